Source: an optimization exercise on an open RTL-to-GDS flow (aim: small area, a short achievable clock period and few clock cycles per item). Production flows keep margins and buffers that such runs may drop. Where RTL was checked, it was by simulation tests only, not by an equivalence proof against the original. Order is by start time. A run may have started before the one above it ended, and the first run may already hold edits. Not every run is shown, and edits may drop behaviour that the tests do not exercise. Only the layout flow was run in runs 2 to 34, 36 to 41, 54 to 58, 60 to 69, 72 to 74, 77, 79, 80, 82, 83, 88 and 89; the RTL was not checked for function there. No driver is modelled on the clock port, so clock power and skew are understated where the tree is cut down; a real chip needs a root buffer or a tree.

<file path="flow/design.v">
`timescale 1ns / 1ps
module function_calculator(
    input clk_i,
    input rst_i,
    input [15:0] sw_i,
    input start_i,
    output busy_o,
    output reg [15:0] y_calc
 );
    reg [7:0] a_q;
    reg [2:0] r_q;
    reg [2:0] r_d;
    wire [7:0] b_i = sw_i[7:0];
    always @(*) begin
        if (b_i >= 8'd216)      r_d = 3'd6;
        else if (b_i >= 8'd125) r_d = 3'd5;
        else if (b_i >= 8'd64)  r_d = 3'd4;
        else if (b_i >= 8'd27)  r_d = 3'd3;
        else if (b_i >= 8'd8)   r_d = 3'd2;
        else if (b_i >= 8'd1)   r_d = 3'd1;
        else                    r_d = 3'd0;
    end
    always @(posedge clk_i) begin
        if (rst_i) begin
            a_q <= 8'd0;
            r_q <= 3'd0;
        end else if (start_i) begin
            a_q <= sw_i[15:8];
            r_q <= r_d;
        end
    end
    assign busy_o = 1'b0;
    always @(*) y_calc = a_q * a_q + r_q;
endmodule
</file>
<file path="flow/constraint.sdc">
create_clock -name core_clock -period 5.0 [get_ports {clk_i}]
set_input_delay 1.0000 -clock core_clock [delete_from_list [all_inputs] [get_ports {clk_i}]]
set_output_delay 1.0000 -clock core_clock [all_outputs]
set_load 0.01 [all_outputs]
</file>
<file path="flow/run.sh">
#!/bin/bash
# synth_recipe.tcl (not shown) runs the flow's synth.tcl, then flattens the netlist and writes it again
# the make line also repeats each setting of config.mk as NAME=value (left out here)
make -C /OpenROAD-flow-scripts/flow DESIGN_CONFIG=/design/flow/config.mk WORK_HOME=/design/flow/orfs CLKGATE_MAP_FILE= SYNTH_SCRIPT=/design/flow/synth_recipe.tcl finish
</file>
<file path="flow/config.mk">
export PLATFORM = sky130hd
export DESIGN_NAME = function_calculator
export DESIGN_NICKNAME = function_calculator
export VERILOG_FILES = /design/flow/design.v
export SDC_FILE = /design/flow/constraint.sdc
export NUM_CORES = 4
export LEC_CHECK = 0
export CAP_MARGIN = 20
export CORE_MARGIN = 2
export CORE_UTILIZATION = 40
export SLEW_MARGIN = 20
</file>
==> qor.csv, run 1 <==
stage,metric,value,unit
synth,Post-synth top flop,dfxtp_1,
cells_and_area,footprint of the multi-input gates,2270,um2
drt,first-pass iteration count of the detailed router,5,
drt,Vias per Instance,4.98,
synth,Post-Synthesis Cells,298,
sta,final hold viol count,0,
sta,min cycle time layout,5.14,ns
setup_path,cell mode on critical path,fa_1,
setup_path,Critical Path AT,4.14,ns
drt,Routed WL,5.58,mm
placed_design,Post-Place Cells,440,
clocking,root buffer cell,clkbuf_8,
clocking,Clock Path Buffers,2,
setup_path,Critical Path RT,4.00,ns
synth,"Avg Cell Area, Syn",8.14,um2
cells_and_area,Final Non-Filler Cells,450,
cells_and_area,fillers,535,
flow_run,maxcap violations,0,
floorplan,Core ar.,5890,um2
cells_and_area,P&R area growth vs syn,44.0,%
floorplan,row cnt,28,
setup_path,worst-path fanout max,5,
synth,Ys Warns,1,
sta,slack of the critical path,-0.138,ns
sta,Final Cycle Share,103,%
cells_and_area,share of cells above drive strength 1,33.9,%
synth,syn nets,372,
floorplan,Chip Width,81.9,um
sta,final setup fails,3,
placed_design,RD Place Congestion,0.869,
cells_and_area,Final Core Density,59.3,%
setup_path,Crit path largest cell delay,0.54,ns
drt,Iter 0 DRT Violations,42,
cells_and_area,post-layout instance area,3490,um2
setup_path,"slowest stage cell, crit path",fa_1,
cells_and_area,Nets,450,
sta,Slew HR,56.5,%
status,Layout Check Fails,negative setup slack,
sta,worst-margin pin slew,0.651,ns
clocking,Worst-Skew Late Latency,0.23,ns
sta,RSZ-0062 raised after global routing,yes,
floorplan,Initial Utilization,41.2,%
cells_and_area,most frequent cells in the layout,"buf_4 (49), inv_1 (32), clkdlybuf4s50_1 (24)",
drt,DRC viols,0,
sta,final hold slack,0.540,ns
global_routing,first-pass GRT wire length,9.81,mm
clocking,CTS buffer count,3,
synth,"EDFF count, synth",0,
floorplan,Die H,81.9,um
setup_path,WP buf/inv,5,
placed_design,Placement Cell Area,3190,um2
global_routing,vias in the first global route,2335,
sta,Setup Skew,0,ns
placed_design,number of port buffers,34,
global_routing,initial antenna violation count,0,
synth,Yosys reg bits,11,
setup_path,critical path type,flip-flop to output port,
drt,vias after detailed routing,2243,
synth,"FFs w/ async S/R, synth",0,%
setup_path,Worst setup EP type,output port,
global_routing,Overall Global Routing Usage,18.2,%
clocking,clock sink total,11,
cells_and_area,n_diodes,0,
setup_path,Crit path max-delay family,adder cells,
placed_design,hpwl dp,4.52,mm
drt,ANT nets after route,0,
floorplan,full die area,6700,um2
clocking,H-tree levels,1,
cells_and_area,"commonest non-fill, non-tap cell in the layout",buf_4,
synth,post-synth cell types,46,
clocking,TritonCTS clock tree,built,
global_routing,largest net degree at the start of global routing,15,
clocking,"Reg clk slew, reported paths",0.05,ns
synth,"Seq/Total Area, Yosys",9.08,%
setup_path,critical path launch point type,flip-flop,
setup_path,CP cell instances,"inv_2, buf_4, ha_2, or2_4, fa_1, fa_1, inv_1, fa_1, inv_2, ha_4, and3_4, nand4_4, a2111o_1, a221oi_2, buf_2",
floorplan,IO Pins,36,
sta,fmax,195,MHz
global_routing,gr ovfl total,0,
min_path,HP Class,flip-flop to flip-flop,
synth,Mapped Area,2420,um2
drt,Routed WL per cell,12.4,um
status,status,failed layout checks,
cells_and_area,register area,230,um2
sta,fin. max-slew vios,0,
==> flip-flops by register name (all words and copies together) (netlist names) <==
register	count
a_q	8
r_q	3
==> per-stage QoR <==
stage | worst slack (ns) | TNS, ns
final | -0.138 | -0.210
after global routing | -0.292 | -1.16
after CTS | -0.231 | -0.266
after detailed placement | -0.514 | -2.92
after global placement | -0.421 | -2.33
after floorplan | 0.000327 | 0
==> kinds of logic (layout without fill, tap and decap cells) <==
| family | count (synthesis) | after routing | share of synthesized area, % |
|---|---|---|---|
| and+or+nand+nor | 94 | 94 | 20.2 |
| adders and majority gates | 56 | 56 | 36.2 |
| AOI/OAI and AO/OA | 53 | 53 | 13.8 |
| buffers and inverters | 51 | 128 | 8.41 |
| xor gates and xnor gates | 21 | 21 | 7.58 |
| muxes | 11 | 11 | 4.59 |
| DFF | 11 | 11 | 9.08 |
| other | 1 | 1 | 0.155 |
==> final timing paths <==
check                      start                  end  slack, ns  cells past startpoint
max          a_q[3]$_SDFFE_PP0P_           y_calc[15]      -0.14                     15
min          r_q[1]$_SDFFE_PP0P_  r_q[1]$_SDFFE_PP0P_       0.54                      2
max reg2reg  a_q[0]$_SDFFE_PP0P_  a_q[0]$_SDFFE_PP0P_       4.03                      4
min reg2reg  r_q[1]$_SDFFE_PP0P_  r_q[1]$_SDFFE_PP0P_       0.54                      2
==> synth_stat cells, types with 3 or more instances <==
cell type	instances	area share [%]
nand2_1	19	2.9
inv_1	37	5.7
mux2i_1	10	4.1
ha_1	31	16
fa_1	24	20
a21oi_1	24	5.0
nand4_1	3	0.77
nand2b_1	4	1.0
nor2b_1	3	0.77
xnor2_1	11	4.0
nand3_1	9	1.9
and2_1	26	6.7
dfxtp_1	11	9.1
xor2_1	10	3.6
o21ai_0	9	1.9
clkbuf_1	10	1.5
nor2_1	21	3.3
and3_1	3	0.77
==> worst reg2reg max path, stage by stage (launching register included) <==
cell	delay, ns
dfxtp_1	0.33
buf_4	0.14
buf_4	0.17
mux2i_1	0.15
nor2_1	0.06
==> routing by layer <==
| metal | share of wire, % | GRT usage (%) |
|---|---|---|
| met5 | 0 | 0 |
| met4 | 0.52 | 2.50 |
| met3 | 1.8 | 2.20 |
| met2 | 52 | 34.3 |
| met1 | 45 | 22.3 |
==> repair_timing <==
item / in CTS / in global routing
setup endpoints to repair: 10 / 11
hold buffers: 0 / 0
pin swaps: 28 / 26
buffers inserted: 5 / 2
gates resized for setup: 65 / 35
==> final cells by class <==
type | instances | share of cell area [%]
tap | 75 | 2.69
inverter | 37 | 3.98
sequential | 11 | 6.59
multi-input combinational | 236 | 65.0
clock buffer | 4 | 1.29
timing repair buffer | 87 | 20.4
Testbench counts, summed over its fixed seeds: cycles 1,280, items 1,280.
Power of run 1 is not shown: the default activity estimate is doubtful for this run.
==> run 2: changes to the inputs <==
==> flow/design.v (replaced) <==
`timescale 1ns / 1ps
module function_calculator(
    input clk_i,
    input rst_i,
    input [15:0] sw_i,
    input start_i,
    output busy_o,
    output reg [15:0] y_calc
 );
    wire [7:0] b_i = sw_i[7:0];
    reg [2:0] r_d;
    always @(*) begin
        if (b_i >= 8'd216)      r_d = 3'd6;
        else if (b_i >= 8'd125) r_d = 3'd5;
        else if (b_i >= 8'd64)  r_d = 3'd4;
        else if (b_i >= 8'd27)  r_d = 3'd3;
        else if (b_i >= 8'd8)   r_d = 3'd2;
        else if (b_i >= 8'd1)   r_d = 3'd1;
        else                    r_d = 3'd0;
    end
    wire [7:0] aa = sw_i[15:8];
    wire [2:0] rr = r_d;
    wire n0 = aa[1] & ~aa[0];
    wire n1 = aa[1] & aa[0];
    wire n2 = aa[2] & ~aa[1];
    wire n3 = aa[2] & aa[1];
    wire n4 = aa[3] & ~aa[2];
    wire n5 = aa[3] & aa[2];
    wire n6 = aa[4] & ~aa[3];
    wire n7 = aa[4] & aa[3];
    wire n8 = aa[5] & ~aa[4];
    wire n9 = aa[5] & aa[4];
    wire n10 = aa[6] & ~aa[5];
    wire n11 = aa[6] & aa[5];
    wire n12 = aa[7] & ~aa[6];
    wire n13 = aa[7] & aa[6];
    wire n14 = aa[0] & aa[2];
    wire n15 = aa[0] & aa[3];
    wire n16 = aa[0] & aa[4];
    wire n17 = aa[0] & aa[5];
    wire n18 = aa[0] & aa[6];
    wire n19 = aa[0] & aa[7];
    wire n20 = aa[1] & aa[3];
    wire n21 = aa[1] & aa[4];
    wire n22 = aa[1] & aa[5];
    wire n23 = aa[1] & aa[6];
    wire n24 = aa[1] & aa[7];
    wire n25 = aa[2] & aa[4];
    wire n26 = aa[2] & aa[5];
    wire n27 = aa[2] & aa[6];
    wire n28 = aa[2] & aa[7];
    wire n29 = aa[3] & aa[5];
    wire n30 = aa[3] & aa[6];
    wire n31 = aa[3] & aa[7];
    wire n32 = aa[4] & aa[6];
    wire n33 = aa[4] & aa[7];
    wire n34 = aa[5] & aa[7];
    wire n35 = n5 ^ n18;
    wire n36 = n5 & n18;
    wire n37 = n6 ^ n19 ^ n23;
    wire n38 = (n6 & n19) | (n6 & n23) | (n19 & n23);
    wire n39 = n7 ^ n24 ^ n27;
    wire n40 = (n7 & n24) | (n7 & n27) | (n24 & n27);
    wire n41 = n8 ^ n28;
    wire n42 = n8 & n28;
    wire n43 = n9 ^ n31;
    wire n44 = n9 & n31;
    wire n45 = n3 ^ n16;
    wire n46 = n3 & n16;
    wire n47 = n4 ^ n17 ^ n21;
    wire n48 = (n4 & n17) | (n4 & n21) | (n17 & n21);
    wire n49 = n22 ^ n25 ^ n35;
    wire n50 = (n22 & n25) | (n22 & n35) | (n25 & n35);
    wire n51 = n26 ^ n36 ^ n37;
    wire n52 = (n26 & n36) | (n26 & n37) | (n36 & n37);
    wire n53 = n29 ^ n38 ^ n39;
    wire n54 = (n29 & n38) | (n29 & n39) | (n38 & n39);
    wire n55 = n30 ^ n40 ^ n41;
    wire n56 = (n30 & n40) | (n30 & n41) | (n40 & n41);
    wire n57 = n32 ^ n42 ^ n43;
    wire n58 = (n32 & n42) | (n32 & n43) | (n42 & n43);
    wire n59 = n10 ^ n33 ^ n44;
    wire n60 = (n10 & n33) | (n10 & n44) | (n33 & n44);
    wire n61 = n11 ^ n34;
    wire n62 = n11 & n34;
    wire n63 = aa[0] ^ rr[0];
    wire n64 = aa[0] & rr[0];
    wire n65 = rr[1] ^ n64;
    wire n66 = rr[1] & n64;
    wire n67 = n0 ^ rr[2] ^ n66;
    wire n68 = (n0 & rr[2]) | (n0 & n66) | (rr[2] & n66);
    wire n69 = n1 ^ n14 ^ n68;
    wire n70 = (n1 & n14) | (n1 & n68) | (n14 & n68);
    wire n71 = n2 ^ n15 ^ n70;
    wire n72 = (n2 & n15) | (n2 & n70) | (n15 & n70);
    wire n73 = n20 ^ n45 ^ n72;
    wire n74 = (n20 & n45) | (n20 & n72) | (n45 & n72);
    wire n75 = n46 ^ n47 ^ n74;
    wire n76 = (n46 & n47) | (n46 & n74) | (n47 & n74);
    wire n77 = n48 ^ n49 ^ n76;
    wire n78 = (n48 & n49) | (n48 & n76) | (n49 & n76);
    wire n79 = n50 ^ n51 ^ n78;
    wire n80 = (n50 & n51) | (n50 & n78) | (n51 & n78);
    wire n81 = n52 ^ n53 ^ n80;
    wire n82 = (n52 & n53) | (n52 & n80) | (n53 & n80);
    wire n83 = n54 ^ n55 ^ n82;
    wire n84 = (n54 & n55) | (n54 & n82) | (n55 & n82);
    wire n85 = n56 ^ n57 ^ n84;
    wire n86 = (n56 & n57) | (n56 & n84) | (n57 & n84);
    wire n87 = n58 ^ n59 ^ n86;
    wire n88 = (n58 & n59) | (n58 & n86) | (n59 & n86);
    wire n89 = n60 ^ n61 ^ n88;
    wire n90 = (n60 & n61) | (n60 & n88) | (n61 & n88);
    wire n91 = n12 ^ n62 ^ n90;
    wire n92 = (n12 & n62) | (n12 & n90) | (n62 & n90);
    wire n93 = n13 ^ n92;
    wire n94 = n13 & n92;
    wire [15:0] sq = {n93, n91, n89, n87, n85, n83, n81, n79, n77, n75, n73, n71, n69, n67, n65, n63};
    always @(posedge clk_i) begin
        if (rst_i)
            y_calc <= 16'd0;
        else if (start_i)
            y_calc <= sq;
    end
    assign busy_o = 1'b0;
endmodule
==> run 2 against run 1 <==
Compared with the run above: still fails the layout checks on negative setup slack; sequential share of layout area up 9.0 points; via count down 48%; worst setup slack got worse by 1.3 ns; register-to-register slack better by 0.26 ns; cell count fell by 46%; synthesized area is 40% lower; synthesized cell count shrank 49%; critical path type is now primary input to flip-flop.
==> qor.csv, run 2 <==
stage,metric,value,unit
cells_and_area,post-layout instance area,2050,um2
synth,complex-gate fraction of the synthesized area,5.97,%
synth,Commonest cells post-synth,"and2_1 (23), fa_1 (22), inv_1 (19)",
drt,Routed WL,3.02,mm
cells_and_area,P&R area growth vs syn,39.9,%
placed_design,RD Place Congestion,0.741,
synth,Synth top area share,30.0,%
sta,min cycle time layout,6.46,ns
sta,final setup fails,6,
min_path,HP Class,flip-flop to flip-flop,
floorplan,row cnt,21,
cells_and_area,Final Non-Filler Cells,244,
status,status,failed layout checks,
clocking,root buffer cell,clkbuf_4,
floorplan,full die area,4170,um2
min_path,hold depth,2,
sta,Sum Neg Setup Slack,-5.09,ns
setup_path,RR Endpoint,y_calc[15]$_SDFFE_PP0P_,
cells_and_area,fillers,308,
global_routing,vias in the first global route,1183,
synth,Post-Synthesis Cells,151,
cells_and_area,Seq Cell Count,16,
synth,"Seq/Total Area, Yosys",21.8,%
clocking,Clock Path Buffers,2,
cells_and_area,final-layout non-clock buffer area share,21.9,%
synth,Synth Area in XOR/XNOR,0.597,%
sta,RSZ-0062 raised after global routing,yes,
flow_run,maxcap violations,0,
clocking,CTS buffer count,3,
setup_path,WP buf/inv,5,
synth,Yosys reg bits,16,
drt,DRC viols,0,
floorplan,IO Pins,36,
setup_path,"slowest stage cell, crit path",fa_2,
sta,slack of the critical path,-1.46,ns
sta,Slew HR,34.3,%
cells_and_area,multi-input combinational area share,54.5,%
setup_path,Critical Path RT,5.19,ns
cells_and_area,n_diodes,0,
cells_and_area,Nets,247,
setup_path,critical path type,primary input to flip-flop,
synth,syn nets,199,
drt,ANT nets after route,0,
floorplan,Initial Utilization,42.9,%
setup_path,Crit path max-delay family,adder cells,
synth,post-synth cell types,26,
synth,"area leader, netlist",fa_1,
status,Layout Check Fails,negative setup slack,
setup_path,critical path launch point type,primary input,
run 2: cell types whose count changed after synthesis, moves of 11 or more:
cell / previous run / this run
xnor2_1: 11 / 0
inv_1: 37 / 19
ha_1: 31 / 7
a21oi_1: 24 / 1
nand2_1: 19 / 6
run 2: worst max path at each step:
stage | to | cells past startpoint | slack [ns] | startpoint
3_3_place_gp | y_calc[15]$_SDFFE_PP0P_ | 25 | -2.04 | sw_i[0]
4_1_cts | y_calc[15]$_SDFFE_PP0P_ | 25 | -1.68 | sw_i[0]
6_report | y_calc[15]$_SDFFE_PP0P_ | 25 | -1.46 | sw_i[4]
2_1_floorplan | y_calc[15]$_SDFFE_PP0P_ | 24 | -1.42 | sw_i[0]
5_1_grt | y_calc[15]$_SDFFE_PP0P_ | 25 | -1.64 | sw_i[1]
3_5_place_dp | y_calc[15]$_SDFFE_PP0P_ | 25 | -2.18 | sw_i[0]
run 2: per-layer routing:
layer  track usage, %  wire [um]
met1             17.8       1210
met2             29.2       1650
met3             3.65        120
met4             4.52         36
met5                0          0
run 2: what timing repair did:
item	4_1_cts	5_1_grt
gates resized for setup	37	3
setup endpoints to repair	7	6
hold endpoints to repair	0	0
setup buffers	0	1
gates cloned	0	0
pin swaps	22	21
Power of run 2 is not shown: the default activity estimate is doubtful for this run.
==> run 3: changes to the inputs <==
--- a/flow/design.v
+++ b/flow/design.v
@@ -7,3 +7,3 @@
     output busy_o,
-    output reg [15:0] y_calc
+    output [15:0] y_calc
  );
@@ -20,4 +20,13 @@
     end
-    wire [7:0] aa = sw_i[15:8];
-    wire [2:0] rr = r_d;
+    reg [7:0] aa;
+    reg [2:0] rr;
+    always @(posedge clk_i) begin
+        if (rst_i) begin
+            aa <= 8'd0;
+            rr <= 3'd0;
+        end else if (start_i) begin
+            aa <= sw_i[15:8];
+            rr <= r_d;
+        end
+    end
     wire n0 = aa[1] & ~aa[0];
@@ -118,8 +127,3 @@
     wire [15:0] sq = {n93, n91, n89, n87, n85, n83, n81, n79, n77, n75, n73, n71, n69, n67, n65, n63};
-    always @(posedge clk_i) begin
-        if (rst_i)
-            y_calc <= 16'd0;
-        else if (start_i)
-            y_calc <= sq;
-    end
+    assign y_calc = sq;
     assign busy_o = 1'b0;
==> run 3 against run 2 <==
Compared with the run above: critical path type is now flip-flop to output port; the layout still fails its checks (negative setup slack); non-clock buffer count down 3; sequential share of layout area fell by 3.6 points; global-route usage down 2.5 points; largest cell class unchanged.
==> qor.csv, run 3 <==
stage,metric,value,unit
clocking,Resize count post-CTS,33,
setup_path,Critical Path AT,5.46,ns
setup_path,worst-path fanout max,2,
drt,Routed WL per cell,10.8,um
sta,final setup fails,6,
synth,Ys Warns,1,
min_path,HP Class,flip-flop to flip-flop,
drt,Iter 0 DRT Violations,16,
global_routing,vias in the first global route,1047,
status,status,failed layout checks,
sta,slack of the critical path,-1.46,ns
setup_path,Crit path largest cell delay,0.38,ns
synth,Synth top area share,30.4,%
placed_design,pre-CTS WS,-1.58,ns
floorplan,full die area,4110,um2
min_path,worst hold path startpoint,rr[1]$_SDFFE_PP0P_,
drt,metal2 WL,1.23,mm
drt,ANT nets after route,0,
flow_run,maxcap violations,0,
synth,Mapped Area,1450,um2
setup_path,cell mode on critical path,fa_2,
global_routing,first-pass GRT wire length,4.38,mm
setup_path,"slowest stage cell, crit path",fa_2,
sta,Setup Skew,0,ns
sta,Slew HR,57.0,%
floorplan,IO Pins,36,
sta,worst-margin pin slew,0.643,ns
drt,highest metal used,met3,
status,Layout Check Fails,negative setup slack,
sta,final hold viol count,0,
synth,"Seq/Total Area, Yosys",15.2,%
sta,Sum Neg Setup Slack,-5.13,ns
synth,largest family of logic cells by synthesized area,adder cells,
setup_path,worst reg2reg path startpoint,rr[0]$_SDFFE_PP0P_,
synth,Synth Area in Adders,38.0,%
sta,Final Cycle Share,129,%
synth,"top cells by area, synth","fa_1 (30%), dfxtp_1 (15%), buf_4 (9.3%), and2_1 (8.7%), inv_1 (6.2%)",
sta,RSZ-0062 raised after global routing,yes,
floorplan,Chip Width,64.1,um
cells_and_area,footprint of the multi-input gates,1050,um2
floorplan,Core ar.,3420,um2
sta,min cycle time layout,6.46,ns
synth,syn nets,205,
synth,Post-synth top flop,dfxtp_1,
drt,Vias per Instance,4.56,
synth,most frequent cell after synthesis,inv_1,
placed_design,Post-Place Cells,227,
synth,Commonest cells post-synth,"inv_1 (24), fa_1 (22), and2_1 (20)",
clocking,post-CTS setup buffer count,0,
[run 3: cell count changes after synthesis, sizes merged, moves of 4 or more]
cell	change
a211oi	-4
buf	+14
dfxtp	-5
inv	+6
mux2i	-4
nor2	-7
[run 3: cell type report]
| class | count | area share (%) |
|---|---|---|
| inverters | 25 | 5.00 |
| clock buffers | 4 | 1.40 |
| repair buffers | 45 | 22.5 |
| flip-flops and latches | 11 | 12.0 |
| well taps | 46 | 3.07 |
| multi-input cells | 100 | 56.0 |
[run 3: path summary, 6_finish.rpt]
kind | endpoint | depth (start not counted) | slack [ns]
max reg2reg | rr[0]$_SDFFE_PP0P_ | 3 | 4.01
min | rr[1]$_SDFFE_PP0P_ | 2 | 0.53
min reg2reg | rr[1]$_SDFFE_PP0P_ | 2 | 0.53
max | y_calc[15] | 21 | -1.46
[run 3: logic make-up (layout without fill, tap and decap cells)]
family | count (synthesis) | in the layout
muxes | 8 | 8
AOI/OAI and AO/OA | 9 | 9
other | 1 | 1
DFF | 11 | 11
xor gates and xnor gates | 3 | 3
buffers and inverters | 46 | 74
and+or+nand+nor | 48 | 48
adders and majority gates | 31 | 31
Power of run 3 is not shown: the default activity estimate is doubtful for this run.
==> run 4: changes to the inputs <==
--- a/flow/design.v
+++ b/flow/design.v
@@ -7,3 +7,3 @@
     output busy_o,
-    output [15:0] y_calc
+    output reg [15:0] y_calc
  );
@@ -20,13 +20,4 @@
     end
-    reg [7:0] aa;
-    reg [2:0] rr;
-    always @(posedge clk_i) begin
-        if (rst_i) begin
-            aa <= 8'd0;
-            rr <= 3'd0;
-        end else if (start_i) begin
-            aa <= sw_i[15:8];
-            rr <= r_d;
-        end
-    end
+    wire [7:0] aa = sw_i[15:8];
+    wire [2:0] rr = r_d;
     wire n0 = aa[1] & ~aa[0];
@@ -94,36 +85,11 @@
     wire n62 = n11 & n34;
-    wire n63 = aa[0] ^ rr[0];
-    wire n64 = aa[0] & rr[0];
-    wire n65 = rr[1] ^ n64;
-    wire n66 = rr[1] & n64;
-    wire n67 = n0 ^ rr[2] ^ n66;
-    wire n68 = (n0 & rr[2]) | (n0 & n66) | (rr[2] & n66);
-    wire n69 = n1 ^ n14 ^ n68;
-    wire n70 = (n1 & n14) | (n1 & n68) | (n14 & n68);
-    wire n71 = n2 ^ n15 ^ n70;
-    wire n72 = (n2 & n15) | (n2 & n70) | (n15 & n70);
-    wire n73 = n20 ^ n45 ^ n72;
-    wire n74 = (n20 & n45) | (n20 & n72) | (n45 & n72);
-    wire n75 = n46 ^ n47 ^ n74;
-    wire n76 = (n46 & n47) | (n46 & n74) | (n47 & n74);
-    wire n77 = n48 ^ n49 ^ n76;
-    wire n78 = (n48 & n49) | (n48 & n76) | (n49 & n76);
-    wire n79 = n50 ^ n51 ^ n78;
-    wire n80 = (n50 & n51) | (n50 & n78) | (n51 & n78);
-    wire n81 = n52 ^ n53 ^ n80;
-    wire n82 = (n52 & n53) | (n52 & n80) | (n53 & n80);
-    wire n83 = n54 ^ n55 ^ n82;
-    wire n84 = (n54 & n55) | (n54 & n82) | (n55 & n82);
-    wire n85 = n56 ^ n57 ^ n84;
-    wire n86 = (n56 & n57) | (n56 & n84) | (n57 & n84);
-    wire n87 = n58 ^ n59 ^ n86;
-    wire n88 = (n58 & n59) | (n58 & n86) | (n59 & n86);
-    wire n89 = n60 ^ n61 ^ n88;
-    wire n90 = (n60 & n61) | (n60 & n88) | (n61 & n88);
-    wire n91 = n12 ^ n62 ^ n90;
-    wire n92 = (n12 & n62) | (n12 & n90) | (n62 & n90);
-    wire n93 = n13 ^ n92;
-    wire n94 = n13 & n92;
-    wire [15:0] sq = {n93, n91, n89, n87, n85, n83, n81, n79, n77, n75, n73, n71, n69, n67, n65, n63};
-    assign y_calc = sq;
+    wire [15:0] ra = {n13, n12, n60, n58, n56, n54, n52, n50, n48, n46, n20, n2, n1, n0, rr[1], aa[0]};
+    wire [15:0] rb = {1'b0, n62, n61, n59, n57, n55, n53, n51, n49, n47, n45, n15, n14, rr[2], 1'b0, rr[0]};
+    wire [15:0] sq = ra + rb;
+    always @(posedge clk_i) begin
+        if (rst_i)
+            y_calc <= 16'd0;
+        else if (start_i)
+            y_calc <= sq;
+    end
     assign busy_o = 1'b0;
==> run 4 against run 3 <==
Compared with the run above: the run now finishes clean; synthesized cell count grew 57%; maximum frequency grew 53%; via count grew 62%; count of clock-buffer cells in the layout is the same; routed wire length grew 68%; clock skew is the same; critical path depth shrank 9; sequential share of layout area grew 1.1 points; core utilization shrank 4.0 points; non-clock buffer count shrank 11; global-route usage grew 3.2 points; sequential cell count grew 5; critical path type is now primary input to flip-flop.
==> qor.csv, run 4 <==
stage,metric,value,unit
status,status,finished clean,
floorplan,row cnt,25,
sta,RSZ-0062 raised after global routing,no,
setup_path,Critical Path RT,5.13,ns
synth,Post-synth top flop,dfxtp_1,
drt,Vias per Instance,5.04,
cells_and_area,multi-input combinational area share,64.4,%
synth,largest family of logic cells by synthesized area,simple AND/OR/NAND/NOR gates,
clocking,TritonCTS clock tree,built,
drt,ANT nets after route,0,
clocking,root buffer cell,clkbuf_8,
synth,"top cells by area, synth","dfxtp_1 (16%), ha_1 (13%), fa_1 (9.0%), and2_1 (5.9%), mux2i_1 (4.5%)",
synth,Ys Warns,1,
cells_and_area,ClkCell Share,2.26,%
synth,"FFs w/ async S/R, synth",0,%
synth,most frequent cell after synthesis,nand2_1,
clocking,post-CTS setup buffer count,0,
global_routing,first-pass GRT wire length,7.35,mm
cells_and_area,Final Core Density,50.9,%
sta,final setup fails,0,
synth,Mapped Area,2010,um2
setup_path,Critical Path AT,4.34,ns
placed_design,RD Place Congestion,0.800,
cells_and_area,final-layout non-clock buffer area share,14.0,%
global_routing,largest net degree at the start of global routing,22,
cells_and_area,P&R area growth vs syn,21.2,%
sta,fin. max-slew vios,0,
drt,Iter 0 DRT Violations,59,
synth,Synth Area in Adders,22.0,%
floorplan,Well Taps,67,
clocking,Resize count post-CTS,0,
synth,Synth top area share,15.9,%
cells_and_area,post-layout instance area,2440,um2
cells_and_area,share of cells above drive strength 1,5.88,%
## run 4: cell count changes after synthesis, sizes merged, moves of 6 or more
| cell | previous run | this run |
|---|---|---|
| inv | 25 | 18 |
| ha | 7 | 21 |
| fa | 22 | 9 |
| buf | 18 | 4 |
| nand2 | 9 | 24 |
| clkbuf | 3 | 9 |
| nor2 | 11 | 18 |
| o21ai | 1 | 12 |
| a21oi | 2 | 16 |
| xor2 | 0 | 6 |
## run 4: worst paths after layout
path                            from                       to  slack [ns]  cells after the start
max                         sw_i[12]  y_calc[12]$_SDFFE_PP0P_        0.78                     12
min reg2reg  y_calc[15]$_SDFFE_PP0P_  y_calc[15]$_SDFFE_PP0P_        0.45                      2
min          y_calc[15]$_SDFFE_PP0P_  y_calc[15]$_SDFFE_PP0P_        0.45                      2
max reg2reg  y_calc[12]$_SDFFE_PP0P_  y_calc[12]$_SDFFE_PP0P_        4.12                      2
## run 4: worst min-delay path, cell delays in order (launching register included)
cell and delay (ns):
dfxtp_1 0.32, nand2_1 0.05, o21ai_0 0.05
## run 4: metal layers
layer | wire length [um] | global-route usage, %
met2 | 1810 | 24.4
met3 | 98 | 0.803
met5 | 0 | 0
met4 | 31 | 4.17
met1 | 2270 | 25.9
Power of run 4 is not shown: the default activity estimate is doubtful for this run.
==> run 5: changes to the inputs <==
--- a/flow/design.v
+++ b/flow/design.v
@@ -7,3 +7,3 @@
     output busy_o,
-    output reg [15:0] y_calc
+    output [15:0] y_calc
  );
@@ -20,4 +20,13 @@
     end
-    wire [7:0] aa = sw_i[15:8];
-    wire [2:0] rr = r_d;
+    reg [7:0] aa;
+    reg [2:0] rr;
+    always @(posedge clk_i) begin
+        if (rst_i) begin
+            aa <= 8'd0;
+            rr <= 3'd0;
+        end else if (start_i) begin
+            aa <= sw_i[15:8];
+            rr <= r_d;
+        end
+    end
     wire n0 = aa[1] & ~aa[0];
@@ -88,8 +97,3 @@
     wire [15:0] sq = ra + rb;
-    always @(posedge clk_i) begin
-        if (rst_i)
-            y_calc <= 16'd0;
-        else if (start_i)
-            y_calc <= sq;
-    end
+    assign y_calc = sq;
     assign busy_o = 1'b0;
==> run 5 against run 4 <==
Compared with the run above: still clean; via count decreased by 7.7%; global-route usage decreased by 0.76 points; synthesized cell count decreased by 12%; sequential share of layout area decreased by 2.7 points; critical path type is now flip-flop to output port.
==> qor.csv, run 5 <==
stage,metric,value,unit
drt,ANT nets after route,0,
sta,final hold viol count,0,
clocking,TritonCTS clock tree,built,
clocking,Worst-Skew Late Latency,0.23,ns
synth,Simple-Gate Fraction of Synth Area,24.4,%
setup_path,critical path type,flip-flop to output port,
floorplan,row cnt,23,
status,status,finished clean,
cells_and_area,Top reg by flops,aa,
cells_and_area,ClkCell Share,2.09,%
min_path,hold depth,2,
sta,final hold slack,0.489,ns
synth,"Seq/Total Area, Yosys",12.8,%
cells_and_area,Final Non-Filler Cells,298,
clocking,H-tree levels,1,
cells_and_area,#MultiIn Comb,182,
cells_and_area,P&R area growth vs syn,25.3,%
min_path,Worst Hold Path EP,rr[1]$_SDFFE_PP0P_,
sta,RSZ-0062 raised after global routing,no,
clocking,root buffer cell,clkbuf_8,
cells_and_area,Seq area share,10.4,%
cells_and_area,clock buffer count in the final layout,4,
cells_and_area,Largest register FFs,8,
global_routing,gr ovfl total,0,
floorplan,Well Taps,50,
cells_and_area,Nets,297,
global_routing,Top Usage Layer GRT,met2,
synth,"top cells by area, synth","ha_1 (15%), dfxtp_1 (13%), fa_1 (10%), and2_1 (6.5%), xnor2_1 (5.1%)",
sta,fmax,209,MHz
synth,most frequent cell after synthesis,ha_1,
setup_path,FF-to-FF path depth,3,
drt,vias after detailed routing,1579,
flow_run,maxcap violations,0,
sta,Slew HR,55.8,%
setup_path,worst-path fanout max,10,
cells_and_area,"commonest non-fill, non-tap cell in the layout",clkdlybuf4s50_1,
sta,worst-margin pin slew,0.660,ns
setup_path,RR Endpoint,aa[6]$_SDFFE_PP0P_,
global_routing,vias in the first global route,1560,
clocking,CTS buffer count,3,
drt,first-pass iteration count of the detailed router,5,
global_routing,GR Util met1,22.8,%
global_routing,largest net degree at the start of global routing,15,
sta,Final Cycle Share,95.7,%
cells_and_area,fillers,406,
sta,Sum Neg Setup Slack,0,ns
floorplan,Chip Width,69.6,um
global_routing,met3 usage,0.872,%
floorplan,Initial Utilization,42.2,%
## run 5: changes by cell type after synthesis, sizes merged, moves of 3 or more
cell    change
nand4       -5
or3         -3
o21ai       -3
nand2       -8
inv         -3
xnor2       +3
nor2        -3
o211ai      +3
nor3        +3
dfxtp       -5
xor2        -3
## run 5: through the flow
stage | utilization [%] | cell area (um2)
floorplan | - | 1720
global placement | 51.5 | 2100
detailed placement | 51.5 | 2100
CTS | 52.6 | 2150
global route | 52.8 | 2160
finish | 52.8 | 2160
## run 5: metal layers
layer,vias to the layer above,wire length (um)
met4,0,10
met1,720,1900
met3,2,123
met2,34,1650
met5,-,0
li1,823,-
## run 5: what timing repair did
item,CTS,global route
resized for setup,0,5
buffers inserted,0,0
endpoints found under the setup margin,0,3
## run 5: worst max-delay path: stages, from the launching register on
cell and delay, ns:
dfxtp_2 0.36, nand2b_1 0.18, fa_1 0.54, inv_1 0.05, fa_1 0.43, ha_1 0.36, a21oi_1 0.22, nor2_1 0.10
or4_4 0.42, a21oi_2 0.20, xnor2_1 0.13, clkdlybuf4s50_1 0.55
Power of run 5 is not shown: the default activity estimate is doubtful for this run.
==> run 6: changes to the inputs <==
--- a/flow/design.v
+++ b/flow/design.v
@@ -7,3 +7,3 @@
     output busy_o,
-    output [15:0] y_calc
+    output reg [15:0] y_calc
  );
@@ -20,13 +20,4 @@
     end
-    reg [7:0] aa;
-    reg [2:0] rr;
-    always @(posedge clk_i) begin
-        if (rst_i) begin
-            aa <= 8'd0;
-            rr <= 3'd0;
-        end else if (start_i) begin
-            aa <= sw_i[15:8];
-            rr <= r_d;
-        end
-    end
+    wire [7:0] aa = sw_i[15:8];
+    wire [2:0] rr = r_d;
     wire n0 = aa[1] & ~aa[0];
@@ -97,3 +88,8 @@
     wire [15:0] sq = ra + rb;
-    assign y_calc = sq;
+    always @(posedge clk_i) begin
+        if (rst_i)
+            y_calc <= 16'd0;
+        else if (start_i)
+            y_calc <= sq;
+    end
     assign busy_o = 1'b0;
--- a/flow/config.mk
+++ b/flow/config.mk
@@ -7,2 +7,3 @@
 export LEC_CHECK = 0
+export ABC_AREA = 1
 export CAP_MARGIN = 20
==> run 6 against run 5 <==
Compared with the run above: die area rose by 16%; register-to-register slack better by 0.08 ns; maximum frequency up 20%; non-clock buffer count shrank 1; largest cell class unchanged; final area up 14%; critical endpoint is now y_calc[13]$_SDFFE_PP0P_; via count increased by 24%; cell count up 39%; clock skew did not move.
==> qor.csv, run 6 <==
stage,metric,value,unit
clocking,cts hold-fix bufs,0,
placed_design,Placement Cell Area,2400,um2
drt,Iter 0 DRT Violations,59,
setup_path,Crit path max-delay family,adder cells,
setup_path,worst-path fanout max,8,
sta,fin. max-slew vios,0,
placed_design,RD Place Congestion,0.922,
clocking,CTS buffer count,3,
global_routing,met2 GRT Util,31.9,%
status,status,finished clean,
min_path,hold depth,2,
sta,Final Cycle Share,80.0,%
setup_path,"slowest stage cell, crit path",clkdlybuf4s50_1,
setup_path,critical path type,primary input to flip-flop,
placed_design,pre-CTS WS,0.731,ns
cells_and_area,n_diodes,0,
global_routing,first-pass GRT wire length,8.07,mm
global_routing,initial antenna violation count,0,
synth,syn nets,371,
drt,WL met1,2.20,mm
cells_and_area,P&R area growth vs syn,21.4,%
floorplan,row cnt,25,
synth,"FFs w/ async S/R, synth",0,%
setup_path,cell mode on critical path,nand2_1,
global_routing,Overall Global Routing Usage,17.9,%
synth,Synth top area share,15.8,%
drt,ANT nets after route,0,
cells_and_area,fillers,540,
setup_path,Critical Path AT,4.14,ns
sta,final hold slack,0.509,ns
min_path,HP Class,flip-flop to flip-flop,
setup_path,Critical Path RT,5.15,ns
global_routing,GR Util met1,24.0,%
cells_and_area,most frequent cells in the layout,"inv_1 (63), nand2_1 (60), nor2_1 (48)",
synth,Mapped Area,2020,um2
drt,Routed WL,4.56,mm
cells_and_area,Nets,398,
sta,worst-margin pin slew,0.824,ns
floorplan,full die area,5650,um2
drt,Vias per Instance,4.72,
clocking,clock sink total,16,
drt,Routed WL per cell,11.0,um
sta,Slew HR,44.9,%
placed_design,hpwl dp,3.77,mm
global_routing,gr ovfl total,0,
sta,fmax,250,MHz
cells_and_area,post-layout instance area,2460,um2
global_routing,largest net degree at the start of global routing,26,
setup_path,FF-to-FF path depth,4,
run 6: path summary, 6_finish.rpt:
path                                         startpoint                 endpoint  slack, ns
worst max-delay path                           sw_i[11]  y_calc[13]$_SDFFE_PP0P_       1.00
worst min-delay path             y_calc[1]$_SDFFE_PP0P_   y_calc[1]$_SDFFE_PP0P_       0.51
worst max register to register  y_calc[10]$_SDFFE_PP0P_  y_calc[10]$_SDFFE_PP0P_       4.30
worst min register to register   y_calc[1]$_SDFFE_PP0P_   y_calc[1]$_SDFFE_PP0P_       0.51
run 6: cells by family (layout without fill, tap and decap cells):
group,Yosys count,after routing,share of synthesized area [%]
and+or+nand+nor,137,137,28.6
xor gates and xnor gates,7,7,3.03
adders and majority gates,30,30,21.9
AOI/OAI and AO/OA,53,53,15.9
buffers and inverters,78,104,14.6
DFF,16,16,15.8
other,1,1,0.185
run 6: layout make-up:
type,count,area share (%)
Inverter,65,9.92
Timing Repair Buffer,35,14.1
Tap cell,67,3.41
Multi-Input combinational cell,228,57.3
Sequential cell,16,13.0
Clock buffer,4,2.24
Power of run 6 is not shown: the default activity estimate is doubtful for this run.
==> run 7: changes to the inputs <==
--- a/flow/design.v
+++ b/flow/design.v
@@ -7,3 +7,3 @@
     output busy_o,
-    output reg [15:0] y_calc
+    output [15:0] y_calc
  );
@@ -20,4 +20,13 @@
     end
-    wire [7:0] aa = sw_i[15:8];
-    wire [2:0] rr = r_d;
+    reg [7:0] aa;
+    reg [2:0] rr;
+    always @(posedge clk_i) begin
+        if (rst_i) begin
+            aa <= 8'd0;
+            rr <= 3'd0;
+        end else if (start_i) begin
+            aa <= sw_i[15:8];
+            rr <= r_d;
+        end
+    end
     wire n0 = aa[1] & ~aa[0];
@@ -88,8 +97,3 @@
     wire [15:0] sq = ra + rb;
-    always @(posedge clk_i) begin
-        if (rst_i)
-            y_calc <= 16'd0;
-        else if (start_i)
-            y_calc <= sq;
-    end
+    assign y_calc = sq;
     assign busy_o = 1'b0;
==> run 7 against run 6 <==
Compared with the run above: hold slack worse by 0.012 ns; final area down 12%; non-clock buffer count unchanged; routed wire length down 19%; register-to-register slack worse by 0.20 ns; critical path depth down 4; first-iteration DRC count up 51%; global-route usage down 1.9 points; via count down 13%; maximum frequency down 12%; synthesized area down 14%; critical endpoint is now y_calc[15].
==> qor.csv, run 7 <==
stage,metric,value,unit
synth,"area leader, netlist",nand2_1,
floorplan,row cnt,24,
synth,"Avg Cell Area, Syn",6.06,um2
sta,RSZ-0062 raised after global routing,no,
drt,ANT nets after route,0,
min_path,hold depth,2,
setup_path,Critical path origin,aa[4]$_SDFFE_PP0P_,
cells_and_area,Final Non-Filler Cells,368,
setup_path,"setup slack, reg-to-reg",4.10,ns
setup_path,FF-to-FF path depth,2,
sta,final hold viol count,0,
status,status,finished clean,
cells_and_area,most frequent cells in the layout,"nand2_1 (84), inv_1 (54), clkdlybuf4s50_1 (34)",
cells_and_area,n_diodes,0,
setup_path,critical path type,flip-flop to output port,
setup_path,RR Endpoint,aa[2]$_SDFFE_PP0P_,
synth,most frequent cell after synthesis,nand2_1,
clocking,TritonCTS clock tree,built,
synth,Commonest cells post-synth,"nand2_1 (84), inv_1 (54), nor2_1 (30)",
drt,Vias per Instance,4.65,
clocking,clock sink total,11,
synth,Ys Warns,1,
floorplan,Die H,70.1,um
synth,"Seq/Total Area, Yosys",12.6,%
cells_and_area,P&R area growth vs syn,23.5,%
sta,Final Cycle Share,90.7,%
sta,final setup fails,0,
sta,fin. max-slew vios,0,
clocking,"Reg clk slew, reported paths",0.05,ns
setup_path,Critical Path AT,3.53,ns
flow_run,maxcap violations,0,
placed_design,hpwl dp,3.23,mm
cells_and_area,"commonest non-fill, non-tap cell in the layout",nand2_1,
setup_path,worst-path fanout max,10,
placed_design,Post-Place Cells,364,
global_routing,vias in the first global route,1607,
floorplan,full die area,4910,um2
sta,Sum Neg Setup Slack,0,ns
drt,vias after detailed routing,1711,
clocking,Worst-Skew Late Latency,0.23,ns
sta,slack of the critical path,0.467,ns
global_routing,largest net degree at the start of global routing,17,
clocking,root buffer cell,clkbuf_8,
setup_path,Critical Path RT,4.00,ns
clocking,Resize count post-CTS,0,
placed_design,number of port buffers,34,
synth,Mapped Area,1750,um2
global_routing,Overall Global Routing Usage,16.0,%
synth,Synth top area share,18.1,%
## run 7: cells by family (layout without fill, tap and decap cells)
logic type      Yosys count  after routing  share of synthesized area [%]
fa+ha+maj                29             29                           24.6
other cells               1              1                          0.215
xor+xnor                  8              8                           4.01
compound gates           35             35                           11.7
simple gates            138            138                           32.2
buf+inv                  66             94                           14.6
flops                    11             11                           12.6
## run 7: per-layer routing
metal | vias up | GRT usage (%) | routed length [um]
met2 | 44 | 27.4 | 1700
met3 | 0 | 1.73 | 176
met4 | 0 | 1.28 | 0
li1 | 943 | - | -
met5 | - | 0 | 0
met1 | 724 | 22.5 | 1830
## run 7: critical path: stages, from the launching register on
cell	delay, ns
dfxtp_1	0.48
nand2_1	0.13
fa_1	0.54
inv_1	0.05
fa_1	0.43
ha_1	0.36
a21oi_1	0.28
o21ai_0	0.16
a21oi_1	0.18
nand3b_1	0.09
nand2_1	0.07
clkdlybuf4s50_1	0.52
## run 7: area by class of cell
type	count	area, um2
Fill cell	479	2140
Sequential cell	11	220
Inverter	55	208
Clock buffer	4	45.0
Tap cell	52	65.1
Multi-Input combinational cell	211	1270
Timing Repair Buffer	35	348
Power of run 7 is not shown: the default activity estimate is doubtful for this run.
==> run 8: changes to the inputs <==
--- a/flow/design.v
+++ b/flow/design.v
@@ -7,3 +7,3 @@
     output busy_o,
-    output [15:0] y_calc
+    output reg [15:0] y_calc
  );
@@ -20,13 +20,4 @@
     end
-    reg [7:0] aa;
-    reg [2:0] rr;
-    always @(posedge clk_i) begin
-        if (rst_i) begin
-            aa <= 8'd0;
-            rr <= 3'd0;
-        end else if (start_i) begin
-            aa <= sw_i[15:8];
-            rr <= r_d;
-        end
-    end
+    wire [7:0] aa = sw_i[15:8];
+    wire [2:0] rr = r_d;
     wire n0 = aa[1] & ~aa[0];
@@ -97,3 +88,8 @@
     wire [15:0] sq = ra + rb;
-    assign y_calc = sq;
+    always @(posedge clk_i) begin
+        if (rst_i)
+            y_calc <= 16'd0;
+        else if (start_i)
+            y_calc <= sq;
+    end
     assign busy_o = 1'b0;
==> flow/flow/run.sh (new file) <==
#!/bin/bash
# Standard layout, with the port buffers inserted as buf_1 cells instead of
# the resizer's default choice (clkdlybuf4s50_1, larger and slower).
set -euo pipefail
echo 'export BUFFER_PORTS_ARGS = -buffer_cell sky130_fd_sc_hd__buf_1' >> config.mk
bash standard.sh > standard.log 2>&1
==> flow/standard.sh (new file) <==
#!/bin/bash
# synth_recipe.tcl (not shown) runs the flow's synth.tcl, then flattens the netlist and writes it again
# the make line also repeats each setting of config.mk as NAME=value (left out here)
make -C /OpenROAD-flow-scripts/flow DESIGN_CONFIG=/design/flow/config.mk WORK_HOME=/design/flow/orfs CLKGATE_MAP_FILE= SYNTH_SCRIPT=/design/flow/synth_recipe.tcl "${@:-finish}"
--- a/flow/config.mk
+++ b/flow/config.mk
@@ -12 +12,2 @@
 export SLEW_MARGIN = 20
+export BUFFER_PORTS_ARGS = -buffer_cell sky130_fd_sc_hd__buf_1
removed: flow/run.sh
==> run 8 against run 7 <==
Compared with the run above: sequential share of layout area grew 4.2 points; routed wire length up 23%; final area increased by 3.1%; maximum frequency is 20% higher; synthesized cell count up 12%; clock skew is the same; die area rose by 15%; core utilization fell by 4.1 points.
==> qor.csv, run 8 <==
stage,metric,value,unit
status,status,finished clean,
cells_and_area,P&R area growth vs syn,9.89,%
setup_path,critical path type,primary input to flip-flop,
flow_run,maxcap violations,0,
synth,"EDFF count, synth",0,
synth,Synth top area share,15.8,%
min_path,worst hold path startpoint,y_calc[1]$_SDFFE_PP0P_,
placed_design,RD Place Congestion,0.906,
cells_and_area,n_diodes,0,
global_routing,gr ovfl total,0,
cells_and_area,Top reg by flops,y_calc,
cells_and_area,Nets,397,
sta,Final Cycle Share,75.3,%
placed_design,pre-CTS WS,0.987,ns
sta,final setup fails,0,
setup_path,Critical Path AT,3.92,ns
sta,Slew HR,27.9,%
sta,Setup Skew,0,ns
synth,Mapped Area,2020,um2
clocking,Worst-Skew Late Latency,0.25,ns
synth,"area leader, netlist",dfxtp_1,
cells_and_area,Final Core Density,46.2,%
synth,"Avg Cell Area, Syn",6.29,um2
cells_and_area,Largest register FFs,16,
synth,Yosys reg bits,16,
setup_path,worst reg2reg path startpoint,y_calc[10]$_SDFFE_PP0P_,
setup_path,CP Depth,14,
setup_path,RR Endpoint,y_calc[10]$_SDFFE_PP0P_,
drt,Routed WL,4.53,mm
sta,RSZ-0062 raised after global routing,no,
drt,ANT nets after route,0,
synth,"top cells by area, synth","dfxtp_1 (16%), ha_1 (13%), inv_1 (12%), nand2_1 (11%), fa_1 (8.9%)",
sta,worst-margin pin slew,1.08,ns
clocking,"Reg clk slew, reported paths",0.06,ns
synth,most frequent cell after synthesis,inv_1,
floorplan,row cnt,25,
sta,final hold viol count,0,
cells_and_area,most frequent cells in the layout,"inv_1 (63), nand2_1 (60), nor2_1 (48)",
setup_path,FF-to-FF path depth,4,
placed_design,hpwl dp,3.72,mm
floorplan,Core ar.,4820,um2
clocking,Clock Path Buffers,2,
cells_and_area,"commonest non-fill, non-tap cell in the layout",inv_1,
clocking,clock sink total,16,
placed_design,Placement Cell Area,2180,um2
clocking,CTS buffer count,3,
global_routing,initial antenna violation count,0,
clocking,post-CTS setup buffer count,0,
global_routing,largest net degree at the start of global routing,26,
==> run 8: changes by cell type after synthesis, sizes merged, moves of 2 or more <==
cell / change
nand2: -20
nor2: +19
o21ai: +15
inv: +10
a211oi: -5
dfxtp: +5
clkbuf: +4
a21o: +2
buf: -2
o31ai: +2
==> run 8: metrics by stage <==
stage / cells / hold WS [ns]
after floorplan: 322 / 0.533
after detailed placement: 410 / 0.491
after CTS: 413 / 0.504
after global routing: 413 / 0.548
after global placement: 410 / 0.482
final: 413 / 0.504
==> run 8: routing by layer <==
metal	GRT usage [%]	share of wire, %	vias up
met5	0	0	-
met4	2.92	0.88	0
met3	2.81	3.5	6
met2	32.0	48	54
met1	22.8	47	901
li1	-	-	1038
==> run 8: layout make-up <==
| class | instances | area (um2) | share of cell area [%] |
|---|---|---|---|
| multi-input combinational | 228 | 1410 | 63.3 |
| tap | 67 | 83.8 | 3.77 |
| inverter | 65 | 244 | 11.0 |
| sequential | 16 | 320 | 14.4 |
| timing repair buffer | 34 | 128 | 5.74 |
| clock buffer | 3 | 41.3 | 1.86 |
Power of run 8 is not shown: the default activity estimate is doubtful for this run.
==> run 9: changes to the inputs <==
--- a/flow/config.mk
+++ b/flow/config.mk
@@ -7,3 +7,2 @@
 export LEC_CHECK = 0
-export ABC_AREA = 1
 export CAP_MARGIN = 20
==> run 9 against run 8 <==
Compared with the run above: sequential cell count is the same; synthesized area shrank 0.68%; register-to-register slack lost 0.18 ns; count of clock-buffer cells in the layout grew 1; worst setup slack lost 0.12 ns; highest routed layer unchanged; first-iteration DRC count shrank 28%; final area is essentially flat; core utilization grew 0.28 points; hold slack lost 0.046 ns.
==> qor.csv, run 9 <==
stage,metric,value,unit
sta,fmax,257,MHz
sta,Slew HR,28.1,%
synth,post-synth cell types,51,
cells_and_area,post-layout instance area,2220,um2
floorplan,row cnt,25,
setup_path,CP cell instances,"buf_1, nand2_1, fa_1, inv_1, fa_1, ha_1, a21oi_1, o21bai_1, a21oi_1, o21ai_2, and4bb_1, or3_1",
setup_path,Critical Path AT,4.02,ns
drt,Routed WL,4.23,mm
global_routing,first-pass GRT wire length,7.24,mm
sta,final setup fails,0,
clocking,cts hold-fix bufs,0,
synth,"EDFF count, synth",0,
global_routing,gr ovfl total,0,
setup_path,Worst setup EP type,flip-flop,
setup_path,worst-path fanout max,9,
synth,"Seq/Total Area, Yosys",15.9,%
drt,Iter 0 DRT Violations,64,
sta,RSZ-0062 raised after global routing,no,
drt,metal2 WL,1.85,mm
global_routing,met2 GRT Util,26.3,%
floorplan,Initial Utilization,42.0,%
cells_and_area,fillers,501,
clocking,Worst-Skew Late Latency,0.24,ns
status,status,finished clean,
clocking,Resize count post-CTS,0,
setup_path,critical path launch point type,primary input,
cells_and_area,Nets,322,
placed_design,number of port buffers,34,
synth,Post-Synthesis Cells,247,
drt,ANT nets after route,0,
cells_and_area,n_diodes,0,
global_routing,vias in the first global route,1600,
synth,Yosys reg bits,16,
synth,Commonest cells post-synth,"nand2_1 (24), ha_1 (21), and2_1 (19)",
run 9: path summary, 6_finish.rpt:
check | endpoint | slack, ns | cells past startpoint
min | y_calc[11]$_SDFFE_PP0P_ | 0.46 | 2
max reg2reg | y_calc[12]$_SDFFE_PP0P_ | 4.13 | 2
max | y_calc[12]$_SDFFE_PP0P_ | 1.11 | 12
min reg2reg | y_calc[11]$_SDFFE_PP0P_ | 0.46 | 2
run 9: cells by family (layout without fill, tap and decap cells):
family                     Yosys count  after routing  synth area share, %
AOI/OAI and AO/OA                   52             52                 20.0
xor gates and xnor gates            13             13                 6.04
adders and majority gates           30             30                 22.0
buffers and inverters               31             56                 6.04
DFF                                 16             16                 15.9
muxes                                9              9                 4.48
other                                1              1                0.187
and+or+nand+nor                     95             95                 25.3
run 9: area by class of cell:
type | count | area (um2) | area share (%)
Sequential cell | 16 | 320 | 14.4
Tap cell | 67 | 83.8 | 3.77
Inverter | 18 | 67.6 | 3.04
Clock buffer | 4 | 55.1 | 2.48
Timing Repair Buffer | 34 | 128 | 5.74
Multi-Input combinational cell | 200 | 1570 | 70.6
run 9: worst register-to-register path, cell delays in order, from the launching register on:
cell and delay [ns]:
dfxtp_1 0.31, nor3b_1 0.12, or3_1 0.33
Power of run 9 is not shown: the default activity estimate is doubtful for this run.
==> run 10: changes to the inputs <==
--- a/flow/design.v
+++ b/flow/design.v
@@ -7,17 +7,22 @@
     output busy_o,
-    output reg [15:0] y_calc
+    output [15:0] y_calc
  );
     wire [7:0] b_i = sw_i[7:0];
-    reg [2:0] r_d;
-    always @(*) begin
-        if (b_i >= 8'd216)      r_d = 3'd6;
-        else if (b_i >= 8'd125) r_d = 3'd5;
-        else if (b_i >= 8'd64)  r_d = 3'd4;
-        else if (b_i >= 8'd27)  r_d = 3'd3;
-        else if (b_i >= 8'd8)   r_d = 3'd2;
-        else if (b_i >= 8'd1)   r_d = 3'd1;
-        else                    r_d = 3'd0;
+    wire [2:0] r_d = (b_i >= 8'd216) ? 3'd6 :
+                     (b_i >= 8'd125) ? 3'd5 :
+                     (b_i >= 8'd64)  ? 3'd4 :
+                     (b_i >= 8'd27)  ? 3'd3 :
+                     (b_i >= 8'd8)   ? 3'd2 :
+                     (b_i >= 8'd1)   ? 3'd1 : 3'd0;
+    reg [7:0] aa;
+    reg [2:0] rr;
+    always @(posedge clk_i) begin
+        if (rst_i) begin
+            aa <= 8'd0;
+            rr <= 3'd0;
+        end else if (start_i) begin
+            aa <= sw_i[15:8];
+            rr <= r_d;
+        end
     end
-    wire [7:0] aa = sw_i[15:8];
-    wire [2:0] rr = r_d;
     wire n0 = aa[1] & ~aa[0];
@@ -85,11 +90,36 @@
     wire n62 = n11 & n34;
-    wire [15:0] ra = {n13, n12, n60, n58, n56, n54, n52, n50, n48, n46, n20, n2, n1, n0, rr[1], aa[0]};
-    wire [15:0] rb = {1'b0, n62, n61, n59, n57, n55, n53, n51, n49, n47, n45, n15, n14, rr[2], 1'b0, rr[0]};
-    wire [15:0] sq = ra + rb;
-    always @(posedge clk_i) begin
-        if (rst_i)
-            y_calc <= 16'd0;
-        else if (start_i)
-            y_calc <= sq;
-    end
+    wire n63 = aa[0] ^ rr[0];
+    wire n64 = aa[0] & rr[0];
+    wire n65 = rr[1] ^ n64;
+    wire n66 = rr[1] & n64;
+    wire n67 = n0 ^ rr[2] ^ n66;
+    wire n68 = (n0 & rr[2]) | (n0 & n66) | (rr[2] & n66);
+    wire n69 = n1 ^ n14 ^ n68;
+    wire n70 = (n1 & n14) | (n1 & n68) | (n14 & n68);
+    wire n71 = n2 ^ n15 ^ n70;
+    wire n72 = (n2 & n15) | (n2 & n70) | (n15 & n70);
+    wire n73 = n20 ^ n45 ^ n72;
+    wire n74 = (n20 & n45) | (n20 & n72) | (n45 & n72);
+    wire n75 = n46 ^ n47 ^ n74;
+    wire n76 = (n46 & n47) | (n46 & n74) | (n47 & n74);
+    wire n77 = n48 ^ n49 ^ n76;
+    wire n78 = (n48 & n49) | (n48 & n76) | (n49 & n76);
+    wire n79 = n50 ^ n51 ^ n78;
+    wire n80 = (n50 & n51) | (n50 & n78) | (n51 & n78);
+    wire n81 = n52 ^ n53 ^ n80;
+    wire n82 = (n52 & n53) | (n52 & n80) | (n53 & n80);
+    wire n83 = n54 ^ n55 ^ n82;
+    wire n84 = (n54 & n55) | (n54 & n82) | (n55 & n82);
+    wire n85 = n56 ^ n57 ^ n84;
+    wire n86 = (n56 & n57) | (n56 & n84) | (n57 & n84);
+    wire n87 = n58 ^ n59 ^ n86;
+    wire n88 = (n58 & n59) | (n58 & n86) | (n59 & n86);
+    wire n89 = n60 ^ n61 ^ n88;
+    wire n90 = (n60 & n61) | (n60 & n88) | (n61 & n88);
+    wire n91 = n12 ^ n62 ^ n90;
+    wire n92 = (n12 & n62) | (n12 & n90) | (n62 & n90);
+    wire n93 = n13 ^ n92;
+    wire n94 = n13 & n92;
+    wire [15:0] sq = {n93, n91, n89, n87, n85, n83, n81, n79, n77, n75, n73, n71, n69, n67, n65, n63};
+    assign y_calc = sq;
     assign busy_o = 1'b0;
--- a/flow/config.mk
+++ b/flow/config.mk
@@ -7,2 +7,3 @@
 export LEC_CHECK = 0
+export ABC_AREA = 1
 export CAP_MARGIN = 20
==> run 10 against run 9 <==
Compared with the run above: routed wire length fell by 42%; sequential cell count decreased by 5; cell count is 19% lower; final area fell by 21%; hold slack gained 0.048 ns; die area is 25% lower; critical path type is now flip-flop to output port; maximum frequency decreased by 40%; largest cell class unchanged; worst setup slack lost 2.6 ns; now fails the layout checks on negative setup slack; register-to-register slack lost 0.05 ns; count of clock-buffer cells in the layout is the same.
==> qor.csv, run 10 <==
stage,metric,value,unit
clocking,clock sink total,11,
synth,Commonest cells post-synth,"inv_1 (49), nand2_1 (40), fa_1 (22)",
clocking,Worst-Skew Late Latency,0.23,ns
cells_and_area,share of cells above drive strength 1,21.9,%
cells_and_area,Final Core Density,48.5,%
setup_path,worst-path fanout max,2,
global_routing,largest net degree at the start of global routing,18,
floorplan,row cnt,22,
synth,most frequent cell after synthesis,inv_1,
sta,final setup fails,6,
placed_design,hpwl dp,2.17,mm
drt,Vias per Instance,4.20,
placed_design,Post-Place Cells,272,
synth,"EDFF count, synth",0,
setup_path,cell mode on critical path,fa_2,
synth,"area leader, netlist",fa_1,
floorplan,Die H,64.9,um
global_routing,vias in the first global route,1221,
cells_and_area,Largest register FFs,8,
sta,slack of the critical path,-1.45,ns
clocking,CTS buffer count,3,
floorplan,IO Pins,36,
drt,DRC viols,0,
drt,Routed WL per cell,8.83,um
status,Layout Check Fails,negative setup slack,
min_path,HP Class,flip-flop to flip-flop,
synth,Post-synth top flop,dfxtp_1,
floorplan,Chip Width,64.9,um
drt,ANT nets after route,0,
global_routing,met2 GRT Util,26.2,%
status,status,failed layout checks,
global_routing,gr ovfl total,0,
global_routing,initial antenna violation count,0,
setup_path,critical path launch point type,flip-flop,
run 10: final cells by class:
class                      count  share of cell area, %
multi-input combinational    112                   54.5
timing repair buffer          47                   15.1
clock buffer                   4                   2.58
sequential                    11                   12.7
inverter                      54                   11.6
tap                           48                   3.44
run 10: path summary, 6_finish.rpt:
kind / from / to / depth (start not counted)
worst min-delay path: rr[0]$_SDFFE_PP0P_ / rr[0]$_SDFFE_PP0P_ / 2
worst max register to register: aa[0]$_SDFFE_PP0P_ / aa[0]$_SDFFE_PP0P_ / 4
worst min register to register: rr[0]$_SDFFE_PP0P_ / rr[0]$_SDFFE_PP0P_ / 2
worst max-delay path: aa[0]$_SDFFE_PP0P_ / y_calc[14] / 18
run 10: cells by family after synthesis:
kind of cell | share of synthesized area [%]
buf+inv | 24.7
fa+ha+maj | 35.6
simple gates | 14.9
flops | 14.9
compound gates | 9.12
xor+xnor | 0.591
other cells | 0.253
run 10: worst max-delay path: cells and delay by family, from the launching register on:
family                   cells  cell delay, ns
adder cells (fa/ha/maj)     15            4.68
buffers and inverters        3            0.20
flip-flops                   1            0.33
run 10: repair_timing:
item                                    4_1_cts  5_1_grt
pin swaps                                     2        1
resized for setup                            11        0
endpoints found under the setup margin        6        6
Power of run 10 is not shown: the default activity estimate is doubtful for this run.
--- run 11: outline of the changes from run 10 ---
flow/design.v: 126 -> 130 lines; modules unchanged: 0
  function_calculator: edited, 125 -> 129 lines, shown in part
==> module function_calculator as of run 11, first 32 of 129 lines <==
module function_calculator(
    input clk_i,
    input rst_i,
    input [15:0] sw_i,
    input start_i,
    output busy_o,
    output [15:0] y_calc
 );
    wire [7:0] b_i = sw_i[7:0];
    wire [2:0] r_d = (b_i >= 8'd216) ? 3'd6 :
                     (b_i >= 8'd125) ? 3'd5 :
                     (b_i >= 8'd64)  ? 3'd4 :
                     (b_i >= 8'd27)  ? 3'd3 :
                     (b_i >= 8'd8)   ? 3'd2 :
                     (b_i >= 8'd1)   ? 3'd1 : 3'd0;
    reg [7:0] aa;
    reg [2:0] rr;
    always @(posedge clk_i) begin
        if (rst_i) begin
            aa <= 8'd0;
            rr <= 3'd0;
        end else if (start_i) begin
            aa <= sw_i[15:8];
            rr <= r_d;
        end
    end
    wire n0 = ~aa[0];
    wire n1 = ~(aa[1] & ~aa[0]);
    wire n2 = ~(aa[1] & aa[0]);
    wire n3 = ~(aa[2] & ~aa[1]);
    wire n4 = ~(aa[2] & aa[1]);
    wire n5 = ~(aa[3] & ~aa[2]);
==> run 11 against run 10 <==
Compared with the run above: the layout still fails its checks (negative setup slack); global-route usage grew 0.63 points; cell count rose by 4.3%; hold slack worse by 0.017 ns; synthesized cell count decreased by 0.99%; core utilization up 4.5 points; count of clock-buffer cells in the layout did not move; clock skew unchanged; first-iteration DRC count is 20% lower; sequential cell count stayed put; critical path depth rose by 6; synthesized area decreased by 4.8%; sequential share of layout area decreased by 0.25 points.
==> qor.csv, run 11 <==
stage,metric,value,unit
placed_design,RD Place Congestion,0.733,
drt,Routed WL per cell,8.81,um
synth,"Seq/Total Area, Yosys",15.6,%
cells_and_area,Largest register FFs,8,
placed_design,Post-Place Cells,284,
drt,Routed WL,2.54,mm
sta,slack of the critical path,-1.26,ns
synth,Commonest cells post-synth,"inv_1 (63), nand2_1 (44), fa_1 (22), nor2_1 (22), dfxtp_1 (11)",
drt,ANT nets after route,0,
cells_and_area,register area,223,um2
global_routing,met2 GRT Util,25.8,%
placed_design,number of port buffers,34,
cells_and_area,n_diodes,0,
global_routing,met3 usage,2.14,%
setup_path,Critical Path AT,5.26,ns
sta,final setup fails,6,
synth,Post-synth top flop,dfxtp_1,
sta,fin. max-slew vios,0,
status,Layout Check Fails,negative setup slack,
floorplan,Well Taps,46,
drt,Iter 0 DRT Violations,8,
setup_path,worst reg2reg path startpoint,aa[2]$_SDFFE_PP0P_,
synth,Mapped Area,1410,um2
min_path,Worst Hold Path EP,rr[0]$_SDFFE_PP0P_,
cells_and_area,Largest cell class,multi-input gates,
cells_and_area,Nets,291,
setup_path,"setup slack, reg-to-reg",4.04,ns
synth,Yosys reg bits,11,
sta,final hold slack,0.489,ns
synth,post-synth cell types,19,
sta,fmax,160,MHz
global_routing,vias in the first global route,1170,
synth,most frequent cell after synthesis,inv_1,
status,status,failed layout checks,
setup_path,Critical path origin,aa[0]$_SDFFE_PP0P_,
clocking,Worst-Skew Late Latency,0.26,ns
global_routing,initial antenna violation count,0,
min_path,worst hold path startpoint,rr[0]$_SDFFE_PP0P_,
cells_and_area,Inverters,64,
setup_path,CP Capture Point,y_calc[14],
drt,first-pass iteration count of the detailed router,4,
cells_and_area,fillers,372,
global_routing,largest net degree at the start of global routing,19,
sta,Setup Skew,0,ns
cells_and_area,Final Non-Filler Cells,288,
setup_path,critical path launch point type,flip-flop,
cells_and_area,Top reg by flops,aa,
synth,"area leader, netlist",fa_1,
synth,Ys Warns,1,
[run 11: worst max-delay path: stages, from the launching register on]
cell	delay (ns)
dfxtp_2	0.37
ha_4	0.14
ha_4	0.12
fa_2	0.19
inv_2	0.04
fa_2	0.32
inv_2	0.07
fa_2	0.19
inv_2	0.04
fa_2	0.32
inv_2	0.06
fa_2	0.18
inv_2	0.04
fa_2	0.33
fa_2	0.34
fa_2	0.34
fa_2	0.34
fa_2	0.34
inv_2	0.06
fa_2	0.18
inv_2	0.04
fa_2	0.32
inv_2	0.06
fa_2	0.44
buf_6	0.13
[run 11: per-layer routing]
metal / wire (um) / share of wire (%) / vias up
met3: 81 / 3.2 / 2
met2: 1300 / 51 / 23
li1: - / - / 643
met1: 1150 / 45 / 553
met5: 0 / 0 / -
met4: 12 / 0.47 / 0
[run 11: cells by family after synthesis]
| logic type | count (synthesis) | synth area share (%) |
|---|---|---|
| compound gates | 15 | 7.10 |
| xor+xnor | 1 | 0.621 |
| fa+ha+maj | 29 | 37.4 |
| buf+inv | 75 | 20.3 |
| flops | 11 | 15.6 |
| other cells | 1 | 0.266 |
| simple gates | 69 | 18.6 |
Power of run 11 is not shown: the default activity estimate is doubtful for this run.
--- run 12: outline of the changes from run 11 ---
flow/design.v: 130 -> 145 lines; modules unchanged: 0
  function_calculator: edited, 129 -> 144 lines, shown in part
==> module function_calculator as of run 12, first 32 of 144 lines <==
module function_calculator(
    input clk_i,
    input rst_i,
    input [15:0] sw_i,
    input start_i,
    output busy_o,
    output [15:0] y_calc
 );
    wire [7:0] b_i = sw_i[7:0];
    wire [2:0] r_d = (b_i >= 8'd216) ? 3'd6 :
                     (b_i >= 8'd125) ? 3'd5 :
                     (b_i >= 8'd64)  ? 3'd4 :
                     (b_i >= 8'd27)  ? 3'd3 :
                     (b_i >= 8'd8)   ? 3'd2 :
                     (b_i >= 8'd1)   ? 3'd1 : 3'd0;
    reg [7:0] aa;
    reg [2:0] rr;
    always @(posedge clk_i) begin
        if (rst_i) begin
            aa <= 8'd0;
            rr <= 3'd0;
        end else if (start_i) begin
            aa <= sw_i[15:8];
            rr <= r_d;
        end
    end
    wire n0 = aa[1] & ~aa[0];
    wire n1 = aa[1] & aa[0];
    wire n2 = aa[2] & ~aa[1];
    wire n3 = aa[2] & aa[1];
    wire n4 = aa[3] & ~aa[2];
    wire n5 = aa[3] & aa[2];
==> run 12 against run 11 <==
Compared with the run above: the run now finishes clean; count of clock-buffer cells in the layout stayed put; critical endpoint unchanged; hold slack worse by 0.016 ns; synthesized area is 17% higher; critical path depth is 8 lower; cell count is 9.4% higher; largest cell class unchanged; global-route usage is 0.15 points higher; first-iteration DRC count grew to 5.9 times the previous value.
==> qor.csv, run 12 <==
stage,metric,value,unit
status,status,finished clean,
sta,final hold slack,0.473,ns
synth,"FFs w/ async S/R, synth",0,%
setup_path,RR Endpoint,aa[2]$_SDFFE_PP0P_,
sta,final hold viol count,0,
clocking,TritonCTS clock tree,built,
sta,Setup Skew,0,ns
floorplan,row cnt,23,
sta,RSZ-0062 raised after global routing,no,
cells_and_area,P&R area growth vs syn,7.39,%
placed_design,hpwl dp,2.39,mm
cells_and_area,Nets,315,
synth,syn nets,297,
setup_path,Critical Path AT,3.73,ns
synth,Mapped Area,1640,um2
cells_and_area,most frequent cells in the layout,"nand2_1 (68), inv_1 (52), buf_1 (34)",
global_routing,gr ovfl total,0,
cells_and_area,post-layout instance area,1760,um2
global_routing,vias in the first global route,1336,
setup_path,FF-to-FF path depth,2,
synth,Ys Warns,1,
cells_and_area,share of cells above drive strength 1,4.53,%
clocking,Clock Path Buffers,2,
global_routing,first-pass GRT wire length,5.29,mm
floorplan,IO Pins,36,
setup_path,CP Depth,16,
min_path,worst hold path startpoint,rr[0]$_SDFFE_PP0P_,
setup_path,Critical Path RT,4.00,ns
global_routing,initial antenna violation count,0,
cells_and_area,Largest register FFs,8,
setup_path,worst-path fanout max,12,
min_path,HP Class,flip-flop to flip-flop,
synth,post-synth cell types,26,
sta,min cycle time layout,4.73,ns
## run 12: changes by cell type after synthesis, sizes merged, moves of 4 or more
cell,change
xnor2,+4
inv,-10
nor2,-5
nand3,+6
ha,+8
or2,+5
fa,-7
buf,+10
nand2,+26
o21ai,+5
## run 12: layer usage
metal,wire length [um],vias to the layer above,track usage [%]
met3,107,2,2.47
met1,1410,605,18.3
met5,0,-,0
met2,1270,23,26.0
li1,-,761,-
met4,17,0,1.50
## run 12: repair_timing
action	4_1_cts	5_1_grt
hold buffers	0	0
gates resized for setup	0	1
setup endpoints to repair	0	7
## run 12: final cells by class
| cell class | count | area, um2 |
|---|---|---|
| Multi-Input combinational cell | 162 | 1110 |
| Inverter | 54 | 203 |
| Clock buffer | 4 | 45.0 |
| Tap cell | 50 | 62.6 |
| Fill cell | 444 | 2210 |
| Timing Repair Buffer | 34 | 128 |
| Sequential cell | 11 | 220 |
## run 12: logic make-up after synthesis
logic type	after synthesis	share of synthesized area, %
adders and majority gates	30	29.7
buffers and inverters	75	19.4
xor gates and xnor gates	7	3.73
AOI/OAI and AO/OA	23	8.30
other	1	0.228
and+or+nand+nor	101	25.2
DFF	11	13.4
Power of run 12 is not shown: the default activity estimate is doubtful for this run.
--- run 13: outline of the changes from run 12 ---
flow/design.v: 145 -> 149 lines; modules unchanged: 0
  function_calculator: edited, 144 -> 148 lines, shown in part
==> module function_calculator as of run 13, first 32 of 148 lines <==
module function_calculator(
    input clk_i,
    input rst_i,
    input [15:0] sw_i,
    input start_i,
    output busy_o,
    output [15:0] y_calc
 );
    wire [7:0] b_i = sw_i[7:0];
    wire [2:0] r_d = (b_i >= 8'd216) ? 3'd6 :
                     (b_i >= 8'd125) ? 3'd5 :
                     (b_i >= 8'd64)  ? 3'd4 :
                     (b_i >= 8'd27)  ? 3'd3 :
                     (b_i >= 8'd8)   ? 3'd2 :
                     (b_i >= 8'd1)   ? 3'd1 : 3'd0;
    reg [7:0] aa;
    reg [2:0] rr;
    always @(posedge clk_i) begin
        if (rst_i) begin
            aa <= 8'd0;
            rr <= 3'd0;
        end else if (start_i) begin
            aa <= sw_i[15:8];
            rr <= r_d;
        end
    end
    wire n0 = ~aa[0];
    wire n1 = ~(aa[1] & ~aa[0]);
    wire n2 = ~(aa[1] & aa[0]);
    wire n3 = ~(aa[2] & ~aa[1]);
    wire n4 = ~(aa[2] & aa[1]);
    wire n5 = ~(aa[3] & ~aa[2]);
==> run 13 against run 12 <==
Compared with the run above: now fails the layout checks on negative setup slack; largest cell class unchanged; critical path type unchanged; synthesized area is 0.53% lower; count of clock-buffer cells in the layout unchanged; non-clock buffer count increased by 14; maximum frequency shrank 9.2%; hold slack better by 0.021 ns; final area is 12% higher; global-route usage grew 0.20 points.
==> qor.csv, run 13 <==
stage,metric,value,unit
status,status,failed layout checks,
status,Layout Check Fails,negative setup slack,
cells_and_area,register area,221,um2
cells_and_area,"commonest non-fill, non-tap cell in the layout",inv_1,
setup_path,"slowest stage cell, crit path",fa_1,
cells_and_area,Final Non-Filler Cells,303,
synth,Yosys reg bits,11,
cells_and_area,post-layout instance area,1970,um2
placed_design,RD Place Congestion,0.832,
synth,"top cells by area, synth","fa_1 (33%), dfxtp_1 (13%), inv_1 (13%), nand2_1 (9.2%), ha_1 (6.9%)",
cells_and_area,Largest cell class,multi-input gates,
sta,fmax,192,MHz
global_routing,Overall Global Routing Usage,14.5,%
sta,min cycle time layout,5.21,ns
cells_and_area,final-layout non-clock buffer area share,12.5,%
sta,final setup fails,2,
cells_and_area,n_diodes,0,
synth,"EDFF count, synth",0,
floorplan,Well Taps,50,
synth,"Avg Cell Area, Syn",7.67,um2
sta,slack of the critical path,-0.210,ns
floorplan,row cnt,23,
sta,Sum Neg Setup Slack,-0.394,ns
synth,Synth top area share,33.1,%
sta,fin. max-slew vios,0,
synth,Ys Warns,1,
min_path,HP Class,flip-flop to flip-flop,
sta,RSZ-0062 raised after global routing,yes,
setup_path,worst reg2reg path startpoint,aa[6]$_SDFFE_PP0P_,
clocking,root buffer cell,clkbuf_8,
cells_and_area,Seq Cell Count,11,
global_routing,vias in the first global route,1315,
global_routing,gr ovfl total,0,
clocking,CTS buffer count,3,
run 13: changes by cell type after synthesis, sizes merged, moves of 4 or more:
cell,previous run,this run
fa,15,27
nor2,17,23
inv,54,61
mux2,0,4
or2,5,0
buf,12,3
nand3,8,3
a21oi,8,3
ha,15,9
nand2,70,41
run 13: path summary, 6_finish.rpt:
kind                         to  depth (start not counted)  slack [ns]
max                  y_calc[14]                         16       -0.21
min          rr[0]$_SDFFE_PP0P_                          2        0.49
max reg2reg  aa[6]$_SDFFE_PP0P_                          3        4.11
min reg2reg  rr[0]$_SDFFE_PP0P_                          2        0.49
run 13: cell families (layout without fill, tap and decap cells):
group / Yosys count / after routing / share of synthesized area [%]
AOI/OAI and AO/OA: 13 / 13 / 5.28
xor gates and xnor gates: 2 / 2 / 1.07
adders and majority gates: 36 / 36 / 40.0
buffers and inverters: 73 / 113 / 17.9
DFF: 11 / 11 / 13.5
muxes: 7 / 7 / 4.59
other: 1 / 1 / 0.229
and+or+nand+nor: 70 / 70 / 17.5
run 13: layer usage:
layer  GRT usage [%]  wire (um)  part of all wire (%)
met1            18.1       1330                    47
met5               0          0                     0
met3            1.97         70                   2.4
met2            26.5       1440                    50
met4            3.75         21                  0.73
Power of run 13 is not shown: the default activity estimate is doubtful for this run.
==> run 14: changes to the inputs <==
--- a/flow/design.v
+++ b/flow/design.v
@@ -94,54 +94,5 @@
     wire n66 = n12 | n35;
-    wire n67 = ~(n0 ^ n36);
-    wire n68 = n0 | n36;
-    wire n69 = ~(n37 ^ n68);
-    wire n70 = n37 | n68;
-    wire n71 = n1 ^ n38 ^ n70;
-    wire n72 = (n1 & n38) | (n1 & n70) | (n38 & n70);
-    wire n73 = n2 ^ n15 ^ n72;
-    wire n74 = (n2 & n15) | (n2 & n72) | (n15 & n72);
-    wire n75 = n3 ^ n16 ^ n74;
-    wire n76 = (n3 & n16) | (n3 & n74) | (n16 & n74);
-    wire n77 = n21 ^ n49 ^ n76;
-    wire n78 = (n21 & n49) | (n21 & n76) | (n49 & n76);
-    wire n79 = n50 ^ n51 ^ n78;
-    wire n80 = (n50 & n51) | (n50 & n78) | (n51 & n78);
-    wire n81 = n52 ^ n53 ^ n80;
-    wire n82 = (n52 & n53) | (n52 & n80) | (n53 & n80);
-    wire n83 = ~(n54 ^ n55);
-    wire n84 = n54 | n55;
-    wire n85 = n56 ^ n57 ^ n84;
-    wire n86 = (n56 & n57) | (n56 & n84) | (n57 & n84);
-    wire n87 = n58 ^ n59 ^ n86;
-    wire n88 = (n58 & n59) | (n58 & n86) | (n59 & n86);
-    wire n89 = n60 ^ n61 ^ n88;
-    wire n90 = (n60 & n61) | (n60 & n88) | (n61 & n88);
-    wire n91 = n62 ^ n63 ^ n90;
-    wire n92 = (n62 & n63) | (n62 & n90) | (n63 & n90);
-    wire n93 = n64 ^ n65 ^ n92;
-    wire n94 = (n64 & n65) | (n64 & n92) | (n65 & n92);
-    wire n95 = n13 ^ n66 ^ n94;
-    wire n96 = (n13 & n66) | (n13 & n94) | (n66 & n94);
-    wire n97 = ~(n14 ^ n96);
-    wire n98 = n14 | n96;
-    wire n99 = n54 ^ n55 ^ 1'b0;
-    wire n100 = (n54 & n55) | (n54 & 1'b0) | (n55 & 1'b0);
-    wire n101 = n56 ^ n57 ^ n100;
-    wire n102 = (n56 & n57) | (n56 & n100) | (n57 & n100);
-    wire n103 = n58 ^ n59 ^ n102;
-    wire n104 = (n58 & n59) | (n58 & n102) | (n59 & n102);
-    wire n105 = n60 ^ n61 ^ n104;
-    wire n106 = (n60 & n61) | (n60 & n104) | (n61 & n104);
-    wire n107 = n62 ^ n63 ^ n106;
-    wire n108 = (n62 & n63) | (n62 & n106) | (n63 & n106);
-    wire n109 = n64 ^ n65 ^ n108;
-    wire n110 = (n64 & n65) | (n64 & n108) | (n65 & n108);
-    wire n111 = n13 ^ n66 ^ n110;
-    wire n112 = (n13 & n66) | (n13 & n110) | (n66 & n110);
-    wire n113 = ~(n14 ^ n112);
-    wire n114 = n14 | n112;
-    wire [7:0] hi0 = ~{n97, n95, n93, n91, n89, n87, n85, n83};
-    wire [7:0] hi1 = ~{n113, n111, n109, n107, n105, n103, n101, n99};
-    wire [7:0] lo = ~{n81, n79, n77, n75, n73, n71, n69, n67};
-    wire [15:0] sq = {~n82 ? hi1 : hi0, lo};
+    wire [15:0] ra = {n14, n13, n64, n62, n60, n58, n56, n54, n52, n50, n21, n3, n2, n1, n37, n0};
+    wire [15:0] rb = {1'b1, n66, n65, n63, n61, n59, n57, n55, n53, n51, n49, n16, n15, n38, 1'b1, n36};
+    wire [15:0] sq = ~(ra + rb + 16'd1);
     assign y_calc = sq;
==> run 14 against run 13 <==
Compared with the run above: now clean on timing, DRC and antenna; clock skew did not move; critical path type unchanged; maximum frequency increased by 26%; largest cell class unchanged; count of clock-buffer cells in the layout stayed put; routed wire length up 29%; worst setup slack improved by 1.1 ns; sequential cell count stayed put; highest routed layer unchanged; sequential share of layout area down 0.24 points.
==> qor.csv, run 14 <==
stage,metric,value,unit
cells_and_area,clock buffer count in the final layout,4,
sta,fin. max-slew vios,0,
cells_and_area,Largest register FFs,8,
min_path,hold depth,2,
clocking,"Reg clk slew, reported paths",0.05,ns
drt,first-pass iteration count of the detailed router,4,
clocking,cts hold-fix bufs,0,
synth,"area leader, netlist",nand2_1,
cells_and_area,multi-input combinational area share,65.0,%
sta,final hold viol count,0,
setup_path,worst-path fanout max,9,
drt,Routed WL per cell,9.74,um
synth,Post-Synthesis Cells,300,
floorplan,Die H,71.3,um
placed_design,RD Place Congestion,0.840,
cells_and_area,fillers,499,
floorplan,IO Pins,36,
global_routing,largest net degree at the start of global routing,17,
sta,min cycle time layout,4.15,ns
drt,ANT nets after route,0,
cells_and_area,register area,220,um2
sta,fmax,241,MHz
synth,post-synth cell types,29,
cells_and_area,final-layout non-clock buffer area share,6.37,%
drt,Iter 0 DRT Violations,83,
synth,Synth Area in XOR/XNOR,4.83,%
clocking,Clock Path Buffers,2,
setup_path,Critical Path RT,4.00,ns
cells_and_area,Inverters,65,
synth,mux contribution to synthesized area,0,%
synth,"EDFF count, synth",0,
status,status,finished clean,
setup_path,WP buf/inv,3,
floorplan,Chip Width,71.3,um
cells_and_area,ClkCell Share,2.25,%
cells_and_area,Nets,376,
setup_path,CP Depth,12,
global_routing,gr ovfl total,0,
global_routing,initial antenna violation count,0,
floorplan,Initial Utilization,41.6,%
synth,largest family of logic cells by synthesized area,simple AND/OR/NAND/NOR gates,
sta,Setup Skew,0,ns
synth,"FFs w/ async S/R, synth",0,%
cells_and_area,"commonest non-fill, non-tap cell in the layout",nand2_1,
setup_path,critical path type,flip-flop to output port,
synth,"top cells by area, synth","nand2_1 (17%), ha_1 (14%), inv_1 (13%), dfxtp_1 (12%), fa_1 (9.9%)",
cells_and_area,Top reg by flops,aa,
floorplan,row cnt,24,
drt,Vias per Instance,4.68,
==> run 14: per-stage QoR <==
stage	util, %	cells	area [um2]	hold slack (ns)	setup WS [ns]
CTS	46.0	379	2000	0.501	0.832
floorplan	-	300	1810	0.448	1.38
global placement	45.0	375	1960	0.481	1.10
global route	46.0	379	2000	0.518	0.518
finish	46.0	379	2000	0.498	0.849
detailed placement	45.0	375	1960	0.493	1.09
==> run 14: worst register-to-register path: stages, from the launching register on <==
cell	delay [ns]
dfxtp_1	0.48
inv_1	0.15
a211oi_1	0.24
==> run 14: final timing paths <==
check                           from            endpoint  slack [ns]
setup reg to reg  aa[6]$_SDFFE_PP0P_  aa[6]$_SDFFE_PP0P_        4.04
hold / removal    rr[0]$_SDFFE_PP0P_  rr[0]$_SDFFE_PP0P_        0.50
setup / recovery  aa[4]$_SDFFE_PP0P_          y_calc[15]        0.85
hold reg to reg   rr[0]$_SDFFE_PP0P_  rr[0]$_SDFFE_PP0P_        0.50
==> run 14: layer usage <==
metal	part of all wire [%]	vias to the layer above	GRT usage, %
li1	-	971	-
met1	53	772	23.4
met2	43	30	27.0
met3	3.4	2	1.69
met4	0.49	0	3.35
met5	0	-	0
Power of run 14 is not shown: the default activity estimate is doubtful for this run.
==> run 15: changes to the inputs <==
==> flow/design.v (replaced) <==
`timescale 1ns / 1ps
module fa3(input x, input y, input z, output s, output c);
    assign s = x ^ y ^ z;
    assign c = (x & y) | (x & z) | (y & z);
endmodule
module ha2(input x, input y, output s, output c);
    assign s = x ^ y;
    assign c = x & y;
endmodule
`timescale 1ns / 1ps
module function_calculator(
    input clk_i,
    input rst_i,
    input [15:0] sw_i,
    input start_i,
    output busy_o,
    output [15:0] y_calc
 );
    wire [7:0] b_i = sw_i[7:0];
    wire [2:0] r_d = (b_i >= 8'd216) ? 3'd6 :
                     (b_i >= 8'd125) ? 3'd5 :
                     (b_i >= 8'd64)  ? 3'd4 :
                     (b_i >= 8'd27)  ? 3'd3 :
                     (b_i >= 8'd8)   ? 3'd2 :
                     (b_i >= 8'd1)   ? 3'd1 : 3'd0;
    reg [7:0] aa;
    reg [2:0] rr;
    always @(posedge clk_i) begin
        if (rst_i) begin
            aa <= 8'd0;
            rr <= 3'd0;
        end else if (start_i) begin
            aa <= sw_i[15:8];
            rr <= r_d;
        end
    end
    wire n0 = aa[1] & ~aa[0];
    wire n1 = aa[1] & aa[0];
    wire n2 = aa[2] & ~aa[1];
    wire n3 = aa[2] & aa[1];
    wire n4 = aa[3] & ~aa[2];
    wire n5 = aa[3] & aa[2];
    wire n6 = aa[4] & ~aa[3];
    wire n7 = aa[4] & aa[3];
    wire n8 = aa[5] & ~aa[4];
    wire n9 = aa[5] & aa[4];
    wire n10 = aa[6] & ~aa[5];
    wire n11 = aa[6] & aa[5];
    wire n12 = aa[7] & ~aa[6];
    wire n13 = aa[7] & aa[6];
    wire n14 = aa[0] & aa[2];
    wire n15 = aa[0] & aa[3];
    wire n16 = aa[0] & aa[4];
    wire n17 = aa[0] & aa[5];
    wire n18 = aa[0] & aa[6];
    wire n19 = aa[0] & aa[7];
    wire n20 = aa[1] & aa[3];
    wire n21 = aa[1] & aa[4];
    wire n22 = aa[1] & aa[5];
    wire n23 = aa[1] & aa[6];
    wire n24 = aa[1] & aa[7];
    wire n25 = aa[2] & aa[4];
    wire n26 = aa[2] & aa[5];
    wire n27 = aa[2] & aa[6];
    wire n28 = aa[2] & aa[7];
    wire n29 = aa[3] & aa[5];
    wire n30 = aa[3] & aa[6];
    wire n31 = aa[3] & aa[7];
    wire n32 = aa[4] & aa[6];
    wire n33 = aa[4] & aa[7];
    wire n34 = aa[5] & aa[7];
    wire n35, n36;
    ha2 un35 (.x(n5), .y(n18), .s(n35), .c(n36));
    wire n37, n38;
    fa3 un37 (.x(n6), .y(n19), .z(n23), .s(n37), .c(n38));
    wire n39, n40;
    fa3 un39 (.x(n7), .y(n24), .z(n27), .s(n39), .c(n40));
    wire n41, n42;
    ha2 un41 (.x(n8), .y(n28), .s(n41), .c(n42));
    wire n43, n44;
    ha2 un43 (.x(n9), .y(n31), .s(n43), .c(n44));
    wire n45, n46;
    ha2 un45 (.x(n3), .y(n16), .s(n45), .c(n46));
    wire n47, n48;
    fa3 un47 (.x(n4), .y(n17), .z(n21), .s(n47), .c(n48));
    wire n49, n50;
    fa3 un49 (.x(n22), .y(n25), .z(n35), .s(n49), .c(n50));
    wire n51, n52;
    fa3 un51 (.x(n26), .y(n36), .z(n37), .s(n51), .c(n52));
    wire n53, n54;
    fa3 un53 (.x(n29), .y(n38), .z(n39), .s(n53), .c(n54));
    wire n55, n56;
    fa3 un55 (.x(n30), .y(n40), .z(n41), .s(n55), .c(n56));
    wire n57, n58;
    fa3 un57 (.x(n32), .y(n42), .z(n43), .s(n57), .c(n58));
    wire n59, n60;
    fa3 un59 (.x(n10), .y(n33), .z(n44), .s(n59), .c(n60));
    wire n61, n62;
    ha2 un61 (.x(n11), .y(n34), .s(n61), .c(n62));
    wire [15:0] ra = {n13, n12, n60, n58, n56, n54, n52, n50, n48, n46, n20, n2, n1, n0, rr[1], aa[0]};
    wire [15:0] rb = {1'b0, n62, n61, n59, n57, n55, n53, n51, n49, n47, n45, n15, n14, rr[2], 1'b0, rr[0]};
    wire [15:0] sq = ra + rb;
    assign y_calc = sq;
    assign busy_o = 1'b0;
endmodule
--- a/flow/config.mk
+++ b/flow/config.mk
@@ -7,3 +7,3 @@
 export LEC_CHECK = 0
-export ABC_AREA = 1
+export ABC_AREA = 0
 export CAP_MARGIN = 20
@@ -12,2 +12,4 @@
 export SLEW_MARGIN = 20
+export SYNTH_HIERARCHICAL = 1
+export SYNTH_MINIMUM_KEEP_SIZE = 0
 export BUFFER_PORTS_ARGS = -buffer_cell sky130_fd_sc_hd__buf_1
==> run 15 against run 14 <==
Compared with the run above: routed wire length shrank 3.1%; largest cell class unchanged; critical path depth shrank 2; core utilization is 1.1 points higher; synthesized area down 6.1%.
==> qor.csv, run 15 <==
stage,metric,value,unit
status,status,finished clean,
global_routing,gr ovfl total,0,
clocking,"Reg clk slew, reported paths",0.05,ns
synth,Synth Area in Adders,25.9,%
clocking,root buffer cell,clkbuf_8,
floorplan,IO Pins,36,
cells_and_area,most frequent cells in the layout,"buf_1 (34), and2_1 (28), nor2_1 (21)",
sta,final hold viol count,0,
synth,mux contribution to synthesized area,4.70,%
floorplan,Die H,69.2,um
synth,post-synth cell types,47,
synth,largest family of logic cells by synthesized area,adder cells,
synth,Synth top area share,14.7,%
sta,slack of the critical path,0.688,ns
cells_and_area,Final Non-Filler Cells,286,
global_routing,initial antenna violation count,0,
placed_design,Post-Place Cells,282,
setup_path,Crit path max-delay family,adder cells,
sta,final hold slack,0.495,ns
floorplan,Core ar.,4060,um2
setup_path,Critical Path RT,4.00,ns
drt,Iter 0 DRT Violations,46,
setup_path,"slowest stage cell, crit path",dfxtp_1,
global_routing,largest net degree at the start of global routing,15,
global_routing,first-pass GRT wire length,6.19,mm
cells_and_area,post-layout instance area,1910,um2
drt,DRC viols,0,
synth,syn nets,251,
sta,final setup fails,0,
placed_design,RD Place Congestion,0.793,
clocking,H-tree levels,1,
drt,Routed WL per cell,12.5,um
min_path,HP Class,flip-flop to flip-flop,
clocking,CTS buffer count,3,
placed_design,number of port buffers,34,
clocking,Clock Path Buffers,2,
synth,Simple-Gate Fraction of Synth Area,23.1,%
setup_path,worst-path fanout max,10,
setup_path,critical path type,flip-flop to output port,
synth,Post-synth top flop,dfxtp_1,
setup_path,critical path launch point type,flip-flop,
setup_path,Worst setup EP type,output port,
synth,most frequent cell after synthesis,and2_1,
synth,"Avg Cell Area, Syn",8.39,um2
sta,Final Cycle Share,86.2,%
floorplan,Initial Utilization,42.0,%
setup_path,Critical Path AT,3.31,ns
synth,Synth Area in XOR/XNOR,6.69,%
clocking,Resize count post-CTS,0,
## run 15: cell count changes after synthesis, moves of 7 or more
cell      previous run  this run
mux2i_1              0         8
nor2b_1              0         7
a21oi_1             20        13
nand2_1             83         5
inv_1               65         7
nand3_1             10         2
and2_1               0        28
clkbuf_1             9         2
nor2_1              30        21
## run 15: cell type report
cell class / instances / area (um2)
fill: 424 / 2140
multi-input combinational: 180 / 1430
sequential: 11 / 220
timing repair buffer: 34 / 128
tap: 50 / 62.6
clock buffer: 4 / 45.0
inverter: 7 / 26.3
## run 15: metal layers
layer,global-route usage [%],routed length [um],vias to the layer above
met4,5.23,39,0
met3,1.16,115,4
met5,0,0,-
met1,22.6,1930,665
met2,23.6,1490,38
li1,-,-,798
## run 15: final timing paths
kind,start,depth (start not counted),slack (ns),endpoint
worst max-delay path,aa[4]$_SDFFE_PP0P_,10,0.69,y_calc[13]
worst min-delay path,rr[0]$_SDFFE_PP0P_,2,0.50,rr[0]$_SDFFE_PP0P_
worst max register to register,aa[5]$_SDFFE_PP0P_,2,4.24,aa[5]$_SDFFE_PP0P_
worst min register to register,rr[0]$_SDFFE_PP0P_,2,0.50,rr[0]$_SDFFE_PP0P_
Power of run 15 is not shown: the default activity estimate is doubtful for this run.
==> run 16: changes to the inputs <==
--- a/flow/design.v
+++ b/flow/design.v
@@ -99,5 +99,35 @@
     ha2 un61 (.x(n11), .y(n34), .s(n61), .c(n62));
-    wire [15:0] ra = {n13, n12, n60, n58, n56, n54, n52, n50, n48, n46, n20, n2, n1, n0, rr[1], aa[0]};
-    wire [15:0] rb = {1'b0, n62, n61, n59, n57, n55, n53, n51, n49, n47, n45, n15, n14, rr[2], 1'b0, rr[0]};
-    wire [15:0] sq = ra + rb;
+    wire n63, n64;
+    ha2 un63 (.x(aa[0]), .y(rr[0]), .s(n63), .c(n64));
+    wire n65, n66;
+    ha2 un65 (.x(rr[1]), .y(n64), .s(n65), .c(n66));
+    wire n67, n68;
+    fa3 un67 (.x(n0), .y(rr[2]), .z(n66), .s(n67), .c(n68));
+    wire n69, n70;
+    fa3 un69 (.x(n1), .y(n14), .z(n68), .s(n69), .c(n70));
+    wire n71, n72;
+    fa3 un71 (.x(n2), .y(n15), .z(n70), .s(n71), .c(n72));
+    wire n73, n74;
+    fa3 un73 (.x(n20), .y(n45), .z(n72), .s(n73), .c(n74));
+    wire n75, n76;
+    fa3 un75 (.x(n46), .y(n47), .z(n74), .s(n75), .c(n76));
+    wire n77, n78;
+    fa3 un77 (.x(n48), .y(n49), .z(n76), .s(n77), .c(n78));
+    wire n79, n80;
+    fa3 un79 (.x(n50), .y(n51), .z(n78), .s(n79), .c(n80));
+    wire n81, n82;
+    fa3 un81 (.x(n52), .y(n53), .z(n80), .s(n81), .c(n82));
+    wire n83, n84;
+    fa3 un83 (.x(n54), .y(n55), .z(n82), .s(n83), .c(n84));
+    wire n85, n86;
+    fa3 un85 (.x(n56), .y(n57), .z(n84), .s(n85), .c(n86));
+    wire n87, n88;
+    fa3 un87 (.x(n58), .y(n59), .z(n86), .s(n87), .c(n88));
+    wire n89, n90;
+    fa3 un89 (.x(n60), .y(n61), .z(n88), .s(n89), .c(n90));
+    wire n91, n92;
+    fa3 un91 (.x(n12), .y(n62), .z(n90), .s(n91), .c(n92));
+    wire n93, n94;
+    ha2 un93 (.x(n13), .y(n92), .s(n93), .c(n94));
+    wire [15:0] sq = {n93, n91, n89, n87, n85, n83, n81, n79, n77, n75, n73, n71, n69, n67, n65, n63};
     assign y_calc = sq;
==> run 16 against run 15 <==
Compared with the run above: now fails the layout checks on negative setup slack; die area shrank 18%; hold slack improved by 0.017 ns; clock skew is the same; via count decreased by 35%; critical path depth rose by 7; critical path type unchanged; highest routed layer unchanged.
==> qor.csv, run 16 <==
stage,metric,value,unit
setup_path,"slowest stage cell, crit path",fa_2,
global_routing,met3 usage,2.16,%
drt,vias after detailed routing,975,
sta,RSZ-0062 raised after global routing,yes,
drt,ANT nets after route,0,
cells_and_area,Seq area share,13.6,%
clocking,TritonCTS clock tree,built,
global_routing,largest net degree at the start of global routing,14,
min_path,HP Class,flip-flop to flip-flop,
flow_run,maxcap violations,0,
cells_and_area,Seq Cell Count,11,
cells_and_area,clock buffer count in the final layout,4,
synth,Mapped Area,1380,um2
status,Layout Check Fails,negative setup slack,
setup_path,worst-path fanout max,2,
setup_path,worst reg2reg path startpoint,rr[0]$_SDFFE_PP0P_,
cells_and_area,"commonest non-fill, non-tap cell in the layout",and2_1,
cells_and_area,P&R area growth vs syn,19.9,%
cells_and_area,most frequent cells in the layout,"and2_1 (28), buf_1 (27), fa_2 (13)",
setup_path,FF-to-FF path depth,3,
synth,"EDFF count, synth",0,
synth,"Avg Cell Area, Syn",10.3,um2
drt,first-pass iteration count of the detailed router,2,
cells_and_area,Largest register FFs,8,
cells_and_area,ClkCell Share,1.58,%
cells_and_area,#MultiIn Comb,100,
clocking,CTS buffer count,3,
floorplan,Well Taps,46,
drt,Iter 0 DRT Violations,13,
cells_and_area,Inverters,4,
cells_and_area,Top reg by flops,aa,
cells_and_area,footprint of the multi-input gates,1080,um2
sta,final setup fails,7,
sta,slack of the critical path,-1.86,ns
setup_path,Crit path max-delay family,adder cells,
clocking,"Reg clk slew, reported paths",0.07,ns
cells_and_area,n_diodes,0,
placed_design,Post-Place Cells,205,
clocking,H-tree levels,1,
status,status,failed layout checks,
cells_and_area,Nets,213,
setup_path,RR Endpoint,rr[0]$_SDFFE_PP0P_,
setup_path,cell mode on critical path,fa_2,
sta,final hold viol count,0,
synth,Commonest cells post-synth,"and2_1 (28), fa_1 (22), buf_4 (18)",
setup_path,Worst setup EP type,output port,
floorplan,Initial Utilization,41.5,%
drt,Vias per Instance,4.67,
cells_and_area,fillers,328,
## run 16: timing repair
| item | 4_1_cts | 5_1_grt |
|---|---|---|
| resized for setup | 15 | 0 |
| hold buffers | 0 | 0 |
| setup endpoints to repair | 7 | 7 |
| cloned | 0 | 0 |
| setup buffers | 0 | 0 |
| pin swaps | 3 | 0 |
## run 16: cells by family (layout without fill, tap and decap cells)
kind of cell | after synthesis | after routing | share of synthesized area (%)
compound gates | 9 | 9 | 5.24
xor+xnor | 2 | 2 | 1.27
fa+ha+maj | 32 | 32 | 40.6
buf+inv | 23 | 52 | 11.1
flops | 11 | 11 | 15.9
mux | 8 | 8 | 5.79
other cells | 1 | 1 | 0.271
simple gates | 48 | 48 | 19.8
## run 16: metrics by stage
step,hold WS (ns),instance area [um2]
2_1_floorplan,0.477,1480
3_3_place_gp,0.503,1580
3_5_place_dp,0.503,1580
4_1_cts,0.513,1660
5_1_grt,0.556,1660
6_report,0.512,1660
## run 16: routing by layer
layer,vias to the layer above,routed length [um]
li1,473,-
met1,481,1080
met2,19,1240
met3,2,83
met4,0,13
met5,-,0
Power of run 16 is not shown: the default activity estimate is doubtful for this run.
==> run 17: changes to the inputs <==
--- a/flow/design.v
+++ b/flow/design.v
@@ -116,3 +116,3 @@
     wire n79, n80;
-    fa3 un79 (.x(n50), .y(n51), .z(n78), .s(n79), .c(n80));
+    ha2 un79 (.x(n50), .y(n51), .s(n79), .c(n80));
     wire n81, n82;
@@ -131,3 +131,22 @@
     ha2 un93 (.x(n13), .y(n92), .s(n93), .c(n94));
-    wire [15:0] sq = {n93, n91, n89, n87, n85, n83, n81, n79, n77, n75, n73, n71, n69, n67, n65, n63};
+    wire n95, n96;
+    fa3 un95 (.x(n50), .y(n51), .z(1'b1), .s(n95), .c(n96));
+    wire n97, n98;
+    fa3 un97 (.x(n52), .y(n53), .z(n96), .s(n97), .c(n98));
+    wire n99, n100;
+    fa3 un99 (.x(n54), .y(n55), .z(n98), .s(n99), .c(n100));
+    wire n101, n102;
+    fa3 un101 (.x(n56), .y(n57), .z(n100), .s(n101), .c(n102));
+    wire n103, n104;
+    fa3 un103 (.x(n58), .y(n59), .z(n102), .s(n103), .c(n104));
+    wire n105, n106;
+    fa3 un105 (.x(n60), .y(n61), .z(n104), .s(n105), .c(n106));
+    wire n107, n108;
+    fa3 un107 (.x(n12), .y(n62), .z(n106), .s(n107), .c(n108));
+    wire n109, n110;
+    ha2 un109 (.x(n13), .y(n108), .s(n109), .c(n110));
+    wire [7:0] hi0 = {n93, n91, n89, n87, n85, n83, n81, n79};
+    wire [7:0] hi1 = {n109, n107, n105, n103, n101, n99, n97, n95};
+    wire [7:0] lo = {n77, n75, n73, n71, n69, n67, n65, n63};
+    wire [15:0] sq = {n78 ? hi1 : hi0, lo};
     assign y_calc = sq;
==> run 17 against run 16 <==
Compared with the run above: the layout still fails its checks (negative setup slack); clock skew unchanged; first-iteration DRC count up 130%; synthesized area up 12%; critical path type unchanged; largest cell class unchanged; worst setup slack better by 0.95 ns.
==> qor.csv, run 17 <==
stage,metric,value,unit
status,status,failed layout checks,
status,Layout Check Fails,negative setup slack,
clocking,TritonCTS clock tree,built,
setup_path,Crit path largest cell delay,0.55,ns
clocking,Clock Path Buffers,2,
synth,complex-gate fraction of the synthesized area,4.35,%
clocking,CTS buffer count,3,
setup_path,worst-path fanout max,2,
synth,Commonest cells post-synth,"and2_1 (28), fa_1 (28), nor2_1 (13)",
synth,Synth Area in XOR/XNOR,0.565,%
sta,Sum Neg Setup Slack,-2.11,ns
setup_path,Worst setup EP type,output port,
drt,WL met1,1.21,mm
placed_design,number of port buffers,34,
floorplan,Core ar.,3690,um2
global_routing,gr ovfl total,0,
setup_path,"slowest stage cell, crit path",fa_1,
sta,slack of the critical path,-0.901,ns
floorplan,Die H,66.3,um
synth,Ys Warns,7,
synth,mux contribution to synthesized area,11.0,%
synth,Post-synth top flop,dfxtp_1,
sta,min cycle time layout,5.90,ns
setup_path,critical path launch point type,flip-flop,
drt,Vias per Instance,4.88,
drt,vias after detailed routing,1136,
drt,met3 WL,98,um
cells_and_area,share of cells above drive strength 1,33.0,%
drt,Routed WL,2.92,mm
sta,final setup fails,4,
sta,final hold viol count,0,
cells_and_area,Final Non-Filler Cells,233,
synth,Yosys reg bits,11,
drt,first-pass iteration count of the detailed router,4,
synth,Post-Synthesis Cells,145,
sta,fin. max-slew vios,0,
synth,"EDFF count, synth",0,
global_routing,Overall Global Routing Usage,15.0,%
setup_path,critical path type,flip-flop to output port,
sta,Setup Skew,0,ns
floorplan,Initial Utilization,42.1,%
sta,fmax,169,MHz
drt,DRC viols,0,
synth,syn nets,202,
synth,Synth top area share,36.1,%
global_routing,initial antenna violation count,0,
min_path,HP Class,flip-flop to flip-flop,
global_routing,first-pass GRT wire length,5.17,mm
clocking,H-tree levels,1,
-- run 17: changes by cell type in the layout (fill, tap and decap cells not counted), sizes merged, moves of 2 or more --
cell and delta:
nor2 +2, buf +2, mux2 +8, ha +2, fa +6, nor4 +2, clkbuf +2
-- run 17: worst paths after layout --
kind,startpoint,slack [ns],endpoint
max reg2reg,rr[0]$_SDFFE_PP0P_,3.74,rr[0]$_SDFFE_PP0P_
max,aa[0]$_SDFFE_PP0P_,-0.90,y_calc[15]
min reg2reg,rr[1]$_SDFFE_PP0P_,0.48,rr[1]$_SDFFE_PP0P_
min,rr[1]$_SDFFE_PP0P_,0.48,rr[1]$_SDFFE_PP0P_
-- run 17: worst min-delay path: stages, from the launching register on --
cell and delay [ns]:
dfxtp_1 0.31, nand2_1 0.06, a21oi_1 0.05
-- run 17: timing repair --
action	4_1_cts	5_1_grt
pin swaps	11	9
endpoints found under the setup margin	8	8
resized for setup	12	18
buffers inserted	1	0
hold buffers	0	0
-- run 17: layout make-up --
class | count | area [um2]
Fill cell | 340 | 1720
Timing Repair Buffer | 48 | 274
Sequential cell | 11 | 226
Tap cell | 48 | 60.1
Multi-Input combinational cell | 119 | 1350
Clock buffer | 4 | 45.0
Inverter | 3 | 11.3
Power of run 17 is not shown: the default activity estimate is doubtful for this run.
==> run 18: changes to the inputs <==
--- a/flow/design.v
+++ b/flow/design.v
@@ -107,46 +107,75 @@
     fa3 un69 (.x(n1), .y(n14), .z(n68), .s(n69), .c(n70));
-    wire n71, n72;
-    fa3 un71 (.x(n2), .y(n15), .z(n70), .s(n71), .c(n72));
-    wire n73, n74;
-    fa3 un73 (.x(n20), .y(n45), .z(n72), .s(n73), .c(n74));
-    wire n75, n76;
-    fa3 un75 (.x(n46), .y(n47), .z(n74), .s(n75), .c(n76));
-    wire n77, n78;
-    fa3 un77 (.x(n48), .y(n49), .z(n76), .s(n77), .c(n78));
-    wire n79, n80;
-    ha2 un79 (.x(n50), .y(n51), .s(n79), .c(n80));
-    wire n81, n82;
-    fa3 un81 (.x(n52), .y(n53), .z(n80), .s(n81), .c(n82));
-    wire n83, n84;
-    fa3 un83 (.x(n54), .y(n55), .z(n82), .s(n83), .c(n84));
-    wire n85, n86;
-    fa3 un85 (.x(n56), .y(n57), .z(n84), .s(n85), .c(n86));
-    wire n87, n88;
-    fa3 un87 (.x(n58), .y(n59), .z(n86), .s(n87), .c(n88));
-    wire n89, n90;
-    fa3 un89 (.x(n60), .y(n61), .z(n88), .s(n89), .c(n90));
-    wire n91, n92;
-    fa3 un91 (.x(n12), .y(n62), .z(n90), .s(n91), .c(n92));
-    wire n93, n94;
-    ha2 un93 (.x(n13), .y(n92), .s(n93), .c(n94));
-    wire n95, n96;
-    fa3 un95 (.x(n50), .y(n51), .z(1'b1), .s(n95), .c(n96));
-    wire n97, n98;
-    fa3 un97 (.x(n52), .y(n53), .z(n96), .s(n97), .c(n98));
-    wire n99, n100;
-    fa3 un99 (.x(n54), .y(n55), .z(n98), .s(n99), .c(n100));
-    wire n101, n102;
-    fa3 un101 (.x(n56), .y(n57), .z(n100), .s(n101), .c(n102));
-    wire n103, n104;
-    fa3 un103 (.x(n58), .y(n59), .z(n102), .s(n103), .c(n104));
-    wire n105, n106;
-    fa3 un105 (.x(n60), .y(n61), .z(n104), .s(n105), .c(n106));
-    wire n107, n108;
-    fa3 un107 (.x(n12), .y(n62), .z(n106), .s(n107), .c(n108));
-    wire n109, n110;
-    ha2 un109 (.x(n13), .y(n108), .s(n109), .c(n110));
-    wire [7:0] hi0 = {n93, n91, n89, n87, n85, n83, n81, n79};
-    wire [7:0] hi1 = {n109, n107, n105, n103, n101, n99, n97, n95};
-    wire [7:0] lo = {n77, n75, n73, n71, n69, n67, n65, n63};
-    wire [15:0] sq = {n78 ? hi1 : hi0, lo};
+    wire n71 = n2 ^ n15;
+    wire n72 = n2 & n15;
+    wire n73 = n20 ^ n45;
+    wire n74 = n20 & n45;
+    wire n75 = n46 ^ n47;
+    wire n76 = n46 & n47;
+    wire n77 = n48 ^ n49;
+    wire n78 = n48 & n49;
+    wire n79 = n50 ^ n51;
+    wire n80 = n50 & n51;
+    wire n81 = n52 ^ n53;
+    wire n82 = n52 & n53;
+    wire n83 = n54 ^ n55;
+    wire n84 = n54 & n55;
+    wire n85 = n56 ^ n57;
+    wire n86 = n56 & n57;
+    wire n87 = n58 ^ n59;
+    wire n88 = n58 & n59;
+    wire n89 = n60 ^ n61;
+    wire n90 = n60 & n61;
+    wire n91 = n12 ^ n62;
+    wire n92 = n12 & n62;
+    wire n93 = n72 | (n71 & n70);
+    wire n94 = n71 & 1'b0;
+    wire n95 = n76 | (n75 & n74);
+    wire n96 = n75 & n73;
+    wire n97 = n80 | (n79 & n78);
+    wire n98 = n79 & n77;
+    wire n99 = n84 | (n83 & n82);
+    wire n100 = n83 & n81;
+    wire n101 = n88 | (n87 & n86);
+    wire n102 = n87 & n85;
+    wire n103 = n92 | (n91 & n90);
+    wire n104 = n91 & n89;
+    wire n105 = n95 | (n96 & n93);
+    wire n106 = n96 & n94;
+    wire n107 = n99 | (n100 & n97);
+    wire n108 = n100 & n98;
+    wire n109 = n103 | (n104 & n101);
+    wire n110 = n104 & n102;
+    wire n111 = n107 | (n108 & n105);
+    wire n112 = n108 & n106;
+    wire n113 = n109 | (n110 & n111);
+    wire n114 = n110 & n112;
+    wire n115 = n97 | (n98 & n105);
+    wire n116 = n98 & n106;
+    wire n117 = n101 | (n102 & n111);
+    wire n118 = n102 & n112;
+    wire n119 = n74 | (n73 & n93);
+    wire n120 = n73 & n94;
+    wire n121 = n78 | (n77 & n105);
+    wire n122 = n77 & n106;
+    wire n123 = n82 | (n81 & n115);
+    wire n124 = n81 & n116;
+    wire n125 = n86 | (n85 & n111);
+    wire n126 = n85 & n112;
+    wire n127 = n90 | (n89 & n117);
+    wire n128 = n89 & n118;
+    wire n129 = 1'b0 | (n13 & n113);
+    wire n130 = n13 & n114;
+    wire n131 = n71 ^ n70;
+    wire n132 = n73 ^ n93;
+    wire n133 = n75 ^ n119;
+    wire n134 = n77 ^ n105;
+    wire n135 = n79 ^ n121;
+    wire n136 = n81 ^ n115;
+    wire n137 = n83 ^ n123;
+    wire n138 = n85 ^ n111;
+    wire n139 = n87 ^ n125;
+    wire n140 = n89 ^ n117;
+    wire n141 = n91 ^ n127;
+    wire n142 = n13 ^ n113;
+    wire [15:0] sq = {n142, n141, n140, n139, n138, n137, n136, n135, n134, n133, n132, n131, n69, n67, n65, n63};
     assign y_calc = sq;
==> run 18 against run 17 <==
Compared with the run above: the run now finishes clean; clock skew stayed put; global-route usage fell by 1.9 points; maximum frequency up 31%; sequential share of layout area increased by 1.5 points; first-iteration DRC count down 13%; die area is 2.8% higher; cell count up 5.2%; count of clock-buffer cells in the layout did not move; register-to-register slack improved by 0.40 ns; critical endpoint is now y_calc[11]; highest routed layer unchanged.
==> qor.csv, run 18 <==
stage,metric,value,unit
status,status,finished clean,
setup_path,Critical Path AT,3.52,ns
setup_path,WP buf/inv,3,
global_routing,Top Usage Layer GRT,met2,
placed_design,pre-CTS WS,0.710,ns
clocking,"Reg clk slew, reported paths",0.05,ns
cells_and_area,Final Non-Filler Cells,245,
setup_path,"setup slack, reg-to-reg",4.14,ns
clocking,cts hold-fix bufs,0,
sta,RSZ-0062 raised after global routing,no,
global_routing,vias in the first global route,1103,
cells_and_area,n_diodes,0,
sta,final hold viol count,0,
sta,Setup Skew,0,ns
setup_path,worst-path fanout max,10,
synth,Post-synth top flop,dfxtp_1,
cells_and_area,P&R area growth vs syn,6.03,%
floorplan,Initial Utilization,42.7,%
cells_and_area,Nets,251,
sta,final setup fails,0,
setup_path,"slowest stage cell, crit path",fa_1,
drt,Iter 0 DRT Violations,26,
setup_path,critical path launch point type,flip-flop,
drt,met3 WL,71,um
synth,"FFs w/ async S/R, synth",0,%
sta,fin. max-slew vios,0,
synth,Commonest cells post-synth,"and2_1 (26), buf_4 (17), fa_1 (17), ha_1 (17), nor2_1 (15)",
drt,Routed WL,2.62,mm
setup_path,Worst setup EP type,output port,
placed_design,RD Place Congestion,0.788,
cells_and_area,Final Core Density,45.3,%
setup_path,Crit path max-delay family,adder cells,
drt,Routed WL per cell,10.7,um
global_routing,largest net degree at the start of global routing,15,
synth,complex-gate fraction of the synthesized area,8.30,%
setup_path,critical path type,flip-flop to output port,
global_routing,GR Util met1,18.0,%
global_routing,Overall Global Routing Usage,13.1,%
synth,syn nets,231,
synth,Yosys reg bits,11,
sta,final hold slack,0.495,ns
cells_and_area,most frequent cells in the layout,"buf_1 (34), and2_1 (26), fa_1 (17), ha_1 (17), nor2_1 (15)",
synth,most frequent cell after synthesis,and2_1,
sta,worst-margin pin slew,0.774,ns
drt,Vias per Instance,4.77,
flow_run,maxcap violations,0,
setup_path,Critical Path RT,4.00,ns
drt,DRC viols,0,
clocking,CTS buffer count,3,
==> run 18: final cells by class <==
class                   instances  area [um2]
clock buffers                   4        45.0
fillers                       386        2050
inverters                      14        52.6
multi-input cells             134        1190
flip-flops and latches         11         220
well taps                      48        60.1
repair buffers                 34         128
==> run 18: path summary, 6_finish.rpt <==
path | start | endpoint | cells after the start
setup / recovery | aa[0]$_SDFFE_PP0P_ | y_calc[11] | 14
hold / removal | rr[1]$_SDFFE_PP0P_ | rr[1]$_SDFFE_PP0P_ | 2
setup reg to reg | rr[0]$_SDFFE_PP0P_ | rr[0]$_SDFFE_PP0P_ | 2
hold reg to reg | rr[1]$_SDFFE_PP0P_ | rr[1]$_SDFFE_PP0P_ | 2
==> run 18: modules after synthesis, one instance, submodules excluded <==
module | flops+latches | cells | area (um2)
fa3 | 0 | 1 | 20.0
function_calculator | 11 | 160 | 1290
ha2 | 0 | 1 | 12.5
==> run 18: cells by family after synthesis <==
group,after synthesis
DFF,11
xor gates and xnor gates,7
adders and majority gates,36
other,1
and+or+nand+nor,63
AOI/OAI and AO/OA,19
buffers and inverters,33
muxes,8
Power of run 18 is not shown: the default activity estimate is doubtful for this run.
==> run 19: changes to the inputs <==
--- a/flow/design.v
+++ b/flow/design.v
@@ -107,75 +107,44 @@
     fa3 un69 (.x(n1), .y(n14), .z(n68), .s(n69), .c(n70));
-    wire n71 = n2 ^ n15;
-    wire n72 = n2 & n15;
-    wire n73 = n20 ^ n45;
-    wire n74 = n20 & n45;
-    wire n75 = n46 ^ n47;
-    wire n76 = n46 & n47;
-    wire n77 = n48 ^ n49;
-    wire n78 = n48 & n49;
-    wire n79 = n50 ^ n51;
-    wire n80 = n50 & n51;
-    wire n81 = n52 ^ n53;
-    wire n82 = n52 & n53;
-    wire n83 = n54 ^ n55;
-    wire n84 = n54 & n55;
-    wire n85 = n56 ^ n57;
-    wire n86 = n56 & n57;
-    wire n87 = n58 ^ n59;
-    wire n88 = n58 & n59;
-    wire n89 = n60 ^ n61;
-    wire n90 = n60 & n61;
-    wire n91 = n12 ^ n62;
-    wire n92 = n12 & n62;
-    wire n93 = n72 | (n71 & n70);
-    wire n94 = n71 & 1'b0;
-    wire n95 = n76 | (n75 & n74);
-    wire n96 = n75 & n73;
-    wire n97 = n80 | (n79 & n78);
-    wire n98 = n79 & n77;
-    wire n99 = n84 | (n83 & n82);
-    wire n100 = n83 & n81;
-    wire n101 = n88 | (n87 & n86);
-    wire n102 = n87 & n85;
-    wire n103 = n92 | (n91 & n90);
-    wire n104 = n91 & n89;
-    wire n105 = n95 | (n96 & n93);
-    wire n106 = n96 & n94;
-    wire n107 = n99 | (n100 & n97);
-    wire n108 = n100 & n98;
-    wire n109 = n103 | (n104 & n101);
-    wire n110 = n104 & n102;
-    wire n111 = n107 | (n108 & n105);
-    wire n112 = n108 & n106;
-    wire n113 = n109 | (n110 & n111);
-    wire n114 = n110 & n112;
-    wire n115 = n97 | (n98 & n105);
-    wire n116 = n98 & n106;
-    wire n117 = n101 | (n102 & n111);
-    wire n118 = n102 & n112;
-    wire n119 = n74 | (n73 & n93);
-    wire n120 = n73 & n94;
-    wire n121 = n78 | (n77 & n105);
-    wire n122 = n77 & n106;
-    wire n123 = n82 | (n81 & n115);
-    wire n124 = n81 & n116;
-    wire n125 = n86 | (n85 & n111);
-    wire n126 = n85 & n112;
-    wire n127 = n90 | (n89 & n117);
-    wire n128 = n89 & n118;
-    wire n129 = 1'b0 | (n13 & n113);
-    wire n130 = n13 & n114;
-    wire n131 = n71 ^ n70;
-    wire n132 = n73 ^ n93;
-    wire n133 = n75 ^ n119;
-    wire n134 = n77 ^ n105;
-    wire n135 = n79 ^ n121;
-    wire n136 = n81 ^ n115;
-    wire n137 = n83 ^ n123;
-    wire n138 = n85 ^ n111;
-    wire n139 = n87 ^ n125;
-    wire n140 = n89 ^ n117;
-    wire n141 = n91 ^ n127;
-    wire n142 = n13 ^ n113;
-    wire [15:0] sq = {n142, n141, n140, n139, n138, n137, n136, n135, n134, n133, n132, n131, n69, n67, n65, n63};
+    wire n71, n72;
+    fa3 un71 (.x(n2), .y(n15), .z(n70), .s(n71), .c(n72));
+    wire n73, n74;
+    fa3 un73 (.x(n20), .y(n45), .z(n72), .s(n73), .c(n74));
+    wire n75, n76;
+    fa3 un75 (.x(n46), .y(n47), .z(n74), .s(n75), .c(n76));
+    wire n77, n78;
+    fa3 un77 (.x(n48), .y(n49), .z(n76), .s(n77), .c(n78));
+    wire n79, n80;
+    fa3 un79 (.x(n50), .y(n51), .z(n78), .s(n79), .c(n80));
+    wire n81, n82;
+    ha2 un81 (.x(n52), .y(n53), .s(n81), .c(n82));
+    wire n83, n84;
+    fa3 un83 (.x(n54), .y(n55), .z(n82), .s(n83), .c(n84));
+    wire n85, n86;
+    fa3 un85 (.x(n56), .y(n57), .z(n84), .s(n85), .c(n86));
+    wire n87, n88;
+    fa3 un87 (.x(n58), .y(n59), .z(n86), .s(n87), .c(n88));
+    wire n89, n90;
+    fa3 un89 (.x(n60), .y(n61), .z(n88), .s(n89), .c(n90));
+    wire n91, n92;
+    fa3 un91 (.x(n12), .y(n62), .z(n90), .s(n91), .c(n92));
+    wire n93, n94;
+    ha2 un93 (.x(n13), .y(n92), .s(n93), .c(n94));
+    wire n95, n96;
+    fa3 un95 (.x(n52), .y(n53), .z(1'b1), .s(n95), .c(n96));
+    wire n97, n98;
+    fa3 un97 (.x(n54), .y(n55), .z(n96), .s(n97), .c(n98));
+    wire n99, n100;
+    fa3 un99 (.x(n56), .y(n57), .z(n98), .s(n99), .c(n100));
+    wire n101, n102;
+    fa3 un101 (.x(n58), .y(n59), .z(n100), .s(n101), .c(n102));
+    wire n103, n104;
+    fa3 un103 (.x(n60), .y(n61), .z(n102), .s(n103), .c(n104));
+    wire n105, n106;
+    fa3 un105 (.x(n12), .y(n62), .z(n104), .s(n105), .c(n106));
+    wire n107, n108;
+    ha2 un107 (.x(n13), .y(n106), .s(n107), .c(n108));
+    wire [6:0] hi0 = {n93, n91, n89, n87, n85, n83, n81};
+    wire [6:0] hi1 = {n107, n105, n103, n101, n99, n97, n95};
+    wire [8:0] lo = {n79, n77, n75, n73, n71, n69, n67, n65, n63};
+    wire [15:0] sq = {n80 ? hi1 : hi0, lo};
     assign y_calc = sq;
==> run 19 against run 18 <==
Compared with the run above: now fails the layout checks on negative setup slack; clock skew stayed put; final area is 12% higher; count of clock-buffer cells in the layout stayed put; cell count is 4.9% lower.
==> qor.csv, run 19 <==
stage,metric,value,unit
sta,Final Cycle Share,111,%
setup_path,cell mode on critical path,fa_2,
drt,metal2 WL,1.54,mm
setup_path,FF-to-FF path depth,3,
sta,final hold slack,0.527,ns
cells_and_area,#MultiIn Comb,118,
flow_run,maxcap violations,0,
setup_path,Crit path largest cell delay,0.55,ns
synth,"Avg Cell Area, Syn",10.6,um2
sta,slack of the critical path,-0.537,ns
min_path,HP Class,flip-flop to flip-flop,
clocking,TritonCTS clock tree,built,
setup_path,CP Capture Point,y_calc[15],
sta,fin. max-slew vios,0,
setup_path,Critical Path RT,4.00,ns
synth,"EDFF count, synth",0,
status,Layout Check Fails,negative setup slack,
floorplan,row cnt,22,
sta,final hold viol count,0,
clocking,CTS buffer count,3,
floorplan,Well Taps,48,
cells_and_area,fillers,329,
synth,complex-gate fraction of the synthesized area,3.84,%
synth,Post-synth top flop,dfxtp_1,
synth,Mapped Area,1530,um2
synth,Synth Area in Adders,44.9,%
synth,most frequent cell after synthesis,and2_1,
floorplan,Initial Utilization,41.8,%
sta,final setup fails,2,
synth,Yosys reg bits,11,
cells_and_area,share of cells above drive strength 1,33.0,%
clocking,Resize count post-CTS,16,
global_routing,largest net degree at the start of global routing,14,
cells_and_area,Inverters,3,
sta,Sum Neg Setup Slack,-0.847,ns
synth,mux contribution to synthesized area,10.4,%
floorplan,Chip Width,65.9,um
placed_design,hpwl dp,2.42,mm
drt,highest metal used,met4,
synth,post-synth cell types,26,
status,status,failed layout checks,
synth,"FFs w/ async S/R, synth",0,%
cells_and_area,register area,230,um2
global_routing,met2 GRT Util,27.9,%
drt,Routed WL per cell,12.0,um
setup_path,"setup slack, reg-to-reg",3.98,ns
global_routing,gr ovfl total,0,
setup_path,Crit path max-delay family,adder cells,
synth,Commonest cells post-synth,"and2_1 (28), fa_1 (27), nor2_1 (15)",
[run 19: cell types whose count changed in the layout (fill, tap and decap cells not counted), sizes merged, moves of 4 or more]
| cell | delta |
|---|---|
| mux2 | +7 |
| buf | +15 |
| nand2b | -5 |
| inv | -11 |
| fa | +10 |
| nand2 | -5 |
| o21ai | -4 |
| a21oi | -6 |
| ha | -7 |
[run 19: how the worst min path moves through the flow]
stage                        from                  to  cells past startpoint
2_1_floorplan  rr[1]$_SDFFE_PP0P_  rr[1]$_SDFFE_PP0P_                      2
3_3_place_gp   rr[2]$_SDFFE_PP0P_  rr[2]$_SDFFE_PP0P_                      2
3_5_place_dp   rr[2]$_SDFFE_PP0P_  rr[2]$_SDFFE_PP0P_                      2
4_1_cts        rr[2]$_SDFFE_PP0P_  rr[2]$_SDFFE_PP0P_                      2
5_1_grt        rr[2]$_SDFFE_PP0P_  rr[2]$_SDFFE_PP0P_                      2
6_report       rr[2]$_SDFFE_PP0P_  rr[2]$_SDFFE_PP0P_                      2
[run 19: per-stage QoR]
step,area [um2],instances
after global routing,1900,233
after floorplan,1590,145
after global placement,1790,228
after detailed placement,1790,228
final,1900,233
after CTS,1890,233
Power of run 19 is not shown: the default activity estimate is doubtful for this run.
==> run 20: changes to the inputs <==
--- a/flow/design.v
+++ b/flow/design.v
@@ -107,44 +107,81 @@
     fa3 un69 (.x(n1), .y(n14), .z(n68), .s(n69), .c(n70));
-    wire n71, n72;
-    fa3 un71 (.x(n2), .y(n15), .z(n70), .s(n71), .c(n72));
-    wire n73, n74;
-    fa3 un73 (.x(n20), .y(n45), .z(n72), .s(n73), .c(n74));
-    wire n75, n76;
-    fa3 un75 (.x(n46), .y(n47), .z(n74), .s(n75), .c(n76));
-    wire n77, n78;
-    fa3 un77 (.x(n48), .y(n49), .z(n76), .s(n77), .c(n78));
-    wire n79, n80;
-    fa3 un79 (.x(n50), .y(n51), .z(n78), .s(n79), .c(n80));
-    wire n81, n82;
-    ha2 un81 (.x(n52), .y(n53), .s(n81), .c(n82));
-    wire n83, n84;
-    fa3 un83 (.x(n54), .y(n55), .z(n82), .s(n83), .c(n84));
-    wire n85, n86;
-    fa3 un85 (.x(n56), .y(n57), .z(n84), .s(n85), .c(n86));
-    wire n87, n88;
-    fa3 un87 (.x(n58), .y(n59), .z(n86), .s(n87), .c(n88));
-    wire n89, n90;
-    fa3 un89 (.x(n60), .y(n61), .z(n88), .s(n89), .c(n90));
-    wire n91, n92;
-    fa3 un91 (.x(n12), .y(n62), .z(n90), .s(n91), .c(n92));
-    wire n93, n94;
-    ha2 un93 (.x(n13), .y(n92), .s(n93), .c(n94));
-    wire n95, n96;
-    fa3 un95 (.x(n52), .y(n53), .z(1'b1), .s(n95), .c(n96));
-    wire n97, n98;
-    fa3 un97 (.x(n54), .y(n55), .z(n96), .s(n97), .c(n98));
-    wire n99, n100;
-    fa3 un99 (.x(n56), .y(n57), .z(n98), .s(n99), .c(n100));
-    wire n101, n102;
-    fa3 un101 (.x(n58), .y(n59), .z(n100), .s(n101), .c(n102));
-    wire n103, n104;
-    fa3 un103 (.x(n60), .y(n61), .z(n102), .s(n103), .c(n104));
-    wire n105, n106;
-    fa3 un105 (.x(n12), .y(n62), .z(n104), .s(n105), .c(n106));
-    wire n107, n108;
-    ha2 un107 (.x(n13), .y(n106), .s(n107), .c(n108));
-    wire [6:0] hi0 = {n93, n91, n89, n87, n85, n83, n81};
-    wire [6:0] hi1 = {n107, n105, n103, n101, n99, n97, n95};
-    wire [8:0] lo = {n79, n77, n75, n73, n71, n69, n67, n65, n63};
-    wire [15:0] sq = {n80 ? hi1 : hi0, lo};
+    wire n71 = n2 ^ n15;
+    wire n72 = n2 & n15;
+    wire n73 = n20 ^ n45;
+    wire n74 = n20 & n45;
+    wire n75 = n46 ^ n47;
+    wire n76 = n46 & n47;
+    wire n77 = n48 ^ n49;
+    wire n78 = n48 & n49;
+    wire n79 = n50 ^ n51;
+    wire n80 = n50 & n51;
+    wire n81 = n52 ^ n53;
+    wire n82 = n52 & n53;
+    wire n83 = n54 ^ n55;
+    wire n84 = n54 & n55;
+    wire n85 = n56 ^ n57;
+    wire n86 = n56 & n57;
+    wire n87 = n58 ^ n59;
+    wire n88 = n58 & n59;
+    wire n89 = n60 ^ n61;
+    wire n90 = n60 & n61;
+    wire n91 = n12 ^ n62;
+    wire n92 = n12 & n62;
+    wire n93 = n72 | (n71 & n70);
+    wire n94 = n71 & 1'b0;
+    wire n95 = n76 | (n75 & n74);
+    wire n96 = n75 & n73;
+    wire n97 = n80 | (n79 & n78);
+    wire n98 = n79 & n77;
+    wire n99 = n84 | (n83 & n82);
+    wire n100 = n83 & n81;
+    wire n101 = n88 | (n87 & n86);
+    wire n102 = n87 & n85;
+    wire n103 = n92 | (n91 & n90);
+    wire n104 = n91 & n89;
+    wire n105 = n74 | (n73 & n93);
+    wire n106 = n73 & n94;
+    wire n107 = n95 | (n96 & n93);
+    wire n108 = n96 & n94;
+    wire n109 = n82 | (n81 & n97);
+    wire n110 = n81 & n98;
+    wire n111 = n99 | (n100 & n97);
+    wire n112 = n100 & n98;
+    wire n113 = n90 | (n89 & n101);
+    wire n114 = n89 & n102;
+    wire n115 = n103 | (n104 & n101);
+    wire n116 = n104 & n102;
+    wire n117 = n78 | (n77 & n107);
+    wire n118 = n77 & n108;
+    wire n119 = n97 | (n98 & n107);
+    wire n120 = n98 & n108;
+    wire n121 = n109 | (n110 & n107);
+    wire n122 = n110 & n108;
+    wire n123 = n111 | (n112 & n107);
+    wire n124 = n112 & n108;
+    wire n125 = 1'b0 | (n13 & n115);
+    wire n126 = n13 & n116;
+    wire n127 = n86 | (n85 & n123);
+    wire n128 = n85 & n124;
+    wire n129 = n101 | (n102 & n123);
+    wire n130 = n102 & n124;
+    wire n131 = n113 | (n114 & n123);
+    wire n132 = n114 & n124;
+    wire n133 = n115 | (n116 & n123);
+    wire n134 = n116 & n124;
+    wire n135 = n125 | (n126 & n123);
+    wire n136 = n126 & n124;
+    wire n137 = n71 ^ n70;
+    wire n138 = n73 ^ n93;
+    wire n139 = n75 ^ n105;
+    wire n140 = n77 ^ n107;
+    wire n141 = n79 ^ n117;
+    wire n142 = n81 ^ n119;
+    wire n143 = n83 ^ n121;
+    wire n144 = n85 ^ n123;
+    wire n145 = n87 ^ n127;
+    wire n146 = n89 ^ n129;
+    wire n147 = n91 ^ n131;
+    wire n148 = n13 ^ n133;
+    wire [15:0] sq = {n148, n147, n146, n145, n144, n143, n142, n141, n140, n139, n138, n137, n69, n67, n65, n63};
     assign y_calc = sq;
==> run 20 against run 19 <==
Compared with the run above: synthesized cell count is 22% higher; sequential share of layout area is 0.96 points higher; cell count is 4.7% higher; the run now finishes clean; critical path depth is 2 higher; hold slack worse by 0.039 ns; non-clock buffer count is 15 lower; die area is 3.3% higher; synthesized area is 3.5% higher; clock skew stayed put.
==> qor.csv, run 20 <==
stage,metric,value,unit
clocking,Clock Path Buffers,2,
cells_and_area,Seq Cell Count,11,
setup_path,FF-to-FF path depth,2,
global_routing,vias in the first global route,1176,
sta,final hold slack,0.488,ns
synth,Post-synth top flop,dfxtp_1,
synth,"Avg Cell Area, Syn",8.96,um2
clocking,CTS buffer count,3,
setup_path,cell mode on critical path,fa_1,
drt,DRC viols,0,
cells_and_area,Signal buffers,34,
synth,"top cells by area, synth","fa_1 (19%), dfxtp_1 (14%), ha_1 (13%), and2_1 (10%), buf_4 (8.1%)",
synth,"EDFF count, synth",0,
cells_and_area,Final Non-Filler Cells,244,
floorplan,row cnt,22,
setup_path,WP buf/inv,2,
setup_path,CP Depth,14,
drt,vias after detailed routing,1166,
sta,final hold viol count,0,
cells_and_area,Largest cell class,multi-input gates,
drt,first-pass iteration count of the detailed router,4,
clocking,TritonCTS clock tree,built,
setup_path,critical path type,flip-flop to output port,
setup_path,"slowest stage cell, crit path",fa_1,
clocking,Worst-Skew Late Latency,0.23,ns
sta,Slew HR,48.4,%
global_routing,gr ovfl total,0,
clocking,cts hold-fix bufs,0,
synth,Yosys reg bits,11,
synth,Mapped Area,1590,um2
placed_design,RD Place Congestion,0.701,
status,status,finished clean,
floorplan,Die H,67.0,um
drt,Vias per Instance,4.78,
setup_path,Critical Path AT,3.54,ns
setup_path,Worst setup EP type,output port,
floorplan,Initial Utilization,42.3,%
sta,Setup Skew,0,ns
clocking,root buffer cell,clkbuf_8,
placed_design,hpwl dp,2.18,mm
cells_and_area,multi-input combinational area share,70.4,%
global_routing,initial antenna violation count,0,
sta,fmax,220,MHz
clocking,Resize count post-CTS,0,
floorplan,Well Taps,48,
cells_and_area,clock buffer count in the final layout,4,
clocking,clock sink total,11,
setup_path,Crit path max-delay family,adder cells,
synth,Post-Synthesis Cells,177,
-- run 20: metal layers --
| layer | up-vias | global-route usage, % | part of all wire (%) |
|---|---|---|---|
| met1 | 536 | 18.3 | 48 |
| li1 | 605 | - | - |
| met5 | - | 0 | 0 |
| met4 | 0 | 3.06 | 0.68 |
| met3 | 2 | 1.52 | 3.8 |
| met2 | 23 | 24.3 | 47 |
-- run 20: final timing paths --
path | start | to | slack (ns)
setup / recovery | aa[0]$_SDFFE_PP0P_ | y_calc[12] | 0.46
hold reg to reg | rr[0]$_SDFFE_PP0P_ | rr[0]$_SDFFE_PP0P_ | 0.49
setup reg to reg | aa[2]$_SDFFE_PP0P_ | aa[2]$_SDFFE_PP0P_ | 4.21
hold / removal | rr[0]$_SDFFE_PP0P_ | rr[0]$_SDFFE_PP0P_ | 0.49
-- run 20: cells by family (layout without fill, tap and decap cells) --
kind of cell / Yosys count / count (layout) / share of synthesized area (%)
simple gates: 60 / 60 / 20.0
fa+ha+maj: 34 / 34 / 33.7
buf+inv: 31 / 50 / 11.4
compound gates: 24 / 24 / 11.2
flops: 11 / 11 / 13.9
xor+xnor: 8 / 8 / 4.42
mux: 8 / 8 / 5.05
other cells: 1 / 1 / 0.237
Power of run 20 is not shown: the default activity estimate is doubtful for this run.
==> run 21: changes to the inputs <==
--- a/flow/design.v
+++ b/flow/design.v
@@ -16,3 +16,3 @@
     output busy_o,
-    output [15:0] y_calc
+    output reg [15:0] y_calc
  );
@@ -25,13 +25,4 @@
                      (b_i >= 8'd1)   ? 3'd1 : 3'd0;
-    reg [7:0] aa;
-    reg [2:0] rr;
-    always @(posedge clk_i) begin
-        if (rst_i) begin
-            aa <= 8'd0;
-            rr <= 3'd0;
-        end else if (start_i) begin
-            aa <= sw_i[15:8];
-            rr <= r_d;
-        end
-    end
+    wire [7:0] aa = sw_i[15:8];
+    wire [2:0] rr = r_d;
     wire n0 = aa[1] & ~aa[0];
@@ -186,3 +177,8 @@
     wire [15:0] sq = {n148, n147, n146, n145, n144, n143, n142, n141, n140, n139, n138, n137, n69, n67, n65, n63};
-    assign y_calc = sq;
+    always @(posedge clk_i) begin
+        if (rst_i)
+            y_calc <= 16'd0;
+        else if (start_i)
+            y_calc <= sq;
+    end
     assign busy_o = 1'b0;
==> run 21 against run 20 <==
Compared with the run above: still clean; count of clock-buffer cells in the layout decreased by 1; synthesized area increased by 5.3%; die area increased by 5.0%; synthesized cell count increased by 5.1%; maximum frequency decreased by 2.1%; routed wire length increased by 22%.
==> qor.csv, run 21 <==
stage,metric,value,unit
status,status,finished clean,
setup_path,"slowest stage cell, crit path",fa_1,
floorplan,full die area,4710,um2
global_routing,vias in the first global route,1186,
placed_design,hpwl dp,2.63,mm
synth,mux contribution to synthesized area,4.20,%
placed_design,RD Place Congestion,0.804,
cells_and_area,Nets,271,
synth,Synth Area in XOR/XNOR,2.10,%
synth,largest family of logic cells by synthesized area,adder cells,
setup_path,critical path launch point type,primary input,
min_path,HP Class,flip-flop to flip-flop,
cells_and_area,most frequent cells in the layout,"buf_1 (34), and2_1 (25), nor2_1 (18)",
sta,final hold slack,0.477,ns
setup_path,Critical Path AT,4.73,ns
sta,final setup fails,0,
cells_and_area,share of cells above drive strength 1,3.67,%
setup_path,worst-path fanout max,4,
clocking,root buffer cell,clkbuf_8,
setup_path,"setup slack, reg-to-reg",4.09,ns
clocking,CTS buffer count,3,
min_path,hold depth,2,
clocking,H-tree levels,1,
cells_and_area,Largest register FFs,16,
synth,"EDFF count, synth",0,
cells_and_area,fillers,428,
floorplan,Initial Utilization,41.7,%
synth,"area leader, netlist",dfxtp_1,
global_routing,largest net degree at the start of global routing,28,
synth,Mapped Area,1670,um2
setup_path,Critical Path RT,5.09,ns
synth,complex-gate fraction of the synthesized area,12.1,%
setup_path,Critical path origin,sw_i[3],
cells_and_area,register area,320,um2
synth,Ys Warns,7,
min_path,worst hold path startpoint,y_calc[7]$_SDFFE_PP0P_,
global_routing,gr ovfl total,0,
synth,syn nets,237,
floorplan,Chip Width,68.6,um
drt,Routed WL,3.22,mm
sta,fmax,216,MHz
clocking,TritonCTS clock tree,built,
cells_and_area,n_diodes,0,
sta,Final Cycle Share,92.7,%
drt,Iter 0 DRT Violations,37,
drt,ANT nets after route,0,
cells_and_area,Top reg by flops,y_calc,
cells_and_area,footprint of the multi-input gates,1300,um2
floorplan,Die H,68.6,um
==> run 21: area by class of cell <==
type	count	share of cell area [%]
Sequential cell	16	17.0
Tap cell	50	3.32
Timing Repair Buffer	35	7.17
Clock buffer	3	2.19
Inverter	7	1.39
Multi-Input combinational cell	157	68.9
==> run 21: worst max-delay path: cells and delay by family <==
family	cells	cell delay (ns)
adder cells (fa/ha/maj)	7	2.14
AO/OA/AOI/OAI	7	0.97
buffers and inverters	3	0.30
XOR/XNOR	1	0.20
AND/OR/NAND/NOR	1	0.13
==> run 21: Yosys stat by module, one instance, submodules excluded <==
module,cells,cell area [um2],copies in the design
ha2,1,12.5,7
function_calculator,168,1360,1
fa3,1,20.0,11
==> run 21: stage by stage <==
step	setup WS (ns)	cells
4_1_cts	0.346	268
6_report	0.366	268
3_5_place_dp	0.0999	265
5_1_grt	0.000871	268
3_3_place_gp	0.189	265
2_1_floorplan	0.513	186
==> run 21: layer usage <==
| layer | GRT usage, % | wire length, um |
|---|---|---|
| met5 | 0 | 0 |
| met4 | 4.50 | 28 |
| met3 | 0.974 | 93 |
| met2 | 24.2 | 1420 |
| met1 | 21.3 | 1690 |
Power of run 21 is not shown: the default activity estimate is doubtful for this run.
--- run 22: outline of the changes from run 21 ---
flow/design.v: 185 -> 203 lines; modules unchanged: 2
  function_calculator: edited, 175 -> 193 lines, shown in part
==> module function_calculator, changes in run 22, first 33 of 170 lines <==
@@ -6,3 +6,3 @@
     output busy_o,
-    output reg [15:0] y_calc
+    output [15:0] y_calc
  );
@@ -15,4 +15,13 @@
                      (b_i >= 8'd1)   ? 3'd1 : 3'd0;
-    wire [7:0] aa = sw_i[15:8];
-    wire [2:0] rr = r_d;
+    reg [7:0] aa;
+    reg [2:0] rr;
+    always @(posedge clk_i) begin
+        if (rst_i) begin
+            aa <= 8'd0;
+            rr <= 3'd0;
+        end else if (start_i) begin
+            aa <= sw_i[15:8];
+            rr <= r_d;
+        end
+    end
     wire n0 = aa[1] & ~aa[0];
@@ -84,6 +93,6 @@
     ha2 un65 (.x(rr[1]), .y(n64), .s(n65), .c(n66));
-    wire n67, n68;
-    fa3 un67 (.x(n0), .y(rr[2]), .z(n66), .s(n67), .c(n68));
-    wire n69, n70;
-    fa3 un69 (.x(n1), .y(n14), .z(n68), .s(n69), .c(n70));
+    wire n67 = n0 ^ rr[2];
+    wire n68 = n0 & rr[2];
+    wire n69 = n1 ^ n14;
+    wire n70 = n1 & n14;
     wire n71 = n2 ^ n15;
@@ -110,65 +119,74 @@
==> run 22 against run 21 <==
Compared with the run above: non-clock buffer count shrank 1; count of clock-buffer cells in the layout grew 1; clock skew stayed put; via count is 0.98% higher; synthesized cell count rose by 9.1%; cell count grew 1.1%; still clean; synthesized area rose by 3.9%; routed wire length is 9.1% lower; highest routed layer unchanged.
==> qor.csv, run 22 <==
stage,metric,value,unit
clocking,root buffer cell,clkbuf_8,
setup_path,WP buf/inv,1,
sta,final setup fails,0,
cells_and_area,most frequent cells in the layout,"buf_1 (34), and2_1 (29), ha_1 (19)",
global_routing,GR Util met1,16.3,%
global_routing,Overall Global Routing Usage,12.7,%
drt,highest metal used,met4,
drt,vias after detailed routing,1346,
drt,Iter 0 DRT Violations,33,
min_path,Worst Hold Path EP,rr[1]$_SDFFE_PP0P_,
status,status,finished clean,
global_routing,Top Usage Layer GRT,met2,
global_routing,met3 usage,1.60,%
cells_and_area,fillers,418,
floorplan,Chip Width,69.8,um
floorplan,row cnt,23,
setup_path,Worst setup EP type,output port,
drt,first-pass iteration count of the detailed router,4,
global_routing,initial antenna violation count,0,
global_routing,first-pass GRT wire length,5.36,mm
setup_path,critical path launch point type,flip-flop,
cells_and_area,register area,220,um2
floorplan,Initial Utilization,42.4,%
cells_and_area,Top reg by flops,aa,
synth,"Avg Cell Area, Syn",8.54,um2
setup_path,worst reg2reg path startpoint,aa[5]$_SDFFE_PP0P_,
cells_and_area,#MultiIn Comb,156,
cells_and_area,Inverters,16,
setup_path,FF-to-FF path depth,2,
global_routing,largest net degree at the start of global routing,15,
floorplan,full die area,4880,um2
placed_design,RD Place Congestion,0.789,
drt,ANT nets after route,0,
setup_path,Critical Path AT,3.17,ns
synth,Yosys reg bits,11,
clocking,H-tree levels,1,
setup_path,"slowest stage cell, crit path",dfxtp_1,
setup_path,CP Capture Point,y_calc[10],
setup_path,Critical Path RT,4.00,ns
clocking,clock sink total,11,
placed_design,hpwl dp,2.42,mm
global_routing,vias in the first global route,1314,
sta,worst-margin pin slew,0.767,ns
floorplan,IO Pins,36,
cells_and_area,clock buffer count in the final layout,4,
floorplan,Well Taps,50,
cells_and_area,P&R area growth vs syn,5.41,%
cells_and_area,share of cells above drive strength 1,4.98,%
placed_design,Placement Cell Area,1780,um2
==> run 22: cell count changes after synthesis, sizes merged, moves of 3 or more <==
cell,previous run,this run
o21ai,3,6
xor2,0,4
inv,7,16
nand2,10,7
dfxtp,16,11
a21oi,7,11
a211oi,4,1
a21o,7,2
buf,3,19
nor3b,3,0
and2,25,29
==> run 22: metrics by stage <==
step | hold slack [ns] | setup WS, ns | std cells | util, %
final | 0.480 | 0.835 | 271 | 44.7
after global routing | 0.524 | 0.593 | 271 | 44.7
after CTS | 0.485 | 0.779 | 271 | 44.7
after detailed placement | 0.476 | 1.04 | 267 | 43.6
after global placement | 0.465 | 1.02 | 267 | 43.6
after floorplan | 0.449 | 1.39 | 203 | -
==> run 22: cell families (layout without fill, tap and decap cells) <==
kind of cell / Yosys count / after routing / synth area share, %
simple gates: 74 / 74 / 23.2
buf+inv: 36 / 54 / 11.6
fa+ha+maj: 34 / 34 / 29.9
compound gates: 30 / 30 / 13.2
flops: 11 / 11 / 12.7
xor+xnor: 9 / 9 / 4.55
mux: 8 / 8 / 4.62
other cells: 1 / 1 / 0.216
Power of run 22 is not shown: the default activity estimate is doubtful for this run.
==> run 23: changes to the inputs <==
--- a/flow/design.v
+++ b/flow/design.v
@@ -103,10 +103,10 @@
     ha2 un65 (.x(rr[1]), .y(n64), .s(n65), .c(n66));
-    wire n67 = n0 ^ rr[2];
-    wire n68 = n0 & rr[2];
-    wire n69 = n1 ^ n14;
-    wire n70 = n1 & n14;
-    wire n71 = n2 ^ n15;
-    wire n72 = n2 & n15;
-    wire n73 = n20 ^ n45;
-    wire n74 = n20 & n45;
+    wire n67, n68;
+    fa3 un67 (.x(n0), .y(rr[2]), .z(n66), .s(n67), .c(n68));
+    wire n69, n70;
+    fa3 un69 (.x(n1), .y(n14), .z(n68), .s(n69), .c(n70));
+    wire n71, n72;
+    fa3 un71 (.x(n2), .y(n15), .z(n70), .s(n71), .c(n72));
+    wire n73, n74;
+    fa3 un73 (.x(n20), .y(n45), .z(n72), .s(n73), .c(n74));
     wire n75 = n46 ^ n47;
@@ -129,73 +129,47 @@
     wire n92 = n12 & n62;
-    wire n93 = n68 | (n67 & n66);
-    wire n94 = n67 & 1'b0;
-    wire n95 = n72 | (n71 & n70);
-    wire n96 = n71 & n69;
-    wire n97 = n76 | (n75 & n74);
-    wire n98 = n75 & n73;
-    wire n99 = n80 | (n79 & n78);
-    wire n100 = n79 & n77;
-    wire n101 = n84 | (n83 & n82);
-    wire n102 = n83 & n81;
-    wire n103 = n88 | (n87 & n86);
-    wire n104 = n87 & n85;
-    wire n105 = n92 | (n91 & n90);
-    wire n106 = n91 & n89;
-    wire n107 = n70 | (n69 & n93);
-    wire n108 = n69 & n94;
-    wire n109 = n95 | (n96 & n93);
-    wire n110 = n96 & n94;
-    wire n111 = n78 | (n77 & n97);
-    wire n112 = n77 & n98;
-    wire n113 = n99 | (n100 & n97);
-    wire n114 = n100 & n98;
-    wire n115 = n86 | (n85 & n101);
-    wire n116 = n85 & n102;
-    wire n117 = n103 | (n104 & n101);
-    wire n118 = n104 & n102;
-    wire n119 = 1'b0 | (n13 & n105);
-    wire n120 = n13 & n106;
-    wire n121 = n74 | (n73 & n109);
-    wire n122 = n73 & n110;
-    wire n123 = n97 | (n98 & n109);
-    wire n124 = n98 & n110;
-    wire n125 = n111 | (n112 & n109);
-    wire n126 = n112 & n110;
-    wire n127 = n113 | (n114 & n109);
-    wire n128 = n114 & n110;
-    wire n129 = n90 | (n89 & n117);
-    wire n130 = n89 & n118;
-    wire n131 = n105 | (n106 & n117);
-    wire n132 = n106 & n118;
-    wire n133 = n119 | (n120 & n117);
-    wire n134 = n120 & n118;
-    wire n135 = n82 | (n81 & n127);
-    wire n136 = n81 & n128;
-    wire n137 = n101 | (n102 & n127);
-    wire n138 = n102 & n128;
-    wire n139 = n115 | (n116 & n127);
-    wire n140 = n116 & n128;
-    wire n141 = n117 | (n118 & n127);
-    wire n142 = n118 & n128;
-    wire n143 = n129 | (n130 & n127);
-    wire n144 = n130 & n128;
-    wire n145 = n131 | (n132 & n127);
-    wire n146 = n132 & n128;
-    wire n147 = n133 | (n134 & n127);
-    wire n148 = n134 & n128;
-    wire n149 = n67 ^ n66;
-    wire n150 = n69 ^ n93;
-    wire n151 = n71 ^ n107;
-    wire n152 = n73 ^ n109;
-    wire n153 = n75 ^ n121;
-    wire n154 = n77 ^ n123;
-    wire n155 = n79 ^ n125;
-    wire n156 = n81 ^ n127;
-    wire n157 = n83 ^ n135;
-    wire n158 = n85 ^ n137;
-    wire n159 = n87 ^ n139;
-    wire n160 = n89 ^ n141;
-    wire n161 = n91 ^ n143;
-    wire n162 = n13 ^ n145;
-    wire [15:0] sq = {n162, n161, n160, n159, n158, n157, n156, n155, n154, n153, n152, n151, n150, n149, n65, n63};
+    wire n93 = n76 | (n75 & n74);
+    wire n94 = n75 & 1'b0;
+    wire n95 = n80 | (n79 & n78);
+    wire n96 = n79 & n77;
+    wire n97 = n84 | (n83 & n82);
+    wire n98 = n83 & n81;
+    wire n99 = n88 | (n87 & n86);
+    wire n100 = n87 & n85;
+    wire n101 = n92 | (n91 & n90);
+    wire n102 = n91 & n89;
+    wire n103 = n78 | (n77 & n93);
+    wire n104 = n77 & n94;
+    wire n105 = n95 | (n96 & n93);
+    wire n106 = n96 & n94;
+    wire n107 = n86 | (n85 & n97);
+    wire n108 = n85 & n98;
+    wire n109 = n99 | (n100 & n97);
+    wire n110 = n100 & n98;
+    wire n111 = 1'b0 | (n13 & n101);
+    wire n112 = n13 & n102;
+    wire n113 = n82 | (n81 & n105);
+    wire n114 = n81 & n106;
+    wire n115 = n97 | (n98 & n105);
+    wire n116 = n98 & n106;
+    wire n117 = n107 | (n108 & n105);
+    wire n118 = n108 & n106;
+    wire n119 = n109 | (n110 & n105);
+    wire n120 = n110 & n106;
+    wire n121 = n90 | (n89 & n119);
+    wire n122 = n89 & n120;
+    wire n123 = n101 | (n102 & n119);
+    wire n124 = n102 & n120;
+    wire n125 = n111 | (n112 & n119);
+    wire n126 = n112 & n120;
+    wire n127 = n75 ^ n74;
+    wire n128 = n77 ^ n93;
+    wire n129 = n79 ^ n103;
+    wire n130 = n81 ^ n105;
+    wire n131 = n83 ^ n113;
+    wire n132 = n85 ^ n115;
+    wire n133 = n87 ^ n117;
+    wire n134 = n89 ^ n119;
+    wire n135 = n91 ^ n121;
+    wire n136 = n13 ^ n123;
+    wire [15:0] sq = {n136, n135, n134, n133, n132, n131, n130, n129, n128, n127, n73, n71, n69, n67, n65, n63};
     assign y_calc = sq;
==> run 23 against run 22 <==
Compared with the run above: via count fell by 13%; maximum frequency fell by 14%; die area fell by 9.7%; final area fell by 5.3%; sequential share of layout area rose by 0.74 points.
==> qor.csv, run 23 <==
stage,metric,value,unit
floorplan,Core ar.,3690,um2
drt,vias after detailed routing,1166,
setup_path,"setup slack, reg-to-reg",4.09,ns
drt,Routed WL per cell,11.6,um
drt,DRC viols,0,
min_path,HP Class,flip-flop to flip-flop,
cells_and_area,post-layout instance area,1730,um2
cells_and_area,P&R area growth vs syn,11.3,%
sta,final hold slack,0.478,ns
synth,"FFs w/ async S/R, synth",0,%
cells_and_area,most frequent cells in the layout,"buf_1 (32), and2_1 (28), nor2_1 (14)",
clocking,H-tree levels,1,
clocking,TritonCTS clock tree,built,
placed_design,Post-Place Cells,236,
placed_design,Placement Cell Area,1640,um2
setup_path,critical path type,flip-flop to output port,
placed_design,hpwl dp,2.35,mm
global_routing,vias in the first global route,1143,
clocking,CTS buffer count,3,
synth,"Seq/Total Area, Yosys",14.2,%
synth,largest family of logic cells by synthesized area,adder cells,
global_routing,gr ovfl total,0,
cells_and_area,n_diodes,0,
setup_path,"slowest stage cell, crit path",fa_2,
sta,final hold viol count,0,
setup_path,Crit path largest cell delay,0.53,ns
setup_path,Critical path origin,rr[0]$_SDFFE_PP0P_,
min_path,Worst Hold Path EP,rr[1]$_SDFFE_PP0P_,
drt,Routed WL,2.81,mm
synth,Simple-Gate Fraction of Synth Area,20.0,%
status,status,finished clean,
setup_path,CP Capture Point,y_calc[13],
setup_path,Worst setup EP type,output port,
placed_design,RD Place Congestion,0.764,
cells_and_area,Final Core Density,46.9,%
sta,Slew HR,44.6,%
drt,ANT nets after route,0,
drt,first-pass iteration count of the detailed router,4,
floorplan,Initial Utilization,42.2,%
global_routing,initial antenna violation count,0,
setup_path,critical path launch point type,flip-flop,
min_path,worst hold path startpoint,rr[1]$_SDFFE_PP0P_,
clocking,Worst-Skew Late Latency,0.23,ns
flow_run,maxcap violations,0,
cells_and_area,share of cells above drive strength 1,12.4,%
global_routing,first-pass GRT wire length,4.62,mm
synth,Post-Synthesis Cells,169,
clocking,cts hold-fix bufs,0,
synth,Synth Area in Adders,35.2,%
-- run 23: changes by cell type in the layout (fill, tap and decap cells not counted), moves of 3 or more --
cell	delta
o21a_1	+3
fa_2	+6
ha_1	-6
a21oi_1	-3
nand2_1	-4
buf_4	+6
nand2b_1	-7
inv_1	-6
-- run 23: layer usage --
layer | wire length [um] | share of wire (%) | global-route usage [%]
met4 | 18 | 0.64 | 3.06
met3 | 86 | 3.1 | 1.87
met1 | 1270 | 45 | 16.4
met2 | 1440 | 51 | 24.0
met5 | 0 | 0 | 0
-- run 23: cell type report --
class                   instances  area (um2)  area share [%]
inverters                      10        37.5            2.17
clock buffers                   4        45.0            2.60
flip-flops and latches         11         221            12.8
well taps                      48        60.1            3.47
repair buffers                 40         181            10.5
multi-input cells             129        1190            68.5
-- run 23: what timing repair did --
action / CTS / global route
resized for setup: 8 / 6
setup buffers: 2 / 0
pin swaps: 5 / 5
setup endpoints to repair: 5 / 3
-- run 23: tightest hold or removal path: stages (launching register included) --
cell     delay, ns
dfxtp_1       0.31
nand2_1       0.07
a21oi_1       0.05
Power of run 23 is not shown: the default activity estimate is doubtful for this run.
==> run 24: changes to the inputs <==
--- a/flow/design.v
+++ b/flow/design.v
@@ -16,3 +16,3 @@
     output busy_o,
-    output [15:0] y_calc
+    output reg [15:0] y_calc
  );
@@ -25,13 +25,4 @@
                      (b_i >= 8'd1)   ? 3'd1 : 3'd0;
-    reg [7:0] aa;
-    reg [2:0] rr;
-    always @(posedge clk_i) begin
-        if (rst_i) begin
-            aa <= 8'd0;
-            rr <= 3'd0;
-        end else if (start_i) begin
-            aa <= sw_i[15:8];
-            rr <= r_d;
-        end
-    end
+    wire [7:0] aa = sw_i[15:8];
+    wire [2:0] rr = r_d;
     wire n0 = aa[1] & ~aa[0];
@@ -107,6 +98,6 @@
     fa3 un69 (.x(n1), .y(n14), .z(n68), .s(n69), .c(n70));
-    wire n71, n72;
-    fa3 un71 (.x(n2), .y(n15), .z(n70), .s(n71), .c(n72));
-    wire n73, n74;
-    fa3 un73 (.x(n20), .y(n45), .z(n72), .s(n73), .c(n74));
+    wire n71 = n2 ^ n15;
+    wire n72 = n2 & n15;
+    wire n73 = n20 ^ n45;
+    wire n74 = n20 & n45;
     wire n75 = n46 ^ n47;
@@ -129,48 +120,59 @@
     wire n92 = n12 & n62;
-    wire n93 = n76 | (n75 & n74);
-    wire n94 = n75 & 1'b0;
-    wire n95 = n80 | (n79 & n78);
-    wire n96 = n79 & n77;
-    wire n97 = n84 | (n83 & n82);
-    wire n98 = n83 & n81;
-    wire n99 = n88 | (n87 & n86);
-    wire n100 = n87 & n85;
-    wire n101 = n92 | (n91 & n90);
-    wire n102 = n91 & n89;
-    wire n103 = n78 | (n77 & n93);
-    wire n104 = n77 & n94;
+    wire n93 = n72 | (n71 & n70);
+    wire n94 = n71 & 1'b0;
+    wire n95 = n76 | (n75 & n74);
+    wire n96 = n75 & n73;
+    wire n97 = n80 | (n79 & n78);
+    wire n98 = n79 & n77;
+    wire n99 = n84 | (n83 & n82);
+    wire n100 = n83 & n81;
+    wire n101 = n88 | (n87 & n86);
+    wire n102 = n87 & n85;
+    wire n103 = n92 | (n91 & n90);
+    wire n104 = n91 & n89;
     wire n105 = n95 | (n96 & n93);
     wire n106 = n96 & n94;
-    wire n107 = n86 | (n85 & n97);
-    wire n108 = n85 & n98;
-    wire n109 = n99 | (n100 & n97);
-    wire n110 = n100 & n98;
-    wire n111 = 1'b0 | (n13 & n101);
-    wire n112 = n13 & n102;
-    wire n113 = n82 | (n81 & n105);
-    wire n114 = n81 & n106;
+    wire n107 = n99 | (n100 & n97);
+    wire n108 = n100 & n98;
+    wire n109 = n103 | (n104 & n101);
+    wire n110 = n104 & n102;
+    wire n111 = n107 | (n108 & n105);
+    wire n112 = n108 & n106;
+    wire n113 = n109 | (n110 & n111);
+    wire n114 = n110 & n112;
     wire n115 = n97 | (n98 & n105);
     wire n116 = n98 & n106;
-    wire n117 = n107 | (n108 & n105);
-    wire n118 = n108 & n106;
-    wire n119 = n109 | (n110 & n105);
-    wire n120 = n110 & n106;
-    wire n121 = n90 | (n89 & n119);
-    wire n122 = n89 & n120;
-    wire n123 = n101 | (n102 & n119);
-    wire n124 = n102 & n120;
-    wire n125 = n111 | (n112 & n119);
-    wire n126 = n112 & n120;
-    wire n127 = n75 ^ n74;
-    wire n128 = n77 ^ n93;
-    wire n129 = n79 ^ n103;
-    wire n130 = n81 ^ n105;
-    wire n131 = n83 ^ n113;
-    wire n132 = n85 ^ n115;
-    wire n133 = n87 ^ n117;
-    wire n134 = n89 ^ n119;
-    wire n135 = n91 ^ n121;
-    wire n136 = n13 ^ n123;
-    wire [15:0] sq = {n136, n135, n134, n133, n132, n131, n130, n129, n128, n127, n73, n71, n69, n67, n65, n63};
-    assign y_calc = sq;
+    wire n117 = n101 | (n102 & n111);
+    wire n118 = n102 & n112;
+    wire n119 = n74 | (n73 & n93);
+    wire n120 = n73 & n94;
+    wire n121 = n78 | (n77 & n105);
+    wire n122 = n77 & n106;
+    wire n123 = n82 | (n81 & n115);
+    wire n124 = n81 & n116;
+    wire n125 = n86 | (n85 & n111);
+    wire n126 = n85 & n112;
+    wire n127 = n90 | (n89 & n117);
+    wire n128 = n89 & n118;
+    wire n129 = 1'b0 | (n13 & n113);
+    wire n130 = n13 & n114;
+    wire n131 = n71 ^ n70;
+    wire n132 = n73 ^ n93;
+    wire n133 = n75 ^ n119;
+    wire n134 = n77 ^ n105;
+    wire n135 = n79 ^ n121;
+    wire n136 = n81 ^ n115;
+    wire n137 = n83 ^ n123;
+    wire n138 = n85 ^ n111;
+    wire n139 = n87 ^ n125;
+    wire n140 = n89 ^ n117;
+    wire n141 = n91 ^ n127;
+    wire n142 = n13 ^ n113;
+    wire [15:0] sq = {n142, n141, n140, n139, n138, n137, n136, n135, n134, n133, n132, n131, n69, n67, n65, n63};
+    always @(posedge clk_i) begin
+        if (rst_i)
+            y_calc <= 16'd0;
+        else if (start_i)
+            y_calc <= sq;
+    end
     assign busy_o = 1'b0;
==> run 24 against run 23 <==
Compared with the run above: hold slack got worse by 0.0039 ns; routed wire length rose by 11%; global-route usage rose by 2.1 points; die area rose by 6.6%; count of clock-buffer cells in the layout did not move; register-to-register slack improved by 0.08 ns; final area rose by 8.1%; non-clock buffer count fell by 5; worst setup slack improved by 0.63 ns; sequential cell count rose by 5.
==> qor.csv, run 24 <==
stage,metric,value,unit
setup_path,critical path launch point type,primary input,
cells_and_area,P&R area growth vs syn,12.5,%
clocking,root buffer cell,clkbuf_8,
synth,Synth top area share,20.5,%
setup_path,worst-path fanout max,5,
clocking,cts hold-fix bufs,0,
floorplan,Initial Utilization,41.6,%
placed_design,RD Place Congestion,0.817,
drt,ANT nets after route,0,
clocking,Clock Path Buffers,2,
synth,"Avg Cell Area, Syn",9.14,um2
setup_path,Crit path largest cell delay,0.41,ns
global_routing,gr ovfl total,0,
floorplan,Die H,68.5,um
synth,largest family of logic cells by synthesized area,adder cells,
setup_path,CP Capture Point,y_calc[14]$_SDFFE_PP0P_,
sta,RSZ-0062 raised after global routing,no,
global_routing,first-pass GRT wire length,5.55,mm
sta,slack of the critical path,0.779,ns
flow_run,maxcap violations,0,
synth,most frequent cell after synthesis,and2_1,
setup_path,CP Depth,19,
synth,Ys Warns,7,
clocking,H-tree levels,1,
setup_path,cell mode on critical path,fa_1,
synth,Simple-Gate Fraction of Synth Area,21.7,%
synth,Mapped Area,1660,um2
status,status,finished clean,
clocking,clock sink total,16,
setup_path,CP cell instances,"buf_1, xor2_1, nor2_1, o21ai_0, nand2_1, ha_1, ha_1, fa_1, fa_1, inv_1, fa_1, nand2b_1, a21o_2, nand2_1, o21ai_1, nand2_1, fa_1, xnor2_1, a211oi_1",
synth,Synth Area in XOR/XNOR,3.16,%
cells_and_area,Nets,269,
sta,final hold viol count,0,
synth,"FFs w/ async S/R, synth",0,%
-- run 24: cell count changes after synthesis, sizes merged, moves of 5 or more --
cell / delta
buf: -15
dfxtp: +5
nor2: +7
nand2: +10
-- run 24: metal layers --
metal	GRT usage (%)	up-vias	wire length, um
met5	0	-	0
met4	3.75	0	21
met3	1.14	2	122
met1	23.1	577	1660
li1	-	672	-
met2	23.7	23	1320
-- run 24: cell type report --
cell class / count / share of cell area (%)
repair buffers: 35 / 7.22
clock buffers: 4 / 2.94
well taps: 50 / 3.34
inverters: 10 / 2.01
multi-input cells: 150 / 67.4
flip-flops and latches: 16 / 17.1
-- run 24: through the flow --
| step | hold WS [ns] | utilization (%) | cell area, um2 |
|---|---|---|---|
| 2_1_floorplan | 0.497 | - | 1660 |
| 3_3_place_gp | 0.472 | 45.4 | 1820 |
| 3_5_place_dp | 0.469 | 45.4 | 1820 |
| 4_1_cts | 0.478 | 46.8 | 1870 |
| 5_1_grt | 0.509 | 46.8 | 1870 |
| 6_report | 0.474 | 46.8 | 1870 |
-- run 24: tightest hold or removal path: cells and delay by family (launching register included) --
kind | cells | cell delay [ns]
AOI/OAI and AO/OA | 1 | 0.04
DFF | 1 | 0.31
and+or+nand+nor | 1 | 0.08
Power of run 24 is not shown: the default activity estimate is doubtful for this run.
--- run 25: outline of the changes from run 24 ---
flow/design.v: 179 -> 219 lines; modules unchanged: 2
  function_calculator: edited, 169 -> 209 lines, shown in part
==> module function_calculator, changes in run 25, first 33 of 165 lines <==
@@ -6,3 +6,3 @@
     output busy_o,
-    output reg [15:0] y_calc
+    output [15:0] y_calc
  );
@@ -15,4 +15,13 @@
                      (b_i >= 8'd1)   ? 3'd1 : 3'd0;
-    wire [7:0] aa = sw_i[15:8];
-    wire [2:0] rr = r_d;
+    reg [7:0] aa;
+    reg [2:0] rr;
+    always @(posedge clk_i) begin
+        if (rst_i) begin
+            aa <= 8'd0;
+            rr <= 3'd0;
+        end else if (start_i) begin
+            aa <= sw_i[15:8];
+            rr <= r_d;
+        end
+    end
     wire n0 = aa[1] & ~aa[0];
@@ -112,57 +121,88 @@
     wire n94 = n71 & 1'b0;
-    wire n95 = n76 | (n75 & n74);
-    wire n96 = n75 & n73;
-    wire n97 = n80 | (n79 & n78);
-    wire n98 = n79 & n77;
-    wire n99 = n84 | (n83 & n82);
-    wire n100 = n83 & n81;
-    wire n101 = n88 | (n87 & n86);
-    wire n102 = n87 & n85;
-    wire n103 = n92 | (n91 & n90);
-    wire n104 = n91 & n89;
==> run 25 against run 24 <==
Compared with the run above: sequential share of layout area shrank 4.5 points; cell count down 4.5%; critical path depth shrank 8; non-clock buffer count is 1 lower; hold slack better by 0.0011 ns.
==> qor.csv, run 25 <==
stage,metric,value,unit
status,status,finished clean,
synth,Synth Area in XOR/XNOR,6.39,%
cells_and_area,Largest register FFs,8,
clocking,TritonCTS clock tree,built,
synth,Mapped Area,1650,um2
drt,ANT nets after route,0,
setup_path,CP Capture Point,y_calc[15],
synth,complex-gate fraction of the synthesized area,17.9,%
sta,Sum Neg Setup Slack,0,ns
floorplan,Core ar.,3970,um2
global_routing,met3 usage,3.13,%
sta,fmax,226,MHz
min_path,hold depth,2,
drt,Routed WL per cell,11.9,um
global_routing,largest net degree at the start of global routing,15,
clocking,post-CTS setup buffer count,0,
sta,Setup Skew,0,ns
setup_path,FF-to-FF path depth,2,
clocking,Worst-Skew Late Latency,0.24,ns
clocking,root buffer cell,clkbuf_8,
synth,"EDFF count, synth",0,
synth,Synth Area in Adders,29.5,%
floorplan,Initial Utilization,41.4,%
clocking,cts hold-fix bufs,0,
synth,"FFs w/ async S/R, synth",0,%
synth,mux contribution to synthesized area,4.87,%
placed_design,pre-CTS WS,0.809,ns
floorplan,row cnt,23,
synth,Synth top area share,14.6,%
sta,Final Cycle Share,88.5,%
sta,final setup fails,0,
synth,"area leader, netlist",fa_1,
synth,"Avg Cell Area, Syn",8.94,um2
synth,Post-synth top flop,dfxtp_1,
drt,Routed WL,3.01,mm
clocking,H-tree levels,1,
setup_path,"setup slack, reg-to-reg",4.13,ns
setup_path,worst-path fanout max,10,
setup_path,CP cell instances,"ha_1, ha_1, fa_1, fa_1, fa_1, a211oi_2, o21ai_2, o2111ai_1, nand2_1, xnor2_1, buf_1",
setup_path,Crit path largest cell delay,0.51,ns
clocking,CTS buffer count,3,
synth,Yosys reg bits,11,
sta,final hold viol count,0,
sta,Slew HR,47.0,%
cells_and_area,P&R area growth vs syn,6.01,%
drt,DRC viols,0,
floorplan,full die area,4640,um2
setup_path,cell mode on critical path,fa_1,
setup_path,CP Depth,11,
[run 25: layer usage]
layer  wire length [um]  part of all wire [%]
met1               1480                    49
met2               1390                    46
met5                  0                     0
met4                 30                   1.0
met3                110                   3.7
[run 25: area by class of cell]
class	instances	area share [%]
clock buffer	4	2.58
inverter	5	1.08
multi-input combinational	149	72.8
sequential	11	12.6
tap	50	3.59
timing repair buffer	34	7.32
[run 25: through the flow]
stage          cell area (um2)  instances  util, %  hold slack, ns
2_1_floorplan             1650        184        -           0.443
3_3_place_gp              1700        249     42.8           0.469
3_5_place_dp              1700        249     42.8           0.468
4_1_cts                   1740        253     43.9           0.477
5_1_grt                   1740        253     43.9           0.539
6_report                  1740        253     43.9           0.475
[run 25: cells by family (layout without fill, tap and decap cells)]
kind of cell | after synthesis | count (layout)
AOI/OAI and AO/OA | 40 | 40
xor gates and xnor gates | 12 | 12
adders and majority gates | 32 | 32
buffers and inverters | 24 | 43
DFF | 11 | 11
muxes | 8 | 8
other | 1 | 1
and+or+nand+nor | 56 | 56
[run 25: modules after synthesis (local to each module, per instance)]
module | flops+latches | times used
ha2 | 0 | 7
function_calculator | 11 | 1
fa3 | 0 | 11
Power of run 25 is not shown: the default activity estimate is doubtful for this run.
--- run 26: outline of the changes from run 25 ---
flow/design.v: 219 -> 131 lines; modules unchanged: 2
  function_calculator: edited, 209 -> 121 lines, shown in part
==> module function_calculator as of run 26, first 30 of 121 lines <==
module function_calculator(
    input clk_i,
    input rst_i,
    input [15:0] sw_i,
    input start_i,
    output busy_o,
    output reg [15:0] y_calc
 );
    wire [7:0] b_i = sw_i[7:0];
    wire [2:0] r_d = (b_i >= 8'd216) ? 3'd6 :
                     (b_i >= 8'd125) ? 3'd5 :
                     (b_i >= 8'd64)  ? 3'd4 :
                     (b_i >= 8'd27)  ? 3'd3 :
                     (b_i >= 8'd8)   ? 3'd2 :
                     (b_i >= 8'd1)   ? 3'd1 : 3'd0;
    wire [7:0] aa = sw_i[15:8];
    wire [2:0] rr = r_d;
    wire n0 = aa[1] & ~aa[0];
    wire n1 = aa[1] & aa[0];
    wire n2 = aa[2] & ~aa[1];
    wire n3 = aa[2] & aa[1];
    wire n4 = aa[3] & ~aa[2];
    wire n5 = aa[3] & aa[2];
    wire n6 = aa[4] & ~aa[3];
    wire n7 = aa[4] & aa[3];
    wire n8 = aa[5] & ~aa[4];
    wire n9 = aa[5] & aa[4];
    wire n10 = aa[6] & ~aa[5];
    wire n11 = aa[6] & aa[5];
    wire n12 = aa[7] & ~aa[6];
==> run 26 against run 25 <==
Compared with the run above: now fails the layout checks on negative setup slack; final area increased by 4.5%; register-to-register slack better by 0.23 ns; sequential share of layout area grew 4.9 points; non-clock buffer count up 12; worst setup slack lost 2.4 ns; maximum frequency down 35%; first-iteration DRC count fell by 44%; synthesized cell count down 26%; sequential cell count is 5 higher; synthesized area decreased by 12%; hold slack improved by 0.027 ns.
==> qor.csv, run 26 <==
stage,metric,value,unit
status,status,failed layout checks,
status,Layout Check Fails,negative setup slack,
setup_path,worst-path fanout max,4,
floorplan,IO Pins,36,
synth,"EDFF count, synth",0,
cells_and_area,multi-input combinational area share,63.6,%
floorplan,full die area,4130,um2
sta,worst-margin pin slew,0.712,ns
synth,largest family of logic cells by synthesized area,adder cells,
sta,Final Cycle Share,137,%
clocking,Clock Path Buffers,2,
cells_and_area,final-layout non-clock buffer area share,13.5,%
global_routing,Overall Global Routing Usage,16.2,%
drt,metal2 WL,1.63,mm
cells_and_area,#MultiIn Comb,115,
synth,Post-synth top flop,dfxtp_1,
sta,slack of the critical path,-1.83,ns
global_routing,largest net degree at the start of global routing,17,
global_routing,Top Usage Layer GRT,met2,
sta,final setup fails,6,
placed_design,pre-CTS WS,-2.32,ns
sta,final hold slack,0.503,ns
floorplan,Chip Width,64.2,um
setup_path,Worst setup EP type,flip-flop,
synth,"Seq/Total Area, Yosys",22.1,%
sta,fin. max-slew vios,0,
setup_path,Critical Path RT,5.15,ns
sta,Setup Skew,0,ns
sta,final hold viol count,0,
synth,"FFs w/ async S/R, synth",0,%
setup_path,"slowest stage cell, crit path",fa_2,
drt,met3 WL,104,um
cells_and_area,Final Core Density,53.4,%
drt,first-pass iteration count of the detailed router,4,
flow_run,maxcap violations,0,
synth,Synth Area in XOR/XNOR,0.603,%
clocking,TritonCTS clock tree,built,
drt,vias after detailed routing,1108,
setup_path,CP Depth,22,
clocking,root buffer cell,clkbuf_4,
synth,"Avg Cell Area, Syn",10.6,um2
floorplan,Well Taps,46,
synth,Ys Warns,7,
drt,DRC viols,0,
synth,most frequent cell after synthesis,and2_1,
synth,Synth Area in Adders,37.2,%
setup_path,FF-to-FF path depth,2,
synth,mux contribution to synthesized area,11.0,%
setup_path,cell mode on critical path,fa_2,
## run 26: cell types whose count changed after synthesis, moves of 3 or more
cell | before | now
buf_4 | 17 | 2
inv_1 | 5 | 1
dfxtp_1 | 11 | 16
xor2_1 | 5 | 1
a21oi_1 | 9 | 1
nand2_1 | 6 | 1
fa_1 | 12 | 22
ha_1 | 18 | 8
a21o_1 | 5 | 0
xnor2_1 | 7 | 0
nor2_1 | 13 | 19
a31oi_1 | 3 | 0
mux2i_1 | 8 | 16
## run 26: worst paths after layout
kind / from / to
min reg2reg: y_calc[1]$_SDFFE_PP0P_ / y_calc[1]$_SDFFE_PP0P_
min: y_calc[1]$_SDFFE_PP0P_ / y_calc[1]$_SDFFE_PP0P_
max reg2reg: y_calc[3]$_SDFFE_PP0P_ / y_calc[3]$_SDFFE_PP0P_
max: sw_i[4] / y_calc[15]$_SDFFE_PP0P_
## run 26: timing repair
item | 4_1_cts | 5_1_grt
setup endpoints to repair | 7 | 7
hold buffers | 0 | 0
resized for setup | 8 | 4
pin swaps | 5 | 5
setup buffers | 0 | 0
Power of run 26 is not shown: the default activity estimate is doubtful for this run.
==> run 27: changes to the inputs <==
==> flow/design.v: back to that of run 20 <==
--- a/flow/config.mk
+++ b/flow/config.mk
@@ -7,3 +7,3 @@
 export LEC_CHECK = 0
-export ABC_AREA = 0
+export ABC_AREA = 1
 export CAP_MARGIN = 20
==> run 27 against run 26 <==
Compared with the run above: the run now finishes clean; global-route usage decreased by 2.4 points; first-iteration DRC count grew to 2.9 times the previous value; worst setup slack gained 2.6 ns; critical endpoint is now y_calc[12]; hold slack lost 0.024 ns; synthesized cell count grew 86%; sequential cell count down 5; clock skew stayed put; die area rose by 15%; synthesized area increased by 16%; routed wire length down 5.6%; core utilization is 10 points lower; non-clock buffer count decreased by 12.
==> qor.csv, run 27 <==
stage,metric,value,unit
min_path,worst hold path startpoint,rr[0]$_SDFFE_PP0P_,
synth,"top cells by area, synth","fa_1 (18%), nand2_1 (16%), dfxtp_1 (13%), inv_1 (13%), ha_1 (13%)",
cells_and_area,P&R area growth vs syn,4.18,%
setup_path,critical path launch point type,flip-flop,
cells_and_area,register area,220,um2
floorplan,Chip Width,68.7,um
global_routing,gr ovfl total,0,
clocking,Worst-Skew Late Latency,0.23,ns
setup_path,Critical Path RT,4.00,ns
synth,Ys Warns,7,
cells_and_area,share of cells above drive strength 1,2.25,%
setup_path,RR Endpoint,aa[6]$_SDFFE_PP0P_,
clocking,H-tree levels,1,
global_routing,initial antenna violation count,0,
synth,"EDFF count, synth",0,
sta,Setup Skew,0,ns
cells_and_area,n_diodes,0,
status,status,finished clean,
synth,post-synth cell types,21,
floorplan,full die area,4730,um2
cells_and_area,Final Non-Filler Cells,317,
setup_path,Crit path largest cell delay,0.47,ns
min_path,hold depth,2,
setup_path,worst-path fanout max,9,
drt,first-pass iteration count of the detailed router,4,
setup_path,"slowest stage cell, crit path",dfxtp_1,
synth,Post-Synthesis Cells,255,
setup_path,critical path type,flip-flop to output port,
drt,WL met1,1.43,mm
sta,fmax,235,MHz
setup_path,Worst setup EP type,output port,
clocking,"Reg clk slew, reported paths",0.05,ns
drt,Routed WL per cell,8.84,um
min_path,HP Class,flip-flop to flip-flop,
==> run 27: cell count changes after synthesis, moves of 5 or more <==
cell	change
mux2i_1	-16
o21ai_0	+9
ha_1	+9
inv_1	+56
and2_1	-28
clkbuf_1	+8
a21oi_1	+12
dfxtp_1	-5
nor2b_1	-8
fa_1	-7
buf_4	+16
nand2_1	+71
==> run 27: through the flow <==
step           area, um2  hold slack, ns
2_1_floorplan       1680           0.442
3_3_place_gp        1700           0.478
3_5_place_dp        1700           0.477
4_1_cts             1750           0.485
5_1_grt             1750           0.535
6_report            1750           0.479
==> run 27: modules after synthesis (local to each module, per instance) <==
module | copies in the design | cells inside | flip-flops and latches | area, um2
fa3 | 11 | 1 | 0 | 20.0
ha2 | 7 | 1 | 0 | 12.5
function_calculator | 1 | 237 | 11 | 1370
==> run 27: metal layers <==
metal	track usage, %	vias up
met1	17.8	600
met3	0.487	4
met4	3.68	0
met2	25.1	24
li1	-	756
met5	0	-
==> run 27: cell type report <==
cell class | count | share of cell area (%)
Sequential cell | 11 | 12.6
Clock buffer | 4 | 2.58
Timing Repair Buffer | 34 | 7.31
Inverter | 57 | 12.2
Multi-Input combinational cell | 161 | 61.7
Tap cell | 50 | 3.58
Power of run 27 is not shown: the default activity estimate is doubtful for this run.
==> run 28: changes to the inputs <==
--- a/flow/design.v
+++ b/flow/design.v
@@ -107,6 +107,6 @@
     fa3 un69 (.x(n1), .y(n14), .z(n68), .s(n69), .c(n70));
-    wire n71 = n2 ^ n15;
-    wire n72 = n2 & n15;
-    wire n73 = n20 ^ n45;
-    wire n74 = n20 & n45;
+    wire n71, n72;
+    fa3 un71 (.x(n2), .y(n15), .z(n70), .s(n71), .c(n72));
+    wire n73, n74;
+    fa3 un73 (.x(n20), .y(n45), .z(n72), .s(n73), .c(n74));
     wire n75 = n46 ^ n47;
@@ -129,59 +129,43 @@
     wire n92 = n12 & n62;
-    wire n93 = n72 | (n71 & n70);
-    wire n94 = n71 & 1'b0;
-    wire n95 = n76 | (n75 & n74);
-    wire n96 = n75 & n73;
-    wire n97 = n80 | (n79 & n78);
-    wire n98 = n79 & n77;
-    wire n99 = n84 | (n83 & n82);
-    wire n100 = n83 & n81;
-    wire n101 = n88 | (n87 & n86);
-    wire n102 = n87 & n85;
-    wire n103 = n92 | (n91 & n90);
-    wire n104 = n91 & n89;
-    wire n105 = n74 | (n73 & n93);
-    wire n106 = n73 & n94;
-    wire n107 = n95 | (n96 & n93);
-    wire n108 = n96 & n94;
-    wire n109 = n82 | (n81 & n97);
-    wire n110 = n81 & n98;
-    wire n111 = n99 | (n100 & n97);
-    wire n112 = n100 & n98;
-    wire n113 = n90 | (n89 & n101);
-    wire n114 = n89 & n102;
-    wire n115 = n103 | (n104 & n101);
-    wire n116 = n104 & n102;
-    wire n117 = n78 | (n77 & n107);
-    wire n118 = n77 & n108;
-    wire n119 = n97 | (n98 & n107);
-    wire n120 = n98 & n108;
-    wire n121 = n109 | (n110 & n107);
-    wire n122 = n110 & n108;
-    wire n123 = n111 | (n112 & n107);
-    wire n124 = n112 & n108;
-    wire n125 = 1'b0 | (n13 & n115);
-    wire n126 = n13 & n116;
-    wire n127 = n86 | (n85 & n123);
-    wire n128 = n85 & n124;
-    wire n129 = n101 | (n102 & n123);
-    wire n130 = n102 & n124;
-    wire n131 = n113 | (n114 & n123);
-    wire n132 = n114 & n124;
-    wire n133 = n115 | (n116 & n123);
-    wire n134 = n116 & n124;
-    wire n135 = n125 | (n126 & n123);
-    wire n136 = n126 & n124;
-    wire n137 = n71 ^ n70;
-    wire n138 = n73 ^ n93;
-    wire n139 = n75 ^ n105;
-    wire n140 = n77 ^ n107;
-    wire n141 = n79 ^ n117;
-    wire n142 = n81 ^ n119;
-    wire n143 = n83 ^ n121;
-    wire n144 = n85 ^ n123;
-    wire n145 = n87 ^ n127;
-    wire n146 = n89 ^ n129;
-    wire n147 = n91 ^ n131;
-    wire n148 = n13 ^ n133;
-    wire [15:0] sq = {n148, n147, n146, n145, n144, n143, n142, n141, n140, n139, n138, n137, n69, n67, n65, n63};
+    wire n93 = n76 | (n75 & n74);
+    wire n94 = n75 & 1'b0;
+    wire n95 = n80 | (n79 & n78);
+    wire n96 = n79 & n77;
+    wire n97 = n84 | (n83 & n82);
+    wire n98 = n83 & n81;
+    wire n99 = n88 | (n87 & n86);
+    wire n100 = n87 & n85;
+    wire n101 = n92 | (n91 & n90);
+    wire n102 = n91 & n89;
+    wire n103 = n95 | (n96 & n93);
+    wire n104 = n96 & n94;
+    wire n105 = n99 | (n100 & n97);
+    wire n106 = n100 & n98;
+    wire n107 = n105 | (n106 & n103);
+    wire n108 = n106 & n104;
+    wire n109 = n97 | (n98 & n103);
+    wire n110 = n98 & n104;
+    wire n111 = n101 | (n102 & n107);
+    wire n112 = n102 & n108;
+    wire n113 = n78 | (n77 & n93);
+    wire n114 = n77 & n94;
+    wire n115 = n82 | (n81 & n103);
+    wire n116 = n81 & n104;
+    wire n117 = n86 | (n85 & n109);
+    wire n118 = n85 & n110;
+    wire n119 = n90 | (n89 & n107);
+    wire n120 = n89 & n108;
+    wire n121 = 1'b0 | (n13 & n111);
+    wire n122 = n13 & n112;
+    wire n123 = n75 ^ n74;
+    wire n124 = n77 ^ n93;
+    wire n125 = n79 ^ n113;
+    wire n126 = n81 ^ n103;
+    wire n127 = n83 ^ n115;
+    wire n128 = n85 ^ n109;
+    wire n129 = n87 ^ n117;
+    wire n130 = n89 ^ n107;
+    wire n131 = n91 ^ n119;
+    wire n132 = n13 ^ n111;
+    wire [15:0] sq = {n132, n131, n130, n129, n128, n127, n126, n125, n124, n123, n73, n71, n69, n67, n65, n63};
     assign y_calc = sq;
--- a/flow/config.mk
+++ b/flow/config.mk
@@ -7,3 +7,3 @@
 export LEC_CHECK = 0
-export ABC_AREA = 1
+export ABC_AREA = 0
 export CAP_MARGIN = 20
==> run 28 against run 27 <==
Compared with the run above: still clean; critical path depth unchanged; maximum frequency decreased by 14%; die area decreased by 6.5%; cell count decreased by 23%; core utilization increased by 4.6 points; critical endpoint is now y_calc[13]; highest routed layer unchanged.
==> qor.csv, run 28 <==
stage,metric,value,unit
synth,Synth Area in Adders,35.2,%
floorplan,Core ar.,3720,um2
status,status,finished clean,
clocking,TritonCTS clock tree,built,
clocking,post-CTS setup buffer count,2,
setup_path,"setup slack, reg-to-reg",4.21,ns
sta,final setup fails,0,
setup_path,CP Capture Point,y_calc[13],
sta,RSZ-0062 raised after global routing,yes,
synth,syn nets,220,
synth,Yosys reg bits,11,
sta,Setup Skew,0,ns
placed_design,RD Place Congestion,0.725,
min_path,hold depth,2,
cells_and_area,Signal buffers,41,
floorplan,Chip Width,66.5,um
synth,mux contribution to synthesized area,5.13,%
cells_and_area,Nets,247,
cells_and_area,Seq area share,12.5,%
synth,Commonest cells post-synth,"and2_1 (28), nor2_1 (19), buf_4 (17), fa_1 (17), ha_1 (15)",
sta,Final Cycle Share,98.8,%
placed_design,hpwl dp,2.30,mm
flow_run,maxcap violations,0,
synth,"Seq/Total Area, Yosys",14.1,%
drt,ANT nets after route,0,
synth,Post-synth top flop,dfxtp_1,
drt,DRC viols,0,
clocking,clock sink total,11,
global_routing,gr ovfl total,0,
clocking,CTS buffer count,3,
cells_and_area,P&R area growth vs syn,14.3,%
synth,"FFs w/ async S/R, synth",0,%
synth,"area leader, netlist",fa_1,
setup_path,critical path launch point type,flip-flop,
synth,"Avg Cell Area, Syn",9.23,um2
synth,largest family of logic cells by synthesized area,adder cells,
cells_and_area,most frequent cells in the layout,"buf_1 (30), and2_1 (28), nor2_1 (18)",
global_routing,Overall Global Routing Usage,13.5,%
floorplan,IO Pins,36,
min_path,worst hold path startpoint,rr[1]$_SDFFE_PP0P_,
setup_path,"slowest stage cell, crit path",fa_2,
synth,"top cells by area, synth","fa_1 (22%), dfxtp_1 (14%), ha_1 (12%), and2_1 (11%), buf_4 (8.2%)",
cells_and_area,final-layout non-clock buffer area share,11.1,%
cells_and_area,fillers,374,
setup_path,cell mode on critical path,fa_2,
min_path,Worst Hold Path EP,rr[1]$_SDFFE_PP0P_,
global_routing,initial antenna violation count,0,
drt,vias after detailed routing,1208,
setup_path,worst-path fanout max,4,
run 28: cell count changes after synthesis, sizes merged, moves of 8 or more:
cell and delta:
and2 +28, a21oi -10, nand2 -70, mux2i +8, inv -51
run 28: critical path, delay by kind of cell (launching register included):
family,cells,cell delay [ns]
AOI/OAI and AO/OA,2,0.44
adders and majority gates,8,2.74
buffers and inverters,1,0.10
DFF,1,0.34
and+or+nand+nor,1,0.10
run 28: per-layer routing:
metal | up-vias | wire length (um) | GRT usage [%]
li1 | 607 | - | -
met1 | 578 | 1270 | 17.1
met2 | 21 | 1560 | 24.6
met3 | 2 | 100 | 2.36
met4 | 0 | 11 | 1.53
met5 | - | 0 | 0
run 28: per-stage QoR:
step / worst slack, ns / instance area, um2 / hold slack, ns / std cells / setup TNS, ns
5_1_grt: -0.0633 / 1780 / 0.542 / 243 / -0.167
4_1_cts: -0.0191 / 1730 / 0.486 / 243 / -0.0296
6_report: 0.0576 / 1780 / 0.517 / 243 / 0
3_5_place_dp: -0.116 / 1650 / 0.478 / 237 / -0.348
2_1_floorplan: 0.0298 / 1560 / 0.449 / 169 / 0
3_3_place_gp: -0.0474 / 1650 / 0.467 / 237 / -0.109
Power of run 28 is not shown: the default activity estimate is doubtful for this run.
--- run 29: outline of the changes from run 28 ---
flow/design.v: 173 -> 250 lines; modules unchanged: 2
  function_calculator: edited, 163 -> 240 lines, shown in part
==> module function_calculator, changes in run 29, first 30 of 333 lines <==
@@ -8,2 +8,72 @@
  );
+    function [3:0] low4;
+        input [5:0] ar;
+        case (ar)
+            6'd0: low4 = 4'd0;
+            6'd1: low4 = 4'd1;
+            6'd2: low4 = 4'd2;
+            6'd3: low4 = 4'd3;
+            6'd4: low4 = 4'd4;
+            6'd5: low4 = 4'd5;
+            6'd6: low4 = 4'd6;
+            6'd7: low4 = 4'd7;
+            6'd8: low4 = 4'd1;
+            6'd9: low4 = 4'd2;
+            6'd10: low4 = 4'd3;
+            6'd11: low4 = 4'd4;
+            6'd12: low4 = 4'd5;
+            6'd13: low4 = 4'd6;
+            6'd14: low4 = 4'd7;
+            6'd15: low4 = 4'd8;
+            6'd16: low4 = 4'd4;
+            6'd17: low4 = 4'd5;
+            6'd18: low4 = 4'd6;
+            6'd19: low4 = 4'd7;
+            6'd20: low4 = 4'd8;
+            6'd21: low4 = 4'd9;
+            6'd22: low4 = 4'd10;
+            6'd23: low4 = 4'd11;
+            6'd24: low4 = 4'd9;
==> run 29 against run 28 <==
Compared with the run above: maximum frequency up 11%; hold slack got worse by 0.032 ns; sequential share of layout area grew 4.0 points; sequential cell count is 4 higher; critical path depth shrank 1; via count is 5.0% higher; critical endpoint is now y_calc[12].
==> qor.csv, run 29 <==
stage,metric,value,unit
status,status,finished clean,
floorplan,full die area,4800,um2
setup_path,worst-path fanout max,10,
cells_and_area,#MultiIn Comb,151,
global_routing,met2 GRT Util,21.6,%
synth,"Avg Cell Area, Syn",9.26,um2
setup_path,critical path type,flip-flop to output port,
synth,post-synth cell types,45,
drt,met3 WL,132,um
cells_and_area,Signal buffers,34,
synth,"area leader, netlist",dfxtp_1,
cells_and_area,register area,300,um2
cells_and_area,Final Core Density,44.8,%
drt,WL met1,1.47,mm
placed_design,Post-Place Cells,251,
floorplan,IO Pins,36,
sta,fin. max-slew vios,0,
clocking,Clock Path Buffers,2,
synth,Mapped Area,1700,um2
cells_and_area,Largest cell class,multi-input gates,
floorplan,Die H,69.3,um
cells_and_area,fillers,420,
cells_and_area,ClkCell Share,2.55,%
synth,Post-Synthesis Cells,184,
cells_and_area,Nets,256,
drt,Routed WL,2.89,mm
cells_and_area,Final Non-Filler Cells,255,
global_routing,met3 usage,3.49,%
drt,first-pass iteration count of the detailed router,4,
drt,ANT nets after route,0,
setup_path,Critical Path AT,3.47,ns
drt,Iter 0 DRT Violations,32,
global_routing,Overall Global Routing Usage,13.7,%
clocking,Resize count post-CTS,0,
clocking,cts hold-fix bufs,0,
global_routing,largest net degree at the start of global routing,16,
setup_path,CP cell instances,"and2_1, fa_1, fa_1, ha_1, or3_1, a21oi_2, nor2_1, ha_1, nor2_1, xnor2_1, buf_1",
cells_and_area,Largest register FFs,8,
floorplan,row cnt,23,
synth,"FFs w/ async S/R, synth",0,%
sta,Sum Neg Setup Slack,0,ns
synth,most frequent cell after synthesis,and2_1,
cells_and_area,post-layout instance area,1820,um2
cells_and_area,footprint of the multi-input gates,1280,um2
cells_and_area,clock buffer count in the final layout,3,
placed_design,RD Place Congestion,0.727,
drt,highest metal used,met4,
setup_path,Crit path max-delay family,adder cells,
synth,Post-synth top flop,dfxtp_1,
## run 29: cell types whose count changed in the layout (fill, tap and decap cells not counted), moves of 4 or more
cell,delta
dfxtp_1,+6
inv_1,-5
fa_2,-7
buf_4,-7
buf_1,+4
nor3_1,+4
ha_1,+8
## run 29: logic make-up (layout without fill, tap and decap cells)
kind of cell / count (synthesis) / after routing / synth area share (%)
compound gates: 29 / 29 / 13.5
flops: 15 / 15 / 17.6
other cells: 1 / 1 / 0.220
mux: 10 / 10 / 6.02
simple gates: 70 / 70 / 22.8
buf+inv: 18 / 39 / 7.49
fa+ha+maj: 32 / 32 / 27.8
xor+xnor: 9 / 9 / 4.63
## run 29: path summary, 6_finish.rpt
kind,startpoint,end,slack [ns],cells past startpoint
max,aa[6]$_SDFFE_PP0P_,y_calc[12],0.53,11
min,rr[1]$_SDFFE_PP0P_,rr[1]$_SDFFE_PP0P_,0.49,2
max reg2reg,rr[0]$_SDFFE_PP0P_,low4$func$/design/flow/design.v:248$5470.$result[3]$_DFF_P_,3.38,7
min reg2reg,rr[1]$_SDFFE_PP0P_,rr[1]$_SDFFE_PP0P_,0.49,2
Power of run 29 is not shown: the default activity estimate is doubtful for this run.
==> run 30: changes to the inputs <==
--- a/flow/design.v
+++ b/flow/design.v
@@ -191,28 +191,28 @@
     ha2 un83 (.x(n10), .y(n62), .s(n83), .c(n84));
-    wire n85 = n64 | (n63 & 1'b0);
-    wire n86 = n63 & 1'b0;
-    wire n87 = n68 | (n67 & n66);
-    wire n88 = n67 & n65;
-    wire n89 = n72 | (n71 & n70);
-    wire n90 = n71 & n69;
-    wire n91 = n76 | (n75 & n74);
-    wire n92 = n75 & n73;
-    wire n93 = n80 | (n79 & n78);
-    wire n94 = n79 & n77;
-    wire n95 = n84 | (n83 & n82);
-    wire n96 = n83 & n81;
-    wire n97 = n66 | (n65 & n85);
-    wire n98 = n65 & n86;
+    wire n85 = n66 | (n65 & n64);
+    wire n86 = n65 & 1'b0;
+    wire n87 = n70 | (n69 & n68);
+    wire n88 = n69 & n67;
+    wire n89 = n74 | (n73 & n72);
+    wire n90 = n73 & n71;
+    wire n91 = n78 | (n77 & n76);
+    wire n92 = n77 & n75;
+    wire n93 = n82 | (n81 & n80);
+    wire n94 = n81 & n79;
+    wire n95 = 1'b0 | (n11 & n84);
+    wire n96 = n11 & n83;
+    wire n97 = n68 | (n67 & n85);
+    wire n98 = n67 & n86;
     wire n99 = n87 | (n88 & n85);
     wire n100 = n88 & n86;
-    wire n101 = n74 | (n73 & n89);
-    wire n102 = n73 & n90;
+    wire n101 = n76 | (n75 & n89);
+    wire n102 = n75 & n90;
     wire n103 = n91 | (n92 & n89);
     wire n104 = n92 & n90;
-    wire n105 = n82 | (n81 & n93);
-    wire n106 = n81 & n94;
+    wire n105 = n84 | (n83 & n93);
+    wire n106 = n83 & n94;
     wire n107 = n95 | (n96 & n93);
     wire n108 = n96 & n94;
-    wire n109 = n70 | (n69 & n99);
-    wire n110 = n69 & n100;
+    wire n109 = n72 | (n71 & n99);
+    wire n110 = n71 & n100;
     wire n111 = n89 | (n90 & n99);
@@ -223,26 +223,22 @@
     wire n116 = n104 & n100;
-    wire n117 = 1'b0 | (n11 & n107);
-    wire n118 = n11 & n108;
-    wire n119 = n78 | (n77 & n115);
-    wire n120 = n77 & n116;
-    wire n121 = n93 | (n94 & n115);
-    wire n122 = n94 & n116;
-    wire n123 = n105 | (n106 & n115);
-    wire n124 = n106 & n116;
-    wire n125 = n107 | (n108 & n115);
-    wire n126 = n108 & n116;
-    wire n127 = n117 | (n118 & n115);
-    wire n128 = n118 & n116;
-    wire n129 = n65 ^ n85;
-    wire n130 = n67 ^ n97;
-    wire n131 = n69 ^ n99;
-    wire n132 = n71 ^ n109;
-    wire n133 = n73 ^ n111;
-    wire n134 = n75 ^ n113;
-    wire n135 = n77 ^ n115;
-    wire n136 = n79 ^ n119;
-    wire n137 = n81 ^ n121;
-    wire n138 = n83 ^ n123;
-    wire n139 = n11 ^ n125;
-    wire [11:0] hi = {n139, n138, n137, n136, n135, n134, n133, n132, n131, n130, n129, n63};
+    wire n117 = n80 | (n79 & n115);
+    wire n118 = n79 & n116;
+    wire n119 = n93 | (n94 & n115);
+    wire n120 = n94 & n116;
+    wire n121 = n105 | (n106 & n115);
+    wire n122 = n106 & n116;
+    wire n123 = n107 | (n108 & n115);
+    wire n124 = n108 & n116;
+    wire n125 = n65 ^ n64;
+    wire n126 = n67 ^ n85;
+    wire n127 = n69 ^ n97;
+    wire n128 = n71 ^ n99;
+    wire n129 = n73 ^ n109;
+    wire n130 = n75 ^ n111;
+    wire n131 = n77 ^ n113;
+    wire n132 = n79 ^ n115;
+    wire n133 = n81 ^ n117;
+    wire n134 = n83 ^ n119;
+    wire n135 = n11 ^ n121;
+    wire [11:0] hi = {n135, n134, n133, n132, n131, n130, n129, n128, n127, n126, n125, n63};
     assign y_calc = {hi, low4({aa[2:0], rr})};
==> run 30 against run 29 <==
Compared with the run above: still clean; clock skew is 0.0025 ns lower; synthesized cell count increased by 4.9%; count of clock-buffer cells in the layout is 1 higher; final area increased by 0.96%; critical path depth up 1; via count rose by 1.8%; sequential share of layout area fell by 0.16 points; synthesized area rose by 1.2%; critical path type unchanged; largest cell class unchanged; highest routed layer unchanged.
==> qor.csv, run 30 <==
stage,metric,value,unit
floorplan,Chip Width,69.7,um
synth,most frequent cell after synthesis,and2_1,
cells_and_area,Seq Cell Count,15,
setup_path,RR Endpoint,low4$func$/design/flow/design.v:244$5470.$result[3]$_DFF_P_,
drt,Vias per Instance,4.93,
global_routing,initial antenna violation count,0,
cells_and_area,footprint of the multi-input gates,1290,um2
clocking,Clock Path Buffers,2,
global_routing,vias in the first global route,1354,
synth,"top cells by area, synth","dfxtp_1 (17%), ha_1 (16%), fa_1 (12%), and2_1 (9.4%), buf_4 (6.1%)",
setup_path,worst reg2reg path startpoint,aa[1]$_SDFFE_PP0P_,
synth,Synth top area share,17.4,%
synth,Simple-Gate Fraction of Synth Area,22.4,%
setup_path,Crit path largest cell delay,0.48,ns
placed_design,hpwl dp,2.38,mm
placed_design,number of port buffers,34,
drt,highest metal used,met4,
status,status,finished clean,
cells_and_area,share of cells above drive strength 1,4.72,%
drt,DRC viols,0,
setup_path,FF-to-FF path depth,5,
drt,WL met1,1.54,mm
cells_and_area,fillers,441,
setup_path,"setup slack, reg-to-reg",3.58,ns
global_routing,Top Usage Layer GRT,met2,
synth,Synth Area in XOR/XNOR,4.06,%
min_path,Worst Hold Path EP,rr[1]$_SDFFE_PP0P_,
cells_and_area,clock buffer count in the final layout,4,
clocking,cts hold-fix bufs,0,
sta,min cycle time layout,4.55,ns
sta,Final Cycle Share,91.0,%
cells_and_area,most frequent cells in the layout,"buf_1 (34), and2_1 (26), ha_1 (22)",
sta,worst-margin pin slew,0.969,ns
cells_and_area,ClkCell Share,2.46,%
[run 30: cell types whose count changed in the layout (fill, tap and decap cells not counted), sizes merged, moves of 2 or more]
cell    before  now
a21o         4    0
o21ai        2    4
o211ai       1    3
nor3         5    3
nand2        4    7
nand4b       0    2
inv          1    3
xor2         5    3
a21boi       0    2
[run 30: worst max-delay path: cells and delay by family (launching register included)]
family                   cells  cell delay [ns]
AO/OA/AOI/OAI                2             0.55
adder cells (fa/ha/maj)      4             1.47
buffers and inverters        1             0.16
AND/OR/NAND/NOR              4             0.51
flip-flops                   1             0.48
XOR/XNOR                     1             0.12
[run 30: through the flow]
stage               hold slack, ns  worst slack (ns)  std cells  area [um2]  utilization [%]
detailed placement           0.476             0.678        258        1790             43.8
global placement             0.472             0.742        258        1790             43.8
floorplan                    0.456             0.879        193        1730                -
global route                 0.515             0.105        262        1830             44.9
finish                       0.487             0.451        262        1830             44.9
CTS                          0.485             0.396        262        1830             44.9
[run 30: per-module statistics from Yosys (local to each module, per instance)]
module / times used / cells / flops+latches
function_calculator: 1 / 167 / 15
ha2: 16 / 1 / 0
fa3: 10 / 1 / 0
Power of run 30 is not shown: the default activity estimate is doubtful for this run.
==> run 31: changes to the inputs <==
--- a/flow/design.v
+++ b/flow/design.v
@@ -172,3 +172,3 @@
     wire n65, n66;
-    ha2 un65 (.x(n44), .y(n45), .s(n65), .c(n66));
+    fa3 un65 (.x(n44), .y(n45), .z(n64), .s(n65), .c(n66));
     wire n67, n68;
@@ -191,54 +191,47 @@
     ha2 un83 (.x(n10), .y(n62), .s(n83), .c(n84));
-    wire n85 = n66 | (n65 & n64);
-    wire n86 = n65 & 1'b0;
-    wire n87 = n70 | (n69 & n68);
-    wire n88 = n69 & n67;
-    wire n89 = n74 | (n73 & n72);
-    wire n90 = n73 & n71;
-    wire n91 = n78 | (n77 & n76);
-    wire n92 = n77 & n75;
-    wire n93 = n82 | (n81 & n80);
-    wire n94 = n81 & n79;
-    wire n95 = 1'b0 | (n11 & n84);
-    wire n96 = n11 & n83;
-    wire n97 = n68 | (n67 & n85);
-    wire n98 = n67 & n86;
-    wire n99 = n87 | (n88 & n85);
-    wire n100 = n88 & n86;
-    wire n101 = n76 | (n75 & n89);
-    wire n102 = n75 & n90;
-    wire n103 = n91 | (n92 & n89);
-    wire n104 = n92 & n90;
-    wire n105 = n84 | (n83 & n93);
-    wire n106 = n83 & n94;
-    wire n107 = n95 | (n96 & n93);
-    wire n108 = n96 & n94;
-    wire n109 = n72 | (n71 & n99);
-    wire n110 = n71 & n100;
-    wire n111 = n89 | (n90 & n99);
-    wire n112 = n90 & n100;
-    wire n113 = n101 | (n102 & n99);
-    wire n114 = n102 & n100;
-    wire n115 = n103 | (n104 & n99);
-    wire n116 = n104 & n100;
-    wire n117 = n80 | (n79 & n115);
-    wire n118 = n79 & n116;
-    wire n119 = n93 | (n94 & n115);
-    wire n120 = n94 & n116;
-    wire n121 = n105 | (n106 & n115);
-    wire n122 = n106 & n116;
-    wire n123 = n107 | (n108 & n115);
-    wire n124 = n108 & n116;
-    wire n125 = n65 ^ n64;
-    wire n126 = n67 ^ n85;
-    wire n127 = n69 ^ n97;
-    wire n128 = n71 ^ n99;
-    wire n129 = n73 ^ n109;
-    wire n130 = n75 ^ n111;
-    wire n131 = n77 ^ n113;
-    wire n132 = n79 ^ n115;
-    wire n133 = n81 ^ n117;
-    wire n134 = n83 ^ n119;
-    wire n135 = n11 ^ n121;
-    wire [11:0] hi = {n135, n134, n133, n132, n131, n130, n129, n128, n127, n126, n125, n63};
+    wire n85 = n68 | (n67 & n66);
+    wire n86 = n67 & 1'b0;
+    wire n87 = n72 | (n71 & n70);
+    wire n88 = n71 & n69;
+    wire n89 = n76 | (n75 & n74);
+    wire n90 = n75 & n73;
+    wire n91 = n80 | (n79 & n78);
+    wire n92 = n79 & n77;
+    wire n93 = n84 | (n83 & n82);
+    wire n94 = n83 & n81;
+    wire n95 = n70 | (n69 & n85);
+    wire n96 = n69 & n86;
+    wire n97 = n87 | (n88 & n85);
+    wire n98 = n88 & n86;
+    wire n99 = n78 | (n77 & n89);
+    wire n100 = n77 & n90;
+    wire n101 = n91 | (n92 & n89);
+    wire n102 = n92 & n90;
+    wire n103 = 1'b0 | (n11 & n93);
+    wire n104 = n11 & n94;
+    wire n105 = n74 | (n73 & n97);
+    wire n106 = n73 & n98;
+    wire n107 = n89 | (n90 & n97);
+    wire n108 = n90 & n98;
+    wire n109 = n99 | (n100 & n97);
+    wire n110 = n100 & n98;
+    wire n111 = n101 | (n102 & n97);
+    wire n112 = n102 & n98;
+    wire n113 = n82 | (n81 & n111);
+    wire n114 = n81 & n112;
+    wire n115 = n93 | (n94 & n111);
+    wire n116 = n94 & n112;
+    wire n117 = n103 | (n104 & n111);
+    wire n118 = n104 & n112;
+    wire n119 = n67 ^ n66;
+    wire n120 = n69 ^ n85;
+    wire n121 = n71 ^ n95;
+    wire n122 = n73 ^ n97;
+    wire n123 = n75 ^ n105;
+    wire n124 = n77 ^ n107;
+    wire n125 = n79 ^ n109;
+    wire n126 = n81 ^ n111;
+    wire n127 = n83 ^ n113;
+    wire n128 = n11 ^ n115;
+    wire [11:0] hi = {n128, n127, n126, n125, n124, n123, n122, n121, n120, n119, n65, n63};
     assign y_calc = {hi, low4({aa[2:0], rr})};
==> run 31 against run 30 <==
Compared with the run above: still clean on timing, DRC and antenna; maximum frequency is 3.1% higher; die area fell by 1.3%; via count rose by 1.0%; first-iteration DRC count down 21%; count of clock-buffer cells in the layout down 1; sequential cell count did not move; critical path depth down 3; routed wire length shrank 1.5%; clock skew up 0.00071 ns; global-route usage shrank 0.33 points; cell count down 1.5%; hold slack worse by 0.015 ns; critical path type unchanged; largest cell class unchanged.
==> qor.csv, run 31 <==
stage,metric,value,unit
sta,final hold viol count,0,
global_routing,first-pass GRT wire length,5.31,mm
setup_path,"setup slack, reg-to-reg",3.41,ns
clocking,Worst-Skew Late Latency,0.25,ns
sta,fmax,227,MHz
global_routing,initial antenna violation count,0,
synth,Mapped Area,1700,um2
clocking,TritonCTS clock tree,built,
placed_design,pre-CTS WS,0.842,ns
setup_path,"slowest stage cell, crit path",or4_1,
cells_and_area,Final Core Density,44.5,%
synth,Simple-Gate Fraction of Synth Area,24.3,%
cells_and_area,P&R area growth vs syn,6.18,%
placed_design,RD Place Congestion,0.767,
synth,Synth Area in Adders,29.6,%
synth,Post-synth top flop,dfxtp_1,
sta,final setup fails,0,
global_routing,gr ovfl total,0,
placed_design,hpwl dp,2.30,mm
drt,WL met1,1.49,mm
drt,Routed WL per cell,11.1,um
synth,Ys Warns,7,
global_routing,Overall Global Routing Usage,13.2,%
drt,Vias per Instance,5.05,
clocking,root buffer cell,clkbuf_8,
status,status,finished clean,
setup_path,critical path launch point type,flip-flop,
setup_path,Crit path max-delay family,adder cells,
drt,met3 WL,107,um
setup_path,Worst setup EP type,output port,
floorplan,Initial Utilization,41.9,%
drt,vias after detailed routing,1304,
sta,min cycle time layout,4.41,ns
sta,Final Cycle Share,88.3,%
synth,complex-gate fraction of the synthesized area,10.9,%
drt,Routed WL,2.85,mm
sta,Slew HR,45.7,%
cells_and_area,share of cells above drive strength 1,4.81,%
synth,Synth top area share,17.6,%
clocking,Clock Path Buffers,2,
setup_path,cell mode on critical path,fa_1,
global_routing,GR Util met1,18.9,%
cells_and_area,n_diodes,0,
cells_and_area,"commonest non-fill, non-tap cell in the layout",buf_1,
global_routing,largest net degree at the start of global routing,19,
setup_path,critical path type,flip-flop to output port,
flow_run,maxcap violations,0,
floorplan,Chip Width,69.2,um
sta,Setup Skew,0.00163,ns
## run 31: path summary, 6_finish.rpt
kind / start / to / depth (start not counted)
max: aa[4]$_SDFFE_PP0P_ / y_calc[15] / 9
min: rr[1]$_SDFFE_PP0P_ / rr[1]$_SDFFE_PP0P_ / 2
max reg2reg: aa[0]$_SDFFE_PP0P_ / low4$func$/design/flow/design.v:237$5470.$result[3]$_DFF_P_ / 5
min reg2reg: rr[1]$_SDFFE_PP0P_ / rr[1]$_SDFFE_PP0P_ / 2
## run 31: per-module statistics from Yosys (local to each module, per instance)
module	cells inside	copies in the design	flops+latches	area, um2
function_calculator	161	1	15	1290
fa3	1	11	0	20.0
ha2	1	15	0	12.5
## run 31: area by class of cell
class | count | share of cell area [%]
Tap cell | 50 | 3.46
Sequential cell | 15 | 16.6
Inverter | 3 | 0.623
Timing Repair Buffer | 34 | 7.06
Clock inverter | 1 | 0.277
Clock buffer | 3 | 2.29
Multi-Input combinational cell | 152 | 69.7
## run 31: per-stage QoR
stage	std cells	hold slack [ns]	cell area, um2
floorplan	187	0.440	1700
detailed placement	254	0.465	1760
CTS	258	0.474	1810
global placement	254	0.454	1760
finish	258	0.472	1810
global route	258	0.508	1810
Power of run 31 is not shown: the default activity estimate is doubtful for this run.
==> run 32: changes to the inputs <==
--- a/flow/design.v
+++ b/flow/design.v
@@ -172,3 +172,3 @@
     wire n65, n66;
-    fa3 un65 (.x(n44), .y(n45), .z(n64), .s(n65), .c(n66));
+    ha2 un65 (.x(n44), .y(n45), .s(n65), .c(n66));
     wire n67, n68;
@@ -191,47 +191,88 @@
     ha2 un83 (.x(n10), .y(n62), .s(n83), .c(n84));
-    wire n85 = n68 | (n67 & n66);
-    wire n86 = n67 & 1'b0;
-    wire n87 = n72 | (n71 & n70);
-    wire n88 = n71 & n69;
-    wire n89 = n76 | (n75 & n74);
-    wire n90 = n75 & n73;
-    wire n91 = n80 | (n79 & n78);
-    wire n92 = n79 & n77;
-    wire n93 = n84 | (n83 & n82);
-    wire n94 = n83 & n81;
-    wire n95 = n70 | (n69 & n85);
-    wire n96 = n69 & n86;
-    wire n97 = n87 | (n88 & n85);
-    wire n98 = n88 & n86;
-    wire n99 = n78 | (n77 & n89);
-    wire n100 = n77 & n90;
-    wire n101 = n91 | (n92 & n89);
-    wire n102 = n92 & n90;
-    wire n103 = 1'b0 | (n11 & n93);
-    wire n104 = n11 & n94;
-    wire n105 = n74 | (n73 & n97);
-    wire n106 = n73 & n98;
-    wire n107 = n89 | (n90 & n97);
-    wire n108 = n90 & n98;
-    wire n109 = n99 | (n100 & n97);
-    wire n110 = n100 & n98;
-    wire n111 = n101 | (n102 & n97);
-    wire n112 = n102 & n98;
-    wire n113 = n82 | (n81 & n111);
-    wire n114 = n81 & n112;
-    wire n115 = n93 | (n94 & n111);
-    wire n116 = n94 & n112;
-    wire n117 = n103 | (n104 & n111);
-    wire n118 = n104 & n112;
-    wire n119 = n67 ^ n66;
-    wire n120 = n69 ^ n85;
-    wire n121 = n71 ^ n95;
-    wire n122 = n73 ^ n97;
-    wire n123 = n75 ^ n105;
-    wire n124 = n77 ^ n107;
-    wire n125 = n79 ^ n109;
-    wire n126 = n81 ^ n111;
-    wire n127 = n83 ^ n113;
-    wire n128 = n11 ^ n115;
-    wire [11:0] hi = {n128, n127, n126, n125, n124, n123, n122, n121, n120, n119, n65, n63};
+    wire n85 = n64 | (n63 & 1'b0);
+    wire n86 = n63 & 1'b0;
+    wire n87 = n66 | (n65 & n64);
+    wire n88 = n65 & n63;
+    wire n89 = n68 | (n67 & n66);
+    wire n90 = n67 & n65;
+    wire n91 = n70 | (n69 & n68);
+    wire n92 = n69 & n67;
+    wire n93 = n72 | (n71 & n70);
+    wire n94 = n71 & n69;
+    wire n95 = n74 | (n73 & n72);
+    wire n96 = n73 & n71;
+    wire n97 = n76 | (n75 & n74);
+    wire n98 = n75 & n73;
+    wire n99 = n78 | (n77 & n76);
+    wire n100 = n77 & n75;
+    wire n101 = n80 | (n79 & n78);
+    wire n102 = n79 & n77;
+    wire n103 = n82 | (n81 & n80);
+    wire n104 = n81 & n79;
+    wire n105 = n84 | (n83 & n82);
+    wire n106 = n83 & n81;
+    wire n107 = 1'b0 | (n11 & n84);
+    wire n108 = n11 & n83;
+    wire n109 = n87 | (n88 & 1'b0);
+    wire n110 = n88 & 1'b0;
+    wire n111 = n89 | (n90 & n85);
+    wire n112 = n90 & n86;
+    wire n113 = n91 | (n92 & n87);
+    wire n114 = n92 & n88;
+    wire n115 = n93 | (n94 & n89);
+    wire n116 = n94 & n90;
+    wire n117 = n95 | (n96 & n91);
+    wire n118 = n96 & n92;
+    wire n119 = n97 | (n98 & n93);
+    wire n120 = n98 & n94;
+    wire n121 = n99 | (n100 & n95);
+    wire n122 = n100 & n96;
+    wire n123 = n101 | (n102 & n97);
+    wire n124 = n102 & n98;
+    wire n125 = n103 | (n104 & n99);
+    wire n126 = n104 & n100;
+    wire n127 = n105 | (n106 & n101);
+    wire n128 = n106 & n102;
+    wire n129 = n107 | (n108 & n103);
+    wire n130 = n108 & n104;
+    wire n131 = n113 | (n114 & 1'b0);
+    wire n132 = n114 & 1'b0;
+    wire n133 = n115 | (n116 & n85);
+    wire n134 = n116 & n86;
+    wire n135 = n117 | (n118 & n109);
+    wire n136 = n118 & n110;
+    wire n137 = n119 | (n120 & n111);
+    wire n138 = n120 & n112;
+    wire n139 = n121 | (n122 & n113);
+    wire n140 = n122 & n114;
+    wire n141 = n123 | (n124 & n115);
+    wire n142 = n124 & n116;
+    wire n143 = n125 | (n126 & n117);
+    wire n144 = n126 & n118;
+    wire n145 = n127 | (n128 & n119);
+    wire n146 = n128 & n120;
+    wire n147 = n129 | (n130 & n121);
+    wire n148 = n130 & n122;
+    wire n149 = n139 | (n140 & 1'b0);
+    wire n150 = n140 & 1'b0;
+    wire n151 = n141 | (n142 & n85);
+    wire n152 = n142 & n86;
+    wire n153 = n143 | (n144 & n109);
+    wire n154 = n144 & n110;
+    wire n155 = n145 | (n146 & n111);
+    wire n156 = n146 & n112;
+    wire n157 = n147 | (n148 & n131);
+    wire n158 = n148 & n132;
+    wire n159 = n65 ^ n85;
+    wire n160 = n67 ^ n109;
+    wire n161 = n69 ^ n111;
+    wire n162 = n71 ^ n131;
+    wire n163 = n73 ^ n133;
+    wire n164 = n75 ^ n135;
+    wire n165 = n77 ^ n137;
+    wire n166 = n79 ^ n149;
+    wire n167 = n81 ^ n151;
+    wire n168 = n83 ^ n153;
+    wire n169 = n11 ^ n155;
+    wire [11:0] hi = {n169, n168, n167, n166, n165, n164, n163, n162, n161, n160, n159, n63};
     assign y_calc = {hi, low4({aa[2:0], rr})};
==> run 32 against run 31 <==
Compared with the run above: still clean; sequential share of layout area decreased by 1.5 points; global-route usage increased by 1.4 points; synthesized area increased by 11%; largest cell class unchanged.
==> qor.csv, run 32 <==
stage,metric,value,unit
global_routing,gr ovfl total,0,
setup_path,RR Endpoint,low4$func$/design/flow/design.v:278$5470.$result[3]$_DFF_P_,
setup_path,"slowest stage cell, crit path",fa_1,
cells_and_area,fillers,476,
cells_and_area,P&R area growth vs syn,5.30,%
drt,ANT nets after route,0,
synth,Commonest cells post-synth,"and2_1 (25), nor2_1 (23), ha_1 (21)",
clocking,Clock Path Buffers,2,
sta,Slew HR,43.7,%
global_routing,GR Util met1,20.6,%
drt,highest metal used,met4,
cells_and_area,Signal buffers,35,
cells_and_area,#MultiIn Comb,179,
cells_and_area,share of cells above drive strength 1,8.02,%
synth,"Avg Cell Area, Syn",8.70,um2
status,status,finished clean,
cells_and_area,"commonest non-fill, non-tap cell in the layout",buf_1,
synth,"EDFF count, synth",0,
placed_design,number of port buffers,34,
cells_and_area,ClkCell Share,2.45,%
synth,"FFs w/ async S/R, synth",0,%
drt,first-pass iteration count of the detailed router,4,
sta,fin. max-slew vios,0,
cells_and_area,footprint of the multi-input gates,1420,um2
cells_and_area,Seq Cell Count,15,
drt,Vias per Instance,5.15,
setup_path,worst reg2reg path startpoint,rr[0]$_SDFFE_PP0P_,
drt,metal2 WL,1.50,mm
synth,Synth top area share,15.9,%
sta,min cycle time layout,4.16,ns
min_path,Worst Hold Path EP,rr[1]$_SDFFE_PP0P_,
drt,vias after detailed routing,1489,
synth,Post-synth top flop,dfxtp_1,
setup_path,Crit path largest cell delay,0.49,ns
cells_and_area,Nets,288,
setup_path,CP Depth,9,
clocking,"Reg clk slew, reported paths",0.07,ns
drt,Iter 0 DRT Violations,50,
min_path,hold depth,2,
drt,DRC viols,0,
cells_and_area,final-layout non-clock buffer area share,6.80,%
setup_path,CP Capture Point,y_calc[13],
sta,final setup fails,0,
cells_and_area,Seq area share,15.1,%
global_routing,Top Usage Layer GRT,met2,
floorplan,IO Pins,36,
min_path,HP Class,flip-flop to flip-flop,
clocking,Worst-Skew Late Latency,0.26,ns
floorplan,full die area,5290,um2
==> run 32: cell count changes in the layout (fill, tap and decap cells not counted), moves of 3 or more <==
cell and change:
o21ai_1 +3, nand2_1 +3, o21a_1 +3, nor2_1 +8
==> run 32: per-stage QoR <==
| step | worst slack (ns) | instances | instance area, um2 | hold WS [ns] | util [%] |
|---|---|---|---|---|---|
| detailed placement | 1.11 | 285 | 1940 | 0.512 | 43.6 |
| floorplan | 1.29 | 217 | 1890 | 0.479 | - |
| CTS | 0.816 | 289 | 1990 | 0.528 | 44.7 |
| finish | 0.845 | 289 | 1990 | 0.519 | 44.7 |
| global placement | 1.12 | 285 | 1940 | 0.509 | 43.6 |
| global route | 0.447 | 289 | 1990 | 0.578 | 44.7 |
==> run 32: cell families after synthesis <==
family                   count (synthesis)  synth area share (%)
flip-flops                              15                  15.9
AO/OA/AOI/OAI                           40                  14.9
multiplexers                            10                  5.43
buffers and inverters                   23                  8.68
XOR/XNOR                                12                  5.57
AND/OR/NAND/NOR                         85                  24.8
adder cells (fa/ha/maj)                 31                  24.5
other                                    1                 0.199
==> run 32: modules after synthesis (local to each module, per instance) <==
module,flip-flops and latches,cells
function_calculator,15,191
fa3,0,1
ha2,0,1
Power of run 32 is not shown: the default activity estimate is doubtful for this run.
==> run 33: changes to the inputs <==
--- a/flow/design.v
+++ b/flow/design.v
@@ -193,86 +193,50 @@
     wire n86 = n63 & 1'b0;
-    wire n87 = n66 | (n65 & n64);
-    wire n88 = n65 & n63;
-    wire n89 = n68 | (n67 & n66);
-    wire n90 = n67 & n65;
-    wire n91 = n70 | (n69 & n68);
-    wire n92 = n69 & n67;
-    wire n93 = n72 | (n71 & n70);
-    wire n94 = n71 & n69;
-    wire n95 = n74 | (n73 & n72);
-    wire n96 = n73 & n71;
-    wire n97 = n76 | (n75 & n74);
-    wire n98 = n75 & n73;
-    wire n99 = n78 | (n77 & n76);
-    wire n100 = n77 & n75;
-    wire n101 = n80 | (n79 & n78);
-    wire n102 = n79 & n77;
-    wire n103 = n82 | (n81 & n80);
-    wire n104 = n81 & n79;
-    wire n105 = n84 | (n83 & n82);
-    wire n106 = n83 & n81;
-    wire n107 = 1'b0 | (n11 & n84);
-    wire n108 = n11 & n83;
-    wire n109 = n87 | (n88 & 1'b0);
-    wire n110 = n88 & 1'b0;
-    wire n111 = n89 | (n90 & n85);
-    wire n112 = n90 & n86;
-    wire n113 = n91 | (n92 & n87);
-    wire n114 = n92 & n88;
-    wire n115 = n93 | (n94 & n89);
-    wire n116 = n94 & n90;
-    wire n117 = n95 | (n96 & n91);
-    wire n118 = n96 & n92;
-    wire n119 = n97 | (n98 & n93);
-    wire n120 = n98 & n94;
-    wire n121 = n99 | (n100 & n95);
-    wire n122 = n100 & n96;
-    wire n123 = n101 | (n102 & n97);
-    wire n124 = n102 & n98;
-    wire n125 = n103 | (n104 & n99);
-    wire n126 = n104 & n100;
-    wire n127 = n105 | (n106 & n101);
-    wire n128 = n106 & n102;
-    wire n129 = n107 | (n108 & n103);
-    wire n130 = n108 & n104;
-    wire n131 = n113 | (n114 & 1'b0);
-    wire n132 = n114 & 1'b0;
-    wire n133 = n115 | (n116 & n85);
-    wire n134 = n116 & n86;
-    wire n135 = n117 | (n118 & n109);
-    wire n136 = n118 & n110;
-    wire n137 = n119 | (n120 & n111);
-    wire n138 = n120 & n112;
-    wire n139 = n121 | (n122 & n113);
-    wire n140 = n122 & n114;
-    wire n141 = n123 | (n124 & n115);
-    wire n142 = n124 & n116;
-    wire n143 = n125 | (n126 & n117);
-    wire n144 = n126 & n118;
-    wire n145 = n127 | (n128 & n119);
-    wire n146 = n128 & n120;
-    wire n147 = n129 | (n130 & n121);
-    wire n148 = n130 & n122;
-    wire n149 = n139 | (n140 & 1'b0);
-    wire n150 = n140 & 1'b0;
-    wire n151 = n141 | (n142 & n85);
-    wire n152 = n142 & n86;
-    wire n153 = n143 | (n144 & n109);
-    wire n154 = n144 & n110;
-    wire n155 = n145 | (n146 & n111);
-    wire n156 = n146 & n112;
-    wire n157 = n147 | (n148 & n131);
-    wire n158 = n148 & n132;
-    wire n159 = n65 ^ n85;
-    wire n160 = n67 ^ n109;
-    wire n161 = n69 ^ n111;
-    wire n162 = n71 ^ n131;
-    wire n163 = n73 ^ n133;
-    wire n164 = n75 ^ n135;
-    wire n165 = n77 ^ n137;
-    wire n166 = n79 ^ n149;
-    wire n167 = n81 ^ n151;
-    wire n168 = n83 ^ n153;
-    wire n169 = n11 ^ n155;
-    wire [11:0] hi = {n169, n168, n167, n166, n165, n164, n163, n162, n161, n160, n159, n63};
+    wire n87 = n68 | (n67 & n66);
+    wire n88 = n67 & n65;
+    wire n89 = n72 | (n71 & n70);
+    wire n90 = n71 & n69;
+    wire n91 = n76 | (n75 & n74);
+    wire n92 = n75 & n73;
+    wire n93 = n80 | (n79 & n78);
+    wire n94 = n79 & n77;
+    wire n95 = n84 | (n83 & n82);
+    wire n96 = n83 & n81;
+    wire n97 = n87 | (n88 & n85);
+    wire n98 = n88 & n86;
+    wire n99 = n91 | (n92 & n89);
+    wire n100 = n92 & n90;
+    wire n101 = n95 | (n96 & n93);
+    wire n102 = n96 & n94;
+    wire n103 = n99 | (n100 & n97);
+    wire n104 = n100 & n98;
+    wire n105 = n101 | (n102 & n103);
+    wire n106 = n102 & n104;
+    wire n107 = n89 | (n90 & n97);
+    wire n108 = n90 & n98;
+    wire n109 = n93 | (n94 & n103);
+    wire n110 = n94 & n104;
+    wire n111 = n66 | (n65 & n85);
+    wire n112 = n65 & n86;
+    wire n113 = n70 | (n69 & n97);
+    wire n114 = n69 & n98;
+    wire n115 = n74 | (n73 & n107);
+    wire n116 = n73 & n108;
+    wire n117 = n78 | (n77 & n103);
+    wire n118 = n77 & n104;
+    wire n119 = n82 | (n81 & n109);
+    wire n120 = n81 & n110;
+    wire n121 = 1'b0 | (n11 & n105);
+    wire n122 = n11 & n106;
+    wire n123 = n65 ^ n85;
+    wire n124 = n67 ^ n111;
+    wire n125 = n69 ^ n97;
+    wire n126 = n71 ^ n113;
+    wire n127 = n73 ^ n107;
+    wire n128 = n75 ^ n115;
+    wire n129 = n77 ^ n103;
+    wire n130 = n79 ^ n117;
+    wire n131 = n81 ^ n109;
+    wire n132 = n83 ^ n119;
+    wire n133 = n11 ^ n105;
+    wire [11:0] hi = {n133, n132, n131, n130, n129, n128, n127, n126, n125, n124, n123, n63};
     assign y_calc = {hi, low4({aa[2:0], rr})};
==> run 33 against run 32 <==
Compared with the run above: count of clock-buffer cells in the layout up 1; cell count down 9.7%; final area down 8.0%; clock skew down 0.0042 ns; core utilization up 0.35 points; synthesized cell count down 12%; via count down 13%; global-route usage down 1.0 points; first-iteration DRC count down 38%; routed wire length down 13%; critical path depth up 3; die area down 8.4%; critical path type unchanged.
==> qor.csv, run 33 <==
stage,metric,value,unit
status,status,finished clean,
synth,Ys Warns,7,
synth,"Avg Cell Area, Syn",9.01,um2
setup_path,worst-path fanout max,10,
clocking,cts hold-fix bufs,0,
clocking,post-CTS setup buffer count,0,
cells_and_area,Largest register FFs,8,
flow_run,maxcap violations,0,
cells_and_area,Top reg by flops,aa,
synth,"top cells by area, synth","dfxtp_1 (17%), ha_1 (17%), fa_1 (12%), and2_1 (10%), buf_4 (6.5%)",
setup_path,FF-to-FF path depth,5,
clocking,"Reg clk slew, reported paths",0.06,ns
floorplan,IO Pins,36,
global_routing,Top Usage Layer GRT,met2,
setup_path,CP Depth,12,
sta,final setup fails,0,
cells_and_area,share of cells above drive strength 1,5.21,%
synth,"FFs w/ async S/R, synth",0,%
setup_path,WP buf/inv,2,
synth,Post-Synthesis Cells,191,
global_routing,GR Util met1,18.7,%
cells_and_area,n_diodes,0,
sta,fin. max-slew vios,0,
setup_path,Critical path origin,aa[1]$_SDFFE_PP0P_,
drt,ANT nets after route,0,
drt,Vias per Instance,4.98,
synth,Mapped Area,1720,um2
synth,Post-synth top flop,dfxtp_1,
drt,WL met1,1.52,mm
setup_path,critical path type,flip-flop to output port,
min_path,Worst Hold Path EP,rr[1]$_SDFFE_PP0P_,
synth,"Seq/Total Area, Yosys",17.5,%
sta,fmax,226,MHz
sta,RSZ-0062 raised after global routing,no,
floorplan,Core ar.,4060,um2
sta,final hold viol count,0,
sta,Slew HR,30.2,%
min_path,hold depth,2,
synth,post-synth cell types,40,
clocking,H-tree levels,1,
drt,Routed WL,2.99,mm
global_routing,largest net degree at the start of global routing,18,
placed_design,Post-Place Cells,257,
clocking,root buffer cell,clkbuf_8,
setup_path,worst reg2reg path startpoint,aa[1]$_SDFFE_PP0P_,
cells_and_area,Final Non-Filler Cells,261,
floorplan,row cnt,23,
drt,first-pass iteration count of the detailed router,4,
setup_path,critical path launch point type,flip-flop,
[run 33: cells by family (layout without fill, tap and decap cells)]
group                      Yosys count  in the layout  share of synthesized area, %
and+or+nand+nor                     69             69                          21.2
adders and majority gates           34             34                          29.0
AOI/OAI and AO/OA                   32             32                          13.6
other                                1              1                         0.218
muxes                               10             10                          5.96
xor gates and xnor gates             9              9                          4.58
buffers and inverters               21             41                          8.00
DFF                                 15             15                          17.5
[run 33: layout make-up]
type / count / area, um2 / share of cell area (%)
repair buffers: 34 / 128 / 6.98
well taps: 50 / 62.6 / 3.42
multi-input cells: 155 / 1280 / 70.1
clock buffers: 4 / 45.0 / 2.46
flip-flops and latches: 15 / 300 / 16.4
inverters: 3 / 11.3 / 0.616
[run 33: through the flow]
| stage | area, um2 | hold WS, ns | worst slack (ns) |
|---|---|---|---|
| finish | 1830 | 0.504 | 0.567 |
| floorplan | 1720 | 0.477 | 1.02 |
| global route | 1830 | 0.538 | 0.244 |
| CTS | 1830 | 0.507 | 0.520 |
| detailed placement | 1780 | 0.496 | 0.797 |
| global placement | 1780 | 0.493 | 0.898 |
Power of run 33 is not shown: the default activity estimate is doubtful for this run.
==> run 34: changes to the inputs <==
--- a/flow/design.v
+++ b/flow/design.v
@@ -96,3 +96,3 @@
     reg [7:0] aa;
-    reg [2:0] rr;
+    reg [3:0] yl;
     always @(posedge clk_i) begin
@@ -100,6 +100,6 @@
             aa <= 8'd0;
-            rr <= 3'd0;
+            yl <= 4'd0;
         end else if (start_i) begin
             aa <= sw_i[15:8];
-            rr <= r_d;
+            yl <= low4({sw_i[10:8], r_d});
         end
@@ -203,41 +203,47 @@
     wire n96 = n83 & n81;
-    wire n97 = n87 | (n88 & n85);
-    wire n98 = n88 & n86;
-    wire n99 = n91 | (n92 & n89);
-    wire n100 = n92 & n90;
-    wire n101 = n95 | (n96 & n93);
-    wire n102 = n96 & n94;
-    wire n103 = n99 | (n100 & n97);
-    wire n104 = n100 & n98;
-    wire n105 = n101 | (n102 & n103);
-    wire n106 = n102 & n104;
-    wire n107 = n89 | (n90 & n97);
-    wire n108 = n90 & n98;
-    wire n109 = n93 | (n94 & n103);
-    wire n110 = n94 & n104;
-    wire n111 = n66 | (n65 & n85);
-    wire n112 = n65 & n86;
-    wire n113 = n70 | (n69 & n97);
-    wire n114 = n69 & n98;
-    wire n115 = n74 | (n73 & n107);
-    wire n116 = n73 & n108;
-    wire n117 = n78 | (n77 & n103);
-    wire n118 = n77 & n104;
-    wire n119 = n82 | (n81 & n109);
-    wire n120 = n81 & n110;
-    wire n121 = 1'b0 | (n11 & n105);
-    wire n122 = n11 & n106;
-    wire n123 = n65 ^ n85;
-    wire n124 = n67 ^ n111;
-    wire n125 = n69 ^ n97;
-    wire n126 = n71 ^ n113;
-    wire n127 = n73 ^ n107;
-    wire n128 = n75 ^ n115;
-    wire n129 = n77 ^ n103;
-    wire n130 = n79 ^ n117;
-    wire n131 = n81 ^ n109;
-    wire n132 = n83 ^ n119;
-    wire n133 = n11 ^ n105;
-    wire [11:0] hi = {n133, n132, n131, n130, n129, n128, n127, n126, n125, n124, n123, n63};
-    assign y_calc = {hi, low4({aa[2:0], rr})};
+    wire n97 = n66 | (n65 & n85);
+    wire n98 = n65 & n86;
+    wire n99 = n87 | (n88 & n85);
+    wire n100 = n88 & n86;
+    wire n101 = n74 | (n73 & n89);
+    wire n102 = n73 & n90;
+    wire n103 = n91 | (n92 & n89);
+    wire n104 = n92 & n90;
+    wire n105 = n82 | (n81 & n93);
+    wire n106 = n81 & n94;
+    wire n107 = n95 | (n96 & n93);
+    wire n108 = n96 & n94;
+    wire n109 = n70 | (n69 & n99);
+    wire n110 = n69 & n100;
+    wire n111 = n89 | (n90 & n99);
+    wire n112 = n90 & n100;
+    wire n113 = n101 | (n102 & n99);
+    wire n114 = n102 & n100;
+    wire n115 = n103 | (n104 & n99);
+    wire n116 = n104 & n100;
+    wire n117 = 1'b0 | (n11 & n107);
+    wire n118 = n11 & n108;
+    wire n119 = n78 | (n77 & n115);
+    wire n120 = n77 & n116;
+    wire n121 = n93 | (n94 & n115);
+    wire n122 = n94 & n116;
+    wire n123 = n105 | (n106 & n115);
+    wire n124 = n106 & n116;
+    wire n125 = n107 | (n108 & n115);
+    wire n126 = n108 & n116;
+    wire n127 = n117 | (n118 & n115);
+    wire n128 = n118 & n116;
+    wire n129 = n65 ^ n85;
+    wire n130 = n67 ^ n97;
+    wire n131 = n69 ^ n99;
+    wire n132 = n71 ^ n109;
+    wire n133 = n73 ^ n111;
+    wire n134 = n75 ^ n113;
+    wire n135 = n77 ^ n115;
+    wire n136 = n79 ^ n119;
+    wire n137 = n81 ^ n121;
+    wire n138 = n83 ^ n123;
+    wire n139 = n11 ^ n125;
+    wire [11:0] hi = {n139, n138, n137, n136, n135, n134, n133, n132, n131, n130, n129, n63};
+    assign y_calc = {hi, yl};
     assign busy_o = 1'b0;
==> run 34 against run 33 <==
Compared with the run above: global-route usage is 0.35 points higher; critical endpoint is now y_calc[12]; register-to-register slack gained 0.52 ns; sequential share of layout area shrank 2.5 points; cell count shrank 2.3%; non-clock buffer count unchanged; sequential cell count down 3; synthesized area fell by 6.2%; critical path type unchanged; count of clock-buffer cells in the layout shrank 1; hold slack lost 0.035 ns; synthesized cell count decreased by 2.6%.
==> qor.csv, run 34 <==
stage,metric,value,unit
floorplan,Die H,67.5,um
global_routing,largest net degree at the start of global routing,18,
placed_design,RD Place Congestion,0.762,
drt,met3 WL,94,um
cells_and_area,Top reg by flops,aa,
setup_path,"setup slack, reg-to-reg",4.12,ns
synth,"area leader, netlist",ha_1,
synth,Post-Synthesis Cells,186,
clocking,TritonCTS clock tree,built,
drt,ANT nets after route,0,
status,status,finished clean,
synth,"Avg Cell Area, Syn",8.68,um2
sta,min cycle time layout,4.52,ns
drt,first-pass iteration count of the detailed router,4,
setup_path,Worst setup EP type,output port,
synth,Synth Area in Adders,29.3,%
cells_and_area,P&R area growth vs syn,7.05,%
cells_and_area,fillers,391,
setup_path,worst-path fanout max,10,
global_routing,gr ovfl total,0,
sta,final hold viol count,0,
placed_design,number of port buffers,34,
synth,post-synth cell types,40,
drt,Routed WL,2.80,mm
cells_and_area,"commonest non-fill, non-tap cell in the layout",buf_1,
setup_path,RR Endpoint,yl[0]$_SDFFE_PP0P_,
min_path,HP Class,flip-flop to flip-flop,
synth,largest family of logic cells by synthesized area,adder cells,
cells_and_area,share of cells above drive strength 1,1.95,%
clocking,CTS buffer count,3,
synth,Synth Area in XOR/XNOR,6.51,%
floorplan,full die area,4560,um2
floorplan,Core ar.,3940,um2
drt,WL met1,1.49,mm
sta,fmax,221,MHz
cells_and_area,n_diodes,0,
global_routing,initial antenna violation count,0,
sta,worst-margin pin slew,0.873,ns
sta,fin. max-slew vios,0,
synth,Mapped Area,1610,um2
setup_path,Crit path max-delay family,adder cells,
cells_and_area,Largest register FFs,8,
floorplan,Initial Utilization,40.9,%
placed_design,hpwl dp,2.27,mm
synth,complex-gate fraction of the synthesized area,12.2,%
synth,Simple-Gate Fraction of Synth Area,23.8,%
flow_run,maxcap violations,0,
setup_path,Crit path largest cell delay,0.47,ns
sta,final setup fails,0,
==> run 34: worst max-delay path by stage <==
stage / endpoint / from / cells after the start
finish: y_calc[12] / aa[6]$_SDFFE_PP0P_ / 12
global route: y_calc[12] / aa[6]$_SDFFE_PP0P_ / 12
CTS: y_calc[12] / aa[4]$_SDFFE_PP0P_ / 12
detailed placement: y_calc[12] / aa[4]$_SDFFE_PP0P_ / 12
global placement: y_calc[12] / aa[6]$_SDFFE_PP0P_ / 12
floorplan: y_calc[12] / aa[0]$_SDFFE_PP0P_ / 12
==> run 34: metrics by stage <==
stage	cells	worst slack (ns)	area (um2)	hold slack [ns]
floorplan	186	1.03	1610	0.487
global placement	252	0.824	1690	0.468
detailed placement	252	0.726	1690	0.465
CTS	255	0.459	1730	0.476
global route	255	0.222	1730	0.523
finish	255	0.481	1730	0.469
==> run 34: layout make-up <==
class / count / area share, %
sequential: 12 / 13.9
multi-input combinational: 150 / 71.4
clock buffer: 3 / 2.39
inverter: 6 / 1.30
tap: 50 / 3.62
timing repair buffer: 34 / 7.39
==> run 34: Yosys stat by module, one instance, submodules excluded <==
module	area [um2]	flops+latches	cells inside
function_calculator	1210	12	160
fa3	20.0	0	1
ha2	12.5	0	1
Power of run 34 is not shown: the default activity estimate is doubtful for this run.
==> run 35: changes to the inputs <==
--- a/flow/design.v
+++ b/flow/design.v
@@ -20,69 +20,3 @@
         input [5:0] ar;
-        case (ar)
-            6'd0: low4 = 4'd0;
-            6'd1: low4 = 4'd1;
-            6'd2: low4 = 4'd2;
-            6'd3: low4 = 4'd3;
-            6'd4: low4 = 4'd4;
-            6'd5: low4 = 4'd5;
-            6'd6: low4 = 4'd6;
-            6'd7: low4 = 4'd7;
-            6'd8: low4 = 4'd1;
-            6'd9: low4 = 4'd2;
-            6'd10: low4 = 4'd3;
-            6'd11: low4 = 4'd4;
-            6'd12: low4 = 4'd5;
-            6'd13: low4 = 4'd6;
-            6'd14: low4 = 4'd7;
-            6'd15: low4 = 4'd8;
-            6'd16: low4 = 4'd4;
-            6'd17: low4 = 4'd5;
-            6'd18: low4 = 4'd6;
-            6'd19: low4 = 4'd7;
-            6'd20: low4 = 4'd8;
-            6'd21: low4 = 4'd9;
-            6'd22: low4 = 4'd10;
-            6'd23: low4 = 4'd11;
-            6'd24: low4 = 4'd9;
-            6'd25: low4 = 4'd10;
-            6'd26: low4 = 4'd11;
-            6'd27: low4 = 4'd12;
-            6'd28: low4 = 4'd13;
-            6'd29: low4 = 4'd14;
-            6'd30: low4 = 4'd15;
-            6'd31: low4 = 4'd0;
-            6'd32: low4 = 4'd0;
-            6'd33: low4 = 4'd1;
-            6'd34: low4 = 4'd2;
-            6'd35: low4 = 4'd3;
-            6'd36: low4 = 4'd4;
-            6'd37: low4 = 4'd5;
-            6'd38: low4 = 4'd6;
-            6'd39: low4 = 4'd7;
-            6'd40: low4 = 4'd9;
-            6'd41: low4 = 4'd10;
-            6'd42: low4 = 4'd11;
-            6'd43: low4 = 4'd12;
-            6'd44: low4 = 4'd13;
-            6'd45: low4 = 4'd14;
-            6'd46: low4 = 4'd15;
-            6'd47: low4 = 4'd0;
-            6'd48: low4 = 4'd4;
-            6'd49: low4 = 4'd5;
-            6'd50: low4 = 4'd6;
-            6'd51: low4 = 4'd7;
-            6'd52: low4 = 4'd8;
-            6'd53: low4 = 4'd9;
-            6'd54: low4 = 4'd10;
-            6'd55: low4 = 4'd11;
-            6'd56: low4 = 4'd1;
-            6'd57: low4 = 4'd2;
-            6'd58: low4 = 4'd3;
-            6'd59: low4 = 4'd4;
-            6'd60: low4 = 4'd5;
-            6'd61: low4 = 4'd6;
-            6'd62: low4 = 4'd7;
-            6'd63: low4 = 4'd8;
-            default: low4 = 4'd0;
-        endcase
+        low4 = {ar[3] & (ar[4] ^ ar[5]), ar[4] & ~ar[3], 1'b0, ar[3]} + ar[2:0];
     endfunction
@@ -96,3 +30,3 @@
     reg [7:0] aa;
-    reg [3:0] yl;
+    reg [2:0] rr;
     always @(posedge clk_i) begin
@@ -100,6 +34,6 @@
             aa <= 8'd0;
-            yl <= 4'd0;
+            rr <= 3'd0;
         end else if (start_i) begin
             aa <= sw_i[15:8];
-            yl <= low4({sw_i[10:8], r_d});
+            rr <= r_d;
         end
@@ -247,3 +181,3 @@
     wire [11:0] hi = {n139, n138, n137, n136, n135, n134, n133, n132, n131, n130, n129, n63};
-    assign y_calc = {hi, yl};
+    assign y_calc = {hi, low4({aa[2:0], rr})};
     assign busy_o = 1'b0;
==> run 35 against run 34 <==
Compared with the run above: non-clock buffer count is the same; still clean on timing, DRC and antenna; critical path depth is the same; critical endpoint unchanged; sequential cell count shrank 1; count of clock-buffer cells in the layout grew 1; maximum frequency shrank 0.23%; first-iteration DRC count shrank 63%; highest routed layer unchanged; cell count shrank 3.9%; global-route usage shrank 0.24 points; largest cell class unchanged; routed wire length shrank 8.2%.
==> qor.csv, run 35 <==
stage,metric,value,unit
status,status,finished clean,
setup_path,Critical Path AT,3.53,ns
global_routing,met2 GRT Util,24.7,%
min_path,HP Class,flip-flop to flip-flop,
cells_and_area,footprint of the multi-input gates,1190,um2
sta,final hold viol count,0,
global_routing,met3 usage,2.39,%
global_routing,Overall Global Routing Usage,13.6,%
setup_path,Critical Path RT,4.00,ns
cells_and_area,most frequent cells in the layout,"buf_1 (34), and2_1 (25), ha_1 (24)",
drt,Iter 0 DRT Violations,19,
clocking,post-CTS setup buffer count,0,
clocking,H-tree levels,1,
cells_and_area,P&R area growth vs syn,8.25,%
drt,ANT nets after route,0,
cells_and_area,Top reg by flops,aa,
sta,Setup Skew,0,ns
synth,Post-synth top flop,dfxtp_1,
synth,largest family of logic cells by synthesized area,adder cells,
drt,Vias per Instance,4.80,
drt,metal2 WL,1.23,mm
clocking,Worst-Skew Late Latency,0.23,ns
cells_and_area,Nets,251,
synth,post-synth cell types,33,
placed_design,RD Place Congestion,0.780,
synth,Synth Area in Adders,32.7,%
drt,vias after detailed routing,1175,
global_routing,GR Util met1,16.5,%
cells_and_area,n_diodes,0,
drt,WL met1,1.25,mm
clocking,CTS buffer count,3,
sta,Final Cycle Share,90.6,%
floorplan,Initial Utilization,41.8,%
floorplan,Die H,65.9,um
==> run 35: worst paths after layout <==
path | from | end | slack, ns | cells after the start
setup reg to reg | aa[2]$_SDFFE_PP0P_ | aa[2]$_SDFFE_PP0P_ | 4.22 | 2
setup / recovery | aa[6]$_SDFFE_PP0P_ | y_calc[12] | 0.47 | 12
hold / removal | rr[1]$_SDFFE_PP0P_ | rr[1]$_SDFFE_PP0P_ | 0.50 | 2
hold reg to reg | rr[1]$_SDFFE_PP0P_ | rr[1]$_SDFFE_PP0P_ | 0.50 | 2
==> run 35: final cells by class <==
cell class	instances	area share (%)
Tap cell	48	3.62
Inverter	3	0.679
Multi-Input combinational cell	145	72.0
Timing Repair Buffer	34	7.70
Clock buffer	4	2.72
Sequential cell	11	13.3
==> run 35: through the flow <==
step | instance area [um2] | std cells | utilization [%] | setup WS [ns] | hold slack (ns)
final | 1660 | 245 | 45.3 | 0.471 | 0.498
after global routing | 1660 | 245 | 45.3 | 0.202 | 0.525
after CTS | 1660 | 245 | 45.3 | 0.487 | 0.498
after detailed placement | 1610 | 241 | 44.1 | 0.748 | 0.489
after global placement | 1610 | 241 | 44.1 | 0.821 | 0.488
after floorplan | 1530 | 174 | - | 0.999 | 0.463
Testbench counts for the RTL of run 35, summed over its fixed seeds: cycles 1,280, items 1,280.
Power of run 35 is not shown: the default activity estimate is doubtful for this run.
--- run 36: outline of the changes from run 35 ---
flow/design.v: 184 -> 240 lines; modules unchanged: 2
  function_calculator: edited, 174 -> 230 lines, shown in part
==> module function_calculator, changes in run 36, first 27 of 256 lines <==
@@ -10,3 +10,69 @@
         input [5:0] ar;
-        low4 = {ar[3] & (ar[4] ^ ar[5]), ar[4] & ~ar[3], 1'b0, ar[3]} + ar[2:0];
+        case (ar)
+            6'd0: low4 = 4'd0;
+            6'd1: low4 = 4'd1;
+            6'd2: low4 = 4'd2;
+            6'd3: low4 = 4'd3;
+            6'd4: low4 = 4'd4;
+            6'd5: low4 = 4'd5;
+            6'd6: low4 = 4'd6;
+            6'd7: low4 = 4'd7;
+            6'd8: low4 = 4'd1;
+            6'd9: low4 = 4'd2;
+            6'd10: low4 = 4'd3;
+            6'd11: low4 = 4'd4;
+            6'd12: low4 = 4'd5;
+            6'd13: low4 = 4'd6;
+            6'd14: low4 = 4'd7;
+            6'd15: low4 = 4'd8;
+            6'd16: low4 = 4'd4;
+            6'd17: low4 = 4'd5;
+            6'd18: low4 = 4'd6;
+            6'd19: low4 = 4'd7;
+            6'd20: low4 = 4'd8;
+            6'd21: low4 = 4'd9;
+            6'd22: low4 = 4'd10;
==> run 36 against run 35 <==
Compared with the run above: still clean on timing, DRC and antenna; core utilization decreased by 1.8 points; largest cell class unchanged; die area grew 14%; non-clock buffer count rose by 1.
==> qor.csv, run 36 <==
stage,metric,value,unit
setup_path,"slowest stage cell, crit path",dfxtp_1,
status,status,finished clean,
sta,slack of the critical path,0.319,ns
setup_path,Critical path origin,aa[2]$_SDFFE_PP0P_,
setup_path,critical path launch point type,flip-flop,
drt,metal2 WL,1.40,mm
synth,Commonest cells post-synth,"and2_1 (25), dfxtp_1 (15), fa_1 (15)",
cells_and_area,most frequent cells in the layout,"buf_1 (34), and2_1 (25), fa_1 (15), dfxtp_1 (15)",
setup_path,Crit path largest cell delay,0.50,ns
drt,Vias per Instance,5.09,
floorplan,row cnt,24,
sta,fmax,214,MHz
floorplan,full die area,4940,um2
clocking,clock sink total,15,
floorplan,Initial Utilization,40.9,%
synth,Synth top area share,17.1,%
clocking,"Reg clk slew, reported paths",0.06,ns
cells_and_area,Final Non-Filler Cells,263,
setup_path,"setup slack, reg-to-reg",3.17,ns
sta,RSZ-0062 raised after global routing,no,
min_path,worst hold path startpoint,rr[1]$_SDFFE_PP0P_,
synth,"area leader, netlist",dfxtp_1,
sta,worst-margin pin slew,0.882,ns
placed_design,number of port buffers,34,
synth,Yosys reg bits,15,
setup_path,critical path type,flip-flop to output port,
placed_design,Placement Cell Area,1820,um2
synth,Ys Warns,7,
setup_path,CP Capture Point,y_calc[14],
clocking,H-tree levels,1,
setup_path,Critical Path AT,3.68,ns
clocking,CTS buffer count,3,
synth,Post-synth top flop,dfxtp_1,
clocking,cts hold-fix bufs,0,
min_path,Worst Hold Path EP,rr[1]$_SDFFE_PP0P_,
drt,Routed WL per cell,11.8,um
setup_path,Crit path max-delay family,adder cells,
drt,Iter 0 DRT Violations,81,
setup_path,RR Endpoint,low4$func$/design/flow/design.v:238$5470.$result[3]$_DFF_P_,
drt,first-pass iteration count of the detailed router,4,
global_routing,Overall Global Routing Usage,13.9,%
clocking,TritonCTS clock tree,built,
sta,fin. max-slew vios,0,
sta,min cycle time layout,4.68,ns
setup_path,CP Depth,11,
cells_and_area,post-layout instance area,1870,um2
synth,"top cells by area, synth","dfxtp_1 (17%), fa_1 (17%), ha_1 (9.3%), and2_1 (8.9%), buf_4 (5.6%)",
clocking,post-CTS setup buffer count,0,
drt,highest metal used,met4,
-- run 36: cell types whose count changed after synthesis, sizes merged, moves of 3 or more --
cell   delta
nand3     +5
or2       +3
buf       +5
nor2      -4
fa        +5
a21oi     -3
o21ai     -4
ha       -11
dfxtp     +4
-- run 36: cell families (layout without fill, tap and decap cells) --
logic type,Yosys count,count (layout),synth area share (%)
compound gates,27,27,12.7
other cells,1,1,0.213
mux,11,11,6.41
simple gates,75,75,23.3
xor+xnor,9,9,4.48
fa+ha+maj,29,29,26.9
flops,15,15,17.1
buf+inv,25,44,8.90
-- run 36: worst min-delay path, stage by stage, from the launching register on --
cell     delay, ns
dfxtp_1       0.31
nand2_1       0.09
a21oi_1       0.06
-- run 36: area by class of cell --
type	count	area, um2
timing repair buffer	35	135
sequential	15	300
clock buffer	3	41.3
multi-input combinational	152	1300
fill	442	2430
inverter	5	18.8
tap	52	65.1
clock inverter	1	5.00
-- run 36: metal layers --
| metal | global-route usage [%] | vias to the layer above |
|---|---|---|
| met4 | 4.49 | 0 |
| met2 | 22.4 | 32 |
| met5 | 0 | - |
| li1 | - | 675 |
| met3 | 1.44 | 4 |
| met1 | 19.5 | 628 |
Power of run 36 is not shown: the default activity estimate is doubtful for this run.
--- run 37: outline of the changes from run 36 ---
flow/design.v: 240 -> 179 lines; modules unchanged: 2
  function_calculator: edited, 230 -> 169 lines, shown in part
==> module function_calculator as of run 37, first 24 of 169 lines <==
module function_calculator(
    input clk_i,
    input rst_i,
    input [15:0] sw_i,
    input start_i,
    output busy_o,
    output reg [15:0] y_calc
 );
    function [3:0] low4;
        input [5:0] ar;
        low4 = {ar[3] & (ar[4] ^ ar[5]), ar[4] & ~ar[3], 1'b0, ar[3]} + ar[2:0];
    endfunction
    wire [7:0] b_i = sw_i[7:0];
    wire [2:0] r_d = (b_i >= 8'd216) ? 3'd6 :
                     (b_i >= 8'd125) ? 3'd5 :
                     (b_i >= 8'd64)  ? 3'd4 :
                     (b_i >= 8'd27)  ? 3'd3 :
                     (b_i >= 8'd8)   ? 3'd2 :
                     (b_i >= 8'd1)   ? 3'd1 : 3'd0;
    wire [7:0] aa = sw_i[15:8];
    wire n0 = aa[2] & ~aa[1];
    wire n1 = aa[2] & aa[1];
    wire n2 = aa[3] & ~aa[2];
    wire n3 = aa[3] & aa[2];
--- a/flow/config.mk
+++ b/flow/config.mk
@@ -7,3 +7,3 @@
 export LEC_CHECK = 0
-export ABC_AREA = 0
+export ABC_AREA = 1
 export CAP_MARGIN = 20
==> run 37 against run 36 <==
Compared with the run above: routed wire length up 15%; core utilization up 2.0 points; synthesized area up 2.5%; worst setup slack better by 1.0 ns; first-iteration DRC count down 14%; critical endpoint is now y_calc[12]$_SDFFE_PP0P_; register-to-register slack better by 1.1 ns; hold slack worse by 0.053 ns; sequential share of layout area up 0.096 points; still clean; global-route usage up 1.4 points.
==> qor.csv, run 37 <==
stage,metric,value,unit
status,status,finished clean,
global_routing,gr ovfl total,0,
cells_and_area,most frequent cells in the layout,"nand2_1 (76), inv_1 (62), nor2_1 (37)",
drt,Vias per Instance,4.58,
sta,min cycle time layout,3.67,ns
clocking,CTS buffer count,3,
synth,post-synth cell types,24,
floorplan,Die H,71.1,um
synth,"EDFF count, synth",0,
clocking,H-tree levels,1,
drt,DRC viols,0,
clocking,cts hold-fix bufs,0,
min_path,hold depth,2,
clocking,clock sink total,16,
global_routing,met2 GRT Util,27.7,%
setup_path,Critical Path AT,3.81,ns
clocking,root buffer cell,clkbuf_8,
synth,most frequent cell after synthesis,nand2_1,
global_routing,Overall Global Routing Usage,15.3,%
sta,Setup Skew,0,ns
setup_path,worst-path fanout max,9,
setup_path,"setup slack, reg-to-reg",4.28,ns
clocking,Clock Path Buffers,2,
setup_path,CP Capture Point,y_calc[12]$_SDFFE_PP0P_,
setup_path,Worst setup EP type,flip-flop,
drt,ANT nets after route,0,
placed_design,hpwl dp,3.00,mm
setup_path,"slowest stage cell, crit path",fa_1,
sta,RSZ-0062 raised after global routing,no,
global_routing,first-pass GRT wire length,6.33,mm
sta,Sum Neg Setup Slack,0,ns
placed_design,Post-Place Cells,354,
cells_and_area,P&R area growth vs syn,9.86,%
synth,Ys Warns,7,
## run 37: changes by cell type after synthesis, moves of 4 or more
cell / previous run / this run
buf_4: 13 / 3
nor2_1: 13 / 37
clkbuf_1: 0 / 5
xor2_1: 6 / 2
inv_1: 4 / 62
fa_1: 15 / 10
nand2_1: 10 / 76
mux2i_1: 9 / 0
nor2b_1: 9 / 0
ha_1: 13 / 24
o21ai_0: 2 / 6
and2_1: 25 / 0
nand3_1: 5 / 13
## run 37: cell type report
type                       count  area share [%]
timing repair buffer          34            6.45
inverter                      62            11.8
multi-input combinational    190            60.2
sequential                    16            16.2
clock buffer                   3            2.09
tap                           52            3.29
## run 37: stage by stage
step                util (%)  setup slack (ns)
floorplan                  -              1.40
global placement        44.5              1.19
detailed placement      44.5              1.09
CTS                     45.5              1.35
global route            45.5              1.09
finish                  45.5              1.33
## run 37: cells by family after synthesis
kind of cell / Yosys count / synth area share (%)
and+or+nand+nor: 129 / 28.7
buffers and inverters: 73 / 16.0
adders and majority gates: 34 / 27.8
AOI/OAI and AO/OA: 21 / 7.08
DFF: 16 / 17.8
xor gates and xnor gates: 5 / 2.43
other: 1 / 0.208
Power of run 37 is not shown: the default activity estimate is doubtful for this run.
==> run 38: changes to the inputs <==
--- a/flow/config.mk
+++ b/flow/config.mk
@@ -7,3 +7,3 @@
 export LEC_CHECK = 0
-export ABC_AREA = 1
+export ABC_AREA = 0
 export CAP_MARGIN = 20
==> run 38 against run 37 <==
Compared with the run above: sequential cell count did not move; hold slack gained 0.0055 ns; die area decreased by 7.4%; clock skew did not move; core utilization rose by 1.2 points; cell count down 26%; global-route usage up 0.85 points; first-iteration DRC count shrank 40%; critical endpoint unchanged; highest routed layer is now met4.
==> qor.csv, run 38 <==
stage,metric,value,unit
status,status,finished clean,
setup_path,WP buf/inv,1,
cells_and_area,n_diodes,0,
setup_path,FF-to-FF path depth,2,
cells_and_area,Seq area share,17.1,%
floorplan,Core ar.,4000,um2
placed_design,number of port buffers,34,
setup_path,Crit path max-delay family,adder cells,
sta,worst-margin pin slew,0.986,ns
clocking,Worst-Skew Late Latency,0.24,ns
sta,Sum Neg Setup Slack,0,ns
synth,Mapped Area,1660,um2
drt,highest metal used,met4,
cells_and_area,#MultiIn Comb,158,
cells_and_area,Final Non-Filler Cells,264,
sta,min cycle time layout,3.92,ns
setup_path,"slowest stage cell, crit path",fa_1,
cells_and_area,post-layout instance area,1870,um2
clocking,TritonCTS clock tree,built,
cells_and_area,Largest cell class,multi-input gates,
clocking,clock sink total,16,
setup_path,critical path launch point type,primary input,
synth,"EDFF count, synth",0,
setup_path,Crit path largest cell delay,0.47,ns
synth,"Avg Cell Area, Syn",9.12,um2
drt,Iter 0 DRT Violations,42,
cells_and_area,footprint of the multi-input gates,1310,um2
floorplan,Well Taps,50,
sta,Final Cycle Share,78.5,%
setup_path,CP cell instances,"buf_1, and2_1, fa_1, fa_1, ha_1, a21oi_1, o21ai_0, a21o_1, a21o_1, ha_1, nor2_1, xnor2_1, mux2i_1, nor2_1",
synth,Post-Synthesis Cells,182,
cells_and_area,Inverters,3,
cells_and_area,most frequent cells in the layout,"buf_1 (34), and2_1 (24), ha_1 (24)",
min_path,hold depth,2,
setup_path,Worst setup EP type,flip-flop,
cells_and_area,final-layout non-clock buffer area share,6.83,%
global_routing,initial antenna violation count,0,
clocking,H-tree levels,1,
setup_path,critical path type,primary input to flip-flop,
global_routing,Top Usage Layer GRT,met2,
drt,Routed WL,3.35,mm
sta,final hold slack,0.467,ns
clocking,Clock Path Buffers,2,
setup_path,Critical Path AT,4.03,ns
cells_and_area,Largest register FFs,16,
cells_and_area,Seq Cell Count,16,
cells_and_area,register area,320,um2
synth,Ys Warns,7,
drt,met3 WL,112,um
-- run 38: changes by cell type in the layout (fill, tap and decap cells not counted), moves of 6 or more --
| cell | previous run | this run |
|---|---|---|
| nor2b_1 | 0 | 6 |
| nand2_1 | 76 | 6 |
| nor2_1 | 37 | 16 |
| a21oi_1 | 9 | 3 |
| and2_1 | 0 | 24 |
| a21o_1 | 1 | 7 |
| mux2i_1 | 0 | 10 |
| inv_1 | 62 | 3 |
| nand3_1 | 13 | 0 |
-- run 38: kinds of logic after synthesis --
| group | count (synthesis) | synth area share, % |
|---|---|---|
| XOR/XNOR | 10 | 5.28 |
| multiplexers | 10 | 6.03 |
| other | 1 | 0.226 |
| adder cells (fa/ha/maj) | 35 | 30.7 |
| AND/OR/NAND/NOR | 72 | 24.6 |
| AO/OA/AOI/OAI | 30 | 11.7 |
| buffers and inverters | 8 | 2.11 |
| flip-flops | 16 | 19.3 |
-- run 38: modules after synthesis, one instance, submodules excluded --
module,flops+latches,copies in the design,cells,area (um2)
function_calculator,16,1,156,1260
ha2,0,16,1,12.5
fa3,0,10,1,20.0
-- run 38: worst min-delay path: stages, from the launching register on --
cell and delay (ns):
dfxtp_1 0.33, nand2_1 0.05, o21ai_0 0.06
Power of run 38 is not shown: the default activity estimate is doubtful for this run.
==> run 39: changes to the inputs <==
--- a/flow/design.v
+++ b/flow/design.v
@@ -127,46 +127,40 @@
     wire n96 = n83 & n81;
-    wire n97 = n66 | (n65 & n85);
-    wire n98 = n65 & n86;
-    wire n99 = n87 | (n88 & n85);
-    wire n100 = n88 & n86;
-    wire n101 = n74 | (n73 & n89);
-    wire n102 = n73 & n90;
-    wire n103 = n91 | (n92 & n89);
-    wire n104 = n92 & n90;
-    wire n105 = n82 | (n81 & n93);
-    wire n106 = n81 & n94;
-    wire n107 = n95 | (n96 & n93);
-    wire n108 = n96 & n94;
-    wire n109 = n70 | (n69 & n99);
-    wire n110 = n69 & n100;
-    wire n111 = n89 | (n90 & n99);
-    wire n112 = n90 & n100;
-    wire n113 = n101 | (n102 & n99);
-    wire n114 = n102 & n100;
-    wire n115 = n103 | (n104 & n99);
-    wire n116 = n104 & n100;
-    wire n117 = 1'b0 | (n11 & n107);
-    wire n118 = n11 & n108;
-    wire n119 = n78 | (n77 & n115);
-    wire n120 = n77 & n116;
-    wire n121 = n93 | (n94 & n115);
-    wire n122 = n94 & n116;
-    wire n123 = n105 | (n106 & n115);
-    wire n124 = n106 & n116;
-    wire n125 = n107 | (n108 & n115);
-    wire n126 = n108 & n116;
-    wire n127 = n117 | (n118 & n115);
-    wire n128 = n118 & n116;
-    wire n129 = n65 ^ n85;
-    wire n130 = n67 ^ n97;
-    wire n131 = n69 ^ n99;
-    wire n132 = n71 ^ n109;
-    wire n133 = n73 ^ n111;
-    wire n134 = n75 ^ n113;
-    wire n135 = n77 ^ n115;
-    wire n136 = n79 ^ n119;
-    wire n137 = n81 ^ n121;
-    wire n138 = n83 ^ n123;
-    wire n139 = n11 ^ n125;
-    wire [11:0] hi = {n139, n138, n137, n136, n135, n134, n133, n132, n131, n130, n129, n63};
+    wire n97 = n87 | (n88 & n85);
+    wire n98 = n88 & n86;
+    wire n99 = n91 | (n92 & n89);
+    wire n100 = n92 & n90;
+    wire n101 = n95 | (n96 & n93);
+    wire n102 = n96 & n94;
+    wire n103 = n99 | (n100 & n97);
+    wire n104 = n100 & n98;
+    wire n105 = n101 | (n102 & n103);
+    wire n106 = n102 & n104;
+    wire n107 = n89 | (n90 & n97);
+    wire n108 = n90 & n98;
+    wire n109 = n93 | (n94 & n103);
+    wire n110 = n94 & n104;
+    wire n111 = n66 | (n65 & n85);
+    wire n112 = n65 & n86;
+    wire n113 = n70 | (n69 & n97);
+    wire n114 = n69 & n98;
+    wire n115 = n74 | (n73 & n107);
+    wire n116 = n73 & n108;
+    wire n117 = n78 | (n77 & n103);
+    wire n118 = n77 & n104;
+    wire n119 = n82 | (n81 & n109);
+    wire n120 = n81 & n110;
+    wire n121 = 1'b0 | (n11 & n105);
+    wire n122 = n11 & n106;
+    wire n123 = n65 ^ n85;
+    wire n124 = n67 ^ n111;
+    wire n125 = n69 ^ n97;
+    wire n126 = n71 ^ n113;
+    wire n127 = n73 ^ n107;
+    wire n128 = n75 ^ n115;
+    wire n129 = n77 ^ n103;
+    wire n130 = n79 ^ n117;
+    wire n131 = n81 ^ n109;
+    wire n132 = n83 ^ n119;
+    wire n133 = n11 ^ n105;
+    wire [11:0] hi = {n133, n132, n131, n130, n129, n128, n127, n126, n125, n124, n123, n63};
     always @(posedge clk_i) begin
==> run 39 against run 38 <==
Compared with the run above: routed wire length is 1.4% lower; first-iteration DRC count up 31%; count of clock-buffer cells in the layout up 1; core utilization is 0.50 points higher; global-route usage fell by 0.17 points; worst setup slack better by 0.021 ns.
==> qor.csv, run 39 <==
stage,metric,value,unit
sta,final hold viol count,0,
synth,"Seq/Total Area, Yosys",19.5,%
drt,DRC viols,0,
min_path,HP Class,flip-flop to flip-flop,
sta,min cycle time layout,3.90,ns
cells_and_area,Largest register FFs,16,
synth,Ys Warns,7,
setup_path,worst reg2reg path startpoint,y_calc[3]$_SDFFE_PP0P_,
setup_path,CP Depth,14,
global_routing,Overall Global Routing Usage,16.0,%
synth,"FFs w/ async S/R, synth",0,%
setup_path,Crit path max-delay family,adder cells,
clocking,cts hold-fix bufs,0,
placed_design,hpwl dp,2.60,mm
setup_path,worst-path fanout max,10,
sta,worst-margin pin slew,0.765,ns
synth,"Avg Cell Area, Syn",9.25,um2
cells_and_area,P&R area growth vs syn,13.8,%
drt,first-pass iteration count of the detailed router,4,
flow_run,maxcap violations,0,
synth,Synth Area in XOR/XNOR,3.72,%
synth,syn nets,233,
synth,Simple-Gate Fraction of Synth Area,22.0,%
placed_design,number of port buffers,34,
drt,metal2 WL,1.27,mm
clocking,H-tree levels,1,
synth,Yosys reg bits,16,
synth,Synth top area share,19.8,%
clocking,Clock Path Buffers,2,
setup_path,RR Endpoint,y_calc[3]$_SDFFE_PP0P_,
global_routing,first-pass GRT wire length,5.62,mm
setup_path,"slowest stage cell, crit path",fa_1,
min_path,worst hold path startpoint,y_calc[13]$_SDFFE_PP0P_,
floorplan,Chip Width,68.2,um
sta,Setup Skew,0,ns
synth,"area leader, netlist",ha_1,
global_routing,gr ovfl total,0,
status,status,finished clean,
sta,fin. max-slew vios,0,
sta,Sum Neg Setup Slack,0,ns
setup_path,Critical Path RT,5.11,ns
setup_path,CP Capture Point,y_calc[14]$_SDFFE_PP0P_,
min_path,Worst Hold Path EP,y_calc[13]$_SDFFE_PP0P_,
sta,Final Cycle Share,78.1,%
synth,mux contribution to synthesized area,7.90,%
setup_path,critical path launch point type,primary input,
cells_and_area,Nets,268,
setup_path,CP cell instances,"buf_1, and2_1, fa_1, fa_1, ha_1, a21oi_1, nand3_1, a21oi_1, o21ai_0, ha_1, nor2_1, xnor2_1, mux2i_1, nor2_1",
sta,Slew HR,49.0,%
## run 39: layer usage
layer	vias up	track usage [%]
li1	682	-
met1	577	27.3
met2	25	19.8
met3	2	1.48
met4	0	5.25
met5	-	0
## run 39: logic make-up (layout without fill, tap and decap cells)
family	count (synthesis)	after routing
other	1	1
DFF	16	16
and+or+nand+nor	68	68
xor gates and xnor gates	7	7
muxes	13	13
adders and majority gates	38	38
buffers and inverters	12	46
AOI/OAI and AO/OA	23	23
## run 39: per-stage QoR
step / area (um2) / std cells / setup WS, ns / util [%]
after floorplan: 1650 / 178 / 1.33 / -
after global placement: 1820 / 258 / 0.927 / 45.8
after detailed placement: 1820 / 258 / 0.842 / 45.8
after CTS: 1870 / 262 / 1.10 / 47.2
after global routing: 1870 / 262 / 0.856 / 47.2
final: 1870 / 262 / 1.10 / 47.2
## run 39: Yosys stat by module (local to each module, per instance)
module | cells | area [um2]
fa3 | 1 | 20.0
ha2 | 1 | 12.5
function_calculator | 152 | 1250
## run 39: layout make-up
cell class | instances | area (um2)
multi-input combinational | 150 | 1270
clock buffer | 4 | 55.1
timing repair buffer | 35 | 135
tap | 50 | 62.6
inverter | 7 | 26.3
sequential | 16 | 320
fill | 407 | 2100
Power of run 39 is not shown: the default activity estimate is doubtful for this run.
==> run 40: changes to the inputs <==
--- a/flow/design.v
+++ b/flow/design.v
@@ -96,71 +96,24 @@
     wire n65, n66;
-    ha2 un65 (.x(n44), .y(n45), .s(n65), .c(n66));
+    fa3 un65 (.x(n44), .y(n45), .z(n64), .s(n65), .c(n66));
     wire n67, n68;
-    ha2 un67 (.x(n46), .y(n47), .s(n67), .c(n68));
+    fa3 un67 (.x(n46), .y(n47), .z(n66), .s(n67), .c(n68));
     wire n69, n70;
-    ha2 un69 (.x(n48), .y(n49), .s(n69), .c(n70));
+    fa3 un69 (.x(n48), .y(n49), .z(n68), .s(n69), .c(n70));
     wire n71, n72;
-    ha2 un71 (.x(n50), .y(n51), .s(n71), .c(n72));
+    fa3 un71 (.x(n50), .y(n51), .z(n70), .s(n71), .c(n72));
     wire n73, n74;
-    ha2 un73 (.x(n52), .y(n53), .s(n73), .c(n74));
+    fa3 un73 (.x(n52), .y(n53), .z(n72), .s(n73), .c(n74));
     wire n75, n76;
-    ha2 un75 (.x(n54), .y(n55), .s(n75), .c(n76));
+    fa3 un75 (.x(n54), .y(n55), .z(n74), .s(n75), .c(n76));
     wire n77, n78;
-    ha2 un77 (.x(n56), .y(n57), .s(n77), .c(n78));
+    fa3 un77 (.x(n56), .y(n57), .z(n76), .s(n77), .c(n78));
     wire n79, n80;
-    ha2 un79 (.x(n58), .y(n59), .s(n79), .c(n80));
+    fa3 un79 (.x(n58), .y(n59), .z(n78), .s(n79), .c(n80));
     wire n81, n82;
-    ha2 un81 (.x(n60), .y(n61), .s(n81), .c(n82));
+    fa3 un81 (.x(n60), .y(n61), .z(n80), .s(n81), .c(n82));
     wire n83, n84;
-    ha2 un83 (.x(n10), .y(n62), .s(n83), .c(n84));
-    wire n85 = n64 | (n63 & 1'b0);
-    wire n86 = n63 & 1'b0;
-    wire n87 = n68 | (n67 & n66);
-    wire n88 = n67 & n65;
-    wire n89 = n72 | (n71 & n70);
-    wire n90 = n71 & n69;
-    wire n91 = n76 | (n75 & n74);
-    wire n92 = n75 & n73;
-    wire n93 = n80 | (n79 & n78);
-    wire n94 = n79 & n77;
-    wire n95 = n84 | (n83 & n82);
-    wire n96 = n83 & n81;
-    wire n97 = n87 | (n88 & n85);
-    wire n98 = n88 & n86;
-    wire n99 = n91 | (n92 & n89);
-    wire n100 = n92 & n90;
-    wire n101 = n95 | (n96 & n93);
-    wire n102 = n96 & n94;
-    wire n103 = n99 | (n100 & n97);
-    wire n104 = n100 & n98;
-    wire n105 = n101 | (n102 & n103);
-    wire n106 = n102 & n104;
-    wire n107 = n89 | (n90 & n97);
-    wire n108 = n90 & n98;
-    wire n109 = n93 | (n94 & n103);
-    wire n110 = n94 & n104;
-    wire n111 = n66 | (n65 & n85);
-    wire n112 = n65 & n86;
-    wire n113 = n70 | (n69 & n97);
-    wire n114 = n69 & n98;
-    wire n115 = n74 | (n73 & n107);
-    wire n116 = n73 & n108;
-    wire n117 = n78 | (n77 & n103);
-    wire n118 = n77 & n104;
-    wire n119 = n82 | (n81 & n109);
-    wire n120 = n81 & n110;
-    wire n121 = 1'b0 | (n11 & n105);
-    wire n122 = n11 & n106;
-    wire n123 = n65 ^ n85;
-    wire n124 = n67 ^ n111;
-    wire n125 = n69 ^ n97;
-    wire n126 = n71 ^ n113;
-    wire n127 = n73 ^ n107;
-    wire n128 = n75 ^ n115;
-    wire n129 = n77 ^ n103;
-    wire n130 = n79 ^ n117;
-    wire n131 = n81 ^ n109;
-    wire n132 = n83 ^ n119;
-    wire n133 = n11 ^ n105;
-    wire [11:0] hi = {n133, n132, n131, n130, n129, n128, n127, n126, n125, n124, n123, n63};
+    fa3 un83 (.x(n10), .y(n62), .z(n82), .s(n83), .c(n84));
+    wire n85, n86;
+    ha2 un85 (.x(n11), .y(n84), .s(n85), .c(n86));
+    wire [11:0] hi = {n85, n83, n81, n79, n77, n75, n73, n71, n69, n67, n65, n63};
     always @(posedge clk_i) begin
==> run 40 against run 39 <==
Compared with the run above: the layout now fails its checks (negative setup slack); count of clock-buffer cells in the layout is the same; sequential cell count did not move; first-iteration DRC count down 80%; core utilization increased by 5.5 points; synthesized area is 7.8% lower; final area rose by 3.0%; highest routed layer unchanged.
==> qor.csv, run 40 <==
stage,metric,value,unit
synth,Commonest cells post-synth,"and2_1 (25), fa_1 (20), nor2_1 (20)",
min_path,worst hold path startpoint,y_calc[2]$_SDFFE_PP0P_,
cells_and_area,Inverters,2,
synth,"FFs w/ async S/R, synth",0,%
synth,Yosys reg bits,16,
sta,Setup Skew,0,ns
clocking,CTS buffer count,3,
cells_and_area,ClkCell Share,2.85,%
synth,syn nets,197,
synth,complex-gate fraction of the synthesized area,4.28,%
cells_and_area,Nets,242,
synth,"top cells by area, synth","fa_1 (26%), dfxtp_1 (21%), and2_1 (10%), ha_1 (9.9%), mux2i_1 (9.2%)",
placed_design,RD Place Congestion,0.704,
cells_and_area,P&R area growth vs syn,27.1,%
drt,ANT nets after route,0,
drt,metal2 WL,1.55,mm
global_routing,largest net degree at the start of global routing,20,
global_routing,vias in the first global route,1120,
clocking,"Reg clk slew, reported paths",0.06,ns
cells_and_area,register area,320,um2
sta,final setup fails,2,
sta,Final Cycle Share,110,%
sta,slack of the critical path,-0.515,ns
synth,Simple-Gate Fraction of Synth Area,23.6,%
setup_path,Critical Path RT,5.11,ns
global_routing,GR Util met1,17.9,%
global_routing,met3 usage,2.05,%
floorplan,Well Taps,48,
cells_and_area,Largest register FFs,16,
status,status,failed layout checks,
clocking,cts hold-fix bufs,0,
floorplan,full die area,4310,um2
setup_path,worst-path fanout max,2,
drt,Vias per Instance,4.77,
floorplan,Die H,65.6,um
clocking,post-CTS setup buffer count,0,
global_routing,met2 GRT Util,27.9,%
status,Layout Check Fails,negative setup slack,
synth,"Avg Cell Area, Syn",10.4,um2
synth,"area leader, netlist",fa_1,
sta,final hold slack,0.490,ns
synth,Synth Area in Adders,36.9,%
setup_path,Critical Path AT,5.63,ns
clocking,clock sink total,16,
cells_and_area,clock buffer count in the final layout,4,
global_routing,first-pass GRT wire length,4.98,mm
cells_and_area,most frequent cells in the layout,"buf_1 (29), and2_1 (23), nor2_1 (20)",
cells_and_area,footprint of the multi-input gates,1240,um2
cells_and_area,n_diodes,0,
## run 40: changes by cell type after synthesis, moves of 3 or more
cell and change:
nand2_1 -3, a21oi_1 -3, inv_1 -4, a21o_1 -4, ha_1 -14, fa_1 +10, xnor2_1 -5
## run 40: worst paths after layout
| kind | slack, ns | end |
|---|---|---|
| worst min-delay path | 0.49 | y_calc[2]$_SDFFE_PP0P_ |
| worst max-delay path | -0.52 | y_calc[15]$_SDFFE_PP0P_ |
| worst max register to register | 4.18 | y_calc[3]$_SDFFE_PP0P_ |
| worst min register to register | 0.49 | y_calc[2]$_SDFFE_PP0P_ |
## run 40: what timing repair did
action,CTS,global route
setup endpoints to repair,3,3
resized for setup,18,1
pin swaps,2,0
## run 40: critical path: stages
cell and delay (ns):
buf_8 0.10, and2_4 0.15, fa_1 0.49, fa_2 0.35
fa_2 0.34, fa_2 0.34, fa_2 0.35, fa_2 0.34
fa_2 0.34, fa_2 0.35, fa_2 0.34, fa_2 0.36
fa_2 0.38, ha_4 0.21, mux2i_1 0.13, nor2_1 0.05
Power of run 40 is not shown: the default activity estimate is doubtful for this run.
==> run 41: changes to the inputs <==
==> flow/design.v: back to that of run 39 <==
--- a/flow/config.mk
+++ b/flow/config.mk
@@ -7,3 +7,3 @@
 export LEC_CHECK = 0
-export ABC_AREA = 0
+export ABC_AREA = 1
 export CAP_MARGIN = 20
==> run 41 against run 40 <==
Compared with the run above: now clean on timing, DRC and antenna; critical endpoint is now y_calc[14]$_SDFFE_PP0P_; core utilization fell by 7.5 points; critical path depth is the same; global-route usage increased by 0.18 points; sequential cell count unchanged; first-iteration DRC count rose to 5.8 times the previous value; clock skew unchanged.
==> qor.csv, run 41 <==
stage,metric,value,unit
placed_design,RD Place Congestion,0.839,
cells_and_area,n_diodes,0,
global_routing,first-pass GRT wire length,6.55,mm
clocking,clock sink total,16,
sta,final hold slack,0.462,ns
synth,"Seq/Total Area, Yosys",17.6,%
global_routing,initial antenna violation count,0,
synth,Simple-Gate Fraction of Synth Area,25.3,%
clocking,H-tree levels,1,
setup_path,worst-path fanout max,9,
sta,Slew HR,46.8,%
placed_design,pre-CTS WS,0.987,ns
setup_path,"slowest stage cell, crit path",fa_1,
synth,most frequent cell after synthesis,nand2_1,
global_routing,gr ovfl total,0,
synth,"area leader, netlist",ha_1,
cells_and_area,P&R area growth vs syn,9.00,%
cells_and_area,most frequent cells in the layout,"nand2_1 (64), inv_1 (49), buf_1 (34)",
floorplan,row cnt,24,
global_routing,met2 GRT Util,22.9,%
synth,Post-synth top flop,dfxtp_1,
sta,Final Cycle Share,75.4,%
drt,vias after detailed routing,1529,
sta,min cycle time layout,3.77,ns
clocking,post-CTS setup buffer count,0,
sta,final setup fails,0,
synth,Mapped Area,1820,um2
setup_path,critical path type,primary input to flip-flop,
global_routing,GR Util met1,24.2,%
drt,WL met1,1.90,mm
floorplan,Chip Width,71.5,um
setup_path,WP buf/inv,3,
setup_path,Worst setup EP type,flip-flop,
cells_and_area,post-layout instance area,1980,um2
clocking,"Reg clk slew, reported paths",0.06,ns
global_routing,vias in the first global route,1502,
setup_path,"setup slack, reg-to-reg",4.30,ns
setup_path,critical path launch point type,primary input,
drt,metal2 WL,1.46,mm
synth,Synth top area share,17.9,%
drt,DRC viols,0,
cells_and_area,Final Non-Filler Cells,340,
sta,Sum Neg Setup Slack,0,ns
clocking,CTS buffer count,3,
drt,met3 WL,119,um
clocking,root buffer cell,clkbuf_8,
setup_path,Critical Path AT,3.91,ns
drt,ANT nets after route,0,
status,status,finished clean,
run 41: cell types whose count changed after synthesis, moves of 10 or more:
cell and delta:
inv_1 +47, ha_1 +14, nand2_1 +62, fa_1 -10, and2_1 -25, nor2_1 +13, mux2i_1 -14
run 41: final cells by class:
cell class	instances	share of cell area (%)
Tap cell	52	3.28
Timing Repair Buffer	35	6.81
Sequential cell	16	16.1
Clock buffer	3	2.08
Inverter	55	10.4
Multi-Input combinational cell	179	61.3
run 41: per-module statistics from Yosys, one instance, submodules excluded:
module / flops+latches / cell area (um2) / copies in the design / cells
function_calculator: 16 / 1420 / 1 / 235
fa3: 0 / 20.0 / 10 / 1
ha2: 0 / 12.5 / 16 / 1
run 41: worst paths after layout:
check | from | to | cells past startpoint
worst max-delay path | sw_i[14] | y_calc[14]$_SDFFE_PP0P_ | 16
worst min-delay path | y_calc[4]$_SDFFE_PP0P_ | y_calc[4]$_SDFFE_PP0P_ | 2
worst max register to register | y_calc[10]$_SDFFE_PP0P_ | y_calc[10]$_SDFFE_PP0P_ | 4
worst min register to register | y_calc[4]$_SDFFE_PP0P_ | y_calc[4]$_SDFFE_PP0P_ | 2
Power of run 41 is not shown: the default activity estimate is doubtful for this run.
==> run 42: changes to the inputs <==
==> flow/design.v: back to that of run 35 <==
==> run 42 against run 41 <==
Compared with the run above: still clean; routed wire length fell by 23%; sequential cell count fell by 5; clock skew did not move; cell count fell by 8.8%; sequential share of layout area fell by 3.3 points; largest cell class unchanged; worst setup slack got worse by 0.41 ns; count of clock-buffer cells in the layout rose by 1; synthesized area fell by 11%; die area fell by 10%.
==> qor.csv, run 42 <==
stage,metric,value,unit
setup_path,Critical Path RT,4.00,ns
synth,Synth Area in XOR/XNOR,3.23,%
clocking,Worst-Skew Late Latency,0.24,ns
synth,"EDFF count, synth",0,
cells_and_area,P&R area growth vs syn,5.69,%
setup_path,"slowest stage cell, crit path",dfxtp_1,
clocking,clock sink total,11,
cells_and_area,fillers,451,
sta,final hold slack,0.479,ns
cells_and_area,Inverters,46,
global_routing,first-pass GRT wire length,5.00,mm
drt,Routed WL per cell,8.67,um
sta,Setup Skew,0,ns
setup_path,critical path type,flip-flop to output port,
global_routing,met3 usage,1.50,%
synth,Yosys reg bits,11,
clocking,Clock Path Buffers,2,
cells_and_area,share of cells above drive strength 1,2.69,%
setup_path,Worst setup EP type,output port,
synth,Synth Area in Adders,30.7,%
drt,DRC viols,0,
synth,largest family of logic cells by synthesized area,adder cells,
cells_and_area,Largest cell class,multi-input gates,
global_routing,Top Usage Layer GRT,met2,
setup_path,worst-path fanout max,9,
clocking,H-tree levels,1,
placed_design,pre-CTS WS,1.05,ns
synth,post-synth cell types,26,
setup_path,Crit path largest cell delay,0.47,ns
synth,Synth top area share,18.4,%
synth,"top cells by area, synth","ha_1 (18%), nand2_1 (15%), dfxtp_1 (14%), fa_1 (12%), inv_1 (11%)",
synth,"Avg Cell Area, Syn",6.73,um2
global_routing,met2 GRT Util,24.8,%
floorplan,Initial Utilization,41.0,%
setup_path,critical path launch point type,flip-flop,
synth,syn nets,295,
cells_and_area,multi-input combinational area share,63.5,%
drt,vias after detailed routing,1369,
floorplan,full die area,4600,um2
synth,Post-Synthesis Cells,242,
cells_and_area,Nets,314,
floorplan,IO Pins,36,
status,status,finished clean,
floorplan,Chip Width,67.8,um
cells_and_area,Signal buffers,34,
sta,Sum Neg Setup Slack,0,ns
drt,first-pass iteration count of the detailed router,4,
placed_design,hpwl dp,2.31,mm
setup_path,Crit path max-delay family,adder cells,
-- run 42: changes by cell type in the layout (fill, tap and decap cells not counted), moves of 5 or more --
cell and delta:
nor2_1 -11, o21ai_0 +6, dfxtp_1 -5, inv_2 -5
-- run 42: Yosys stat by module, one instance, submodules excluded --
module               cells inside  flip-flops and latches  times used  cell area [um2]
ha2                             1                       0          16             12.5
function_calculator           216                      11           1             1230
fa3                             1                       0          10             20.0
-- run 42: logic make-up after synthesis --
family          count (synthesis)
simple gates                   94
buf+inv                        66
fa+ha+maj                      34
compound gates                 30
flops                          11
xor+xnor                        6
other cells                     1
-- run 42: worst paths after layout --
check,start,end,slack [ns],cells after the start
hold reg to reg,rr[0]$_SDFFE_PP0P_,rr[0]$_SDFFE_PP0P_,0.48,2
setup / recovery,aa[4]$_SDFFE_PP0P_,y_calc[12],0.82,13
setup reg to reg,aa[0]$_SDFFE_PP0P_,aa[0]$_SDFFE_PP0P_,4.20,2
hold / removal,rr[0]$_SDFFE_PP0P_,rr[0]$_SDFFE_PP0P_,0.48,2
-- run 42: worst min-delay path, cell delays in order, from the launching register on --
cell,delay (ns)
dfxtp_1,0.32
nand2_1,0.06
a21oi_1,0.05
Testbench counts for the RTL of run 42, summed over its fixed seeds: cycles 1,280, items 1,280.
Power of run 42 is not shown: the default activity estimate is doubtful for this run.
==> run 43: changes to the inputs <==
--- a/flow/config.mk
+++ b/flow/config.mk
@@ -11,2 +11,3 @@
 export CORE_UTILIZATION = 40
+export CTS_BUF_LIST = sky130_fd_sc_hd__clkbuf_4
 export SLEW_MARGIN = 20
==> run 43 against run 42 <==
Compared with the run above: core utilization decreased by 0.38 points; critical endpoint unchanged; largest cell class unchanged; critical path depth unchanged; final area decreased by 0.87%; critical path type unchanged; hold slack improved by 0.0044 ns; still clean on timing, DRC and antenna.
==> qor.csv, run 43 <==
stage,metric,value,unit
synth,Post-synth top flop,dfxtp_1,
floorplan,Initial Utilization,41.0,%
min_path,hold depth,2,
global_routing,gr ovfl total,0,
cells_and_area,register area,220,um2
cells_and_area,post-layout instance area,1710,um2
setup_path,"slowest stage cell, crit path",dfxtp_1,
sta,Sum Neg Setup Slack,0,ns
synth,post-synth cell types,26,
floorplan,row cnt,23,
drt,Routed WL,2.67,mm
global_routing,vias in the first global route,1275,
drt,DRC viols,0,
synth,Mapped Area,1630,um2
drt,vias after detailed routing,1372,
setup_path,CP Capture Point,y_calc[12],
clocking,root buffer cell,clkbuf_4,
synth,"Seq/Total Area, Yosys",13.5,%
synth,Ys Warns,7,
clocking,H-tree levels,1,
cells_and_area,Top reg by flops,aa,
drt,ANT nets after route,0,
cells_and_area,#MultiIn Comb,165,
synth,Yosys reg bits,11,
cells_and_area,Seq Cell Count,11,
sta,final hold slack,0.483,ns
clocking,TritonCTS clock tree,built,
setup_path,worst reg2reg path startpoint,aa[0]$_SDFFE_PP0P_,
sta,Setup Skew,0,ns
status,status,finished clean,
cells_and_area,multi-input combinational area share,64.0,%
setup_path,Critical Path RT,4.00,ns
floorplan,Core ar.,3970,um2
setup_path,Critical path origin,aa[4]$_SDFFE_PP0P_,
min_path,HP Class,flip-flop to flip-flop,
synth,syn nets,295,
global_routing,largest net degree at the start of global routing,18,
synth,Synth top area share,18.4,%
global_routing,met3 usage,0.500,%
floorplan,Chip Width,67.8,um
clocking,cts hold-fix bufs,0,
clocking,post-CTS setup buffer count,0,
drt,metal2 WL,1.28,mm
floorplan,full die area,4600,um2
synth,Post-Synthesis Cells,242,
cells_and_area,Seq area share,12.9,%
cells_and_area,footprint of the multi-input gates,1090,um2
synth,"area leader, netlist",ha_1,
drt,Vias per Instance,4.43,
## run 43: kinds of logic (layout without fill, tap and decap cells)
group / after synthesis / count (layout) / share of synthesized area [%]
and+or+nand+nor: 94 / 94 / 22.5
buffers and inverters: 66 / 84 / 19.4
adders and majority gates: 34 / 34 / 30.7
AOI/OAI and AO/OA: 30 / 30 / 10.4
DFF: 11 / 11 / 13.5
xor gates and xnor gates: 6 / 6 / 3.23
other: 1 / 1 / 0.230
## run 43: how the worst min path moves through the flow
| stage | start | endpoint | slack, ns |
|---|---|---|---|
| after floorplan | rr[0]$_SDFFE_PP0P_ | rr[0]$_SDFFE_PP0P_ | 0.44 |
| after global placement | rr[0]$_SDFFE_PP0P_ | rr[0]$_SDFFE_PP0P_ | 0.48 |
| after detailed placement | rr[0]$_SDFFE_PP0P_ | rr[0]$_SDFFE_PP0P_ | 0.48 |
| after CTS | rr[0]$_SDFFE_PP0P_ | rr[0]$_SDFFE_PP0P_ | 0.49 |
| after global routing | rr[0]$_SDFFE_PP0P_ | rr[0]$_SDFFE_PP0P_ | 0.52 |
| final | rr[0]$_SDFFE_PP0P_ | rr[0]$_SDFFE_PP0P_ | 0.48 |
Power of run 43 is not shown: the default activity estimate is doubtful for this run.
==> run 44: changes to the inputs <==
--- a/flow/config.mk
+++ b/flow/config.mk
@@ -11,3 +11,4 @@
 export CORE_UTILIZATION = 40
-export CTS_BUF_LIST = sky130_fd_sc_hd__clkbuf_4
+export CTS_CLUSTER_DIAMETER = 200
+export CTS_CLUSTER_SIZE = 30
 export SLEW_MARGIN = 20
==> run 44 against run 43 <==
Compared with the run above: still clean on timing, DRC and antenna; via count decreased by 0.22%; sequential share of layout area decreased by 0.11 points; first-iteration DRC count increased by 8.6%.
==> qor.csv, run 44 <==
stage,metric,value,unit
status,status,finished clean,
global_routing,met3 usage,1.50,%
setup_path,"slowest stage cell, crit path",dfxtp_1,
placed_design,number of port buffers,34,
sta,Sum Neg Setup Slack,0,ns
synth,mux contribution to synthesized area,0,%
synth,Post-Synthesis Cells,242,
setup_path,Critical path origin,aa[4]$_SDFFE_PP0P_,
cells_and_area,Top reg by flops,aa,
clocking,Worst-Skew Late Latency,0.24,ns
clocking,TritonCTS clock tree,built,
sta,Final Cycle Share,83.6,%
floorplan,Initial Utilization,41.0,%
synth,Commonest cells post-synth,"nand2_1 (64), inv_1 (46), ha_1 (24)",
drt,DRC viols,0,
min_path,HP Class,flip-flop to flip-flop,
sta,RSZ-0062 raised after global routing,no,
drt,Vias per Instance,4.42,
floorplan,Core ar.,3970,um2
cells_and_area,most frequent cells in the layout,"nand2_1 (64), inv_1 (46), buf_1 (34)",
synth,Synth Area in XOR/XNOR,3.23,%
drt,Routed WL per cell,8.67,um
global_routing,Overall Global Routing Usage,14.0,%
drt,Routed WL,2.69,mm
synth,Ys Warns,7,
min_path,worst hold path startpoint,rr[0]$_SDFFE_PP0P_,
global_routing,GR Util met1,17.4,%
clocking,"Reg clk slew, reported paths",0.05,ns
global_routing,gr ovfl total,0,
placed_design,RD Place Congestion,0.799,
synth,syn nets,295,
setup_path,cell mode on critical path,nor2_1,
synth,Synth top area share,18.4,%
cells_and_area,share of cells above drive strength 1,2.69,%
==> run 44: cell counts after synthesis <==
Identical to the previous run, type by type.
==> run 44: kinds of logic after synthesis <==
family	after synthesis
AND/OR/NAND/NOR	94
buffers and inverters	66
adder cells (fa/ha/maj)	34
AO/OA/AOI/OAI	30
flip-flops	11
XOR/XNOR	6
other	1
==> run 44: final cells by class <==
type / count / area share, %
clock buffers: 4 / 2.62
repair buffers: 34 / 7.42
multi-input cells: 165 / 63.5
flip-flops and latches: 11 / 12.8
inverters: 46 / 10.0
well taps: 50 / 3.64
==> run 44: stage by stage <==
step,cell area (um2),cells,worst slack [ns],utilization [%],hold slack [ns]
3_5_place_dp,1680,306,1.05,42.2,0.477
4_1_cts,1720,310,0.793,43.3,0.485
6_report,1720,310,0.818,43.3,0.479
3_3_place_gp,1680,306,1.09,42.2,0.478
5_1_grt,1720,310,0.543,43.3,0.516
2_1_floorplan,1630,242,1.13,-,0.442
==> run 44: worst min-delay path, stage by stage (launching register included) <==
cell	delay, ns
dfxtp_1	0.32
nand2_1	0.06
a21oi_1	0.05
==> run 44: metal layers <==
layer	vias up	part of all wire, %
li1	764	-
met1	580	49
met2	21	47
met3	4	2.5
met4	0	1.5
met5	-	0
Power of run 44 is not shown: the default activity estimate is doubtful for this run.
==> run 45: changes to the inputs <==
--- a/flow/config.mk
+++ b/flow/config.mk
@@ -11,2 +11,3 @@
 export CORE_UTILIZATION = 40
+export CTS_BUF_LIST = sky130_fd_sc_hd__clkbuf_4
 export CTS_CLUSTER_DIAMETER = 200
==> run 45 against run 44 <==
Compared with the run above: sequential cell count is the same; final area decreased by 0.87%; die area is the same; clock skew did not move; non-clock buffer count stayed put; register-to-register slack about the same; first-iteration DRC count decreased by 7.9%; critical path depth unchanged; routed wire length is 0.74% lower; highest routed layer unchanged; critical endpoint unchanged.
==> qor.csv, run 45 <==
stage,metric,value,unit
status,status,finished clean,
floorplan,Well Taps,50,
cells_and_area,multi-input combinational area share,64.0,%
sta,Setup Skew,0,ns
cells_and_area,share of cells above drive strength 1,3.08,%
flow_run,maxcap violations,0,
placed_design,Post-Place Cells,306,
setup_path,worst reg2reg path startpoint,aa[0]$_SDFFE_PP0P_,
sta,final setup fails,0,
placed_design,Placement Cell Area,1680,um2
cells_and_area,Final Non-Filler Cells,310,
cells_and_area,footprint of the multi-input gates,1090,um2
cells_and_area,Top reg by flops,aa,
placed_design,hpwl dp,2.31,mm
clocking,cts hold-fix bufs,0,
drt,vias after detailed routing,1372,
drt,highest metal used,met4,
setup_path,cell mode on critical path,nor2_1,
drt,ANT nets after route,0,
synth,Ys Warns,7,
setup_path,Crit path largest cell delay,0.47,ns
sta,min cycle time layout,4.21,ns
setup_path,CP cell instances,"inv_1, nor2_1, fa_1, fa_1, ha_1, a21oi_2, nor2_1, nor2_1, nand2_2, ha_1, nor2_1, xnor2_1, buf_1",
clocking,TritonCTS clock tree,built,
sta,Sum Neg Setup Slack,0,ns
setup_path,critical path type,flip-flop to output port,
cells_and_area,Largest register FFs,8,
clocking,root buffer cell,clkbuf_4,
floorplan,Initial Utilization,41.0,%
drt,Iter 0 DRT Violations,35,
placed_design,pre-CTS WS,1.05,ns
setup_path,Critical Path RT,4.00,ns
synth,"EDFF count, synth",0,
cells_and_area,P&R area growth vs syn,4.77,%
setup_path,Worst setup EP type,output port,
sta,fin. max-slew vios,0,
setup_path,RR Endpoint,aa[0]$_SDFFE_PP0P_,
floorplan,full die area,4600,um2
cells_and_area,register area,220,um2
cells_and_area,"commonest non-fill, non-tap cell in the layout",nand2_1,
clocking,Worst-Skew Late Latency,0.26,ns
global_routing,vias in the first global route,1275,
sta,fmax,238,MHz
cells_and_area,Inverters,46,
synth,"Seq/Total Area, Yosys",13.5,%
min_path,Worst Hold Path EP,rr[0]$_SDFFE_PP0P_,
cells_and_area,ClkCell Share,1.76,%
cells_and_area,Signal buffers,34,
cells_and_area,Final Core Density,42.9,%
==> run 45: cells by family (layout without fill, tap and decap cells) <==
kind of cell | after synthesis | count (layout) | share of synthesized area [%]
flip-flops | 11 | 11 | 13.5
AO/OA/AOI/OAI | 30 | 30 | 10.4
other | 1 | 1 | 0.230
AND/OR/NAND/NOR | 94 | 94 | 22.5
XOR/XNOR | 6 | 6 | 3.23
buffers and inverters | 66 | 84 | 19.4
adder cells (fa/ha/maj) | 34 | 34 | 30.7
==> run 45: worst max path at each step <==
| stage | startpoint | to | slack (ns) | depth (start not counted) |
|---|---|---|---|---|
| floorplan | aa[4]$_SDFFE_PP0P_ | y_calc[12] | 1.13 | 14 |
| global placement | aa[4]$_SDFFE_PP0P_ | y_calc[12] | 1.09 | 13 |
| detailed placement | aa[4]$_SDFFE_PP0P_ | y_calc[12] | 1.05 | 13 |
| CTS | aa[4]$_SDFFE_PP0P_ | y_calc[12] | 0.76 | 13 |
| global route | aa[6]$_SDFFE_PP0P_ | y_calc[12] | 0.51 | 13 |
| finish | aa[4]$_SDFFE_PP0P_ | y_calc[12] | 0.79 | 13 |
Power of run 45 is not shown: the default activity estimate is doubtful for this run.
==> run 46: changes to the inputs <==
--- a/flow/config.mk
+++ b/flow/config.mk
@@ -11,5 +11,3 @@
 export CORE_UTILIZATION = 40
-export CTS_BUF_LIST = sky130_fd_sc_hd__clkbuf_4
-export CTS_CLUSTER_DIAMETER = 200
-export CTS_CLUSTER_SIZE = 30
+export SETUP_SLACK_MARGIN = 0.5
 export SLEW_MARGIN = 20
==> run 46 against run 45 <==
Compared with the run above: synthesized area unchanged; sequential cell count is the same; first-iteration DRC count rose by 8.6%; die area did not move; worst setup slack gained 0.028 ns; clock skew unchanged; count of clock-buffer cells in the layout stayed put; routed wire length grew 0.75%; global-route usage increased by 0.31 points; critical path depth unchanged; highest routed layer unchanged.
==> qor.csv, run 46 <==
stage,metric,value,unit
synth,most frequent cell after synthesis,nand2_1,
drt,Routed WL per cell,8.67,um
cells_and_area,Largest register FFs,8,
sta,fmax,239,MHz
cells_and_area,Top reg by flops,aa,
synth,"Avg Cell Area, Syn",6.73,um2
setup_path,Crit path largest cell delay,0.47,ns
synth,Yosys reg bits,11,
sta,slack of the critical path,0.818,ns
setup_path,critical path launch point type,flip-flop,
global_routing,initial antenna violation count,0,
synth,Ys Warns,7,
cells_and_area,P&R area growth vs syn,5.69,%
synth,Simple-Gate Fraction of Synth Area,22.5,%
setup_path,Critical Path AT,3.18,ns
clocking,cts hold-fix bufs,0,
clocking,Worst-Skew Late Latency,0.24,ns
global_routing,vias in the first global route,1273,
synth,Commonest cells post-synth,"nand2_1 (64), inv_1 (46), ha_1 (24)",
floorplan,Core ar.,3970,um2
sta,Sum Neg Setup Slack,0,ns
clocking,Clock Path Buffers,2,
drt,highest metal used,met4,
setup_path,Crit path max-delay family,adder cells,
cells_and_area,n_diodes,0,
sta,Final Cycle Share,83.6,%
synth,"FFs w/ async S/R, synth",0,%
setup_path,Critical Path RT,4.00,ns
synth,post-synth cell types,26,
min_path,hold depth,2,
clocking,root buffer cell,clkbuf_8,
global_routing,met2 GRT Util,24.8,%
synth,"area leader, netlist",ha_1,
sta,Setup Skew,0,ns
drt,ANT nets after route,0,
global_routing,first-pass GRT wire length,5.00,mm
clocking,Resize count post-CTS,0,
synth,"Seq/Total Area, Yosys",13.5,%
setup_path,WP buf/inv,2,
placed_design,RD Place Congestion,0.799,
setup_path,Worst setup EP type,output port,
placed_design,Placement Cell Area,1680,um2
synth,Synth Area in Adders,30.7,%
status,status,finished clean,
synth,"EDFF count, synth",0,
clocking,CTS buffer count,3,
global_routing,GR Util met1,17.4,%
clocking,TritonCTS clock tree,built,
synth,syn nets,295,
[run 46: cell counts after synthesis]
Identical to the previous run, type by type.
[run 46: kinds of logic after synthesis]
logic type	Yosys count
flip-flops	11
adder cells (fa/ha/maj)	34
AO/OA/AOI/OAI	30
buffers and inverters	66
other	1
AND/OR/NAND/NOR	94
XOR/XNOR	6
[run 46: area by class of cell]
cell class	instances	area [um2]
Multi-Input combinational cell	165	1090
Clock buffer	4	45.0
Fill cell	451	2250
Tap cell	50	62.6
Inverter	46	173
Timing Repair Buffer	34	128
Sequential cell	11	220
[run 46: path summary, 6_finish.rpt]
kind	from	to	slack, ns
worst max-delay path	aa[4]$_SDFFE_PP0P_	y_calc[12]	0.82
worst min-delay path	rr[0]$_SDFFE_PP0P_	rr[0]$_SDFFE_PP0P_	0.48
worst max register to register	aa[0]$_SDFFE_PP0P_	aa[0]$_SDFFE_PP0P_	4.20
worst min register to register	rr[0]$_SDFFE_PP0P_	rr[0]$_SDFFE_PP0P_	0.48
[run 46: worst min-delay path, cell delays in order, from the launching register on]
cell and delay [ns]:
dfxtp_1 0.32, nand2_1 0.06, a21oi_1 0.05
Power of run 46 is not shown: the default activity estimate is doubtful for this run.
==> run 47: changes to the inputs <==
--- a/flow/config.mk
+++ b/flow/config.mk
@@ -7,3 +7,3 @@
 export LEC_CHECK = 0
-export ABC_AREA = 1
+export ABC_AREA = 0
 export CAP_MARGIN = 20
==> run 47 against run 46 <==
Compared with the run above: register-to-register slack better by 0.02 ns; die area down 5.6%; hold slack gained 0.019 ns; routed wire length fell by 3.3%; sequential cell count unchanged; cell count is 21% lower; non-clock buffer count is the same; first-iteration DRC count down 66%; maximum frequency fell by 2.2%; still clean; count of clock-buffer cells in the layout stayed put; critical endpoint unchanged; highest routed layer unchanged.
==> qor.csv, run 47 <==
stage,metric,value,unit
drt,DRC viols,0,
sta,fin. max-slew vios,0,
global_routing,GR Util met1,16.5,%
clocking,H-tree levels,1,
cells_and_area,Final Non-Filler Cells,245,
clocking,Resize count post-CTS,1,
global_routing,met2 GRT Util,24.7,%
setup_path,critical path type,flip-flop to output port,
clocking,cts hold-fix bufs,0,
sta,Final Cycle Share,85.5,%
synth,"Seq/Total Area, Yosys",14.4,%
global_routing,largest net degree at the start of global routing,15,
drt,Routed WL per cell,10.6,um
clocking,TritonCTS clock tree,built,
synth,Ys Warns,7,
status,status,finished clean,
sta,Slew HR,48.2,%
synth,post-synth cell types,33,
sta,final setup fails,0,
global_routing,met3 usage,2.39,%
cells_and_area,footprint of the multi-input gates,1210,um2
cells_and_area,most frequent cells in the layout,"buf_1 (34), and2_1 (25), ha_1 (23)",
synth,complex-gate fraction of the synthesized area,13.1,%
floorplan,Core ar.,3660,um2
min_path,Worst Hold Path EP,rr[1]$_SDFFE_PP0P_,
cells_and_area,Final Core Density,45.9,%
drt,met3 WL,71,um
setup_path,RR Endpoint,aa[2]$_SDFFE_PP0P_,
floorplan,row cnt,22,
floorplan,Chip Width,65.9,um
placed_design,Post-Place Cells,241,
synth,Post-synth top flop,dfxtp_1,
synth,"EDFF count, synth",0,
cells_and_area,share of cells above drive strength 1,6.60,%
setup_path,worst-path fanout max,10,
cells_and_area,post-layout instance area,1680,um2
placed_design,RD Place Congestion,0.780,
clocking,Worst-Skew Late Latency,0.23,ns
synth,Synth top area share,19.6,%
floorplan,Die H,65.9,um
setup_path,critical path launch point type,flip-flop,
clocking,CTS buffer count,3,
global_routing,Top Usage Layer GRT,met2,
cells_and_area,Largest register FFs,8,
synth,"FFs w/ async S/R, synth",0,%
drt,metal2 WL,1.25,mm
global_routing,vias in the first global route,1178,
synth,"Avg Cell Area, Syn",8.80,um2
drt,first-pass iteration count of the detailed router,4,
[run 47: how the worst max path moves through the flow]
stage / start / to / slack (ns) / cells after the start
floorplan: aa[0]$_SDFFE_PP0P_ / y_calc[12] / 1.0 / 12
global placement: aa[0]$_SDFFE_PP0P_ / y_calc[12] / 0.82 / 12
detailed placement: aa[6]$_SDFFE_PP0P_ / y_calc[12] / 0.75 / 12
CTS: aa[1]$_SDFFE_PP0P_ / y_calc[12] / 0.51 / 12
global route: aa[2]$_SDFFE_PP0P_ / y_calc[15] / 0.51 / 10
finish: aa[0]$_SDFFE_PP0P_ / y_calc[12] / 0.72 / 12
[run 47: worst max-delay path, stage by stage, from the launching register on]
cell and delay, ns:
dfxtp_1 0.38, and2_1 0.21, fa_1 0.57, fa_1 0.46, ha_4 0.31, o211ai_2 0.10, o21ai_1 0.24, a21oi_2 0.10
o21ai_0 0.17, ha_1 0.17, nor2_1 0.05, xnor2_1 0.13, buf_1 0.16
[run 47: final cells by class]
type                    instances  area share, %
flip-flops and latches         11           13.3
multi-input cells             145           72.2
repair buffers                 34           7.59
inverters                       3          0.670
well taps                      48           3.57
clock buffers                   4           2.68
Power of run 47 is not shown: the default activity estimate is doubtful for this run.
==> run 48: changes to the inputs <==
--- a/flow/config.mk
+++ b/flow/config.mk
@@ -11,3 +11,3 @@
 export CORE_UTILIZATION = 40
-export SETUP_SLACK_MARGIN = 0.5
+export SETUP_SLACK_MARGIN = 1.0
 export SLEW_MARGIN = 20
==> run 48 against run 47 <==
Compared with the run above: die area stayed put; sequential cell count stayed put; sequential share of layout area is 0.12 points higher; worst setup slack improved by 0.22 ns; first-iteration DRC count decreased by 31%; global-route usage increased by 0.87 points; still clean on timing, DRC and antenna; maximum frequency is 5.4% higher; via count is 3.8% higher.
==> qor.csv, run 48 <==
stage,metric,value,unit
drt,met3 WL,68,um
drt,Vias per Instance,4.87,
global_routing,met3 usage,2.04,%
floorplan,row cnt,22,
drt,Routed WL per cell,10.6,um
floorplan,full die area,4340,um2
sta,fmax,247,MHz
cells_and_area,share of cells above drive strength 1,19.1,%
sta,final hold slack,0.496,ns
sta,fin. max-slew vios,0,
drt,vias after detailed routing,1226,
synth,Post-Synthesis Cells,174,
setup_path,Critical Path RT,4.00,ns
cells_and_area,Signal buffers,41,
clocking,clock sink total,11,
sta,min cycle time layout,4.06,ns
placed_design,pre-CTS WS,0.787,ns
synth,most frequent cell after synthesis,and2_1,
cells_and_area,Seq area share,13.4,%
cells_and_area,#MultiIn Comb,145,
cells_and_area,ClkCell Share,2.48,%
floorplan,Core ar.,3660,um2
status,status,finished clean,
floorplan,Chip Width,65.9,um
cells_and_area,final-layout non-clock buffer area share,10.3,%
cells_and_area,most frequent cells in the layout,"buf_1 (29), and2_1 (23), ha_1 (22)",
cells_and_area,Final Core Density,49.6,%
synth,"Seq/Total Area, Yosys",14.4,%
drt,WL met1,1.29,mm
sta,worst-margin pin slew,0.770,ns
floorplan,Initial Utilization,41.8,%
placed_design,number of port buffers,34,
drt,DRC viols,0,
setup_path,Worst setup EP type,output port,
drt,Iter 0 DRT Violations,9,
sta,RSZ-0062 raised after global routing,yes,
clocking,Clock Path Buffers,2,
global_routing,first-pass GRT wire length,5.02,mm
clocking,Resize count post-CTS,22,
synth,Ys Warns,7,
global_routing,Overall Global Routing Usage,14.5,%
placed_design,RD Place Congestion,0.784,
sta,Sum Neg Setup Slack,0,ns
clocking,TritonCTS clock tree,built,
setup_path,worst-path fanout max,3,
sta,final setup fails,0,
drt,highest metal used,met4,
floorplan,Well Taps,48,
cells_and_area,footprint of the multi-input gates,1270,um2
-- run 48: final timing paths --
kind,start,end,slack (ns),cells after the start
max,aa[0]$_SDFFE_PP0P_,y_calc[15],0.94,10
min,rr[1]$_SDFFE_PP0P_,rr[1]$_SDFFE_PP0P_,0.50,2
max reg2reg,aa[6]$_SDFFE_PP0P_,aa[6]$_SDFFE_PP0P_,4.20,3
min reg2reg,rr[1]$_SDFFE_PP0P_,rr[1]$_SDFFE_PP0P_,0.50,2
-- run 48: modules after synthesis (local to each module, per instance) --
module	flops+latches	copies in the design
function_calculator	11	1
fa3	0	10
ha2	0	16
-- run 48: worst max-delay path, stage by stage (launching register included) --
cell and delay, ns:
dfxtp_4 0.34, and2_4 0.15, fa_1 0.56, fa_1 0.47
ha_4 0.32, o211ai_2 0.10, o211ai_1 0.32, a21oi_2 0.10
and2b_1 0.18, xor2_1 0.13, buf_2 0.15
-- run 48: cell families after synthesis --
kind of cell	count (synthesis)	synth area share (%)
fa+ha+maj	34	32.7
simple gates	63	21.6
flops	11	14.4
xor+xnor	9	5.15
compound gates	30	13.1
buf+inv	18	7.68
mux	8	5.23
other cells	1	0.245
Power of run 48 is not shown: the default activity estimate is doubtful for this run.
==> run 49: changes to the inputs <==
--- a/flow/config.mk
+++ b/flow/config.mk
@@ -7,3 +7,3 @@
 export LEC_CHECK = 0
-export ABC_AREA = 0
+export ABC_AREA = 1
 export CAP_MARGIN = 20
==> run 49 against run 48 <==
Compared with the run above: synthesized cell count increased by 39%; worst setup slack better by 0.18 ns; clock skew stayed put; die area up 5.9%; register-to-register slack better by 0.03 ns; hold slack got worse by 0.016 ns; global-route usage shrank 0.35 points; critical path depth increased by 3; count of clock-buffer cells in the layout stayed put; sequential share of layout area fell by 0.22 points; synthesized area up 6.3%; maximum frequency grew 4.7%.
==> qor.csv, run 49 <==
stage,metric,value,unit
drt,Routed WL per cell,9.13,um
cells_and_area,Nets,320,
cells_and_area,Signal buffers,40,
status,status,finished clean,
global_routing,Overall Global Routing Usage,14.1,%
cells_and_area,most frequent cells in the layout,"nand2_1 (58), inv_1 (45), buf_1 (31)",
synth,"top cells by area, synth","ha_1 (18%), nand2_1 (15%), dfxtp_1 (14%), fa_1 (12%), inv_1 (11%)",
cells_and_area,P&R area growth vs syn,15.1,%
cells_and_area,final-layout non-clock buffer area share,9.95,%
synth,"Seq/Total Area, Yosys",13.5,%
min_path,hold depth,2,
drt,vias after detailed routing,1433,
sta,Setup Skew,0,ns
floorplan,Die H,67.8,um
drt,Routed WL,2.89,mm
setup_path,Critical Path RT,4.00,ns
cells_and_area,Final Non-Filler Cells,316,
floorplan,full die area,4600,um2
global_routing,vias in the first global route,1273,
cells_and_area,share of cells above drive strength 1,13.5,%
synth,Yosys reg bits,11,
drt,Iter 0 DRT Violations,42,
placed_design,Post-Place Cells,306,
floorplan,Chip Width,67.8,um
sta,final setup fails,0,
setup_path,Critical path origin,aa[7]$_SDFFE_PP0P_,
synth,post-synth cell types,26,
global_routing,gr ovfl total,0,
setup_path,critical path launch point type,flip-flop,
synth,most frequent cell after synthesis,nand2_1,
cells_and_area,fillers,435,
drt,Vias per Instance,4.53,
sta,min cycle time layout,3.87,ns
synth,Post-synth top flop,dfxtp_1,
==> run 49: per-layer routing <==
metal	up-vias	GRT usage, %	routed length (um)
met3	4	1.50	73
met1	629	17.5	1380
met5	-	0	0
met4	0	5.25	43
met2	23	25.0	1390
li1	777	-	-
==> run 49: cell families (layout without fill, tap and decap cells) <==
kind of cell / count (synthesis) / count (layout) / synth area share [%]
fa+ha+maj: 34 / 34 / 30.7
other cells: 1 / 1 / 0.230
compound gates: 30 / 30 / 10.4
simple gates: 94 / 94 / 22.5
xor+xnor: 6 / 6 / 3.23
buf+inv: 66 / 90 / 19.4
flops: 11 / 11 / 13.5
==> run 49: critical path: cells and delay by family (launching register included) <==
kind,cells,cell delay [ns]
fa+ha+maj,4,1.45
buf+inv,2,0.18
xor+xnor,1,0.11
compound gates,1,0.13
simple gates,5,0.43
flops,1,0.36
==> run 49: per-module statistics from Yosys (local to each module, per instance) <==
module               cell area (um2)  times used
function_calculator             1230           1
fa3                             20.0          10
ha2                             12.5          16
==> run 49: repair_timing <==
action	CTS	global route
setup buffers	0	6
pin swaps	1	14
resized for setup	10	26
setup endpoints to repair	3	5
gates cloned	0	0
Power of run 49 is not shown: the default activity estimate is doubtful for this run.
==> run 50: changes to the inputs <==
--- a/flow/config.mk
+++ b/flow/config.mk
@@ -7,3 +7,3 @@
 export LEC_CHECK = 0
-export ABC_AREA = 1
+export ABC_AREA = 0
 export CAP_MARGIN = 20
@@ -11,3 +11,3 @@
 export CORE_UTILIZATION = 40
-export SETUP_SLACK_MARGIN = 1.0
+export SETUP_SLACK_MARGIN = 1.5
 export SLEW_MARGIN = 20
==> run 50 against run 49 <==
Compared with the run above: global-route usage grew 1.8 points; count of clock-buffer cells in the layout unchanged; critical path depth down 1; clock skew did not move.
==> qor.csv, run 50 <==
stage,metric,value,unit
synth,largest family of logic cells by synthesized area,adder cells,
synth,Post-synth top flop,dfxtp_1,
sta,fmax,250,MHz
placed_design,pre-CTS WS,1.11,ns
cells_and_area,most frequent cells in the layout,"buf_1 (24), and2_1 (22), ha_1 (19)",
drt,Routed WL,3.19,mm
setup_path,Critical Path AT,3.00,ns
synth,Ys Warns,7,
cells_and_area,clock buffer count in the final layout,4,
sta,worst-margin pin slew,0.779,ns
cells_and_area,"commonest non-fill, non-tap cell in the layout",buf_1,
floorplan,IO Pins,36,
cells_and_area,Seq Cell Count,11,
sta,Sum Neg Setup Slack,0,ns
sta,Slew HR,48.1,%
global_routing,Overall Global Routing Usage,15.9,%
drt,highest metal used,met4,
drt,Vias per Instance,4.95,
sta,Setup Skew,0,ns
sta,min cycle time layout,4.00,ns
global_routing,initial antenna violation count,0,
cells_and_area,ClkCell Share,2.33,%
cells_and_area,#MultiIn Comb,145,
cells_and_area,multi-input combinational area share,68.5,%
clocking,root buffer cell,clkbuf_8,
status,status,finished clean,
drt,vias after detailed routing,1273,
drt,Routed WL per cell,12.4,um
drt,Iter 0 DRT Violations,11,
cells_and_area,n_diodes,0,
drt,first-pass iteration count of the detailed router,2,
floorplan,Well Taps,48,
cells_and_area,post-layout instance area,1940,um2
synth,Synth top area share,19.6,%
cells_and_area,footprint of the multi-input gates,1330,um2
setup_path,Critical Path RT,4.00,ns
cells_and_area,Seq area share,12.5,%
sta,final hold viol count,0,
clocking,Resize count post-CTS,18,
drt,metal2 WL,1.75,mm
synth,"EDFF count, synth",0,
placed_design,Post-Place Cells,241,
global_routing,met3 usage,1.19,%
synth,"Avg Cell Area, Syn",8.80,um2
floorplan,full die area,4340,um2
synth,Post-Synthesis Cells,174,
global_routing,largest net degree at the start of global routing,15,
global_routing,Top Usage Layer GRT,met2,
cells_and_area,Signal buffers,46,
[run 50: changes by cell type in the layout (fill, tap and decap cells not counted), moves of 4 or more]
cell and delta:
buf_2 +6, o21ai_0 -7, and2_1 +22, nand2_1 -51
inv_1 -42, nor2b_1 +7, nor2_1 -4, buf_1 -7
mux2i_1 +8, a21oi_1 -5, nand3_1 -5, nand2_2 -4
[run 50: critical path: stages, from the launching register on]
cell,delay (ns)
dfxtp_4,0.34
and2_4,0.15
fa_1,0.54
fa_1,0.45
ha_4,0.26
a21oi_4,0.14
o21ai_2,0.09
a21oi_2,0.15
o21ai_1,0.08
ha_1,0.17
nor2_1,0.11
xnor2_1,0.12
buf_2,0.14
[run 50: final timing paths]
path | startpoint | end | slack [ns] | cells past startpoint
hold / removal | rr[2]$_SDFFE_PP0P_ | rr[2]$_SDFFE_PP0P_ | 0.51 | 2
hold reg to reg | rr[2]$_SDFFE_PP0P_ | rr[2]$_SDFFE_PP0P_ | 0.51 | 2
setup / recovery | aa[1]$_SDFFE_PP0P_ | y_calc[12] | 1.0 | 12
setup reg to reg | aa[1]$_SDFFE_PP0P_ | aa[1]$_SDFFE_PP0P_ | 4.14 | 4
Power of run 50 is not shown: the default activity estimate is doubtful for this run.
==> run 51: changes to the inputs <==
--- a/flow/config.mk
+++ b/flow/config.mk
@@ -7,3 +7,3 @@
 export LEC_CHECK = 0
-export ABC_AREA = 0
+export ABC_AREA = 1
 export CAP_MARGIN = 20
==> run 51 against run 50 <==
Compared with the run above: critical path depth is 1 higher; count of clock-buffer cells in the layout stayed put; core utilization shrank 3.9 points; register-to-register slack better by 0.06 ns; maximum frequency increased by 4.1%; sequential share of layout area increased by 0.26 points; clock skew did not move; global-route usage down 0.96 points; via count grew 14%; worst setup slack gained 0.16 ns; final area is 0.52% higher; synthesized cell count up 39%.
==> qor.csv, run 51 <==
stage,metric,value,unit
min_path,Worst Hold Path EP,rr[0]$_SDFFE_PP0P_,
sta,final setup fails,0,
setup_path,worst reg2reg path startpoint,aa[1]$_SDFFE_PP0P_,
synth,"EDFF count, synth",0,
setup_path,FF-to-FF path depth,3,
drt,DRC viols,0,
global_routing,Top Usage Layer GRT,met2,
synth,Commonest cells post-synth,"nand2_1 (64), inv_1 (46), ha_1 (24)",
drt,metal2 WL,1.52,mm
drt,highest metal used,met4,
synth,Synth top area share,18.4,%
global_routing,met3 usage,1.17,%
synth,Post-Synthesis Cells,242,
synth,most frequent cell after synthesis,nand2_1,
sta,fin. max-slew vios,0,
sta,Sum Neg Setup Slack,0,ns
drt,WL met1,1.44,mm
clocking,TritonCTS clock tree,built,
sta,fmax,260,MHz
synth,Yosys reg bits,11,
synth,"FFs w/ async S/R, synth",0,%
floorplan,row cnt,23,
synth,"Avg Cell Area, Syn",6.73,um2
sta,Final Cycle Share,76.9,%
global_routing,first-pass GRT wire length,5.34,mm
synth,"Seq/Total Area, Yosys",13.5,%
synth,Mapped Area,1630,um2
floorplan,Initial Utilization,41.0,%
status,status,finished clean,
cells_and_area,Largest register FFs,8,
global_routing,largest net degree at the start of global routing,18,
setup_path,Crit path max-delay family,adder cells,
setup_path,CP Capture Point,y_calc[12],
setup_path,Critical Path AT,2.85,ns
## run 51: cells by family after synthesis
| family | share of synthesized area [%] |
|---|---|
| simple gates | 22.5 |
| xor+xnor | 3.23 |
| fa+ha+maj | 30.7 |
| flops | 13.5 |
| compound gates | 10.4 |
| buf+inv | 19.4 |
| other cells | 0.230 |
## run 51: modules after synthesis, one instance, submodules excluded
module               cells  flops+latches  times used
fa3                      1              0          10
function_calculator    216             11           1
ha2                      1              0          16
## run 51: through the flow
| step | instance area (um2) | instances | utilization [%] | hold slack, ns | setup slack (ns) |
|---|---|---|---|---|---|
| final | 1950 | 320 | 49.0 | 0.475 | 1.15 |
| after global routing | 1950 | 320 | 49.0 | 0.514 | 0.999 |
| after CTS | 1890 | 319 | 47.5 | 0.474 | 1.13 |
| after detailed placement | 1700 | 306 | 42.7 | 0.466 | 1.18 |
| after global placement | 1700 | 306 | 42.7 | 0.467 | 1.22 |
| after floorplan | 1670 | 242 | - | 0.442 | 1.39 |
## run 51: cell type report
type	instances	area, um2	area share [%]
Clock buffer	4	45.0	2.32
Inverter	46	173	8.87
Multi-Input combinational cell	165	1200	61.6
Sequential cell	11	248	12.7
Tap cell	50	62.6	3.22
Timing Repair Buffer	44	219	11.3
Power of run 51 is not shown: the default activity estimate is doubtful for this run.
==> run 52: changes to the inputs <==
==> flow/flow/run.sh (replaced) <==
#!/bin/bash
# Standard layout, with the port buffers inserted as buf_1 cells instead of
# the resizer's default choice (clkdlybuf4s50_1, larger and slower), and a
# smaller clock tree (no sink clustering, no dummy loads).
set -euo pipefail
echo 'export BUFFER_PORTS_ARGS = -buffer_cell sky130_fd_sc_hd__buf_1' >> config.mk
echo 'export CTS_ARGS = -buf_list sky130_fd_sc_hd__clkbuf_4 -root_buf sky130_fd_sc_hd__clkbuf_4 -dont_use_dummy_load -repair_clock_nets' >> config.mk
bash standard.sh > standard.log 2>&1
--- a/flow/config.mk
+++ b/flow/config.mk
@@ -11,3 +11,2 @@
 export CORE_UTILIZATION = 40
-export SETUP_SLACK_MARGIN = 1.5
 export SLEW_MARGIN = 20
@@ -16 +15,2 @@
 export BUFFER_PORTS_ARGS = -buffer_cell sky130_fd_sc_hd__buf_1
+export CTS_ARGS = -buf_list sky130_fd_sc_hd__clkbuf_4 -root_buf sky130_fd_sc_hd__clkbuf_4 -dont_use_dummy_load -repair_clock_nets
==> run 52 against run 51 <==
Compared with the run above: via count down 5.7%; sequential share of layout area is 0.24 points higher; sequential cell count did not move; maximum frequency down 8.7%; highest routed layer unchanged.
==> qor.csv, run 52 <==
stage,metric,value,unit
status,status,finished clean,
global_routing,first-pass GRT wire length,4.97,mm
setup_path,Critical Path AT,3.21,ns
clocking,post-CTS setup buffer count,0,
drt,ANT nets after route,0,
global_routing,largest net degree at the start of global routing,18,
setup_path,FF-to-FF path depth,2,
flow_run,maxcap violations,0,
global_routing,vias in the first global route,1275,
synth,Commonest cells post-synth,"nand2_1 (64), inv_1 (46), ha_1 (24)",
floorplan,Die H,67.8,um
floorplan,row cnt,23,
setup_path,"setup slack, reg-to-reg",4.20,ns
synth,Yosys reg bits,11,
synth,"Avg Cell Area, Syn",6.73,um2
placed_design,number of port buffers,34,
placed_design,pre-CTS WS,1.05,ns
setup_path,"slowest stage cell, crit path",dfxtp_1,
drt,DRC viols,0,
floorplan,Initial Utilization,41.0,%
clocking,Resize count post-CTS,0,
cells_and_area,Final Non-Filler Cells,309,
clocking,root buffer cell,clkbuf_4,
setup_path,worst-path fanout max,9,
drt,met3 WL,60,um
min_path,HP Class,flip-flop to flip-flop,
synth,Synth Area in Adders,30.7,%
synth,mux contribution to synthesized area,0,%
synth,syn nets,295,
synth,Synth Area in XOR/XNOR,3.23,%
global_routing,gr ovfl total,0,
synth,Mapped Area,1630,um2
cells_and_area,share of cells above drive strength 1,2.70,%
sta,final hold slack,0.483,ns
setup_path,cell mode on critical path,nor2_1,
setup_path,critical path launch point type,flip-flop,
clocking,"Reg clk slew, reported paths",0.07,ns
sta,Final Cycle Share,84.2,%
clocking,Clock Path Buffers,2,
floorplan,IO Pins,36,
synth,Post-synth top flop,dfxtp_1,
clocking,cts hold-fix bufs,0,
drt,WL met1,1.31,mm
sta,fmax,237,MHz
synth,Post-Synthesis Cells,242,
setup_path,CP cell instances,"inv_1, nor2_1, fa_1, fa_1, ha_1, a21oi_2, nor2_1, nor2_1, nand2_2, ha_1, nor2_1, xnor2_1, buf_1",
setup_path,Crit path largest cell delay,0.47,ns
sta,Setup Skew,0,ns
global_routing,initial antenna violation count,0,
-- run 52: cell counts after synthesis --
No cell type changed its count.
-- run 52: final timing paths --
kind / endpoint / startpoint
worst max-delay path: y_calc[12] / aa[4]$_SDFFE_PP0P_
worst max register to register: aa[0]$_SDFFE_PP0P_ / aa[0]$_SDFFE_PP0P_
worst min register to register: rr[0]$_SDFFE_PP0P_ / rr[0]$_SDFFE_PP0P_
worst min-delay path: rr[0]$_SDFFE_PP0P_ / rr[0]$_SDFFE_PP0P_
-- run 52: area by class of cell --
class / count / area (um2) / area share [%]
tap: 50 / 62.6 / 3.68
timing repair buffer: 34 / 128 / 7.52
clock buffer: 3 / 22.5 / 1.33
multi-input combinational: 165 / 1090 / 64.3
sequential: 11 / 220 / 13.0
inverter: 46 / 173 / 10.2
-- run 52: metal layers --
layer  vias to the layer above  GRT usage [%]
met5                         -              0
met4                         0           4.50
met3                         2          0.500
met2                        18           24.8
met1                       580           17.4
li1                        764              -
-- run 52: per-module statistics from Yosys, one instance, submodules excluded --
module | flip-flops and latches | copies in the design | cells inside | area, um2
function_calculator | 11 | 1 | 216 | 1230
fa3 | 0 | 10 | 1 | 20.0
ha2 | 0 | 16 | 1 | 12.5
Power of run 52 is not shown: the default activity estimate is doubtful for this run.
==> run 53: changes to the inputs <==
--- a/flow/config.mk
+++ b/flow/config.mk
@@ -7,3 +7,3 @@
 export LEC_CHECK = 0
-export ABC_AREA = 1
+export ABC_AREA = 0
 export CAP_MARGIN = 20
==> run 53 against run 52 <==
Compared with the run above: worst setup slack got worse by 0.34 ns; count of clock-buffer cells in the layout unchanged; maximum frequency decreased by 7.4%; clock skew unchanged; first-iteration DRC count decreased by 50%; cell count decreased by 21%; synthesized area decreased by 5.9%; register-to-register slack about the same; non-clock buffer count unchanged; global-route usage decreased by 0.20 points; die area decreased by 5.6%; critical path type unchanged; largest cell class unchanged.
==> qor.csv, run 53 <==
stage,metric,value,unit
status,status,finished clean,
synth,Ys Warns,7,
synth,most frequent cell after synthesis,and2_1,
setup_path,WP buf/inv,1,
min_path,HP Class,flip-flop to flip-flop,
synth,Synth Area in XOR/XNOR,5.15,%
floorplan,Core ar.,3660,um2
clocking,root buffer cell,clkbuf_4,
synth,Simple-Gate Fraction of Synth Area,21.6,%
synth,Post-synth top flop,dfxtp_1,
global_routing,GR Util met1,16.5,%
cells_and_area,"commonest non-fill, non-tap cell in the layout",buf_1,
synth,Synth top area share,19.6,%
sta,Setup Skew,0,ns
global_routing,met3 usage,1.87,%
sta,Final Cycle Share,91.0,%
setup_path,critical path type,flip-flop to output port,
cells_and_area,Largest register FFs,8,
global_routing,first-pass GRT wire length,4.73,mm
sta,Sum Neg Setup Slack,0,ns
placed_design,pre-CTS WS,0.748,ns
floorplan,Die H,65.9,um
sta,final hold slack,0.500,ns
synth,post-synth cell types,33,
sta,fmax,220,MHz
drt,Routed WL,2.54,mm
clocking,H-tree levels,1,
drt,ANT nets after route,0,
drt,Iter 0 DRT Violations,19,
global_routing,Top Usage Layer GRT,met2,
floorplan,row cnt,22,
setup_path,worst reg2reg path startpoint,aa[2]$_SDFFE_PP0P_,
synth,"EDFF count, synth",0,
sta,slack of the critical path,0.452,ns
global_routing,initial antenna violation count,0,
clocking,CTS buffer count,3,
drt,metal2 WL,1.22,mm
global_routing,largest net degree at the start of global routing,15,
floorplan,Initial Utilization,41.8,%
sta,Slew HR,47.8,%
synth,Post-Synthesis Cells,174,
floorplan,Chip Width,65.9,um
synth,mux contribution to synthesized area,5.23,%
placed_design,number of port buffers,34,
clocking,TritonCTS clock tree,built,
placed_design,RD Place Congestion,0.780,
synth,"Seq/Total Area, Yosys",14.4,%
synth,"top cells by area, synth","ha_1 (20%), dfxtp_1 (14%), fa_1 (13%), and2_1 (10%), buf_4 (6.4%)",
placed_design,Placement Cell Area,1610,um2
[run 53: cell types whose count changed after synthesis, moves of 3 or more]
cell and delta:
a21oi_1 -3, and2_1 +25, clkbuf_1 -3, inv_1 -43, mux2i_1 +8, nand2_1 -55
nand3_1 -5, nor2_1 -5, nor2b_1 +8, o21ai_0 -5
[run 53: path summary, 6_finish.rpt]
check             slack [ns]  cells after the start                 end
setup / recovery        0.45                     12          y_calc[12]
hold / removal          0.50                      2  rr[1]$_SDFFE_PP0P_
hold reg to reg         0.50                      2  rr[1]$_SDFFE_PP0P_
setup reg to reg        4.21                      2  aa[2]$_SDFFE_PP0P_
[run 53: Yosys stat by module, one instance, submodules excluded]
module / cell area [um2] / cells inside
function_calculator: 1130 / 148
fa3: 20.0 / 1
ha2: 12.5 / 1
[run 53: area by class of cell]
class / count / area, um2 / area share (%)
Timing Repair Buffer: 34 / 128 / 7.80
Clock buffer: 3 / 22.5 / 1.38
Tap cell: 48 / 60.1 / 3.67
Inverter: 3 / 11.3 / 0.689
Sequential cell: 11 / 220 / 13.5
Multi-Input combinational cell: 145 / 1190 / 73.0
Power of run 53 is not shown: the default activity estimate is doubtful for this run.
--- run 54: outline of the changes from run 53 ---
flow/design.v: 184 -> 209 lines; modules unchanged: 2
  function_calculator: edited, 174 -> 199 lines, shown in part
==> module function_calculator as of run 54, first 24 of 199 lines <==
module function_calculator(
    input clk_i,
    input rst_i,
    input [15:0] sw_i,
    input start_i,
    output busy_o,
    output reg [15:0] y_calc
 );
    function [3:0] low4;
        input [5:0] ar;
        low4 = {ar[3] & (ar[4] ^ ar[5]), ar[4] & ~ar[3], 1'b0, ar[3]} + ar[2:0];
    endfunction
    wire [7:0] b_i = sw_i[7:0];
    wire [2:0] r_d = (b_i >= 8'd216) ? 3'd6 :
                     (b_i >= 8'd125) ? 3'd5 :
                     (b_i >= 8'd64)  ? 3'd4 :
                     (b_i >= 8'd27)  ? 3'd3 :
                     (b_i >= 8'd8)   ? 3'd2 :
                     (b_i >= 8'd1)   ? 3'd1 : 3'd0;
    wire [7:0] aa = sw_i[15:8];
    wire n0 = aa[2] & ~aa[1];
    wire n1 = aa[2] & aa[1];
    wire n2 = aa[3] & ~aa[2];
    wire n3 = aa[3] & aa[2];
--- a/flow/config.mk
+++ b/flow/config.mk
@@ -7,3 +7,3 @@
 export LEC_CHECK = 0
-export ABC_AREA = 0
+export ABC_AREA = 1
 export CAP_MARGIN = 20
==> run 54 against run 53 <==
Compared with the run above: still clean; worst setup slack gained 1.2 ns; count of clock-buffer cells in the layout is the same; sequential share of layout area grew 1.4 points; register-to-register slack gained 0.09 ns; cell count grew 71%; critical endpoint is now y_calc[14]$_SDFFE_PP0P_; first-iteration DRC count grew to 4.0 times the previous value; non-clock buffer count grew 1; via count grew 61%; highest routed layer unchanged; sequential cell count grew 5.
==> qor.csv, run 54 <==
stage,metric,value,unit
status,status,finished clean,
placed_design,Placement Cell Area,2130,um2
sta,final hold viol count,0,
placed_design,RD Place Congestion,0.816,
synth,Synth Area in Adders,24.1,%
drt,WL met1,1.88,mm
drt,met3 WL,158,um
global_routing,GR Util met1,20.5,%
sta,Slew HR,52.8,%
setup_path,"slowest stage cell, crit path",fa_1,
cells_and_area,Top reg by flops,y_calc,
placed_design,hpwl dp,3.32,mm
setup_path,worst reg2reg path startpoint,y_calc[6]$_SDFFE_PP0P_,
setup_path,Critical path origin,sw_i[10],
drt,Routed WL per cell,9.52,um
sta,Setup Skew,0,ns
cells_and_area,post-layout instance area,2150,um2
global_routing,largest net degree at the start of global routing,26,
clocking,cts hold-fix bufs,0,
synth,"Avg Cell Area, Syn",6.08,um2
synth,post-synth cell types,28,
sta,worst-margin pin slew,0.707,ns
cells_and_area,Final Core Density,45.5,%
synth,Synth top area share,17.5,%
drt,Iter 0 DRT Violations,76,
synth,Post-synth top flop,dfxtp_1,
cells_and_area,most frequent cells in the layout,"nand2_1 (92), inv_1 (72), nor2_1 (47)",
global_routing,gr ovfl total,0,
synth,"Seq/Total Area, Yosys",16.3,%
cells_and_area,Nets,404,
placed_design,number of port buffers,34,
drt,DRC viols,0,
setup_path,cell mode on critical path,nand2_1,
setup_path,Critical Path RT,5.19,ns
floorplan,Chip Width,74.2,um
synth,"EDFF count, synth",0,
clocking,Resize count post-CTS,0,
global_routing,met2 GRT Util,30.4,%
setup_path,critical path launch point type,primary input,
synth,"FFs w/ async S/R, synth",0,%
sta,final setup fails,0,
drt,ANT nets after route,0,
setup_path,critical path type,primary input to flip-flop,
drt,Vias per Instance,4.53,
setup_path,WP buf/inv,3,
clocking,H-tree levels,1,
setup_path,FF-to-FF path depth,4,
synth,syn nets,375,
min_path,Worst Hold Path EP,y_calc[1]$_SDFFE_PP0P_,
## run 54: changes by cell type in the layout (fill, tap and decap cells not counted), sizes merged, moves of 4 or more
cell,previous run,this run
dfxtp,11,16
nand3,0,19
mux2i,8,0
inv,3,72
nor2,17,47
nand2,9,94
and2,25,0
nor2b,8,0
xnor2,5,1
## run 54: worst reg2reg max path: stages, from the launching register on
cell	delay, ns
dfxtp_1	0.32
nor2_1	0.10
nor2_1	0.04
o21ai_0	0.09
inv_1	0.05
## run 54: kinds of logic (layout without fill, tap and decap cells)
group	after synthesis	after routing
AND/OR/NAND/NOR	165	165
buffers and inverters	83	110
adder cells (fa/ha/maj)	32	32
AO/OA/AOI/OAI	23	23
flip-flops	16	16
XOR/XNOR	4	4
other	1	1
## run 54: final cells by class
class	instances	area, um2	area share, %
Multi-Input combinational cell	225	1320	61.3
Clock buffer	3	22.5	1.05
Timing Repair Buffer	35	135	6.28
Tap cell	67	83.8	3.90
Sequential cell	16	320	14.9
Inverter	72	270	12.6
## run 54: Yosys stat by module (local to each module, per instance)
module	copies in the design	flops+latches	cells inside
ha2	16	0	1
fa3	10	0	1
function_calculator	1	16	298
Power of run 54 is not shown: the default activity estimate is doubtful for this run.
--- run 55: outline of the changes from run 54 ---
flow/design.v: 209 -> 178 lines; modules unchanged: 2
  function_calculator: edited, 199 -> 168 lines, shown in part
==> module function_calculator, changes in run 55, first 33 of 162 lines <==
@@ -6,3 +6,3 @@
     output busy_o,
-    output reg [15:0] y_calc
+    output [15:0] y_calc
  );
@@ -19,3 +19,13 @@
                      (b_i >= 8'd1)   ? 3'd1 : 3'd0;
-    wire [7:0] aa = sw_i[15:8];
+    reg [7:0] aa;
+    reg [2:0] rr;
+    always @(posedge clk_i) begin
+        if (rst_i) begin
+            aa <= 8'd0;
+            rr <= 3'd0;
+        end else if (start_i) begin
+            aa <= sw_i[15:8];
+            rr <= r_d;
+        end
+    end
     wire n0 = aa[2] & ~aa[1];
@@ -107,92 +117,51 @@
     wire n86 = n63 & 1'b0;
-    wire n87 = n66 | (n65 & n64);
-    wire n88 = n65 & n63;
-    wire n89 = n68 | (n67 & n66);
-    wire n90 = n67 & n65;
-    wire n91 = n70 | (n69 & n68);
-    wire n92 = n69 & n67;
-    wire n93 = n72 | (n71 & n70);
-    wire n94 = n71 & n69;
-    wire n95 = n74 | (n73 & n72);
-    wire n96 = n73 & n71;
-    wire n97 = n76 | (n75 & n74);
==> run 55 against run 54 <==
Compared with the run above: critical path depth rose by 1; maximum frequency fell by 22%; sequential share of layout area fell by 1.9 points; non-clock buffer count fell by 1; via count fell by 29%; critical path type is now flip-flop to output port.
==> qor.csv, run 55 <==
stage,metric,value,unit
status,status,finished clean,
synth,Synth Area in Adders,32.4,%
setup_path,worst-path fanout max,9,
synth,Ys Warns,7,
drt,vias after detailed routing,1344,
sta,RSZ-0062 raised after global routing,no,
synth,Post-Synthesis Cells,231,
synth,syn nets,286,
drt,ANT nets after route,0,
synth,Post-synth top flop,dfxtp_1,
sta,final hold viol count,0,
synth,Synth Area in XOR/XNOR,3.78,%
clocking,cts hold-fix bufs,0,
drt,first-pass iteration count of the detailed router,4,
setup_path,CP cell instances,"inv_1, nor2_1, fa_1, fa_1, ha_1, nand2_1, nand2_1, nand3_1, nand3_4, nand3_1, nand2_1, ha_1, nor2_1, xnor2_1, buf_1",
synth,"Seq/Total Area, Yosys",13.6,%
drt,DRC viols,0,
min_path,Worst Hold Path EP,rr[0]$_SDFFE_PP0P_,
floorplan,row cnt,23,
clocking,Resize count post-CTS,0,
cells_and_area,Final Non-Filler Cells,298,
cells_and_area,Nets,305,
synth,largest family of logic cells by synthesized area,adder cells,
synth,Synth top area share,20.1,%
global_routing,vias in the first global route,1243,
min_path,HP Class,flip-flop to flip-flop,
floorplan,Die H,67.7,um
setup_path,RR Endpoint,aa[0]$_SDFFE_PP0P_,
clocking,"Reg clk slew, reported paths",0.06,ns
synth,Mapped Area,1620,um2
setup_path,Crit path largest cell delay,0.47,ns
setup_path,critical path type,flip-flop to output port,
drt,Vias per Instance,4.51,
cells_and_area,n_diodes,0,
clocking,CTS buffer count,3,
global_routing,gr ovfl total,0,
clocking,post-CTS setup buffer count,0,
setup_path,Crit path max-delay family,adder cells,
cells_and_area,share of cells above drive strength 1,4.44,%
synth,Commonest cells post-synth,"nand2_1 (53), inv_1 (41), ha_1 (26)",
setup_path,CP Depth,15,
sta,fmax,234,MHz
sta,final setup fails,0,
global_routing,largest net degree at the start of global routing,18,
global_routing,initial antenna violation count,0,
floorplan,Core ar.,3940,um2
floorplan,Initial Utilization,41.1,%
cells_and_area,post-layout instance area,1690,um2
placed_design,RD Place Congestion,0.762,
## run 55: worst min-delay path: stages (launching register included)
cell and delay [ns]:
dfxtp_1 0.32, nand2_1 0.07, a21oi_1 0.06
## run 55: layer usage
metal | part of all wire, % | vias up | global-route usage, % | wire length, um
li1 | - | 729 | - | -
met1 | 47 | 580 | 16.7 | 1260
met2 | 47 | 33 | 24.4 | 1260
met3 | 4.5 | 2 | 2.17 | 121
met4 | 0.71 | 0 | 3.06 | 19
met5 | 0 | - | 0 | 0
## run 55: area by class of cell
| cell class | instances | area, um2 | share of cell area [%] |
|---|---|---|---|
| flip-flops and latches | 11 | 220 | 13.0 |
| inverters | 41 | 154 | 9.10 |
| clock buffers | 3 | 22.5 | 1.33 |
| repair buffers | 34 | 128 | 7.54 |
| multi-input cells | 159 | 1100 | 65.3 |
| well taps | 50 | 62.6 | 3.70 |
## run 55: modules after synthesis, one instance, submodules excluded
module	copies in the design	flip-flops and latches	cells inside	area, um2
function_calculator	1	11	205	1220
fa3	10	0	1	20.0
ha2	16	0	1	12.5
Power of run 55 is not shown: the default activity estimate is doubtful for this run.
==> run 56: changes to the inputs <==
--- a/flow/design.v
+++ b/flow/design.v
@@ -127,50 +127,86 @@
     wire n86 = n63 & 1'b0;
-    wire n87 = n68 | (n67 & n66);
-    wire n88 = n67 & n65;
-    wire n89 = n72 | (n71 & n70);
-    wire n90 = n71 & n69;
-    wire n91 = n76 | (n75 & n74);
-    wire n92 = n75 & n73;
-    wire n93 = n80 | (n79 & n78);
-    wire n94 = n79 & n77;
-    wire n95 = n84 | (n83 & n82);
-    wire n96 = n83 & n81;
-    wire n97 = n87 | (n88 & n85);
-    wire n98 = n88 & n86;
-    wire n99 = n91 | (n92 & n89);
-    wire n100 = n92 & n90;
-    wire n101 = n95 | (n96 & n93);
-    wire n102 = n96 & n94;
-    wire n103 = n99 | (n100 & n97);
-    wire n104 = n100 & n98;
-    wire n105 = n101 | (n102 & n103);
-    wire n106 = n102 & n104;
-    wire n107 = n89 | (n90 & n97);
-    wire n108 = n90 & n98;
-    wire n109 = n93 | (n94 & n103);
-    wire n110 = n94 & n104;
-    wire n111 = n66 | (n65 & n85);
-    wire n112 = n65 & n86;
-    wire n113 = n70 | (n69 & n97);
-    wire n114 = n69 & n98;
-    wire n115 = n74 | (n73 & n107);
-    wire n116 = n73 & n108;
-    wire n117 = n78 | (n77 & n103);
-    wire n118 = n77 & n104;
-    wire n119 = n82 | (n81 & n109);
-    wire n120 = n81 & n110;
-    wire n121 = 1'b0 | (n11 & n105);
-    wire n122 = n11 & n106;
-    wire n123 = n65 ^ n85;
-    wire n124 = n67 ^ n111;
-    wire n125 = n69 ^ n97;
-    wire n126 = n71 ^ n113;
-    wire n127 = n73 ^ n107;
-    wire n128 = n75 ^ n115;
-    wire n129 = n77 ^ n103;
-    wire n130 = n79 ^ n117;
-    wire n131 = n81 ^ n109;
-    wire n132 = n83 ^ n119;
-    wire n133 = n11 ^ n105;
-    wire [11:0] hi = {n133, n132, n131, n130, n129, n128, n127, n126, n125, n124, n123, n63};
+    wire n87 = n66 | (n65 & n64);
+    wire n88 = n65 & n63;
+    wire n89 = n68 | (n67 & n66);
+    wire n90 = n67 & n65;
+    wire n91 = n70 | (n69 & n68);
+    wire n92 = n69 & n67;
+    wire n93 = n72 | (n71 & n70);
+    wire n94 = n71 & n69;
+    wire n95 = n74 | (n73 & n72);
+    wire n96 = n73 & n71;
+    wire n97 = n76 | (n75 & n74);
+    wire n98 = n75 & n73;
+    wire n99 = n78 | (n77 & n76);
+    wire n100 = n77 & n75;
+    wire n101 = n80 | (n79 & n78);
+    wire n102 = n79 & n77;
+    wire n103 = n82 | (n81 & n80);
+    wire n104 = n81 & n79;
+    wire n105 = n84 | (n83 & n82);
+    wire n106 = n83 & n81;
+    wire n107 = 1'b0 | (n11 & n84);
+    wire n108 = n11 & n83;
+    wire n109 = n87 | (n88 & 1'b0);
+    wire n110 = n88 & 1'b0;
+    wire n111 = n89 | (n90 & n85);
+    wire n112 = n90 & n86;
+    wire n113 = n91 | (n92 & n87);
+    wire n114 = n92 & n88;
+    wire n115 = n93 | (n94 & n89);
+    wire n116 = n94 & n90;
+    wire n117 = n95 | (n96 & n91);
+    wire n118 = n96 & n92;
+    wire n119 = n97 | (n98 & n93);
+    wire n120 = n98 & n94;
+    wire n121 = n99 | (n100 & n95);
+    wire n122 = n100 & n96;
+    wire n123 = n101 | (n102 & n97);
+    wire n124 = n102 & n98;
+    wire n125 = n103 | (n104 & n99);
+    wire n126 = n104 & n100;
+    wire n127 = n105 | (n106 & n101);
+    wire n128 = n106 & n102;
+    wire n129 = n107 | (n108 & n103);
+    wire n130 = n108 & n104;
+    wire n131 = n113 | (n114 & 1'b0);
+    wire n132 = n114 & 1'b0;
+    wire n133 = n115 | (n116 & n85);
+    wire n134 = n116 & n86;
+    wire n135 = n117 | (n118 & n109);
+    wire n136 = n118 & n110;
+    wire n137 = n119 | (n120 & n111);
+    wire n138 = n120 & n112;
+    wire n139 = n121 | (n122 & n113);
+    wire n140 = n122 & n114;
+    wire n141 = n123 | (n124 & n115);
+    wire n142 = n124 & n116;
+    wire n143 = n125 | (n126 & n117);
+    wire n144 = n126 & n118;
+    wire n145 = n127 | (n128 & n119);
+    wire n146 = n128 & n120;
+    wire n147 = n129 | (n130 & n121);
+    wire n148 = n130 & n122;
+    wire n149 = n139 | (n140 & 1'b0);
+    wire n150 = n140 & 1'b0;
+    wire n151 = n141 | (n142 & n85);
+    wire n152 = n142 & n86;
+    wire n153 = n143 | (n144 & n109);
+    wire n154 = n144 & n110;
+    wire n155 = n145 | (n146 & n111);
+    wire n156 = n146 & n112;
+    wire n157 = n147 | (n148 & n131);
+    wire n158 = n148 & n132;
+    wire n159 = n65 ^ n85;
+    wire n160 = n67 ^ n109;
+    wire n161 = n69 ^ n111;
+    wire n162 = n71 ^ n131;
+    wire n163 = n73 ^ n133;
+    wire n164 = n75 ^ n135;
+    wire n165 = n77 ^ n137;
+    wire n166 = n79 ^ n149;
+    wire n167 = n81 ^ n151;
+    wire n168 = n83 ^ n153;
+    wire n169 = n11 ^ n155;
+    wire [11:0] hi = {n169, n168, n167, n166, n165, n164, n163, n162, n161, n160, n159, n63};
     assign y_calc = {hi, low4({aa[2:0], rr})};
==> run 56 against run 55 <==
Compared with the run above: sequential cell count stayed put; highest routed layer unchanged; final area is 7.3% higher; routed wire length is 24% higher; critical endpoint is now y_calc[15]; still clean; maximum frequency is 4.1% higher; synthesized cell count is 16% higher; count of clock-buffer cells in the layout stayed put; register-to-register slack worse by 0.02 ns; global-route usage is 0.72 points higher; cell count is 12% higher.
==> qor.csv, run 56 <==
stage,metric,value,unit
cells_and_area,Final Core Density,44.4,%
placed_design,number of port buffers,34,
synth,syn nets,318,
sta,fin. max-slew vios,0,
sta,Sum Neg Setup Slack,0,ns
floorplan,full die area,4860,um2
sta,final hold slack,0.496,ns
setup_path,Critical path origin,aa[4]$_SDFFE_PP0P_,
setup_path,Crit path largest cell delay,0.47,ns
clocking,root buffer cell,clkbuf_4,
placed_design,RD Place Congestion,0.783,
synth,Commonest cells post-synth,"nand2_1 (63), inv_1 (53), nor2_1 (26)",
clocking,TritonCTS clock tree,built,
cells_and_area,share of cells above drive strength 1,3.52,%
synth,"area leader, netlist",ha_1,
drt,Vias per Instance,4.66,
setup_path,critical path type,flip-flop to output port,
global_routing,gr ovfl total,0,
min_path,worst hold path startpoint,rr[0]$_SDFFE_PP0P_,
setup_path,CP Capture Point,y_calc[15],
sta,final setup fails,0,
setup_path,Worst setup EP type,output port,
synth,Mapped Area,1730,um2
status,status,finished clean,
floorplan,Initial Utilization,42.3,%
sta,final hold viol count,0,
setup_path,RR Endpoint,aa[1]$_SDFFE_PP0P_,
min_path,hold depth,2,
global_routing,vias in the first global route,1445,
setup_path,worst-path fanout max,9,
cells_and_area,Nets,337,
floorplan,Core ar.,4090,um2
floorplan,row cnt,23,
global_routing,Overall Global Routing Usage,14.2,%
-- run 56: cell type report --
type                       instances  area [um2]
timing repair buffer              34         128
fill                             447        2270
inverter                          53         199
tap                               50        62.6
sequential                        11         220
multi-input combinational        183        1180
clock buffer                       3        22.5
-- run 56: critical path, delay by kind of cell, from the launching register on --
kind                       cells  cell delay, ns
DFF                            1            0.46
buffers and inverters          2            0.25
adders and majority gates      3            1.29
and+or+nand+nor                4            0.43
AOI/OAI and AO/OA              2            0.42
-- run 56: cells by family (layout without fill, tap and decap cells) --
family / Yosys count / count (layout) / synth area share [%]
compound gates: 38 / 38 / 12.0
buf+inv: 73 / 90 / 18.8
fa+ha+maj: 32 / 32 / 27.5
other cells: 1 / 1 / 0.217
simple gates: 103 / 103 / 24.2
flops: 11 / 11 / 12.7
xor+xnor: 9 / 9 / 4.56
-- run 56: per-layer routing --
metal / GRT usage [%] / wire length (um)
met1: 19.0 / 1630
met2: 24.5 / 1490
met3: 2.33 / 143
met4: 2.56 / 16
met5: 0 / 0
-- run 56: per-module statistics from Yosys, one instance, submodules excluded --
module | copies in the design | flops+latches | cells
ha2 | 16 | 0 | 1
function_calculator | 1 | 11 | 241
fa3 | 10 | 0 | 1
Power of run 56 is not shown: the default activity estimate is doubtful for this run.
==> run 57: changes to the inputs <==
--- a/flow/design.v
+++ b/flow/design.v
@@ -16,3 +16,3 @@
     output busy_o,
-    output [15:0] y_calc
+    output reg [15:0] y_calc
  );
@@ -29,13 +29,3 @@
                      (b_i >= 8'd1)   ? 3'd1 : 3'd0;
-    reg [7:0] aa;
-    reg [2:0] rr;
-    always @(posedge clk_i) begin
-        if (rst_i) begin
-            aa <= 8'd0;
-            rr <= 3'd0;
-        end else if (start_i) begin
-            aa <= sw_i[15:8];
-            rr <= r_d;
-        end
-    end
+    wire [7:0] aa = sw_i[15:8];
     wire n0 = aa[2] & ~aa[1];
@@ -211,3 +201,8 @@
     wire [11:0] hi = {n169, n168, n167, n166, n165, n164, n163, n162, n161, n160, n159, n63};
-    assign y_calc = {hi, low4({aa[2:0], rr})};
+    always @(posedge clk_i) begin
+        if (rst_i)
+            y_calc <= 16'd0;
+        else if (start_i)
+            y_calc <= {hi, low4({aa[2:0], r_d})};
+    end
     assign busy_o = 1'b0;
--- a/flow/config.mk
+++ b/flow/config.mk
@@ -7,3 +7,3 @@
 export LEC_CHECK = 0
-export ABC_AREA = 1
+export ABC_AREA = 0
 export CAP_MARGIN = 20
==> run 57 against run 56 <==
Compared with the run above: still clean on timing, DRC and antenna; core utilization grew 1.7 points; hold slack got worse by 0.0063 ns; cell count decreased by 22%; critical endpoint is now y_calc[14]$_SDFFE_PP0P_.
==> qor.csv, run 57 <==
stage,metric,value,unit
setup_path,CP Capture Point,y_calc[14]$_SDFFE_PP0P_,
synth,Synth top area share,19.4,%
sta,final setup fails,0,
floorplan,Initial Utilization,41.4,%
sta,final hold viol count,0,
drt,met3 WL,106,um
floorplan,full die area,4670,um2
setup_path,critical path type,primary input to flip-flop,
cells_and_area,"commonest non-fill, non-tap cell in the layout",buf_1,
global_routing,Top Usage Layer GRT,met2,
cells_and_area,n_diodes,0,
sta,worst-margin pin slew,0.965,ns
sta,Setup Skew,0,ns
floorplan,IO Pins,36,
synth,Yosys reg bits,16,
global_routing,initial antenna violation count,0,
synth,"FFs w/ async S/R, synth",0,%
synth,"Avg Cell Area, Syn",9.29,um2
status,status,finished clean,
setup_path,worst-path fanout max,9,
global_routing,largest net degree at the start of global routing,18,
min_path,Worst Hold Path EP,y_calc[15]$_SDFFE_PP0P_,
global_routing,first-pass GRT wire length,5.65,mm
cells_and_area,post-layout instance area,1850,um2
sta,final hold slack,0.489,ns
setup_path,"slowest stage cell, crit path",fa_1,
sta,Slew HR,35.7,%
drt,first-pass iteration count of the detailed router,4,
setup_path,"setup slack, reg-to-reg",4.28,ns
placed_design,RD Place Congestion,0.752,
setup_path,critical path launch point type,primary input,
setup_path,CP cell instances,"buf_1, and2_1, fa_1, fa_1, ha_1, a21o_1, a31o_1, a21oi_2, o21ai_1, xor2_1, a22o_1",
synth,post-synth cell types,39,
setup_path,Crit path max-delay family,adder cells,
floorplan,Die H,68.3,um
setup_path,Critical Path RT,5.17,ns
setup_path,RR Endpoint,y_calc[2]$_SDFFE_PP0P_,
clocking,post-CTS setup buffer count,0,
drt,WL met1,1.63,mm
global_routing,gr ovfl total,0,
sta,slack of the critical path,1.34,ns
setup_path,Crit path largest cell delay,0.48,ns
floorplan,Core ar.,4000,um2
placed_design,number of port buffers,34,
synth,syn nets,229,
drt,DRC viols,0,
setup_path,WP buf/inv,1,
clocking,clock sink total,16,
setup_path,cell mode on critical path,fa_1,
## run 57: changes by cell type in the layout (fill, tap and decap cells not counted), moves of 6 or more
cell / previous run / this run
mux2i_1: 0 / 10
o21ai_0: 15 / 5
and2_1: 0 / 24
a21oi_1: 16 / 6
nor2b_1: 0 / 6
nor2_1: 26 / 17
nand2_1: 63 / 6
inv_1: 53 / 4
nand3_1: 6 / 0
## run 57: per-module statistics from Yosys (local to each module, per instance)
module	flops+latches	cell area (um2)
function_calculator	16	1250
fa3	0	20.0
ha2	0	12.5
## run 57: area by class of cell
cell class / count / area (um2) / area share, %
well taps: 50 / 62.6 / 3.39
inverters: 4 / 15.0 / 0.813
repair buffers: 34 / 128 / 6.91
clock buffers: 3 / 22.5 / 1.22
multi-input cells: 154 / 1300 / 70.3
flip-flops and latches: 16 / 320 / 17.3
## run 57: cell families (layout without fill, tap and decap cells)
kind of cell               after synthesis  count (layout)  share of synthesized area, %
and+or+nand+nor                         61              61                          20.1
AOI/OAI and AO/OA                       36              36                          15.8
adders and majority gates               34              34                          30.0
DFF                                     16              16                          19.4
xor gates and xnor gates                12              12                          6.35
muxes                                   10              10                          6.05
buffers and inverters                    8              41                          2.12
other                                    1               1                         0.227
Power of run 57 is not shown: the default activity estimate is doubtful for this run.
--- run 58: outline of the changes from run 57 ---
flow/design.v: 209 -> 168 lines; modules unchanged: 2
  function_calculator: edited, 199 -> 158 lines, shown in part
==> module function_calculator as of run 58, first 24 of 158 lines <==
module function_calculator(
    input clk_i,
    input rst_i,
    input [15:0] sw_i,
    input start_i,
    output busy_o,
    output reg [15:0] y_calc
 );
    function [3:0] low4;
        input [5:0] ar;
        low4 = {ar[3] & (ar[4] ^ ar[5]), ar[4] & ~ar[3], 1'b0, ar[3]} + ar[2:0];
    endfunction
    wire [7:0] b_i = sw_i[7:0];
    wire [2:0] r_d = (b_i >= 8'd216) ? 3'd6 :
                     (b_i >= 8'd125) ? 3'd5 :
                     (b_i >= 8'd64)  ? 3'd4 :
                     (b_i >= 8'd27)  ? 3'd3 :
                     (b_i >= 8'd8)   ? 3'd2 :
                     (b_i >= 8'd1)   ? 3'd1 : 3'd0;
    wire [7:0] aa = sw_i[15:8];
    wire n0 = aa[2] & ~aa[1];
    wire n1 = aa[2] & aa[1];
    wire n2 = aa[3] & ~aa[2];
    wire n3 = aa[3] & aa[2];
--- a/flow/config.mk
+++ b/flow/config.mk
@@ -7,3 +7,3 @@
 export LEC_CHECK = 0
-export ABC_AREA = 0
+export ABC_AREA = 1
 export CAP_MARGIN = 20
==> run 58 against run 57 <==
Compared with the run above: global-route usage is 1.6 points lower; hold slack worse by 0.024 ns; die area rose by 5.5%; first-iteration DRC count rose by 68%; critical endpoint unchanged.
==> qor.csv, run 58 <==
stage,metric,value,unit
synth,"area leader, netlist",dfxtp_1,
drt,Routed WL per cell,9.51,um
global_routing,first-pass GRT wire length,5.83,mm
setup_path,"slowest stage cell, crit path",fa_1,
synth,"FFs w/ async S/R, synth",0,%
drt,Routed WL,3.27,mm
cells_and_area,fillers,479,
cells_and_area,P&R area growth vs syn,8.94,%
cells_and_area,Largest register FFs,16,
synth,Post-Synthesis Cells,266,
cells_and_area,register area,320,um2
synth,"EDFF count, synth",0,
synth,Synth top area share,18.3,%
setup_path,Crit path max-delay family,adder cells,
placed_design,hpwl dp,2.77,mm
cells_and_area,multi-input combinational area share,59.9,%
status,status,finished clean,
synth,Ys Warns,7,
floorplan,Chip Width,70.2,um
sta,Sum Neg Setup Slack,0,ns
sta,fin. max-slew vios,0,
synth,Synth Area in Adders,29.7,%
floorplan,Die H,70.2,um
global_routing,gr ovfl total,0,
sta,final hold viol count,0,
cells_and_area,"commonest non-fill, non-tap cell in the layout",nand2_1,
setup_path,CP cell instances,"buf_1, inv_1, nor2_1, fa_1, fa_1, ha_1, a21oi_1, nand2_2, nand2_1, nand2_2, ha_1, nor2_1, xnor2_1, o21ai_0, inv_1",
setup_path,worst reg2reg path startpoint,y_calc[10]$_SDFFE_PP0P_,
synth,"Seq/Total Area, Yosys",18.3,%
cells_and_area,Inverters,61,
cells_and_area,footprint of the multi-input gates,1140,um2
clocking,clock sink total,16,
floorplan,Core ar.,4290,um2
synth,syn nets,320,
global_routing,largest net degree at the start of global routing,21,
drt,Iter 0 DRT Violations,47,
setup_path,CP Depth,15,
synth,Commonest cells post-synth,"nand2_1 (72), inv_1 (61), nor2_1 (31)",
synth,post-synth cell types,22,
setup_path,"setup slack, reg-to-reg",4.29,ns
cells_and_area,Nets,348,
clocking,cts hold-fix bufs,0,
setup_path,Critical Path RT,5.17,ns
cells_and_area,Signal buffers,34,
sta,fmax,284,MHz
setup_path,Critical Path AT,3.69,ns
placed_design,number of port buffers,34,
sta,min cycle time layout,3.52,ns
sta,Setup Skew,0,ns
run 58: worst min-delay path by stage:
| stage | end | from | slack [ns] |
|---|---|---|---|
| after floorplan | y_calc[0]$_SDFFE_PP0P_ | y_calc[0]$_SDFFE_PP0P_ | 0.49 |
| after global placement | y_calc[1]$_SDFFE_PP0P_ | y_calc[1]$_SDFFE_PP0P_ | 0.45 |
| after detailed placement | y_calc[1]$_SDFFE_PP0P_ | y_calc[1]$_SDFFE_PP0P_ | 0.46 |
| after CTS | y_calc[9]$_SDFFE_PP0P_ | y_calc[9]$_SDFFE_PP0P_ | 0.47 |
| after global routing | y_calc[1]$_SDFFE_PP0P_ | y_calc[1]$_SDFFE_PP0P_ | 0.48 |
| final | y_calc[1]$_SDFFE_PP0P_ | y_calc[1]$_SDFFE_PP0P_ | 0.47 |
run 58: metrics by stage:
step	instances	cell area [um2]	setup WS [ns]	hold slack [ns]	utilization [%]
CTS	344	1910	1.46	0.470	44.4
detailed placement	341	1880	1.17	0.457	43.9
floorplan	266	1750	1.36	0.486	-
finish	344	1910	1.48	0.465	44.4
global route	344	1910	1.26	0.483	44.4
global placement	341	1880	1.22	0.451	43.9
Power of run 58 is not shown: the default activity estimate is doubtful for this run.
==> run 59: changes to the inputs <==
--- a/flow/design.v
+++ b/flow/design.v
@@ -16,3 +16,3 @@
     output busy_o,
-    output reg [15:0] y_calc
+    output [15:0] y_calc
  );
@@ -29,3 +29,13 @@
                      (b_i >= 8'd1)   ? 3'd1 : 3'd0;
-    wire [7:0] aa = sw_i[15:8];
+    reg [7:0] aa;
+    reg [2:0] rr;
+    always @(posedge clk_i) begin
+        if (rst_i) begin
+            aa <= 8'd0;
+            rr <= 3'd0;
+        end else if (start_i) begin
+            aa <= sw_i[15:8];
+            rr <= r_d;
+        end
+    end
     wire n0 = aa[2] & ~aa[1];
@@ -160,8 +170,3 @@
     wire [11:0] hi = {n128, n127, n126, n125, n124, n123, n122, n121, n120, n119, n65, n63};
-    always @(posedge clk_i) begin
-        if (rst_i)
-            y_calc <= 16'd0;
-        else if (start_i)
-            y_calc <= {hi, low4({aa[2:0], r_d})};
-    end
+    assign y_calc = {hi, low4({aa[2:0], rr})};
     assign busy_o = 1'b0;
==> run 59 against run 58 <==
Compared with the run above: worst setup slack lost 0.68 ns; sequential share of layout area shrank 3.6 points; first-iteration DRC count shrank 55%; non-clock buffer count is the same; clock skew is the same; sequential cell count shrank 5; routed wire length shrank 17%; critical path type is now flip-flop to output port; critical endpoint is now y_calc[14].
==> qor.csv, run 59 <==
stage,metric,value,unit
setup_path,critical path type,flip-flop to output port,
sta,RSZ-0062 raised after global routing,no,
floorplan,IO Pins,36,
floorplan,Initial Utilization,42.6,%
cells_and_area,P&R area growth vs syn,4.40,%
setup_path,FF-to-FF path depth,2,
status,status,finished clean,
placed_design,number of port buffers,34,
sta,Setup Skew,0,ns
drt,Routed WL per cell,9.32,um
synth,most frequent cell after synthesis,nand2_1,
synth,syn nets,282,
min_path,HP Class,flip-flop to flip-flop,
clocking,Resize count post-CTS,0,
global_routing,Overall Global Routing Usage,14.0,%
drt,ANT nets after route,0,
setup_path,"setup slack, reg-to-reg",4.20,ns
cells_and_area,Final Non-Filler Cells,293,
drt,first-pass iteration count of the detailed router,5,
synth,"EDFF count, synth",0,
setup_path,critical path launch point type,flip-flop,
floorplan,Chip Width,67.1,um
clocking,"Reg clk slew, reported paths",0.07,ns
min_path,Worst Hold Path EP,rr[0]$_SDFFE_PP0P_,
synth,post-synth cell types,25,
sta,final hold viol count,0,
synth,"Avg Cell Area, Syn",6.99,um2
clocking,CTS buffer count,3,
synth,Post-synth top flop,dfxtp_1,
clocking,post-CTS setup buffer count,0,
cells_and_area,share of cells above drive strength 1,7.35,%
cells_and_area,Largest register FFs,8,
synth,Post-Synthesis Cells,228,
synth,"Seq/Total Area, Yosys",13.8,%
cells_and_area,post-layout instance area,1660,um2
synth,Yosys reg bits,11,
sta,slack of the critical path,0.800,ns
synth,Commonest cells post-synth,"nand2_1 (53), inv_1 (40), ha_1 (24)",
setup_path,RR Endpoint,aa[1]$_SDFFE_PP0P_,
global_routing,vias in the first global route,1274,
floorplan,Die H,67.1,um
drt,Routed WL,2.73,mm
floorplan,row cnt,22,
drt,DRC viols,0,
cells_and_area,fillers,435,
global_routing,initial antenna violation count,0,
cells_and_area,"commonest non-fill, non-tap cell in the layout",nand2_1,
global_routing,gr ovfl total,0,
sta,fin. max-slew vios,0,
[run 59: cell types whose count changed in the layout (fill, tap and decap cells not counted), moves of 2 or more]
cell	change
inv_1	-21
nand2_1	-19
nor2_1	-11
dfxtp_1	-5
inv_2	+5
nand3_1	-3
o21ai_0	+3
a21oi_2	+2
o21bai_1	-2
[run 59: routing by layer]
| metal | GRT usage (%) | vias up | routed length (um) |
|---|---|---|---|
| met2 | 25.2 | 29 | 1240 |
| met4 | 3.83 | 0 | 21 |
| met1 | 17.4 | 585 | 1390 |
| met3 | 1.52 | 2 | 85 |
| met5 | 0 | - | 0 |
| li1 | - | 712 | - |
[run 59: layout make-up]
type                            instances  area (um2)  share of cell area (%)
Sequential cell                        11         220                    13.2
Tap cell                               48        60.1                    3.61
Clock buffer                            3        22.5                    1.35
Multi-Input combinational cell        152        1060                    64.0
Timing Repair Buffer                   34         128                    7.67
Inverter                               45         169                    10.2
[run 59: logic make-up after synthesis]
group           synth area share [%]
compound gates                  9.66
xor+xnor                        3.30
fa+ha+maj                       32.7
buf+inv                         19.4
flops                           13.8
other cells                    0.235
simple gates                    21.0
Testbench counts for the RTL of run 59, summed over its fixed seeds: cycles 1,280, items 1,280.
Power of run 59 is not shown: the default activity estimate is doubtful for this run.
==> run 60: changes to the inputs <==
--- a/flow/design.v
+++ b/flow/design.v
@@ -16,3 +16,3 @@
     output busy_o,
-    output [15:0] y_calc
+    output reg [15:0] y_calc
  );
@@ -29,13 +29,3 @@
                      (b_i >= 8'd1)   ? 3'd1 : 3'd0;
-    reg [7:0] aa;
-    reg [2:0] rr;
-    always @(posedge clk_i) begin
-        if (rst_i) begin
-            aa <= 8'd0;
-            rr <= 3'd0;
-        end else if (start_i) begin
-            aa <= sw_i[15:8];
-            rr <= r_d;
-        end
-    end
+    wire [7:0] aa = sw_i[15:8];
     wire n0 = aa[2] & ~aa[1];
@@ -103,70 +93,11 @@
     ha2 un61 (.x(n9), .y(n31), .s(n61), .c(n62));
-    wire n63, n64;
-    ha2 un63 (.x(n32), .y(n43), .s(n63), .c(n64));
-    wire n65, n66;
-    fa3 un65 (.x(n44), .y(n45), .z(n64), .s(n65), .c(n66));
-    wire n67, n68;
-    ha2 un67 (.x(n46), .y(n47), .s(n67), .c(n68));
-    wire n69, n70;
-    ha2 un69 (.x(n48), .y(n49), .s(n69), .c(n70));
-    wire n71, n72;
-    ha2 un71 (.x(n50), .y(n51), .s(n71), .c(n72));
-    wire n73, n74;
-    ha2 un73 (.x(n52), .y(n53), .s(n73), .c(n74));
-    wire n75, n76;
-    ha2 un75 (.x(n54), .y(n55), .s(n75), .c(n76));
-    wire n77, n78;
-    ha2 un77 (.x(n56), .y(n57), .s(n77), .c(n78));
-    wire n79, n80;
-    ha2 un79 (.x(n58), .y(n59), .s(n79), .c(n80));
-    wire n81, n82;
-    ha2 un81 (.x(n60), .y(n61), .s(n81), .c(n82));
-    wire n83, n84;
-    ha2 un83 (.x(n10), .y(n62), .s(n83), .c(n84));
-    wire n85 = n68 | (n67 & n66);
-    wire n86 = n67 & 1'b0;
-    wire n87 = n72 | (n71 & n70);
-    wire n88 = n71 & n69;
-    wire n89 = n76 | (n75 & n74);
-    wire n90 = n75 & n73;
-    wire n91 = n80 | (n79 & n78);
-    wire n92 = n79 & n77;
-    wire n93 = n84 | (n83 & n82);
-    wire n94 = n83 & n81;
-    wire n95 = n70 | (n69 & n85);
-    wire n96 = n69 & n86;
-    wire n97 = n87 | (n88 & n85);
-    wire n98 = n88 & n86;
-    wire n99 = n78 | (n77 & n89);
-    wire n100 = n77 & n90;
-    wire n101 = n91 | (n92 & n89);
-    wire n102 = n92 & n90;
-    wire n103 = 1'b0 | (n11 & n93);
-    wire n104 = n11 & n94;
-    wire n105 = n74 | (n73 & n97);
-    wire n106 = n73 & n98;
-    wire n107 = n89 | (n90 & n97);
-    wire n108 = n90 & n98;
-    wire n109 = n99 | (n100 & n97);
-    wire n110 = n100 & n98;
-    wire n111 = n101 | (n102 & n97);
-    wire n112 = n102 & n98;
-    wire n113 = n82 | (n81 & n111);
-    wire n114 = n81 & n112;
-    wire n115 = n93 | (n94 & n111);
-    wire n116 = n94 & n112;
-    wire n117 = n103 | (n104 & n111);
-    wire n118 = n104 & n112;
-    wire n119 = n67 ^ n66;
-    wire n120 = n69 ^ n85;
-    wire n121 = n71 ^ n95;
-    wire n122 = n73 ^ n97;
-    wire n123 = n75 ^ n105;
-    wire n124 = n77 ^ n107;
-    wire n125 = n79 ^ n109;
-    wire n126 = n81 ^ n111;
-    wire n127 = n83 ^ n113;
-    wire n128 = n11 ^ n115;
-    wire [11:0] hi = {n128, n127, n126, n125, n124, n123, n122, n121, n120, n119, n65, n63};
-    assign y_calc = {hi, low4({aa[2:0], rr})};
+    wire [11:0] ra = {n11, n10, n60, n58, n56, n54, n52, n50, n48, n46, n44, n32};
+    wire [11:0] rb = {1'b0, n62, n61, n59, n57, n55, n53, n51, n49, n47, n45, n43};
+    wire [11:0] hi = ra + rb;
+    always @(posedge clk_i) begin
+        if (rst_i)
+            y_calc <= 16'd0;
+        else if (start_i)
+            y_calc <= {hi, low4({aa[2:0], r_d})};
+    end
     assign busy_o = 1'b0;
==> run 60 against run 59 <==
Compared with the run above: register-to-register slack improved by 0.10 ns; die area rose by 23%; routed wire length is 45% higher; highest routed layer unchanged; critical path depth is 1 higher; synthesized cell count increased by 43%; sequential share of layout area rose by 1.6 points.
==> qor.csv, run 60 <==
stage,metric,value,unit
cells_and_area,n_diodes,0,
synth,Commonest cells post-synth,"nand2_1 (91), inv_1 (75), nor2_1 (49)",
setup_path,Critical Path AT,3.47,ns
sta,slack of the critical path,1.72,ns
status,status,finished clean,
floorplan,Chip Width,74.3,um
drt,WL met1,1.87,mm
setup_path,Critical Path RT,5.19,ns
cells_and_area,Largest register FFs,16,
synth,Ys Warns,7,
synth,syn nets,378,
sta,Sum Neg Setup Slack,0,ns
sta,Setup Skew,0,ns
clocking,CTS buffer count,3,
cells_and_area,"commonest non-fill, non-tap cell in the layout",nand2_1,
sta,final hold slack,0.469,ns
sta,Slew HR,52.8,%
synth,Synth top area share,17.3,%
floorplan,Core ar.,4750,um2
clocking,TritonCTS clock tree,built,
synth,"top cells by area, synth","nand2_1 (17%), dfxtp_1 (16%), inv_1 (14%), ha_1 (13%), fa_1 (11%)",
clocking,clock sink total,16,
placed_design,Post-Place Cells,417,
synth,most frequent cell after synthesis,nand2_1,
placed_design,number of port buffers,34,
synth,Mapped Area,1980,um2
setup_path,worst-path fanout max,9,
global_routing,Overall Global Routing Usage,15.9,%
clocking,root buffer cell,clkbuf_4,
global_routing,met2 GRT Util,28.9,%
cells_and_area,Final Core Density,45.4,%
cells_and_area,multi-input combinational area share,61.2,%
synth,Yosys reg bits,16,
global_routing,met3 usage,3.39,%
floorplan,Well Taps,67,
drt,vias after detailed routing,1869,
synth,post-synth cell types,26,
cells_and_area,footprint of the multi-input gates,1320,um2
cells_and_area,Nets,406,
clocking,"Reg clk slew, reported paths",0.10,ns
cells_and_area,final-layout non-clock buffer area share,5.97,%
sta,fin. max-slew vios,0,
synth,"EDFF count, synth",0,
placed_design,Placement Cell Area,2140,um2
drt,Routed WL per cell,9.42,um
cells_and_area,clock buffer count in the final layout,3,
drt,Iter 0 DRT Violations,89,
clocking,H-tree levels,1,
clocking,cts hold-fix bufs,0,
-- run 60: path summary, 6_finish.rpt --
kind         cells after the start                    from                 endpoint
min                              2  y_calc[1]$_SDFFE_PP0P_   y_calc[1]$_SDFFE_PP0P_
min reg2reg                      2  y_calc[1]$_SDFFE_PP0P_   y_calc[1]$_SDFFE_PP0P_
max                             14                sw_i[10]  y_calc[14]$_SDFFE_PP0P_
max reg2reg                      4  y_calc[7]$_SDFFE_PP0P_   y_calc[7]$_SDFFE_PP0P_
-- run 60: cells by family after synthesis --
family / synth area share [%]
and+or+nand+nor: 33.7
adders and majority gates: 24.4
buffers and inverters: 16.9
other: 0.190
AOI/OAI and AO/OA: 6.33
DFF: 16.2
xor gates and xnor gates: 2.22
-- run 60: worst max-delay path, stage by stage --
cell	delay, ns
buf_1	0.32
nand2_1	0.10
inv_1	0.09
fa_1	0.44
fa_1	0.47
ha_1	0.35
a21oi_2	0.23
nand2_1	0.09
nand2_1	0.08
nand3_1	0.07
nand2_1	0.06
nand3_1	0.06
nand2_1	0.08
inv_1	0.03
-- run 60: modules after synthesis (local to each module, per instance) --
module / flip-flops and latches / times used
fa3: 0 / 10
function_calculator: 16 / 1
ha2: 0 / 5
Power of run 60 is not shown: the default activity estimate is doubtful for this run.
==> run 61: changes to the inputs <==
--- a/flow/design.v
+++ b/flow/design.v
@@ -16,3 +16,3 @@
     output busy_o,
-    output reg [15:0] y_calc
+    output [15:0] y_calc
  );
@@ -29,3 +29,13 @@
                      (b_i >= 8'd1)   ? 3'd1 : 3'd0;
-    wire [7:0] aa = sw_i[15:8];
+    reg [7:0] aa;
+    reg [2:0] rr;
+    always @(posedge clk_i) begin
+        if (rst_i) begin
+            aa <= 8'd0;
+            rr <= 3'd0;
+        end else if (start_i) begin
+            aa <= sw_i[15:8];
+            rr <= r_d;
+        end
+    end
     wire n0 = aa[2] & ~aa[1];
@@ -96,8 +106,3 @@
     wire [11:0] hi = ra + rb;
-    always @(posedge clk_i) begin
-        if (rst_i)
-            y_calc <= 16'd0;
-        else if (start_i)
-            y_calc <= {hi, low4({aa[2:0], r_d})};
-    end
+    assign y_calc = {hi, low4({aa[2:0], rr})};
     assign busy_o = 1'b0;
==> run 61 against run 60 <==
Compared with the run above: still clean; die area decreased by 18%; routed wire length decreased by 21%; sequential cell count decreased by 5; non-clock buffer count unchanged; via count decreased by 20%; highest routed layer unchanged.
==> qor.csv, run 61 <==
stage,metric,value,unit
status,status,finished clean,
clocking,post-CTS setup buffer count,0,
drt,DRC viols,0,
sta,RSZ-0062 raised after global routing,no,
synth,"EDFF count, synth",0,
sta,Setup Skew,0,ns
global_routing,GR Util met1,21.1,%
global_routing,initial antenna violation count,0,
cells_and_area,Nets,328,
synth,mux contribution to synthesized area,0,%
cells_and_area,P&R area growth vs syn,11.2,%
floorplan,IO Pins,36,
floorplan,Core ar.,3740,um2
setup_path,worst-path fanout max,9,
drt,met3 WL,80,um
floorplan,row cnt,22,
drt,Routed WL,3.12,mm
setup_path,Crit path max-delay family,adder cells,
global_routing,Overall Global Routing Usage,15.9,%
sta,final hold viol count,0,
sta,fmax,248,MHz
sta,fin. max-slew vios,0,
synth,"FFs w/ async S/R, synth",0,%
clocking,H-tree levels,1,
global_routing,met2 GRT Util,27.8,%
clocking,cts hold-fix bufs,0,
setup_path,Crit path largest cell delay,0.48,ns
clocking,"Reg clk slew, reported paths",0.07,ns
cells_and_area,Final Core Density,47.6,%
synth,Ys Warns,7,
cells_and_area,Final Non-Filler Cells,323,
placed_design,RD Place Congestion,0.777,
synth,most frequent cell after synthesis,nand2_1,
clocking,CTS buffer count,3,
floorplan,Chip Width,67.3,um
setup_path,CP cell instances,"inv_1, nor2_1, fa_1, fa_1, ha_1, a21oi_1, nor2_1, nor2_2, nand2_2, nand2_1, nand3b_1, nand2_1, buf_1",
synth,complex-gate fraction of the synthesized area,11.1,%
synth,Synth Area in XOR/XNOR,4.92,%
setup_path,Worst setup EP type,output port,
synth,largest family of logic cells by synthesized area,adder cells,
min_path,HP Class,flip-flop to flip-flop,
cells_and_area,share of cells above drive strength 1,5.09,%
synth,"Seq/Total Area, Yosys",13.7,%
synth,"top cells by area, synth","ha_1 (16%), nand2_1 (15%), dfxtp_1 (14%), fa_1 (14%), inv_1 (10%)",
sta,final setup fails,0,
setup_path,"slowest stage cell, crit path",dfxtp_1,
global_routing,first-pass GRT wire length,5.69,mm
drt,metal2 WL,1.46,mm
global_routing,largest net degree at the start of global routing,19,
-- run 61: per-module statistics from Yosys (local to each module, per instance) --
| module | flops+latches | cell area [um2] | copies in the design | cells |
|---|---|---|---|---|
| function_calculator | 11 | 1340 | 1 | 230 |
| fa3 | 0 | 20.0 | 10 | 1 |
| ha2 | 0 | 12.5 | 5 | 1 |
-- run 61: tightest hold or removal path, stage by stage, from the launching register on --
cell     delay (ns)
dfxtp_1        0.31
nand2_1        0.06
a21oi_1        0.05
-- run 61: layout make-up --
class                           instances  area [um2]
Fill cell                             410        1960
Inverter                               48         180
Clock buffer                            3        22.5
Timing Repair Buffer                   34         128
Multi-Input combinational cell        179        1170
Tap cell                               48        60.1
Sequential cell                        11         220
-- run 61: final timing paths --
path	from	end	slack, ns	depth (start not counted)
setup / recovery	aa[4]$_SDFFE_PP0P_	y_calc[15]	0.97	13
hold / removal	rr[0]$_SDFFE_PP0P_	rr[0]$_SDFFE_PP0P_	0.47	2
hold reg to reg	rr[0]$_SDFFE_PP0P_	rr[0]$_SDFFE_PP0P_	0.47	2
setup reg to reg	aa[0]$_SDFFE_PP0P_	aa[0]$_SDFFE_PP0P_	4.17	2
Power of run 61 is not shown: the default activity estimate is doubtful for this run.
==> run 62: changes to the inputs <==
--- a/flow/design.v
+++ b/flow/design.v
@@ -16,3 +16,3 @@
     output busy_o,
-    output [15:0] y_calc
+    output reg [15:0] y_calc
  );
@@ -29,13 +29,3 @@
                      (b_i >= 8'd1)   ? 3'd1 : 3'd0;
-    reg [7:0] aa;
-    reg [2:0] rr;
-    always @(posedge clk_i) begin
-        if (rst_i) begin
-            aa <= 8'd0;
-            rr <= 3'd0;
-        end else if (start_i) begin
-            aa <= sw_i[15:8];
-            rr <= r_d;
-        end
-    end
+    wire [7:0] aa = sw_i[15:8];
     wire n0 = aa[2] & ~aa[1];
@@ -103,6 +93,71 @@
     ha2 un61 (.x(n9), .y(n31), .s(n61), .c(n62));
-    wire [11:0] ra = {n11, n10, n60, n58, n56, n54, n52, n50, n48, n46, n44, n32};
-    wire [11:0] rb = {1'b0, n62, n61, n59, n57, n55, n53, n51, n49, n47, n45, n43};
-    wire [11:0] hi = ra + rb;
-    assign y_calc = {hi, low4({aa[2:0], rr})};
+    wire n63, n64;
+    ha2 un63 (.x(n32), .y(n43), .s(n63), .c(n64));
+    wire n65, n66;
+    fa3 un65 (.x(n44), .y(n45), .z(n64), .s(n65), .c(n66));
+    wire n67, n68;
+    ha2 un67 (.x(n46), .y(n47), .s(n67), .c(n68));
+    wire n69, n70;
+    ha2 un69 (.x(n48), .y(n49), .s(n69), .c(n70));
+    wire n71, n72;
+    ha2 un71 (.x(n50), .y(n51), .s(n71), .c(n72));
+    wire n73, n74;
+    ha2 un73 (.x(n52), .y(n53), .s(n73), .c(n74));
+    wire n75, n76;
+    ha2 un75 (.x(n54), .y(n55), .s(n75), .c(n76));
+    wire n77, n78;
+    ha2 un77 (.x(n56), .y(n57), .s(n77), .c(n78));
+    wire n79, n80;
+    ha2 un79 (.x(n58), .y(n59), .s(n79), .c(n80));
+    wire n81, n82;
+    ha2 un81 (.x(n60), .y(n61), .s(n81), .c(n82));
+    wire n83, n84;
+    ha2 un83 (.x(n10), .y(n62), .s(n83), .c(n84));
+    wire n85 = n68 | (n67 & n66);
+    wire n86 = n67 & 1'b0;
+    wire n87 = n72 | (n71 & n70);
+    wire n88 = n71 & n69;
+    wire n89 = n76 | (n75 & n74);
+    wire n90 = n75 & n73;
+    wire n91 = n80 | (n79 & n78);
+    wire n92 = n79 & n77;
+    wire n93 = n84 | (n83 & n82);
+    wire n94 = n83 & n81;
+    wire n95 = n87 | (n88 & n85);
+    wire n96 = n88 & n86;
+    wire n97 = n91 | (n92 & n89);
+    wire n98 = n92 & n90;
+    wire n99 = n97 | (n98 & n95);
+    wire n100 = n98 & n96;
+    wire n101 = n89 | (n90 & n95);
+    wire n102 = n90 & n96;
+    wire n103 = n93 | (n94 & n99);
+    wire n104 = n94 & n100;
+    wire n105 = n70 | (n69 & n85);
+    wire n106 = n69 & n86;
+    wire n107 = n74 | (n73 & n95);
+    wire n108 = n73 & n96;
+    wire n109 = n78 | (n77 & n101);
+    wire n110 = n77 & n102;
+    wire n111 = n82 | (n81 & n99);
+    wire n112 = n81 & n100;
+    wire n113 = 1'b0 | (n11 & n103);
+    wire n114 = n11 & n104;
+    wire n115 = n67 ^ n66;
+    wire n116 = n69 ^ n85;
+    wire n117 = n71 ^ n105;
+    wire n118 = n73 ^ n95;
+    wire n119 = n75 ^ n107;
+    wire n120 = n77 ^ n101;
+    wire n121 = n79 ^ n109;
+    wire n122 = n81 ^ n99;
+    wire n123 = n83 ^ n111;
+    wire n124 = n11 ^ n103;
+    wire [11:0] hi = {n124, n123, n122, n121, n120, n119, n118, n117, n116, n115, n65, n63};
+    always @(posedge clk_i) begin
+        if (rst_i)
+            y_calc <= 16'd0;
+        else if (start_i)
+            y_calc <= {hi, low4({aa[2:0], r_d})};
+    end
     assign busy_o = 1'b0;
--- a/flow/config.mk
+++ b/flow/config.mk
@@ -7,3 +7,3 @@
 export LEC_CHECK = 0
-export ABC_AREA = 1
+export ABC_AREA = 0
 export CAP_MARGIN = 20
==> run 62 against run 61 <==
Compared with the run above: still clean; worst setup slack worse by 0.092 ns; die area grew 1.3%; cell count decreased by 20%; sequential cell count is 5 higher; synthesized cell count down 29%; highest routed layer unchanged.
==> qor.csv, run 62 <==
stage,metric,value,unit
floorplan,Core ar.,3940,um2
clocking,"Reg clk slew, reported paths",0.09,ns
setup_path,critical path launch point type,primary input,
sta,Setup Skew,0,ns
status,status,finished clean,
sta,worst-margin pin slew,1.06,ns
floorplan,row cnt,23,
synth,post-synth cell types,37,
drt,met3 WL,101,um
clocking,cts hold-fix bufs,0,
min_path,hold depth,2,
setup_path,"setup slack, reg-to-reg",4.09,ns
placed_design,pre-CTS WS,0.561,ns
global_routing,gr ovfl total,0,
global_routing,largest net degree at the start of global routing,19,
floorplan,Initial Utilization,41.2,%
synth,Mapped Area,1620,um2
global_routing,GR Util met1,23.0,%
clocking,post-CTS setup buffer count,0,
setup_path,Worst setup EP type,flip-flop,
drt,Vias per Instance,4.82,
floorplan,IO Pins,36,
min_path,Worst Hold Path EP,y_calc[2]$_SDFFE_PP0P_,
cells_and_area,"commonest non-fill, non-tap cell in the layout",buf_1,
setup_path,CP cell instances,"buf_1, and2_1, fa_1, fa_1, ha_1, a21oi_1, a21oi_1, or3b_2, nand3_1, nand2_1, ha_1, nor2_1, xnor2_1, mux2i_1, nor2_1",
cells_and_area,P&R area growth vs syn,12.1,%
sta,fmax,243,MHz
floorplan,full die area,4590,um2
sta,slack of the critical path,0.880,ns
synth,complex-gate fraction of the synthesized area,7.01,%
synth,"EDFF count, synth",0,
sta,final setup fails,0,
drt,vias after detailed routing,1239,
drt,Iter 0 DRT Violations,50,
cells_and_area,n_diodes,0,
synth,Synth Area in Adders,33.4,%
synth,Post-synth top flop,dfxtp_1,
synth,Synth Area in XOR/XNOR,4.31,%
cells_and_area,Largest register FFs,16,
synth,"top cells by area, synth","dfxtp_1 (20%), ha_1 (19%), fa_1 (14%), and2_1 (9.2%), mux2i_1 (8.0%)",
synth,"FFs w/ async S/R, synth",0,%
synth,"Avg Cell Area, Syn",9.33,um2
synth,mux contribution to synthesized area,8.01,%
cells_and_area,Top reg by flops,y_calc,
sta,Slew HR,29.1,%
synth,Synth top area share,19.7,%
sta,final hold viol count,0,
synth,syn nets,229,
cells_and_area,Nets,264,
## run 62: changes by cell type after synthesis, sizes merged, moves of 7 or more
cell / before / now
o21ai: 11 / 2
nand2: 69 / 6
nand3: 9 / 1
xor2: 8 / 1
a21oi: 19 / 4
mux2i: 0 / 13
and2: 0 / 24
inv: 48 / 5
## run 62: area by class of cell
| type | instances | area [um2] |
|---|---|---|
| clock buffers | 3 | 22.5 |
| repair buffers | 35 | 135 |
| fillers | 406 | 2120 |
| multi-input cells | 148 | 1260 |
| well taps | 50 | 62.6 |
| flip-flops and latches | 16 | 320 |
| inverters | 5 | 18.8 |
## run 62: worst max path at each step
stage	cells past startpoint	startpoint	to
6_report	15	sw_i[8]	y_calc[14]$_SDFFE_PP0P_
4_1_cts	15	sw_i[8]	y_calc[14]$_SDFFE_PP0P_
3_3_place_gp	15	sw_i[12]	y_calc[14]$_SDFFE_PP0P_
3_5_place_dp	15	sw_i[8]	y_calc[14]$_SDFFE_PP0P_
5_1_grt	15	sw_i[8]	y_calc[14]$_SDFFE_PP0P_
2_1_floorplan	14	sw_i[15]	y_calc[14]$_SDFFE_PP0P_
Power of run 62 is not shown: the default activity estimate is doubtful for this run.
==> run 63: changes to the inputs <==
--- a/flow/design.v
+++ b/flow/design.v
@@ -125,33 +125,37 @@
     wire n94 = n83 & n81;
-    wire n95 = n87 | (n88 & n85);
-    wire n96 = n88 & n86;
-    wire n97 = n91 | (n92 & n89);
-    wire n98 = n92 & n90;
-    wire n99 = n97 | (n98 & n95);
-    wire n100 = n98 & n96;
-    wire n101 = n89 | (n90 & n95);
-    wire n102 = n90 & n96;
-    wire n103 = n93 | (n94 & n99);
-    wire n104 = n94 & n100;
-    wire n105 = n70 | (n69 & n85);
-    wire n106 = n69 & n86;
-    wire n107 = n74 | (n73 & n95);
-    wire n108 = n73 & n96;
-    wire n109 = n78 | (n77 & n101);
-    wire n110 = n77 & n102;
-    wire n111 = n82 | (n81 & n99);
-    wire n112 = n81 & n100;
-    wire n113 = 1'b0 | (n11 & n103);
-    wire n114 = n11 & n104;
-    wire n115 = n67 ^ n66;
-    wire n116 = n69 ^ n85;
-    wire n117 = n71 ^ n105;
-    wire n118 = n73 ^ n95;
-    wire n119 = n75 ^ n107;
-    wire n120 = n77 ^ n101;
-    wire n121 = n79 ^ n109;
-    wire n122 = n81 ^ n99;
-    wire n123 = n83 ^ n111;
-    wire n124 = n11 ^ n103;
-    wire [11:0] hi = {n124, n123, n122, n121, n120, n119, n118, n117, n116, n115, n65, n63};
+    wire n95 = n70 | (n69 & n85);
+    wire n96 = n69 & n86;
+    wire n97 = n87 | (n88 & n85);
+    wire n98 = n88 & n86;
+    wire n99 = n78 | (n77 & n89);
+    wire n100 = n77 & n90;
+    wire n101 = n91 | (n92 & n89);
+    wire n102 = n92 & n90;
+    wire n103 = 1'b0 | (n11 & n93);
+    wire n104 = n11 & n94;
+    wire n105 = n74 | (n73 & n97);
+    wire n106 = n73 & n98;
+    wire n107 = n89 | (n90 & n97);
+    wire n108 = n90 & n98;
+    wire n109 = n99 | (n100 & n97);
+    wire n110 = n100 & n98;
+    wire n111 = n101 | (n102 & n97);
+    wire n112 = n102 & n98;
+    wire n113 = n82 | (n81 & n111);
+    wire n114 = n81 & n112;
+    wire n115 = n93 | (n94 & n111);
+    wire n116 = n94 & n112;
+    wire n117 = n103 | (n104 & n111);
+    wire n118 = n104 & n112;
+    wire n119 = n67 ^ n66;
+    wire n120 = n69 ^ n85;
+    wire n121 = n71 ^ n95;
+    wire n122 = n73 ^ n97;
+    wire n123 = n75 ^ n105;
+    wire n124 = n77 ^ n107;
+    wire n125 = n79 ^ n109;
+    wire n126 = n81 ^ n111;
+    wire n127 = n83 ^ n113;
+    wire n128 = n11 ^ n115;
+    wire [11:0] hi = {n128, n127, n126, n125, n124, n123, n122, n121, n120, n119, n65, n63};
     always @(posedge clk_i) begin
==> run 63 against run 62 <==
Compared with the run above: non-clock buffer count did not move; worst setup slack better by 0.14 ns; clock skew stayed put; count of clock-buffer cells in the layout unchanged; synthesized area grew 1.5%; critical path depth decreased by 1.
==> qor.csv, run 63 <==
stage,metric,value,unit
setup_path,"setup slack, reg-to-reg",4.03,ns
synth,"Seq/Total Area, Yosys",19.4,%
cells_and_area,ClkCell Share,1.22,%
cells_and_area,#MultiIn Comb,146,
synth,Synth Area in XOR/XNOR,3.19,%
floorplan,Well Taps,50,
cells_and_area,final-layout non-clock buffer area share,7.34,%
cells_and_area,"commonest non-fill, non-tap cell in the layout",buf_1,
cells_and_area,footprint of the multi-input gates,1280,um2
setup_path,RR Endpoint,y_calc[12]$_SDFFE_PP0P_,
sta,slack of the critical path,1.02,ns
synth,"area leader, netlist",dfxtp_1,
sta,Slew HR,38.4,%
synth,largest family of logic cells by synthesized area,adder cells,
cells_and_area,multi-input combinational area share,69.6,%
synth,Ys Warns,7,
setup_path,Worst setup EP type,flip-flop,
cells_and_area,Largest cell class,multi-input gates,
setup_path,WP buf/inv,1,
clocking,root buffer cell,clkbuf_4,
status,status,finished clean,
drt,DRC viols,0,
floorplan,Initial Utilization,41.5,%
min_path,hold depth,2,
synth,"EDFF count, synth",0,
placed_design,Placement Cell Area,1820,um2
cells_and_area,n_diodes,0,
clocking,"Reg clk slew, reported paths",0.09,ns
sta,fin. max-slew vios,0,
setup_path,worst reg2reg path startpoint,y_calc[12]$_SDFFE_PP0P_,
sta,min cycle time layout,3.98,ns
cells_and_area,post-layout instance area,1840,um2
cells_and_area,clock buffer count in the final layout,3,
setup_path,Crit path max-delay family,adder cells,
floorplan,IO Pins,36,
clocking,H-tree levels,1,
cells_and_area,P&R area growth vs syn,11.6,%
cells_and_area,Signal buffers,35,
cells_and_area,Top reg by flops,y_calc,
synth,"FFs w/ async S/R, synth",0,%
synth,syn nets,226,
global_routing,initial antenna violation count,0,
cells_and_area,Largest register FFs,16,
global_routing,vias in the first global route,1212,
placed_design,hpwl dp,2.54,mm
cells_and_area,Final Core Density,46.3,%
drt,Iter 0 DRT Violations,31,
drt,Vias per Instance,5.06,
sta,worst-margin pin slew,0.924,ns
run 63: changes by cell type in the layout (fill, tap and decap cells not counted), sizes merged, moves of 2 or more:
cell    delta
o311ai     +2
xnor2      -2
nor3       -2
a211oi     -2
mux2i      -2
nand4b     +2
a21o       +4
nor2       -4
run 63: metal layers:
metal  global-route usage (%)  share of wire [%]  vias up
met5                        0                  0        -
met4                     5.25                1.1        0
met3                     1.64                3.6        4
met2                     22.7                 42       27
met1                     21.3                 53      587
li1                         -                  -      672
run 63: worst min-delay path: stages, from the launching register on:
cell,delay (ns)
dfxtp_1,0.33
mux2i_1,0.06
nor2_1,0.07
run 63: worst max path at each step:
| stage | from | endpoint | cells past startpoint |
|---|---|---|---|
| after floorplan | sw_i[15] | y_calc[14]$_SDFFE_PP0P_ | 13 |
| after global placement | sw_i[8] | y_calc[14]$_SDFFE_PP0P_ | 14 |
| after detailed placement | sw_i[8] | y_calc[14]$_SDFFE_PP0P_ | 14 |
| after CTS | sw_i[8] | y_calc[14]$_SDFFE_PP0P_ | 14 |
| after global routing | sw_i[10] | y_calc[14]$_SDFFE_PP0P_ | 14 |
| final | sw_i[8] | y_calc[14]$_SDFFE_PP0P_ | 14 |
Power of run 63 is not shown: the default activity estimate is doubtful for this run.
==> run 64: changes to the inputs <==
--- a/flow/design.v
+++ b/flow/design.v
@@ -96,3 +96,3 @@
     wire n65, n66;
-    fa3 un65 (.x(n44), .y(n45), .z(n64), .s(n65), .c(n66));
+    ha2 un65 (.x(n44), .y(n45), .s(n65), .c(n66));
     wire n67, n68;
@@ -115,47 +115,54 @@
     ha2 un83 (.x(n10), .y(n62), .s(n83), .c(n84));
-    wire n85 = n68 | (n67 & n66);
-    wire n86 = n67 & 1'b0;
-    wire n87 = n72 | (n71 & n70);
-    wire n88 = n71 & n69;
-    wire n89 = n76 | (n75 & n74);
-    wire n90 = n75 & n73;
-    wire n91 = n80 | (n79 & n78);
-    wire n92 = n79 & n77;
-    wire n93 = n84 | (n83 & n82);
-    wire n94 = n83 & n81;
-    wire n95 = n70 | (n69 & n85);
-    wire n96 = n69 & n86;
-    wire n97 = n87 | (n88 & n85);
-    wire n98 = n88 & n86;
-    wire n99 = n78 | (n77 & n89);
-    wire n100 = n77 & n90;
-    wire n101 = n91 | (n92 & n89);
-    wire n102 = n92 & n90;
-    wire n103 = 1'b0 | (n11 & n93);
-    wire n104 = n11 & n94;
-    wire n105 = n74 | (n73 & n97);
-    wire n106 = n73 & n98;
-    wire n107 = n89 | (n90 & n97);
-    wire n108 = n90 & n98;
-    wire n109 = n99 | (n100 & n97);
-    wire n110 = n100 & n98;
-    wire n111 = n101 | (n102 & n97);
-    wire n112 = n102 & n98;
-    wire n113 = n82 | (n81 & n111);
-    wire n114 = n81 & n112;
-    wire n115 = n93 | (n94 & n111);
-    wire n116 = n94 & n112;
-    wire n117 = n103 | (n104 & n111);
-    wire n118 = n104 & n112;
-    wire n119 = n67 ^ n66;
-    wire n120 = n69 ^ n85;
-    wire n121 = n71 ^ n95;
-    wire n122 = n73 ^ n97;
-    wire n123 = n75 ^ n105;
-    wire n124 = n77 ^ n107;
-    wire n125 = n79 ^ n109;
-    wire n126 = n81 ^ n111;
-    wire n127 = n83 ^ n113;
-    wire n128 = n11 ^ n115;
-    wire [11:0] hi = {n128, n127, n126, n125, n124, n123, n122, n121, n120, n119, n65, n63};
+    wire n85 = n66 | (n65 & n64);
+    wire n86 = n65 & 1'b0;
+    wire n87 = n70 | (n69 & n68);
+    wire n88 = n69 & n67;
+    wire n89 = n74 | (n73 & n72);
+    wire n90 = n73 & n71;
+    wire n91 = n78 | (n77 & n76);
+    wire n92 = n77 & n75;
+    wire n93 = n82 | (n81 & n80);
+    wire n94 = n81 & n79;
+    wire n95 = 1'b0 | (n11 & n84);
+    wire n96 = n11 & n83;
+    wire n97 = n68 | (n67 & n85);
+    wire n98 = n67 & n86;
+    wire n99 = n87 | (n88 & n85);
+    wire n100 = n88 & n86;
+    wire n101 = n76 | (n75 & n89);
+    wire n102 = n75 & n90;
+    wire n103 = n91 | (n92 & n89);
+    wire n104 = n92 & n90;
+    wire n105 = n84 | (n83 & n93);
+    wire n106 = n83 & n94;
+    wire n107 = n95 | (n96 & n93);
+    wire n108 = n96 & n94;
+    wire n109 = n72 | (n71 & n99);
+    wire n110 = n71 & n100;
+    wire n111 = n89 | (n90 & n99);
+    wire n112 = n90 & n100;
+    wire n113 = n101 | (n102 & n99);
+    wire n114 = n102 & n100;
+    wire n115 = n103 | (n104 & n99);
+    wire n116 = n104 & n100;
+    wire n117 = n80 | (n79 & n115);
+    wire n118 = n79 & n116;
+    wire n119 = n93 | (n94 & n115);
+    wire n120 = n94 & n116;
+    wire n121 = n105 | (n106 & n115);
+    wire n122 = n106 & n116;
+    wire n123 = n107 | (n108 & n115);
+    wire n124 = n108 & n116;
+    wire n125 = n65 ^ n64;
+    wire n126 = n67 ^ n85;
+    wire n127 = n69 ^ n97;
+    wire n128 = n71 ^ n99;
+    wire n129 = n73 ^ n109;
+    wire n130 = n75 ^ n111;
+    wire n131 = n77 ^ n113;
+    wire n132 = n79 ^ n115;
+    wire n133 = n81 ^ n117;
+    wire n134 = n83 ^ n119;
+    wire n135 = n11 ^ n121;
+    wire [11:0] hi = {n135, n134, n133, n132, n131, n130, n129, n128, n127, n126, n125, n63};
     always @(posedge clk_i) begin
==> run 64 against run 63 <==
Compared with the run above: worst setup slack better by 0.19 ns; die area is 0.51% lower; sequential cell count stayed put; maximum frequency is 4.9% higher; routed wire length is 1.0% lower; register-to-register slack better by 0.30 ns; critical path type unchanged; sequential share of layout area stayed put; largest cell class unchanged; core utilization stayed put; via count is 3.3% higher.
==> qor.csv, run 64 <==
stage,metric,value,unit
cells_and_area,clock buffer count in the final layout,3,
clocking,"Reg clk slew, reported paths",0.08,ns
floorplan,full die area,4630,um2
setup_path,Critical Path RT,5.15,ns
synth,post-synth cell types,42,
setup_path,Crit path largest cell delay,0.48,ns
min_path,hold depth,1,
placed_design,RD Place Congestion,0.772,
setup_path,cell mode on critical path,nor2_1,
setup_path,"slowest stage cell, crit path",fa_1,
synth,syn nets,229,
setup_path,Crit path max-delay family,adder cells,
sta,worst-margin pin slew,0.699,ns
min_path,HP Class,flip-flop to flip-flop,
clocking,post-CTS setup buffer count,0,
floorplan,Core ar.,3970,um2
global_routing,Overall Global Routing Usage,15.7,%
cells_and_area,Final Core Density,46.3,%
setup_path,FF-to-FF path depth,2,
placed_design,Placement Cell Area,1820,um2
setup_path,"setup slack, reg-to-reg",4.33,ns
drt,DRC viols,0,
floorplan,IO Pins,36,
cells_and_area,ClkCell Share,1.22,%
cells_and_area,Top reg by flops,y_calc,
synth,Yosys reg bits,16,
synth,Commonest cells post-synth,"ha_1 (25), and2_1 (24), nor2_1 (17)",
clocking,clock sink total,16,
synth,Simple-Gate Fraction of Synth Area,20.7,%
synth,Ys Warns,7,
sta,RSZ-0062 raised after global routing,no,
drt,Vias per Instance,5.15,
synth,"area leader, netlist",dfxtp_1,
sta,fmax,263,MHz
sta,final hold viol count,0,
drt,vias after detailed routing,1333,
sta,Sum Neg Setup Slack,0,ns
sta,slack of the critical path,1.20,ns
cells_and_area,multi-input combinational area share,69.6,%
status,status,finished clean,
drt,Routed WL per cell,12.1,um
cells_and_area,most frequent cells in the layout,"buf_1 (34), ha_1 (25), and2_1 (24)",
setup_path,CP Depth,13,
drt,Iter 0 DRT Violations,56,
cells_and_area,final-layout non-clock buffer area share,7.34,%
clocking,Resize count post-CTS,0,
cells_and_area,Signal buffers,35,
global_routing,initial antenna violation count,0,
cells_and_area,Inverters,5,
==> run 64: cell types whose count changed in the layout (fill, tap and decap cells not counted), sizes merged, moves of 2 or more <==
cell,change
o21ai,+5
a211o,+2
a32o,+2
nand2,-3
==> run 64: worst max-delay path by stage <==
stage | startpoint | end | slack, ns
5_1_grt | sw_i[14] | y_calc[13]$_SDFFE_PP0P_ | 0.93
2_1_floorplan | sw_i[15] | y_calc[13]$_SDFFE_PP0P_ | 1.27
4_1_cts | sw_i[14] | y_calc[13]$_SDFFE_PP0P_ | 1.18
3_3_place_gp | sw_i[14] | y_calc[13]$_SDFFE_PP0P_ | 0.91
6_report | sw_i[14] | y_calc[13]$_SDFFE_PP0P_ | 1.20
3_5_place_dp | sw_i[14] | y_calc[13]$_SDFFE_PP0P_ | 0.87
==> run 64: modules after synthesis, one instance, submodules excluded <==
module               cells inside  cell area [um2]  flip-flops and latches
fa3                             1             20.0                       0
function_calculator           149             1240                      16
ha2                             1             12.5                       0
==> run 64: per-layer routing <==
metal  wire length [um]  up-vias  GRT usage, %
met1               1660      604          21.2
met4                 53        0          6.75
li1                   -      694             -
met3                108        5          1.97
met2               1310       30          25.1
met5                  0        -             0
Power of run 64 is not shown: the default activity estimate is doubtful for this run.
==> run 65: changes to the inputs <==
--- a/flow/design.v
+++ b/flow/design.v
@@ -96,3 +96,3 @@
     wire n65, n66;
-    ha2 un65 (.x(n44), .y(n45), .s(n65), .c(n66));
+    fa3 un65 (.x(n44), .y(n45), .z(n64), .s(n65), .c(n66));
     wire n67, n68;
@@ -115,54 +115,71 @@
     ha2 un83 (.x(n10), .y(n62), .s(n83), .c(n84));
-    wire n85 = n66 | (n65 & n64);
-    wire n86 = n65 & 1'b0;
+    wire n85 = n68 | (n67 & n66);
+    wire n86 = n67 & 1'b0;
     wire n87 = n70 | (n69 & n68);
     wire n88 = n69 & n67;
-    wire n89 = n74 | (n73 & n72);
-    wire n90 = n73 & n71;
-    wire n91 = n78 | (n77 & n76);
-    wire n92 = n77 & n75;
-    wire n93 = n82 | (n81 & n80);
-    wire n94 = n81 & n79;
-    wire n95 = 1'b0 | (n11 & n84);
-    wire n96 = n11 & n83;
-    wire n97 = n68 | (n67 & n85);
-    wire n98 = n67 & n86;
-    wire n99 = n87 | (n88 & n85);
-    wire n100 = n88 & n86;
-    wire n101 = n76 | (n75 & n89);
-    wire n102 = n75 & n90;
-    wire n103 = n91 | (n92 & n89);
-    wire n104 = n92 & n90;
-    wire n105 = n84 | (n83 & n93);
-    wire n106 = n83 & n94;
-    wire n107 = n95 | (n96 & n93);
-    wire n108 = n96 & n94;
-    wire n109 = n72 | (n71 & n99);
-    wire n110 = n71 & n100;
-    wire n111 = n89 | (n90 & n99);
-    wire n112 = n90 & n100;
-    wire n113 = n101 | (n102 & n99);
-    wire n114 = n102 & n100;
-    wire n115 = n103 | (n104 & n99);
-    wire n116 = n104 & n100;
-    wire n117 = n80 | (n79 & n115);
-    wire n118 = n79 & n116;
-    wire n119 = n93 | (n94 & n115);
-    wire n120 = n94 & n116;
-    wire n121 = n105 | (n106 & n115);
-    wire n122 = n106 & n116;
-    wire n123 = n107 | (n108 & n115);
-    wire n124 = n108 & n116;
-    wire n125 = n65 ^ n64;
-    wire n126 = n67 ^ n85;
-    wire n127 = n69 ^ n97;
-    wire n128 = n71 ^ n99;
-    wire n129 = n73 ^ n109;
-    wire n130 = n75 ^ n111;
-    wire n131 = n77 ^ n113;
-    wire n132 = n79 ^ n115;
-    wire n133 = n81 ^ n117;
-    wire n134 = n83 ^ n119;
-    wire n135 = n11 ^ n121;
-    wire [11:0] hi = {n135, n134, n133, n132, n131, n130, n129, n128, n127, n126, n125, n63};
+    wire n89 = n72 | (n71 & n70);
+    wire n90 = n71 & n69;
+    wire n91 = n74 | (n73 & n72);
+    wire n92 = n73 & n71;
+    wire n93 = n76 | (n75 & n74);
+    wire n94 = n75 & n73;
+    wire n95 = n78 | (n77 & n76);
+    wire n96 = n77 & n75;
+    wire n97 = n80 | (n79 & n78);
+    wire n98 = n79 & n77;
+    wire n99 = n82 | (n81 & n80);
+    wire n100 = n81 & n79;
+    wire n101 = n84 | (n83 & n82);
+    wire n102 = n83 & n81;
+    wire n103 = 1'b0 | (n11 & n84);
+    wire n104 = n11 & n83;
+    wire n105 = n87 | (n88 & n66);
+    wire n106 = n88 & 1'b0;
+    wire n107 = n89 | (n90 & n85);
+    wire n108 = n90 & n86;
+    wire n109 = n91 | (n92 & n87);
+    wire n110 = n92 & n88;
+    wire n111 = n93 | (n94 & n89);
+    wire n112 = n94 & n90;
+    wire n113 = n95 | (n96 & n91);
+    wire n114 = n96 & n92;
+    wire n115 = n97 | (n98 & n93);
+    wire n116 = n98 & n94;
+    wire n117 = n99 | (n100 & n95);
+    wire n118 = n100 & n96;
+    wire n119 = n101 | (n102 & n97);
+    wire n120 = n102 & n98;
+    wire n121 = n103 | (n104 & n99);
+    wire n122 = n104 & n100;
+    wire n123 = n109 | (n110 & n66);
+    wire n124 = n110 & 1'b0;
+    wire n125 = n111 | (n112 & n85);
+    wire n126 = n112 & n86;
+    wire n127 = n113 | (n114 & n105);
+    wire n128 = n114 & n106;
+    wire n129 = n115 | (n116 & n107);
+    wire n130 = n116 & n108;
+    wire n131 = n117 | (n118 & n109);
+    wire n132 = n118 & n110;
+    wire n133 = n119 | (n120 & n111);
+    wire n134 = n120 & n112;
+    wire n135 = n121 | (n122 & n113);
+    wire n136 = n122 & n114;
+    wire n137 = n131 | (n132 & n66);
+    wire n138 = n132 & 1'b0;
+    wire n139 = n133 | (n134 & n85);
+    wire n140 = n134 & n86;
+    wire n141 = n135 | (n136 & n105);
+    wire n142 = n136 & n106;
+    wire n143 = n67 ^ n66;
+    wire n144 = n69 ^ n85;
+    wire n145 = n71 ^ n105;
+    wire n146 = n73 ^ n107;
+    wire n147 = n75 ^ n123;
+    wire n148 = n77 ^ n125;
+    wire n149 = n79 ^ n127;
+    wire n150 = n81 ^ n129;
+    wire n151 = n83 ^ n137;
+    wire n152 = n11 ^ n139;
+    wire [11:0] hi = {n152, n151, n150, n149, n148, n147, n146, n145, n144, n143, n65, n63};
     always @(posedge clk_i) begin
==> run 65 against run 64 <==
Compared with the run above: global-route usage increased by 0.45 points; synthesized cell count increased by 17%; critical path type unchanged; non-clock buffer count unchanged; clock skew unchanged; still clean; critical path depth decreased by 3; first-iteration DRC count decreased by 21%; synthesized area increased by 6.9%; routed wire length increased by 18%; sequential cell count unchanged.
==> qor.csv, run 65 <==
stage,metric,value,unit
cells_and_area,post-layout instance area,1950,um2
synth,Ys Warns,7,
drt,highest metal used,met4,
placed_design,RD Place Congestion,0.847,
synth,largest family of logic cells by synthesized area,adder cells,
synth,Commonest cells post-synth,"and2_1 (25), ha_1 (21), nor2_1 (19)",
synth,most frequent cell after synthesis,and2_1,
placed_design,hpwl dp,2.98,mm
drt,WL met1,2.09,mm
setup_path,CP Depth,10,
global_routing,first-pass GRT wire length,6.53,mm
placed_design,pre-CTS WS,1.08,ns
setup_path,"slowest stage cell, crit path",fa_1,
sta,Slew HR,47.3,%
floorplan,IO Pins,36,
clocking,clock sink total,16,
min_path,HP Class,flip-flop to flip-flop,
drt,met3 WL,105,um
sta,Sum Neg Setup Slack,0,ns
global_routing,largest net degree at the start of global routing,20,
sta,fin. max-slew vios,0,
setup_path,Critical path origin,sw_i[12],
cells_and_area,Largest register FFs,16,
cells_and_area,n_diodes,0,
drt,Iter 0 DRT Violations,44,
status,status,finished clean,
setup_path,WP buf/inv,1,
setup_path,Worst setup EP type,flip-flop,
global_routing,Top Usage Layer GRT,met1,
floorplan,Core ar.,4290,um2
floorplan,row cnt,24,
sta,final hold slack,0.489,ns
synth,"EDFF count, synth",0,
sta,final hold viol count,0,
setup_path,Critical Path RT,5.23,ns
drt,Routed WL,3.69,mm
global_routing,Overall Global Routing Usage,16.2,%
floorplan,Die H,70.2,um
synth,"Seq/Total Area, Yosys",18.3,%
setup_path,worst-path fanout max,9,
drt,Vias per Instance,5.14,
cells_and_area,P&R area growth vs syn,11.2,%
cells_and_area,"commonest non-fill, non-tap cell in the layout",buf_1,
setup_path,CP Capture Point,y_calc[13]$_SDFFE_PP0P_,
floorplan,Chip Width,70.2,um
clocking,root buffer cell,clkbuf_4,
cells_and_area,fillers,448,
cells_and_area,register area,320,um2
sta,Setup Skew,0,ns
run 65: changes by cell type after synthesis, sizes merged, moves of 4 or more:
cell   before  now
a21o        5    1
a21oi       4    8
ha         25   21
inv         5   10
nand2       3   13
nor3        0    7
o21ai       7   11
run 65: kinds of logic (layout without fill, tap and decap cells):
group | Yosys count | count (layout)
adders and majority gates | 34 | 34
muxes | 7 | 7
buffers and inverters | 16 | 48
AOI/OAI and AO/OA | 41 | 41
xor gates and xnor gates | 6 | 6
and+or+nand+nor | 83 | 83
DFF | 16 | 16
other | 1 | 1
run 65: stage by stage:
step,util [%],instances
final,45.4,288
after global routing,45.4,288
after CTS,45.4,288
after detailed placement,44.9,285
after global placement,44.9,285
after floorplan,-,204
run 65: final cells by class:
type	instances	share of cell area (%)
multi-input combinational	172	70.2
clock buffer	3	1.16
tap	52	3.34
timing repair buffer	35	6.93
inverter	10	1.93
sequential	16	16.4
run 65: per-module statistics from Yosys, one instance, submodules excluded:
module,flip-flops and latches,times used,cell area [um2],cells
function_calculator,16,1,1350,178
fa3,0,11,20.0,1
ha2,0,15,12.5,1
run 65: tightest hold or removal path, stage by stage (launching register included):
cell and delay, ns:
dfxtp_1 0.32, nor2_1 0.08, a211oi_1 0.05
Power of run 65 is not shown: the default activity estimate is doubtful for this run.
==> run 66: changes to the inputs <==
--- a/flow/design.v
+++ b/flow/design.v
@@ -98,3 +98,3 @@
     wire n67, n68;
-    ha2 un67 (.x(n46), .y(n47), .s(n67), .c(n68));
+    fa3 un67 (.x(n46), .y(n47), .z(n66), .s(n67), .c(n68));
     wire n69, n70;
@@ -115,71 +115,42 @@
     ha2 un83 (.x(n10), .y(n62), .s(n83), .c(n84));
-    wire n85 = n68 | (n67 & n66);
-    wire n86 = n67 & 1'b0;
-    wire n87 = n70 | (n69 & n68);
-    wire n88 = n69 & n67;
-    wire n89 = n72 | (n71 & n70);
-    wire n90 = n71 & n69;
-    wire n91 = n74 | (n73 & n72);
-    wire n92 = n73 & n71;
-    wire n93 = n76 | (n75 & n74);
-    wire n94 = n75 & n73;
-    wire n95 = n78 | (n77 & n76);
-    wire n96 = n77 & n75;
-    wire n97 = n80 | (n79 & n78);
-    wire n98 = n79 & n77;
-    wire n99 = n82 | (n81 & n80);
-    wire n100 = n81 & n79;
-    wire n101 = n84 | (n83 & n82);
-    wire n102 = n83 & n81;
-    wire n103 = 1'b0 | (n11 & n84);
-    wire n104 = n11 & n83;
-    wire n105 = n87 | (n88 & n66);
-    wire n106 = n88 & 1'b0;
-    wire n107 = n89 | (n90 & n85);
-    wire n108 = n90 & n86;
-    wire n109 = n91 | (n92 & n87);
-    wire n110 = n92 & n88;
-    wire n111 = n93 | (n94 & n89);
-    wire n112 = n94 & n90;
-    wire n113 = n95 | (n96 & n91);
-    wire n114 = n96 & n92;
-    wire n115 = n97 | (n98 & n93);
-    wire n116 = n98 & n94;
-    wire n117 = n99 | (n100 & n95);
-    wire n118 = n100 & n96;
-    wire n119 = n101 | (n102 & n97);
-    wire n120 = n102 & n98;
-    wire n121 = n103 | (n104 & n99);
-    wire n122 = n104 & n100;
-    wire n123 = n109 | (n110 & n66);
-    wire n124 = n110 & 1'b0;
-    wire n125 = n111 | (n112 & n85);
-    wire n126 = n112 & n86;
-    wire n127 = n113 | (n114 & n105);
-    wire n128 = n114 & n106;
-    wire n129 = n115 | (n116 & n107);
-    wire n130 = n116 & n108;
-    wire n131 = n117 | (n118 & n109);
-    wire n132 = n118 & n110;
-    wire n133 = n119 | (n120 & n111);
-    wire n134 = n120 & n112;
-    wire n135 = n121 | (n122 & n113);
-    wire n136 = n122 & n114;
-    wire n137 = n131 | (n132 & n66);
-    wire n138 = n132 & 1'b0;
-    wire n139 = n133 | (n134 & n85);
-    wire n140 = n134 & n86;
-    wire n141 = n135 | (n136 & n105);
-    wire n142 = n136 & n106;
-    wire n143 = n67 ^ n66;
-    wire n144 = n69 ^ n85;
-    wire n145 = n71 ^ n105;
-    wire n146 = n73 ^ n107;
-    wire n147 = n75 ^ n123;
-    wire n148 = n77 ^ n125;
-    wire n149 = n79 ^ n127;
-    wire n150 = n81 ^ n129;
-    wire n151 = n83 ^ n137;
-    wire n152 = n11 ^ n139;
-    wire [11:0] hi = {n152, n151, n150, n149, n148, n147, n146, n145, n144, n143, n65, n63};
+    wire n85 = n70 | (n69 & n68);
+    wire n86 = n69 & 1'b0;
+    wire n87 = n74 | (n73 & n72);
+    wire n88 = n73 & n71;
+    wire n89 = n78 | (n77 & n76);
+    wire n90 = n77 & n75;
+    wire n91 = n82 | (n81 & n80);
+    wire n92 = n81 & n79;
+    wire n93 = 1'b0 | (n11 & n84);
+    wire n94 = n11 & n83;
+    wire n95 = n72 | (n71 & n85);
+    wire n96 = n71 & n86;
+    wire n97 = n87 | (n88 & n85);
+    wire n98 = n88 & n86;
+    wire n99 = n80 | (n79 & n89);
+    wire n100 = n79 & n90;
+    wire n101 = n91 | (n92 & n89);
+    wire n102 = n92 & n90;
+    wire n103 = n76 | (n75 & n97);
+    wire n104 = n75 & n98;
+    wire n105 = n89 | (n90 & n97);
+    wire n106 = n90 & n98;
+    wire n107 = n99 | (n100 & n97);
+    wire n108 = n100 & n98;
+    wire n109 = n101 | (n102 & n97);
+    wire n110 = n102 & n98;
+    wire n111 = n84 | (n83 & n109);
+    wire n112 = n83 & n110;
+    wire n113 = n93 | (n94 & n109);
+    wire n114 = n94 & n110;
+    wire n115 = n69 ^ n68;
+    wire n116 = n71 ^ n85;
+    wire n117 = n73 ^ n95;
+    wire n118 = n75 ^ n97;
+    wire n119 = n77 ^ n103;
+    wire n120 = n79 ^ n105;
+    wire n121 = n81 ^ n107;
+    wire n122 = n83 ^ n109;
+    wire n123 = n11 ^ n111;
+    wire [11:0] hi = {n123, n122, n121, n120, n119, n118, n117, n116, n115, n67, n65, n63};
     always @(posedge clk_i) begin
==> run 66 against run 65 <==
Compared with the run above: global-route usage increased by 0.39 points; still clean on timing, DRC and antenna; sequential cell count unchanged; hold slack improved by 0.0092 ns; count of clock-buffer cells in the layout unchanged; non-clock buffer count unchanged; synthesized area decreased by 10%; cell count decreased by 15%.
==> qor.csv, run 66 <==
stage,metric,value,unit
synth,most frequent cell after synthesis,and2_1,
sta,fmax,236,MHz
setup_path,worst reg2reg path startpoint,y_calc[13]$_SDFFE_PP0P_,
cells_and_area,Largest register FFs,16,
global_routing,met2 GRT Util,27.6,%
clocking,"Reg clk slew, reported paths",0.09,ns
cells_and_area,fillers,376,
synth,"FFs w/ async S/R, synth",0,%
min_path,Worst Hold Path EP,y_calc[2]$_SDFFE_PP0P_,
synth,Synth top area share,20.4,%
synth,Yosys reg bits,16,
status,status,finished clean,
floorplan,full die area,4440,um2
cells_and_area,multi-input combinational area share,68.7,%
cells_and_area,clock buffer count in the final layout,3,
placed_design,pre-CTS WS,0.416,ns
min_path,hold depth,2,
global_routing,largest net degree at the start of global routing,20,
placed_design,RD Place Congestion,0.765,
cells_and_area,Final Core Density,47.6,%
placed_design,Placement Cell Area,1740,um2
setup_path,CP Capture Point,y_calc[15]$_SDFFE_PP0P_,
cells_and_area,P&R area growth vs syn,12.8,%
clocking,root buffer cell,clkbuf_4,
drt,metal2 WL,1.51,mm
setup_path,worst-path fanout max,8,
setup_path,FF-to-FF path depth,2,
synth,Commonest cells post-synth,"and2_1 (24), ha_1 (23), nor2_1 (21)",
synth,"Seq/Total Area, Yosys",20.4,%
setup_path,Critical Path AT,4.46,ns
sta,Sum Neg Setup Slack,0,ns
cells_and_area,Nets,254,
floorplan,row cnt,22,
floorplan,IO Pins,36,
cells_and_area,ClkCell Share,1.27,%
clocking,Clock Path Buffers,2,
global_routing,vias in the first global route,1309,
global_routing,Overall Global Routing Usage,16.6,%
min_path,HP Class,flip-flop to flip-flop,
cells_and_area,most frequent cells in the layout,"buf_1 (34), and2_1 (24), ha_1 (23)",
cells_and_area,final-layout non-clock buffer area share,7.85,%
drt,highest metal used,met4,
sta,slack of the critical path,0.756,ns
synth,Post-synth top flop,dfxtp_1,
sta,final hold viol count,0,
placed_design,number of port buffers,34,
cells_and_area,Largest cell class,multi-input gates,
cells_and_area,"commonest non-fill, non-tap cell in the layout",buf_1,
cells_and_area,Inverters,3,
[run 66: cell count changes in the layout (fill, tap and decap cells not counted), moves of 3 or more]
| cell | delta |
|---|---|
| mux2i_1 | +6 |
| a21oi_1 | -3 |
| o21a_1 | -3 |
| nor3_1 | -6 |
| nand2_1 | -8 |
| nand3_1 | -4 |
| inv_1 | -8 |
| a211oi_1 | -3 |
| o21ai_0 | -9 |
[run 66: cell families (layout without fill, tap and decap cells)]
family	after synthesis	count (layout)	synth area share, %
AO/OA/AOI/OAI	18	18	8.21
XOR/XNOR	7	7	3.91
adder cells (fa/ha/maj)	36	36	34.3
buffers and inverters	7	41	2.07
flip-flops	16	16	20.4
multiplexers	13	13	8.29
other	1	1	0.239
AND/OR/NAND/NOR	66	66	22.6
[run 66: worst max-delay path: stages]
cell and delay [ns]:
buf_1 0.22, inv_1 0.11, ha_1 0.23, ha_1 0.29, ha_1 0.22, fa_1 0.42
fa_1 0.41, ha_1 0.22, o211ai_1 0.18, nand2_1 0.11, a31oi_2 0.27, o21ai_1 0.11
ha_1 0.19, nor2_1 0.13, xor2_1 0.15, mux2i_1 0.09, nor2_1 0.11
Power of run 66 is not shown: the default activity estimate is doubtful for this run.
==> run 67: changes to the inputs <==
==> flow/design.v: back to that of run 64 <==
--- a/flow/config.mk
+++ b/flow/config.mk
@@ -7,3 +7,3 @@
 export LEC_CHECK = 0
-export ABC_AREA = 0
+export ABC_AREA = 1
 export CAP_MARGIN = 20
==> run 67 against run 66 <==
Compared with the run above: clock skew is the same; maximum frequency grew 22%; highest routed layer unchanged; sequential share of layout area down 1.4 points; sequential cell count did not move; worst setup slack better by 0.78 ns; synthesized area rose by 12%; non-clock buffer count decreased by 1; core utilization is 2.9 points lower; critical path type unchanged; still clean; final area grew 8.6%; synthesized cell count up 65%; global-route usage decreased by 1.4 points; die area rose by 11%.
==> qor.csv, run 67 <==
stage,metric,value,unit
global_routing,GR Util met1,17.5,%
setup_path,Critical Path AT,3.66,ns
drt,Routed WL,3.34,mm
clocking,TritonCTS clock tree,built,
setup_path,CP Capture Point,y_calc[13]$_SDFFE_PP0P_,
cells_and_area,Final Core Density,44.7,%
clocking,root buffer cell,clkbuf_4,
cells_and_area,n_diodes,0,
placed_design,Post-Place Cells,346,
global_routing,Top Usage Layer GRT,met2,
cells_and_area,Nets,353,
clocking,cts hold-fix bufs,0,
setup_path,CP Depth,15,
sta,final hold slack,0.464,ns
clocking,CTS buffer count,3,
drt,Iter 0 DRT Violations,48,
drt,WL met1,1.44,mm
clocking,clock sink total,16,
sta,fmax,289,MHz
drt,vias after detailed routing,1598,
synth,Simple-Gate Fraction of Synth Area,27.0,%
synth,Post-synth top flop,dfxtp_1,
global_routing,largest net degree at the start of global routing,22,
cells_and_area,P&R area growth vs syn,9.17,%
global_routing,Overall Global Routing Usage,15.1,%
clocking,post-CTS setup buffer count,0,
setup_path,"slowest stage cell, crit path",fa_1,
sta,Setup Skew,0,ns
synth,Yosys reg bits,16,
global_routing,met2 GRT Util,28.5,%
setup_path,"setup slack, reg-to-reg",4.27,ns
synth,Post-Synthesis Cells,271,
synth,complex-gate fraction of the synthesized area,6.90,%
setup_path,Critical Path RT,5.19,ns
status,status,finished clean,
global_routing,initial antenna violation count,0,
clocking,Clock Path Buffers,2,
min_path,worst hold path startpoint,y_calc[4]$_SDFFE_PP0P_,
synth,syn nets,325,
setup_path,Crit path max-delay family,adder cells,
min_path,hold depth,2,
synth,mux contribution to synthesized area,0,%
sta,RSZ-0062 raised after global routing,no,
setup_path,Worst setup EP type,flip-flop,
clocking,H-tree levels,1,
clocking,Resize count post-CTS,0,
floorplan,row cnt,24,
setup_path,cell mode on critical path,nand2_1,
drt,Routed WL per cell,9.56,um
-- run 67: cell count changes after synthesis, moves of 10 or more --
cell     before  now
and2_1       24    0
nor2_1       21   35
inv_1         2   61
mux2i_1      13    0
nand3_1       0   10
nand2_1       5   70
-- run 67: area by class of cell --
type	instances	area, um2	area share [%]
Clock buffer	3	22.5	1.17
Multi-Input combinational cell	183	1160	60.2
Sequential cell	16	320	16.7
Timing Repair Buffer	34	128	6.64
Inverter	61	229	11.9
Tap cell	52	65.1	3.39
-- run 67: tightest hold or removal path, delay by kind of cell, from the launching register on --
| kind | cells | cell delay, ns |
|---|---|---|
| AND/OR/NAND/NOR | 1 | 0.06 |
| flip-flops | 1 | 0.32 |
| AO/OA/AOI/OAI | 1 | 0.05 |
-- run 67: kinds of logic after synthesis --
| group | after synthesis |
|---|---|
| AO/OA/AOI/OAI | 22 |
| XOR/XNOR | 5 |
| adder cells (fa/ha/maj) | 35 |
| buffers and inverters | 72 |
| flip-flops | 16 |
| other | 1 |
| AND/OR/NAND/NOR | 120 |
-- run 67: per-module statistics from Yosys, one instance, submodules excluded --
module	copies in the design	cells	cell area [um2]
ha2	16	1	12.5
fa3	10	1	20.0
function_calculator	1	245	1360
Power of run 67 is not shown: the default activity estimate is doubtful for this run.
==> run 68: changes to the inputs <==
==> flow/design.v: back to that of run 58 <==
==> flow/flow/run.sh (replaced) <==
#!/bin/bash
# Standard layout with two changes:
#  - port buffers are buf_1 cells (the resizer's default pick is clkdlybuf4s50_1,
#    larger and slower);
#  - after CTS, the clock tree's leaf buffers are removed so one root clock
#    buffer drives every flip-flop (the design has only a few registers).
set -euo pipefail
here=$(pwd)
echo 'export BUFFER_PORTS_ARGS = -buffer_cell sky130_fd_sc_hd__buf_1' >> config.mk
echo 'export CTS_ARGS = -buf_list sky130_fd_sc_hd__clkbuf_4 -root_buf sky130_fd_sc_hd__clkbuf_8 -dont_use_dummy_load -repair_clock_nets' >> config.mk
echo "export POST_CTS_TCL = $here/flow/post_cts.tcl" >> config.mk
bash standard.sh > standard.log 2>&1
==> flow/flow/post_cts.tcl (new file) <==
# Collapse the clock tree to a single buffer: every sink of a leaf clock
# buffer is moved onto the root buffer's output net, then the leaf buffers
# are deleted.
set block [ord::get_db_block]
set clk_port_net [$block findNet clk_i]
set root ""
foreach it [$clk_port_net getITerms] {
  set inst [$it getInst]
  if {[string match "*clkbuf*" [[$inst getMaster] getName]]} { set root $inst }
}
if {$root ne ""} {
  set rootnet [[$root findITerm X] getNet]
  set leaves {}
  foreach it [$rootnet getITerms] {
    set inst [$it getInst]
    if {$inst ne $root && [string match "*clkbuf*" [[$inst getMaster] getName]]} {
      lappend leaves $inst
    }
  }
  foreach leaf $leaves {
    set out [[$leaf findITerm X] getNet]
    set sinks {}
    foreach it [$out getITerms] {
      if {[$it getInst] ne $leaf} { lappend sinks $it }
    }
    foreach it $sinks {
      $it disconnect
      $it connect $rootnet
    }
    [$leaf findITerm A] disconnect
    [$leaf findITerm X] disconnect
    odb::dbInst_destroy $leaf
    odb::dbNet_destroy $out
  }
  puts "post_cts: moved sinks of [llength $leaves] leaf buffers onto [$root getName]"
}
estimate_parasitics -placement
report_clock_skew
report_checks -path_delay max -format end
--- a/flow/config.mk
+++ b/flow/config.mk
@@ -15,2 +15,3 @@
 export BUFFER_PORTS_ARGS = -buffer_cell sky130_fd_sc_hd__buf_1
-export CTS_ARGS = -buf_list sky130_fd_sc_hd__clkbuf_4 -root_buf sky130_fd_sc_hd__clkbuf_4 -dont_use_dummy_load -repair_clock_nets
+export CTS_ARGS = -buf_list sky130_fd_sc_hd__clkbuf_4 -root_buf sky130_fd_sc_hd__clkbuf_8 -dont_use_dummy_load -repair_clock_nets
+export POST_CTS_TCL = /design/flow/flow/post_cts.tcl
==> run 68 against run 67 <==
Compared with the run above: cell count decreased by 2.0%; sequential share of layout area grew 0.20 points; core utilization shrank 0.52 points; die area fell by 0.47%; critical path depth did not move; critical path type unchanged; critical endpoint is now y_calc[14]$_SDFFE_PP0P_; largest cell class unchanged.
==> qor.csv, run 68 <==
stage,metric,value,unit
global_routing,GR Util met1,20.1,%
setup_path,Worst setup EP type,flip-flop,
floorplan,Well Taps,52,
setup_path,critical path launch point type,primary input,
global_routing,met2 GRT Util,27.3,%
synth,"top cells by area, synth","dfxtp_1 (18%), ha_1 (17%), nand2_1 (15%), inv_1 (13%), fa_1 (13%)",
clocking,Worst-Skew Late Latency,0.15,ns
cells_and_area,Inverters,61,
global_routing,largest net degree at the start of global routing,21,
drt,DRC viols,0,
setup_path,Critical Path RT,5.06,ns
floorplan,Die H,70.2,um
sta,Final Cycle Share,72.7,%
cells_and_area,Final Core Density,44.2,%
flow_run,maxcap violations,0,
synth,Post-synth top flop,dfxtp_1,
global_routing,vias in the first global route,1434,
setup_path,critical path type,primary input to flip-flop,
min_path,hold depth,2,
floorplan,Chip Width,70.2,um
cells_and_area,fillers,478,
cells_and_area,#MultiIn Comb,178,
cells_and_area,Seq area share,16.9,%
cells_and_area,footprint of the multi-input gates,1140,um2
sta,min cycle time layout,3.63,ns
min_path,HP Class,flip-flop to flip-flop,
cells_and_area,clock buffer count in the final layout,1,
drt,metal2 WL,1.57,mm
drt,Iter 0 DRT Violations,96,
sta,worst-margin pin slew,0.833,ns
cells_and_area,Largest register FFs,16,
synth,mux contribution to synthesized area,0,%
floorplan,IO Pins,36,
synth,"Seq/Total Area, Yosys",18.3,%
cells_and_area,share of cells above drive strength 1,2.07,%
synth,Commonest cells post-synth,"nand2_1 (72), inv_1 (61), nor2_1 (31)",
cells_and_area,multi-input combinational area share,60.2,%
status,status,finished clean,
setup_path,"slowest stage cell, crit path",fa_1,
placed_design,number of port buffers,34,
cells_and_area,Largest cell class,multi-input gates,
cells_and_area,most frequent cells in the layout,"nand2_1 (72), inv_1 (61), buf_1 (34)",
synth,complex-gate fraction of the synthesized area,6.93,%
synth,"EDFF count, synth",0,
setup_path,Critical Path AT,3.69,ns
setup_path,Crit path max-delay family,adder cells,
setup_path,FF-to-FF path depth,4,
synth,"area leader, netlist",dfxtp_1,
floorplan,row cnt,24,
run 68: changes by cell type in the layout (fill, tap and decap cells not counted), moves of 2 or more:
cell / change
nand2_1: +2
nand3_1: -4
o21bai_1: +2
nor2_1: -4
clkbuf_4: -3
run 68: path summary, 6_finish.rpt:
kind,startpoint,end,slack [ns]
min reg2reg,y_calc[1]$_SDFFE_PP0P_,y_calc[1]$_SDFFE_PP0P_,0.46
min,y_calc[1]$_SDFFE_PP0P_,y_calc[1]$_SDFFE_PP0P_,0.46
max,sw_i[12],y_calc[14]$_SDFFE_PP0P_,1.37
max reg2reg,y_calc[11]$_SDFFE_PP0P_,y_calc[11]$_SDFFE_PP0P_,4.29
run 68: through the flow:
| stage | setup slack (ns) | cell area, um2 | instances |
|---|---|---|---|
| final | 1.37 | 1900 | 342 |
| after global routing | 1.13 | 1900 | 342 |
| after detailed placement | 1.17 | 1880 | 341 |
| after global placement | 1.22 | 1880 | 341 |
| after floorplan | 1.36 | 1750 | 266 |
run 68: worst min-delay path, cell delays in order (launching register included):
cell and delay, ns:
dfxtp_1 0.32, nand2_1 0.06, a21oi_1 0.05
Power of run 68 is not shown: the default activity estimate is doubtful for this run.
==> run 69: changes to the inputs <==
==> flow/design.v: back to that of run 64 <==
--- a/flow/config.mk
+++ b/flow/config.mk
@@ -10,3 +10,3 @@
 export CORE_MARGIN = 2
-export CORE_UTILIZATION = 40
+export CORE_UTILIZATION = 55
 export SLEW_MARGIN = 20
==> run 69 against run 68 <==
Compared with the run above: synthesized area increased by 0.50%; clock skew stayed put; global-route usage is 5.9 points higher; count of clock-buffer cells in the layout unchanged; critical path type unchanged; first-iteration DRC count rose by 8.3%; synthesized cell count is 1.9% higher; cell count shrank 0.88%.
==> qor.csv, run 69 <==
stage,metric,value,unit
synth,"FFs w/ async S/R, synth",0,%
setup_path,critical path launch point type,primary input,
sta,fin. max-slew vios,0,
drt,WL met1,1.54,mm
synth,"top cells by area, synth","dfxtp_1 (18%), ha_1 (18%), nand2_1 (15%), inv_1 (13%), fa_1 (11%)",
setup_path,RR Endpoint,y_calc[9]$_SDFFE_PP0P_,
sta,Slew HR,40.6,%
synth,post-synth cell types,23,
placed_design,hpwl dp,2.66,mm
min_path,HP Class,flip-flop to flip-flop,
drt,highest metal used,met4,
global_routing,largest net degree at the start of global routing,22,
setup_path,Critical Path AT,3.66,ns
synth,largest family of logic cells by synthesized area,adder cells,
setup_path,FF-to-FF path depth,4,
synth,"area leader, netlist",dfxtp_1,
sta,worst-margin pin slew,0.891,ns
synth,syn nets,325,
sta,final setup fails,0,
drt,met3 WL,127,um
sta,Setup Skew,0,ns
synth,"Seq/Total Area, Yosys",18.2,%
drt,Iter 0 DRT Violations,104,
min_path,worst hold path startpoint,y_calc[5]$_SDFFE_PP0P_,
cells_and_area,share of cells above drive strength 1,1.69,%
cells_and_area,n_diodes,0,
drt,first-pass iteration count of the detailed router,4,
clocking,"Reg clk slew, reported paths",0.10,ns
synth,most frequent cell after synthesis,nand2_1,
floorplan,Chip Width,60.6,um
synth,"EDFF count, synth",0,
sta,RSZ-0062 raised after global routing,no,
placed_design,Placement Cell Area,1890,um2
status,status,finished clean,
drt,ANT nets after route,0,
setup_path,worst-path fanout max,9,
synth,Post-synth top flop,dfxtp_1,
synth,Mapped Area,1760,um2
placed_design,pre-CTS WS,1.19,ns
cells_and_area,Largest register FFs,16,
sta,Final Cycle Share,72.1,%
synth,Synth Area in XOR/XNOR,2.49,%
synth,Post-Synthesis Cells,271,
placed_design,RD Place Congestion,0.799,
synth,"Avg Cell Area, Syn",6.49,um2
floorplan,Core ar.,3050,um2
synth,Yosys reg bits,16,
global_routing,met3 usage,1.92,%
cells_and_area,most frequent cells in the layout,"nand2_1 (70), inv_1 (61), nor2_1 (35)",
[run 69: changes by cell type after synthesis, sizes merged, moves of 2 or more]
cell    change
clkbuf      +2
buf         -2
nor2        +4
nand2       -3
nand3       +4
o21bai      -2
[run 69: cell type report]
class	count	share of cell area, %
well taps	44	2.89
clock buffers	1	0.724
multi-input cells	183	60.8
inverters	61	12.0
flip-flops and latches	16	16.8
repair buffers	34	6.71
[run 69: worst max-delay path, cell delays in order]
cell     delay (ns)
buf_1          0.30
nand2_1        0.09
inv_1          0.08
fa_1           0.43
fa_1           0.47
ha_1           0.35
nand2_1        0.08
nand2_1        0.06
a21oi_1        0.15
nand2_2        0.09
ha_1           0.18
nor2_1         0.12
xnor2_1        0.07
o21ai_0        0.13
inv_1          0.05
[run 69: worst max-delay path by stage]
stage	end	slack, ns	cells past startpoint
after detailed placement	y_calc[13]$_SDFFE_PP0P_	1.19	15
after global routing	y_calc[13]$_SDFFE_PP0P_	1.12	15
after floorplan	y_calc[13]$_SDFFE_PP0P_	1.42	15
final	y_calc[13]$_SDFFE_PP0P_	1.40	15
after global placement	y_calc[13]$_SDFFE_PP0P_	1.27	15
Power of run 69 is not shown: the default activity estimate is doubtful for this run.
==> run 70: changes to the inputs <==
==> flow/design.v: back to that of run 59 <==
==> run 70 against run 69 <==
Compared with the run above: synthesized area shrank 9.4%; sequential share of layout area decreased by 3.4 points; count of clock-buffer cells in the layout did not move; synthesized cell count shrank 16%; via count fell by 14%; core utilization shrank 3.0 points; maximum frequency decreased by 12%; hold slack improved by 0.011 ns; largest cell class unchanged.
==> qor.csv, run 70 <==
stage,metric,value,unit
synth,mux contribution to synthesized area,0,%
floorplan,Die H,57.8,um
synth,"area leader, netlist",ha_1,
placed_design,number of port buffers,34,
drt,met3 WL,182,um
cells_and_area,post-layout instance area,1630,um2
drt,Iter 0 DRT Violations,49,
global_routing,vias in the first global route,1289,
floorplan,full die area,3340,um2
placed_design,RD Place Congestion,0.806,
sta,Final Cycle Share,82.3,%
drt,Routed WL per cell,10.1,um
setup_path,RR Endpoint,aa[6]$_SDFFE_PP0P_,
placed_design,hpwl dp,2.43,mm
sta,fin. max-slew vios,0,
synth,Synth top area share,18.8,%
cells_and_area,P&R area growth vs syn,2.51,%
status,status,finished clean,
setup_path,"setup slack, reg-to-reg",4.15,ns
min_path,Worst Hold Path EP,rr[0]$_SDFFE_PP0P_,
drt,metal2 WL,1.46,mm
synth,"Seq/Total Area, Yosys",13.8,%
sta,final hold slack,0.477,ns
sta,final hold viol count,0,
drt,vias after detailed routing,1353,
setup_path,Critical path origin,aa[4]$_SDFFE_PP0P_,
setup_path,worst reg2reg path startpoint,aa[6]$_SDFFE_PP0P_,
setup_path,Critical Path RT,4.00,ns
cells_and_area,"commonest non-fill, non-tap cell in the layout",nand2_1,
synth,Yosys reg bits,11,
drt,Routed WL,2.77,mm
synth,largest family of logic cells by synthesized area,adder cells,
cells_and_area,Final Core Density,59.3,%
floorplan,row cnt,19,
floorplan,IO Pins,36,
synth,Simple-Gate Fraction of Synth Area,21.0,%
synth,Synth Area in XOR/XNOR,3.30,%
cells_and_area,most frequent cells in the layout,"nand2_1 (53), inv_1 (40), buf_1 (34)",
drt,DRC viols,0,
setup_path,Worst setup EP type,output port,
sta,Sum Neg Setup Slack,0,ns
cells_and_area,Nets,299,
min_path,hold depth,2,
sta,fmax,243,MHz
cells_and_area,Top reg by flops,aa,
synth,"EDFF count, synth",0,
global_routing,largest net degree at the start of global routing,18,
global_routing,met2 GRT Util,39.4,%
synth,most frequent cell after synthesis,nand2_1,
run 70: how the worst max path moves through the flow:
stage / end / slack, ns / depth (start not counted)
finish: y_calc[14] / 0.88 / 13
detailed placement: y_calc[14] / 1.04 / 13
floorplan: y_calc[14] / 1.17 / 14
global placement: y_calc[14] / 1.14 / 13
global route: y_calc[14] / 0.65 / 13
run 70: per-module statistics from Yosys (local to each module, per instance):
| module | flops+latches | cells | cell area, um2 | copies in the design |
|---|---|---|---|---|
| function_calculator | 11 | 202 | 1190 | 1 |
| fa3 | 0 | 1 | 20.0 | 11 |
| ha2 | 0 | 1 | 12.5 | 15 |
run 70: worst max-delay path: cells and delay by family, from the launching register on:
family          cells  cell delay [ns]
compound gates      1             0.16
xor+xnor            1             0.12
fa+ha+maj           4             1.46
buf+inv             2             0.26
flops               1             0.49
simple gates        5             0.49
run 70: final cells by class:
cell class,count,area [um2]
Inverter,45,169
Timing Repair Buffer,34,128
Tap cell,31,38.8
Fill cell,275,1120
Multi-Input combinational cell,152,1060
Clock buffer,1,13.8
Sequential cell,11,220
run 70: stage by stage:
stage	setup WS, ns	cells
finish	0.885	274
global route	0.654	274
detailed placement	1.04	273
global placement	1.14	273
floorplan	1.17	228
Testbench counts for the RTL of run 70, summed over its fixed seeds: cycles 1,280, items 1,280.
Power of run 70 is not shown: the default activity estimate is doubtful for this run.
==> run 71: changes to the inputs <==
--- a/flow/config.mk
+++ b/flow/config.mk
@@ -10,3 +10,3 @@
 export CORE_MARGIN = 2
-export CORE_UTILIZATION = 55
+export CORE_UTILIZATION = 70
 export SLEW_MARGIN = 20
==> run 71 against run 70 <==
Compared with the run above: still clean on timing, DRC and antenna; cell count down 1.1%; synthesized cell count unchanged; routed wire length up 0.43%; sequential share of layout area about the same; maximum frequency decreased by 2.8%; core utilization rose by 15 points; non-clock buffer count unchanged; via count increased by 1.6%; synthesized area is the same; critical path depth stayed put; sequential cell count unchanged.
==> qor.csv, run 71 <==
stage,metric,value,unit
cells_and_area,Seq area share,13.5,%
synth,Synth top area share,18.8,%
synth,"EDFF count, synth",0,
synth,Synth Area in Adders,32.7,%
synth,complex-gate fraction of the synthesized area,9.65,%
sta,final setup fails,0,
cells_and_area,"commonest non-fill, non-tap cell in the layout",nand2_1,
cells_and_area,footprint of the multi-input gates,1060,um2
setup_path,Critical Path AT,3.23,ns
status,status,finished clean,
setup_path,critical path launch point type,flip-flop,
sta,Final Cycle Share,84.6,%
placed_design,hpwl dp,2.49,mm
synth,"Seq/Total Area, Yosys",13.8,%
placed_design,RD Place Congestion,0.825,
global_routing,largest net degree at the start of global routing,18,
sta,slack of the critical path,0.768,ns
floorplan,Well Taps,28,
cells_and_area,most frequent cells in the layout,"nand2_1 (53), inv_1 (40), buf_1 (34)",
cells_and_area,clock buffer count in the final layout,1,
placed_design,number of port buffers,34,
cells_and_area,Seq Cell Count,11,
drt,first-pass iteration count of the detailed router,6,
placed_design,Placement Cell Area,1620,um2
synth,Synth Area in XOR/XNOR,3.30,%
synth,Ys Warns,7,
synth,"FFs w/ async S/R, synth",0,%
sta,fmax,236,MHz
flow_run,maxcap violations,0,
setup_path,critical path type,flip-flop to output port,
synth,Commonest cells post-synth,"nand2_1 (53), inv_1 (40), ha_1 (24)",
floorplan,Initial Utilization,72.8,%
sta,RSZ-0062 raised after global routing,no,
cells_and_area,Largest register FFs,8,
clocking,Worst-Skew Late Latency,0.13,ns
drt,vias after detailed routing,1374,
cells_and_area,Inverters,45,
global_routing,GR Util met1,32.7,%
synth,Simple-Gate Fraction of Synth Area,21.0,%
global_routing,gr ovfl total,0,
cells_and_area,P&R area growth vs syn,2.28,%
sta,final hold viol count,0,
floorplan,IO Pins,36,
setup_path,worst-path fanout max,9,
drt,Routed WL per cell,10.3,um
cells_and_area,Largest cell class,multi-input gates,
floorplan,row cnt,17,
global_routing,initial antenna violation count,0,
synth,"area leader, netlist",ha_1,
[run 71: cell counts in the layout (fill, tap and decap cells not counted)]
No cell type changed its count.
[run 71: critical path: stages, from the launching register on]
cell and delay, ns:
dfxtp_1 0.49, inv_1 0.10, nor2_1 0.14, fa_1 0.46, fa_1 0.47, ha_1 0.36, a21oi_2 0.16, nand2_2 0.08
nand2_1 0.08, nand2_2 0.07, ha_1 0.18, nor2_1 0.16, xnor2_1 0.16, buf_1 0.17
[run 71: modules after synthesis (local to each module, per instance)]
module               flops+latches  cells inside
function_calculator             11           202
ha2                              0             1
fa3                              0             1
[run 71: worst paths after layout]
kind / startpoint / end / slack [ns] / depth (start not counted)
worst min-delay path: rr[0]$_SDFFE_PP0P_ / rr[0]$_SDFFE_PP0P_ / 0.47 / 2
worst max register to register: aa[3]$_SDFFE_PP0P_ / aa[3]$_SDFFE_PP0P_ / 4.19 / 2
worst min register to register: rr[0]$_SDFFE_PP0P_ / rr[0]$_SDFFE_PP0P_ / 0.47 / 2
worst max-delay path: aa[4]$_SDFFE_PP0P_ / y_calc[14] / 0.77 / 13
Power of run 71 is not shown: the default activity estimate is doubtful for this run.
==> run 72: changes to the inputs <==
==> flow/design.v: back to that of run 64 <==
==> run 72 against run 71 <==
Compared with the run above: via count up 17%; critical path depth grew 2; sequential share of layout area increased by 3.5 points; count of clock-buffer cells in the layout unchanged; worst setup slack gained 0.54 ns; die area is 9.5% higher; cell count is 20% higher; sequential cell count rose by 5; synthesized area up 10%; register-to-register slack improved by 0.07 ns; hold slack got worse by 0.0049 ns; maximum frequency is 15% higher; largest cell class unchanged.
==> qor.csv, run 72 <==
stage,metric,value,unit
min_path,HP Class,flip-flop to flip-flop,
min_path,worst hold path startpoint,y_calc[0]$_SDFFE_PP0P_,
sta,worst-margin pin slew,0.837,ns
synth,"FFs w/ async S/R, synth",0,%
clocking,"Reg clk slew, reported paths",0.09,ns
setup_path,Critical Path AT,3.74,ns
setup_path,critical path launch point type,primary input,
floorplan,full die area,2930,um2
status,status,finished clean,
sta,final hold viol count,0,
global_routing,Overall Global Routing Usage,24.5,%
drt,ANT nets after route,0,
floorplan,Die H,54.1,um
sta,Final Cycle Share,73.8,%
setup_path,CP Capture Point,y_calc[13]$_SDFFE_PP0P_,
flow_run,maxcap violations,0,
cells_and_area,most frequent cells in the layout,"nand2_1 (70), inv_1 (61), nor2_1 (35)",
sta,RSZ-0062 raised after global routing,no,
synth,"Seq/Total Area, Yosys",18.2,%
synth,Synth top area share,18.2,%
setup_path,RR Endpoint,y_calc[7]$_SDFFE_PP0P_,
sta,min cycle time layout,3.69,ns
setup_path,worst reg2reg path startpoint,y_calc[7]$_SDFFE_PP0P_,
setup_path,critical path type,primary input to flip-flop,
cells_and_area,share of cells above drive strength 1,1.69,%
drt,Routed WL,3.23,mm
placed_design,hpwl dp,2.71,mm
cells_and_area,Largest register FFs,16,
floorplan,row cnt,18,
synth,"area leader, netlist",dfxtp_1,
cells_and_area,Top reg by flops,y_calc,
cells_and_area,Final Core Density,77.5,%
setup_path,worst-path fanout max,9,
synth,syn nets,325,
cells_and_area,P&R area growth vs syn,7.11,%
drt,DRC viols,0,
sta,Slew HR,44.2,%
drt,first-pass iteration count of the detailed router,7,
synth,Mapped Area,1760,um2
cells_and_area,post-layout instance area,1880,um2
placed_design,pre-CTS WS,1.18,ns
sta,final setup fails,0,
cells_and_area,Final Non-Filler Cells,325,
sta,Setup Skew,0,ns
setup_path,Critical Path RT,5.05,ns
synth,"EDFF count, synth",0,
sta,final hold slack,0.467,ns
min_path,Worst Hold Path EP,y_calc[0]$_SDFFE_PP0P_,
global_routing,first-pass GRT wire length,5.16,mm
## run 72: cell type report
type                    count  area (um2)
multi-input cells         183        1160
fillers                   208         548
flip-flops and latches     16         320
inverters                  61         229
repair buffers             34         128
well taps                  30        37.5
clock buffers               1        13.8
## run 72: per-layer routing
layer	wire length, um	global-route usage [%]
met1	1460	33.3
met5	0	0
met2	1620	44.6
met3	145	2.22
met4	6	0
## run 72: cell families (layout without fill, tap and decap cells)
group,Yosys count,after routing,synth area share (%)
and+or+nand+nor,120,120,27.0
buffers and inverters,72,96,16.1
adders and majority gates,35,35,29.2
AOI/OAI and AO/OA,22,22,6.90
DFF,16,16,18.2
xor gates and xnor gates,5,5,2.49
other,1,1,0.213
## run 72: worst max-delay path: stages
cell,delay (ns)
buf_1,0.31
nand2_1,0.09
inv_1,0.08
fa_1,0.43
fa_1,0.47
ha_1,0.36
nand2_1,0.08
nand2_1,0.07
a21oi_1,0.16
nand2_2,0.09
ha_1,0.20
nor2_1,0.13
xnor2_1,0.07
o21ai_0,0.15
inv_1,0.05
Power of run 72 is not shown: the default activity estimate is doubtful for this run.
==> run 73: changes to the inputs <==
--- a/flow/config.mk
+++ b/flow/config.mk
@@ -10,3 +10,3 @@
 export CORE_MARGIN = 2
-export CORE_UTILIZATION = 70
+export CORE_UTILIZATION = 40
 export SLEW_MARGIN = 20
==> run 73 against run 72 <==
Compared with the run above: still clean on timing, DRC and antenna; via count increased by 0.62%; worst setup slack improved by 0.10 ns; global-route usage decreased by 8.0 points; synthesized area unchanged; first-iteration DRC count increased by 120%; hold slack about the same; critical path depth unchanged; sequential share of layout area decreased by 0.24 points; routed wire length increased by 5.2%; critical path type unchanged.
==> qor.csv, run 73 <==
stage,metric,value,unit
global_routing,met2 GRT Util,29.7,%
global_routing,Overall Global Routing Usage,16.5,%
setup_path,Critical Path AT,3.66,ns
drt,ANT nets after route,0,
drt,met3 WL,172,um
setup_path,Critical Path RT,5.07,ns
placed_design,RD Place Congestion,0.801,
clocking,Worst-Skew Late Latency,0.16,ns
placed_design,Placement Cell Area,1900,um2
drt,vias after detailed routing,1612,
cells_and_area,Final Core Density,44.5,%
sta,fmax,279,MHz
synth,"area leader, netlist",dfxtp_1,
setup_path,Crit path max-delay family,adder cells,
setup_path,critical path type,primary input to flip-flop,
floorplan,Initial Utilization,41.0,%
global_routing,initial antenna violation count,0,
flow_run,maxcap violations,0,
sta,slack of the critical path,1.41,ns
placed_design,pre-CTS WS,1.19,ns
synth,Post-synth top flop,dfxtp_1,
global_routing,first-pass GRT wire length,6.32,mm
synth,"top cells by area, synth","dfxtp_1 (18%), ha_1 (18%), nand2_1 (15%), inv_1 (13%), fa_1 (11%)",
status,status,finished clean,
synth,Ys Warns,7,
global_routing,GR Util met1,20.9,%
sta,final hold slack,0.467,ns
placed_design,number of port buffers,34,
sta,Sum Neg Setup Slack,0,ns
sta,final setup fails,0,
clocking,"Reg clk slew, reported paths",0.10,ns
floorplan,IO Pins,36,
cells_and_area,fillers,474,
synth,Synth top area share,18.2,%
global_routing,met3 usage,2.02,%
sta,worst-margin pin slew,0.820,ns
drt,Routed WL per cell,9.79,um
floorplan,row cnt,24,
synth,Commonest cells post-synth,"nand2_1 (70), inv_1 (61), nor2_1 (35)",
cells_and_area,register area,320,um2
setup_path,"slowest stage cell, crit path",fa_1,
floorplan,full die area,4940,um2
cells_and_area,footprint of the multi-input gates,1160,um2
drt,metal2 WL,1.72,mm
clocking,clock sink total,16,
placed_design,Post-Place Cells,346,
setup_path,CP cell instances,"buf_1, nand2_1, inv_1, fa_1, fa_1, ha_1, nand2_1, nand2_1, a21oi_1, nand2_2, ha_1, nor2_1, xnor2_1, o21ai_0, inv_1",
global_routing,gr ovfl total,0,
cells_and_area,"commonest non-fill, non-tap cell in the layout",nand2_1,
[run 73: cell counts after synthesis]
No cell type changed its count.
[run 73: layout make-up]
class                   instances  area share (%)
well taps                      52            3.40
multi-input cells             183            60.5
repair buffers                 34            6.68
clock buffers                   1           0.720
flip-flops and latches         16            16.8
inverters                      61            12.0
[run 73: worst paths after layout]
path                          start                      end  slack, ns  cells after the start
max                        sw_i[12]  y_calc[13]$_SDFFE_PP0P_       1.41                     15
min          y_calc[4]$_SDFFE_PP0P_   y_calc[4]$_SDFFE_PP0P_       0.47                      2
max reg2reg  y_calc[7]$_SDFFE_PP0P_   y_calc[7]$_SDFFE_PP0P_       4.27                      4
min reg2reg  y_calc[4]$_SDFFE_PP0P_   y_calc[4]$_SDFFE_PP0P_       0.47                      2
[run 73: kinds of logic (layout without fill, tap and decap cells)]
logic type                 Yosys count  in the layout  synth area share (%)
and+or+nand+nor                    120            120                  27.0
AOI/OAI and AO/OA                   22             22                  6.90
buffers and inverters               72             96                  16.1
DFF                                 16             16                  18.2
adders and majority gates           35             35                  29.2
xor gates and xnor gates             5              5                  2.49
other                                1              1                 0.213
Power of run 73 is not shown: the default activity estimate is doubtful for this run.
==> run 74: changes to the inputs <==
--- a/flow/config.mk
+++ b/flow/config.mk
@@ -10,3 +10,3 @@
 export CORE_MARGIN = 2
-export CORE_UTILIZATION = 40
+export CORE_UTILIZATION = 50
 export SLEW_MARGIN = 20
==> run 74 against run 73 <==
Compared with the run above: highest routed layer unchanged; critical endpoint unchanged; synthesized area unchanged; register-to-register slack about the same; global-route usage rose by 3.6 points; cell count decreased by 1.7%; final area shrank 0.39%; sequential cell count did not move; sequential share of layout area increased by 0.066 points; maximum frequency is 0.29% lower; core utilization up 12 points.
==> qor.csv, run 74 <==
stage,metric,value,unit
synth,"FFs w/ async S/R, synth",0,%
cells_and_area,fillers,375,
cells_and_area,P&R area growth vs syn,8.25,%
synth,"EDFF count, synth",0,
setup_path,cell mode on critical path,nand2_1,
synth,"Seq/Total Area, Yosys",18.2,%
setup_path,"setup slack, reg-to-reg",4.27,ns
setup_path,worst-path fanout max,9,
setup_path,critical path launch point type,primary input,
placed_design,number of port buffers,34,
setup_path,Worst setup EP type,flip-flop,
status,status,finished clean,
setup_path,Critical Path RT,5.06,ns
synth,Synth Area in Adders,29.2,%
floorplan,Die H,63.3,um
synth,Commonest cells post-synth,"nand2_1 (70), inv_1 (61), nor2_1 (35)",
sta,fin. max-slew vios,0,
synth,"area leader, netlist",dfxtp_1,
synth,largest family of logic cells by synthesized area,adder cells,
setup_path,worst reg2reg path startpoint,y_calc[7]$_SDFFE_PP0P_,
drt,first-pass iteration count of the detailed router,4,
sta,worst-margin pin slew,0.878,ns
global_routing,vias in the first global route,1550,
cells_and_area,Nets,351,
setup_path,critical path type,primary input to flip-flop,
sta,Final Cycle Share,72.0,%
min_path,Worst Hold Path EP,y_calc[5]$_SDFFE_PP0P_,
drt,ANT nets after route,0,
synth,"Avg Cell Area, Syn",6.49,um2
floorplan,Core ar.,3360,um2
sta,Slew HR,41.5,%
placed_design,pre-CTS WS,1.20,ns
placed_design,hpwl dp,2.66,mm
placed_design,RD Place Congestion,0.757,
clocking,Worst-Skew Late Latency,0.16,ns
drt,Iter 0 DRT Violations,76,
cells_and_area,n_diodes,0,
drt,Routed WL,3.23,mm
global_routing,gr ovfl total,0,
cells_and_area,Largest register FFs,16,
synth,syn nets,325,
synth,Simple-Gate Fraction of Synth Area,27.0,%
setup_path,CP cell instances,"buf_1, nand2_1, inv_1, fa_1, fa_1, ha_1, nand2_1, nand2_1, a21oi_1, nand2_2, ha_1, nor2_1, xnor2_1, o21ai_0, inv_1",
sta,RSZ-0062 raised after global routing,no,
placed_design,Post-Place Cells,340,
placed_design,Placement Cell Area,1890,um2
setup_path,Critical Path AT,3.66,ns
synth,Post-Synthesis Cells,271,
cells_and_area,share of cells above drive strength 1,1.69,%
run 74: cell type report:
cell class | count | area, um2 | area share [%]
clock buffer | 1 | 13.8 | 0.723
inverter | 61 | 229 | 12.0
timing repair buffer | 34 | 128 | 6.70
multi-input combinational | 183 | 1160 | 60.7
sequential | 16 | 320 | 16.8
tap | 46 | 57.6 | 3.02
run 74: per-module statistics from Yosys, one instance, submodules excluded:
module               copies in the design  area [um2]
fa3                                    10        20.0
function_calculator                     1        1360
ha2                                    16        12.5
run 74: worst register-to-register path: cells and delay by family, from the launching register on:
kind                   cells  cell delay, ns
AO/OA/AOI/OAI              1            0.10
buffers and inverters      1            0.05
flip-flops                 1            0.33
AND/OR/NAND/NOR            2            0.15
run 74: layer usage:
| metal | vias to the layer above | global-route usage, % | routed length (um) |
|---|---|---|---|
| li1 | 852 | - | - |
| met1 | 698 | 25.6 | 1440 |
| met2 | 37 | 37.2 | 1590 |
| met3 | 2 | 2.32 | 186 |
| met4 | 0 | 2.45 | 15 |
| met5 | - | 0 | 0 |
Power of run 74 is not shown: the default activity estimate is doubtful for this run.
==> run 75: changes to the inputs <==
==> flow/design.v: back to that of run 59 <==
==> run 75 against run 74 <==
Compared with the run above: still clean; sequential share of layout area is 3.5 points lower; critical path type is now flip-flop to output port; core utilization down 2.6 points; critical endpoint is now y_calc[14]; register-to-register slack got worse by 0.10 ns.
==> qor.csv, run 75 <==
stage,metric,value,unit
drt,ANT nets after route,0,
synth,most frequent cell after synthesis,nand2_1,
sta,final hold slack,0.469,ns
cells_and_area,Nets,299,
setup_path,Crit path largest cell delay,0.50,ns
synth,Post-Synthesis Cells,228,
cells_and_area,final-layout non-clock buffer area share,7.73,%
status,status,finished clean,
drt,Routed WL,2.55,mm
floorplan,Initial Utilization,52.2,%
synth,Commonest cells post-synth,"nand2_1 (53), inv_1 (40), ha_1 (24)",
setup_path,WP buf/inv,2,
synth,Synth top area share,18.8,%
sta,fin. max-slew vios,0,
placed_design,RD Place Congestion,0.752,
global_routing,gr ovfl total,0,
synth,Post-synth top flop,dfxtp_1,
global_routing,initial antenna violation count,0,
synth,"FFs w/ async S/R, synth",0,%
placed_design,number of port buffers,34,
drt,Vias per Instance,4.45,
drt,Iter 0 DRT Violations,69,
setup_path,Critical Path AT,3.09,ns
clocking,clock sink total,11,
sta,RSZ-0062 raised after global routing,no,
global_routing,first-pass GRT wire length,4.57,mm
setup_path,"slowest stage cell, crit path",dfxtp_1,
placed_design,hpwl dp,2.13,mm
flow_run,maxcap violations,0,
global_routing,GR Util met1,23.7,%
cells_and_area,most frequent cells in the layout,"nand2_1 (53), inv_1 (40), buf_1 (34)",
drt,WL met1,1.30,mm
cells_and_area,Largest register FFs,8,
setup_path,CP cell instances,"inv_1, nor2_1, fa_1, fa_1, ha_1, a21oi_2, nand2_2, nand2_1, nand2_2, ha_1, nor2_1, xnor2_1, buf_1",
cells_and_area,multi-input combinational area share,64.5,%
setup_path,critical path launch point type,flip-flop,
cells_and_area,Final Core Density,54.1,%
cells_and_area,Seq Cell Count,11,
floorplan,Core ar.,3050,um2
setup_path,worst-path fanout max,9,
synth,Yosys reg bits,11,
cells_and_area,n_diodes,0,
min_path,HP Class,flip-flop to flip-flop,
cells_and_area,#MultiIn Comb,152,
drt,Routed WL per cell,8.87,um
synth,"top cells by area, synth","ha_1 (19%), dfxtp_1 (14%), fa_1 (14%), nand2_1 (12%), inv_1 (9.4%)",
setup_path,Critical Path RT,4.00,ns
setup_path,critical path type,flip-flop to output port,
placed_design,pre-CTS WS,1.04,ns
run 75: changes by cell type after synthesis, moves of 2 or more:
cell / previous run / this run
nor2_1: 35 / 20
buf_4: 1 / 13
nand3_1: 10 / 3
a21oi_2: 0 / 2
nand2_1: 70 / 53
clkbuf_1: 8 / 4
o21ai_0: 6 / 8
inv_1: 61 / 40
inv_2: 0 / 5
dfxtp_1: 16 / 11
run 75: logic make-up (layout without fill, tap and decap cells):
group                      after synthesis  after routing  synth area share (%)
AOI/OAI and AO/OA                       27             27                  9.66
DFF                                     11             11                  13.8
and+or+nand+nor                         83             83                  21.0
buffers and inverters                   65             80                  19.4
other                                    1              1                 0.235
xor gates and xnor gates                 6              6                  3.30
adders and majority gates               35             35                  32.7
run 75: path summary, 6_finish.rpt:
kind	from	cells after the start	slack, ns	endpoint
setup / recovery	aa[4]$_SDFFE_PP0P_	13	0.91	y_calc[14]
setup reg to reg	aa[6]$_SDFFE_PP0P_	2	4.17	aa[6]$_SDFFE_PP0P_
hold reg to reg	rr[0]$_SDFFE_PP0P_	2	0.47	rr[0]$_SDFFE_PP0P_
hold / removal	rr[0]$_SDFFE_PP0P_	2	0.47	rr[0]$_SDFFE_PP0P_
Testbench counts for the RTL of run 75, summed over its fixed seeds: cycles 1,280, items 1,280.
Power of run 75 is not shown: the default activity estimate is doubtful for this run.
==> run 76: changes to the inputs <==
--- a/flow/config.mk
+++ b/flow/config.mk
@@ -7,6 +7,6 @@
 export LEC_CHECK = 0
-export ABC_AREA = 1
+export ABC_AREA = 0
 export CAP_MARGIN = 20
 export CORE_MARGIN = 2
-export CORE_UTILIZATION = 50
+export CORE_UTILIZATION = 40
 export SLEW_MARGIN = 20
==> run 76 against run 75 <==
Compared with the run above: non-clock buffer count unchanged; die area up 18%; synthesized cell count down 25%; maximum frequency down 9.2%; global-route usage down 2.0 points; routed wire length up 5.0%; core utilization down 10 points; sequential cell count unchanged; critical path type unchanged; cell count down 17%; largest cell class unchanged; register-to-register slack better by 0.05 ns; sequential share of layout area up 0.35 points.
==> qor.csv, run 76 <==
stage,metric,value,unit
synth,"area leader, netlist",ha_1,
setup_path,RR Endpoint,aa[6]$_SDFFE_PP0P_,
setup_path,critical path launch point type,flip-flop,
sta,fin. max-slew vios,0,
synth,Post-synth top flop,dfxtp_1,
cells_and_area,most frequent cells in the layout,"buf_1 (34), and2_1 (26), ha_1 (24)",
setup_path,FF-to-FF path depth,2,
floorplan,Chip Width,65.6,um
synth,"Seq/Total Area, Yosys",14.5,%
setup_path,critical path type,flip-flop to output port,
global_routing,met3 usage,0.514,%
status,status,finished clean,
synth,Ys Warns,7,
synth,"EDFF count, synth",0,
floorplan,Core ar.,3660,um2
setup_path,CP cell instances,"and2_1, fa_1, fa_1, ha_1, a21oi_1, a21oi_1, or3_1, ha_1, nor2_1, xnor2_1, buf_1",
placed_design,number of port buffers,34,
synth,Yosys reg bits,11,
setup_path,Crit path max-delay family,adder cells,
synth,post-synth cell types,37,
cells_and_area,P&R area growth vs syn,6.02,%
cells_and_area,Signal buffers,34,
global_routing,first-pass GRT wire length,5.00,mm
drt,Vias per Instance,5.02,
sta,Setup Skew,0,ns
sta,final hold slack,0.500,ns
setup_path,worst-path fanout max,11,
setup_path,WP buf/inv,1,
global_routing,initial antenna violation count,0,
global_routing,vias in the first global route,1184,
floorplan,Well Taps,48,
cells_and_area,"commonest non-fill, non-tap cell in the layout",buf_1,
drt,metal2 WL,1.32,mm
cells_and_area,Inverters,1,
sta,min cycle time layout,4.51,ns
sta,worst-margin pin slew,0.787,ns
floorplan,Die H,65.6,um
cells_and_area,Top reg by flops,aa,
cells_and_area,multi-input combinational area share,73.5,%
cells_and_area,Largest cell class,multi-input gates,
placed_design,RD Place Congestion,0.867,
setup_path,CP Depth,11,
synth,Mapped Area,1520,um2
cells_and_area,Nets,245,
cells_and_area,Seq Cell Count,11,
setup_path,"slowest stage cell, crit path",dfxtp_1,
min_path,HP Class,flip-flop to flip-flop,
drt,Routed WL,2.68,mm
floorplan,IO Pins,36,
-- run 76: cell types whose count changed after synthesis, moves of 3 or more --
cell / previous run / this run
a21oi_1: 12 / 8
and2_1: 0 / 26
inv_1: 40 / 1
inv_2: 5 / 0
mux2i_1: 0 / 8
nand2_1: 53 / 7
nand2_2: 5 / 0
nor2b_1: 0 / 6
o211ai_1: 0 / 3
o21ai_0: 8 / 3
-- run 76: through the flow --
step	std cells	setup WS [ns]	instance area, um2
2_1_floorplan	170	0.868	1520
6_report	237	0.492	1610
5_1_grt	237	0.261	1610
3_5_place_dp	236	0.650	1590
3_3_place_gp	236	0.728	1590
-- run 76: worst reg2reg max path, stage by stage, from the launching register on --
cell,delay [ns]
dfxtp_1,0.51
mux2i_1,0.12
nor2_1,0.10
-- run 76: logic make-up after synthesis --
group / Yosys count / share of synthesized area [%]
xor+xnor: 6 / 3.47
other cells: 1 / 0.247
fa+ha+maj: 35 / 34.3
simple gates: 68 / 24.0
mux: 8 / 5.28
buf+inv: 17 / 7.51
flops: 11 / 14.5
compound gates: 24 / 10.6
-- run 76: per-module statistics from Yosys (local to each module, per instance) --
module               times used  cells
fa3                          11      1
function_calculator           1    144
ha2                          15      1
Power of run 76 is not shown: the default activity estimate is doubtful for this run.
==> run 77: changes to the inputs <==
==> flow/design.v: back to that of run 64 <==
==> run 77 against run 76 <==
Compared with the run above: non-clock buffer count rose by 1; first-iteration DRC count rose by 57%; critical path depth rose by 2; clock skew did not move; cell count rose by 8.4%; critical path type is now primary input to flip-flop; die area rose by 7.7%; sequential share of layout area rose by 3.8 points; core utilization rose by 2.2 points; still clean; hold slack got worse by 0.018 ns; maximum frequency rose by 15%.
==> qor.csv, run 77 <==
stage,metric,value,unit
sta,fmax,255,MHz
cells_and_area,register area,320,um2
synth,post-synth cell types,42,
setup_path,RR Endpoint,y_calc[2]$_SDFFE_PP0P_,
sta,min cycle time layout,3.93,ns
synth,"FFs w/ async S/R, synth",0,%
setup_path,FF-to-FF path depth,2,
status,status,finished clean,
floorplan,Initial Utilization,41.3,%
floorplan,full die area,4630,um2
setup_path,worst reg2reg path startpoint,y_calc[2]$_SDFFE_PP0P_,
global_routing,GR Util met1,23.6,%
placed_design,hpwl dp,2.55,mm
sta,Sum Neg Setup Slack,0,ns
sta,final setup fails,0,
setup_path,Critical Path AT,3.95,ns
synth,Synth Area in XOR/XNOR,3.20,%
cells_and_area,Final Non-Filler Cells,257,
synth,"Seq/Total Area, Yosys",19.5,%
global_routing,Overall Global Routing Usage,16.4,%
setup_path,critical path launch point type,primary input,
setup_path,"setup slack, reg-to-reg",4.33,ns
floorplan,Die H,68.0,um
placed_design,Placement Cell Area,1820,um2
cells_and_area,share of cells above drive strength 1,3.38,%
synth,mux contribution to synthesized area,6.10,%
placed_design,number of port buffers,34,
synth,Post-synth top flop,dfxtp_1,
setup_path,Critical Path RT,5.03,ns
global_routing,gr ovfl total,0,
cells_and_area,Largest register FFs,16,
synth,"top cells by area, synth","dfxtp_1 (20%), ha_1 (19%), fa_1 (12%), and2_1 (9.2%), mux2i_1 (6.1%)",
clocking,clock sink total,16,
synth,syn nets,229,
[run 77: cell types whose count changed in the layout (fill, tap and decap cells not counted), moves of 2 or more]
cell and change:
a21oi_1 -4, nand2b_1 +2, a32o_1 +2, o21ai_0 +4
a21o_1 +2, maj3_1 +2, nand2_1 -4, mux2i_1 +2
a211o_1 +2, dfxtp_1 +5, inv_1 +4, and2_1 -2
[run 77: area by class of cell]
type	count	share of cell area, %
flip-flops and latches	16	17.5
inverters	5	1.02
multi-input cells	150	69.9
repair buffers	35	7.38
well taps	50	3.42
clock buffers	1	0.751
[run 77: per-layer routing]
| metal | vias to the layer above | part of all wire (%) | wire length, um |
|---|---|---|---|
| met5 | - | 0 | 0 |
| met3 | 2 | 4.9 | 151 |
| met1 | 596 | 52 | 1630 |
| met2 | 39 | 42 | 1310 |
| li1 | 686 | - | - |
| met4 | 0 | 0.74 | 23 |
[run 77: critical path, stage by stage]
cell and delay, ns:
buf_1 0.27, and2_1 0.20, fa_1 0.44, fa_1 0.48, ha_1 0.37, a211oi_2 0.23
nor2_1 0.09, a211o_1 0.30, ha_1 0.19, nor2_1 0.12, xnor2_1 0.08, mux2i_1 0.13
nor2_1 0.05
Power of run 77 is not shown: the default activity estimate is doubtful for this run.
==> run 78: changes to the inputs <==
==> flow/design.v: back to that of run 59 <==
--- a/flow/config.mk
+++ b/flow/config.mk
@@ -10,3 +10,3 @@
 export CORE_MARGIN = 2
-export CORE_UTILIZATION = 40
+export CORE_UTILIZATION = 50
 export SLEW_MARGIN = 20
==> run 78 against run 77 <==
Compared with the run above: first-iteration DRC count decreased by 55%; global-route usage increased by 3.7 points; via count decreased by 8.4%; core utilization increased by 10 points; routed wire length decreased by 9.5%; count of clock-buffer cells in the layout unchanged; critical path type is now flip-flop to output port; worst setup slack got worse by 0.60 ns; critical path depth decreased by 2; die area decreased by 25%; final area decreased by 13%; highest routed layer is now met3; synthesized cell count decreased by 2.9%; still clean on timing, DRC and antenna.
==> qor.csv, run 78 <==
stage,metric,value,unit
synth,"Seq/Total Area, Yosys",14.5,%
cells_and_area,share of cells above drive strength 1,2.12,%
drt,Routed WL per cell,12.8,um
sta,worst-margin pin slew,0.838,ns
global_routing,met2 GRT Util,34.9,%
clocking,clock sink total,11,
setup_path,Crit path max-delay family,adder cells,
synth,Synth top area share,19.8,%
drt,metal2 WL,1.36,mm
clocking,Worst-Skew Late Latency,0.13,ns
synth,"EDFF count, synth",0,
cells_and_area,most frequent cells in the layout,"buf_1 (34), and2_1 (26), ha_1 (24)",
setup_path,critical path launch point type,flip-flop,
drt,Vias per Instance,5.51,
synth,Mapped Area,1520,um2
cells_and_area,Top reg by flops,aa,
synth,Post-synth top flop,dfxtp_1,
global_routing,largest net degree at the start of global routing,15,
sta,final setup fails,0,
synth,syn nets,224,
drt,vias after detailed routing,1212,
placed_design,RD Place Congestion,0.778,
sta,Slew HR,44.1,%
global_routing,Overall Global Routing Usage,20.1,%
sta,Setup Skew,0,ns
synth,"Avg Cell Area, Syn",8.92,um2
setup_path,CP cell instances,"and2_1, fa_1, fa_1, ha_1, a21oi_1, a21oi_1, or3_1, ha_1, nor2_1, xnor2_1, buf_1",
synth,most frequent cell after synthesis,and2_1,
drt,WL met1,1.34,mm
floorplan,row cnt,19,
global_routing,GR Util met1,28.3,%
setup_path,"slowest stage cell, crit path",dfxtp_1,
global_routing,vias in the first global route,1190,
global_routing,initial antenna violation count,0,
synth,Yosys reg bits,11,
synth,"area leader, netlist",ha_1,
drt,DRC viols,0,
floorplan,Chip Width,59.1,um
setup_path,Worst setup EP type,output port,
synth,Ys Warns,7,
sta,min cycle time layout,4.53,ns
status,status,finished clean,
sta,fin. max-slew vios,0,
drt,Routed WL,2.81,mm
synth,"FFs w/ async S/R, synth",0,%
drt,first-pass iteration count of the detailed router,4,
cells_and_area,Final Core Density,56.1,%
drt,ANT nets after route,0,
global_routing,gr ovfl total,0,
==> run 78: area by class of cell <==
class,count,area [um2]
fillers,286,1240
multi-input cells,142,1180
flip-flops and latches,11,220
repair buffers,34,128
well taps,31,38.8
clock buffers,1,13.8
inverters,1,3.75
==> run 78: cell families after synthesis <==
family                     share of synthesized area (%)
and+or+nand+nor                                     24.0
adders and majority gates                           34.3
AOI/OAI and AO/OA                                   10.6
buffers and inverters                               7.51
DFF                                                 14.5
muxes                                               5.28
xor gates and xnor gates                            3.47
other                                              0.247
==> run 78: worst paths after layout <==
kind | from | to | slack [ns] | depth (start not counted)
worst max-delay path | aa[6]$_SDFFE_PP0P_ | y_calc[14] | 0.47 | 11
worst min-delay path | rr[0]$_SDFFE_PP0P_ | rr[0]$_SDFFE_PP0P_ | 0.51 | 2
worst max register to register | aa[6]$_SDFFE_PP0P_ | aa[6]$_SDFFE_PP0P_ | 4.19 | 2
worst min register to register | rr[0]$_SDFFE_PP0P_ | rr[0]$_SDFFE_PP0P_ | 0.51 | 2
==> run 78: per-stage QoR <==
stage | std cells | cell area, um2
finish | 220 | 1590
global route | 220 | 1590
detailed placement | 219 | 1570
global placement | 219 | 1570
floorplan | 170 | 1520
Testbench counts for the RTL of run 78, summed over its fixed seeds: cycles 1,280, items 1,280.
Power of run 78 is not shown: the default activity estimate is doubtful for this run.
==> run 79: changes to the inputs <==
==> flow/design.v: back to that of run 64 <==
==> run 79 against run 78 <==
Compared with the run above: still clean; die area is 7.6% higher; routed wire length is 12% higher; first-iteration DRC count is 140% higher; maximum frequency is 13% higher; worst setup slack better by 0.53 ns; global-route usage is 0.25 points higher; count of clock-buffer cells in the layout stayed put; non-clock buffer count is 1 higher; final area is 15% higher; synthesized cell count is 2.9% higher.
==> qor.csv, run 79 <==
stage,metric,value,unit
drt,Iter 0 DRT Violations,73,
cells_and_area,Final Non-Filler Cells,251,
drt,Routed WL per cell,12.5,um
cells_and_area,Largest register FFs,16,
floorplan,IO Pins,36,
flow_run,maxcap violations,0,
synth,Commonest cells post-synth,"ha_1 (25), and2_1 (24), nor2_1 (17)",
floorplan,Initial Utilization,53.3,%
drt,DRC viols,0,
placed_design,hpwl dp,2.68,mm
sta,final setup fails,0,
synth,Post-Synthesis Cells,175,
status,status,finished clean,
sta,final hold viol count,0,
global_routing,gr ovfl total,0,
setup_path,Crit path max-delay family,adder cells,
cells_and_area,"commonest non-fill, non-tap cell in the layout",buf_1,
cells_and_area,fillers,303,
drt,vias after detailed routing,1353,
clocking,"Reg clk slew, reported paths",0.09,ns
synth,post-synth cell types,42,
drt,Routed WL,3.15,mm
synth,Synth top area share,19.5,%
synth,Post-synth top flop,dfxtp_1,
cells_and_area,multi-input combinational area share,70.2,%
clocking,Worst-Skew Late Latency,0.15,ns
floorplan,Core ar.,3080,um2
sta,Sum Neg Setup Slack,0,ns
floorplan,full die area,3750,um2
sta,Setup Skew,0,ns
synth,Ys Warns,7,
synth,most frequent cell after synthesis,ha_1,
synth,"Seq/Total Area, Yosys",19.5,%
drt,ANT nets after route,0,
-- run 79: path summary, 6_finish.rpt --
path / startpoint / endpoint / slack [ns] / depth (start not counted)
setup / recovery: sw_i[10] / y_calc[13]$_SDFFE_PP0P_ / 1.00 / 13
hold / removal: y_calc[14]$_SDFFE_PP0P_ / y_calc[14]$_SDFFE_PP0P_ / 0.48 / 1
setup reg to reg: y_calc[2]$_SDFFE_PP0P_ / y_calc[2]$_SDFFE_PP0P_ / 4.32 / 2
hold reg to reg: y_calc[14]$_SDFFE_PP0P_ / y_calc[14]$_SDFFE_PP0P_ / 0.48 / 1
-- run 79: cell families (layout without fill, tap and decap cells) --
family          Yosys count  count (layout)  synth area share [%]
simple gates             62              62                  20.7
xor+xnor                  6               6                  3.20
mux                      10              10                  6.10
buf+inv                   9              41                  2.36
fa+ha+maj                37              37                  32.5
compound gates           34              34                  15.3
other cells               1               1                 0.229
flops                    16              16                  19.5
-- run 79: metal layers --
| layer | share of wire [%] | wire length, um | global-route usage, % |
|---|---|---|---|
| met1 | 47 | 1480 | 28.5 |
| met2 | 50 | 1570 | 35.7 |
| met3 | 2.6 | 82 | 1.26 |
| met4 | 0.38 | 12 | 1.86 |
| met5 | 0 | 0 | 0 |
Power of run 79 is not shown: the default activity estimate is doubtful for this run.
==> run 80: changes to the inputs <==
--- a/flow/design.v
+++ b/flow/design.v
@@ -16,3 +16,3 @@
     output busy_o,
-    output reg [15:0] y_calc
+    output [15:0] y_calc
  );
@@ -29,3 +29,13 @@
                      (b_i >= 8'd1)   ? 3'd1 : 3'd0;
-    wire [7:0] aa = sw_i[15:8];
+    reg [7:0] aa;
+    reg [2:0] rr;
+    always @(posedge clk_i) begin
+        if (rst_i) begin
+            aa <= 8'd0;
+            rr <= 3'd0;
+        end else if (start_i) begin
+            aa <= sw_i[15:8];
+            rr <= r_d;
+        end
+    end
     wire n0 = aa[2] & ~aa[1];
@@ -167,8 +177,3 @@
     wire [11:0] hi = {n135, n134, n133, n132, n131, n130, n129, n128, n127, n126, n125, n63};
-    always @(posedge clk_i) begin
-        if (rst_i)
-            y_calc <= 16'd0;
-        else if (start_i)
-            y_calc <= {hi, low4({aa[2:0], r_d})};
-    end
+    assign y_calc = {hi, low4({aa[2:0], rr})};
     assign busy_o = 1'b0;
--- a/flow/config.mk
+++ b/flow/config.mk
@@ -7,6 +7,6 @@
 export LEC_CHECK = 0
-export ABC_AREA = 0
+export ABC_AREA = 1
 export CAP_MARGIN = 20
 export CORE_MARGIN = 2
-export CORE_UTILIZATION = 50
+export CORE_UTILIZATION = 40
 export SLEW_MARGIN = 20
==> run 80 against run 79 <==
Compared with the run above: still clean on timing, DRC and antenna; register-to-register slack worse by 0.14 ns; clock skew is the same; sequential cell count fell by 5; critical endpoint is now y_calc[13].
==> qor.csv, run 80 <==
stage,metric,value,unit
status,status,finished clean,
floorplan,Chip Width,67.5,um
clocking,Worst-Skew Late Latency,0.13,ns
global_routing,GR Util met1,18.8,%
global_routing,gr ovfl total,0,
sta,final setup fails,0,
drt,Routed WL per cell,8.71,um
synth,"Avg Cell Area, Syn",6.74,um2
sta,fin. max-slew vios,0,
synth,Post-synth top flop,dfxtp_1,
setup_path,WP buf/inv,2,
placed_design,hpwl dp,2.33,mm
placed_design,Placement Cell Area,1670,um2
cells_and_area,P&R area growth vs syn,4.66,%
cells_and_area,Largest register FFs,8,
synth,"Seq/Total Area, Yosys",13.7,%
drt,Iter 0 DRT Violations,37,
synth,Simple-Gate Fraction of Synth Area,22.7,%
drt,vias after detailed routing,1338,
cells_and_area,Final Non-Filler Cells,304,
sta,slack of the critical path,0.932,ns
drt,DRC viols,0,
synth,Ys Warns,7,
setup_path,Critical Path AT,3.07,ns
cells_and_area,footprint of the multi-input gates,1090,um2
sta,RSZ-0062 raised after global routing,no,
drt,ANT nets after route,0,
global_routing,met2 GRT Util,26.3,%
sta,final hold viol count,0,
drt,Vias per Instance,4.40,
setup_path,Crit path max-delay family,adder cells,
floorplan,Die H,67.5,um
synth,post-synth cell types,23,
synth,"EDFF count, synth",0,
placed_design,RD Place Congestion,0.787,
clocking,"Reg clk slew, reported paths",0.07,ns
setup_path,Critical Path RT,4.00,ns
cells_and_area,post-layout instance area,1690,um2
global_routing,initial antenna violation count,0,
synth,Synth Area in Adders,31.8,%
synth,"top cells by area, synth","ha_1 (19%), nand2_1 (14%), dfxtp_1 (14%), fa_1 (12%), inv_1 (11%)",
sta,min cycle time layout,4.07,ns
floorplan,full die area,4550,um2
setup_path,critical path type,flip-flop to output port,
synth,complex-gate fraction of the synthesized area,9.39,%
cells_and_area,register area,220,um2
sta,Setup Skew,0,ns
clocking,clock sink total,11,
global_routing,Top Usage Layer GRT,met2,
run 80: final cells by class:
class | instances | share of cell area [%]
timing repair buffer | 34 | 7.57
sequential | 11 | 13.1
inverter | 47 | 10.5
clock buffer | 1 | 0.816
multi-input combinational | 161 | 64.4
tap | 50 | 3.71
run 80: layer usage:
| metal | part of all wire [%] | vias up |
|---|---|---|
| met5 | 0 | - |
| met4 | 0.42 | 0 |
| met3 | 3.8 | 2 |
| met2 | 48 | 29 |
| met1 | 48 | 566 |
| li1 | - | 741 |
run 80: path summary, 6_finish.rpt:
kind / start / end / cells after the start
setup / recovery: aa[2]$_SDFFE_PP0P_ / y_calc[13] / 13
hold reg to reg: rr[0]$_SDFFE_PP0P_ / rr[0]$_SDFFE_PP0P_ / 2
hold / removal: rr[0]$_SDFFE_PP0P_ / rr[0]$_SDFFE_PP0P_ / 2
setup reg to reg: aa[0]$_SDFFE_PP0P_ / aa[0]$_SDFFE_PP0P_ / 2
run 80: Yosys stat by module (local to each module, per instance):
| module | flip-flops and latches | copies in the design | cells | cell area (um2) |
|---|---|---|---|---|
| function_calculator | 11 | 1 | 213 | 1210 |
| fa3 | 0 | 10 | 1 | 20.0 |
| ha2 | 0 | 16 | 1 | 12.5 |
Power of run 80 is not shown: the default activity estimate is doubtful for this run.
==> run 81: changes to the inputs <==
==> flow/design.v: back to that of run 59 <==
==> run 81 against run 80 <==
Compared with the run above: die area shrank 1.0%; register-to-register slack is essentially flat; non-clock buffer count is the same; highest routed layer unchanged; maximum frequency shrank 0.50%.
==> qor.csv, run 81 <==
stage,metric,value,unit
synth,mux contribution to synthesized area,0,%
cells_and_area,"commonest non-fill, non-tap cell in the layout",nand2_1,
global_routing,initial antenna violation count,0,
synth,Commonest cells post-synth,"nand2_1 (53), inv_1 (40), ha_1 (24)",
clocking,Worst-Skew Late Latency,0.14,ns
setup_path,WP buf/inv,2,
setup_path,Critical Path AT,3.09,ns
sta,Final Cycle Share,81.8,%
setup_path,critical path launch point type,flip-flop,
placed_design,number of port buffers,34,
setup_path,critical path type,flip-flop to output port,
clocking,"Reg clk slew, reported paths",0.08,ns
synth,"FFs w/ async S/R, synth",0,%
synth,"Avg Cell Area, Syn",6.99,um2
cells_and_area,Final Core Density,44.2,%
drt,DRC viols,0,
cells_and_area,share of cells above drive strength 1,6.58,%
floorplan,Initial Utilization,42.6,%
sta,final setup fails,0,
setup_path,Crit path largest cell delay,0.47,ns
status,status,finished clean,
sta,fmax,245,MHz
sta,final hold slack,0.477,ns
setup_path,worst-path fanout max,9,
drt,first-pass iteration count of the detailed router,4,
setup_path,Critical path origin,aa[4]$_SDFFE_PP0P_,
cells_and_area,Largest register FFs,8,
synth,Post-Synthesis Cells,228,
drt,Routed WL per cell,9.42,um
setup_path,Critical Path RT,4.00,ns
sta,min cycle time layout,4.09,ns
synth,Yosys reg bits,11,
global_routing,Overall Global Routing Usage,14.5,%
synth,syn nets,282,
global_routing,first-pass GRT wire length,4.91,mm
synth,Simple-Gate Fraction of Synth Area,21.0,%
drt,Vias per Instance,4.55,
synth,Synth Area in XOR/XNOR,3.30,%
cells_and_area,Nets,299,
cells_and_area,n_diodes,0,
sta,Setup Skew,0,ns
cells_and_area,most frequent cells in the layout,"nand2_1 (53), inv_1 (40), buf_1 (34)",
floorplan,Core ar.,3740,um2
synth,"area leader, netlist",ha_1,
placed_design,Placement Cell Area,1640,um2
cells_and_area,fillers,434,
setup_path,Worst setup EP type,output port,
synth,Synth top area share,18.8,%
setup_path,worst reg2reg path startpoint,aa[3]$_SDFFE_PP0P_,
==> run 81: metal layers <==
layer,up-vias,part of all wire [%],track usage (%)
li1,706,-,-
met1,576,50,18.9
met2,39,45,26.2
met3,4,3.9,0.507
met4,0,1.6,3.32
met5,-,0,0
==> run 81: through the flow <==
stage	std cells	setup WS, ns
3_3_place_gp	290	1.11
2_1_floorplan	228	1.17
6_report	291	0.912
5_1_grt	291	0.672
3_5_place_dp	290	1.06
==> run 81: Yosys stat by module, one instance, submodules excluded <==
module / copies in the design / area, um2 / flip-flops and latches / cells
function_calculator: 1 / 1190 / 11 / 202
fa3: 11 / 20.0 / 0 / 1
ha2: 15 / 12.5 / 0 / 1
==> run 81: cell type report <==
cell class                 instances  area share [%]
clock buffer                       1           0.831
inverter                          45            10.2
multi-input combinational        152            64.3
sequential                        11            13.3
tap                               48            3.63
timing repair buffer              34            7.71
==> run 81: final timing paths <==
path / cells past startpoint / to / slack [ns]
setup / recovery: 13 / y_calc[14] / 0.91
hold / removal: 2 / rr[0]$_SDFFE_PP0P_ / 0.48
setup reg to reg: 2 / aa[3]$_SDFFE_PP0P_ / 4.19
hold reg to reg: 2 / rr[0]$_SDFFE_PP0P_ / 0.48
Testbench counts for the RTL of run 81, summed over its fixed seeds: cycles 1,280, items 1,280.
Power of run 81 is not shown: the default activity estimate is doubtful for this run.
==> run 82: changes to the inputs <==
--- a/flow/design.v
+++ b/flow/design.v
@@ -16,3 +16,3 @@
     output busy_o,
-    output [15:0] y_calc
+    output reg [15:0] y_calc
  );
@@ -29,13 +29,3 @@
                      (b_i >= 8'd1)   ? 3'd1 : 3'd0;
-    reg [7:0] aa;
-    reg [2:0] rr;
-    always @(posedge clk_i) begin
-        if (rst_i) begin
-            aa <= 8'd0;
-            rr <= 3'd0;
-        end else if (start_i) begin
-            aa <= sw_i[15:8];
-            rr <= r_d;
-        end
-    end
+    wire [7:0] aa = sw_i[15:8];
     wire n0 = aa[2] & ~aa[1];
@@ -170,3 +160,8 @@
     wire [11:0] hi = {n128, n127, n126, n125, n124, n123, n122, n121, n120, n119, n65, n63};
-    assign y_calc = {hi, low4({aa[2:0], rr})};
+    always @(posedge clk_i) begin
+        if (rst_i)
+            y_calc <= 16'd0;
+        else if (start_i)
+            y_calc <= {hi, low4({aa[2:0], r_d})};
+    end
     assign busy_o = 1'b0;
--- a/flow/config.mk
+++ b/flow/config.mk
@@ -10,3 +10,3 @@
 export CORE_MARGIN = 2
-export CORE_UTILIZATION = 40
+export CORE_UTILIZATION = 50
 export SLEW_MARGIN = 20
==> run 82 against run 81 <==
Compared with the run above: sequential share of layout area up 3.6 points; register-to-register slack better by 0.11 ns; final area up 14%; routed wire length grew 18%; critical path depth increased by 2; sequential cell count up 5; count of clock-buffer cells in the layout did not move; non-clock buffer count did not move; synthesized area is 9.8% higher; largest cell class unchanged.
==> qor.csv, run 82 <==
stage,metric,value,unit
sta,Sum Neg Setup Slack,0,ns
sta,final setup fails,0,
drt,met3 WL,138,um
global_routing,Overall Global Routing Usage,19.4,%
drt,metal2 WL,1.63,mm
flow_run,maxcap violations,0,
cells_and_area,#MultiIn Comb,178,
sta,slack of the critical path,1.36,ns
global_routing,GR Util met1,24.6,%
status,status,finished clean,
sta,worst-margin pin slew,0.815,ns
cells_and_area,Seq Cell Count,16,
cells_and_area,final-layout non-clock buffer area share,6.75,%
cells_and_area,Seq area share,16.9,%
sta,Setup Skew,0,ns
synth,"top cells by area, synth","dfxtp_1 (18%), ha_1 (17%), nand2_1 (15%), inv_1 (13%), fa_1 (13%)",
cells_and_area,Signal buffers,34,
cells_and_area,fillers,365,
setup_path,critical path launch point type,primary input,
global_routing,vias in the first global route,1457,
floorplan,Initial Utilization,52.5,%
floorplan,IO Pins,36,
setup_path,worst-path fanout max,9,
cells_and_area,most frequent cells in the layout,"nand2_1 (72), inv_1 (61), buf_1 (34)",
cells_and_area,Final Core Density,56.7,%
global_routing,largest net degree at the start of global routing,21,
drt,highest metal used,met4,
sta,Slew HR,45.7,%
synth,Commonest cells post-synth,"nand2_1 (72), inv_1 (61), nor2_1 (31)",
setup_path,CP cell instances,"buf_1, inv_1, nor2_1, fa_1, fa_1, ha_1, a21oi_1, nand2_2, nand2_1, nand2_2, ha_1, nor2_1, xnor2_1, o21ai_0, inv_1",
sta,RSZ-0062 raised after global routing,no,
setup_path,WP buf/inv,3,
synth,"Seq/Total Area, Yosys",18.3,%
cells_and_area,Top reg by flops,y_calc,
drt,Vias per Instance,4.56,
drt,ANT nets after route,0,
floorplan,row cnt,21,
sta,final hold viol count,0,
cells_and_area,Final Non-Filler Cells,336,
drt,DRC viols,0,
cells_and_area,Nets,346,
synth,Post-Synthesis Cells,266,
floorplan,full die area,3990,um2
cells_and_area,share of cells above drive strength 1,2.07,%
cells_and_area,n_diodes,0,
global_routing,gr ovfl total,0,
setup_path,"slowest stage cell, crit path",fa_1,
cells_and_area,Largest cell class,multi-input gates,
min_path,HP Class,flip-flop to flip-flop,
## run 82: path summary, 6_finish.rpt
path | cells after the start | slack (ns) | endpoint | from
hold / removal | 2 | 0.47 | y_calc[5]$_SDFFE_PP0P_ | y_calc[5]$_SDFFE_PP0P_
hold reg to reg | 2 | 0.47 | y_calc[5]$_SDFFE_PP0P_ | y_calc[5]$_SDFFE_PP0P_
setup / recovery | 15 | 1.36 | y_calc[14]$_SDFFE_PP0P_ | sw_i[12]
setup reg to reg | 4 | 4.30 | y_calc[11]$_SDFFE_PP0P_ | y_calc[11]$_SDFFE_PP0P_
## run 82: worst register-to-register path, delay by kind of cell, from the launching register on
kind                   cells  cell delay (ns)
flip-flops                 1             0.32
AO/OA/AOI/OAI              1             0.09
AND/OR/NAND/NOR            2             0.15
buffers and inverters      1             0.05
## run 82: logic make-up after synthesis
| group | Yosys count | share of synthesized area [%] |
|---|---|---|
| other cells | 1 | 0.214 |
| flops | 16 | 18.3 |
| compound gates | 22 | 6.93 |
| simple gates | 115 | 25.9 |
| fa+ha+maj | 35 | 29.7 |
| xor+xnor | 5 | 2.50 |
| buf+inv | 72 | 16.4 |
Power of run 82 is not shown: the default activity estimate is doubtful for this run.
==> run 83: changes to the inputs <==
==> flow/design.v: back to that of run 80 <==
==> run 83 against run 82 <==
Compared with the run above: synthesized cell count is 10% lower; highest routed layer is now met3; critical endpoint is now y_calc[13]; sequential cell count is 5 lower; via count is 13% lower; final area is 11% lower; still clean on timing, DRC and antenna; die area is 7.5% lower; hold slack better by 0.0058 ns; largest cell class unchanged; critical path depth is 2 lower.
==> qor.csv, run 83 <==
stage,metric,value,unit
cells_and_area,post-layout instance area,1680,um2
drt,Iter 0 DRT Violations,51,
cells_and_area,share of cells above drive strength 1,3.15,%
floorplan,Core ar.,3050,um2
setup_path,FF-to-FF path depth,2,
global_routing,first-pass GRT wire length,4.67,mm
drt,Routed WL,2.62,mm
sta,RSZ-0062 raised after global routing,no,
synth,"top cells by area, synth","ha_1 (19%), nand2_1 (14%), dfxtp_1 (14%), fa_1 (12%), inv_1 (11%)",
synth,"Avg Cell Area, Syn",6.74,um2
setup_path,CP Capture Point,y_calc[13],
synth,syn nets,293,
flow_run,maxcap violations,0,
synth,"FFs w/ async S/R, synth",0,%
sta,final hold slack,0.471,ns
status,status,finished clean,
synth,"area leader, netlist",ha_1,
synth,Mapped Area,1610,um2
clocking,clock sink total,11,
cells_and_area,Final Non-Filler Cells,298,
min_path,Worst Hold Path EP,rr[0]$_SDFFE_PP0P_,
global_routing,Overall Global Routing Usage,16.7,%
floorplan,Initial Utilization,52.8,%
setup_path,RR Endpoint,aa[5]$_SDFFE_PP0P_,
setup_path,"slowest stage cell, crit path",dfxtp_1,
cells_and_area,Top reg by flops,aa,
global_routing,largest net degree at the start of global routing,18,
setup_path,worst-path fanout max,10,
setup_path,Worst setup EP type,output port,
drt,vias after detailed routing,1329,
drt,Vias per Instance,4.46,
sta,min cycle time layout,4.08,ns
setup_path,worst reg2reg path startpoint,aa[5]$_SDFFE_PP0P_,
cells_and_area,n_diodes,0,
cells_and_area,"commonest non-fill, non-tap cell in the layout",nand2_1,
cells_and_area,most frequent cells in the layout,"nand2_1 (59), inv_1 (47), buf_1 (34)",
cells_and_area,Largest register FFs,8,
sta,fin. max-slew vios,0,
setup_path,Critical Path AT,3.08,ns
sta,final hold viol count,0,
setup_path,Critical Path RT,4.00,ns
cells_and_area,register area,220,um2
setup_path,critical path launch point type,flip-flop,
placed_design,number of port buffers,34,
setup_path,Critical path origin,aa[2]$_SDFFE_PP0P_,
setup_path,critical path type,flip-flop to output port,
synth,Post-Synthesis Cells,239,
drt,ANT nets after route,0,
sta,Final Cycle Share,81.5,%
run 83: cell type report:
type                    count  area share [%]
flip-flops and latches     11            13.1
multi-input cells         161            64.7
repair buffers             34            7.60
well taps                  44            3.28
inverters                  47            10.5
clock buffers               1           0.820
run 83: cells by family (layout without fill, tap and decap cells):
logic type,Yosys count,after routing,synth area share (%)
AND/OR/NAND/NOR,92,92,22.7
AO/OA/AOI/OAI,27,27,9.40
buffers and inverters,67,82,18.9
flip-flops,11,11,13.7
adder cells (fa/ha/maj),35,35,31.8
other,1,1,0.233
XOR/XNOR,6,6,3.26
run 83: worst max-delay path, delay by kind of cell (launching register included):
family          cells  cell delay, ns
fa+ha+maj           4            1.44
flops               1            0.51
simple gates        5            0.44
buf+inv             2            0.24
compound gates      1            0.18
xor+xnor            1            0.13
run 83: per-module statistics from Yosys, one instance, submodules excluded:
module,flip-flops and latches,copies in the design,cells inside
function_calculator,11,1,213
fa3,0,10,1
ha2,0,16,1
run 83: routing by layer:
metal  GRT usage (%)  wire [um]  vias to the layer above
li1                -          -                      742
met4               0          0                        0
met5               0          0                        -
met2            30.7       1150                       26
met1            22.6       1360                      561
met3            1.49        106                        0
Power of run 83 is not shown: the default activity estimate is doubtful for this run.
==> run 84: changes to the inputs <==
--- a/flow/design.v
+++ b/flow/design.v
@@ -106,3 +106,3 @@
     wire n65, n66;
-    ha2 un65 (.x(n44), .y(n45), .s(n65), .c(n66));
+    fa3 un65 (.x(n44), .y(n45), .z(n64), .s(n65), .c(n66));
     wire n67, n68;
@@ -125,54 +125,43 @@
     ha2 un83 (.x(n10), .y(n62), .s(n83), .c(n84));
-    wire n85 = n66 | (n65 & n64);
-    wire n86 = n65 & 1'b0;
-    wire n87 = n70 | (n69 & n68);
-    wire n88 = n69 & n67;
-    wire n89 = n74 | (n73 & n72);
-    wire n90 = n73 & n71;
-    wire n91 = n78 | (n77 & n76);
-    wire n92 = n77 & n75;
-    wire n93 = n82 | (n81 & n80);
-    wire n94 = n81 & n79;
-    wire n95 = 1'b0 | (n11 & n84);
-    wire n96 = n11 & n83;
-    wire n97 = n68 | (n67 & n85);
-    wire n98 = n67 & n86;
-    wire n99 = n87 | (n88 & n85);
-    wire n100 = n88 & n86;
-    wire n101 = n76 | (n75 & n89);
-    wire n102 = n75 & n90;
-    wire n103 = n91 | (n92 & n89);
-    wire n104 = n92 & n90;
-    wire n105 = n84 | (n83 & n93);
-    wire n106 = n83 & n94;
-    wire n107 = n95 | (n96 & n93);
-    wire n108 = n96 & n94;
-    wire n109 = n72 | (n71 & n99);
-    wire n110 = n71 & n100;
-    wire n111 = n89 | (n90 & n99);
-    wire n112 = n90 & n100;
-    wire n113 = n101 | (n102 & n99);
-    wire n114 = n102 & n100;
-    wire n115 = n103 | (n104 & n99);
-    wire n116 = n104 & n100;
-    wire n117 = n80 | (n79 & n115);
-    wire n118 = n79 & n116;
-    wire n119 = n93 | (n94 & n115);
-    wire n120 = n94 & n116;
-    wire n121 = n105 | (n106 & n115);
-    wire n122 = n106 & n116;
-    wire n123 = n107 | (n108 & n115);
-    wire n124 = n108 & n116;
-    wire n125 = n65 ^ n64;
-    wire n126 = n67 ^ n85;
-    wire n127 = n69 ^ n97;
-    wire n128 = n71 ^ n99;
-    wire n129 = n73 ^ n109;
-    wire n130 = n75 ^ n111;
-    wire n131 = n77 ^ n113;
-    wire n132 = n79 ^ n115;
-    wire n133 = n81 ^ n117;
-    wire n134 = n83 ^ n119;
-    wire n135 = n11 ^ n121;
-    wire [11:0] hi = {n135, n134, n133, n132, n131, n130, n129, n128, n127, n126, n125, n63};
+    wire n85 = n68 | (n67 & n66);
+    wire n86 = n67 & 1'b0;
+    wire n87 = n72 | (n71 & n70);
+    wire n88 = n71 & n69;
+    wire n89 = n76 | (n75 & n74);
+    wire n90 = n75 & n73;
+    wire n91 = n80 | (n79 & n78);
+    wire n92 = n79 & n77;
+    wire n93 = n84 | (n83 & n82);
+    wire n94 = n83 & n81;
+    wire n95 = n87 | (n88 & n85);
+    wire n96 = n88 & n86;
+    wire n97 = n91 | (n92 & n89);
+    wire n98 = n92 & n90;
+    wire n99 = n97 | (n98 & n95);
+    wire n100 = n98 & n96;
+    wire n101 = n89 | (n90 & n95);
+    wire n102 = n90 & n96;
+    wire n103 = n93 | (n94 & n99);
+    wire n104 = n94 & n100;
+    wire n105 = n70 | (n69 & n85);
+    wire n106 = n69 & n86;
+    wire n107 = n74 | (n73 & n95);
+    wire n108 = n73 & n96;
+    wire n109 = n78 | (n77 & n101);
+    wire n110 = n77 & n102;
+    wire n111 = n82 | (n81 & n99);
+    wire n112 = n81 & n100;
+    wire n113 = 1'b0 | (n11 & n103);
+    wire n114 = n11 & n104;
+    wire n115 = n67 ^ n66;
+    wire n116 = n69 ^ n85;
+    wire n117 = n71 ^ n105;
+    wire n118 = n73 ^ n95;
+    wire n119 = n75 ^ n107;
+    wire n120 = n77 ^ n101;
+    wire n121 = n79 ^ n109;
+    wire n122 = n81 ^ n99;
+    wire n123 = n83 ^ n111;
+    wire n124 = n11 ^ n103;
+    wire [11:0] hi = {n124, n123, n122, n121, n120, n119, n118, n117, n116, n115, n65, n63};
     assign y_calc = {hi, low4({aa[2:0], rr})};
--- a/flow/config.mk
+++ b/flow/config.mk
@@ -10,3 +10,3 @@
 export CORE_MARGIN = 2
-export CORE_UTILIZATION = 50
+export CORE_UTILIZATION = 40
 export SLEW_MARGIN = 20
==> run 84 against run 83 <==
Compared with the run above: non-clock buffer count is the same; largest cell class unchanged; via count down 3.2%; cell count down 3.4%; sequential share of layout area up 0.24 points; critical path depth unchanged; critical endpoint is now y_calc[12].
==> qor.csv, run 84 <==
stage,metric,value,unit
status,status,finished clean,
clocking,"Reg clk slew, reported paths",0.07,ns
setup_path,Critical Path AT,3.11,ns
sta,final hold viol count,0,
synth,post-synth cell types,21,
drt,first-pass iteration count of the detailed router,4,
cells_and_area,Largest register FFs,8,
drt,Routed WL per cell,9.06,um
synth,Synth Area in Adders,33.8,%
synth,Mapped Area,1580,um2
placed_design,hpwl dp,2.26,mm
synth,Synth top area share,19.8,%
global_routing,vias in the first global route,1199,
cells_and_area,Nets,297,
setup_path,RR Endpoint,aa[6]$_SDFFE_PP0P_,
sta,final setup fails,0,
synth,largest family of logic cells by synthesized area,adder cells,
drt,DRC viols,0,
sta,RSZ-0062 raised after global routing,no,
cells_and_area,most frequent cells in the layout,"nand2_1 (48), inv_1 (42), buf_1 (34)",
setup_path,"setup slack, reg-to-reg",4.20,ns
sta,Sum Neg Setup Slack,0,ns
setup_path,"slowest stage cell, crit path",dfxtp_1,
floorplan,Die H,66.8,um
drt,Routed WL,2.61,mm
synth,Simple-Gate Fraction of Synth Area,21.3,%
synth,most frequent cell after synthesis,nand2_1,
setup_path,Worst setup EP type,output port,
floorplan,Chip Width,66.8,um
sta,fin. max-slew vios,0,
sta,Final Cycle Share,82.1,%
placed_design,RD Place Congestion,0.772,
cells_and_area,n_diodes,0,
synth,syn nets,280,
==> run 84: per-stage QoR <==
stage | hold slack, ns | utilization (%) | area (um2) | setup WS, ns | std cells
final | 0.483 | 44.4 | 1650 | 0.895 | 288
after global routing | 0.513 | 44.4 | 1650 | 0.596 | 288
after detailed placement | 0.476 | 44.0 | 1640 | 1.05 | 287
after global placement | 0.476 | 44.0 | 1640 | 1.12 | 287
after floorplan | 0.441 | - | 1580 | 1.15 | 225
==> run 84: worst max-delay path: cells and delay by family, from the launching register on <==
| kind | cells | cell delay (ns) |
|---|---|---|
| DFF | 1 | 0.48 |
| xor gates and xnor gates | 1 | 0.13 |
| and+or+nand+nor | 5 | 0.49 |
| adders and majority gates | 4 | 1.46 |
| buffers and inverters | 2 | 0.27 |
| AOI/OAI and AO/OA | 1 | 0.16 |
==> run 84: area by class of cell <==
cell class	instances	area, um2
Inverter	42	158
Multi-Input combinational cell	152	1070
Timing Repair Buffer	34	128
Tap cell	48	60.1
Clock buffer	1	13.8
Sequential cell	11	220
Fill cell	408	2070
==> run 84: per-layer routing <==
metal  share of wire [%]  global-route usage, %
met5                   0                      0
met4                 1.3                   3.06
met1                  50                   20.7
met2                  46                   25.1
met3                 2.9                  0.676
Power of run 84 is not shown: the default activity estimate is doubtful for this run.
==> run 85: changes to the inputs <==
--- a/flow/design.v
+++ b/flow/design.v
@@ -135,33 +135,37 @@
     wire n94 = n83 & n81;
-    wire n95 = n87 | (n88 & n85);
-    wire n96 = n88 & n86;
-    wire n97 = n91 | (n92 & n89);
-    wire n98 = n92 & n90;
-    wire n99 = n97 | (n98 & n95);
-    wire n100 = n98 & n96;
-    wire n101 = n89 | (n90 & n95);
-    wire n102 = n90 & n96;
-    wire n103 = n93 | (n94 & n99);
-    wire n104 = n94 & n100;
-    wire n105 = n70 | (n69 & n85);
-    wire n106 = n69 & n86;
-    wire n107 = n74 | (n73 & n95);
-    wire n108 = n73 & n96;
-    wire n109 = n78 | (n77 & n101);
-    wire n110 = n77 & n102;
-    wire n111 = n82 | (n81 & n99);
-    wire n112 = n81 & n100;
-    wire n113 = 1'b0 | (n11 & n103);
-    wire n114 = n11 & n104;
-    wire n115 = n67 ^ n66;
-    wire n116 = n69 ^ n85;
-    wire n117 = n71 ^ n105;
-    wire n118 = n73 ^ n95;
-    wire n119 = n75 ^ n107;
-    wire n120 = n77 ^ n101;
-    wire n121 = n79 ^ n109;
-    wire n122 = n81 ^ n99;
-    wire n123 = n83 ^ n111;
-    wire n124 = n11 ^ n103;
-    wire [11:0] hi = {n124, n123, n122, n121, n120, n119, n118, n117, n116, n115, n65, n63};
+    wire n95 = n70 | (n69 & n85);
+    wire n96 = n69 & n86;
+    wire n97 = n87 | (n88 & n85);
+    wire n98 = n88 & n86;
+    wire n99 = n78 | (n77 & n89);
+    wire n100 = n77 & n90;
+    wire n101 = n91 | (n92 & n89);
+    wire n102 = n92 & n90;
+    wire n103 = 1'b0 | (n11 & n93);
+    wire n104 = n11 & n94;
+    wire n105 = n74 | (n73 & n97);
+    wire n106 = n73 & n98;
+    wire n107 = n89 | (n90 & n97);
+    wire n108 = n90 & n98;
+    wire n109 = n99 | (n100 & n97);
+    wire n110 = n100 & n98;
+    wire n111 = n101 | (n102 & n97);
+    wire n112 = n102 & n98;
+    wire n113 = n82 | (n81 & n111);
+    wire n114 = n81 & n112;
+    wire n115 = n93 | (n94 & n111);
+    wire n116 = n94 & n112;
+    wire n117 = n103 | (n104 & n111);
+    wire n118 = n104 & n112;
+    wire n119 = n67 ^ n66;
+    wire n120 = n69 ^ n85;
+    wire n121 = n71 ^ n95;
+    wire n122 = n73 ^ n97;
+    wire n123 = n75 ^ n105;
+    wire n124 = n77 ^ n107;
+    wire n125 = n79 ^ n109;
+    wire n126 = n81 ^ n111;
+    wire n127 = n83 ^ n113;
+    wire n128 = n11 ^ n115;
+    wire [11:0] hi = {n128, n127, n126, n125, n124, n123, n122, n121, n120, n119, n65, n63};
     assign y_calc = {hi, low4({aa[2:0], rr})};
--- a/flow/flow/post_cts.tcl
+++ b/flow/flow/post_cts.tcl
@@ -39 +39,12 @@
 report_checks -path_delay max -format end
+# Upsize the flip-flops that drive the squarer (their Q pins fan out widely).
+set db [ord::get_db]
+set m2 [$db findMaster sky130_fd_sc_hd__dfxtp_2]
+foreach inst [$block getInsts] {
+  if {[[$inst getMaster] getName] eq "sky130_fd_sc_hd__dfxtp_1"} {
+    set q [[$inst findITerm Q] getNet]
+    if {$q ne "NULL" && [llength [$q getITerms]] > 4} { $inst swapMaster $m2 }
+  }
+}
+estimate_parasitics -placement
+report_checks -path_delay max -format end
==> run 85 against run 84 <==
Compared with the run above: synthesized cell count rose by 1.3%; routed wire length grew 5.4%; synthesized area up 1.1%; register-to-register slack improved by 0.09 ns; count of clock-buffer cells in the layout did not move; hold slack lost 0.0065 ns; worst setup slack better by 0.11 ns; core utilization is 0.11 points higher; first-iteration DRC count up 130%; highest routed layer unchanged; largest cell class unchanged; sequential cell count unchanged.
==> qor.csv, run 85 <==
stage,metric,value,unit
synth,Synth Area in XOR/XNOR,3.30,%
cells_and_area,Nets,299,
setup_path,Critical path origin,aa[4]$_SDFFE_PP0P_,
setup_path,Critical Path RT,4.00,ns
cells_and_area,n_diodes,0,
synth,Post-synth top flop,dfxtp_1,
sta,fmax,250,MHz
cells_and_area,Final Core Density,44.5,%
floorplan,full die area,4510,um2
sta,final setup fails,0,
synth,Yosys reg bits,11,
drt,DRC viols,0,
global_routing,largest net degree at the start of global routing,18,
placed_design,hpwl dp,2.30,mm
synth,Synth Area in Adders,32.7,%
synth,"area leader, netlist",ha_1,
floorplan,IO Pins,36,
drt,first-pass iteration count of the detailed router,4,
setup_path,Worst setup EP type,output port,
synth,mux contribution to synthesized area,0,%
clocking,clock sink total,11,
synth,largest family of logic cells by synthesized area,adder cells,
clocking,"Reg clk slew, reported paths",0.08,ns
placed_design,number of port buffers,34,
drt,Routed WL,2.75,mm
floorplan,Die H,67.1,um
floorplan,Initial Utilization,42.6,%
synth,"Avg Cell Area, Syn",6.99,um2
global_routing,vias in the first global route,1261,
cells_and_area,Top reg by flops,aa,
global_routing,first-pass GRT wire length,4.91,mm
sta,final hold viol count,0,
clocking,Worst-Skew Late Latency,0.14,ns
setup_path,critical path type,flip-flop to output port,
drt,ANT nets after route,0,
setup_path,Critical Path AT,2.99,ns
status,status,finished clean,
sta,Setup Skew,0,ns
synth,"FFs w/ async S/R, synth",0,%
sta,fin. max-slew vios,0,
cells_and_area,fillers,428,
cells_and_area,"commonest non-fill, non-tap cell in the layout",nand2_1,
global_routing,initial antenna violation count,0,
sta,final hold slack,0.477,ns
cells_and_area,post-layout instance area,1670,um2
cells_and_area,Largest register FFs,8,
synth,complex-gate fraction of the synthesized area,9.65,%
placed_design,RD Place Congestion,0.775,
cells_and_area,share of cells above drive strength 1,9.88,%
run 85: cell count changes in the layout (fill, tap and decap cells not counted), sizes merged:
cell / delta
nand2: +4
inv: +3
nor2: -2
a21o: -1
a31oi: +1
ha: -1
nand3: -1
nor3: -1
o21bai: +1
xnor2: -1
xor2: +1
run 85: worst reg2reg max path, cell delays in order, from the launching register on:
cell and delay [ns]:
dfxtp_2 0.41, inv_1 0.09, a21oi_1 0.14
run 85: final cells by class:
cell class              count  area, um2  area share, %
clock buffers               1       13.8          0.826
inverters                  45        169           10.1
repair buffers             34        128           7.66
multi-input cells         152       1060           63.9
flip-flops and latches     11        230           13.8
well taps                  48       60.1           3.61
run 85: final timing paths:
path | end | slack (ns) | cells past startpoint
min reg2reg | rr[0]$_SDFFE_PP0P_ | 0.48 | 2
min | rr[0]$_SDFFE_PP0P_ | 0.48 | 2
max reg2reg | aa[1]$_SDFFE_PP0P_ | 4.29 | 2
max | y_calc[14] | 1.01 | 13
run 85: layer usage:
metal | part of all wire, % | vias to the layer above | GRT usage, %
met3 | 3.8 | 4 | 0.507
li1 | - | 706 | -
met5 | 0 | - | 0
met1 | 51 | 581 | 18.9
met4 | 1.6 | 0 | 3.32
met2 | 44 | 37 | 26.2
Testbench counts for the RTL of run 85, summed over its fixed seeds: cycles 1,280, items 1,280.
Power of run 85 is not shown: the default activity estimate is doubtful for this run.
==> run 86: changes to the inputs <==
--- a/flow/design.v
+++ b/flow/design.v
@@ -135,37 +135,33 @@
     wire n94 = n83 & n81;
-    wire n95 = n70 | (n69 & n85);
-    wire n96 = n69 & n86;
-    wire n97 = n87 | (n88 & n85);
-    wire n98 = n88 & n86;
-    wire n99 = n78 | (n77 & n89);
-    wire n100 = n77 & n90;
-    wire n101 = n91 | (n92 & n89);
-    wire n102 = n92 & n90;
-    wire n103 = 1'b0 | (n11 & n93);
-    wire n104 = n11 & n94;
-    wire n105 = n74 | (n73 & n97);
-    wire n106 = n73 & n98;
-    wire n107 = n89 | (n90 & n97);
-    wire n108 = n90 & n98;
-    wire n109 = n99 | (n100 & n97);
-    wire n110 = n100 & n98;
-    wire n111 = n101 | (n102 & n97);
-    wire n112 = n102 & n98;
-    wire n113 = n82 | (n81 & n111);
-    wire n114 = n81 & n112;
-    wire n115 = n93 | (n94 & n111);
-    wire n116 = n94 & n112;
-    wire n117 = n103 | (n104 & n111);
-    wire n118 = n104 & n112;
-    wire n119 = n67 ^ n66;
-    wire n120 = n69 ^ n85;
-    wire n121 = n71 ^ n95;
-    wire n122 = n73 ^ n97;
-    wire n123 = n75 ^ n105;
-    wire n124 = n77 ^ n107;
-    wire n125 = n79 ^ n109;
-    wire n126 = n81 ^ n111;
-    wire n127 = n83 ^ n113;
-    wire n128 = n11 ^ n115;
-    wire [11:0] hi = {n128, n127, n126, n125, n124, n123, n122, n121, n120, n119, n65, n63};
+    wire n95 = n87 | (n88 & n85);
+    wire n96 = n88 & n86;
+    wire n97 = n91 | (n92 & n89);
+    wire n98 = n92 & n90;
+    wire n99 = n97 | (n98 & n95);
+    wire n100 = n98 & n96;
+    wire n101 = n89 | (n90 & n95);
+    wire n102 = n90 & n96;
+    wire n103 = n93 | (n94 & n99);
+    wire n104 = n94 & n100;
+    wire n105 = n70 | (n69 & n85);
+    wire n106 = n69 & n86;
+    wire n107 = n74 | (n73 & n95);
+    wire n108 = n73 & n96;
+    wire n109 = n78 | (n77 & n101);
+    wire n110 = n77 & n102;
+    wire n111 = n82 | (n81 & n99);
+    wire n112 = n81 & n100;
+    wire n113 = 1'b0 | (n11 & n103);
+    wire n114 = n11 & n104;
+    wire n115 = n67 ^ n66;
+    wire n116 = n69 ^ n85;
+    wire n117 = n71 ^ n105;
+    wire n118 = n73 ^ n95;
+    wire n119 = n75 ^ n107;
+    wire n120 = n77 ^ n101;
+    wire n121 = n79 ^ n109;
+    wire n122 = n81 ^ n99;
+    wire n123 = n83 ^ n111;
+    wire n124 = n11 ^ n103;
+    wire [11:0] hi = {n124, n123, n122, n121, n120, n119, n118, n117, n116, n115, n65, n63};
     assign y_calc = {hi, low4({aa[2:0], rr})};
--- a/flow/flow/post_cts.tcl
+++ b/flow/flow/post_cts.tcl
@@ -39,12 +39 @@
 report_checks -path_delay max -format end
-# Upsize the flip-flops that drive the squarer (their Q pins fan out widely).
-set db [ord::get_db]
-set m2 [$db findMaster sky130_fd_sc_hd__dfxtp_2]
-foreach inst [$block getInsts] {
-  if {[[$inst getMaster] getName] eq "sky130_fd_sc_hd__dfxtp_1"} {
-    set q [[$inst findITerm Q] getNet]
-    if {$q ne "NULL" && [llength [$q getITerms]] > 4} { $inst swapMaster $m2 }
-  }
-}
-estimate_parasitics -placement
-report_checks -path_delay max -format end
--- a/flow/config.mk
+++ b/flow/config.mk
@@ -10,3 +10,3 @@
 export CORE_MARGIN = 2
-export CORE_UTILIZATION = 40
+export CORE_UTILIZATION = 50
 export SLEW_MARGIN = 20
==> run 86 against run 85 <==
Compared with the run above: register-to-register slack worse by 0.13 ns; highest routed layer is now met3; final area shrank 1.3%; via count about the same; still clean; cell count is 2.4% lower; clock skew unchanged; synthesized area is 1.1% lower; first-iteration DRC count shrank 13%; hold slack improved by 0.019 ns; synthesized cell count decreased by 1.3%; core utilization rose by 9.8 points.
==> qor.csv, run 86 <==
stage,metric,value,unit
synth,"FFs w/ async S/R, synth",0,%
floorplan,full die area,3620,um2
sta,min cycle time layout,4.15,ns
min_path,HP Class,flip-flop to flip-flop,
synth,Yosys reg bits,11,
placed_design,Placement Cell Area,1630,um2
synth,"Seq/Total Area, Yosys",14.0,%
cells_and_area,Nets,297,
floorplan,row cnt,20,
global_routing,GR Util met1,23.0,%
placed_design,RD Place Congestion,0.747,
cells_and_area,Largest register FFs,8,
global_routing,Top Usage Layer GRT,met2,
drt,metal2 WL,1.19,mm
global_routing,met2 GRT Util,29.2,%
sta,final hold viol count,0,
synth,Mapped Area,1580,um2
status,status,finished clean,
sta,final setup fails,0,
drt,Iter 0 DRT Violations,49,
cells_and_area,Final Non-Filler Cells,284,
drt,DRC viols,0,
floorplan,Die H,60.2,um
sta,RSZ-0062 raised after global routing,no,
drt,Vias per Instance,4.68,
synth,Synth Area in Adders,33.8,%
setup_path,critical path launch point type,flip-flop,
synth,post-synth cell types,21,
synth,Post-Synthesis Cells,225,
sta,fmax,241,MHz
setup_path,Crit path largest cell delay,0.48,ns
sta,Setup Skew,0,ns
synth,Post-synth top flop,dfxtp_1,
synth,Synth Area in XOR/XNOR,3.33,%
[run 86: modules after synthesis (local to each module, per instance)]
module	flops+latches	cells inside	copies in the design	area, um2
ha2	0	1	15	12.5
function_calculator	11	199	1	1170
fa3	0	1	11	20.0
[run 86: cell type report]
| class | count | area, um2 |
|---|---|---|
| Clock buffer | 1 | 13.8 |
| Fill cell | 321 | 1380 |
| Inverter | 42 | 158 |
| Multi-Input combinational cell | 152 | 1070 |
| Sequential cell | 11 | 220 |
| Tap cell | 44 | 55.1 |
| Timing Repair Buffer | 34 | 128 |
[run 86: worst paths after layout]
check,to,slack [ns],depth (start not counted),startpoint
max,y_calc[12],0.85,13,aa[4]$_SDFFE_PP0P_
max reg2reg,aa[0]$_SDFFE_PP0P_,4.16,2,aa[0]$_SDFFE_PP0P_
min reg2reg,rr[0]$_SDFFE_PP0P_,0.50,2,rr[0]$_SDFFE_PP0P_
min,rr[0]$_SDFFE_PP0P_,0.50,2,rr[0]$_SDFFE_PP0P_
[run 86: critical path, delay by kind of cell, from the launching register on]
family          cells  cell delay, ns
flops               1            0.48
simple gates        5            0.52
fa+ha+maj           4            1.46
xor+xnor            1            0.13
buf+inv             2            0.26
compound gates      1            0.16
Power of run 86 is not shown: the default activity estimate is doubtful for this run.
==> run 87: changes to the inputs <==
--- a/flow/design.v
+++ b/flow/design.v
@@ -135,33 +135,37 @@
     wire n94 = n83 & n81;
-    wire n95 = n87 | (n88 & n85);
-    wire n96 = n88 & n86;
-    wire n97 = n91 | (n92 & n89);
-    wire n98 = n92 & n90;
-    wire n99 = n97 | (n98 & n95);
-    wire n100 = n98 & n96;
-    wire n101 = n89 | (n90 & n95);
-    wire n102 = n90 & n96;
-    wire n103 = n93 | (n94 & n99);
-    wire n104 = n94 & n100;
-    wire n105 = n70 | (n69 & n85);
-    wire n106 = n69 & n86;
-    wire n107 = n74 | (n73 & n95);
-    wire n108 = n73 & n96;
-    wire n109 = n78 | (n77 & n101);
-    wire n110 = n77 & n102;
-    wire n111 = n82 | (n81 & n99);
-    wire n112 = n81 & n100;
-    wire n113 = 1'b0 | (n11 & n103);
-    wire n114 = n11 & n104;
-    wire n115 = n67 ^ n66;
-    wire n116 = n69 ^ n85;
-    wire n117 = n71 ^ n105;
-    wire n118 = n73 ^ n95;
-    wire n119 = n75 ^ n107;
-    wire n120 = n77 ^ n101;
-    wire n121 = n79 ^ n109;
-    wire n122 = n81 ^ n99;
-    wire n123 = n83 ^ n111;
-    wire n124 = n11 ^ n103;
-    wire [11:0] hi = {n124, n123, n122, n121, n120, n119, n118, n117, n116, n115, n65, n63};
+    wire n95 = n70 | (n69 & n85);
+    wire n96 = n69 & n86;
+    wire n97 = n87 | (n88 & n85);
+    wire n98 = n88 & n86;
+    wire n99 = n78 | (n77 & n89);
+    wire n100 = n77 & n90;
+    wire n101 = n91 | (n92 & n89);
+    wire n102 = n92 & n90;
+    wire n103 = 1'b0 | (n11 & n93);
+    wire n104 = n11 & n94;
+    wire n105 = n74 | (n73 & n97);
+    wire n106 = n73 & n98;
+    wire n107 = n89 | (n90 & n97);
+    wire n108 = n90 & n98;
+    wire n109 = n99 | (n100 & n97);
+    wire n110 = n100 & n98;
+    wire n111 = n101 | (n102 & n97);
+    wire n112 = n102 & n98;
+    wire n113 = n82 | (n81 & n111);
+    wire n114 = n81 & n112;
+    wire n115 = n93 | (n94 & n111);
+    wire n116 = n94 & n112;
+    wire n117 = n103 | (n104 & n111);
+    wire n118 = n104 & n112;
+    wire n119 = n67 ^ n66;
+    wire n120 = n69 ^ n85;
+    wire n121 = n71 ^ n95;
+    wire n122 = n73 ^ n97;
+    wire n123 = n75 ^ n105;
+    wire n124 = n77 ^ n107;
+    wire n125 = n79 ^ n109;
+    wire n126 = n81 ^ n111;
+    wire n127 = n83 ^ n113;
+    wire n128 = n11 ^ n115;
+    wire [11:0] hi = {n128, n127, n126, n125, n124, n123, n122, n121, n120, n119, n65, n63};
     assign y_calc = {hi, low4({aa[2:0], rr})};
--- a/flow/flow/post_cts.tcl
+++ b/flow/flow/post_cts.tcl
@@ -39 +39,12 @@
 report_checks -path_delay max -format end
+# Upsize the flip-flops that drive the squarer (their Q pins fan out widely).
+set db [ord::get_db]
+set m2 [$db findMaster sky130_fd_sc_hd__dfxtp_4]
+foreach inst [$block getInsts] {
+  if {[[$inst getMaster] getName] eq "sky130_fd_sc_hd__dfxtp_1"} {
+    set q [[$inst findITerm Q] getNet]
+    if {$q ne "NULL" && [llength [$q getITerms]] > 4} { $inst swapMaster $m2 }
+  }
+}
+estimate_parasitics -placement
+report_checks -path_delay max -format end
--- a/flow/config.mk
+++ b/flow/config.mk
@@ -10,3 +10,3 @@
 export CORE_MARGIN = 2
-export CORE_UTILIZATION = 50
+export CORE_UTILIZATION = 40
 export SLEW_MARGIN = 20
==> run 87 against run 86 <==
Compared with the run above: still clean; worst setup slack improved by 0.20 ns; non-clock buffer count did not move; maximum frequency rose by 5.1%; core utilization fell by 9.3 points; global-route usage fell by 2.2 points; count of clock-buffer cells in the layout did not move; critical path depth did not move; final area rose by 2.5%; hold slack got worse by 0.019 ns; highest routed layer is now met4.
==> qor.csv, run 87 <==
stage,metric,value,unit
status,status,finished clean,
global_routing,gr ovfl total,0,
synth,Mapped Area,1590,um2
placed_design,RD Place Congestion,0.775,
cells_and_area,"commonest non-fill, non-tap cell in the layout",nand2_1,
floorplan,full die area,4510,um2
synth,"Seq/Total Area, Yosys",13.8,%
cells_and_area,Seq area share,14.8,%
sta,slack of the critical path,1.05,ns
setup_path,Critical Path RT,4.00,ns
global_routing,GR Util met1,18.9,%
drt,Routed WL,2.76,mm
setup_path,critical path type,flip-flop to output port,
synth,post-synth cell types,25,
cells_and_area,footprint of the multi-input gates,1060,um2
cells_and_area,P&R area growth vs syn,5.73,%
cells_and_area,multi-input combinational area share,63.2,%
cells_and_area,Largest register FFs,8,
sta,final hold viol count,0,
placed_design,Placement Cell Area,1640,um2
cells_and_area,Top reg by flops,aa,
global_routing,met2 GRT Util,26.2,%
clocking,Worst-Skew Late Latency,0.14,ns
drt,metal2 WL,1.23,mm
global_routing,first-pass GRT wire length,4.91,mm
floorplan,row cnt,22,
placed_design,number of port buffers,34,
cells_and_area,Largest cell class,multi-input gates,
setup_path,worst reg2reg path startpoint,aa[2]$_SDFFE_PP0P_,
sta,Sum Neg Setup Slack,0,ns
setup_path,critical path launch point type,flip-flop,
cells_and_area,post-layout instance area,1690,um2
setup_path,"setup slack, reg-to-reg",4.32,ns
synth,Ys Warns,7,
flow_run,maxcap violations,0,
setup_path,Worst setup EP type,output port,
synth,"EDFF count, synth",0,
cells_and_area,clock buffer count in the final layout,1,
drt,Vias per Instance,4.55,
floorplan,Well Taps,48,
global_routing,met3 usage,0.507,%
drt,Iter 0 DRT Violations,49,
clocking,clock sink total,11,
global_routing,Overall Global Routing Usage,14.5,%
cells_and_area,Inverters,45,
sta,Final Cycle Share,79.1,%
synth,Post-Synthesis Cells,228,
clocking,"Reg clk slew, reported paths",0.07,ns
drt,ANT nets after route,0,
-- run 87: cell count changes after synthesis, moves of 2 or more --
| cell | before | now |
|---|---|---|
| inv_2 | 0 | 5 |
| nand2_1 | 48 | 53 |
| buf_6 | 0 | 2 |
| o21ai_1 | 0 | 2 |
| nor2_1 | 23 | 20 |
| o21ai_0 | 10 | 8 |
| inv_1 | 42 | 40 |
-- run 87: cell families (layout without fill, tap and decap cells) --
kind of cell,after synthesis,count (layout),share of synthesized area (%)
compound gates,27,27,9.66
xor+xnor,6,6,3.30
fa+ha+maj,35,35,32.7
buf+inv,65,80,19.4
flops,11,11,13.8
other cells,1,1,0.235
simple gates,83,83,21.0
-- run 87: critical path: cells and delay by family (launching register included) --
kind	cells	cell delay, ns
fa+ha+maj	4	1.46
simple gates	5	0.45
flops	1	0.39
buf+inv	2	0.23
compound gates	1	0.16
xor+xnor	1	0.12
-- run 87: worst min-delay path by stage --
stage | to
final | rr[0]$_SDFFE_PP0P_
after global routing | rr[0]$_SDFFE_PP0P_
after detailed placement | rr[0]$_SDFFE_PP0P_
after global placement | rr[0]$_SDFFE_PP0P_
after floorplan | rr[0]$_SDFFE_PP0P_
Testbench counts for the RTL of run 87, summed over its fixed seeds: cycles 1,280, items 1,280.
Power of run 87 is not shown: the default activity estimate is doubtful for this run.
==> run 88: changes to the inputs <==
==> flow/design.v: back to that of run 54 <==
--- a/flow/flow/post_cts.tcl
+++ b/flow/flow/post_cts.tcl
@@ -39,12 +39 @@
 report_checks -path_delay max -format end
-# Upsize the flip-flops that drive the squarer (their Q pins fan out widely).
-set db [ord::get_db]
-set m2 [$db findMaster sky130_fd_sc_hd__dfxtp_4]
-foreach inst [$block getInsts] {
-  if {[[$inst getMaster] getName] eq "sky130_fd_sc_hd__dfxtp_1"} {
-    set q [[$inst findITerm Q] getNet]
-    if {$q ne "NULL" && [llength [$q getITerms]] > 4} { $inst swapMaster $m2 }
-  }
-}
-estimate_parasitics -placement
-report_checks -path_delay max -format end
--- a/flow/config.mk
+++ b/flow/config.mk
@@ -7,3 +7,3 @@
 export LEC_CHECK = 0
-export ABC_AREA = 1
+export ABC_AREA = 0
 export CAP_MARGIN = 20
==> run 88 against run 87 <==
Compared with the run above: via count is 1.4% higher; final area is 9.1% higher; synthesized area is 3.8% higher; cell count is 11% lower; critical endpoint is now y_calc[14]$_SDFFE_PP0P_.
==> qor.csv, run 88 <==
stage,metric,value,unit
sta,Sum Neg Setup Slack,0,ns
setup_path,critical path launch point type,primary input,
cells_and_area,"commonest non-fill, non-tap cell in the layout",buf_1,
synth,Synth Area in Adders,30.0,%
placed_design,pre-CTS WS,1.04,ns
sta,worst-margin pin slew,0.937,ns
setup_path,worst-path fanout max,9,
drt,ANT nets after route,0,
cells_and_area,clock buffer count in the final layout,1,
floorplan,full die area,4670,um2
synth,Synth Area in XOR/XNOR,6.35,%
floorplan,Initial Utilization,41.4,%
drt,first-pass iteration count of the detailed router,4,
drt,vias after detailed routing,1342,
floorplan,Chip Width,68.3,um
setup_path,RR Endpoint,y_calc[11]$_SDFFE_PP0P_,
floorplan,IO Pins,36,
cells_and_area,final-layout non-clock buffer area share,6.94,%
synth,"Avg Cell Area, Syn",9.29,um2
synth,Post-Synthesis Cells,178,
cells_and_area,Seq area share,17.4,%
min_path,Worst Hold Path EP,y_calc[15]$_SDFFE_PP0P_,
synth,mux contribution to synthesized area,6.05,%
sta,slack of the critical path,1.22,ns
clocking,Worst-Skew Late Latency,0.15,ns
synth,largest family of logic cells by synthesized area,adder cells,
setup_path,CP cell instances,"buf_1, and2_1, fa_1, fa_1, ha_1, a21o_1, a31o_1, a21oi_2, o21ai_1, xor2_1, a22o_1",
cells_and_area,footprint of the multi-input gates,1300,um2
setup_path,Crit path largest cell delay,0.48,ns
synth,complex-gate fraction of the synthesized area,15.8,%
synth,syn nets,229,
global_routing,Overall Global Routing Usage,16.6,%
setup_path,Crit path max-delay family,adder cells,
cells_and_area,register area,320,um2
setup_path,CP Capture Point,y_calc[14]$_SDFFE_PP0P_,
sta,Final Cycle Share,75.7,%
synth,post-synth cell types,39,
drt,Vias per Instance,5.18,
floorplan,Die H,68.3,um
cells_and_area,Final Core Density,45.9,%
status,status,finished clean,
placed_design,hpwl dp,2.75,mm
sta,final hold viol count,0,
cells_and_area,Signal buffers,34,
synth,Yosys reg bits,16,
setup_path,Critical path origin,sw_i[10],
synth,"top cells by area, synth","dfxtp_1 (19%), ha_1 (17%), fa_1 (12%), and2_1 (9.1%), mux2i_1 (6.1%)",
placed_design,RD Place Congestion,0.752,
drt,DRC viols,0,
run 88: cell types whose count changed in the layout (fill, tap and decap cells not counted), sizes merged, moves of 6 or more:
cell and change:
and2 +24, nor2b +6, mux2i +10, inv -41, a21oi -7, nand2 -52
run 88: modules after synthesis, one instance, submodules excluded:
module	times used	flops+latches	area, um2	cells inside
fa3	10	0	20.0	1
ha2	16	0	12.5	1
function_calculator	1	16	1250	152
run 88: stage by stage:
| stage | hold WS, ns | cell area (um2) |
|---|---|---|
| final | 0.493 | 1840 |
| after global routing | 0.530 | 1840 |
| after detailed placement | 0.468 | 1820 |
| after global placement | 0.470 | 1820 |
| after floorplan | 0.500 | 1650 |
run 88: cells by family after synthesis:
kind of cell / Yosys count
mux: 10
xor+xnor: 12
flops: 16
fa+ha+maj: 34
simple gates: 61
compound gates: 36
other cells: 1
buf+inv: 8
run 88: metal layers:
layer	share of wire, %	global-route usage [%]	vias to the layer above
li1	-	-	689
met1	49	22.6	627
met2	47	29.4	24
met3	3.1	0.987	2
met4	0.55	2.25	0
met5	0	0	-
Power of run 88 is not shown: the default activity estimate is doubtful for this run.
==> run 89: changes to the inputs <==
--- a/flow/config.mk
+++ b/flow/config.mk
@@ -10,3 +10,3 @@
 export CORE_MARGIN = 2
-export CORE_UTILIZATION = 40
+export CORE_UTILIZATION = 50
 export SLEW_MARGIN = 20
==> run 89 against run 88 <==
Compared with the run above: sequential share of layout area up 0.071 points; cell count decreased by 2.3%; die area fell by 19%; register-to-register slack hardly changed; synthesized cell count unchanged; first-iteration DRC count fell by 34%; non-clock buffer count unchanged; count of clock-buffer cells in the layout unchanged.
==> qor.csv, run 89 <==
stage,metric,value,unit
cells_and_area,"commonest non-fill, non-tap cell in the layout",buf_1,
setup_path,Critical path origin,sw_i[10],
min_path,Worst Hold Path EP,y_calc[14]$_SDFFE_PP0P_,
drt,Vias per Instance,5.37,
sta,Slew HR,38.1,%
synth,Yosys reg bits,16,
global_routing,met2 GRT Util,37.1,%
sta,slack of the critical path,1.20,ns
synth,Commonest cells post-synth,"and2_1 (24), ha_1 (22), nor2_1 (17)",
floorplan,Initial Utilization,53.3,%
synth,"Seq/Total Area, Yosys",19.4,%
cells_and_area,most frequent cells in the layout,"buf_1 (34), and2_1 (24), ha_1 (22)",
cells_and_area,n_diodes,0,
drt,vias after detailed routing,1359,
floorplan,Chip Width,61.5,um
clocking,Worst-Skew Late Latency,0.15,ns
min_path,hold depth,1,
status,status,finished clean,
setup_path,Worst setup EP type,flip-flop,
setup_path,RR Endpoint,y_calc[11]$_SDFFE_PP0P_,
synth,most frequent cell after synthesis,and2_1,
drt,highest metal used,met4,
synth,post-synth cell types,39,
flow_run,maxcap violations,0,
setup_path,critical path type,primary input to flip-flop,
setup_path,critical path launch point type,primary input,
sta,final hold slack,0.489,ns
min_path,HP Class,flip-flop to flip-flop,
synth,"area leader, netlist",dfxtp_1,
cells_and_area,share of cells above drive strength 1,2.87,%
synth,Ys Warns,7,
placed_design,hpwl dp,2.74,mm
drt,metal2 WL,1.57,mm
sta,fin. max-slew vios,0,
synth,Mapped Area,1650,um2
floorplan,row cnt,20,
placed_design,RD Place Congestion,0.767,
drt,met3 WL,142,um
cells_and_area,fillers,315,
floorplan,Core ar.,3100,um2
synth,"FFs w/ async S/R, synth",0,%
cells_and_area,Final Core Density,59.0,%
global_routing,Overall Global Routing Usage,20.8,%
sta,worst-margin pin slew,0.929,ns
sta,Sum Neg Setup Slack,0,ns
cells_and_area,Final Non-Filler Cells,253,
sta,final setup fails,0,
synth,Synth top area share,19.4,%
drt,first-pass iteration count of the detailed router,4,
## run 89: cell counts after synthesis
Identical to the previous run, type by type.
## run 89: kinds of logic (layout without fill, tap and decap cells)
group	Yosys count	after routing	share of synthesized area, %
AOI/OAI and AO/OA	36	36	15.8
adders and majority gates	34	34	30.0
xor gates and xnor gates	12	12	6.35
buffers and inverters	8	39	2.12
other	1	1	0.227
and+or+nand+nor	61	61	20.1
DFF	16	16	19.4
muxes	10	10	6.05
## run 89: worst max-delay path, stage by stage
cell,delay (ns)
buf_1,0.28
and2_1,0.21
fa_1,0.44
fa_1,0.48
ha_1,0.38
a21o_1,0.21
a31o_1,0.22
a21oi_2,0.14
o21ai_1,0.10
xor2_1,0.15
a22o_1,0.23
## run 89: per-module statistics from Yosys (local to each module, per instance)
module / flops+latches / copies in the design / cells inside
function_calculator: 16 / 1 / 152
ha2: 0 / 16 / 1
fa3: 0 / 10 / 1
## run 89: area by class of cell
class,instances,area (um2),area share (%)
clock buffer,1,13.8,0.752
inverter,4,15.0,0.820
multi-input combinational,154,1300,71.0
sequential,16,320,17.5
tap,44,55.1,3.01
timing repair buffer,34,128,6.97
Power of run 89 is not shown: the default activity estimate is doubtful for this run.

[afterwards: timing with drivers on the ports]
In the flow no input, the clock included, has a driving cell. The finished layouts below were timed again as built, in two steps. Step 1 sets driving cells, clkbuf_16 on the clock port and buf_2 on the other inputs (assumed; they add their load-dependent delay and slew). Step 2 adds t to the input delays and takes it off the output delays; t is the mean of the earliest and latest rising clock arrival at the registers after step 1. Input paths then give back, and output paths get back, about the clock's delay inside the block. Three values: ideal, step 1, step 2; two values: the first two.
run | t, ns | slack for setup (ns) | hold slack, ns | clock arrival spread, ns | worst slew at a driven data input, ns
run 1 | 0.257 | -0.138 / -0.160 / 0.097 | 0.540 / 0.540 / 0.540 | 0.002 / 0.002 | 0.04
run 2 | 0.298 | -1.461 / -1.472 / -1.770 | 0.482 / 0.482 / 0.482 | 0.002 / 0.002 | 0.05
run 3 | 0.270 | -1.456 / -1.473 / -1.204 | 0.532 / 0.532 / 0.532 | 0.004 / 0.003 | 0.03
run 4 | 0.266 | 0.784 / 0.786 / 0.520 | 0.453 / 0.453 / 0.453 | 0.003 / 0.002 | 0.03
run 5 | 0.247 | 0.213 / 0.193 / 0.440 | 0.489 / 0.489 / 0.489 | 0.000 / 0.000 | 0.04
run 6 | 0.269 | 1.002 / 1.007 / 0.738 | 0.509 / 0.509 / 0.509 | 0.003 / 0.004 | 0.03
run 7 | 0.249 | 0.467 / 0.446 / 0.695 | 0.497 / 0.497 / 0.497 | 0.001 / 0.002 | 0.03
run 8 | 0.272 | 1.234 / 1.230 / 0.958 | 0.504 / 0.504 / 0.504 | 0.002 / 0.002 | 0.03
run 9 | 0.268 | 1.110 / 1.111 / 0.844 | 0.458 / 0.458 / 0.458 | 0.003 / 0.003 | 0.03
run 10 | 0.252 | -1.445 / -1.466 / -1.214 | 0.506 / 0.506 / 0.506 | 0.002 / 0.002 | 0.03
run 11 | 0.281 | -1.258 / -1.276 / -0.995 | 0.489 / 0.489 / 0.489 | 0.003 / 0.004 | 0.04
run 12 | 0.249 | 0.270 / 0.249 / 0.499 | 0.473 / 0.473 / 0.473 | 0.003 / 0.003 | 0.03
run 13 | 0.255 | -0.210 / -0.232 / 0.022 | 0.494 / 0.494 / 0.494 | 0.002 / 0.001 | 0.03
run 14 | 0.254 | 0.849 / 0.828 / 1.082 | 0.498 / 0.498 / 0.498 | 0.002 / 0.001 | 0.03
run 15 | 0.255 | 0.688 / 0.667 / 0.921 | 0.495 / 0.495 / 0.495 | 0.003 / 0.003 | 0.03
run 16 | 0.281 | -1.856 / -1.874 / -1.592 | 0.512 / 0.512 / 0.512 | 0.003 / 0.003 | 0.03
run 17 | 0.254 | -0.901 / -0.919 / -0.665 | 0.477 / 0.477 / 0.477 | 0.003 / 0.004 | 0.03
run 18 | 0.253 | 0.482 / 0.462 / 0.715 | 0.495 / 0.495 / 0.495 | 0.002 / 0.002 | 0.03
run 19 | 0.253 | -0.537 / -0.558 / -0.305 | 0.527 / 0.527 / 0.527 | 0.001 / 0.001 | 0.03
run 20 | 0.252 | 0.463 / 0.441 / 0.692 | 0.488 / 0.488 / 0.488 | 0.001 / 0.001 | 0.03
run 21 | 0.264 | 0.366 / 0.364 / 0.101 | 0.477 / 0.477 / 0.477 | 0.003 / 0.003 | 0.03
run 22 | 0.252 | 0.835 / 0.814 / 1.066 | 0.480 / 0.480 / 0.480 | 0.003 / 0.002 | 0.03
run 23 | 0.251 | 0.146 / 0.125 / 0.376 | 0.478 / 0.478 / 0.478 | 0.001 / 0.000 | 0.03
run 24 | 0.267 | 0.779 / 0.781 / 0.515 | 0.474 / 0.474 / 0.474 | 0.005 / 0.005 | 0.03
run 25 | 0.258 | 0.574 / 0.554 / 0.812 | 0.475 / 0.475 / 0.475 | 0.001 / 0.001 | 0.04
run 26 | 0.302 | -1.826 / -1.847 / -2.150 | 0.503 / 0.503 / 0.503 | 0.004 / 0.003 | 0.05
run 27 | 0.248 | 0.747 / 0.726 / 0.974 | 0.479 / 0.479 / 0.479 | 0.004 / 0.004 | 0.03
run 28 | 0.256 | 0.058 / 0.040 / 0.296 | 0.517 / 0.517 / 0.517 | 0.002 / 0.002 | 0.04
run 29 | 0.273 | 0.532 / 0.508 / 0.780 | 0.486 / 0.486 / 0.486 | 0.003 / 0.003 | 0.03
run 30 | 0.263 | 0.451 / 0.428 / 0.691 | 0.487 / 0.487 / 0.487 | 0.001 / 0.001 | 0.03
run 31 | 0.273 | 0.587 / 0.561 / 0.834 | 0.472 / 0.472 / 0.472 | 0.001 / 0.002 | 0.03
run 32 | 0.276 | 0.845 / 0.822 / 1.098 | 0.519 / 0.519 / 0.519 | 0.007 / 0.007 | 0.03
run 33 | 0.268 | 0.567 / 0.542 / 0.810 | 0.504 / 0.504 / 0.504 | 0.002 / 0.003 | 0.03
run 34 | 0.258 | 0.481 / 0.458 / 0.716 | 0.469 / 0.469 / 0.469 | 0.000 / 0.001 | 0.03
run 35 | 0.253 | 0.471 / 0.448 / 0.701 | 0.498 / 0.498 / 0.498 | 0.003 / 0.003 | 0.04
run 36 | 0.274 | 0.319 / 0.295 / 0.569 | 0.514 / 0.514 / 0.514 | 0.002 / 0.002 | 0.03
run 37 | 0.264 | 1.327 / 1.325 / 1.061 | 0.461 / 0.461 / 0.461 | 0.006 / 0.005 | 0.03
run 38 | 0.265 | 1.076 / 1.074 / 0.809 | 0.467 / 0.467 / 0.467 | 0.002 / 0.002 | 0.03
run 39 | 0.269 | 1.097 / 1.098 / 0.829 | 0.495 / 0.495 / 0.495 | 0.004 / 0.005 | 0.03
run 40 | 0.272 | -0.515 / -0.531 / -0.803 | 0.490 / 0.490 / 0.490 | 0.003 / 0.002 | 0.05
run 41 | 0.267 | 1.232 / 1.233 / 0.967 | 0.462 / 0.462 / 0.462 | 0.002 / 0.003 | 0.03
run 42 | 0.258 | 0.818 / 0.794 / 1.052 | 0.479 / 0.479 / 0.479 | 0.003 / 0.004 | 0.03
run 43 | 0.279 | 0.790 / 0.770 / 1.048 | 0.483 / 0.483 / 0.483 | 0.003 / 0.003 | 0.03
run 44 | 0.258 | 0.818 / 0.794 / 1.052 | 0.479 / 0.479 / 0.479 | 0.003 / 0.004 | 0.03
run 45 | 0.279 | 0.790 / 0.770 / 1.048 | 0.483 / 0.483 / 0.483 | 0.003 / 0.003 | 0.03
run 46 | 0.258 | 0.818 / 0.794 / 1.052 | 0.479 / 0.479 / 0.479 | 0.003 / 0.004 | 0.03
run 47 | 0.253 | 0.724 / 0.702 / 0.955 | 0.498 / 0.498 / 0.498 | 0.003 / 0.003 | 0.04
run 48 | 0.253 | 0.944 / 0.924 / 1.177 | 0.496 / 0.496 / 0.496 | 0.001 / 0.002 | 0.04
run 49 | 0.258 | 1.126 / 1.102 / 1.360 | 0.480 / 0.480 / 0.480 | 0.001 / 0.000 | 0.03
run 50 | 0.252 | 0.997 / 0.975 / 1.227 | 0.512 / 0.512 / 0.512 | 0.003 / 0.003 | 0.04
run 51 | 0.248 | 1.154 / 1.134 / 1.383 | 0.475 / 0.475 / 0.475 | 0.001 / 0.001 | 0.03
run 52 | 0.279 | 0.788 / 0.768 / 1.047 | 0.483 / 0.483 / 0.483 | 0.001 / 0.001 | 0.03
run 53 | 0.274 | 0.452 / 0.432 / 0.706 | 0.500 / 0.500 / 0.500 | 0.006 / 0.006 | 0.04
run 54 | 0.303 | 1.651 / 1.650 / 1.347 | 0.463 / 0.463 / 0.463 | 0.010 / 0.010 | 0.03
run 55 | 0.277 | 0.718 / 0.699 / 0.976 | 0.485 / 0.485 / 0.485 | 0.005 / 0.005 | 0.03
run 56 | 0.273 | 0.888 / 0.870 / 1.143 | 0.496 / 0.496 / 0.496 | 0.008 / 0.008 | 0.04
run 57 | 0.299 | 1.335 / 1.325 / 1.026 | 0.489 / 0.489 / 0.489 | 0.013 / 0.012 | 0.03
run 58 | 0.295 | 1.483 / 1.481 / 1.186 | 0.465 / 0.465 / 0.465 | 0.013 / 0.012 | 0.03
run 59 | 0.280 | 0.800 / 0.781 / 1.062 | 0.475 / 0.475 / 0.475 | 0.006 / 0.007 | 0.03
run 60 | 0.314 | 1.720 / 1.722 / 1.408 | 0.469 / 0.469 / 0.469 | 0.019 / 0.019 | 0.03
run 61 | 0.279 | 0.972 / 0.954 / 1.233 | 0.471 / 0.471 / 0.471 | 0.003 / 0.004 | 0.04
run 62 | 0.293 | 0.880 / 0.878 / 0.585 | 0.499 / 0.499 / 0.499 | 0.008 / 0.008 | 0.03
run 63 | 0.295 | 1.016 / 1.011 / 0.716 | 0.499 / 0.499 / 0.499 | 0.004 / 0.004 | 0.03
run 64 | 0.302 | 1.202 / 1.199 / 0.896 | 0.490 / 0.490 / 0.490 | 0.005 / 0.005 | 0.03
run 65 | 0.304 | 1.371 / 1.368 / 1.063 | 0.489 / 0.489 / 0.489 | 0.006 / 0.007 | 0.03
run 66 | 0.292 | 0.756 / 0.750 / 0.458 | 0.498 / 0.498 / 0.498 | 0.013 / 0.014 | 0.03
run 67 | 0.302 | 1.535 / 1.533 / 1.230 | 0.464 / 0.464 / 0.464 | 0.006 / 0.007 | 0.03
run 68 | 0.175 | 1.367 / 1.368 / 1.193 | 0.465 / 0.465 / 0.465 | 0.001 / 0.000 | 0.03
run 69 | 0.178 | 1.397 / 1.397 / 1.219 | 0.466 / 0.466 / 0.466 | 0.002 / 0.003 | 0.03
run 70 | 0.158 | 0.885 / 0.864 / 1.022 | 0.477 / 0.477 / 0.477 | 0.002 / 0.001 | 0.03
run 71 | 0.151 | 0.768 / 0.750 / 0.901 | 0.471 / 0.472 / 0.472 | 0.001 / 0.000 | 0.03
run 72 | 0.171 | 1.309 / 1.300 / 1.130 | 0.467 / 0.467 / 0.467 | 0.002 / 0.001 | 0.03
run 73 | 0.184 | 1.411 / 1.414 / 1.230 | 0.467 / 0.467 / 0.467 | 0.001 / 0.001 | 0.03
run 74 | 0.181 | 1.401 / 1.403 / 1.222 | 0.467 / 0.467 / 0.467 | 0.002 / 0.002 | 0.03
run 75 | 0.158 | 0.905 / 0.884 / 1.042 | 0.469 / 0.469 / 0.469 | 0.001 / 0.000 | 0.03
run 76 | 0.153 | 0.492 / 0.471 / 0.625 | 0.500 / 0.500 / 0.500 | 0.001 / 0.001 | 0.04
run 77 | 0.173 | 1.075 / 1.074 / 0.900 | 0.482 / 0.482 / 0.482 | 0.002 / 0.001 | 0.03
run 78 | 0.154 | 0.473 / 0.452 / 0.607 | 0.509 / 0.509 / 0.509 | 0.001 / 0.001 | 0.03
run 79 | 0.166 | 1.001 / 0.996 / 0.830 | 0.479 / 0.479 / 0.479 | 0.001 / 0.002 | 0.03
run 80 | 0.158 | 0.932 / 0.910 / 1.067 | 0.486 / 0.486 / 0.486 | 0.001 / 0.001 | 0.03
run 81 | 0.159 | 0.912 / 0.891 / 1.050 | 0.477 / 0.477 / 0.477 | 0.001 / 0.000 | 0.03
run 82 | 0.179 | 1.357 / 1.362 / 1.182 | 0.465 / 0.465 / 0.465 | 0.002 / 0.001 | 0.03
run 83 | 0.153 | 0.924 / 0.905 / 1.058 | 0.471 / 0.471 / 0.471 | 0.001 / 0.001 | 0.03
run 84 | 0.154 | 0.895 / 0.873 / 1.028 | 0.483 / 0.483 / 0.483 | 0.001 / 0.001 | 0.03
run 85 | 0.160 | 1.007 / 0.985 / 1.145 | 0.477 / 0.477 / 0.477 | 0.000 / 0.001 | 0.03
run 86 | 0.157 | 0.845 / 0.824 / 0.981 | 0.496 / 0.496 / 0.496 | 0.000 / 0.000 | 0.03
run 87 | 0.157 | 1.047 / 1.026 / 1.183 | 0.476 / 0.476 / 0.476 | 0.000 / 0.000 | 0.03
run 88 | 0.172 | 1.217 / 1.208 / 1.036 | 0.493 / 0.493 / 0.493 | 0.002 / 0.001 | 0.03
run 89 | 0.167 | 1.204 / 1.202 / 1.036 | 0.489 / 0.489 / 0.489 | 0.002 / 0.001 | 0.03
For run 26, which loses most, drivers alone change the setup slack by -0.021 ns; drivers and shift together by -0.324 ns.
